Source: an optimization exercise on an open RTL-to-GDS flow (aim: small area). Production flows keep margins and buffers that such runs may drop. At most, simulation tests tie the RTL to the original design; equivalence was not proved. The runs stand in the order in which they began. Some may have run side by side, so a run need not build on the results above it, and the first need not be the original design. Some runs may be left out. An edit can pass the tests and still lose a function that they never use. The RTL of run 1 was laid out without a check of its function. No activity file was given, so power comes from the tool's default toggle rates.

<file path="flow/design.v">
module clock_divider #(parameter div_val=1)(
    input clk,
    input rst,
    output reg clk_div,
    output rise
    );
    integer counter_val;
    assign rise = (counter_val==div_val) && !clk_div;
    always @(posedge clk) 
    begin
    if (rst)
    counter_val<=0;
    else if (counter_val==div_val)
    counter_val<=0;
    else 
    counter_val<=counter_val+1;
    end
    always @(posedge clk) begin
    if (rst)
    clk_div<=1'b0;
    else if(counter_val==div_val) 
    clk_div<=~clk_div;
    else
    clk_div<=clk_div;
    end
endmodule
`timescale 1ns / 1ps
module Horizontal_counter(
    input clk_25MHz,
    input rst,
    output reg enable_V_Counter,
    output reg [15:0] H_count_value
);
    always @(posedge clk_25MHz) begin
        if(rst) begin
            H_count_value<=0;
            enable_V_Counter<=0;
        end
        else if(H_count_value<799) begin
            H_count_value<=H_count_value+1;
            enable_V_Counter<=0;
        end
        else begin
            H_count_value<=0;
            enable_V_Counter<=1;
        end
       end
endmodule
module Vertical_counter(
input clk_25MHz,
input rst,
input enable_V_Counter,
output reg [15:0] V_count_value
);
always @(posedge clk_25MHz) begin
if (rst)
    V_count_value<=0;
else if (enable_V_Counter==1'b1) begin
    if(V_count_value<524 && enable_V_Counter==1'b1) begin
        V_count_value<=V_count_value+1;
    end
    else
        V_count_value<=0;
    end
end
endmodule
`timescale 1ns / 1ps
module dino(
    input clk,
    input rst,
    input clk_animate,  
    input jump,
    input duck,
    input [2:0] gameState,
    input [15:0] Hcount,
    input [15:0] Vcount,
    output reg [3:0] r_red,
    output reg [3:0] r_blue,
    output reg [3:0] r_green
    );
    wire clk_jump;
    integer ox;
    always @(posedge clk) begin
        if(rst) begin
            ox=0;
            r_red <= 4'h0;
            r_green <= 4'h0;
            r_blue <=4'h0;
        end
        else
        if(gameState==3'b001) begin
        case (jump)
        1'b0: ox=120;
        1'b1: ox=0;
        endcase
        case(duck)
        1'b1: 
        if(Hcount>=195 && Hcount<200 && Vcount>=275-ox && Vcount<385-ox) begin
            if(Vcount>=275-ox && Vcount<300-ox) begin
                r_red <= 4'hF;
                r_green <= 4'hF;
                r_blue <=4'hF;
            end
            else if(Vcount>=300-ox && Vcount<350-ox) begin
                r_red <= 4'h0;
                r_green <= 4'h0;
                r_blue <=4'h0;
            end
            else if(Vcount>=350-ox && Vcount <385-ox) begin
                r_red <= 4'hF;
                r_green <= 4'hF;
                r_blue <=4'hF;
            end
        end
        else if(Hcount>=200 && Hcount<205 && Vcount>=275-ox && Vcount<385-ox) begin
            if(Vcount>=275-ox && Vcount<315-ox) begin
                r_red <= 4'hF;
                r_green <= 4'hF;
                r_blue <=4'hF;
            end
            else if(Vcount>=315-ox && Vcount<350-ox) begin
                r_red <= 4'h0;
                r_green <= 4'h0;
                r_blue <=4'h0;
            end
            else if(Vcount>=350-ox && Vcount <385-ox) begin
                r_red <= 4'hF;
                r_green <= 4'hF;
                r_blue <=4'hF;
            end
        end
        else if(Hcount>=205 && Hcount<215 && Vcount>=275-ox && Vcount<385-ox) begin
            if(Vcount>=275-ox && Vcount<315-ox) begin
                r_red <= 4'hF;
                r_green <= 4'hF;
                r_blue <=4'hF;
            end
            else if(Vcount>=315-ox && Vcount<360-ox) begin
                r_red <= 4'h0;
                r_green <= 4'h0;
                r_blue <=4'h0;
            end
            else if(Vcount>=360-ox && Vcount <385-ox) begin
                r_red <= 4'hF;
                r_green <= 4'hF;
                r_blue <=4'hF;
            end
        end
        else if(Hcount>=215 && Hcount<225 && Vcount>=275-ox && Vcount<385-ox) begin
            if(Vcount>=275-ox && Vcount<325-ox) begin
                r_red <= 4'hF;
                r_green <= 4'hF;
                r_blue <=4'hF;
            end
            else if(Vcount>=325-ox && Vcount<360-ox) begin
                r_red <= 4'h0;
                r_green <= 4'h0;
                r_blue <=4'h0;
            end
            else if(Vcount>=360-ox && Vcount <385-ox) begin
                r_red <= 4'hF;
                r_green <= 4'hF;
                r_blue <=4'hF;
            end
        end
        else if(Hcount>=225 && Hcount<235 && Vcount>=275-ox && Vcount<365-ox) begin
            if(Vcount>=275-ox && Vcount<330-ox) begin
                r_red <= 4'hF;
                r_green <= 4'hF;
                r_blue <=4'hF;
            end
            else if(Vcount>=330-ox && Vcount<365-ox) begin
                r_red <= 4'h0;
                r_green <= 4'h0;
                r_blue <=4'h0;
            end
        end
        else if(Hcount>=235 && Hcount<240 && Vcount>=275-ox && Vcount<365-ox) begin
            if(Vcount>=275-ox && Vcount<325-ox) begin
                r_red <= 4'hF;
                r_green <= 4'hF;
                r_blue <=4'hF;
            end
            else if(Vcount>=325-ox && Vcount<365-ox) begin
                r_red <= 4'h0;
                r_green <= 4'h0;
                r_blue <=4'h0;
            end
        end
        else if (Hcount>=225 && Hcount<235 && Vcount>=365-ox && Vcount<385-ox) begin
            if(clk_animate) begin
                if(Vcount>=365-ox && Vcount <375-ox) begin
                    r_red <= 4'h0;
                    r_green <= 4'h0;
                    r_blue <=4'h0;
                end 
                else if(Vcount >=376-ox && Vcount < 385-ox) begin
                    r_red <= 4'hF;
                    r_green <= 4'hF;
                    r_blue <=4'hF;
                end
            end
            else begin
                if(Vcount>=365-ox && Vcount <375-ox) begin
                    r_red <= 4'h0;
                    r_green <= 4'h0;
                    r_blue <=4'h0;
                end 
                else if(Vcount >=375-ox && Vcount < 385-ox) begin
                    r_red <= 4'h0;
                    r_green <= 4'h0;
                    r_blue <=4'h0;
                end
            end
        end
        else if (Hcount>=235 && Hcount<240 && Vcount>=365-ox && Vcount<385-ox) begin
            if(clk_animate) begin
                if(Vcount >=365-ox && Vcount <375-ox) begin
                    r_red <= 4'h0;
                    r_green <= 4'h0;
                    r_blue <=4'h0;
                end
                else if (Vcount >=375-ox && Vcount<385-ox) begin
                    r_red <= 4'hF;
                    r_green <= 4'hF;
                    r_blue <=4'hF;
                end
            end
            else begin
                if(Vcount >=365-ox && Vcount <375-ox) begin
                    r_red <= 4'hF;
                    r_green <= 4'hF;
                    r_blue <=4'hF;
                end
                else if (Vcount >=375-ox && Vcount<385-ox) begin
                    r_red <= 4'h0;
                    r_green <= 4'h0;
                    r_blue <=4'h0;
                end
            end
        end
        else if(Hcount>=240 && Hcount<250 && Vcount>=275-ox && Vcount<385-ox) begin
            if(Vcount>=275-ox && Vcount<325-ox) begin
                r_red <= 4'hF;
                r_green <= 4'hF;
                r_blue <=4'hF;
            end
            else if(Vcount>=325-ox && Vcount<365-ox) begin
                r_red <= 4'h0;
                r_green <= 4'h0;
                r_blue <=4'h0;
            end
            else if(Vcount>=365-ox && Vcount <385-ox) begin
                r_red <= 4'hF;
                r_green <= 4'hF;
                r_blue <=4'hF;
            end
        end
        else if(Hcount>=250 && Hcount<255 && Vcount>=275-ox && Vcount<365-ox) begin
            if(Vcount>=275-ox && Vcount<305-ox) begin
                r_red <= 4'hF;
                r_green <= 4'hF;
                r_blue <=4'hF;
            end
            else if(Vcount>=305-ox && Vcount<365-ox) begin
                r_red <= 4'h0;
                r_green <= 4'h0;
                r_blue <=4'h0;
            end
        end
        else if(Hcount>=255 && Hcount<265 && Vcount>=275-ox && Vcount<365-ox) begin
            if(Vcount>=275-ox && Vcount<305-ox) begin
                r_red <= 4'hF;
                r_green <= 4'hF;
                r_blue <=4'hF;
            end
            else if(Vcount>=305-ox && Vcount<360-ox) begin
                r_red <= 4'h0;
                r_green <= 4'h0;
                r_blue <=4'h0;
            end
        end
        else if (Hcount>=250 && Hcount<255 && Vcount>=365-ox && Vcount<385-ox) begin
            if (clk_animate) begin
                if(Vcount>=365-ox && Vcount<375-ox) begin
                    r_red <= 4'h0;
                    r_green <= 4'h0;
                    r_blue <=4'h0;
                end
                else if (Vcount>= 375-ox && Vcount<385-ox) begin
                    r_red <= 4'h0;
                    r_green <= 4'h0;
                    r_blue <=4'h0;
                end  
            end
            else begin
                if(Vcount>=365-ox && Vcount<375-ox) begin
                    r_red <= 4'h0;
                    r_green <= 4'h0;
                    r_blue <=4'h0;
                end
                else if (Vcount>= 375-ox && Vcount<385-ox) begin
                    r_red <= 4'hF;
                    r_green <= 4'hF;
                    r_blue <=4'hF;
                end  
            end
        end
        else if(Hcount>=255 && Hcount<265 && Vcount>=365-ox && Vcount<385-ox) begin
            if(clk_animate) begin
                if(Vcount>=365-ox && Vcount<=375-ox) begin
                    r_red <= 4'hF;
                    r_green <= 4'hF;
                    r_blue <=4'hF;
                end
                else if(Vcount>=375-ox && Vcount<385-ox) begin
                    r_red <= 4'h0;
                    r_green <= 4'h0;
                    r_blue <=4'h0;
                end
            end
            else begin
                if(Vcount>=365-ox && Vcount<=375-ox) begin
                    r_red <= 4'h0;
                    r_green <= 4'h0;
                    r_blue <=4'h0;
                end
                else if(Vcount>=375-ox && Vcount<385-ox) begin
                    r_red <= 4'hF;
                    r_green <= 4'hF;
                    r_blue <=4'hF;
                end
            end
        end
        else if(Hcount>=265 && Hcount<270 && Vcount>=270-ox && Vcount<385-ox) begin
            if(Vcount>=275-ox && Vcount<360-ox) begin
                r_red <= 4'h0;
                r_green <= 4'h0;
                r_blue <=4'h0;
            end
            else if(Vcount>=360-ox && Vcount<385-ox) begin
                r_red <= 4'hF;
                r_green <= 4'hF;
                r_blue <=4'hF;
            end
        end
        else if(Hcount>=270 && Hcount<275 && Vcount>=275-ox && Vcount<385-ox) begin
            if(Vcount>=275-ox && Vcount<285-ox) begin
                r_red <= 4'h0;
                r_green <= 4'h0;
                r_blue <=4'h0;
            end
            else if(Vcount>=285-ox && Vcount<290-ox) begin
                r_red <= 4'hF;
                r_green <= 4'hF;
                r_blue <=4'hF;
            end
            else if(Vcount>=290-ox && Vcount <360-ox) begin
                r_red <= 4'h0;
                r_green <= 4'h0;
                r_blue <=4'h0;
            end
             else if(Vcount>=360-ox && Vcount<385-ox) begin
                r_red <= 4'hF;
                r_green <= 4'hF;
                r_blue <=4'hF;
            end
        end
        else if(Hcount>=275 && Hcount<285 && Vcount>=275-ox && Vcount<385-ox) begin
            if(Vcount>=275-ox && Vcount<335-ox) begin
                r_red <= 4'h0;
                r_green <= 4'h0;
                r_blue <=4'h0;
            end
            else if(Vcount>=335-ox && Vcount <385-ox) begin
                r_red <= 4'hF;
                r_green <= 4'hF;
                r_blue <=4'hF;
            end
        end
        else if(Hcount>=285 && Hcount<290 && Vcount>=275-ox && Vcount<385-ox) begin
            if(Vcount>=275-ox && Vcount<300-ox) begin
                r_red <= 4'h0;
                r_green <= 4'h0;
                r_blue <=4'h0;
            end
            else if(Vcount>=300-ox && Vcount<305-ox) begin
                r_red <= 4'hF;
                r_green <= 4'hF;
                r_blue <=4'hF;
            end
            else if(Vcount>=305-ox && Vcount <310-ox) begin
                r_red <= 4'h0;
                r_green <= 4'h0;
                r_blue <=4'h0;
            end
            else if(Vcount>=310-ox && Vcount<320-ox) begin
                r_red <= 4'hF;
                r_green <= 4'hF;
                r_blue <=4'hF;
            end
            else if(Vcount>=320-ox && Vcount <325-ox) begin
                r_red <= 4'h0;
                r_green <= 4'h0;
                r_blue <=4'h0;
            end
            else if(Vcount>=325-ox && Vcount<385-ox) begin
                r_red <= 4'hF;
                r_green <= 4'hF;
                r_blue <=4'hF;
            end
        end
        else if(Hcount>=290 && Hcount<300 && Vcount>=275-ox && Vcount<385-ox) begin
            if(Vcount>=275-ox && Vcount<300-ox) begin
                r_red <= 4'h0;
                r_green <= 4'h0;
                r_blue <=4'h0;
            end
            else if(Vcount>=300-ox && Vcount<305-ox) begin
                r_red <= 4'hF;
                r_green <= 4'hF;
                r_blue <=4'hF;
            end
            else if(Vcount>=305-ox && Vcount <310-ox) begin
                r_red <= 4'h0;
                r_green <= 4'h0;
                r_blue <=4'h0;
            end
            else if(Vcount>=310-ox && Vcount<320-ox) begin
                r_red <= 4'hF;
                r_green <= 4'hF;
                r_blue <=4'hF;
            end
            else if(Vcount>=320-ox && Vcount <335-ox) begin
                r_red <= 4'h0;
                r_green <= 4'h0;
                r_blue <=4'h0;
            end
            else if(Vcount>=335-ox && Vcount<385-ox) begin
                r_red <= 4'hF;
                r_green <= 4'hF;
                r_blue <=4'hF;
            end
        end
        else if(Hcount>=300 && Hcount<305 && Vcount>=275-ox && Vcount<385-ox) begin
            if(Vcount>=275-ox && Vcount<300-ox) begin
                r_red <= 4'h0;
                r_green <= 4'h0;
                r_blue <=4'h0;
            end
            else if(Vcount>=300-ox && Vcount<385-ox) begin
                r_red <= 4'hF;
                r_green <= 4'hF;
                r_blue <=4'hF;
            end
        end
        else begin
            r_red <= 4'hF;
            r_green <= 4'hF;
            r_blue <=4'hF;
        end
        1'b0:
        if (Hcount>=285 && Hcount<305 && Vcount>=330 && Vcount<340) begin
            r_red <= 4'h0;
            r_green <= 4'h0;
            r_blue <=4'h0;
        end
        else if(Hcount>=285 && Hcount<330 && Vcount>=310 && Vcount<330) begin
            if(Hcount>=290 && Hcount<295 && Vcount >= 315 && Vcount<320) begin
                r_red <= 4'hF;
                r_green <= 4'hF;
                r_blue <=4'hF;
            end
            else begin
                r_red <= 4'h0;
                r_green <= 4'h0;
                r_blue <=4'h0;
            end
        end
        else if (Hcount>=305 && Hcount<325 && Vcount>=335 && Vcount<340) begin
            r_red <= 4'h0;
            r_green <= 4'h0;
            r_blue <=4'h0;
        end
        else if (Hcount>=280 && Hcount<285 && Vcount>=320 && Vcount<340) begin
            r_red <= 4'h0;
            r_green <= 4'h0;
            r_blue <=4'h0;
        end
        else if (Hcount>=270 && Hcount<280 && Vcount>=325 && Vcount<335) begin
            r_red <= 4'h0;
            r_green <= 4'h0;
            r_blue <=4'h0;
        end
        else if (Hcount>=260 && Hcount<270 && Vcount>=325 && Vcount<350) begin
            r_red <= 4'h0;
            r_green <= 4'h0;
            r_blue <=4'h0;
        end
         else if (Hcount>=245 && Hcount<260 && Vcount>=320 && Vcount<350) begin
            r_red <= 4'h0;
            r_green <= 4'h0;
            r_blue <=4'h0;
        end
         else if (Hcount>=220 && Hcount<245 && Vcount>=320 && Vcount<360) begin
            r_red <= 4'h0;
            r_green <= 4'h0;
            r_blue <=4'h0;
        end
          else if (Hcount>=265 && Hcount<270 && Vcount>=355 && Vcount<360) begin
            r_red <= 4'h0;
            r_green <= 4'h0;
            r_blue <=4'h0;
        end
         else if (Hcount>=255 && Hcount<265 && Vcount>=350 && Vcount<360) begin
            r_red <= 4'h0;
            r_green <= 4'h0;
            r_blue <=4'h0;
        end
        else if (Hcount>=210 && Hcount<225 && Vcount>=325 && Vcount<360) begin
            r_red <= 4'h0;
            r_green <= 4'h0;
            r_blue <=4'h0;
        end
        else if (Hcount>=200 && Hcount<210 && Vcount>=315 && Vcount<360) begin
            r_red <= 4'h0;
            r_green <= 4'h0;
            r_blue <=4'h0;
        end
         else if (Hcount>=200 && Hcount<235 && Vcount>=360 && Vcount<365) begin
            r_red <= 4'h0;
            r_green <= 4'h0;
            r_blue <=4'h0;
        end
         else if (Hcount>=200 && Hcount<205 && Vcount>=365 && Vcount<370) begin
            r_red <= 4'h0;
            r_green <= 4'h0;
            r_blue <=4'h0;
        end
         else if (Hcount>=200 && Hcount<210 && Vcount>=370 && Vcount<375) begin
            r_red <= 4'h0;
            r_green <= 4'h0;
            r_blue <=4'h0;
        end
         else if (Hcount>=220 && Hcount<235 && Vcount>=365 && Vcount<370) begin
            r_red <= 4'h0;
            r_green <= 4'h0;
            r_blue <=4'h0;
        end
         else if (Hcount>=220 && Hcount<225 && Vcount>=370 && Vcount<385) begin
            r_red <= 4'h0;
            r_green <= 4'h0;
            r_blue <=4'h0;
        end
         else if (Hcount>=225 && Hcount<235 && Vcount>=380 && Vcount<385) begin
            r_red <= 4'h0;
            r_green <= 4'h0;
            r_blue <=4'h0;
        end
         else if (Hcount>=195 && Hcount<200 && Vcount>=310 && Vcount<360) begin
            r_red <= 4'h0;
            r_green <= 4'h0;
            r_blue <=4'h0;
        end
        else begin
            r_red <= 4'hF;
            r_green <= 4'hF;
            r_blue <=4'hF;
        end
    endcase
    end
    else if(gameState==3'b100) begin
            if(Hcount>=195 && Hcount<200 && Vcount>=275-ox && Vcount<385-ox) begin
            if(Vcount>=275-ox && Vcount<300-ox) begin
                r_red <= 4'hF;
                r_green <= 4'hF;
                r_blue <=4'hF;
            end
            else if(Vcount>=300-ox && Vcount<350-ox) begin
                r_red <= 4'h0;
                r_green <= 4'h0;
                r_blue <=4'h0;
            end
            else if(Vcount>=350-ox && Vcount <385-ox) begin
                r_red <= 4'hF;
                r_green <= 4'hF;
                r_blue <=4'hF;
            end
        end
        else if(Hcount>=200 && Hcount<205 && Vcount>=275-ox && Vcount<385-ox) begin
            if(Vcount>=275-ox && Vcount<315-ox) begin
                r_red <= 4'hF;
                r_green <= 4'hF;
                r_blue <=4'hF;
            end
            else if(Vcount>=315-ox && Vcount<350-ox) begin
                r_red <= 4'h0;
                r_green <= 4'h0;
                r_blue <=4'h0;
            end
            else if(Vcount>=350-ox && Vcount <385-ox) begin
                r_red <= 4'hF;
                r_green <= 4'hF;
                r_blue <=4'hF;
            end
        end
        else if(Hcount>=205 && Hcount<215 && Vcount>=275-ox && Vcount<385-ox) begin
            if(Vcount>=275-ox && Vcount<315-ox) begin
                r_red <= 4'hF;
                r_green <= 4'hF;
                r_blue <=4'hF;
            end
            else if(Vcount>=315-ox && Vcount<360-ox) begin
                r_red <= 4'h0;
                r_green <= 4'h0;
                r_blue <=4'h0;
            end
            else if(Vcount>=360-ox && Vcount <385-ox) begin
                r_red <= 4'hF;
                r_green <= 4'hF;
                r_blue <=4'hF;
            end
        end
        else if(Hcount>=215 && Hcount<225 && Vcount>=275-ox && Vcount<385-ox) begin
            if(Vcount>=275-ox && Vcount<325-ox) begin
                r_red <= 4'hF;
                r_green <= 4'hF;
                r_blue <=4'hF;
            end
            else if(Vcount>=325-ox && Vcount<360-ox) begin
                r_red <= 4'h0;
                r_green <= 4'h0;
                r_blue <=4'h0;
            end
            else if(Vcount>=360-ox && Vcount <385-ox) begin
                r_red <= 4'hF;
                r_green <= 4'hF;
                r_blue <=4'hF;
            end
        end
        else if(Hcount>=225 && Hcount<235 && Vcount>=275-ox && Vcount<385-ox) begin
            if(Vcount>=275-ox && Vcount<330-ox) begin
                r_red <= 4'hF;
                r_green <= 4'hF;
                r_blue <=4'hF;
            end
            else if(Vcount>=330-ox && Vcount<385-ox) begin
                r_red <= 4'h0;
                r_green <= 4'h0;
                r_blue <=4'h0;
            end
        end
        else if(Hcount>=235 && Hcount<240 && Vcount>=275-ox && Vcount<385-ox) begin
            if(Vcount>=275-ox && Vcount<325-ox) begin
                r_red <= 4'hF;
                r_green <= 4'hF;
                r_blue <=4'hF;
            end
            else if(Vcount>=325-ox && Vcount<365-ox) begin
                r_red <= 4'h0;
                r_green <= 4'h0;
                r_blue <=4'h0;
            end
            else if(Vcount>=365-ox && Vcount <375-ox) begin
                r_red <= 4'hF;
                r_green <= 4'hF;
                r_blue <=4'hF;
            end
             else if(Vcount>=375-ox && Vcount<385-ox) begin
                r_red <= 4'h0;
                r_green <= 4'h0;
                r_blue <=4'h0;
            end
        end
        else if(Hcount>=240 && Hcount<250 && Vcount>=275-ox && Vcount<385-ox) begin
            if(Vcount>=275-ox && Vcount<325-ox) begin
                r_red <= 4'hF;
                r_green <= 4'hF;
                r_blue <=4'hF;
            end
            else if(Vcount>=325-ox && Vcount<365-ox) begin
                r_red <= 4'h0;
                r_green <= 4'h0;
                r_blue <=4'h0;
            end
            else if(Vcount>=365-ox && Vcount <385-ox) begin
                r_red <= 4'hF;
                r_green <= 4'hF;
                r_blue <=4'hF;
            end
        end
        else if(Hcount>=250 && Hcount<255 && Vcount>=275-ox && Vcount<385-ox) begin
            if(Vcount>=275-ox && Vcount<305-ox) begin
                r_red <= 4'hF;
                r_green <= 4'hF;
                r_blue <=4'hF;
            end
            else if(Vcount>=305-ox && Vcount<385-ox) begin
                r_red <= 4'h0;
                r_green <= 4'h0;
                r_blue <=4'h0;
            end
        end
        else if(Hcount>=255 && Hcount<265 && Vcount>=275-ox && Vcount<385-ox) begin
            if(Vcount>=275-ox && Vcount<305-ox) begin
                r_red <= 4'hF;
                r_green <= 4'hF;
                r_blue <=4'hF;
            end
            else if(Vcount>=305-ox && Vcount<360-ox) begin
                r_red <= 4'h0;
                r_green <= 4'h0;
                r_blue <=4'h0;
            end
            else if(Vcount>=360-ox && Vcount <375-ox) begin
                r_red <= 4'hF;
                r_green <= 4'hF;
                r_blue <=4'hF;
            end
             else if(Vcount>=375-ox && Vcount<385-ox) begin
                r_red <= 4'h0;
                r_green <= 4'h0;
                r_blue <=4'h0;
            end
        end
        else if(Hcount>=265 && Hcount<270 && Vcount>=270-ox && Vcount<385-ox) begin
            if(Vcount>=275-ox && Vcount<360-ox) begin
                r_red <= 4'h0;
                r_green <= 4'h0;
                r_blue <=4'h0;
            end
            else if(Vcount>=360-ox && Vcount<385-ox) begin
                r_red <= 4'hF;
                r_green <= 4'hF;
                r_blue <=4'hF;
            end
        end
        else if(Hcount>=270 && Hcount<275 && Vcount>=275-ox && Vcount<385-ox) begin
            if(Vcount>=275-ox && Vcount<285-ox) begin
                r_red <= 4'h0;
                r_green <= 4'h0;
                r_blue <=4'h0;
            end
            else if(Vcount>=285-ox && Vcount<290-ox) begin
                r_red <= 4'hF;
                r_green <= 4'hF;
                r_blue <=4'hF;
            end
            else if(Vcount>=290-ox && Vcount <360-ox) begin
                r_red <= 4'h0;
                r_green <= 4'h0;
                r_blue <=4'h0;
            end
             else if(Vcount>=360-ox && Vcount<385-ox) begin
                r_red <= 4'hF;
                r_green <= 4'hF;
                r_blue <=4'hF;
            end
        end
        else if(Hcount>=275 && Hcount<285 && Vcount>=275-ox && Vcount<385-ox) begin
            if(Vcount>=275-ox && Vcount<335-ox) begin
                r_red <= 4'h0;
                r_green <= 4'h0;
                r_blue <=4'h0;
            end
            else if(Vcount>=335-ox && Vcount <385-ox) begin
                r_red <= 4'hF;
                r_green <= 4'hF;
                r_blue <=4'hF;
            end
        end
        else if(Hcount>=285 && Hcount<290 && Vcount>=275-ox && Vcount<385-ox) begin
            if(Vcount>=275-ox && Vcount<300-ox) begin
                r_red <= 4'h0;
                r_green <= 4'h0;
                r_blue <=4'h0;
            end
            else if(Vcount>=300-ox && Vcount<305-ox) begin
                r_red <= 4'hF;
                r_green <= 4'hF;
                r_blue <=4'hF;
            end
            else if(Vcount>=305-ox && Vcount <310-ox) begin
                r_red <= 4'h0;
                r_green <= 4'h0;
                r_blue <=4'h0;
            end
            else if(Vcount>=310-ox && Vcount<320-ox) begin
                r_red <= 4'hF;
                r_green <= 4'hF;
                r_blue <=4'hF;
            end
            else if(Vcount>=320-ox && Vcount <325-ox) begin
                r_red <= 4'h0;
                r_green <= 4'h0;
                r_blue <=4'h0;
            end
            else if(Vcount>=325-ox && Vcount<385-ox) begin
                r_red <= 4'hF;
                r_green <= 4'hF;
                r_blue <=4'hF;
            end
        end
        else if(Hcount>=290 && Hcount<300 && Vcount>=275-ox && Vcount<385-ox) begin
            if(Vcount>=275-ox && Vcount<300-ox) begin
                r_red <= 4'h0;
                r_green <= 4'h0;
                r_blue <=4'h0;
            end
            else if(Vcount>=300-ox && Vcount<305-ox) begin
                r_red <= 4'hF;
                r_green <= 4'hF;
                r_blue <=4'hF;
            end
            else if(Vcount>=305-ox && Vcount <310-ox) begin
                r_red <= 4'h0;
                r_green <= 4'h0;
                r_blue <=4'h0;
            end
            else if(Vcount>=310-ox && Vcount<320-ox) begin
                r_red <= 4'hF;
                r_green <= 4'hF;
                r_blue <=4'hF;
            end
            else if(Vcount>=320-ox && Vcount <335-ox) begin
                r_red <= 4'h0;
                r_green <= 4'h0;
                r_blue <=4'h0;
            end
            else if(Vcount>=335-ox && Vcount<385-ox) begin
                r_red <= 4'hF;
                r_green <= 4'hF;
                r_blue <=4'hF;
            end
        end
        else if(Hcount>=300 && Hcount<305 && Vcount>=275-ox && Vcount<385-ox) begin
            if(Vcount>=275-ox && Vcount<300-ox) begin
                r_red <= 4'h0;
                r_green <= 4'h0;
                r_blue <=4'h0;
            end
            else if(Vcount>=300-ox && Vcount<385-ox) begin
                r_red <= 4'hF;
                r_green <= 4'hF;
                r_blue <=4'hF;
            end
        end
        else begin
            r_red <= 4'hF;
            r_green <= 4'hF;
            r_blue <=4'hF;
        end
    end
    else begin
        r_red <= 4'hF;
        r_green <= 4'hF;
        r_blue <=4'hF;
    end
    end
endmodule
`timescale 1ns / 1ps
module obstacle(
    input clk,
    input rst,
    input jump,
    input reset,
    input [2:0] gameState,
    input [15:0] Hcount,
    input [15:0] Vcount,
    output reg collision,
    output reg [3:0] r_red,
    output reg [3:0] r_blue,
    output reg [3:0] r_green
    );
    wire clk_obstacle;
    wire obstacle_tick;
    integer ox;
    clock_divider #(.div_val(1999)) obs(clk, rst, clk_obstacle, obstacle_tick);  
    always @(posedge clk) begin
    if(rst) begin
        collision<=1'b0;
        ox<=0;
    end
    else if(obstacle_tick) begin
    if(reset==1'b1) begin   
        collision<=1'b0;  
        ox<=0;   
    end
    else begin
    if(gameState == 3'b001) begin  
        if(ox<470) begin
            ox<=ox+10;
            collision<=1'b0;
        end
        else if(ox>=470 && ox<473) begin
            ox<=ox+3;
            collision<=1'b0;
        end
        else if(jump==1'b0 && ox>=473 && ox<670) begin
            ox<=ox+10;
            collision<=1'b0;  
        end
        else if(jump==1'b1 && ox>=473 && ox<660) begin
            collision<=1'b1;     
        end
        else begin
            ox<=0;    
        end
    end
    end
    end
    end
    always @(posedge clk) begin
    if(rst) begin
        r_red <= 4'h0;
        r_green <= 4'h0;
        r_blue <=4'h0;
    end
    else if(gameState==3'b001) begin   
        if(Hcount>=783-ox && Hcount<788-ox && Vcount>=300 && Vcount<350) begin
            r_red <= 4'h0;
            r_green <= 4'h0;
            r_blue <=4'h0;
        end
        else if (Hcount>=788-ox && Hcount<798-ox && Vcount>=295 && Vcount<350) begin
            r_red <= 4'h0;
            r_green <= 4'h0;
            r_blue <=4'h0;
        end
         else if (Hcount>=798-ox && Hcount<803-ox && Vcount>=300 && Vcount<350) begin
            r_red <= 4'h0;
            r_green <= 4'h0;
            r_blue <=4'h0;
        end
          else if (Hcount>=803-ox && Hcount<813-ox && Vcount>=335 && Vcount<350) begin
            r_red <= 4'h0;
            r_green <= 4'h0;
            r_blue <=4'h0;
        end
        else if (Hcount>=813-ox && Hcount<818-ox && Vcount>=285 && Vcount<385) begin
            r_red <= 4'h0;
            r_green <= 4'h0;
            r_blue <=4'h0;
        end
        else if (Hcount>=818-ox && Hcount<823-ox && Vcount>=280 && Vcount<385) begin
            r_red <= 4'h0;
            r_green <= 4'h0;
            r_blue <=4'h0;
        end
        else if (Hcount>=823-ox && Hcount<838-ox && Vcount>=280 && Vcount<385) begin
            r_red <= 4'h0;
            r_green <= 4'h0;
            r_blue <=4'h0;
        end
        else if (Hcount>=823-ox && Hcount<833-ox && Vcount>=275 && Vcount<385) begin
            r_red <= 4'h0;
            r_green <= 4'h0;
            r_blue <=4'h0;
        end
        else if (Hcount>=838-ox && Hcount<858-ox && Vcount>=335 && Vcount<350) begin
            r_red <= 4'h0;
            r_green <= 4'h0;
            r_blue <=4'h0;
        end
         else if (Hcount>=858-ox && Hcount<863-ox && Vcount>=300 && Vcount<350) begin
            r_red <= 4'h0;
            r_green <= 4'h0;
            r_blue <=4'h0;
        end
         else if (Hcount>=863-ox && Hcount<873-ox && Vcount>=295 && Vcount<350) begin
            r_red <= 4'h0;
            r_green <= 4'h0;
            r_blue <=4'h0;
        end
         else if (Hcount>=873-ox && Hcount<878-ox && Vcount>=300 && Vcount<350) begin
            r_red <= 4'h0;
            r_green <= 4'h0;
            r_blue <=4'h0;
        end
         else if (Hcount>=145 && Hcount<783 && Vcount>=385 && Vcount<390) begin
            r_red <= 4'h0;
            r_green <= 4'h0;
            r_blue <=4'h0;
        end
        else begin
            r_red <= 4'hF;
            r_green <= 4'hF;
            r_blue <=4'hF;
        end
    end
    end
endmodule
`timescale 1ns / 1ps
module gameFSM(
    input clk,  
    input start,   
    input collided,
    input reset,
    input rst,
    output reg [2:0]state,  
    output reg run,
    output reg dead
    );
    always @(posedge clk) begin
        if(rst) begin
            state<=3'b000;
            run<=1'b0;
            dead<=1'b0;
        end
        else if(start==1'b0) begin
            state<=000;
        end
        else if(collided) begin
            state <= 3'b100;  
            run<=1'b0;
            dead<=1'b1;
        end
        else begin 
            state<= 3'b001;
            run<= 1'b1;
            dead<=1'b0;
        end
    end
endmodule
`timescale 1ns / 1ps
module gameoverscreen(
    input clk,
    input [15:0] Hcount,
    input [15:0] Vcount,
    output reg [3:0] r_red,
    output reg [3:0] r_blue,
    output reg [3:0] r_green
    );
    always @(posedge clk) begin
        if(Hcount>=220 && Hcount<320 && Vcount>=110 && Vcount<135) begin
            r_red<=4'hF;
            r_blue<=4'hF;
            r_green<=4'hF;
        end
        else if(Hcount>=220 && Hcount<245 && Vcount>=135 && Vcount<235) begin
            r_red<=4'hF;
            r_blue<=4'hF;
            r_green<=4'hF;
        end
        else if(Hcount>=245 && Hcount<320 && Vcount>=210 && Vcount<235) begin
            r_red<=4'hF;
            r_blue<=4'hF;
            r_green<=4'hF;
        end
        else if(Hcount>=295 && Hcount<320 && Vcount>=160 && Vcount<210) begin
            r_red<=4'hF;
            r_blue<=4'hF;
            r_green<=4'hF;
        end
        else if(Hcount>=270 && Hcount<295 && Vcount>=160 && Vcount<185) begin
            r_red<=4'hF;
            r_blue<=4'hF;
            r_green<=4'hF;
        end
        else if(Hcount>=345 && Hcount<370 && Vcount>=110 && Vcount<235) begin
            r_red<=4'hF;
            r_blue<=4'hF;
            r_green<=4'hF;
        end
        else if(Hcount>=370 && Hcount<420 && Vcount>=110 && Vcount<135) begin
            r_red<=4'hF;
            r_blue<=4'hF;
            r_green<=4'hF;
        end
        else if(Hcount>=370 && Hcount<420 && Vcount>=160 && Vcount<185) begin
            r_red<=4'hF;
            r_blue<=4'hF;
            r_green<=4'hF;
        end
        else if(Hcount>=420 && Hcount<445 && Vcount>=110 && Vcount<235) begin
            r_red<=4'hF;
            r_blue<=4'hF;
            r_green<=4'hF;
        end
        else if(Hcount>=470 && Hcount<495 && Vcount>=110 && Vcount<235) begin
            r_red<=4'hF;
            r_blue<=4'hF;
            r_green<=4'hF;
        end
        else if(Hcount>=495 && Hcount<570 && Vcount>=110 && Vcount<135) begin
            r_red<=4'hF;
            r_blue<=4'hF;
            r_green<=4'hF;
        end
        else if(Hcount>=520 && Hcount<545 && Vcount>=135 && Vcount<185) begin
            r_red<=4'hF;
            r_blue<=4'hF;
            r_green<=4'hF;
        end
        else if(Hcount>=570 && Hcount<595 && Vcount>=110 && Vcount<235) begin
            r_red<=4'hF;
            r_blue<=4'hF;
            r_green<=4'hF;
        end
        else if(Hcount>=620 && Hcount<645 && Vcount>=110 && Vcount<235) begin
            r_red<=4'hF;
            r_blue<=4'hF;
            r_green<=4'hF;
        end
        else if(Hcount>=645 && Hcount<720 && Vcount>=110 && Vcount<135) begin
            r_red<=4'hF;
            r_blue<=4'hF;
            r_green<=4'hF;
        end
        else if(Hcount>=645 && Hcount<720 && Vcount>=160 && Vcount<185) begin
            r_red<=4'hF;
            r_blue<=4'hF;
            r_green<=4'hF;
        end
        else if(Hcount>=645 && Hcount<720 && Vcount>=210 && Vcount<235) begin
            r_red<=4'hF;
            r_blue<=4'hF;
            r_green<=4'hF;
        end
        else if(Hcount>=245 && Hcount<270 && Vcount>=260 && Vcount<385) begin
            r_red<=4'hF;
            r_blue<=4'hF;
            r_green<=4'hF;
        end
        else if(Hcount>=270 && Hcount<320 && Vcount>=260 && Vcount<285) begin
            r_red<=4'hF;
            r_blue<=4'hF;
            r_green<=4'hF;
        end
        else if(Hcount>=270 && Hcount<320 && Vcount>=360 && Vcount<385) begin
            r_red<=4'hF;
            r_blue<=4'hF;
            r_green<=4'hF;
        end
        else if(Hcount>=320 && Hcount<345 && Vcount>=260 && Vcount<385) begin
            r_red<=4'hF;
            r_blue<=4'hF;
            r_green<=4'hF;
        end 
        else if(Hcount>=370 && Hcount<395 && Vcount>=260 && Vcount<335) begin
            r_red<=4'hF;
            r_blue<=4'hF;
            r_green<=4'hF;
        end
        else if(Hcount>=370 && Hcount<405 && Vcount>=335 && Vcount<345) begin
            r_red<=4'hF;
            r_blue<=4'hF;
            r_green<=4'hF;
        end
        else if(Hcount>=380 && Hcount<415 && Vcount>=345 && Vcount<355) begin
            r_red<=4'hF;
            r_blue<=4'hF;
            r_green<=4'hF;
        end
        else if(Hcount>=390 && Hcount<450 && Vcount>=355 && Vcount<365) begin
            r_red<=4'hF;
            r_blue<=4'hF;
            r_green<=4'hF;
        end
        else if(Hcount>=395 && Hcount<440 && Vcount>=365 && Vcount<375) begin
            r_red<=4'hF;
            r_blue<=4'hF;
            r_green<=4'hF;
        end
        else if(Hcount>=405 && Hcount<430 && Vcount>=375 && Vcount<385) begin
            r_red<=4'hF;
            r_blue<=4'hF;
            r_green<=4'hF;
        end
        else if(Hcount>=425 && Hcount<460 && Vcount>=345 && Vcount<355) begin
            r_red<=4'hF;
            r_blue<=4'hF;
            r_green<=4'hF;
        end
        else if(Hcount>=435 && Hcount<470 && Vcount>=335 && Vcount<345) begin
            r_red<=4'hF;
            r_blue<=4'hF;
            r_green<=4'hF;
        end
        else if(Hcount>=445 && Hcount<470 && Vcount>=260 && Vcount<335) begin
            r_red<=4'hF;
            r_blue<=4'hF;
            r_green<=4'hF;
        end
        else if(Hcount>=495 && Hcount<520 && Vcount>=260 && Vcount<385) begin
            r_red<=4'hF;
            r_blue<=4'hF;
            r_green<=4'hF;
        end
        else if(Hcount>=520 && Hcount<595 && Vcount>=260 && Vcount<285) begin
            r_red<=4'hF;
            r_blue<=4'hF;
            r_green<=4'hF;
        end
        else if(Hcount>=520 && Hcount<595 && Vcount>=310 && Vcount<335) begin
            r_red<=4'hF;
            r_blue<=4'hF;
            r_green<=4'hF;
        end
        else if(Hcount>=520 && Hcount<595 && Vcount>=360 && Vcount<385) begin
            r_red<=4'hF;
            r_blue<=4'hF;
            r_green<=4'hF;
        end
        else if(Hcount>=620 && Hcount<645 && Vcount>=260 && Vcount<385) begin
            r_red<=4'hF;
            r_blue<=4'hF;
            r_green<=4'hF;
        end
        else if(Hcount>=645 && Hcount<720 && Vcount>=260 && Vcount<285) begin
            r_red<=4'hF;
            r_blue<=4'hF;
            r_green<=4'hF;
        end
        else if(Hcount>=695 && Hcount<720 && Vcount>=285 && Vcount<335) begin
            r_red<=4'hF;
            r_blue<=4'hF;
            r_green<=4'hF;
        end
        else if(Hcount>=645 && Hcount<695 && Vcount>=310 && Vcount<335) begin
            r_red<=4'hF;
            r_blue<=4'hF;
            r_green<=4'hF;
        end
        else if(Hcount>=655 && Hcount<680 && Vcount>=335 && Vcount<345) begin
            r_red<=4'hF;
            r_blue<=4'hF;
            r_green<=4'hF;
        end
        else if(Hcount>=665 && Hcount<690 && Vcount>=345 && Vcount<355) begin
            r_red<=4'hF;
            r_blue<=4'hF;
            r_green<=4'hF;
        end
        else if(Hcount>=675 && Hcount<700 && Vcount>=355 && Vcount<365) begin
            r_red<=4'hF;
            r_blue<=4'hF;
            r_green<=4'hF;
        end
        else if(Hcount>=685 && Hcount<710 && Vcount>=365 && Vcount<375) begin
            r_red<=4'hF;
            r_blue<=4'hF;
            r_green<=4'hF;
        end
        else if(Hcount>=695 && Hcount<720 && Vcount>=375 && Vcount<385) begin
            r_red<=4'hF;
            r_blue<=4'hF;
            r_green<=4'hF;
        end
        else begin
            r_red<=4'h0;
            r_blue<=4'h0;
            r_green<=4'h0;
        end
    end
endmodule
`timescale 1ns / 1ps
module mainmenu(
    input clk,
    input [15:0] Hcount,
    input [15:0] Vcount,
    output reg [3:0] r_red,
    output reg [3:0] r_blue,
    output reg [3:0] r_green
    );
    always @(posedge clk) begin
        if(Hcount>=310 && Hcount<620 && Vcount>=220 && Vcount<300) begin
            if(Hcount>=320 && Hcount<370 && Vcount>=235 && Vcount<245) begin
                r_red<=4'h0;
                r_blue<=4'h0;
                r_green<=4'h0;
            end
            else if(Hcount>=320 && Hcount<330 && Vcount>=245 && Vcount<265) begin
                r_red<=4'h0;
                r_blue<=4'h0;
                r_green<=4'h0;
            end
            else if(Hcount>=330 && Hcount<370 && Vcount>=255 && Vcount<265) begin
                r_red<=4'h0;
                r_blue<=4'h0;
                r_green<=4'h0;
            end
            else if(Hcount>=360 && Hcount<370 && Vcount>=265 && Vcount<285) begin
                r_red<=4'h0;
                r_blue<=4'h0;
                r_green<=4'h0;
            end
            else if(Hcount>=320 && Hcount<370 && Vcount>=275 && Vcount<285) begin
                r_red<=4'h0;
                r_blue<=4'h0;
                r_green<=4'h0;
            end
            else if(Hcount>=380 && Hcount<430 && Vcount>=235 && Vcount<245) begin
                r_red<=4'h0;
                r_blue<=4'h0;
                r_green<=4'h0;
            end
            else if(Hcount>=400 && Hcount<410 && Vcount>=245 && Vcount<285) begin
                r_red<=4'h0;
                r_blue<=4'h0;
                r_green<=4'h0;
            end
            else if(Hcount>=440 && Hcount<450 && Vcount>=235 && Vcount<285) begin
                r_red<=4'h0;
                r_blue<=4'h0;
                r_green<=4'h0;
            end
            else if(Hcount>=450 && Hcount<485 && Vcount>=235 && Vcount<245) begin
                r_red<=4'h0;
                r_blue<=4'h0;
                r_green<=4'h0;
            end
            else if(Hcount>=475 && Hcount<485 && Vcount>=245 && Vcount<285) begin
                r_red<=4'h0;
                r_blue<=4'h0;
                r_green<=4'h0;
            end
            else if(Hcount>=450 && Hcount<475 && Vcount>=255 && Vcount<265) begin
                r_red<=4'h0;
                r_blue<=4'h0;
                r_green<=4'h0;
            end
            else if(Hcount>=495 && Hcount<505 && Vcount>=235 && Vcount<285) begin
                r_red<=4'h0;
                r_blue<=4'h0;
                r_green<=4'h0;
            end
            else if(Hcount>=505 && Hcount<515 && Vcount>=245 && Vcount<255) begin
                r_red<=4'h0;
                r_blue<=4'h0;
                r_green<=4'h0;
            end
            else if(Hcount>=510 && Hcount<520 && Vcount>=240 && Vcount<250) begin
                r_red<=4'h0;
                r_blue<=4'h0;
                r_green<=4'h0;
            end
            else if(Hcount>=515 && Hcount<540 && Vcount>=235 && Vcount<245) begin
                r_red<=4'h0;
                r_blue<=4'h0;
                r_green<=4'h0;
            end
            else if(Hcount>=550 && Hcount<600 && Vcount>=235 && Vcount<245) begin
                r_red<=4'h0;
                r_blue<=4'h0;
                r_green<=4'h0;
            end
            else if(Hcount>=570 && Hcount<580 && Vcount>=245 && Vcount<285) begin
                r_red<=4'h0;
                r_blue<=4'h0;
                r_green<=4'h0;
            end
            else begin
                r_red<=4'hF;
                r_blue<=4'hF;
                r_green<=4'hF;
            end
        end
        else begin
            r_red<=4'h0;
            r_blue<=4'h0;
            r_green<=4'h0;
        end
    end
endmodule
`timescale 1ns / 1ps
module top(
    input clk,
    input rst,
    input jumpButton,
    input duckButton,
    input start,
    output collided,
    output Hsynq,
    output Vsynq,
    output run,
    output dead,
    input resetButton,
    output [3:0] Red,
    output [3:0] Green,
    output [3:0] Blue
    );
    wire clk_animate;  
    wire enable_V_Counter;
    wire [15:0] Hcount;
    wire [15:0] Vcount;
    wire [3:0] r_red;
    wire [3:0] r_green;
    wire [3:0] r_blue;
    wire [3:0] o_red;
    wire [3:0] o_green;
    wire [3:0] o_blue;
    wire [3:0] g_red;
    wire [3:0] g_green;
    wire [3:0] g_blue;
    wire [3:0] m_red;
    wire [3:0] m_green;
    wire [3:0] m_blue;
    wire [3:0] c_red;
    wire [3:0] c_green;
    wire [3:0] c_blue;
    wire [2:0] gameState;
    wire collision;
    reg reset;
    integer ox;
    wire clk_score;
    wire animate_tick;
    clock_divider #(.div_val(31249)) animate(clk, rst, clk_animate, animate_tick);
    Horizontal_counter VGAHoriz(clk, rst, enable_V_Counter, Hcount);
    Vertical_counter VGAVerti(clk, rst, enable_V_Counter, Vcount);
    assign Hsynq = (Hcount<96)? 1'b1:1'b0;
    assign Vsynq = (Vcount<2)? 1'b1:1'b0;
    dino Trexstate(clk, rst, clk_animate, jumpButton, duckButton, gameState, Hcount, Vcount, r_red, r_blue, r_green);
    obstacle cactusState(clk, rst, jumpButton, resetButton, gameState, Hcount, Vcount, collided, o_red, o_blue, o_green);
    gameFSM gamestate(clk, start, collided, resetButton, rst, gameState, run, dead);
    gameoverscreen deadstatescreen(clk, Hcount, Vcount, g_red, g_blue, g_green);
    mainmenu mainscreen(clk, Hcount, Vcount, m_red, m_blue, m_green);
    assign Red = (Hcount < 784 && Hcount > 143 && Vcount <515 && Vcount > 34 && gameState==3'b000)?m_red
    :(Hcount < 784 && Hcount > 143 && Vcount <515 && Vcount > 34 && gameState==3'b100)? g_red
    :(Hcount>=330 && Hcount<784 && Vcount>=275 && Vcount<385 && jumpButton==1'b1 && duckButton==1'b0 && gameState==3'b001)?o_red
    :(Hcount>=305 && Hcount<784 && Vcount>=275 && Vcount<385 && jumpButton==1'b1 && duckButton==1'b1 && gameState==3'b001)?o_red
    :(Hcount>=143 && Hcount<784 && Vcount>=275 && Vcount<385 && jumpButton==1'b0 && gameState==3'b001)?o_red
    :(Hcount >= 195 && Hcount < 330 && Vcount >=275 && Vcount < 385 && gameState==3'b001)? r_red
    : ((Hcount>=145 && Hcount<784 && Vcount>=385 && Vcount<390 && gameState==3'b001)? o_red
    :(Hcount >= 195 && Hcount < 305 && Vcount >=155 && Vcount < 265 && gameState ==3'b001)?r_red
    :(Hcount < 784 && Hcount > 143 && Vcount <515 && Vcount > 34)? 4'hF:4'h0);
    assign Green = (Hcount < 784 && Hcount > 143 && Vcount <515 && Vcount > 34 && gameState==3'b000)?m_green
    :(Hcount < 784 && Hcount > 143 && Vcount <515 && Vcount > 34 && gameState==3'b100)? g_green
    :(Hcount>=330 && Hcount<784 && Vcount>=275 && Vcount<385 && jumpButton==1'b1 && duckButton==1'b0 && gameState==3'b001)?o_green
    :(Hcount>=305 && Hcount<784 && Vcount>=275 && Vcount<385 && jumpButton==1'b1 && duckButton==1'b1 && gameState==3'b001)?o_green
    :(Hcount>=143 && Hcount<784 && Vcount>=275 && Vcount<385 && jumpButton==1'b0 && gameState==3'b001)?o_green
    :(Hcount >= 195 && Hcount < 330 && Vcount >=275 && Vcount < 385 && gameState==3'b001)? r_green
    : ((Hcount>=145 && Hcount<784 && Vcount>=385 && Vcount<390 && gameState==3'b001)? o_green
    :(Hcount >= 195 && Hcount < 305 && Vcount >=155 && Vcount < 265 && gameState ==3'b001)?r_green
    :(Hcount < 784 && Hcount > 143 && Vcount <515 && Vcount > 34)? 4'hF:4'h0);
    assign Blue = (Hcount < 784 && Hcount > 143 && Vcount <515 && Vcount > 34 && gameState==3'b000)?m_blue
    :(Hcount < 784 && Hcount > 143 && Vcount <515 && Vcount > 34 && gameState==3'b100)?g_blue  
    :(Hcount>=330 && Hcount<784 && Vcount>=275 && Vcount<385 && jumpButton==1'b1 && duckButton==1'b0 && gameState==3'b001)?o_blue  
    :(Hcount>=305 && Hcount<784 && Vcount>=275 && Vcount<385 && jumpButton==1'b1 && duckButton==1'b1 && gameState==3'b001)?o_blue  
    :(Hcount>=143 && Hcount<784 && Vcount>=275 && Vcount<385 && jumpButton==1'b0 && gameState==3'b001)?o_blue  
    :(Hcount >= 195 && Hcount < 330 && Vcount >=275 && Vcount < 385 && gameState==3'b001)? r_blue  
    : ((Hcount>=145 && Hcount<784 && Vcount>=385 && Vcount<390 && gameState==3'b001)?o_blue  
    :(Hcount >= 195 && Hcount < 305 && Vcount >=155 && Vcount < 265 && gameState==3'b001)?r_blue  
    :(Hcount < 784 && Hcount > 143 && Vcount <515 && Vcount > 34)? 4'hF:4'h0);  
endmodule
</file>
<file path="flow/run.sh">
#!/bin/bash
# synth_recipe.tcl (not shown) runs the flow's synth.tcl, then flattens the netlist and writes it again
# the make line also repeats each setting of config.mk as NAME=value (left out here)
make -C /OpenROAD-flow-scripts/flow DESIGN_CONFIG=/design/flow/config.mk WORK_HOME=/design/flow/orfs CLKGATE_MAP_FILE= SYNTH_SCRIPT=/design/flow/synth_recipe.tcl finish
</file>
<file path="flow/config.mk">
export PLATFORM = sky130hd
export DESIGN_NAME = top
export DESIGN_NICKNAME = top
export VERILOG_FILES = /design/flow/design.v
export SDC_FILE = /design/flow/constraint.sdc
export NUM_CORES = 4
export LEC_CHECK = 0
export CAP_MARGIN = 20
export CORE_MARGIN = 2
export CORE_UTILIZATION = 40
export SLEW_MARGIN = 20
</file>
<file path="flow/constraint.sdc">
create_clock -name core_clock -period 10.0 [get_ports {clk}]
set_input_delay 2.0000 -clock core_clock [delete_from_list [all_inputs] [get_ports {clk}]]
set_output_delay 2.0000 -clock core_clock [all_outputs]
set_load 0.01 [all_outputs]
</file>
==> results of run 1 <==
[critical path, stage by stage]
cell	delay [ns]
clkdlybuf4s50_1	0.86
inv_1	0.41
a211o_1	0.38
o2bb2ai_1	0.81
a21o_1	0.15
a21oi_1	0.07
nor2_1	0.12
clkdlybuf4s50_1	0.54
[area by class of cell]
| class | instances | area, µm² |
|---|---|---|
| fill | 6274 | 34400 |
| inverter | 72 | 270 |
| clock buffer | 18 | 429 |
| clock inverter | 14 | 204 |
| sequential | 152 | 3050 |
| timing repair buffer | 103 | 823 |
| multi-input combinational | 3037 | 20100 |
| tap | 782 | 978 |
[layer usage]
layer  vias to the layer above  global-route usage, %
met5                         -                      0
met3                       363                   8.43
met2                      1883                   49.2
met4                         4                   15.2
met1                     13400                   49.2
li1                      12800                      -
[final timing paths]
kind,startpoint,end,slack [ns],cells after the start
setup / recovery,jumpButton,Green[2],2.64,8
hold / removal,VGAVerti.V_count_value[15],VGAVerti.V_count_value[15],0.44,2
setup reg to reg,cactusState.ox[5],cactusState.r_red[2],3.83,18
hold reg to reg,VGAVerti.V_count_value[15],VGAVerti.V_count_value[15],0.44,2
[kinds of logic (layout without fill, tap and decap cells)]
family,after synthesis,count (layout),share of synthesized area (%)
AOI/OAI and AO/OA,1066,1066,28.5
xor gates and xnor gates,245,245,8.81
adders and majority gates,240,240,12.3
buffers and inverters,325,207,5.33
DFF,152,152,12.5
muxes,23,23,0.991
other,1,6,0.0154
and+or+nand+nor,1457,1457,31.5
[cell usage after synthesis (24+ instances only)]
cell       number
a2111oi_0      24
or2_2          24
a211oi_1       33
a21o_1         67
a31oi_1        50
xnor2_1       163
nor2b_1        41
o31ai_1        24
nor4_1         59
clkbuf_1      198
buf_2          25
o211ai_1       52
or3_1          48
nand3_1       120
nand2_1       315
dfxtp_1       152
inv_1          68
a21oi_1       280
xor2_1         82
and2_1         43
nor2_1        357
o21ai_0       252
or4_1          32
nand2b_1       47
and3_1         45
nand4_1        83
ha_1          240
nor3_1        113
[through the flow]
stage,cell area [µm²],hold slack [ns]
2_1_floorplan,24400,0.418
3_3_place_gp,25200,0.434
3_5_place_dp,25200,0.437
4_1_cts,25800,0.447
5_1_grt,25800,0.480
6_report,25800,0.444
[power breakdown]
part | leakage (nW) | switching, mW | internal (mW)
sequential | 1.24 | 0.0114 | 0.613
clock | 0.302 | 0.339 | 0.383
combinational | 8.59 | 0.0993 | 0.0512
total | 10.1 | 0.449 | 1.05
[registers in the layout, indices dropped and copies added, names as in the netlist, 4 cells and up]
signal and count:
VGAHoriz.H_count_value 16, animate.counter_val 32, Trexstate.r_green 4, Trexstate.r_blue 4, cactusState.obs.counter_val 32, VGAVerti.V_count_value 16, Trexstate.r_red 4, cactusState.ox 32
==> reports/results.txt, run 1 <==
CTS root buf = clkbuf_16
Final Hold Fails = 0
Post-synth top area share = 12.5%
Met2 routed WL = 45100 µm
Util after Layout = 42.9%
Share of post-route cells with drive strength above 1 = 6.57%
TritonRoute pass-1 iters = 8
Post-synth EDFFs = 0
Share of synthesized flip-flops with an asynchronous set or reset = 0%
WS Path Type = input pin to output port
Fin. max-slew vios = 0
VDD IR max = 0.138 mV
Power Dens Cells = 58.0 nW/µm²
Initial Util = 40.4%
Longest Clk Path Bufs = 2
Leakage = 10.1 nW
Gr ovfl total = 0
Post-Route WL = 113000 µm
CP Capture Type = output port
Synth unique cells = 108
Sequential fraction of the synthesis area = 12.5%
Critical Path Source Type = input pin
Primary FF master, synth = dfxtp_1
Synth top area cells = dfxtp_1 (12%), ha_1 (12%), xnor2_1 (5.9%)
Pre-CTS worst setup slack = 2.68 ns
TNS Setup = 0 ns
Setup bufs post-CTS = 0
Final ANT Viol Nets = 0
Status = complete, no violations
CTS tree = yes
Relative slew slack = 22.9%
Met1 wire length = 48700 µm
Core ar. = 60200 µm²
Slew @ Worst Pin = 1.15 ns
Post-placement cell count = 4146
Crit-path max FO = 12
Finish-stage setup viols = 0
Ys Warns = 9
Overall power = 1.50 mW
Post-CTS sizing = 0
Fmax = 0.136 GHz
Via density = 6.82
DR vias = 28500
Die width = 251 µm
Post-CTS Hold Buffers = 0
Antenna Cells = 0
Synthesized flop and latch total = 152
WL per Instance = 26.9 µm
Post-DP HPWL = 83000 µm
Clk pin slew, worst setup/hold paths = 0.06 ns
Chip height = 251 µm
First-pass GRT wire length = 167000 µm
Most common cell after layout, fill and taps aside = nor2_1
Worst setup margin = 2.64 ns
Area growth syn-to-layout = 6.03%
Clk latency of the worst-skew pair = 0.50 ns
Period utilization = 73.6%
Syn_area_per_cell = 6.94 µm²
WP data required = 8.00 ns
Synth area leader = dfxtp_1
Netlist Area Pre-Place = 24400 µm²
Clock Sinks = 152
Clk_skew = 0.0220 ns
I/O Buffers = 22
Met3 Wirelength = 13400 µm
HP Class = register to register
DRT iter0 DRCs = 4045
Total die area = 62900 µm²
Commonest cells after routing, fill and taps aside = nor2_1 (357), nand2_1 (315), a21oi_1 (280)
Final Non-Filler Cells = 4178
Number of global-route vias before repair = 25600
Initial antenna violation count = 3
Cell count after synthesis = 3509
RSZ-0062 raised after global routing = no
IO Pins = 23
Largest net degree at the start of global routing = 59
FP Rows = 90
CTS Buf Count = 17
Total routing usage reported by global routing = 34.7%
Nets = 3629
Final min period = 7.36 ns
WP data arrival = 5.36 ns
GP Congestion = 1.03
H-tree depth = 4
DRC = 0
Max Cap Viol = 0
Max layer used = met5
==> run 2: changes to the inputs <==
==> flow/design.v (replaced) <==
module top(
    input clk,
    input rst,
    input jumpButton,
    input duckButton,
    input start,
    output collided,
    output Hsynq,
    output Vsynq,
    output run,
    output dead,
    input resetButton,
    output [3:0] Red,
    output [3:0] Green,
    output [3:0] Blue
    );
    reg [7:0] hq;    
    reg [2:0] hr;    
    reg [6:0] vq;    
    reg [2:0] vr;    
    reg en;          
    wire hr4 = hr[2];                        
    wire hend = hr4 & hq[7] & (&hq[4:0]);    
    always @(posedge clk) begin
        if (rst) begin
            hq <= 0; hr <= 0; en <= 0;
        end else begin
            en <= hend;
            if (hr4) begin
                hr <= 0;
                hq <= hend ? 8'd0 : hq + 8'd1;
            end else
                hr <= hr + 3'd1;
        end
    end
    always @(posedge clk) begin
        if (rst) begin
            vq <= 0; vr <= 0;
        end else if (en) begin
            if (vr[2]) begin
                vr <= 0;
                vq <= (vq[6] & vq[5] & vq[3]) ? 7'd0 : vq + 7'd1;    
            end else
                vr <= vr + 3'd1;
        end
    end
    assign Hsynq = (hq < 19) | ((hq == 19) & (hr == 0));    
    assign Vsynq = (vq == 0) & ~vr[2] & ~vr[1];            
    reg [11:0] ac;
    reg anim;
    wire t10 = hq[0] & hr4;                  
    wire awrap = t10 & (ac == 12'd3124);
    always @(posedge clk) begin
        if (rst) begin
            ac <= 0; anim <= 0;
        end else begin
            if (t10) ac <= awrap ? 12'd0 : ac + 12'd1;
            if (awrap) anim <= ~anim;
        end
    end
    reg menu, run_r, dead_r, col;
    always @(posedge clk) begin
        if (rst) begin
            menu <= 1; run_r <= 0; dead_r <= 0;
        end else begin
            menu <= ~start;
            if (start) begin
                run_r <= ~col;
                dead_r <= col;
            end
        end
    end
    wire gs1 = ~menu & run_r;
    assign run = run_r;
    assign dead = dead_r;
    assign collided = col;
    reg seg;
    reg [6:0] c;
    wire otick = hr4 & (hq == 8'd79) & (vr == 3'd2);
    always @(posedge clk) begin
        if (rst) begin
            seg <= 1; c <= 7'd78; col <= 0;
        end else if (otick) begin
            if (resetButton) begin
                seg <= 1; c <= 7'd78; col <= 0;
            end else if (gs1) begin
                if (seg) begin
                    col <= 0;
                    if (c == 7'd31) seg <= 0;
                    else c <= c - 7'd1;
                end else if (~jumpButton && c >= 7'd12) begin
                    c <= c - 7'd1; col <= 0;
                end else if (jumpButton && c >= 7'd13) begin
                    col <= 1;
                end else begin
                    seg <= 1; c <= 7'd78;
                end
            end
        end
    end
    wire [7:0] e = hq - {c, 1'b0} - {7'd0, seg & (hr < 3)};
  wire cact_px = (e>=0 && e<4 && vq>=60 && vq<70)
      | (e>=1 && e<3 && vq>=59 && vq<70)
      | (e>=0 && e<19 && vq>=67 && vq<70)
      | (e>=6 && e<11 && vq>=57 && vq<77)
      | (e>=7 && e<11 && vq>=56 && vq<77)
      | (e>=8 && e<10 && vq>=55 && vq<77)
      | (e>=15 && e<19 && vq>=60 && vq<70)
      | (e>=16 && e<18 && vq>=59 && vq<70);
    wire hlt783 = (hq < 156) | ((hq == 156) & (hr < 3));
    wire ground = (vq == 77) & (hq >= 29) & hlt783;
    reg o;
    always @(posedge clk) begin
        if (rst) o <= 0;
        else if (gs1) o <= ~((e < 19) & cact_px | ground);
    end
    reg jreg;    
    always @(posedge clk) if (gs1) jreg <= ~jumpButton;
    wire jeff = gs1 ? (duckButton & ~jumpButton) : jreg;
    wire [6:0] db0 = vq + (jeff ? 7'd98 : 7'd74);    
    wire [4:0] db = ((db0 == 7'd21) & (vr == 0)) ? 5'd23 : db0[4:0];
    wire dbok = db0 < 7'd23;
  wire body_blk = (hq>=39 && hq<40 && db>=6 && db<16)
      | (hq>=39 && hq<43 && db>=9 && db<16)
      | (hq>=41 && hq<43 && db>=9 && db<18)
      | (hq>=41 && hq<45 && db>=11 && db<18)
      | (hq>=41 && hq<55 && db>=12 && db<18)
      | (hq>=47 && hq<55 && db>=11 && db<18)
      | (hq>=50 && hq<55 && db>=7 && db<18)
      | (hq>=53 && hq<54 && db>=1 && db<18)
      | (hq>=53 && hq<61 && db>=1 && db<3)
      | (hq>=53 && hq<55 && db>=4 && db<18)
      | (hq>=55 && hq<57 && db>=1 && db<13)
      | (hq>=55 && hq<61 && db>=1 && db<6)
      | (hq>=50 && hq<60 && db>=7 && db<8)
      | (hq>=50 && hq<60 && db>=10 && db<11)
      | (hq>=58 && hq<60 && db>=10 && db<13);
  wire body_hld = (hq>=53 && hq<54 && db>=0 && db<1);
  wire st0_blk = (hq>=45 && hq<47 && db>=18 && db<24)
      | (hq>=45 && hq<51 && db>=18 && db<19)
      | (hq>=45 && hq<48 && db>=21 && db<24)
      | (hq>=50 && hq<51 && db>=18 && db<21)
      | (hq>=50 && hq<53 && db>=19 && db<21)
      | (hq>=51 && hq<53 && db>=23 && db<24);
  wire st0_hld = (hq>=51 && hq<53 && db>=18 && db<19);
  wire st1_blk = (hq>=45 && hq<48 && db>=18 && db<21)
      | (hq>=45 && hq<51 && db>=18 && db<19)
      | (hq>=50 && hq<51 && db>=18 && db<24)
      | (hq>=50 && hq<53 && db>=21 && db<23);
  wire st1_hld = (hq>=45 && hq<47 && db>=23 && db<24)
      | (hq>=51 && hq<53 && db>=18 && db<19);
  wire dd_blk = (hq>=45 && hq<47 && db>=18 && db<24)
      | (hq>=45 && hq<51 && db>=18 && db<19)
      | (hq>=45 && hq<48 && db>=21 && db<24)
      | (hq>=50 && hq<51 && db>=18 && db<24)
      | (hq>=50 && hq<53 && db>=21 && db<24);
  wire dd_hld = 1'b0;
  wire cr_blk = (hq>=39 && hq<40 && db>=8 && db<18)
      | (hq>=40 && hq<41 && db>=9 && db<21)
      | (hq>=40 && hq<42 && db>=9 && db<19)
      | (hq>=40 && hq<42 && db>=20 && db<21)
      | (hq>=40 && hq<47 && db>=11 && db<19)
      | (hq>=44 && hq<45 && db>=10 && db<24)
      | (hq>=44 && hq<47 && db>=10 && db<20)
      | (hq>=44 && hq<47 && db>=22 && db<23)
      | (hq>=44 && hq<49 && db>=10 && db<18)
      | (hq>=44 && hq<52 && db>=10 && db<16)
      | (hq>=51 && hq<52 && db>=10 && db<18)
      | (hq>=51 && hq<53 && db>=11 && db<18)
      | (hq>=39 && hq<54 && db>=11 && db<16)
      | (hq>=51 && hq<54 && db>=17 && db<18)
      | (hq>=39 && hq<61 && db>=11 && db<13)
      | (hq>=56 && hq<61 && db>=10 && db<14)
      | (hq>=57 && hq<58 && db>=8 && db<14)
      | (hq>=57 && hq<66 && db>=8 && db<9)
      | (hq>=59 && hq<61 && db>=8 && db<14)
      | (hq>=59 && hq<66 && db>=8 && db<12)
      | (hq>=56 && hq<65 && db>=13 && db<14);
    wire stand = gs1 & duckButton;
    wire crouch = gs1 & ~duckButton;
    wire legs = db >= 18;
    wire st_blk = legs ? (gs1 ? (anim ? st1_blk : st0_blk) : dd_blk) : body_blk;
    wire st_hld = legs ? (gs1 ? (anim ? st1_hld : st0_hld) : dd_hld) : body_hld;
    wire d_blk = dbok & (crouch ? cr_blk : st_blk);
    wire d_hld = dbok & ~crouch & st_hld;
    reg r;
    always @(posedge clk) begin
        if (menu) r <= 1;
        else if (~d_hld) r <= ~d_blk;
    end
  wire menu_px = (hq>=62 && hq<64 && vq>=44 && vq<60)
      | (hq>=62 && hq<124 && vq>=44 && vq<47)
      | (hq>=62 && hq<72 && vq>=53 && vq<55)
      | (hq>=62 && hq<124 && vq>=57 && vq<60)
      | (hq>=66 && hq<80 && vq>=49 && vq<51)
      | (hq>=74 && hq<76 && vq>=44 && vq<60)
      | (hq>=74 && hq<80 && vq>=49 && vq<60)
      | (hq>=82 && hq<88 && vq>=49 && vq<60)
      | (hq>=86 && hq<88 && vq>=44 && vq<60)
      | (hq>=90 && hq<95 && vq>=49 && vq<51)
      | (hq>=90 && hq<95 && vq>=53 && vq<60)
      | (hq>=97 && hq<99 && vq>=44 && vq<60)
      | (hq>=101 && hq<102 && vq>=44 && vq<49)
      | (hq>=101 && hq<114 && vq>=51 && vq<60)
      | (hq>=101 && hq<103 && vq>=44 && vq<48)
      | (hq>=103 && hq<114 && vq>=50 && vq<60)
      | (hq>=104 && hq<114 && vq>=49 && vq<60)
      | (hq>=108 && hq<110 && vq>=44 && vq<60)
      | (hq>=116 && hq<124 && vq>=49 && vq<60)
      | (hq>=120 && hq<124 && vq>=44 && vq<60);
  wire gover_px = (hq>=44 && hq<49 && vq>=22 && vq<47)
      | (hq>=44 && hq<64 && vq>=22 && vq<27)
      | (hq>=44 && hq<64 && vq>=42 && vq<47)
      | (hq>=49 && hq<54 && vq>=52 && vq<77)
      | (hq>=54 && hq<64 && vq>=32 && vq<37)
      | (hq>=49 && hq<69 && vq>=52 && vq<57)
      | (hq>=49 && hq<69 && vq>=72 && vq<77)
      | (hq>=59 && hq<64 && vq>=32 && vq<47)
      | (hq>=64 && hq<69 && vq>=52 && vq<77)
      | (hq>=69 && hq<74 && vq>=22 && vq<47)
      | (hq>=69 && hq<89 && vq>=22 && vq<27)
      | (hq>=69 && hq<89 && vq>=32 && vq<37)
      | (hq>=74 && hq<79 && vq>=52 && vq<69)
      | (hq>=76 && hq<79 && vq>=52 && vq<71)
      | (hq>=78 && hq<79 && vq>=52 && vq<73)
      | (hq>=79 && hq<81 && vq>=67 && vq<75)
      | (hq>=81 && hq<83 && vq>=69 && vq<77)
      | (hq>=81 && hq<86 && vq>=71 && vq<77)
      | (hq>=84 && hq<89 && vq>=22 && vq<47)
      | (hq>=85 && hq<86 && vq>=69 && vq<77)
      | (hq>=85 && hq<88 && vq>=69 && vq<75)
      | (hq>=87 && hq<88 && vq>=67 && vq<75)
      | (hq>=87 && hq<90 && vq>=67 && vq<73)
      | (hq>=89 && hq<90 && vq>=52 && vq<73)
      | (hq>=89 && hq<92 && vq>=52 && vq<71)
      | (hq>=89 && hq<94 && vq>=52 && vq<69)
      | (hq>=94 && hq<99 && vq>=22 && vq<47)
      | (hq>=94 && hq<119 && vq>=22 && vq<27)
      | (hq>=99 && hq<104 && vq>=52 && vq<77)
      | (hq>=104 && hq<109 && vq>=22 && vq<37)
      | (hq>=99 && hq<119 && vq>=52 && vq<57)
      | (hq>=99 && hq<119 && vq>=62 && vq<67)
      | (hq>=99 && hq<119 && vq>=72 && vq<77)
      | (hq>=114 && hq<119 && vq>=22 && vq<47)
      | (hq>=124 && hq<129 && vq>=22 && vq<47)
      | (hq>=124 && hq<129 && vq>=52 && vq<77)
      | (hq>=124 && hq<144 && vq>=22 && vq<27)
      | (hq>=124 && hq<144 && vq>=32 && vq<37)
      | (hq>=124 && hq<144 && vq>=42 && vq<47)
      | (hq>=124 && hq<144 && vq>=52 && vq<57)
      | (hq>=124 && hq<144 && vq>=62 && vq<67)
      | (hq>=131 && hq<136 && vq>=62 && vq<69)
      | (hq>=133 && hq<136 && vq>=62 && vq<71)
      | (hq>=135 && hq<136 && vq>=62 && vq<73)
      | (hq>=135 && hq<138 && vq>=69 && vq<73)
      | (hq>=137 && hq<138 && vq>=69 && vq<75)
      | (hq>=137 && hq<140 && vq>=71 && vq<75)
      | (hq>=139 && hq<144 && vq>=52 && vq<67)
      | (hq>=139 && hq<140 && vq>=71 && vq<77)
      | (hq>=139 && hq<142 && vq>=73 && vq<77)
      | (hq>=139 && hq<144 && vq>=75 && vq<77);
    reg p;
    always @(posedge clk) p <= start ? gover_px : menu_px;
    wire hge143 = (hq >= 29) | ((hq == 28) & (hr >= 3));
    wire hge144 = (hq >= 29) | ((hq == 28) & hr4);
    wire hlt784 = (hq < 156) | ((hq == 156) & ~hr4);
    wire inF = hge144 & hlt784 & (vq >= 7) & (vq < 103);
    wire R1 = (vq >= 55) & (vq < 77);
    wire R2 = (vq == 77);
    wire R3 = (vq >= 31) & (vq < 53);
    wire [7:0] lim = duckButton ? 8'd61 : 8'd66;
    reg w1;
    always @* begin
        if (R1) begin
            if (~jumpButton) w1 = hge143 & hlt784 & o;
            else if ((hq >= lim) & hlt784) w1 = o;
            else if ((hq >= 39) & (hq < lim)) w1 = r;
            else w1 = inF;
        end else if (R2) begin
            if ((hq >= 29) & hlt784) w1 = o;
            else w1 = inF;
        end else if (R3 & (hq >= 39) & (hq < 61)) w1 = r;
        else w1 = inF;
    end
    wire w = gs1 ? w1 : (inF & p);
    assign Red = {4{w}};
    assign Green = {4{w}};
    assign Blue = {4{w}};
endmodule
==> reports/results.txt, run 2 <==
Status = complete, no violations
Final ANT Viol Nets = 0
GP Congestion = 1.02
Area growth syn-to-layout = 5.90%
Total die area = 16800 µm²
Placed cell area = 6520 µm²
Netlist Area Pre-Place = 6290 µm²
Most frequent cells after synthesis = nor2_1 (118), nand2_1 (95), a21oi_1 (75)
Pre-CTS worst setup slack = 2.86 ns
WP data required = 8.00 ns
Worst setup margin = 2.88 ns
Critical Path Source Type = input pin
Post-DP HPWL = 17500 µm
WL per Instance = 21.0 µm
CTS tree = yes
DRC = 0
Primary FF master, synth = dfxtp_1
Core ar. = 15300 µm²
Slew @ Worst Pin = 1.09 ns
Fin. max-slew vios = 0
DR vias = 6907
I/O Buffers = 22
IO Pins = 23
Die width = 129 µm
FP Rows = 45
Fmax = 0.140 GHz
Clk latency of the worst-skew pair = 0.31 ns
CP Capture Type = output port
Util after Layout = 43.5%
Largest net degree at the start of global routing = 39
Syn_area_per_cell = 6.87 µm²
Clk_skew = 0.0105 ns
Clk pin slew, worst setup/hold paths = 0.08 ns
Period utilization = 71.2%
Most common cell after layout, fill and taps aside = nor2_1
Total routing usage reported by global routing = 28.0%
TNS Setup = 0 ns
Sequential fraction of the synthesis area = 16.4%
Synthesized flop and latch total = 51
HP Class = register to register
Final min period = 7.12 ns
Clock Sinks = 51
Ys Warns = 1
Antenna Cells = 0
DRT iter0 DRCs = 1076
Overall power = 461 µW
CTS root buf = clkbuf_16
Final Hold Fails = 0
Max Cap Viol = 0
Post-CTS sizing = 0
Post-CTS Hold Buffers = 0
Synth area leader = dfxtp_1
Final Non-Filler Cells = 1104
Longest Clk Path Bufs = 2
Cell with the most instances after synthesis = nor2_1
WHS = 0.486 ns
Initial antenna violation count = 0
Number of global-route vias before repair = 6359
VDD IR max = 0.0711 mV
Post-synth top area share = 15.9%
Setup bufs post-CTS = 0
Cell area after layout = 6670 µm²
First-pass GRT wire length = 36000 µm
Fill cells = 1690
Synth unique cells = 88
WS Path Type = input pin to output port
Relative slew slack = 26.5%
Post-synth EDFFs = 1
Synth top area cells = dfxtp_1 (16%), ha_1 (8.9%), nor2_1 (7.0%)
Biggest register = ac
Post-placement cell count = 1096
Flip-flop count of the largest register after layout = 12
Initial Util = 41.1%
Via density = 6.26
RSZ-0062 raised after global routing = no
Biggest regs = ac (12), hq (8)
Nets = 944
Share of synthesized flip-flops with an asynchronous set or reset = 0%
Commonest cells after routing, fill and taps aside = nor2_1 (118), nand2_1 (95), a21oi_1 (75)
Power Dens Cells = 69.1 nW/µm²
Crit-path max FO = 12
TritonRoute pass-1 iters = 6
WP data arrival = 5.12 ns
Gr ovfl total = 0
H-tree depth = 2
Cell count after synthesis = 916
Post-Route WL = 23200 µm
Finish-stage setup viols = 0
Leakage = 2.42 nW
Chip height = 129 µm
Share of post-route cells with drive strength above 1 = 5.71%
CTS Buf Count = 5
==> run 2: worst paths after layout <==
kind / from / end / slack [ns] / cells after the start
max: duckButton / Green[2] / 2.88 / 11
min: hr[0] / hr[0] / 0.49 / 1
max reg2reg: menu / r / 6.02 / 13
min reg2reg: hr[0] / hr[0] / 0.49 / 1
==> run 2: where the power goes <==
part	internal (mW)	switching [mW]	leakage, nW
clock	0.0947	0.0939	0.0746
sequential	0.207	0.00339	0.414
combinational	0.0218	0.0405	1.93
total	0.323	0.138	2.42
==> run 2: final cells by class <==
class	instances	area, µm²	share of cell area (%)
sequential	51	1030	15.5
multi-input combinational	758	4750	71.3
timing repair buffer	34	310	4.66
clock buffer	5	125	1.88
inverter	42	158	2.37
tap	211	264	3.96
clock inverter	3	22.5	0.338
==> run 2: cell families after synthesis <==
logic type      count (synthesis)  share of synthesized area [%]
compound gates                275                           28.4
xor+xnor                       39                           6.08
fa+ha+maj                      46                           9.26
buf+inv                       107                           8.07
flops                          51                           16.4
mux                             4                          0.636
simple gates                  394                           31.2
==> run 2: layer usage <==
| metal | routed length (µm) | GRT usage [%] |
|---|---|---|
| met5 | 0 | 0 |
| met4 | 954 | 13.4 |
| met3 | 1940 | 3.55 |
| met2 | 10100 | 43.0 |
| met1 | 10200 | 38.8 |
==> run 2: critical path, cell delays in order <==
cell and delay (ns):
clkdlybuf4s50_1 0.61, inv_1 0.15, ha_1 0.33, or2_2 0.27, a211oi_1 0.24, a21oi_1 0.09, a41oi_1 0.23, o21ai_0 0.11
o21ai_1 0.14, a22o_1 0.35, clkdlybuf4s50_1 0.61
==> run 3: changes to the inputs <==
==> flow/design.v (replaced) <==
module top(clk, rst, jumpButton, duckButton, start, collided, Hsynq, Vsynq, run, dead, resetButton, Red, Green, Blue);
  input clk;
  wire clk;
  input rst;
  wire rst;
  input jumpButton;
  wire jumpButton;
  input duckButton;
  wire duckButton;
  input start;
  wire start;
  output collided;
  reg collided;
  output Hsynq;
  wire Hsynq;
  output Vsynq;
  wire Vsynq;
  output run;
  reg run;
  output dead;
  reg dead;
  input resetButton;
  wire resetButton;
  output [3:0] Red;
  wire [3:0] Red;
  output [3:0] Green;
  wire [3:0] Green;
  output [3:0] Blue;
  wire [3:0] Blue;
  reg [14:0] ac;
  reg anim;
  reg [6:0] c;
  wire d_hld;
  wire [6:0] db0;
  reg en;
  wire gs1;
  wire hend;
  reg [7:0] hq;
  wire [2:0] hr;
  reg hr4;
  reg jreg;
  reg menu;
  wire n0;
  wire n1;
  wire n10;
  wire n100;
  wire n101;
  wire n102;
  wire n103;
  wire n104;
  wire n105;
  wire n106;
  wire n107;
  wire n108;
  wire n109;
  wire n11;
  wire n110;
  wire n111;
  wire n112;
  wire n113;
  wire n114;
  wire n115;
  wire n116;
  wire n117;
  wire n118;
  wire n119;
  wire n12;
  wire n120;
  wire n121;
  wire n122;
  wire n123;
  wire n124;
  wire n125;
  wire n126;
  wire n127;
  wire n128;
  wire n129;
  wire n13;
  wire n130;
  wire n131;
  wire n132;
  wire n133;
  wire n134;
  wire n135;
  wire n136;
  wire n137;
  wire n138;
  wire n139;
  wire n14;
  wire n140;
  wire n141;
  wire n142;
  wire n143;
  wire n144;
  wire n145;
  wire n146;
  wire n147;
  wire n148;
  wire n149;
  wire n15;
  wire n150;
  wire n151;
  wire n152;
  wire n153;
  wire n154;
  wire n155;
  wire n156;
  wire n157;
  wire n158;
  wire n159;
  wire n16;
  wire n160;
  wire n161;
  wire n162;
  wire n163;
  wire n164;
  wire n165;
  wire n166;
  wire n167;
  wire n168;
  wire n169;
  wire n17;
  wire n170;
  wire n171;
  wire n172;
  wire n173;
  wire n174;
  wire n175;
  wire n176;
  wire n177;
  wire n178;
  wire n179;
  wire n18;
  wire n180;
  wire n181;
  wire n182;
  wire n183;
  wire n184;
  wire n185;
  wire n186;
  wire n187;
  wire n188;
  wire n189;
  wire n19;
  wire n190;
  wire n191;
  wire n192;
  wire n193;
  wire n194;
  wire n195;
  wire n196;
  wire n197;
  wire n198;
  wire n199;
  wire n2;
  wire n20;
  wire n200;
  wire n201;
  wire n202;
  wire n203;
  wire n204;
  wire n205;
  wire n206;
  wire n207;
  wire n208;
  wire n209;
  wire n21;
  wire n210;
  wire n211;
  wire n212;
  wire n213;
  wire n214;
  wire n215;
  wire n216;
  wire n217;
  wire n218;
  wire n219;
  wire n22;
  wire n220;
  wire n221;
  wire n222;
  wire n223;
  wire n224;
  wire n225;
  wire n226;
  wire n227;
  wire n228;
  wire n229;
  wire n23;
  wire n230;
  wire n231;
  wire n232;
  wire n233;
  wire n234;
  wire n235;
  wire n236;
  wire n237;
  wire n238;
  wire n239;
  wire n24;
  wire n240;
  wire n241;
  wire n242;
  wire n243;
  wire n244;
  wire n245;
  wire n246;
  wire n247;
  wire n248;
  wire n249;
  wire n25;
  wire n250;
  wire n251;
  wire n252;
  wire n253;
  wire n254;
  wire n255;
  wire n256;
  wire n257;
  wire n258;
  wire n259;
  wire n26;
  wire n260;
  wire n261;
  wire n262;
  wire n263;
  wire n264;
  wire n265;
  wire n266;
  wire n267;
  wire n268;
  wire n269;
  wire n27;
  wire n270;
  wire n271;
  wire n272;
  wire n273;
  wire n274;
  wire n275;
  wire n276;
  wire n277;
  wire n278;
  wire n279;
  wire n28;
  wire n280;
  wire n281;
  wire n282;
  wire n283;
  wire n284;
  wire n285;
  wire n286;
  wire n287;
  wire n288;
  wire n289;
  wire n29;
  wire n290;
  wire n291;
  wire n292;
  wire n293;
  wire n294;
  wire n295;
  wire n296;
  wire n297;
  wire n298;
  wire n299;
  wire n3;
  wire n30;
  wire n300;
  wire n301;
  wire n302;
  wire n303;
  wire n304;
  wire n305;
  wire n306;
  wire n307;
  wire n308;
  wire n309;
  wire n31;
  wire n310;
  wire n311;
  wire n312;
  wire n313;
  wire n314;
  wire n315;
  wire n316;
  wire n317;
  wire n318;
  wire n319;
  wire n32;
  wire n320;
  wire n321;
  wire n322;
  wire n323;
  wire n324;
  wire n325;
  wire n326;
  wire n327;
  wire n328;
  wire n329;
  wire n33;
  wire n330;
  wire n331;
  wire n332;
  wire n333;
  wire n334;
  wire n335;
  wire n336;
  wire n337;
  wire n338;
  wire n339;
  wire n34;
  wire n340;
  wire n341;
  wire n342;
  wire n343;
  wire n344;
  wire n345;
  wire n346;
  wire n347;
  wire n348;
  wire n349;
  wire n35;
  wire n350;
  wire n351;
  wire n352;
  wire n353;
  wire n354;
  wire n355;
  wire n356;
  wire n357;
  wire n358;
  wire n359;
  wire n36;
  wire n360;
  wire n361;
  wire n362;
  wire n363;
  wire n364;
  wire n365;
  wire n366;
  wire n367;
  wire n368;
  wire n369;
  wire n37;
  wire n370;
  wire n371;
  wire n372;
  wire n373;
  wire n374;
  wire n375;
  wire n376;
  wire n377;
  wire n378;
  wire n379;
  wire n38;
  wire n380;
  wire n381;
  wire n382;
  wire n383;
  wire n384;
  wire n385;
  wire n386;
  wire n387;
  wire n388;
  wire n389;
  wire n39;
  wire n390;
  wire n391;
  wire n392;
  wire n393;
  wire n394;
  wire n395;
  wire n396;
  wire n397;
  wire n398;
  wire n399;
  wire n4;
  wire n40;
  wire n400;
  wire n401;
  wire n402;
  wire n403;
  wire n404;
  wire n405;
  wire n406;
  wire n407;
  wire n408;
  wire n409;
  wire n41;
  wire n410;
  wire n411;
  wire n412;
  wire n413;
  wire n414;
  wire n415;
  wire n416;
  wire n417;
  wire n418;
  wire n419;
  wire n42;
  wire n420;
  wire n421;
  wire n422;
  wire n423;
  wire n424;
  wire n425;
  wire n426;
  wire n427;
  wire n428;
  wire n429;
  wire n43;
  wire n430;
  wire n431;
  wire n432;
  wire n433;
  wire n434;
  wire n435;
  wire n436;
  wire n437;
  wire n438;
  wire n439;
  wire n44;
  wire n440;
  wire n441;
  wire n442;
  wire n443;
  wire n444;
  wire n445;
  wire n446;
  wire n447;
  wire n448;
  wire n449;
  wire n45;
  wire n450;
  wire n451;
  wire n452;
  wire n453;
  wire n454;
  wire n455;
  wire n456;
  wire n457;
  wire n458;
  wire n459;
  wire n46;
  wire n460;
  wire n461;
  wire n462;
  wire n463;
  wire n464;
  wire n465;
  wire n466;
  wire n467;
  wire n468;
  wire n469;
  wire n47;
  wire n470;
  wire n471;
  wire n472;
  wire n473;
  wire n474;
  wire n475;
  wire n476;
  wire n477;
  wire n478;
  wire n479;
  wire n48;
  wire n480;
  wire n481;
  wire n482;
  wire n483;
  wire n484;
  wire n485;
  wire n486;
  wire n487;
  wire n488;
  wire n489;
  wire n49;
  wire n490;
  wire n491;
  wire n492;
  wire n493;
  wire n494;
  wire n495;
  wire n496;
  wire n497;
  wire n498;
  wire n499;
  wire n5;
  wire n50;
  wire n500;
  wire n501;
  wire n502;
  wire n503;
  wire n504;
  wire n505;
  wire n506;
  wire n507;
  wire n508;
  wire n509;
  wire n51;
  wire n510;
  wire n511;
  wire n512;
  wire n513;
  wire n514;
  wire n515;
  wire [2:0] n516;
  wire n517;
  wire n518;
  wire n519;
  wire n52;
  wire n520;
  wire n521;
  wire n522;
  wire n523;
  wire n524;
  wire n525;
  wire n526;
  wire n527;
  wire n528;
  wire n529;
  wire n53;
  wire n530;
  wire n531;
  wire n532;
  wire n533;
  wire n534;
  wire n535;
  wire n536;
  wire n537;
  wire n538;
  wire n539;
  wire n54;
  wire n540;
  wire n541;
  wire n542;
  wire n543;
  wire n544;
  wire n545;
  wire n546;
  wire n547;
  wire n548;
  wire n549;
  wire n55;
  wire n550;
  wire n551;
  wire n552;
  wire n553;
  wire n554;
  wire n555;
  wire n556;
  wire n557;
  wire n558;
  wire n559;
  wire n56;
  wire n560;
  wire n561;
  wire n562;
  wire n563;
  wire n564;
  wire n565;
  wire n566;
  wire n567;
  wire n568;
  wire n569;
  wire n57;
  wire n570;
  wire n571;
  wire n572;
  wire n573;
  wire n574;
  wire n575;
  wire n576;
  wire n577;
  wire n578;
  wire n579;
  wire n58;
  wire n580;
  wire n581;
  wire n582;
  wire n583;
  wire n584;
  wire n585;
  wire n586;
  wire n587;
  wire n588;
  wire n589;
  wire n59;
  wire n590;
  wire n591;
  wire n592;
  wire n593;
  wire n594;
  wire n595;
  wire n596;
  wire n597;
  wire n598;
  wire n599;
  wire n6;
  wire n60;
  wire n600;
  wire n601;
  wire n602;
  wire n603;
  wire n604;
  wire n605;
  wire n606;
  wire n607;
  wire n608;
  wire n609;
  wire n61;
  wire n610;
  wire n611;
  wire n612;
  wire n613;
  wire n614;
  wire n615;
  wire n616;
  wire n617;
  wire n618;
  wire n619;
  wire n62;
  wire n620;
  wire n621;
  wire n622;
  wire [2:0] n623;
  wire n624;
  wire n625;
  wire n626;
  wire n627;
  wire n628;
  wire n629;
  wire n63;
  wire n630;
  wire n631;
  wire n632;
  wire n633;
  wire n634;
  wire n635;
  wire n636;
  wire n637;
  wire n638;
  wire n639;
  wire n64;
  wire n640;
  wire n641;
  wire n642;
  wire n643;
  wire n644;
  wire n645;
  wire n646;
  wire n65;
  wire n66;
  wire n67;
  wire n68;
  wire n69;
  wire n7;
  wire n70;
  wire n71;
  wire n72;
  wire n73;
  wire n74;
  wire n75;
  wire n76;
  wire n77;
  wire n78;
  wire n79;
  wire n8;
  wire n80;
  wire n81;
  wire n82;
  wire n83;
  wire n84;
  wire n85;
  wire n86;
  wire n87;
  wire n88;
  wire n89;
  wire n9;
  wire n90;
  wire n91;
  wire n92;
  wire n93;
  wire n94;
  wire n95;
  wire n96;
  wire n97;
  wire n98;
  wire n99;
  reg o;
  reg p;
  reg r;
  reg seg;
  wire [6:0] vq;
  reg [2:0] vr;
  wire w;
  assign n171 = n443 | duckButton;
  assign n170 = n277 & ~(n268);
  assign n169 = ~n430;
  assign n168 = n494 | vr[0];
  assign n167 = n168 | n169;
  assign n166 = n170 & ~(n167);
  assign n165 = anim & ~(n166);
  assign n164 = n165 ^ hq[3];
  assign n163 = n164 | n443;
  assign n162 = n383 & ~(n163);
  assign n161 = n410 | n580;
  assign n160 = n161 | n162;
  assign n159 = n410 & ~(n163);
  assign n158 = n357 ^ hq[3];
  assign n157 = ~(n158 & n385);
  assign n156 = n157 | n159;
  assign n155 = n160 & ~(n156);
  assign n154 = ~(n357 & n539);
  assign n153 = n166 & ~(n154);
  assign n152 = duckButton & ~(jumpButton);
  assign n151 = n443 ? jreg : n152;
  assign n150 = n151 ^ vq[3];
  assign n149 = vq[4] ^ vq[3];
  assign n148 = ~(n149 & n150);
  assign n147 = n565 | ~(n387);
  assign n146 = n450 & ~(n147);
  assign n145 = n146 | n148;
  assign n144 = n145 | n153;
  assign n143 = n144 | n155;
  assign n142 = n340 | n292;
  assign n141 = ~n151;
  assign n140 = vq[1] & ~(n431);
  assign n139 = vq[4] & ~(n140);
  assign n138 = n257 & ~(vq[4]);
  assign n137 = n151 & ~(n138);
  assign n136 = n139 ? n141 : n137;
  assign n135 = n136 | n569;
  assign n134 = n395 & ~(vq[1]);
  assign n133 = n387 | n279;
  assign n132 = n150 ? n134 : n133;
  assign n131 = n132 | ~(n135);
  assign n130 = ~(n131 & n142);
  assign n129 = n561 & ~(n410);
  assign n128 = ~(n129 & n150);
  assign n127 = n150 | n185;
  assign n126 = ~(n127 & n296);
  assign n125 = n128 & ~(n126);
  assign n124 = db0[0] & ~(n357);
  assign n123 = n420 & ~(n124);
  assign n122 = n169 & ~(n123);
  assign n121 = n122 | n158;
  assign n120 = n136 & ~(n121);
  assign n119 = n120 | n125;
  assign n118 = n130 & ~(n119);
  assign n117 = n118 | n329;
  assign n116 = ~(n388 | n258);
  assign n115 = n151 & n431;
  assign n114 = n432 & ~(n406);
  assign n113 = n115 ? vq[4] : n114;
  assign n112 = ~(n113 | n116);
  assign n111 = n580 & ~(n460);
  assign n110 = n111 | ~(n382);
  assign n109 = ~(n110 & n112);
  assign n108 = n136 | n298;
  assign n107 = n109 & ~(n108);
  assign n106 = ~(n430 | n462);
  assign n105 = vq[2] & ~(n106);
  assign n104 = n150 ? n105 : n187;
  assign n103 = ~(n302 | n571);
  assign n102 = n565 | ~(n103);
  assign n101 = n104 & ~(n102);
  assign n100 = n101 | n107;
  assign n99 = n117 & ~(n100);
  assign n98 = n143 & ~(n99);
  assign n97 = n98 | ~(n171);
  assign n96 = vq[3] & ~(vq[4]);
  assign n95 = vq[1] & ~(n455);
  assign n94 = n324 & ~(n95);
  assign n93 = n96 & ~(n94);
  assign n92 = db0[0] | ~(vq[1]);
  assign n91 = vq[2] & ~(n92);
  assign n90 = n91 & ~(n357);
  assign n89 = n90 | n387;
  assign n88 = n170 & ~(n89);
  assign n87 = n297 & ~(n88);
  assign n86 = n87 | vq[4];
  assign n85 = hq[1] & ~(db0[0]);
  assign n84 = n142 & ~(n85);
  assign n83 = n293 & ~(n391);
  assign n82 = hq[3] & ~(n329);
  assign n81 = ~(n82 | n83);
  assign n80 = n81 | n84;
  assign n79 = n112 & ~(n80);
  assign n78 = n86 & ~(n79);
  assign n77 = n78 | n93;
  assign n76 = n96 | ~(n451);
  assign n75 = hq[0] & ~(vq[1]);
  assign n74 = n421 & ~(n75);
  assign n73 = n74 ^ n113;
  assign n72 = n293 & ~(n73);
  assign n71 = n76 & ~(n72);
  assign n70 = n103 & ~(n71);
  assign n69 = n77 & ~(n70);
  assign n68 = n69 | n136;
  assign n67 = n323 & ~(n382);
  assign n66 = n67 | n257;
  assign n65 = ~(n386 | n448);
  assign n64 = n65 & ~(n112);
  assign n63 = n66 & ~(n64);
  assign n62 = ~(n63 | n302);
  assign n61 = ~(n92 & n406);
  assign n60 = n140 & ~(n561);
  assign n59 = n61 & ~(n60);
  assign n58 = n318 & ~(n59);
  assign n57 = n58 & ~(n81);
  assign n56 = n57 | n171;
  assign n55 = n56 | n62;
  assign n54 = n68 & ~(n55);
  assign n53 = n396 | ~(n186);
  assign n52 = n407 & ~(n393);
  assign n51 = n140 & ~(n255);
  assign n50 = n51 | n52;
  assign n49 = n141 ? n53 : n50;
  assign n48 = n49 & ~(n54);
  assign n554 = ~(n48 & n97);
  assign n47 = n90 & ~(n268);
  assign n46 = ~(n47 & n136);
  assign n45 = ~(n357 & n422);
  assign n44 = n170 & ~(n45);
  assign n43 = anim & ~(n167);
  assign n42 = ~(n43 & n111);
  assign n41 = ~(n42 | n298);
  assign n40 = n41 | n44;
  assign n39 = n443 | vq[2];
  assign n38 = n39 | n148;
  assign n37 = n40 & ~(n38);
  assign n36 = n46 & ~(n37);
  assign d_hld = n48 & ~(n36);
  assign n551 = n475 | rst;
  assign n550 = n495 & vr[0];
  assign n545 = ~jumpButton;
  assign n35 = n357 & ~(n459);
  assign n34 = n384 & ~(n35);
  assign n33 = n304 | ~(duckButton);
  assign n32 = n33 | n34;
  assign n31 = n331 & ~(n83);
  assign n30 = n31 | n545;
  assign n29 = n32 & ~(n30);
  assign n28 = n29 | ~(n396);
  assign n27 = n368 | n305;
  assign n26 = ~(n27 | hq[7]);
  assign n25 = n192 | ~(n134);
  assign n24 = ~(n25 | n26);
  assign n23 = n28 & ~(n24);
  assign n22 = n23 | o;
  assign n21 = n302 | n414;
  assign n20 = n50 & ~(n21);
  assign n19 = n20 | n396;
  assign n18 = n306 ^ n384;
  assign n17 = n18 | r;
  assign n16 = n19 & ~(n17);
  assign n15 = n22 & ~(n16);
  assign n14 = n15 | n443;
  assign n13 = n397 & n402;
  assign n12 = n443 & ~(p);
  assign n11 = n432 & ~(n418);
  assign n10 = n425 & ~(n11);
  assign n9 = n10 | n12;
  assign n8 = n9 | n13;
  assign n7 = ~(n458 & hr4);
  assign n6 = n7 & ~(n27);
  assign n5 = n6 ^ hq[7];
  assign n4 = n5 | n8;
  assign n3 = n14 & ~(n4);
  assign n2 = n454 & n458;
  assign n1 = n26 & ~(n2);
  assign n0 = hq[7] & ~(n6);
  assign n646 = n443 | ~(o);
  assign n645 = n646 | n0;
  assign n644 = ~(n645 | n1);
  assign n643 = n644 & ~(n28);
  assign w = n643 | n3;
  assign n642 = n413 & ~(c[5]);
  assign n641 = c[6] & ~(n642);
  assign n640 = ~(n413 & n489);
  assign n639 = ~(n640 & n484);
  assign n548 = n639 | n641;
  assign n638 = seg | jumpButton;
  assign n637 = n483 & ~(n545);
  assign n636 = n490 & ~(n637);
  assign n635 = n636 | n487;
  assign n634 = n490 & c[4];
  assign n633 = n479 | ~(n489);
  assign n632 = n634 & ~(n633);
  assign n631 = seg & ~(n632);
  assign n630 = n492 & ~(n631);
  assign n543 = ~(n630 & n635);
  assign n629 = n638 & ~(n543);
  assign n547 = n566 & ~(n629);
  assign n546 = n485 & ~(resetButton);
  assign n628 = n173 | hq[6];
  assign n627 = n173 & hq[6];
  assign n626 = n627 | hend;
  assign n581 = n628 & ~(n626);
  assign n625 = n2 & hq[7];
  assign n624 = ~(n625 | n0);
  assign n622 = ~(n624 & n24);
  assign n621 = n410 & ~(n257);
  assign n620 = hq[2] & ~(c[1]);
  assign n619 = c[1] & ~(hq[2]);
  assign n618 = ~(n619 | n620);
  assign n617 = hq[1] | ~(c[0]);
  assign n616 = hq[1] & ~(c[0]);
  assign n615 = n617 & ~(n616);
  assign n614 = n454 | hr4;
  assign n613 = n614 | ~(seg);
  assign n612 = n561 & ~(n613);
  assign n611 = n612 & n615;
  assign n610 = n617 & ~(n611);
  assign n609 = n610 ^ n618;
  assign n608 = n612 | n615;
  assign n607 = n608 & ~(n609);
  assign n606 = n251 | ~(vq[1]);
  assign n605 = n606 | n607;
  assign n604 = n613 & ~(n561);
  assign n603 = n615 ? n612 : n604;
  assign n602 = n603 | ~(n609);
  assign n601 = n608 | ~(n251);
  assign n600 = n601 & ~(n602);
  assign n599 = n603 & ~(n609);
  assign n598 = hq[3] & ~(c[2]);
  assign n597 = c[2] & ~(hq[3]);
  assign n596 = ~(n597 | n598);
  assign n595 = n616 ? n620 : n619;
  assign n594 = n595 ^ n596;
  assign n593 = n594 | n599;
  assign n592 = n593 | n600;
  assign n591 = n605 & ~(n592);
  assign n590 = ~(n591 | n621);
  assign n589 = n590 & ~(n406);
  assign n588 = n396 & ~(n589);
  assign n587 = ~n615;
  assign n586 = c[3] & ~(hq[4]);
  assign n585 = hq[4] & ~(c[3]);
  assign n584 = ~(n585 | n586);
  assign n583 = ~(n610 & n618);
  assign n575 = n598 | n620;
  assign n574 = n575 | ~(n583);
  assign n573 = n574 & ~(n597);
  assign n572 = ~(n573 ^ n584);
  assign n556 = n572 & ~(n604);
  assign n553 = n556 ? n587 : n608;
  assign n552 = n553 | ~(n431);
  assign n549 = n405 | ~(n249);
  assign n536 = n552 & ~(n549);
  assign n535 = n536 | n588;
  assign n532 = n590 | ~(n572);
  assign n531 = n594 & n602;
  assign n530 = n532 & ~(n531);
  assign n529 = n603 & ~(n572);
  assign n528 = n597 & ~(n585);
  assign n527 = ~(n528 | n586);
  assign n526 = c[4] | ~(hq[5]);
  assign n525 = n526 & ~(n527);
  assign n524 = c[5] & ~(hq[6]);
  assign n523 = n524 | n525;
  assign n522 = hq[6] & ~(c[5]);
  assign n521 = c[6] ^ hq[7];
  assign n520 = ~(n521 | n522);
  assign n519 = hq[5] | ~(c[4]);
  assign n518 = n519 & n526;
  assign n517 = n518 | ~(n527);
  assign n515 = ~(n517 & n520);
  assign n514 = n515 | n523;
  assign n513 = n524 | ~(n521);
  assign n512 = n513 & ~(n527);
  assign n511 = n519 | n520;
  assign n510 = n512 & ~(n511);
  assign n509 = n514 & ~(n510);
  assign n508 = n509 | n529;
  assign n507 = n508 | n530;
  assign n506 = n535 & ~(n507);
  assign n544 = n622 & ~(n506);
  assign n505 = n492 & ~(n635);
  assign n542 = n566 & ~(n505);
  assign n541 = ~collided;
  assign n538 = en & vr[2];
  assign n537 = ~(ac[14] ^ ac[13]);
  assign n504 = ~(n387 & n493);
  assign Vsynq = n13 & ~(n504);
  assign n503 = ~(n453 | hr4);
  assign n502 = n503 | n461;
  assign n501 = n502 & ~(n323);
  assign n500 = hq[4] & ~(n501);
  assign Hsynq = n26 & ~(n500);
  assign n499 = n427 & ~(n416);
  assign n498 = n403 & ~(n499);
  assign n534 = n411 & ~(n498);
  assign n497 = hq[7] & ~(n626);
  assign n496 = n173 & ~(n437);
  assign n533 = n496 | n497;
  always @(posedge clk)
    if (gs1) jreg <= n545;
  always @(posedge clk)
    if (rst) vr[1] <= 1'h0;
    else if (en) vr[1] <= n579;
  always @(posedge clk)
    if (rst) vr[0] <= 1'h0;
    else if (en) vr[0] <= n567;
  always @(posedge clk)
    if (n551) ac[10] <= 1'h0;
    else ac[10] <= ac[9];
  reg n1305;
  always @(posedge clk)
    if (rst) n1305 <= 1'h0;
    else if (n538) n1305 <= n562;
  assign vq[3] = n1305;
  always @(posedge clk)
    if (menu) r <= 1'h1;
    else if (!d_hld) r <= n554;
  always @(posedge clk)
    if (rst) hq[4] <= 1'h0;
    else if (hr4) hq[4] <= n571;
  always @(posedge clk)
    if (n551) ac[3] <= 1'h0;
    else ac[3] <= ac[2];
  reg n1309;
  always @(posedge clk)
    if (n555) n1309 <= 1'h0;
    else n1309 <= n516[0];
  assign hr[0] = n1309;
  always @(posedge clk)
    if (rst) run <= 1'h0;
    else if (start) run <= n541;
  always @(posedge clk)
    if (rst) c[2] <= 1'h1;
    else if (n547) c[2] <= n568;
  always @(posedge clk)
    if (rst) hq[5] <= 1'h0;
    else if (hr4) hq[5] <= n582;
  always @(posedge clk)
    if (n551) ac[14] <= 1'h0;
    else ac[14] <= ac[13];
  always @(posedge clk)
    if (rst) seg <= 1'h1;
    else if (n566) seg <= n543;
  reg n1315;
  always @(posedge clk)
    if (rst) n1315 <= 1'h0;
    else if (n538) n1315 <= n534;
  assign vq[6] = n1315;
  always @(posedge clk)
    if (rst) dead <= 1'h0;
    else if (start) dead <= collided;
  always @(posedge clk)
    if (rst) c[0] <= 1'h0;
    else if (n547) c[0] <= n570;
  reg n1318;
  always @(posedge clk)
    if (rst) n1318 <= 1'h0;
    else if (n538) n1318 <= n557;
  assign vq[2] = n1318;
  always @(posedge clk)
    p <= n354;
  reg n1320;
  always @(posedge clk)
    if (n555) n1320 <= 1'h0;
    else n1320 <= n516[1];
  assign hr[1] = n1320;
  always @(posedge clk)
    if (rst) c[5] <= 1'h0;
    else if (n547) c[5] <= n559;
  always @(posedge clk)
    if (n551) ac[9] <= 1'h0;
    else ac[9] <= ac[8];
  reg n1323;
  always @(posedge clk)
    if (rst) n1323 <= 1'h0;
    else if (n538) n1323 <= n563;
  assign vq[1] = n1323;
  always @(posedge clk)
    if (rst) hq[0] <= 1'h0;
    else if (hr4) hq[0] <= n561;
  reg n1325;
  always @(posedge clk)
    if (rst) n1325 <= 1'h0;
    else if (n538) n1325 <= n564;
  assign vq[4] = n1325;
  always @(posedge clk)
    if (n551) ac[5] <= 1'h0;
    else ac[5] <= ac[4];
  always @(posedge clk)
    if (n551) ac[4] <= 1'h0;
    else ac[4] <= ac[3];
  always @(posedge clk)
    if (n551) ac[0] <= 1'h0;
    else ac[0] <= n537;
  always @(posedge clk)
    if (rst) hq[7] <= 1'h0;
    else if (hr4) hq[7] <= n533;
  always @(posedge clk)
    if (rst) hq[3] <= 1'h0;
    else if (hr4) hq[3] <= n569;
  always @(posedge clk)
    if (n551) ac[7] <= 1'h0;
    else ac[7] <= ac[6];
  always @(posedge clk)
    if (rst) hq[1] <= 1'h0;
    else if (hr4) hq[1] <= n580;
  always @(posedge clk)
    if (rst) en <= 1'h0;
    else en <= hend;
  always @(posedge clk)
    if (rst) vr[2] <= 1'h0;
    else if (en) vr[2] <= n550;
  always @(posedge clk)
    if (rst) anim <= 1'h0;
    else if (n475) anim <= n539;
  always @(posedge clk)
    if (n551) ac[2] <= 1'h0;
    else ac[2] <= ac[1];
  always @(posedge clk)
    if (n551) ac[13] <= 1'h0;
    else ac[13] <= ac[12];
  always @(posedge clk)
    if (rst) collided <= 1'h0;
    else if (n542) collided <= n546;
  always @(posedge clk)
    if (n551) ac[11] <= 1'h0;
    else ac[11] <= ac[10];
  always @(posedge clk)
    if (rst) hq[2] <= 1'h0;
    else if (hr4) hq[2] <= n565;
  always @(posedge clk)
    if (rst) c[4] <= 1'h0;
    else if (n547) c[4] <= n578;
  always @(posedge clk)
    if (rst) o <= 1'h0;
    else if (gs1) o <= n544;
  always @(posedge clk)
    if (n551) ac[6] <= 1'h0;
    else ac[6] <= ac[5];
  always @(posedge clk)
    if (rst) menu <= 1'h1;
    else menu <= n540;
  always @(posedge clk)
    if (rst) c[6] <= 1'h1;
    else if (n547) c[6] <= n548;
  reg n1346;
  always @(posedge clk)
    if (rst) n1346 <= 1'h0;
    else if (n538) n1346 <= n560;
  assign vq[5] = n1346;
  always @(posedge clk)
    if (n551) ac[8] <= 1'h0;
    else ac[8] <= ac[7];
  always @(posedge clk)
    if (rst) c[3] <= 1'h1;
    else if (n547) c[3] <= n576;
  always @(posedge clk)
    if (n551) ac[12] <= 1'h0;
    else ac[12] <= ac[11];
  always @(posedge clk)
    if (n555) hr4 <= 1'h0;
    else hr4 <= n623[2];
  always @(posedge clk)
    if (rst) c[1] <= 1'h1;
    else if (n547) c[1] <= n577;
  always @(posedge clk)
    if (rst) hq[6] <= 1'h0;
    else if (hr4) hq[6] <= n581;
  reg n1353;
  always @(posedge clk)
    if (rst) n1353 <= 1'h0;
    else if (n538) n1353 <= n558;
  assign db0[0] = n1353;
  always @(posedge clk)
    if (n551) ac[1] <= 1'h0;
    else ac[1] <= ac[0];
  assign n495 = vr[1] & ~(vr[2]);
  assign n494 = vr[1] | vr[2];
  assign n493 = ~n494;
  assign n579 = vr[0] ? n493 : n495;
  assign n492 = ~resetButton;
  assign n491 = jumpButton & ~(seg);
  assign n490 = c[2] & c[3];
  assign n489 = ~(c[6] | c[5]);
  assign n488 = ~(seg | c[4]);
  assign n487 = ~(n488 & n489);
  assign n486 = ~(n487 | n490);
  assign n485 = n486 | n491;
  assign n484 = n492 & ~(n485);
  assign n483 = ~(c[0] | c[1]);
  assign n482 = n483 & ~(c[2]);
  assign n481 = n482 & ~(c[3]);
  assign n480 = ~(n481 ^ c[4]);
  assign n578 = n484 & ~(n480);
  assign n479 = ~(c[0] & c[1]);
  assign n478 = n479 & ~(n483);
  assign n577 = ~(n478 & n484);
  assign n477 = ~(n482 ^ c[3]);
  assign n576 = ~(n477 & n484);
  assign n516[0] = ~hr[0];
  assign n476 = ac[2] & ~(ac[3]);
  assign n474 = ~(ac[5] & ac[4]);
  assign n473 = n476 & ~(n474);
  assign n472 = ac[14] | ~(ac[13]);
  assign n471 = ac[0] | ~(ac[1]);
  assign n470 = n471 | n472;
  assign n469 = n473 & ~(n470);
  assign n468 = ac[11] & ~(ac[10]);
  assign n467 = ~(n468 & ac[12]);
  assign n466 = ac[6] | ~(ac[7]);
  assign n465 = ac[8] | ~(ac[9]);
  assign n464 = n465 | n466;
  assign n463 = n464 | n467;
  assign n475 = n469 & ~(n463);
  assign n462 = hq[1] & hq[0];
  assign n461 = ~n462;
  assign n460 = ~hq[2];
  assign n459 = hq[3] & hq[4];
  assign n458 = n459 & ~(n460);
  assign n457 = n458 & ~(n461);
  assign n456 = ~(hq[7] & hr4);
  assign hend = n457 & ~(n456);
  assign n455 = ~(hq[1] | hq[0]);
  assign n580 = ~(n455 | n462);
  assign n454 = hr[1] & hr[0];
  assign n623[2] = n454 ^ hr4;
  assign n453 = hr[1] | hr[0];
  assign n516[1] = n453 & ~(n454);
  assign n452 = ~hq[3];
  assign n451 = n462 & ~(n460);
  assign n450 = n451 ^ n452;
  assign n449 = hq[4] & ~(n450);
  assign n448 = n451 | hq[4];
  assign n447 = ~(hq[3] | hq[4]);
  assign n446 = n447 | n459;
  assign n445 = n448 & ~(n446);
  assign n571 = n445 | n449;
  assign n570 = n484 & ~(c[0]);
  assign n569 = ~n450;
  assign n444 = ~(n483 ^ c[2]);
  assign n568 = ~(n444 & n484);
  assign n567 = ~(vr[0] | vr[2]);
  assign n443 = menu | ~(run);
  assign gs1 = ~n443;
  assign n442 = n567 & vr[1];
  assign n441 = hq[3] & ~(hq[4]);
  assign n440 = ~(n441 & hr4);
  assign n439 = n442 & ~(n440);
  assign n438 = n443 & ~(resetButton);
  assign n437 = hq[7] | ~(hq[6]);
  assign n436 = n437 | hq[5];
  assign n435 = n436 | ~(n451);
  assign n434 = n435 | n438;
  assign n566 = n439 & ~(n434);
  assign n433 = n460 & ~(n462);
  assign n565 = ~(n433 | n451);
  assign n432 = ~vq[4];
  assign n431 = ~(vq[2] & vq[3]);
  assign n430 = db0[0] & vq[1];
  assign n429 = n431 | ~(n430);
  assign n428 = ~(n429 & n432);
  assign n427 = vq[4] & ~(n429);
  assign n426 = ~vq[3];
  assign n425 = vq[6] & vq[5];
  assign n424 = n425 & ~(n426);
  assign n423 = n424 | n427;
  assign n564 = n428 & ~(n423);
  assign n422 = ~(db0[0] | vq[1]);
  assign n421 = ~(n422 | n430);
  assign n563 = n421 & ~(n424);
  assign n420 = ~vq[2];
  assign n419 = n430 & ~(n420);
  assign n418 = n419 | vq[3];
  assign n417 = n424 | ~(n429);
  assign n562 = n418 & ~(n417);
  assign n561 = ~hq[0];
  assign n416 = ~vq[5];
  assign n415 = ~n427;
  assign n414 = n416 ? n415 : n423;
  assign n560 = ~n414;
  assign n413 = n481 & ~(c[4]);
  assign n412 = ~(n413 ^ c[5]);
  assign n559 = n484 & ~(n412);
  assign n558 = ~(n424 | db0[0]);
  assign n411 = ~n424;
  assign n410 = n430 | vq[2];
  assign n409 = n419 | ~(n410);
  assign n557 = n411 & ~(n409);
  assign n540 = ~start;
  assign n408 = vq[6] | ~(vq[5]);
  assign n407 = ~n408;
  assign n406 = ~(vq[2] | vq[3]);
  assign n405 = n408 | n432;
  assign n404 = n405 | n406;
  assign n403 = ~vq[6];
  assign n402 = ~(vq[5] | vq[4]);
  assign n401 = n402 & ~(n403);
  assign n400 = ~(n422 | n431);
  assign n399 = n401 & ~(n400);
  assign n398 = n404 & ~(n399);
  assign n397 = n403 & ~(n418);
  assign n396 = ~(n397 | n398);
  assign n395 = vq[2] & ~(n422);
  assign n394 = n426 & ~(n395);
  assign n393 = vq[4] & ~(n394);
  assign n392 = ~n447;
  assign n391 = n436 | n392;
  assign n390 = n391 | ~(n393);
  assign n389 = n390 | n396;
  assign n388 = ~(vq[1] | vq[2]);
  assign n387 = n388 & ~(db0[0]);
  assign n386 = vq[3] & ~(n387);
  assign n385 = hq[1] | hq[2];
  assign n384 = ~hq[5];
  assign n383 = ~n422;
  assign n382 = n383 & ~(n410);
  assign n381 = n382 & ~(hq[4]);
  assign n380 = n384 & ~(n381);
  assign n379 = n392 & ~(n380);
  assign n378 = n379 | n385;
  assign n377 = hq[2] | ~(hq[4]);
  assign n376 = hq[1] & ~(n377);
  assign n375 = n392 & ~(n376);
  assign n374 = hq[5] & ~(n375);
  assign n373 = n446 & ~(n382);
  assign n372 = n373 | n457;
  assign n371 = n372 | n374;
  assign n370 = n378 & ~(n371);
  assign n369 = n370 | n386;
  assign n368 = hq[5] | hq[6];
  assign n367 = hq[4] | ~(hq[7]);
  assign n366 = n367 | n368;
  assign n365 = n437 | n384;
  assign n364 = n458 & ~(n365);
  assign n363 = n364 | ~(n366);
  assign n362 = n406 & n422;
  assign n361 = n437 | ~(n429);
  assign n360 = n361 | n362;
  assign n359 = n360 | n363;
  assign n358 = n369 & ~(n359);
  assign n357 = n455 | n460;
  assign n356 = ~n357;
  assign n355 = vq[1] | ~(hq[1]);
  assign n353 = n421 & ~(n462);
  assign n352 = n355 & ~(n353);
  assign n351 = n406 & ~(n352);
  assign n350 = n356 & ~(n351);
  assign n349 = n350 | hq[3];
  assign n348 = hq[4] | ~(hq[2]);
  assign n347 = n348 | hq[1];
  assign n346 = vq[4] | ~(hq[0]);
  assign n345 = ~(n346 & n447);
  assign n344 = ~(n345 & n377);
  assign n343 = n347 & ~(n344);
  assign n342 = n343 | n365;
  assign n341 = n349 & ~(n342);
  assign n340 = hq[1] & ~(hq[2]);
  assign n339 = ~(n340 & n441);
  assign n338 = ~(n385 & hq[4]);
  assign n337 = n338 | n451;
  assign n336 = n393 & ~(n337);
  assign n335 = n336 | ~(n339);
  assign n334 = n335 & ~(n436);
  assign n333 = hq[1] & hq[2];
  assign n332 = n333 & ~(n452);
  assign n331 = hq[6] | hq[7];
  assign n330 = ~(hq[5] & hq[4]);
  assign n329 = n330 | n331;
  assign n328 = n332 & ~(n329);
  assign n327 = ~hq[4];
  assign n326 = n436 | n327;
  assign n325 = n333 & ~(n326);
  assign n324 = n327 & ~(n462);
  assign n323 = hq[3] | hq[2];
  assign n322 = n365 | n323;
  assign n321 = n324 & ~(n322);
  assign n320 = n321 | n325;
  assign n319 = n452 & ~(n455);
  assign n318 = ~n319;
  assign n317 = n320 & ~(n318);
  assign n316 = n317 | n328;
  assign n315 = n316 | n334;
  assign n314 = n315 | n341;
  assign n313 = n314 | n358;
  assign n312 = n431 ^ vq[4];
  assign n311 = n313 & ~(n312);
  assign n310 = n389 & ~(n311);
  assign n309 = n407 & ~(n310);
  assign n308 = n309 | start;
  assign n307 = n460 & ~(n455);
  assign n306 = n447 & ~(n451);
  assign n305 = n459 & ~(n357);
  assign n304 = hq[5] & ~(n305);
  assign n303 = n331 | ~(n304);
  assign n302 = n303 | n306;
  assign n301 = n561 & ~(n385);
  assign n300 = n441 & ~(n301);
  assign n299 = n323 & ~(n300);
  assign n298 = n299 | n302;
  assign n297 = n298 | n307;
  assign n296 = n452 ? n356 : n301;
  assign n295 = n446 & ~(n296);
  assign n294 = ~(n295 | n436);
  assign n293 = ~n385;
  assign n292 = n452 ? hq[2] : n293;
  assign n291 = n292 & n294;
  assign n290 = n291 | n320;
  assign n289 = n297 & ~(n290);
  assign n288 = n445 & ~(n436);
  assign n287 = n366 | n452;
  assign n286 = n307 & ~(n287);
  assign n285 = n286 | n288;
  assign n284 = vq[6] & hq[3];
  assign n283 = n284 & ~(n394);
  assign n282 = n283 | n436;
  assign n281 = ~(n282 | n285);
  assign n280 = ~(n281 & n289);
  assign n279 = hq[1] & ~(n410);
  assign n278 = ~(n279 & vq[6]);
  assign n277 = ~n433;
  assign n276 = n277 & ~(n287);
  assign n275 = ~(n276 & n386);
  assign n274 = n278 & ~(n275);
  assign n273 = n333 | hq[3];
  assign n272 = n273 | n301;
  assign n271 = n323 & ~(n366);
  assign n270 = n271 | ~(n272);
  assign n269 = n363 & ~(n270);
  assign n268 = n329 | n272;
  assign n267 = n447 & ~(n433);
  assign n266 = n267 & ~(n365);
  assign n265 = n266 | ~(n268);
  assign n264 = n265 | n269;
  assign n263 = n264 | n274;
  assign n262 = n280 & ~(n263);
  assign n261 = n262 | n398;
  assign n260 = n408 | vq[4];
  assign n259 = n260 | ~(n394);
  assign n258 = vq[1] & vq[2];
  assign n257 = n258 | vq[3];
  assign n256 = vq[6] | ~(vq[4]);
  assign n255 = n256 | vq[5];
  assign n254 = n257 & ~(n255);
  assign n253 = n254 | ~(n259);
  assign n252 = n404 & ~(n253);
  assign n251 = n252 | n386;
  assign n250 = n363 & ~(n251);
  assign n249 = n410 & ~(n426);
  assign n248 = vq[5] & ~(n294);
  assign n247 = n248 | n249;
  assign n246 = ~(n441 & hq[5]);
  assign n245 = n357 & ~(n246);
  assign n244 = n247 & ~(n245);
  assign n243 = n253 & ~(n244);
  assign n242 = n243 | n250;
  assign n241 = n365 | n449;
  assign n240 = n363 | ~(n329);
  assign n239 = n240 | n294;
  assign n238 = n241 & ~(n239);
  assign n237 = n242 & ~(n238);
  assign n236 = n261 & ~(n237);
  assign n235 = n429 & ~(n260);
  assign n234 = n235 | n253;
  assign n233 = ~(n338 | n241);
  assign n232 = ~n459;
  assign n231 = n433 | n232;
  assign n230 = vq[3] & ~(n388);
  assign n229 = n231 & ~(n230);
  assign n228 = n229 | n416;
  assign n227 = n240 & ~(n228);
  assign n226 = n227 | n269;
  assign n225 = n226 | n233;
  assign n224 = n289 & ~(n225);
  assign n223 = n234 & ~(n224);
  assign n222 = n385 & ~(n319);
  assign n221 = n580 & ~(n421);
  assign n220 = n271 & ~(n221);
  assign n219 = n326 & ~(n220);
  assign n218 = n219 | n222;
  assign n217 = n294 & n332;
  assign n216 = n218 & ~(n217);
  assign n215 = n462 & ~(hq[2]);
  assign n214 = n215 | n394;
  assign n213 = n214 | n386;
  assign n212 = n213 | n216;
  assign n211 = n318 | n449;
  assign n210 = n348 & n377;
  assign n209 = n210 & ~(n319);
  assign n208 = n436 | ~(n410);
  assign n207 = n208 | n418;
  assign n206 = n207 | n209;
  assign n205 = n211 & ~(n206);
  assign n204 = n272 | n395;
  assign n203 = ~(n204 & n249);
  assign n202 = ~(n203 & n418);
  assign n201 = n285 & ~(n202);
  assign n200 = n201 | n205;
  assign n199 = n212 & ~(n200);
  assign n198 = n401 & ~(n199);
  assign n197 = ~(n241 | n446);
  assign n196 = n197 & ~(n253);
  assign n195 = n273 & ~(n329);
  assign n194 = n195 | n196;
  assign n193 = ~n395;
  assign n192 = ~(n401 & vq[3]);
  assign n191 = n193 & ~(n192);
  assign n190 = n251 & ~(n191);
  assign n189 = n194 & ~(n190);
  assign n188 = n197 | n363;
  assign n187 = ~n258;
  assign n186 = n405 | n187;
  assign n185 = ~n410;
  assign n184 = n267 | n185;
  assign n183 = ~(n394 & n401);
  assign n182 = n184 & ~(n183);
  assign n181 = n186 & ~(n182);
  assign n180 = n188 & ~(n181);
  assign n179 = n180 | n540;
  assign n178 = n179 | n189;
  assign n177 = n178 | n198;
  assign n176 = n177 | n223;
  assign n175 = n236 & ~(n176);
  assign n354 = n308 & ~(n175);
  assign n555 = rst | hr4;
  assign n539 = ~anim;
  assign n174 = n457 | hq[5];
  assign n173 = n457 & ~(n384);
  assign n172 = n173 | hend;
  assign n582 = n174 & ~(n172);
  assign n623[1:0] = n516[1:0];
  assign vq[0] = db0[0];
  assign hr[2] = hr4;
  assign Blue = { w, w, w, w };
  assign Green = { w, w, w, w };
  assign Red = { w, w, w, w };
endmodule
--- a/flow/config.mk
+++ b/flow/config.mk
@@ -6,4 +6,5 @@
 export NUM_CORES = 4
 export LEC_CHECK = 0
+export ABC_AREA = 1
 export CAP_MARGIN = 20
 export CORE_MARGIN = 2
==> reports/results.txt, run 3 <==
Nets = 772
DRT iter0 DRCs = 497
Antenna Cells = 0
RSZ-0062 raised after global routing = no
Post-synthesis xor/xnor area fraction = 0.585%
Post-Route WL = 16900 µm
Total routing usage reported by global routing = 30.0%
Flip-flop count of the largest register after layout = 15
Slowest stage delay, CP = 0.68 ns
WS Path Type = input pin to output port
Post-synth top area share = 23.6%
Primary FF master, synth = dfxtp_1
Total die area = 12100 µm²
Seq. cell area = 1090 µm²
Commonest cells after routing, fill and taps aside = nand2_1 (168), inv_1 (109), nor2_1 (79)
Leakage = 2.24 nW
DRC = 0
VDD IR max = 0.117 mV
Clk pin slew, worst setup/hold paths = 0.11 ns
Ys Warns = 1
Slew @ Worst Pin = 0.857 ns
CTS Buf Count = 5
Final Hold Fails = 0
Fmax = 0.163 GHz
FP Rows = 38
WL per Instance = 19.5 µm
Slowest-stage cell, CP = clkdlybuf4s50_1
Cell with the most instances after synthesis = nand2_1
Worst flop-to-flop path startpoint = hq[3]
Area growth syn-to-layout = 7.66%
WP data required = 8.00 ns
Placed cell area = 4740 µm²
Status = complete, no violations
First-pass GRT wire length = 26700 µm
Cell area after layout = 4830 µm²
Post-CTS Hold Buffers = 0
R2r endpoint = r
WHS Endpoint = ac[2]
Synth unique cells = 47
Number of global-route vias before repair = 4740
Cell count after synthesis = 718
Compound-Gate Fraction of Synth Area = 17.6%
Largest family of logic cells by synthesized area = simple AND/OR/NAND/NOR gates
Setup bufs post-CTS = 0
Finish-stage setup viols = 0
Critical Path Source Type = input pin
Biggest regs = ac (15), hq (8), c (7)
Period utilization = 61.4%
Largest net degree at the start of global routing = 20
Clk latency of the worst-skew pair = 0.34 ns
Crit-path max FO = 12
H-tree depth = 2
GP Congestion = 1.01
Netlist Area Pre-Place = 4490 µm²
Via density = 5.69
Post-synth EDFFs = 1
IO Pins = 23
Delay-heaviest family, CP = buffers and inverters
R2r setup slk = 6.81 ns
Cell chain of the critical path = clkdlybuf4s50_1, nand3_1, nand3_1, a21oi_1, o21ai_0, nand2_1, nand2_1, o21ai_1, clkdlybuf4s50_1
Relative slew slack = 42.4%
Worst Hold Path Cells = 2
Biggest register = ac
Initial antenna violation count = 0
I/O Buffers = 22
Reg2Reg Depth = 14
HP Class = register to register
Synth Area in Simple Gates = 33.1%
Longest Clk Path Bufs = 2
DR vias = 4931
TNS Setup = 0 ns
CP Capture Type = output port
Most frequent cells after synthesis = nand2_1 (168), inv_1 (109), nor2_1 (79)
Chip height = 110 µm
Final ANT Viol Nets = 0
Clk_skew = 0.0163 ns
Die width = 110 µm
Share of post-route cells with drive strength above 1 = 4.68%
TritonRoute pass-1 iters = 5
Most common cell after layout, fill and taps aside = nand2_1
Max Cap Viol = 0
Post-CTS sizing = 0
Synth top area cells = dfxtp_1 (24%), nand2_1 (14%), ha_1 (11%)
Share of synthesized flip-flops with an asynchronous set or reset = 0%
Clock Sinks = 54
Core ar. = 10900 µm²
CTS root buf = clkbuf_8
Initial Util = 41.2%
Post-DP HPWL = 13300 µm
Fill cells = 1195
Sequential fraction of the synthesis area = 24.3%
Synthesized flop and latch total = 54
Fin. max-slew vios = 0
CTS tree = yes
Adder-Cell Fraction of Synth Area = 11.1%
Worst hold start = ac[1]
Post-synthesis mux area share = 0%
Final min period = 6.14 ns
Syn_area_per_cell = 6.25 µm²
Buffers plus inverters on the worst setup path = 2
Power Dens Cells = 84.1 nW/µm²
Multi-input logic area = 2800 µm²
Synth area leader = dfxtp_1
WP data arrival = 4.14 ns
Gr ovfl total = 0
## run 3: stage by stage
stage	cells	util (%)	power [mW]	setup WS, ns	hold WS (ns)
after global placement	859	43.5	0.267	3.62	0.416
after CTS	867	44.4	0.409	3.50	0.438
final	867	44.4	0.406	3.86	0.435
after floorplan	718	-	0.252	4.84	0.408
after detailed placement	859	43.5	0.268	3.50	0.420
after global routing	867	44.4	0.423	3.71	0.454
## run 3: cells by family after synthesis
logic type,count (synthesis)
DFF,54
and+or+nand+nor,343
xor gates and xnor gates,3
adders and majority gates,40
AOI/OAI and AO/OA,139
buffers and inverters,139
## run 3: power by group
| part | total, mW | internal (mW) | switching (mW) |
|---|---|---|---|
| Sequential | 0.223 | 0.220 | 0.00350 |
| Clock | 0.143 | 0.0527 | 0.0900 |
| Combinational | 0.0405 | 0.0122 | 0.0283 |
## run 3: area by class of cell
class	count	share of cell area [%]
Clock buffer	5	1.42
Tap cell	140	3.62
Timing Repair Buffer	22	4.55
Multi-Input combinational cell	525	58.0
Clock inverter	3	0.595
Inverter	118	9.24
Sequential cell	54	22.6
## run 3: worst min-delay path, stage by stage (launching register included)
cell     delay, ns
dfxtp_1       0.33
inv_1         0.04
nor2_1        0.03
## run 3: how the worst max path moves through the flow
stage | start | endpoint | slack (ns) | cells past startpoint
CTS | duckButton | Green[3] | 3.50 | 6
floorplan | duckButton | Blue[0] | 4.84 | 5
global placement | duckButton | Green[1] | 3.62 | 6
global route | duckButton | Green[3] | 3.71 | 6
detailed placement | duckButton | Green[3] | 3.50 | 6
finish | duckButton | Green[3] | 3.86 | 9
## run 3: per-layer routing
layer  GRT usage (%)  vias up  routed length (µm)
li1                -     2358                   -
met1            39.7     2294                7530
met2            46.0      225                7290
met3            5.33       54                1160
met4            15.8        0                 887
met5               0        -                   0
==> run 4: changes to the inputs <==
==> flow/flow/run.sh (new file) <==
#!/bin/bash
# Standard ORFS layout, with two changes:
#  - port buffers are sky130_fd_sc_hd__buf_1 (every input and output still gets one);
#  - clock tree synthesis adds no dummy loads.
set -euo pipefail
export BUFFER_PORTS_ARGS="-buffer_cell sky130_fd_sc_hd__buf_1"
export CTS_ARGS="-sink_clustering_enable -repair_clock_nets -dont_use_dummy_load"
bash standard.sh > standard_flow.log 2>&1
==> flow/standard.sh (new file) <==
#!/bin/bash
# synth_recipe.tcl (not shown) runs the flow's synth.tcl, then flattens the netlist and writes it again
# the make line also repeats each setting of config.mk as NAME=value (left out here)
make -C /OpenROAD-flow-scripts/flow DESIGN_CONFIG=/design/flow/config.mk WORK_HOME=/design/flow/orfs CLKGATE_MAP_FILE= SYNTH_SCRIPT=/design/flow/synth_recipe.tcl "${@:-finish}"
removed: flow/run.sh
==> reports/results.txt, run 4 <==
Antenna Cells = 0
Chip height = 110 µm
Primary FF master, synth = dfxtp_1
I/O Buffers = 22
Synthesized flop and latch total = 54
IO Pins = 23
Slowest-stage cell, CP = o21ai_0
WP data required = 8.00 ns
Most frequent cells after synthesis = nand2_1 (168), inv_1 (109), nor2_1 (79)
Clk pwr share = 31.7%
Ys Warns = 1
Setup bufs post-CTS = 0
Share of post-route cells with drive strength above 1 = 4.41%
HP Class = register to register
Commonest cells after routing, fill and taps aside = nand2_1 (168), inv_1 (109), nor2_1 (79)
Largest net degree at the start of global routing = 18
DRC = 0
WS Path Type = register to output port
Most common cell after layout, fill and taps aside = nand2_1
Cell with the most instances after synthesis = nand2_1
Final min period = 5.34 ns
Crit-path max FO = 12
Internal power = 276 µW
Number of global-route vias before repair = 4585
CTS root buf = clkbuf_8
Nets = 773
Seq. cell area = 1090 µm²
Slew @ Worst Pin = 0.810 ns
Switching share of total power = 28.3%
Core ar. = 10900 µm²
CP Capture Type = output port
CTS Buf Count = 5
Period utilization = 53.4%
Gate power share = 10.4%
Overall power = 385 µW
Leakage = 2.18 nW
Flip-flop count of the largest register after layout = 15
Post-CTS sizing = 0
Area growth syn-to-layout = 4.12%
GP Congestion = 1.02
H-tree depth = 2
Synth area leader = dfxtp_1
DRT iter0 DRCs = 459
Sequential share of power = 57.9%
Cell chain of the critical path = ha_1, ha_1, nor2_1, inv_1, o21ai_0, inv_1, a21oi_1, o21ai_0, nand2_1, nand2_1, o21ai_1, buf_1
P_sw = 109 µW
WHS = 0.421 ns
Initial Util = 41.2%
Relative slew slack = 45.7%
CTS tree = yes
Synth top area cells = dfxtp_1 (24%), nand2_1 (14%), ha_1 (11%)
Fill cells = 1213
Via density = 5.69
Gr ovfl total = 0
Total die area = 12100 µm²
Clk_skew = 0.0272 ns
Util after Layout = 42.9%
Post-Route WL = 16600 µm
Slowest stage delay, CP = 0.52 ns
Die width = 110 µm
VDD IR max = 0.0918 mV
Fin. max-slew vios = 0
Share of synthesized flip-flops with an asynchronous set or reset = 0%
Status = complete, no violations
Netlist Area Pre-Place = 4490 µm²
Final ANT Viol Nets = 0
Finish-stage setup viols = 0
Post-DP HPWL = 13200 µm
Synth unique cells = 47
RSZ-0062 raised after global routing = no
DR vias = 4922
Post-synth EDFFs = 1
Fmax = 0.187 GHz
WL per Instance = 19.2 µm
Clk latency of the worst-skew pair = 0.34 ns
First-pass GRT wire length = 25900 µm
Post-synth top area share = 23.6%
Sequential fraction of the synthesis area = 24.3%
Cell count after synthesis = 718
Biggest regs = ac (15), hq (8), c (7)
Initial antenna violation count = 0
WP data arrival = 3.34 ns
Syn_area_per_cell = 6.25 µm²
Final Hold Fails = 0
Multi-input logic area = 2800 µm²
Clock Sinks = 54
TritonRoute pass-1 iters = 5
Critical Path Source Type = register
Power Dens Cells = 82.3 nW/µm²
Biggest register = ac
Post-CTS Hold Buffers = 0
TNS Setup = 0 ns
FP Rows = 38
Longest Clk Path Bufs = 2
Total routing usage reported by global routing = 29.0%
Clk pin slew, worst setup/hold paths = 0.11 ns
Max Cap Viol = 0
run 4: path summary, 6_finish.rpt:
kind	start	endpoint	slack [ns]	cells past startpoint
hold / removal	ac[5]	ac[6]	0.42	2
setup reg to reg	hq[3]	r	6.94	14
setup / recovery	n1323	Blue[2]	4.66	12
hold reg to reg	ac[5]	ac[6]	0.42	2
run 4: cells by family (layout without fill, tap and decap cells):
family,Yosys count,count (layout),share of synthesized area (%)
adder cells (fa/ha/maj),40,40,11.1
AND/OR/NAND/NOR,343,343,33.1
XOR/XNOR,3,3,0.585
AO/OA/AOI/OAI,139,139,17.6
buffers and inverters,139,146,13.3
flip-flops,54,54,24.3
run 4: layout make-up:
type	instances	area share (%)
Timing Repair Buffer	23	1.93
Multi-Input combinational cell	525	60.0
Clock buffer	5	1.47
Inverter	118	9.55
Sequential cell	54	23.3
Tap cell	140	3.75
run 4: power by group through the flow:
stage / registers [mW] / clock network, mW / logic, mW
final: 0.223 / 0.122 / 0.0400
after global placement: 0.228 / 0 / 0.0391
after CTS: 0.223 / 0.127 / 0.0392
after detailed placement: 0.228 / 0 / 0.0390
after floorplan: 0.227 / 0 / 0.0253
after global routing: 0.223 / 0.132 / 0.0451
run 4: critical path: cells and delay by family (launching register included):
| family | cells | cell delay (ns) |
|---|---|---|
| adder cells (fa/ha/maj) | 2 | 0.45 |
| buffers and inverters | 3 | 0.64 |
| AO/OA/AOI/OAI | 4 | 1.22 |
| flip-flops | 1 | 0.39 |
| AND/OR/NAND/NOR | 3 | 0.29 |
run 4: metal layers:
| layer | GRT usage, % | vias up | routed length [µm] |
|---|---|---|---|
| met4 | 11.8 | 0 | 738 |
| met1 | 39.7 | 2290 | 7430 |
| met2 | 44.9 | 221 | 7180 |
| met3 | 5.16 | 56 | 1230 |
| li1 | - | 2355 | - |
| met5 | 0 | - | 0 |
run 4: through the flow:
step                      area, µm²  cells  worst slack (ns)
after floorplan                4490    718              4.84
after global placement         4610    860              4.44
after detailed placement       4610    860              4.38
after CTS                      4680    865              4.38
after global routing           4680    865              4.45
final                          4680    865              4.66
==> run 5: changes to the inputs <==
==> flow/design.v (replaced) <==
module top(clk, rst, jumpButton, duckButton, start, collided, Hsynq, Vsynq, run, dead, resetButton, Red, Green, Blue);
  input clk;
  wire clk;
  input rst;
  wire rst;
  input jumpButton;
  wire jumpButton;
  input duckButton;
  wire duckButton;
  input start;
  wire start;
  output collided;
  reg collided;
  output Hsynq;
  wire Hsynq;
  output Vsynq;
  wire Vsynq;
  output run;
  reg run;
  output dead;
  reg dead;
  input resetButton;
  wire resetButton;
  output [3:0] Red;
  wire [3:0] Red;
  output [3:0] Green;
  wire [3:0] Green;
  output [3:0] Blue;
  wire [3:0] Blue;
  reg [14:0] ac;
  reg anim;
  reg [6:0] c;
  wire d_hld;
  wire [6:0] db0;
  reg en;
  wire gs1;
  wire hend;
  reg [7:0] hq;
  wire [2:0] hr;
  reg hr4;
  reg jreg;
  reg menu;
  wire n0;
  wire n1;
  wire n10;
  wire n100;
  wire n101;
  wire n102;
  wire n103;
  wire n104;
  wire n105;
  wire n106;
  wire n107;
  wire n108;
  wire n109;
  wire n11;
  wire n110;
  wire n111;
  wire n112;
  wire n113;
  wire n114;
  wire n115;
  wire n116;
  wire n117;
  wire n118;
  wire n119;
  wire n12;
  wire n120;
  wire n121;
  wire n122;
  wire n123;
  wire n124;
  wire n125;
  wire n126;
  wire n127;
  wire n128;
  wire n129;
  wire n13;
  wire n130;
  wire n131;
  wire n132;
  wire n133;
  wire n134;
  wire n135;
  wire n136;
  wire n137;
  wire n138;
  wire n139;
  wire n14;
  wire n140;
  wire n141;
  wire n142;
  wire n143;
  wire n144;
  wire n145;
  wire n146;
  wire n147;
  wire n148;
  wire n149;
  wire n15;
  wire n150;
  wire n151;
  wire n152;
  wire n153;
  wire n154;
  wire n155;
  wire n156;
  wire n157;
  wire n158;
  wire n159;
  wire n16;
  wire n160;
  wire n161;
  wire n162;
  wire n163;
  wire n164;
  wire n165;
  wire n166;
  wire n167;
  wire n168;
  wire n169;
  wire n17;
  wire n170;
  wire n171;
  wire n172;
  wire n173;
  wire n174;
  wire n175;
  wire n176;
  wire n177;
  wire n178;
  wire n179;
  wire n18;
  wire n180;
  wire n181;
  wire n182;
  wire n183;
  wire n184;
  wire n185;
  wire n186;
  wire n187;
  wire n188;
  wire n189;
  wire n19;
  wire n190;
  wire n191;
  wire n192;
  wire n193;
  wire n194;
  wire n195;
  wire n196;
  wire n197;
  wire n198;
  wire n199;
  wire n2;
  wire n20;
  wire n200;
  wire n201;
  wire n202;
  wire n203;
  wire n204;
  wire n205;
  wire n206;
  wire n207;
  wire n208;
  wire n209;
  wire n21;
  wire n210;
  wire n211;
  wire n212;
  wire n213;
  wire n214;
  wire n215;
  wire n216;
  wire n217;
  wire n218;
  wire n219;
  wire n22;
  wire n220;
  wire n221;
  wire n222;
  wire n223;
  wire n224;
  wire n225;
  wire n226;
  wire n227;
  wire n228;
  wire n229;
  wire n23;
  wire n230;
  wire n231;
  wire n232;
  wire n233;
  wire n234;
  wire n235;
  wire n236;
  wire n237;
  wire n238;
  wire n239;
  wire n24;
  wire n240;
  wire n241;
  wire n242;
  wire n243;
  wire n244;
  wire n245;
  wire n246;
  wire n247;
  wire n248;
  wire n249;
  wire n25;
  wire n250;
  wire n251;
  wire n252;
  wire n253;
  wire n254;
  wire n255;
  wire n256;
  wire n257;
  wire n258;
  wire n259;
  wire n26;
  wire n260;
  wire n261;
  wire n262;
  wire n263;
  wire n264;
  wire n265;
  wire n266;
  wire n267;
  wire n268;
  wire n269;
  wire n27;
  wire n270;
  wire n271;
  wire n272;
  wire n273;
  wire n274;
  wire n275;
  wire n276;
  wire n277;
  wire n278;
  wire n279;
  wire n28;
  wire n280;
  wire n281;
  wire n282;
  wire n283;
  wire n284;
  wire n285;
  wire n286;
  wire n287;
  wire n288;
  wire n289;
  wire n29;
  wire n290;
  wire n291;
  wire n292;
  wire n293;
  wire n294;
  wire n295;
  wire n296;
  wire n297;
  wire n298;
  wire n299;
  wire n3;
  wire n30;
  wire n300;
  wire n301;
  wire n302;
  wire n303;
  wire n304;
  wire n305;
  wire n306;
  wire n307;
  wire n308;
  wire n309;
  wire n31;
  wire n310;
  wire n311;
  wire n312;
  wire n313;
  wire n314;
  wire n315;
  wire n316;
  wire n317;
  wire n318;
  wire n319;
  wire n32;
  wire n320;
  wire n321;
  wire n322;
  wire n323;
  wire n324;
  wire n325;
  wire n326;
  wire n327;
  wire n328;
  wire n329;
  wire n33;
  wire n330;
  wire n331;
  wire n332;
  wire n333;
  wire n334;
  wire n335;
  wire n336;
  wire n337;
  wire n338;
  wire n339;
  wire n34;
  wire n340;
  wire n341;
  wire n342;
  wire n343;
  wire n344;
  wire n345;
  wire n346;
  wire n347;
  wire n348;
  wire n349;
  wire n35;
  wire n350;
  wire n351;
  wire n352;
  wire n353;
  wire n354;
  wire n355;
  wire n356;
  wire n357;
  wire n358;
  wire n359;
  wire n36;
  wire n360;
  wire n361;
  wire n362;
  wire n363;
  wire n364;
  wire n365;
  wire n366;
  wire n367;
  wire n368;
  wire n369;
  wire n37;
  wire n370;
  wire n371;
  wire n372;
  wire n373;
  wire n374;
  wire n375;
  wire n376;
  wire n377;
  wire n378;
  wire n379;
  wire n38;
  wire n380;
  wire n381;
  wire n382;
  wire n383;
  wire n384;
  wire n385;
  wire n386;
  wire n387;
  wire n388;
  wire n389;
  wire n39;
  wire n390;
  wire n391;
  wire n392;
  wire n393;
  wire n394;
  wire n395;
  wire n396;
  wire n397;
  wire n398;
  wire n399;
  wire n4;
  wire n40;
  wire n400;
  wire n401;
  wire n402;
  wire n403;
  wire n404;
  wire n405;
  wire n406;
  wire n407;
  wire n408;
  wire n409;
  wire n41;
  wire n410;
  wire n411;
  wire n412;
  wire n413;
  wire n414;
  wire n415;
  wire n416;
  wire n417;
  wire n418;
  wire n419;
  wire n42;
  wire n420;
  wire n421;
  wire n422;
  wire n423;
  wire n424;
  wire n425;
  wire n426;
  wire n427;
  wire n428;
  wire n429;
  wire n43;
  wire n430;
  wire n431;
  wire n432;
  wire n433;
  wire n434;
  wire n435;
  wire n436;
  wire n437;
  wire n438;
  wire n439;
  wire n44;
  wire n440;
  wire n441;
  wire n442;
  wire n443;
  wire n444;
  wire n445;
  wire n446;
  wire n447;
  wire n448;
  wire n449;
  wire n45;
  wire n450;
  wire n451;
  wire n452;
  wire n453;
  wire n454;
  wire n455;
  wire n456;
  wire n457;
  wire n458;
  wire n459;
  wire n46;
  wire n460;
  wire n461;
  wire n462;
  wire n463;
  wire n464;
  wire n465;
  wire n466;
  wire n467;
  wire n468;
  wire n469;
  wire n47;
  wire n470;
  wire n471;
  wire n472;
  wire n473;
  wire n474;
  wire n475;
  wire n476;
  wire n477;
  wire n478;
  wire n479;
  wire n48;
  wire n480;
  wire n481;
  wire n482;
  wire n483;
  wire n484;
  wire n485;
  wire n486;
  wire n487;
  wire n488;
  wire n489;
  wire n49;
  wire n490;
  wire n491;
  wire n492;
  wire n493;
  wire n494;
  wire n495;
  wire n496;
  wire n497;
  wire n498;
  wire n499;
  wire n5;
  wire n50;
  wire n500;
  wire n501;
  wire n502;
  wire n503;
  wire n504;
  wire n505;
  wire n506;
  wire n507;
  wire n508;
  wire n509;
  wire n51;
  wire n510;
  wire n511;
  wire n512;
  wire n513;
  wire n514;
  wire n515;
  wire n516;
  wire n517;
  wire n518;
  wire n519;
  wire n52;
  wire n520;
  wire n521;
  wire n522;
  wire n523;
  wire n524;
  wire n525;
  wire n526;
  wire n527;
  wire n528;
  wire [2:0] n529;
  wire n53;
  wire n530;
  wire n531;
  wire n532;
  wire n533;
  wire n534;
  wire n535;
  wire n536;
  wire n537;
  wire n538;
  wire n539;
  wire n54;
  wire n540;
  wire n541;
  wire n542;
  wire n543;
  wire n544;
  wire n545;
  wire n546;
  wire n547;
  wire n548;
  wire n549;
  wire n55;
  wire n550;
  wire n551;
  wire n552;
  wire n553;
  wire n554;
  wire n555;
  wire n556;
  wire n557;
  wire n558;
  wire n559;
  wire n56;
  wire n560;
  wire n561;
  wire n562;
  wire n563;
  wire n564;
  wire n565;
  wire n566;
  wire n567;
  wire n568;
  wire n569;
  wire n57;
  wire n570;
  wire n571;
  wire n572;
  wire n573;
  wire n574;
  wire n575;
  wire n576;
  wire n577;
  wire n578;
  wire n579;
  wire n58;
  wire n580;
  wire n581;
  wire n582;
  wire n583;
  wire n584;
  wire n585;
  wire n586;
  wire n587;
  wire n588;
  wire n589;
  wire n59;
  wire n590;
  wire n591;
  wire n592;
  wire n593;
  wire n594;
  wire n595;
  wire n596;
  wire n597;
  wire n598;
  wire n599;
  wire n6;
  wire n60;
  wire n600;
  wire n601;
  wire n602;
  wire n603;
  wire n604;
  wire n605;
  wire n606;
  wire n607;
  wire n608;
  wire n609;
  wire n61;
  wire n610;
  wire n611;
  wire n612;
  wire n613;
  wire n614;
  wire n615;
  wire n616;
  wire n617;
  wire n618;
  wire n619;
  wire n62;
  wire n620;
  wire n621;
  wire n622;
  wire n623;
  wire n624;
  wire n625;
  wire n626;
  wire n627;
  wire n628;
  wire n629;
  wire n63;
  wire n630;
  wire n631;
  wire n632;
  wire n633;
  wire n634;
  wire n635;
  wire [2:0] n636;
  wire n637;
  wire n638;
  wire n639;
  wire n64;
  wire n640;
  wire n641;
  wire n642;
  wire n643;
  wire n644;
  wire n645;
  wire n646;
  wire n647;
  wire n648;
  wire n649;
  wire n65;
  wire n650;
  wire n651;
  wire n652;
  wire n653;
  wire n654;
  wire n655;
  wire n656;
  wire n657;
  wire n658;
  wire n659;
  wire n66;
  wire n67;
  wire n68;
  wire n69;
  wire n7;
  wire n70;
  wire n71;
  wire n72;
  wire n73;
  wire n74;
  wire n75;
  wire n76;
  wire n77;
  wire n78;
  wire n79;
  wire n8;
  wire n80;
  wire n81;
  wire n82;
  wire n83;
  wire n84;
  wire n85;
  wire n86;
  wire n87;
  wire n88;
  wire n89;
  wire n9;
  wire n90;
  wire n91;
  wire n92;
  wire n93;
  wire n94;
  wire n95;
  wire n96;
  wire n97;
  wire n98;
  wire n99;
  reg o;
  reg p;
  reg r;
  reg seg;
  wire [6:0] vq;
  reg [2:0] vr;
  wire w;
  assign n197 = ~duckButton;
  assign n196 = n197 & ~(n460);
  assign n195 = ~n196;
  assign n194 = hq[3] ? hq[2] : n413;
  assign n193 = ~n383;
  assign n192 = n460 & jreg;
  assign n558 = ~jumpButton;
  assign n191 = n460 | n197;
  assign n190 = n558 & ~(n191);
  assign n189 = ~(n190 | n192);
  assign n188 = n437 ^ vq[3];
  assign n187 = n188 ^ n189;
  assign n186 = n412 & ~(n475);
  assign n185 = ~(n186 | n312);
  assign n184 = n187 ? n185 : n193;
  assign n183 = n184 | n194;
  assign n182 = n187 & ~(n437);
  assign n181 = n182 & ~(n424);
  assign n180 = vq[1] & ~(db0[0]);
  assign n179 = n180 & ~(n425);
  assign n178 = n179 & ~(n187);
  assign n177 = ~(n178 | n181);
  assign n176 = n188 & ~(n189);
  assign n175 = n382 & ~(n176);
  assign n174 = n175 ^ vq[4];
  assign n173 = n187 | n384;
  assign n172 = n173 | n263;
  assign n171 = n387 & n470;
  assign n170 = vq[1] | ~(db0[0]);
  assign n169 = n574 & ~(n170);
  assign n168 = n399 & ~(n169);
  assign n167 = n168 | n171;
  assign n166 = n172 & ~(n167);
  assign n165 = n166 | n174;
  assign n164 = n177 & ~(n165);
  assign n163 = n183 & ~(n164);
  assign n162 = ~(n163 | n337);
  assign n161 = n421 & n593;
  assign n160 = n161 & ~(n359);
  assign n159 = n160 | n420;
  assign n158 = n159 | ~(n182);
  assign n157 = n158 & ~(n174);
  assign n156 = n326 & ~(n157);
  assign n155 = n179 | ~(n447);
  assign n154 = n155 | n329;
  assign n153 = n187 & ~(n154);
  assign n152 = n422 & ~(n470);
  assign n151 = n415 & ~(n474);
  assign n150 = n151 | n360;
  assign n149 = n150 | n152;
  assign n148 = n149 | n414;
  assign n147 = n173 & ~(n148);
  assign n146 = n147 | n153;
  assign n145 = n146 | n156;
  assign n144 = n145 | n162;
  assign n143 = n400 | ~(n412);
  assign n142 = ~n447;
  assign n141 = n508 | vr[0];
  assign n140 = ~n446;
  assign n139 = n140 | n141;
  assign n138 = n142 & ~(n139);
  assign n137 = anim & ~(n138);
  assign n136 = gs1 & ~(n137);
  assign n135 = n136 | n143;
  assign n134 = anim & ~(n460);
  assign n133 = n466 & ~(n134);
  assign n132 = n135 & ~(n133);
  assign n131 = n424 & n466;
  assign n130 = n132 & ~(n131);
  assign n129 = n132 | ~(n424);
  assign n128 = n409 | ~(n129);
  assign n127 = n128 & ~(n593);
  assign n126 = n127 | n130;
  assign n125 = ~n420;
  assign n124 = ~(n125 | n578);
  assign n123 = n124 & ~(n582);
  assign n122 = gs1 & ~(n430);
  assign n121 = n122 | n138;
  assign n120 = n143 | anim;
  assign n119 = n121 & ~(n120);
  assign n118 = n119 | n123;
  assign n117 = ~(n174 & n230);
  assign n116 = n117 | n118;
  assign n115 = n126 & ~(n116);
  assign n114 = n144 & ~(n115);
  assign n113 = n195 & ~(n114);
  assign n112 = n193 & ~(n187);
  assign n111 = n174 & ~(n112);
  assign n110 = ~(n344 | n351);
  assign n109 = ~n253;
  assign n108 = n434 ? n354 : n109;
  assign n107 = n189 ? n110 : n108;
  assign n106 = ~(n107 | n111);
  assign n105 = ~(n400 & n438);
  assign n104 = n174 & ~(n105);
  assign n103 = ~(n281 & n142);
  assign n102 = n103 | n104;
  assign n101 = n125 & ~(n102);
  assign n100 = n101 | n324;
  assign n99 = ~(n100 & n338);
  assign n98 = db0[0] | hq[2];
  assign n97 = n98 & ~(n470);
  assign n96 = n421 & ~(n97);
  assign n95 = n470 | ~(vq[1]);
  assign n94 = n471 | n448;
  assign n93 = n95 & ~(n94);
  assign n92 = n93 | n96;
  assign n91 = n180 & n413;
  assign n90 = vq[3] & ~(n91);
  assign n89 = n92 ? n442 : n90;
  assign n88 = n188 | n374;
  assign n87 = ~(n88 & n89);
  assign n86 = vq[4] & ~(n89);
  assign n85 = n86 | n329;
  assign n84 = n87 & ~(n85);
  assign n83 = vq[2] & hq[3];
  assign n82 = n437 | hq[2];
  assign n81 = n82 & ~(n83);
  assign n80 = hq[0] & vq[1];
  assign n79 = n80 | ~(n83);
  assign n78 = ~(n79 & n359);
  assign n77 = n78 | n81;
  assign n76 = db0[0] | ~(hq[1]);
  assign n75 = n76 & ~(n194);
  assign n74 = ~(n413 & n459);
  assign n73 = n415 & ~(n74);
  assign n72 = hq[6] & ~(n73);
  assign n71 = n72 | n75;
  assign n70 = ~(n80 & n467);
  assign n69 = n180 | vq[2];
  assign n68 = n70 & ~(n69);
  assign n67 = n230 & ~(n68);
  assign n66 = n67 | n71;
  assign n65 = n358 & ~(n66);
  assign n64 = n77 & ~(n65);
  assign n63 = n187 & ~(n64);
  assign n62 = n368 | n415;
  assign n61 = n442 ? vq[4] : n230;
  assign n60 = n61 | n149;
  assign n59 = n62 & ~(n60);
  assign n58 = n59 | n195;
  assign n57 = n58 | n63;
  assign n56 = n57 | n84;
  assign n55 = n56 | ~(n99);
  assign n54 = ~(n55 & n106);
  assign n567 = n54 | n113;
  assign n53 = n139 & n102;
  assign n52 = ~(n593 & anim);
  assign n51 = n324 & ~(n52);
  assign n50 = n125 & ~(n51);
  assign n49 = n50 | n191;
  assign n48 = n49 | n117;
  assign n47 = n48 | n53;
  assign n46 = ~(n400 & vq[4]);
  assign n45 = n195 & ~(n46);
  assign n44 = n45 & n281;
  assign n43 = n44 & ~(n177);
  assign n42 = n47 & ~(n43);
  assign d_hld = n106 & ~(n42);
  assign n564 = n488 | rst;
  assign n41 = vr[2] | ~(vr[1]);
  assign n563 = vr[0] & ~(n41);
  assign n40 = hq[5] & ~(n152);
  assign n39 = n422 & ~(hq[5]);
  assign n38 = n39 | n197;
  assign n37 = n38 | n40;
  assign n36 = hq[7] | ~(jumpButton);
  assign n35 = n36 | n72;
  assign n34 = n37 & ~(n35);
  assign n33 = n34 | n340;
  assign n32 = n318 & ~(n317);
  assign n31 = n32 & ~(n152);
  assign n30 = ~(n383 & vq[3]);
  assign n29 = n30 | n234;
  assign n28 = ~(n29 | n31);
  assign n27 = n33 & ~(n28);
  assign n26 = n27 | o;
  assign n25 = ~(n381 & vq[4]);
  assign n24 = n297 & ~(n351);
  assign n23 = n25 & ~(n24);
  assign n22 = n573 & ~(n23);
  assign n21 = n358 & ~(n22);
  assign n20 = n21 | ~(n149);
  assign n19 = n340 & ~(n22);
  assign n18 = r | ~(n33);
  assign n17 = n18 | n19;
  assign n16 = n20 & ~(n17);
  assign n15 = n26 & ~(n16);
  assign n14 = n15 | n460;
  assign n13 = ~(n469 & n422);
  assign n12 = n13 | n33;
  assign n11 = n470 & ~(hr4);
  assign n10 = n422 & ~(n11);
  assign n9 = ~(n10 | n317);
  assign n8 = n9 & ~(hq[7]);
  assign n7 = n436 | ~(n338);
  assign n6 = n7 ? n441 : n253;
  assign n5 = ~(n6 | n8);
  assign n4 = n12 & ~(n5);
  assign n3 = hq[7] & ~(n9);
  assign n2 = p & ~(n8);
  assign n1 = n460 & ~(n2);
  assign n0 = n1 | n3;
  assign n659 = n0 | n4;
  assign w = n14 & ~(n659);
  assign n658 = n427 & ~(c[5]);
  assign n657 = ~(n658 ^ c[6]);
  assign n561 = ~(n657 & n498);
  assign n656 = seg | jumpButton;
  assign n655 = n506 | ~(n497);
  assign n654 = n503 & ~(n655);
  assign n653 = ~(n654 | n500);
  assign n652 = c[4] & ~(n504);
  assign n651 = n493 | ~(n502);
  assign n650 = n652 & ~(n651);
  assign n649 = seg & ~(n650);
  assign n648 = n507 & ~(n649);
  assign n556 = ~(n648 & n653);
  assign n647 = n656 & ~(n556);
  assign n560 = n579 & ~(n647);
  assign n559 = n499 & ~(resetButton);
  assign n646 = n199 | hq[6];
  assign n645 = n199 & hq[6];
  assign n644 = n645 | hend;
  assign n594 = n646 & ~(n644);
  assign n643 = n469 | hr4;
  assign n642 = n643 | ~(seg);
  assign n641 = n642 & ~(n574);
  assign n640 = hq[4] | ~(c[3]);
  assign n639 = c[3] | ~(hq[4]);
  assign n638 = ~(n639 & n640);
  assign n637 = c[2] | ~(hq[3]);
  assign n635 = hq[3] | ~(c[2]);
  assign n634 = c[1] & ~(hq[2]);
  assign n633 = c[1] | ~(hq[2]);
  assign n632 = c[0] & ~(hq[1]);
  assign n631 = hq[1] ^ c[0];
  assign n630 = n574 & ~(n642);
  assign n629 = n630 & ~(n631);
  assign n628 = n629 | n632;
  assign n627 = n628 & n633;
  assign n626 = n627 | n634;
  assign n625 = n635 & ~(n626);
  assign n624 = n637 & ~(n625);
  assign n623 = n624 ^ n638;
  assign n622 = n623 | n641;
  assign n621 = n631 & ~(n630);
  assign n620 = ~(n621 & n622);
  assign n619 = ~(n622 | n631);
  assign n618 = n619 | n140;
  assign n617 = n618 | ~(n620);
  assign n616 = n617 & ~(n349);
  assign n615 = n382 | ~(n344);
  assign n614 = n351 & ~(n442);
  assign n613 = n615 & ~(n614);
  assign n612 = n631 ? n641 : n630;
  assign n611 = n635 & n637;
  assign n610 = ~n634;
  assign n609 = n628 ? n610 : n633;
  assign n608 = n609 ^ n611;
  assign n607 = ~n608;
  assign n606 = n628 | n633;
  assign n605 = ~n628;
  assign n604 = n634 ? n605 : n627;
  assign n603 = n606 & ~(n604);
  assign n602 = n612 ? n607 : n603;
  assign n601 = ~(n602 | n268);
  assign n600 = n601 | n613;
  assign n599 = n600 | n616;
  assign n598 = n621 | n629;
  assign n597 = n420 & ~(vq[6]);
  assign n596 = n597 & ~(n612);
  assign n588 = n596 | ~(n598);
  assign n587 = n603 ? n612 : n588;
  assign n586 = n608 & ~(n340);
  assign n585 = n586 & ~(n587);
  assign n569 = n599 & ~(n585);
  assign n566 = n603 & ~(n612);
  assign n565 = n566 & ~(n608);
  assign n562 = n623 & ~(n565);
  assign n549 = vq[6] | vq[3];
  assign n548 = n598 & ~(n549);
  assign n545 = hq[6] & ~(c[5]);
  assign n544 = c[6] ^ hq[7];
  assign n543 = ~(n544 | n545);
  assign n542 = c[5] & ~(hq[6]);
  assign n541 = c[4] | ~(hq[5]);
  assign n540 = n639 & ~(n635);
  assign n539 = n640 & ~(n540);
  assign n538 = n539 | ~(n541);
  assign n537 = n538 & ~(n542);
  assign n536 = n543 & ~(n537);
  assign n535 = c[4] & ~(hq[5]);
  assign n534 = n541 & ~(n535);
  assign n533 = n539 & ~(n534);
  assign n532 = n544 & ~(n542);
  assign n531 = n532 | ~(n535);
  assign n530 = n531 & ~(n543);
  assign n528 = n530 | n533;
  assign n527 = n528 | n536;
  assign n526 = n527 | n548;
  assign n525 = n526 | n562;
  assign n524 = n525 | n569;
  assign n523 = n13 | n318;
  assign n522 = n523 & n28;
  assign n521 = n522 & ~(n3);
  assign n557 = n524 & ~(n521);
  assign n520 = n507 & ~(n653);
  assign n555 = n579 & ~(n520);
  assign n554 = ~collided;
  assign n551 = en & vr[2];
  assign n550 = ~(ac[14] ^ ac[13]);
  assign n519 = n253 & ~(n7);
  assign n518 = n508 | ~(n420);
  assign Vsynq = n519 & ~(n518);
  assign n517 = n468 | hr4;
  assign n516 = ~(n517 & n471);
  assign n515 = hq[3] | hq[2];
  assign n514 = n516 & ~(n515);
  assign n513 = hq[4] & ~(n514);
  assign Hsynq = n32 & ~(n513);
  assign n512 = vq[5] & ~(n432);
  assign n511 = n297 & ~(n512);
  assign n547 = n439 & ~(n511);
  assign n510 = hq[7] & ~(n644);
  assign n509 = n473 & ~(n335);
  assign n546 = n509 | n510;
  always @(posedge clk)
    if (gs1) jreg <= n558;
  always @(posedge clk)
    if (rst) vr[1] <= 1'h0;
    else if (en) vr[1] <= n592;
  always @(posedge clk)
    if (rst) vr[0] <= 1'h0;
    else if (en) vr[0] <= n580;
  always @(posedge clk)
    if (n564) ac[10] <= 1'h0;
    else ac[10] <= ac[9];
  reg n1331;
  always @(posedge clk)
    if (rst) n1331 <= 1'h0;
    else if (n551) n1331 <= n575;
  assign vq[3] = n1331;
  always @(posedge clk)
    if (menu) r <= 1'h1;
    else if (!d_hld) r <= n567;
  always @(posedge clk)
    if (rst) hq[4] <= 1'h0;
    else if (hr4) hq[4] <= n584;
  always @(posedge clk)
    if (n564) ac[3] <= 1'h0;
    else ac[3] <= ac[2];
  reg n1335;
  always @(posedge clk)
    if (n568) n1335 <= 1'h0;
    else n1335 <= n529[0];
  assign hr[0] = n1335;
  always @(posedge clk)
    if (rst) run <= 1'h0;
    else if (start) run <= n554;
  always @(posedge clk)
    if (rst) c[2] <= 1'h1;
    else if (n560) c[2] <= n581;
  always @(posedge clk)
    if (rst) hq[5] <= 1'h0;
    else if (hr4) hq[5] <= n595;
  always @(posedge clk)
    if (n564) ac[14] <= 1'h0;
    else ac[14] <= ac[13];
  always @(posedge clk)
    if (rst) seg <= 1'h1;
    else if (n579) seg <= n556;
  reg n1341;
  always @(posedge clk)
    if (rst) n1341 <= 1'h0;
    else if (n551) n1341 <= n547;
  assign vq[6] = n1341;
  always @(posedge clk)
    if (rst) dead <= 1'h0;
    else if (start) dead <= collided;
  always @(posedge clk)
    if (rst) c[0] <= 1'h0;
    else if (n560) c[0] <= n583;
  reg n1344;
  always @(posedge clk)
    if (rst) n1344 <= 1'h0;
    else if (n551) n1344 <= n570;
  assign vq[2] = n1344;
  always @(posedge clk)
    p <= n367;
  reg n1346;
  always @(posedge clk)
    if (n568) n1346 <= 1'h0;
    else n1346 <= n529[1];
  assign hr[1] = n1346;
  always @(posedge clk)
    if (rst) c[5] <= 1'h0;
    else if (n560) c[5] <= n572;
  always @(posedge clk)
    if (n564) ac[9] <= 1'h0;
    else ac[9] <= ac[8];
  reg n1349;
  always @(posedge clk)
    if (rst) n1349 <= 1'h0;
    else if (n551) n1349 <= n576;
  assign vq[1] = n1349;
  always @(posedge clk)
    if (rst) hq[0] <= 1'h0;
    else if (hr4) hq[0] <= n574;
  reg n1351;
  always @(posedge clk)
    if (rst) n1351 <= 1'h0;
    else if (n551) n1351 <= n577;
  assign vq[4] = n1351;
  always @(posedge clk)
    if (n564) ac[5] <= 1'h0;
    else ac[5] <= ac[4];
  always @(posedge clk)
    if (n564) ac[4] <= 1'h0;
    else ac[4] <= ac[3];
  always @(posedge clk)
    if (n564) ac[0] <= 1'h0;
    else ac[0] <= n550;
  always @(posedge clk)
    if (rst) hq[7] <= 1'h0;
    else if (hr4) hq[7] <= n546;
  always @(posedge clk)
    if (rst) hq[3] <= 1'h0;
    else if (hr4) hq[3] <= n582;
  always @(posedge clk)
    if (n564) ac[7] <= 1'h0;
    else ac[7] <= ac[6];
  always @(posedge clk)
    if (rst) hq[1] <= 1'h0;
    else if (hr4) hq[1] <= n593;
  always @(posedge clk)
    if (rst) en <= 1'h0;
    else en <= hend;
  always @(posedge clk)
    if (rst) vr[2] <= 1'h0;
    else if (en) vr[2] <= n563;
  always @(posedge clk)
    if (rst) anim <= 1'h0;
    else if (n488) anim <= n552;
  always @(posedge clk)
    if (n564) ac[2] <= 1'h0;
    else ac[2] <= ac[1];
  always @(posedge clk)
    if (n564) ac[13] <= 1'h0;
    else ac[13] <= ac[12];
  always @(posedge clk)
    if (rst) collided <= 1'h0;
    else if (n555) collided <= n559;
  always @(posedge clk)
    if (n564) ac[11] <= 1'h0;
    else ac[11] <= ac[10];
  always @(posedge clk)
    if (rst) hq[2] <= 1'h0;
    else if (hr4) hq[2] <= n578;
  always @(posedge clk)
    if (rst) c[4] <= 1'h0;
    else if (n560) c[4] <= n591;
  always @(posedge clk)
    if (rst) o <= 1'h0;
    else if (gs1) o <= n557;
  always @(posedge clk)
    if (n564) ac[6] <= 1'h0;
    else ac[6] <= ac[5];
  always @(posedge clk)
    if (rst) menu <= 1'h1;
    else menu <= n553;
  always @(posedge clk)
    if (rst) c[6] <= 1'h1;
    else if (n560) c[6] <= n561;
  reg n1372;
  always @(posedge clk)
    if (rst) n1372 <= 1'h0;
    else if (n551) n1372 <= n573;
  assign vq[5] = n1372;
  always @(posedge clk)
    if (n564) ac[8] <= 1'h0;
    else ac[8] <= ac[7];
  always @(posedge clk)
    if (rst) c[3] <= 1'h1;
    else if (n560) c[3] <= n589;
  always @(posedge clk)
    if (n564) ac[12] <= 1'h0;
    else ac[12] <= ac[11];
  always @(posedge clk)
    if (n568) hr4 <= 1'h0;
    else hr4 <= n636[2];
  always @(posedge clk)
    if (rst) c[1] <= 1'h1;
    else if (n560) c[1] <= n590;
  always @(posedge clk)
    if (rst) hq[6] <= 1'h0;
    else if (hr4) hq[6] <= n594;
  reg n1379;
  always @(posedge clk)
    if (rst) n1379 <= 1'h0;
    else if (n551) n1379 <= n571;
  assign db0[0] = n1379;
  always @(posedge clk)
    if (n564) ac[1] <= 1'h0;
    else ac[1] <= ac[0];
  assign n508 = vr[1] | vr[2];
  assign n580 = ~(vr[0] | vr[2]);
  assign n592 = n508 ? n580 : vr[0];
  assign n507 = ~resetButton;
  assign n506 = seg | ~(jumpButton);
  assign n505 = ~c[4];
  assign n504 = c[6] | c[5];
  assign n503 = n505 & ~(n504);
  assign n502 = c[2] & c[3];
  assign n501 = n502 | seg;
  assign n500 = n503 & ~(n501);
  assign n499 = n500 | ~(n506);
  assign n498 = n507 & ~(n499);
  assign n497 = ~(c[0] | c[1]);
  assign n496 = n497 & ~(c[2]);
  assign n495 = n496 & ~(c[3]);
  assign n494 = n495 ^ n505;
  assign n591 = n498 & ~(n494);
  assign n493 = ~(c[0] & c[1]);
  assign n492 = n493 & ~(n497);
  assign n590 = ~(n492 & n498);
  assign n491 = ~(n496 ^ c[3]);
  assign n589 = ~(n491 & n498);
  assign n529[0] = ~hr[0];
  assign n490 = ac[2] & ~(ac[3]);
  assign n489 = ~(ac[5] & ac[4]);
  assign n487 = n490 & ~(n489);
  assign n486 = ac[14] | ~(ac[13]);
  assign n485 = ac[0] | ~(ac[1]);
  assign n484 = n485 | n486;
  assign n483 = n487 & ~(n484);
  assign n482 = ac[11] & ~(ac[10]);
  assign n481 = ~(n482 & ac[12]);
  assign n480 = ac[6] | ~(ac[7]);
  assign n479 = ac[8] | ~(ac[9]);
  assign n478 = n479 | n480;
  assign n477 = n478 | n481;
  assign n488 = n483 & ~(n477);
  assign n476 = hq[3] & hq[4];
  assign n574 = ~hq[0];
  assign n475 = hq[1] & hq[2];
  assign n474 = n475 & ~(n574);
  assign n473 = n474 & n476;
  assign n472 = hq[7] & hr4;
  assign hend = n472 & n473;
  assign n471 = hq[1] & hq[0];
  assign n470 = ~(hq[1] | hq[0]);
  assign n593 = ~(n470 | n471);
  assign n469 = hr[1] & hr[0];
  assign n636[2] = n469 ^ hr4;
  assign n468 = hr[1] | hr[0];
  assign n529[1] = n468 & ~(n469);
  assign n467 = ~hq[4];
  assign n466 = hq[3] & hq[2];
  assign n465 = n466 & n471;
  assign n464 = n467 & ~(n465);
  assign n584 = ~(n464 | n473);
  assign n583 = n498 & ~(c[0]);
  assign n463 = ~hq[3];
  assign n462 = n463 & ~(n474);
  assign n582 = ~(n462 | n465);
  assign n461 = ~(n497 ^ c[2]);
  assign n581 = ~(n461 & n498);
  assign n460 = menu | ~(run);
  assign gs1 = ~n460;
  assign n459 = ~hq[5];
  assign n458 = hq[7] | ~(hq[6]);
  assign n457 = n459 & ~(n458);
  assign n456 = hq[3] & ~(hq[4]);
  assign n455 = ~(n456 & n475);
  assign n454 = n457 & ~(n455);
  assign n453 = n460 & ~(resetButton);
  assign n452 = ~(hr4 & vr[1]);
  assign n451 = hq[0] & ~(n452);
  assign n450 = ~(n451 & n580);
  assign n449 = n450 | n453;
  assign n579 = n454 & ~(n449);
  assign n448 = ~hq[2];
  assign n447 = n448 & ~(n471);
  assign n578 = ~(n447 | n474);
  assign n446 = db0[0] & vq[1];
  assign n445 = vq[2] & vq[3];
  assign n444 = n445 & n446;
  assign n443 = n444 | vq[4];
  assign n442 = ~vq[3];
  assign n441 = vq[6] & vq[5];
  assign n440 = n441 & ~(n442);
  assign n439 = ~n440;
  assign n438 = ~db0[0];
  assign n437 = vq[1] & vq[2];
  assign n436 = n437 & ~(n438);
  assign n435 = vq[4] & vq[3];
  assign n434 = ~n435;
  assign n433 = n436 & ~(n434);
  assign n432 = n439 & ~(n433);
  assign n577 = n432 & n443;
  assign n431 = ~(db0[0] | vq[1]);
  assign n430 = n431 | n446;
  assign n576 = ~(n430 | n440);
  assign n429 = n442 & ~(n436);
  assign n428 = ~(n440 | n444);
  assign n575 = n428 & ~(n429);
  assign n573 = vq[5] ? n432 : n433;
  assign n427 = n495 & ~(c[4]);
  assign n426 = ~(n427 ^ c[5]);
  assign n572 = n498 & ~(n426);
  assign n571 = n438 & ~(n440);
  assign n425 = ~vq[2];
  assign n424 = n425 & ~(n446);
  assign n423 = ~(n424 | n436);
  assign n570 = n423 & ~(n440);
  assign n553 = ~start;
  assign n422 = n476 & ~(n448);
  assign n421 = ~(vq[1] | vq[2]);
  assign n420 = n421 & ~(db0[0]);
  assign n419 = n420 ^ vq[3];
  assign n418 = ~n419;
  assign n417 = n575 & ~(n418);
  assign n416 = hq[2] & hq[4];
  assign n415 = ~(hq[3] | hq[4]);
  assign n414 = ~n415;
  assign n413 = ~(hq[1] | hq[2]);
  assign n412 = n463 & ~(n413);
  assign n411 = n414 & ~(n412);
  assign n410 = n411 | n416;
  assign n409 = n466 & ~(hq[1]);
  assign n408 = n409 | n476;
  assign n407 = n419 & ~(n408);
  assign n406 = n407 | ~(n410);
  assign n405 = n417 | ~(n406);
  assign n404 = n405 & ~(n422);
  assign n403 = n424 & ~(vq[3]);
  assign n402 = ~(n471 & vq[1]);
  assign n401 = ~(n402 & n403);
  assign n400 = hq[2] & ~(n470);
  assign n399 = n400 & ~(hq[3]);
  assign n398 = ~(n399 & vq[4]);
  assign n397 = n401 & ~(n398);
  assign n396 = n420 & ~(hq[1]);
  assign n395 = vq[3] | ~(hq[2]);
  assign n394 = n395 | n396;
  assign n393 = ~(n415 & n593);
  assign n392 = n394 & ~(n393);
  assign n391 = n392 | n459;
  assign n390 = n391 | n397;
  assign n389 = n390 | n404;
  assign n388 = n415 | n476;
  assign n387 = hq[3] & ~(hq[2]);
  assign n386 = n419 & ~(n387);
  assign n385 = n386 | n388;
  assign n384 = vq[2] & ~(vq[1]);
  assign n383 = n384 & ~(n438);
  assign n382 = n437 | vq[3];
  assign n381 = ~(n382 | n383);
  assign n380 = hq[3] & ~(n381);
  assign n379 = ~vq[4];
  assign n378 = n474 | n379;
  assign n377 = n380 & ~(n378);
  assign n376 = n385 & ~(n377);
  assign n375 = n376 | n413;
  assign n374 = ~n413;
  assign n373 = n374 & ~(n465);
  assign n372 = n456 | vq[2];
  assign n371 = n372 | n373;
  assign n370 = vq[2] & ~(n415);
  assign n369 = n370 | n430;
  assign n368 = n371 & ~(n369);
  assign n366 = n368 | hq[5];
  assign n365 = n366 | n417;
  assign n364 = n375 & ~(n365);
  assign n363 = n364 | n458;
  assign n362 = n389 & ~(n363);
  assign n361 = hq[6] | hq[7];
  assign n360 = n361 | n459;
  assign n359 = hq[4] & ~(n360);
  assign n358 = n463 ? n457 : n359;
  assign n357 = ~(n475 & hq[4]);
  assign n356 = n358 & ~(n357);
  assign n355 = n356 | n362;
  assign n354 = vq[6] | ~(vq[5]);
  assign n353 = n379 & ~(n354);
  assign n352 = ~n353;
  assign n351 = vq[4] & ~(n354);
  assign n350 = ~n351;
  assign n349 = n445 ? n352 : n350;
  assign n348 = n355 & ~(n349);
  assign n347 = n348 | start;
  assign n346 = n351 & ~(n425);
  assign n345 = vq[5] | vq[4];
  assign n344 = vq[6] & ~(n345);
  assign n343 = n431 | ~(n445);
  assign n342 = ~(n343 & n344);
  assign n341 = n351 & ~(n429);
  assign n340 = n342 & ~(n341);
  assign n339 = n340 & ~(n346);
  assign n338 = ~(vq[4] | vq[3]);
  assign n337 = ~n359;
  assign n336 = hq[5] & ~(n458);
  assign n335 = ~n336;
  assign n334 = hq[4] & ~(n462);
  assign n333 = n334 | n335;
  assign n332 = n414 & ~(n333);
  assign n331 = n337 & ~(n332);
  assign n330 = n413 & ~(hq[0]);
  assign n329 = n360 | ~(n456);
  assign n328 = ~(n329 | n330);
  assign n327 = n359 & n462;
  assign n326 = n327 | n328;
  assign n325 = ~(n330 | n466);
  assign n324 = n326 & ~(n325);
  assign n323 = n435 & ~(n420);
  assign n322 = n323 | n324;
  assign n321 = n322 | n331;
  assign n320 = hq[3] & ~(n447);
  assign n319 = n320 | ~(n419);
  assign n318 = ~hq[7];
  assign n317 = hq[5] | hq[6];
  assign n316 = n317 | n318;
  assign n315 = n467 & ~(n316);
  assign n314 = ~n315;
  assign n313 = ~(n431 | hq[1]);
  assign n312 = n424 & ~(n313);
  assign n311 = n312 & ~(vq[4]);
  assign n310 = n311 | n314;
  assign n309 = n319 & ~(n310);
  assign n308 = n321 & ~(n309);
  assign n307 = n308 | n338;
  assign n306 = n400 | n456;
  assign n305 = hq[1] & hq[3];
  assign n304 = n306 & ~(n305);
  assign n303 = n470 & ~(n463);
  assign n302 = n303 | n416;
  assign n301 = n302 | n304;
  assign n300 = n409 | ~(n457);
  assign n299 = n301 & ~(n300);
  assign n298 = ~(n299 | n324);
  assign n297 = ~vq[6];
  assign n296 = n380 & ~(n297);
  assign n295 = n388 | ~(n457);
  assign n294 = ~(n295 | n464);
  assign n293 = n470 | ~(n387);
  assign n292 = n315 & ~(n293);
  assign n291 = ~(n292 | n294);
  assign n290 = ~(n291 & n457);
  assign n289 = n290 | n296;
  assign n288 = n298 & ~(n289);
  assign n287 = n336 & n422;
  assign n286 = n330 & ~(n414);
  assign n285 = n286 & ~(n316);
  assign n284 = n285 | n287;
  assign n283 = n475 | hq[3];
  assign n282 = n283 | n330;
  assign n281 = n359 & ~(n282);
  assign n280 = n414 | n447;
  assign n279 = n336 & ~(n280);
  assign n278 = n279 | n281;
  assign n277 = n278 | n284;
  assign n276 = n277 | n288;
  assign n275 = n307 & ~(n276);
  assign n274 = n275 | n339;
  assign n273 = hq[4] ? n360 : n316;
  assign n272 = ~(n273 & n295);
  assign n271 = n281 | ~(n381);
  assign n270 = n424 | n442;
  assign n269 = n403 | vq[5];
  assign n268 = n270 & ~(n269);
  assign n267 = n271 & ~(n268);
  assign n266 = n272 & ~(n267);
  assign n265 = ~(n444 & n379);
  assign n264 = n379 & ~(n381);
  assign n263 = n400 | n463;
  assign n262 = n263 | n264;
  assign n261 = n415 ? n447 : n412;
  assign n260 = n261 | n268;
  assign n259 = n262 & ~(n260);
  assign n258 = n259 | n333;
  assign n257 = n284 | ~(n298);
  assign n256 = n258 & ~(n257);
  assign n255 = n265 & ~(n256);
  assign n254 = n255 | n266;
  assign n253 = ~(vq[6] | vq[5]);
  assign n252 = ~(n253 & vq[4]);
  assign n251 = n382 & ~(n252);
  assign n250 = n352 & ~(n251);
  assign n249 = n254 & ~(n250);
  assign n248 = n400 & n429;
  assign n247 = ~(n447 & hq[4]);
  assign n246 = ~(n247 & n462);
  assign n245 = n246 | n248;
  assign n244 = ~n457;
  assign n243 = hq[4] ? n244 : n316;
  assign n242 = hq[3] & ~(n413);
  assign n241 = n242 | n243;
  assign n240 = n241 | ~(n245);
  assign n239 = n240 & ~(n454);
  assign n238 = n418 & ~(n239);
  assign n237 = ~(n423 | n445);
  assign n236 = n237 & ~(n291);
  assign n235 = n236 | n238;
  assign n234 = ~n344;
  assign n233 = n234 | n381;
  assign n232 = n235 & ~(n233);
  assign n231 = n381 & ~(n234);
  assign n230 = ~n437;
  assign n229 = n351 & ~(n230);
  assign n228 = ~(n229 | n231);
  assign n227 = n424 | n297;
  assign n226 = n280 & ~(n227);
  assign n225 = ~(n226 | n228);
  assign n224 = n314 & ~(n332);
  assign n223 = n225 & ~(n224);
  assign n222 = vq[3] & ~(n421);
  assign n221 = n320 & n359;
  assign n220 = n221 | n222;
  assign n219 = n444 | ~(n353);
  assign n218 = n219 | n273;
  assign n217 = n220 & ~(n218);
  assign n216 = n217 | n553;
  assign n215 = ~(n466 | n474);
  assign n214 = n215 | n388;
  assign n213 = n330 | n387;
  assign n212 = n429 & ~(n213);
  assign n211 = hq[4] & ~(n212);
  assign n210 = n214 & ~(n211);
  assign n209 = n282 & ~(n429);
  assign n208 = n342 | n244;
  assign n207 = n208 | n209;
  assign n206 = ~(n207 | n210);
  assign n205 = n206 & ~(n225);
  assign n204 = n205 | n216;
  assign n203 = n204 | n223;
  assign n202 = n203 | n232;
  assign n201 = n202 | n249;
  assign n200 = n274 & ~(n201);
  assign n367 = n347 & ~(n200);
  assign n568 = rst | hr4;
  assign n552 = ~anim;
  assign n199 = n473 & ~(n459);
  assign n198 = n473 ? n472 : n459;
  assign n595 = ~(n198 | n199);
  assign n636[1:0] = n529[1:0];
  assign vq[0] = db0[0];
  assign hr[2] = hr4;
  assign Blue = { w, w, w, w };
  assign Green = { w, w, w, w };
  assign Red = { w, w, w, w };
endmodule
==> reports/results.txt, run 5 <==
GP Congestion = 1.02
Initial Util = 41.1%
WP data arrival = 3.43 ns
Gate power share = 11.3%
Post-synth EDFFs = 1
Util after Layout = 42.6%
FP Rows = 38
Synth top area cells = dfxtp_1 (24%), nand2_1 (15%), ha_1 (7.9%)
I/O Buffers = 22
First-pass GRT wire length = 25400 µm
Fmax = 0.184 GHz
TritonRoute pass-1 iters = 5
Cell count after synthesis = 699
Post-Route WL = 16400 µm
Gr ovfl total = 0
Via density = 5.58
WS Path Type = input pin to output port
Final ANT Viol Nets = 0
P_sw = 103 µW
WL per Instance = 19.5 µm
TNS Setup = 0 ns
Clock Sinks = 54
Max Cap Viol = 0
DRC = 0
Post-CTS sizing = 0
Core ar. = 10800 µm²
CP Capture Type = output port
Post-synth top area share = 23.8%
Sequential share of power = 58.4%
Clk_skew = 0.0300 ns
Finish-stage setup viols = 0
Period utilization = 54.3%
Initial antenna violation count = 0
Synthesized flop and latch total = 54
Total routing usage reported by global routing = 28.8%
DR vias = 4692
CTS tree = yes
Critical Path Source Type = input pin
Final min period = 5.43 ns
Clk pwr share = 30.3%
Share of synthesized flip-flops with an asynchronous set or reset = 0%
Die width = 110 µm
Clk pin slew, worst setup/hold paths = 0.10 ns
Chip height = 110 µm
Pre-CTS worst setup slack = 4.56 ns
H-tree depth = 2
Primary FF master, synth = dfxtp_1
Setup bufs post-CTS = 0
Post-placement cell count = 836
Switching share of total power = 27.1%
VDD IR max = 0.105 mV
Ys Warns = 1
Final Hold Fails = 0
Antenna Cells = 0
Power Dens Cells = 82.4 nW/µm²
Post-CTS Hold Buffers = 0
Cell with the most instances after synthesis = nand2_1
HP Class = register to register
Syn_area_per_cell = 6.38 µm²
Post-DP HPWL = 13400 µm
Biggest regs = ac (15), hq (8), c (7)
Netlist Area Pre-Place = 4460 µm²
WP data required = 8.00 ns
Nets = 740
Fin. max-slew vios = 0
Crit-path max FO = 12
Internal power = 278 µW
CTS Buf Count = 5
Most common cell after layout, fill and taps aside = nand2_1
Share of post-route cells with drive strength above 1 = 7.42%
Longest Clk Path Bufs = 2
Cell area after layout = 4620 µm²
Number of global-route vias before repair = 4481
Final Non-Filler Cells = 841
Slew @ Worst Pin = 0.796 ns
Area growth syn-to-layout = 3.68%
CTS root buf = clkbuf_8
RSZ-0062 raised after global routing = no
Most frequent cells after synthesis = nand2_1 (174), inv_1 (86), nor2_1 (73)
Total die area = 12000 µm²
Leakage = 2.06 nW
Commonest cells after routing, fill and taps aside = nand2_1 (174), inv_1 (86), nor2_1 (73)
Worst setup margin = 4.57 ns
Placed cell area = 4550 µm²
Biggest register = ac
Status = complete, no violations
Largest net degree at the start of global routing = 22
Synth area leader = dfxtp_1
Synth unique cells = 50
Relative slew slack = 46.9%
Clk latency of the worst-skew pair = 0.33 ns
Sequential fraction of the synthesis area = 24.5%
IO Pins = 23
Flip-flop count of the largest register after layout = 15
DRT iter0 DRCs = 331
run 5: area by class of cell:
cell class / count / area [µm²]
timing repair buffer: 22 / 82.6
tap: 140 / 175
fill: 1206 / 6220
multi-input combinational: 514 / 2800
clock buffer: 5 / 68.8
sequential: 54 / 1090
inverter: 106 / 405
run 5: cells by family (layout without fill, tap and decap cells):
logic type / after synthesis / after routing / share of synthesized area [%]
and+or+nand+nor: 341 / 341 / 34.2
AOI/OAI and AO/OA: 137 / 137 / 18.4
buffers and inverters: 131 / 133 / 12.7
DFF: 54 / 54 / 24.5
adders and majority gates: 31 / 31 / 9.20
xor gates and xnor gates: 5 / 5 / 0.982
run 5: power groups by stage:
stage	registers (mW)	clock network [mW]	logic, mW
2_1_floorplan	0.227	0	0.0291
3_3_place_gp	0.228	0	0.0426
3_5_place_dp	0.228	0	0.0427
4_1_cts	0.223	0.119	0.0428
5_1_grt	0.223	0.125	0.0487
6_report	0.223	0.115	0.0429
run 5: per-stage QoR:
stage	hold WS, ns	power (mW)
after floorplan	0.408	0.256
after global placement	0.418	0.270
after detailed placement	0.424	0.270
after CTS	0.440	0.384
after global routing	0.454	0.397
final	0.435	0.381
run 5: metal layers:
| layer | vias to the layer above | routed length [µm] | track usage [%] |
|---|---|---|---|
| met5 | - | 0 | 0 |
| met4 | 0 | 682 | 11.1 |
| met3 | 44 | 1130 | 3.97 |
| met2 | 195 | 7880 | 49.5 |
| met1 | 2166 | 6710 | 36.5 |
| li1 | 2287 | - | - |
run 5: path summary, 6_finish.rpt:
kind / start / cells past startpoint / endpoint / slack [ns]
max: duckButton / 8 / Red[1] / 4.57
min: ac[1] / 2 / ac[2] / 0.44
max reg2reg: run / 19 / r / 6.96
min reg2reg: ac[1] / 2 / ac[2] / 0.44
run 5: critical path, stage by stage:
cell and delay, ns:
buf_1 0.13, o211ai_1 0.11, nand4_1 0.14, nand2_1 0.10
o22ai_1 0.13, nand3_1 0.08, a21oi_1 0.52, buf_1 0.22
==> run 6: changes to the inputs <==
==> flow/flow/run.sh (replaced) <==
#!/bin/bash
# Standard ORFS layout (standard.sh), with three changes:
#  - synthesis does not extract half/full adder cells (ADDER_MAP_FILE empty):
#    the logic is mapped by ABC like any other logic; registers are unchanged;
#  - port buffers are sky130_fd_sc_hd__buf_1 (every input and output still gets one);
#  - clock tree synthesis adds no dummy loads.
set -euo pipefail
export ADDER_MAP_FILE=
export BUFFER_PORTS_ARGS="-buffer_cell sky130_fd_sc_hd__buf_1"
export CTS_ARGS="-sink_clustering_enable -repair_clock_nets -dont_use_dummy_load"
bash standard.sh > standard_flow.log 2>&1
==> reports/results.txt, run 6 <==
Total die area = 11100 µm²
Clk pwr share = 31.8%
Overall power = 360 µW
Commonest cells after routing, fill and taps aside = nand2_1 (148), inv_1 (100), nor2_1 (95)
Gr ovfl total = 0
Post-Route WL = 15800 µm
Util after Layout = 43.1%
Clk latency of the worst-skew pair = 0.32 ns
Worst setup margin = 4.61 ns
Largest family of logic cells by synthesized area = simple AND/OR/NAND/NOR gates
HP Class = register to register
Clk pin slew, worst setup/hold paths = 0.10 ns
I/O Buffers = 22
WL per Instance = 19.3 µm
Fmax = 0.186 GHz
Post-synthesis xor/xnor area fraction = 0.824%
Initial antenna violation count = 0
Adder-Cell Fraction of Synth Area = 0%
CTS Buf Count = 5
Post-synth EDFFs = 1
Fin. max-slew vios = 0
Synth area leader = dfxtp_1
CTS root buf = clkbuf_8
Core ar. = 9860 µm²
Clk_skew = 0.0204 ns
Cell count after synthesis = 683
Internal power = 271 µW
Slew @ Worst Pin = 0.614 ns
DRC = 0
FP Rows = 36
Setup bufs post-CTS = 0
Total routing usage reported by global routing = 28.6%
Share of synthesized flip-flops with an asynchronous set or reset = 0%
Biggest register = ac
Synth unique cells = 53
P_sw = 89.2 µW
WP data arrival = 3.39 ns
Final min period = 5.39 ns
Post-CTS sizing = 0
Finish-stage setup viols = 0
WS Path Type = input pin to output port
Worst hold start = ac[9]
Leakage = 1.91 nW
Number of global-route vias before repair = 4578
Share of post-route cells with drive strength above 1 = 5.41%
Critical Path Source Type = input pin
TNS Setup = 0 ns
Nets = 692
GP Congestion = 1.07
Period utilization = 53.9%
DRT iter0 DRCs = 336
Compound-Gate Fraction of Synth Area = 22.4%
Status = complete, no violations
Clock Sinks = 54
Post-DP HPWL = 12600 µm
RSZ-0062 raised after global routing = no
Flip-flop count of the largest register after layout = 15
Final Hold Fails = 0
Largest net degree at the start of global routing = 20
DR vias = 4764
First-pass GRT wire length = 24500 µm
H-tree depth = 2
Relative slew slack = 58.7%
IO Pins = 23
Sequential share of power = 61.2%
CTS tree = yes
Placed cell area = 4190 µm²
Biggest regs = ac (15), hq (8), c (7)
Pre-CTS worst setup slack = 4.61 ns
WHS = 0.435 ns
VDD IR max = 0.0860 mV
CP Capture Type = output port
Area growth syn-to-layout = 3.75%
Setup crit start = duckButton
Longest Clk Path Bufs = 2
WP data required = 8.00 ns
Post-synth top area share = 25.9%
Power Dens Cells = 84.6 nW/µm²
Syn_area_per_cell = 6.01 µm²
Final ANT Viol Nets = 0
Primary FF master, synth = dfxtp_1
Most common cell after layout, fill and taps aside = nand2_1
Synthesized flop and latch total = 54
TritonRoute pass-1 iters = 5
Crit-path max FO = 12
Via density = 5.83
Max Cap Viol = 0
Post-placement cell count = 812
Worst flop-to-flop path startpoint = n1344
Sequential fraction of the synthesis area = 26.6%
Post-CTS Hold Buffers = 0
Cell with the most instances after synthesis = nand2_1
Gate power share = 7.0%
Ys Warns = 1
Post-synthesis mux area share = 0%
Cell area after layout = 4260 µm²
Initial Util = 41.6%
Switching share of total power = 24.8%
Final Non-Filler Cells = 817
Synth Area in Simple Gates = 36.3%
Synth top area cells = dfxtp_1 (26%), nand2_1 (14%), inv_1 (9.2%)
Antenna Cells = 0
Die width = 105 µm
Most frequent cells after synthesis = nand2_1 (148), inv_1 (100), nor2_1 (95)
Netlist Area Pre-Place = 4100 µm²
Chip height = 105 µm
==> run 6: cell types whose count changed after synthesis, sizes merged, moves of 4 or more <==
cell	before	now
a211oi	6	2
a21oi	44	53
nand3	49	40
ha	28	0
nor2	82	102
o22ai	9	14
o211ai	16	4
nor3	7	22
nand2	185	155
==> run 6: cells by family after synthesis <==
logic type	Yosys count
compound gates	153
simple gates	340
flops	54
buf+inv	133
xor+xnor	3
==> run 6: critical path, stage by stage <==
cell and delay (ns):
buf_1 0.12, inv_1 0.07, a21oi_1 0.10, o21ai_0 0.09, nand4_1 0.10, nand2_1 0.09, o32ai_1 0.25, o211a_1 0.37
buf_1 0.20
==> run 6: cell type report <==
| cell class | instances | area, µm² |
|---|---|---|
| Sequential cell | 54 | 1090 |
| Tap cell | 133 | 166 |
| Timing Repair Buffer | 22 | 82.6 |
| Fill cell | 1092 | 5610 |
| Clock buffer | 5 | 68.8 |
| Inverter | 107 | 407 |
| Multi-Input combinational cell | 496 | 2440 |
==> run 6: power groups by stage <==
stage	clock network, mW	logic, mW	registers [mW]
global placement	0	0.0239	0.225
floorplan	0	0.0165	0.225
global route	0.125	0.0280	0.221
finish	0.114	0.0251	0.220
detailed placement	0	0.0243	0.225
CTS	0.118	0.0245	0.220
==> run 6: final timing paths <==
check / end / slack (ns) / depth (start not counted)
worst max register to register: r / 7.20 / 15
worst max-delay path: Red[0] / 4.61 / 9
worst min register to register: ac[10] / 0.43 / 2
worst min-delay path: ac[10] / 0.43 / 2
==> run 6: layer usage <==
layer | GRT usage (%) | vias to the layer above | part of all wire (%)
met5 | 0 | - | 0
met4 | 16.5 | 0 | 6.1
met3 | 5.32 | 62 | 7.8
met2 | 47.1 | 222 | 46
met1 | 34.7 | 2219 | 40
li1 | - | 2261 | -
==> run 7: changes to the inputs <==
--- a/flow/flow/run.sh
+++ b/flow/flow/run.sh
@@ -8,4 +8,4 @@
 export ADDER_MAP_FILE=
 export BUFFER_PORTS_ARGS="-buffer_cell sky130_fd_sc_hd__buf_1"
-export CTS_ARGS="-sink_clustering_enable -repair_clock_nets -dont_use_dummy_load"
+export CTS_ARGS="-sink_clustering_enable -repair_clock_nets -dont_use_dummy_load -sink_clustering_size 30 -sink_clustering_max_diameter 300 -buf_list sky130_fd_sc_hd__clkbuf_16"
 bash standard.sh > standard_flow.log 2>&1
==> reports/results.txt, run 7 <==
Status = complete, no violations
Relative slew slack = 59.8%
Most common cell after layout, fill and taps aside = nand2_1
First-pass GRT wire length = 24600 µm
Placed cell area = 4190 µm²
Met1 wire length = 6380 µm
Most frequent cells after synthesis = nand2_1 (148), inv_1 (100), nor2_1 (95)
CTS Buf Count = 5
Biggest regs = ac (15), hq (8), c (7)
Clk latency of the worst-skew pair = 0.30 ns
WS Path Type = input pin to output port
Synth top area cells = dfxtp_1 (26%), nand2_1 (14%), inv_1 (9.2%)
R2r setup slk = 7.23 ns
Total routing usage reported by global routing = 28.7%
Switching share of total power = 23.5%
Primary FF master, synth = dfxtp_1
Fmax = 0.184 GHz
TritonRoute pass-1 iters = 5
Cell area after layout = 4310 µm²
TNS Setup = 0 ns
Post-Route WL = 15800 µm
H-tree depth = 2
Gr ovfl total = 0
Number of global-route vias before repair = 4553
Met2 routed WL = 7320 µm
DRT iter0 DRCs = 330
Clk pwr share = 40.2%
Flip-flop count of the largest register after layout = 15
Commonest cells after routing, fill and taps aside = nand2_1 (148), inv_1 (100), nor2_1 (95)
I/O Buffers = 22
DRC = 0
P_sw = 96.5 µW
Leakage = 1.94 nW
Clk_skew = 0.0133 ns
Setup crit start = duckButton
Power Dens Cells = 95.2 nW/µm²
Syn_area_per_cell = 6.01 µm²
Largest net degree at the start of global routing = 20
Final ANT Viol Nets = 0
FP Rows = 36
WP data arrival = 3.44 ns
Antenna Cells = 0
HP Class = register to register
Post-DP HPWL = 12600 µm
Crit-path max FO = 12
RSZ-0062 raised after global routing = no
Synth area leader = dfxtp_1
Area growth syn-to-layout = 5.13%
Biggest register = ac
IO Pins = 23
Post-synth EDFFs = 1
Post-CTS Hold Buffers = 0
Share of synthesized flip-flops with an asynchronous set or reset = 0%
Chip height = 105 µm
Finish-stage setup viols = 0
VDD IR max = 0.0986 mV
Post-synth top area share = 25.9%
Ys Warns = 1
Max Cap Viol = 0
Cell count after synthesis = 683
Clock Sinks = 54
Critical Path Source Type = input pin
Cell with the most instances after synthesis = nand2_1
Post-CTS sizing = 0
Period utilization = 54.4%
Worst flop-to-flop path startpoint = n1344
Fin. max-slew vios = 0
Synthesized flop and latch total = 54
Gate power share = 6.2%
Final Non-Filler Cells = 817
CTS root buf = clkbuf_16
Netlist Area Pre-Place = 4100 µm²
Post-placement cell count = 812
Setup bufs post-CTS = 0
Max layer used = met4
Initial Util = 41.6%
Via density = 5.85
Total die area = 11100 µm²
Worst setup margin = 4.56 ns
Initial antenna violation count = 0
Met3 Wirelength = 1200 µm
Final Hold Fails = 0
Nets = 692
Fill cells = 1081
Worst hold start = ac[9]
Pre-CTS worst setup slack = 4.61 ns
DR vias = 4776
CTS tree = yes
Longest Clk Path Bufs = 2
WP data required = 8.00 ns
Synth unique cells = 53
Clk pin slew, worst setup/hold paths = 0.08 ns
Core ar. = 9860 µm²
GP Congestion = 1.07
Sequential share of power = 53.7%
Internal power = 314 µW
CP Capture Type = output port
Slew @ Worst Pin = 0.597 ns
Sequential fraction of the synthesis area = 26.6%
WL per Instance = 19.4 µm
Final min period = 5.44 ns
Die width = 105 µm
Share of post-route cells with drive strength above 1 = 5.41%
run 7: cell types whose count changed in the layout (fill, tap and decap cells not counted):
cell,delta
clkbuf_8,-5
clkbuf_16,+5
run 7: power by group through the flow:
stage	Clock [mW]	Sequential [mW]	Combinational (mW)
floorplan	0	0.225	0.0165
global placement	0	0.225	0.0239
detailed placement	0	0.225	0.0243
CTS	0.168	0.220	0.0247
global route	0.175	0.221	0.0281
finish	0.165	0.220	0.0253
run 7: kinds of logic after synthesis:
group,Yosys count,synth area share [%]
compound gates,153,22.4
xor+xnor,3,0.824
buf+inv,133,13.9
flops,54,26.6
simple gates,340,36.3
run 7: cell type report:
class	count	area, µm²	share of cell area, %
clock buffers	5	125	2.90
inverters	107	407	9.43
multi-input cells	496	2440	56.6
flip-flops and latches	54	1090	25.3
well taps	133	166	3.86
repair buffers	22	82.6	1.92
run 7: critical path, stage by stage:
cell and delay [ns]:
buf_1 0.12, inv_1 0.07, a21oi_1 0.10, o21ai_0 0.09, nand4_1 0.10, nand2_1 0.09, o32ai_1 0.28, o211a_1 0.39
buf_1 0.20
run 7: worst paths after layout:
check	cells past startpoint	endpoint
worst max-delay path	9	Red[0]
worst min-delay path	2	ac[10]
worst max register to register	15	r
worst min register to register	2	ac[10]
run 7: per-stage QoR:
step           hold slack, ns  total power [mW]  utilization (%)
2_1_floorplan           0.403             0.242                -
3_3_place_gp            0.411             0.249             42.4
3_5_place_dp            0.421             0.250             42.4
4_1_cts                 0.435             0.413             43.7
5_1_grt                 0.453             0.423             43.7
6_report                0.432             0.411             43.7
run 7: layer usage:
layer	vias up	GRT usage (%)
li1	2258	-
met1	2209	35.1
met2	248	47.2
met3	61	5.19
met4	0	16.4
met5	-	0
==> run 8: changes to the inputs <==
==> flow/flow/run.sh (replaced) <==
#!/bin/bash
# Standard ORFS layout (standard.sh), with these changes:
#  - synthesis maps the logic with ABC's area-oriented mapper (amap) instead of
#    ORFS's abc_area.script; the ORFS scripts are copied unchanged otherwise;
#  - synthesis does not extract half/full adder cells (ADDER_MAP_FILE empty);
#    registers are exactly those of the standard synthesis;
#  - port buffers are sky130_fd_sc_hd__buf_1 (every input and output still gets one);
#  - clock tree synthesis adds no dummy loads.
set -euo pipefail
here=$(pwd)
rm -rf "$here/scripts_mod"
cp -r "$FLOW_HOME/scripts" "$here/scripts_mod"
cp "$here/flow/abc_area.script" "$here/scripts_mod/abc_area.script"
export SCRIPTS_DIR="$here/scripts_mod"
export ADDER_MAP_FILE=
export BUFFER_PORTS_ARGS="-buffer_cell sky130_fd_sc_hd__buf_1"
export CTS_ARGS="-sink_clustering_enable -repair_clock_nets -dont_use_dummy_load"
bash standard.sh > standard_flow.log 2>&1
==> flow/flow/abc_area.script (new file) <==
strash
dch
amap
topo
==> reports/results.txt, run 8 <==
Status = complete, no violations
Netlist Area Pre-Place = 3760 µm²
Period utilization = 60.9%
Nets = 609
CTS tree = yes
Slowest stage delay, CP = 0.70 ns
Area growth syn-to-layout = 6.25%
CTS Buf Count = 5
Post-CTS Hold Buffers = 0
HP Class = register to register
Switching share of total power = 24.8%
Clock Sinks = 54
Number of global-route vias before repair = 4201
IO Pins = 23
Most frequent cells after synthesis = nor2_1 (151), clkinv_1 (82), dfxtp_1 (53)
Clk pwr share = 32.4%
Initial Util = 40.9%
Slew @ Worst Pin = 0.736 ns
WL per Instance = 21.0 µm
Gr ovfl total = 0
Chip height = 101 µm
Post-synth EDFFs = 1
Post-Route WL = 14900 µm
FP Rows = 35
Fill cells = 1033
Util after Layout = 43.5%
Share of post-route cells with drive strength above 1 = 1.66%
VDD IR max = 0.0824 mV
Primary FF master, synth = dfxtp_1
Post-placement cell count = 707
Synth unique cells = 44
Leakage = 1.28 nW
Power Dens Cells = 90.0 nW/µm²
Total routing usage reported by global routing = 30.0%
TritonRoute pass-1 iters = 5
Worst hold start = ac[12]
Synth top area cells = dfxtp_1 (28%), nor2_1 (15%), clkinv_1 (8.2%)
Worst Hold Path Cells = 2
Core ar. = 9200 µm²
Initial antenna violation count = 0
DR vias = 4455
Longest Clk Path Bufs = 2
Final ANT Viol Nets = 0
Clk latency of the worst-skew pair = 0.31 ns
WP data required = 8.00 ns
RSZ-0062 raised after global routing = no
Setup crit start = hq[1]
Cell chain of the critical path = clkinv_1, nor2_1, clkinv_1, nor2_1, clkinv_1, a211oi_1, nor2_1, nor4_1, nor3_1, a31oi_1, nor3_2, buf_1
Synthesized flop and latch total = 54
Post-synth top area share = 28.2%
H-tree depth = 2
Clk pin slew, worst setup/hold paths = 0.11 ns
Sequential share of power = 61.3%
Flip-flop count of the largest register after layout = 15
Crit-path max FO = 12
Cell with the most instances after synthesis = nor2_1
Largest net degree at the start of global routing = 20
Cell count after synthesis = 582
Fin. max-slew vios = 0
Reg2Reg Depth = 16
Biggest regs = ac (15), hq (8), c (7)
R2r setup slk = 5.60 ns
WP data arrival = 4.09 ns
GP Congestion = 1.03
TNS Setup = 0 ns
Via density = 6.26
First-pass GRT wire length = 23200 µm
Slowest-stage cell, CP = a211oi_1
Syn_area_per_cell = 6.47 µm²
Internal power = 271 µW
Total die area = 10200 µm²
Antenna Cells = 0
Worst flop-to-flop path startpoint = hq[3]
P_sw = 89.3 µW
Max Cap Viol = 0
CTS root buf = clkbuf_8
Ys Warns = 1
Fmax = 0.164 GHz
Gate power share = 6.3%
Relative slew slack = 50.6%
Biggest register = ac
Share of synthesized flip-flops with an asynchronous set or reset = 0%
WS Path Type = register to output port
DRT iter0 DRCs = 461
DRC = 0
CP Capture Type = output port
Sequential fraction of the synthesis area = 29.0%
Setup bufs post-CTS = 0
Final Hold Fails = 0
Finish-stage setup viols = 0
Clk_skew = 0.0165 ns
Most common cell after layout, fill and taps aside = nor2_1
Final Non-Filler Cells = 712
Commonest cells after routing, fill and taps aside = nor2_1 (151), clkinv_1 (82), dfxtp_1 (53)
Post-CTS sizing = 0
Final min period = 6.09 ns
Critical Path Source Type = register
Post-DP HPWL = 11900 µm
Die width = 101 µm
Synth area leader = dfxtp_1
I/O Buffers = 22
run 8: changes by cell type after synthesis, moves of 16 or more:
| cell | delta |
|---|---|
| a21oi_1 | -27 |
| clkinv_1 | +82 |
| inv_1 | -100 |
| nand2_1 | -114 |
| nand3_1 | -30 |
| nor2_1 | +56 |
| nor3_1 | +16 |
run 8: per-layer routing:
| metal | up-vias | share of wire (%) | GRT usage [%] |
|---|---|---|---|
| met3 | 56 | 6.3 | 3.88 |
| met2 | 216 | 47 | 49.5 |
| met5 | - | 0 | 0 |
| met1 | 2075 | 42 | 38.4 |
| met4 | 0 | 5.0 | 14.8 |
| li1 | 2108 | - | - |
run 8: worst paths after layout:
kind              endpoint
setup / recovery    Red[2]
hold / removal      ac[13]
setup reg to reg         r
hold reg to reg     ac[13]
run 8: final cells by class:
class	count	area, µm²	share of cell area (%)
inverters	82	308	7.70
well taps	111	139	3.47
flip-flops and latches	54	1090	27.3
repair buffers	26	113	2.82
clock buffers	5	68.8	1.72
multi-input cells	434	2280	57.0
run 8: power groups by stage:
stage	Combinational, mW	Sequential, mW	Clock, mW
3_5_place_dp	0.0221	0.226	0
3_3_place_gp	0.0219	0.225	0
5_1_grt	0.0254	0.221	0.125
4_1_cts	0.0222	0.221	0.119
2_1_floorplan	0.0139	0.225	0
6_report	0.0227	0.221	0.117
run 8: worst max-delay path: cells and delay by family, from the launching register on:
kind | cells | cell delay (ns)
simple gates | 6 | 1.22
buf+inv | 4 | 1.04
compound gates | 2 | 0.88
flops | 1 | 0.64
run 8: cells by family (layout without fill, tap and decap cells):
| family | count (synthesis) | count (layout) | share of synthesized area, % |
|---|---|---|---|
| compound gates | 170 | 170 | 30.2 |
| flops | 54 | 54 | 29.0 |
| buf+inv | 94 | 113 | 10.6 |
| simple gates | 264 | 264 | 30.3 |
run 8: metrics by stage:
| step | instance area, µm² | power [mW] | hold slack, ns | worst slack [ns] |
|---|---|---|---|---|
| floorplan | 3760 | 0.239 | 0.398 | 4.24 |
| global placement | 3930 | 0.247 | 0.411 | 3.90 |
| detailed placement | 3930 | 0.248 | 0.416 | 3.80 |
| CTS | 3990 | 0.362 | 0.432 | 3.80 |
| global route | 4000 | 0.372 | 0.451 | 3.74 |
| finish | 4000 | 0.360 | 0.426 | 3.91 |
==> run 9: changes to the inputs <==
==> flow/design.v (replaced) <==
module top(clk, rst, jumpButton, duckButton, start, collided, Hsynq, Vsynq, run, dead, resetButton, Red, Green, Blue);
  input clk;
  wire clk;
  input rst;
  wire rst;
  input jumpButton;
  wire jumpButton;
  input duckButton;
  wire duckButton;
  input start;
  wire start;
  output collided;
  reg collided;
  output Hsynq;
  wire Hsynq;
  output Vsynq;
  wire Vsynq;
  output run;
  reg run;
  output dead;
  reg dead;
  input resetButton;
  wire resetButton;
  output [3:0] Red;
  wire [3:0] Red;
  output [3:0] Green;
  wire [3:0] Green;
  output [3:0] Blue;
  wire [3:0] Blue;
  wire q686;
  reg q687;
  wire q688;
  reg q689;
  wire q690;
  reg q691;
  wire q692;
  wire q693;
  reg q694;
  wire q695;
  reg q696;
  wire q697;
  reg q698;
  wire q699;
  reg q700;
  wire q701;
  reg q702;
  wire q703;
  reg q704;
  wire q705;
  reg q706;
  wire q707;
  reg q708;
  wire q709;
  reg q710;
  wire q711;
  reg q712;
  wire q713;
  reg q714;
  wire q715;
  wire q716;
  reg q717;
  wire q718;
  reg q719;
  wire q720;
  reg q721;
  wire q722;
  reg q723;
  wire q724;
  reg q725;
  wire q726;
  reg q727;
  wire q728;
  reg q729;
  wire q730;
  reg q731;
  wire q732;
  reg q733;
  wire q734;
  reg q735;
  wire q736;
  reg q737;
  wire q738;
  reg q739;
  wire q740;
  reg q741;
  wire q742;
  reg q743;
  wire q744;
  reg q745;
  wire q746;
  reg q747;
  wire q748;
  reg q749;
  wire q750;
  reg q751;
  wire q752;
  reg q753;
  wire q754;
  reg q755;
  wire q756;
  reg q757;
  wire q758;
  reg q759;
  wire q760;
  reg q761;
  wire q762;
  reg q763;
  wire q764;
  reg q765;
  wire q766;
  reg q767;
  wire q768;
  reg q769;
  wire q770;
  reg q771;
  wire q772;
  reg q773;
  wire q774;
  wire q775;
  reg q776;
  wire q777;
  reg q778;
  wire q779;
  reg q780;
  wire q781;
  reg q782;
  wire q783;
  reg q784;
  wire q785;
  reg q786;
  wire q787;
  reg q788;
  wire q789;
  reg q790;
  wire w;
  wire z0;
  wire z1;
  wire z10;
  wire z100;
  wire z101;
  wire z102;
  wire z103;
  wire z104;
  wire z105;
  wire z106;
  wire z107;
  wire z108;
  wire z109;
  wire z11;
  wire z110;
  wire z111;
  wire z112;
  wire z113;
  wire z114;
  wire z115;
  wire z116;
  wire z117;
  wire z118;
  wire z119;
  wire z12;
  wire z120;
  wire z121;
  wire z122;
  wire z123;
  wire z124;
  wire z125;
  wire z126;
  wire z127;
  wire z128;
  wire z129;
  wire z13;
  wire z130;
  wire z131;
  wire z132;
  wire z133;
  wire z134;
  wire z135;
  wire z136;
  wire z137;
  wire z138;
  wire z139;
  wire z14;
  wire z140;
  wire z141;
  wire z142;
  wire z143;
  wire z144;
  wire z145;
  wire z146;
  wire z147;
  wire z148;
  wire z149;
  wire z15;
  wire z150;
  wire z151;
  wire z152;
  wire z153;
  wire z154;
  wire z155;
  wire z156;
  wire z157;
  wire z158;
  wire z159;
  wire z16;
  wire z160;
  wire z161;
  wire z162;
  wire z163;
  wire z164;
  wire z165;
  wire z166;
  wire z167;
  wire z168;
  wire z169;
  wire z17;
  wire z170;
  wire z171;
  wire z172;
  wire z173;
  wire z174;
  wire z175;
  wire z176;
  wire z177;
  wire z178;
  wire z179;
  wire z18;
  wire z180;
  wire z181;
  wire z182;
  wire z183;
  wire z184;
  wire z185;
  wire z186;
  wire z187;
  wire z188;
  wire z189;
  wire z19;
  wire z190;
  wire z191;
  wire z192;
  wire z193;
  wire z194;
  wire z195;
  wire z196;
  wire z197;
  wire z198;
  wire z199;
  wire z2;
  wire z20;
  wire z200;
  wire z201;
  wire z202;
  wire z203;
  wire z204;
  wire z205;
  wire z206;
  wire z207;
  wire z208;
  wire z209;
  wire z21;
  wire z210;
  wire z211;
  wire z212;
  wire z213;
  wire z214;
  wire z215;
  wire z216;
  wire z217;
  wire z218;
  wire z219;
  wire z22;
  wire z220;
  wire z221;
  wire z222;
  wire z223;
  wire z224;
  wire z225;
  wire z226;
  wire z227;
  wire z228;
  wire z229;
  wire z23;
  wire z230;
  wire z231;
  wire z232;
  wire z233;
  wire z234;
  wire z235;
  wire z236;
  wire z237;
  wire z238;
  wire z239;
  wire z24;
  wire z240;
  wire z241;
  wire z242;
  wire z243;
  wire z244;
  wire z245;
  wire z246;
  wire z247;
  wire z248;
  wire z249;
  wire z25;
  wire z250;
  wire z251;
  wire z252;
  wire z253;
  wire z254;
  wire z255;
  wire z256;
  wire z257;
  wire z258;
  wire z259;
  wire z26;
  wire z260;
  wire z261;
  wire z262;
  wire z263;
  wire z264;
  wire z265;
  wire z266;
  wire z267;
  wire z268;
  wire z269;
  wire z27;
  wire z270;
  wire z271;
  wire z272;
  wire z273;
  wire z274;
  wire z275;
  wire z276;
  wire z277;
  wire z278;
  wire z279;
  wire z28;
  wire z280;
  wire z281;
  wire z282;
  wire z283;
  wire z284;
  wire z285;
  wire z286;
  wire z287;
  wire z288;
  wire z289;
  wire z29;
  wire z290;
  wire z291;
  wire z292;
  wire z293;
  wire z294;
  wire z295;
  wire z296;
  wire z297;
  wire z298;
  wire z299;
  wire z3;
  wire z30;
  wire z300;
  wire z301;
  wire z302;
  wire z303;
  wire z304;
  wire z305;
  wire z306;
  wire z307;
  wire z308;
  wire z309;
  wire z31;
  wire z310;
  wire z311;
  wire z312;
  wire z313;
  wire z314;
  wire z315;
  wire z316;
  wire z317;
  wire z318;
  wire z319;
  wire z32;
  wire z320;
  wire z321;
  wire z322;
  wire z323;
  wire z324;
  wire z325;
  wire z326;
  wire z327;
  wire z328;
  wire z329;
  wire z33;
  wire z330;
  wire z331;
  wire z332;
  wire z333;
  wire z334;
  wire z335;
  wire z336;
  wire z337;
  wire z338;
  wire z339;
  wire z34;
  wire z340;
  wire z341;
  wire z342;
  wire z343;
  wire z344;
  wire z345;
  wire z346;
  wire z347;
  wire z348;
  wire z349;
  wire z35;
  wire z350;
  wire z351;
  wire z352;
  wire z353;
  wire z354;
  wire z355;
  wire z356;
  wire z357;
  wire z358;
  wire z359;
  wire z36;
  wire z360;
  wire z361;
  wire z362;
  wire z363;
  wire z364;
  wire z365;
  wire z366;
  wire z367;
  wire z368;
  wire z369;
  wire z37;
  wire z370;
  wire z371;
  wire z372;
  wire z373;
  wire z374;
  wire z375;
  wire z376;
  wire z377;
  wire z378;
  wire z379;
  wire z38;
  wire z380;
  wire z381;
  wire z382;
  wire z383;
  wire z384;
  wire z385;
  wire z386;
  wire z387;
  wire z388;
  wire z389;
  wire z39;
  wire z390;
  wire z391;
  wire z392;
  wire z393;
  wire z394;
  wire z395;
  wire z396;
  wire z397;
  wire z398;
  wire z399;
  wire z4;
  wire z40;
  wire z400;
  wire z401;
  wire z402;
  wire z403;
  wire z404;
  wire z405;
  wire z406;
  wire z407;
  wire z408;
  wire z409;
  wire z41;
  wire z410;
  wire z411;
  wire z412;
  wire z413;
  wire z414;
  wire z415;
  wire z416;
  wire z417;
  wire z418;
  wire z419;
  wire z42;
  wire z420;
  wire z421;
  wire z422;
  wire z423;
  wire z424;
  wire z425;
  wire z426;
  wire z427;
  wire z428;
  wire z429;
  wire z43;
  wire z430;
  wire z431;
  wire z432;
  wire z433;
  wire z434;
  wire z435;
  wire z436;
  wire z437;
  wire z438;
  wire z439;
  wire z44;
  wire z440;
  wire z441;
  wire z442;
  wire z443;
  wire z444;
  wire z445;
  wire z446;
  wire z447;
  wire z448;
  wire z449;
  wire z45;
  wire z450;
  wire z451;
  wire z452;
  wire z453;
  wire z454;
  wire z455;
  wire z456;
  wire z457;
  wire z458;
  wire z459;
  wire z46;
  wire z460;
  wire z461;
  wire z462;
  wire z463;
  wire z464;
  wire z465;
  wire z466;
  wire z467;
  wire z468;
  wire z469;
  wire z47;
  wire z470;
  wire z471;
  wire z472;
  wire z473;
  wire z474;
  wire z475;
  wire z476;
  wire z477;
  wire z478;
  wire z479;
  wire z48;
  wire z480;
  wire z481;
  wire z482;
  wire z483;
  wire z484;
  wire z485;
  wire z486;
  wire z487;
  wire z488;
  wire z489;
  wire z49;
  wire z490;
  wire z491;
  wire z492;
  wire z493;
  wire z494;
  wire z495;
  wire z496;
  wire z497;
  wire z498;
  wire z499;
  wire z5;
  wire z50;
  wire z500;
  wire z501;
  wire z502;
  wire z503;
  wire z504;
  wire z505;
  wire z506;
  wire z507;
  wire z508;
  wire z509;
  wire z51;
  wire z510;
  wire z511;
  wire z512;
  wire z513;
  wire z514;
  wire z515;
  wire z516;
  wire z517;
  wire z518;
  wire z519;
  wire z52;
  wire z520;
  wire z521;
  wire z522;
  wire z523;
  wire z524;
  wire z525;
  wire z526;
  wire z527;
  wire z528;
  wire z529;
  wire z53;
  wire z530;
  wire z531;
  wire z532;
  wire z533;
  wire z534;
  wire z535;
  wire z536;
  wire z537;
  wire z538;
  wire z539;
  wire z54;
  wire z540;
  wire z541;
  wire z542;
  wire z543;
  wire z544;
  wire z545;
  wire z546;
  wire z547;
  wire z548;
  wire z549;
  wire z55;
  wire z550;
  wire z551;
  wire z552;
  wire z553;
  wire z554;
  wire z555;
  wire z556;
  wire z557;
  wire z558;
  wire z559;
  wire z56;
  wire z560;
  wire z561;
  wire z562;
  wire z563;
  wire z564;
  wire z565;
  wire z566;
  wire z567;
  wire z568;
  wire z569;
  wire z57;
  wire z570;
  wire z571;
  wire z572;
  wire z573;
  wire z574;
  wire z575;
  wire z576;
  wire z577;
  wire z578;
  wire z579;
  wire z58;
  wire z580;
  wire z581;
  wire z582;
  wire z583;
  wire z584;
  wire z585;
  wire z586;
  wire z587;
  wire z588;
  wire z589;
  wire z59;
  wire z590;
  wire z591;
  wire z592;
  wire z593;
  wire z594;
  wire z595;
  wire z596;
  wire z597;
  wire z598;
  wire z599;
  wire z6;
  wire z60;
  wire z600;
  wire z601;
  wire z602;
  wire z603;
  wire z604;
  wire z605;
  wire z606;
  wire z607;
  wire z608;
  wire z609;
  wire z61;
  wire z610;
  wire z611;
  wire z612;
  wire z613;
  wire z614;
  wire z615;
  wire z616;
  wire z617;
  wire z618;
  wire z619;
  wire z62;
  wire z620;
  wire z621;
  wire z622;
  wire z623;
  wire z624;
  wire z625;
  wire z626;
  wire z627;
  wire z628;
  wire z629;
  wire z63;
  wire z630;
  wire z631;
  wire z632;
  wire z633;
  wire z634;
  wire z635;
  wire z636;
  wire z637;
  wire z638;
  wire z639;
  wire z64;
  wire z640;
  wire z641;
  wire z642;
  wire z643;
  wire z644;
  wire z645;
  wire z646;
  wire z647;
  wire z648;
  wire z649;
  wire z65;
  wire z650;
  wire z651;
  wire z652;
  wire z653;
  wire z654;
  wire z655;
  wire z656;
  wire z657;
  wire z658;
  wire z659;
  wire z66;
  wire z660;
  wire z67;
  wire z68;
  wire z69;
  wire z7;
  wire z70;
  wire z71;
  wire z72;
  wire z73;
  wire z74;
  wire z75;
  wire z76;
  wire z77;
  wire z78;
  wire z79;
  wire z8;
  wire z80;
  wire z81;
  wire z82;
  wire z83;
  wire z84;
  wire z85;
  wire z86;
  wire z87;
  wire z88;
  wire z89;
  wire z9;
  wire z90;
  wire z91;
  wire z92;
  wire z93;
  wire z94;
  wire z95;
  wire z96;
  wire z97;
  wire z98;
  wire z99;
  assign z216 = z217 | z239;
  assign z215 = z225 | z231;
  assign z214 = z216 & ~(z215);
  assign z213 = z226 & ~(z214);
  assign z212 = z213 ^ z218;
  assign z211 = z234 & ~(z212);
  assign z210 = z211 | z235;
  assign z209 = z233 & ~(z212);
  assign z208 = z239 & ~(z236);
  assign z207 = z208 | q733;
  assign z206 = z207 | z209;
  assign z205 = z210 & ~(z206);
  assign z204 = z410 | ~(z441);
  assign z203 = z204 | z205;
  assign z202 = z222 | z510;
  assign z201 = z202 | ~(z203);
  assign z200 = z201 & ~(z221);
  assign z199 = ~(z410 | z511);
  assign z198 = z537 & ~(q735);
  assign z197 = ~(z198 | z239);
  assign z196 = z197 | ~(z232);
  assign z195 = z223 | ~(z227);
  assign z194 = ~(z229 | z237);
  assign z193 = z194 & ~(z224);
  assign z192 = z195 & ~(z193);
  assign z191 = z196 & ~(z192);
  assign z190 = z191 | z199;
  assign z189 = z190 | z200;
  assign z188 = z232 & ~(z228);
  assign z187 = z188 & ~(z222);
  assign z186 = z212 & ~(z187);
  assign z185 = ~(q735 | q784);
  assign z184 = z208 | ~(z235);
  assign z183 = z185 & ~(z184);
  assign z182 = q761 | ~(q729);
  assign z181 = q710 | ~(q704);
  assign z180 = ~(q712 ^ q771);
  assign z179 = z181 & ~(z180);
  assign z178 = z179 | z182;
  assign z177 = q761 & ~(q729);
  assign z176 = ~(z220 | z226);
  assign z175 = z219 & ~(z176);
  assign z174 = z175 | z177;
  assign z173 = q710 & ~(q704);
  assign z172 = z173 | ~(z181);
  assign z171 = z174 & ~(z172);
  assign z170 = z178 & ~(z171);
  assign z169 = z182 & ~(z177);
  assign z168 = z175 & ~(z169);
  assign z167 = ~z255;
  assign z166 = z180 & ~(z173);
  assign z165 = z166 | z167;
  assign z164 = z165 | z168;
  assign z163 = z164 | z312;
  assign z162 = z163 | z170;
  assign z161 = z162 | z183;
  assign z160 = z161 | z186;
  assign z159 = z189 & ~(z160);
  assign q695 = z242 & ~(z159);
  assign q697 = z268 & q759;
  assign z158 = ~resetButton;
  assign z157 = jumpButton & q788;
  assign z156 = ~(q749 | q753);
  assign z155 = q712 & ~(q710);
  assign z154 = q788 & ~(q729);
  assign z153 = ~(z154 & z155);
  assign z152 = ~(z153 | z156);
  assign z151 = ~(z152 | z157);
  assign z150 = ~(z151 & z158);
  assign z149 = z158 & ~(z255);
  assign z148 = z449 | ~(z286);
  assign z147 = ~q778;
  assign z146 = q721 | q725;
  assign z145 = z146 | z147;
  assign z144 = z145 | z148;
  assign z143 = z144 | z298;
  assign z142 = ~(z143 | z149);
  assign z141 = q788 & ~(jumpButton);
  assign z140 = q719 | ~(q700);
  assign z139 = jumpButton & ~(z140);
  assign z138 = z156 & ~(z139);
  assign z137 = ~(z138 | z153);
  assign z136 = ~(z155 & z158);
  assign z135 = ~(z136 | z137);
  assign z134 = z135 & ~(z141);
  assign z133 = z134 | ~(z142);
  assign z132 = z150 & ~(z133);
  assign z131 = z283 & ~(z132);
  assign z130 = z155 & ~(z141);
  assign z129 = q719 | ~(z255);
  assign z128 = z129 | z130;
  assign z127 = z128 | z143;
  assign z126 = z127 ^ q700;
  assign q699 = z131 & ~(z126);
  assign q701 = z268 & q691;
  assign z125 = ~(z148 | z534);
  assign z124 = z283 & ~(z125);
  assign z123 = z124 & q704;
  assign z122 = ~(z125 & z283);
  assign z121 = z333 & ~(z122);
  assign z120 = z121 & ~(z442);
  assign q703 = z120 | z123;
  assign q707 = z268 & q743;
  assign z119 = ~q749;
  assign z118 = z127 | ~(q700);
  assign z117 = z118 | ~(q753);
  assign z116 = z117 | z119;
  assign z115 = ~(z116 | q729);
  assign z114 = ~(z115 ^ q710);
  assign q709 = z131 & ~(z114);
  assign z113 = z115 & ~(q710);
  assign z112 = ~(z113 | q712);
  assign q711 = z131 & ~(z112);
  assign z111 = ~z262;
  assign z110 = z455 & ~(z111);
  assign z109 = z110 | q714;
  assign z108 = z257 | ~(z259);
  assign q713 = z109 & ~(z108);
  assign z107 = dead & ~(z265);
  assign z106 = q705 & collided;
  assign q715 = z106 | z107;
  assign z105 = ~(rst | q741);
  assign z104 = z524 | ~(z247);
  assign q716 = z105 & ~(z104);
  assign z103 = z133 ^ q719;
  assign q718 = z131 & ~(z103);
  assign z102 = z283 & ~(z262);
  assign z101 = ~(q721 ^ q723);
  assign q720 = z102 & ~(z101);
  assign q722 = q771 & ~(z122);
  assign z100 = q723 | ~(q725);
  assign z99 = q721 & q723;
  assign z98 = z99 & ~(z147);
  assign z97 = z100 & ~(z98);
  assign q724 = z283 & ~(z97);
  assign z96 = z269 | q727;
  assign z95 = ~q727;
  assign z94 = z269 & ~(z95);
  assign z93 = z94 | rst;
  assign q726 = z96 & ~(z93);
  assign z92 = z116 ^ q729;
  assign q728 = z131 & ~(z92);
  assign q730 = z268 & q708;
  assign z91 = z258 | q733;
  assign z90 = z542 & ~(z111);
  assign z89 = z90 | rst;
  assign q732 = z91 & ~(z89);
  assign z88 = ~(z257 & q694);
  assign z87 = z88 & ~(q735);
  assign q734 = z259 & ~(z87);
  assign q736 = z268 & q731;
  assign q738 = z268 & q702;
  assign q740 = z105 & ~(z247);
  assign q742 = q757 & ~(rst);
  assign q744 = z105 & ~(q745);
  assign q746 = z268 & q767;
  assign z86 = ~(z117 & z119);
  assign z85 = ~(z116 & z131);
  assign q748 = z86 & ~(z85);
  assign z84 = ~jumpButton;
  assign q750 = z255 ? z84 : q751;
  assign z83 = z118 ^ q753;
  assign q752 = z131 & ~(z83);
  assign q754 = z268 & q739;
  assign q756 = z268 & q763;
  assign q758 = z268 & q689;
  assign q760 = q761 ? z124 : z121;
  assign q762 = z268 & q698;
  assign z82 = z262 & ~(z515);
  assign z81 = z82 | q765;
  assign z80 = z258 | rst;
  assign q764 = z81 & ~(z80);
  assign q766 = z268 & q755;
  assign z79 = z521 | q769;
  assign z78 = ~(z148 & z283);
  assign q768 = z79 & ~(z78);
  assign z77 = z124 & ~(z333);
  assign z76 = z397 & ~(z122);
  assign q770 = z76 | z77;
  assign z75 = z262 ^ z515;
  assign q772 = z259 & ~(z75);
  assign z74 = z142 & ~(z137);
  assign z73 = z74 | collided;
  assign z72 = z158 & ~(z151);
  assign z71 = z142 & ~(z72);
  assign z70 = z71 | rst;
  assign q774 = z73 & ~(z70);
  assign z69 = ~(z148 & z387);
  assign z68 = q776 & ~(z148);
  assign z67 = z68 | rst;
  assign q775 = z69 & ~(z67);
  assign z66 = z99 | q778;
  assign z65 = z98 | rst;
  assign q777 = z66 & ~(z65);
  assign z64 = z493 & ~(z68);
  assign q779 = z124 & ~(z64);
  assign z63 = q782 | q741;
  assign z62 = z286 | rst;
  assign q781 = z63 & ~(z62);
  assign z61 = z90 | q784;
  assign z60 = z110 | ~(z259);
  assign q783 = z61 & ~(z60);
  assign z59 = q687 & ~(z255);
  assign z58 = z59 & ~(z526);
  assign z57 = z391 & ~(q704);
  assign z56 = ~(z529 & duckButton);
  assign z55 = z56 | z57;
  assign z54 = q771 | ~(jumpButton);
  assign z53 = z496 | z500;
  assign z52 = ~(z53 | z424);
  assign z51 = q704 & ~(z52);
  assign z50 = z51 | z54;
  assign z49 = z55 & ~(z50);
  assign z48 = z49 | z312;
  assign z47 = z48 & z249;
  assign z46 = z47 | q696;
  assign z45 = q784 | ~(q714);
  assign z44 = z45 | z510;
  assign z43 = z439 & ~(z542);
  assign z42 = z43 | z429;
  assign z41 = z42 | z529;
  assign z40 = z44 & ~(z41);
  assign z39 = z312 & ~(z40);
  assign z38 = ~q786;
  assign z37 = z57 | z38;
  assign z36 = z37 | z39;
  assign z35 = z48 & ~(z36);
  assign z34 = z35 | z167;
  assign z33 = z46 & ~(z34);
  assign z32 = z33 | z58;
  assign z31 = q771 & ~(z527);
  assign z30 = z48 | ~(z246);
  assign z29 = z540 ? z546 : z263;
  assign z28 = ~(z29 | z526);
  assign z27 = z30 & ~(z28);
  assign z26 = z27 | z31;
  assign w = z32 & ~(z26);
  assign z25 = ~(z380 & z469);
  assign z24 = ~(z255 & q727);
  assign z23 = z517 & ~(z525);
  assign z22 = ~(z23 & z24);
  assign z21 = z531 | ~(z483);
  assign z20 = ~(z24 | z410);
  assign z19 = z20 | z21;
  assign z18 = z22 & ~(z19);
  assign z17 = z18 | z512;
  assign z16 = ~(z17 & z534);
  assign z15 = q778 | ~(q773);
  assign z14 = z15 | z146;
  assign z13 = z405 & ~(z14);
  assign z12 = z13 | z517;
  assign z11 = ~(z255 & z95);
  assign z10 = z11 | z12;
  assign z9 = z462 | z495;
  assign z8 = z10 & ~(z9);
  assign z7 = z8 | z537;
  assign z6 = z12 & ~(z167);
  assign z5 = z6 | z410;
  assign z4 = ~z405;
  assign z3 = z12 & ~(z11);
  assign z2 = z3 | z4;
  assign z1 = z5 & ~(z2);
  assign z0 = z1 | q776;
  assign z660 = z7 & ~(z0);
  assign z659 = z16 & ~(z660);
  assign z658 = z25 & ~(z659);
  assign z657 = z255 & ~(duckButton);
  assign z656 = z496 & ~(z493);
  assign z655 = q790 & q765;
  assign z654 = q790 & ~(q773);
  assign z653 = z654 | q782;
  assign z652 = ~(z653 | z655);
  assign z651 = z652 & ~(z513);
  assign z650 = z656 & ~(z651);
  assign z649 = z534 & ~(z650);
  assign z648 = q790 & ~(z494);
  assign z647 = q782 & ~(q790);
  assign z646 = z460 ? q733 : z647;
  assign z645 = z646 | z648;
  assign z644 = ~z645;
  assign z643 = q750 & ~(z657);
  assign z642 = ~(z512 & q784);
  assign z641 = z642 & z511;
  assign z640 = ~(z641 ^ z643);
  assign z639 = z417 & ~(z640);
  assign z638 = z639 | z644;
  assign z637 = q773 & ~(q733);
  assign z636 = z460 & ~(z647);
  assign z635 = z637 & ~(z636);
  assign z634 = z417 & ~(z635);
  assign z633 = z514 | z522;
  assign z632 = z356 | q765;
  assign z631 = q773 | ~(q733);
  assign z630 = z632 & ~(z631);
  assign z629 = z633 & ~(z630);
  assign z628 = z640 ? z634 : z629;
  assign z627 = ~(z628 & z638);
  assign z626 = z627 | z649;
  assign z625 = ~(z12 | z412);
  assign z624 = ~(z537 & run);
  assign z623 = z483 & ~(z469);
  assign z547 = z624 & ~(z623);
  assign z548 = z547 | z38;
  assign z549 = z548 | z625;
  assign z550 = z626 & ~(z549);
  assign z551 = z550 | z657;
  assign z552 = z551 | z658;
  assign z553 = z640 | z513;
  assign z554 = z553 | ~(z552);
  assign z555 = z641 & ~(z643);
  assign z556 = z642 & ~(z555);
  assign z557 = z556 ^ z438;
  assign z558 = ~(z557 & z554);
  assign z559 = ~(z407 | z512);
  assign z560 = q782 & ~(q780);
  assign z561 = z637 & ~(z560);
  assign z562 = z559 & ~(z561);
  assign z563 = z506 & ~(z654);
  assign z564 = z563 | ~(z446);
  assign z565 = z564 & ~(z52);
  assign z566 = ~(z565 | z562);
  assign z567 = ~(z566 & z640);
  assign z568 = z451 | z438;
  assign z569 = z635 | q790;
  assign z570 = z501 | q769;
  assign z571 = z569 & ~(z570);
  assign z572 = z470 | q765;
  assign z573 = ~(z572 & z462);
  assign z574 = z514 & ~(z405);
  assign z575 = z573 & ~(z574);
  assign z576 = q784 & ~(z575);
  assign z577 = z576 | q780;
  assign z578 = z577 | z571;
  assign z579 = z568 & ~(z578);
  assign z580 = z629 | z644;
  assign z581 = q782 & ~(q769);
  assign z582 = z305 & ~(z581);
  assign z583 = ~(z541 & z387);
  assign z584 = z583 | z582;
  assign z585 = z580 & ~(z584);
  assign z586 = z534 & ~(z517);
  assign z587 = z544 & ~(z586);
  assign z588 = z587 | ~(z522);
  assign z589 = z588 & ~(z511);
  assign z590 = z383 | z642;
  assign z591 = ~(z590 & z657);
  assign z592 = z591 | z589;
  assign z593 = z592 | z585;
  assign z594 = z593 | z579;
  assign z595 = z391 | z529;
  assign z596 = z594 & ~(z595);
  assign z597 = z567 & ~(z596);
  assign z598 = z514 & ~(z500);
  assign z599 = z640 & z418;
  assign z600 = z599 | z598;
  assign z601 = z493 & ~(z469);
  assign z602 = z601 | ~(z637);
  assign z603 = z602 & ~(z559);
  assign z604 = z603 | z471;
  assign z605 = z4 ? z629 : z387;
  assign z606 = z604 & ~(z605);
  assign z607 = z600 & ~(z606);
  assign z608 = ~(z462 & q786);
  assign z609 = z412 & ~(z608);
  assign z610 = z557 | z657;
  assign z611 = z610 | z609;
  assign z612 = z611 | z607;
  assign z613 = z626 & ~(z612);
  assign z614 = z441 ? z545 : z323;
  assign z615 = z325 & ~(z322);
  assign z616 = z643 ? z614 : z615;
  assign z617 = z616 | ~(q706);
  assign z618 = z617 | z613;
  assign z619 = z618 | z597;
  assign q785 = z558 & ~(z619);
  assign z620 = z142 | q788;
  assign z621 = z142 & ~(z135);
  assign z622 = z621 | rst;
  assign q787 = z620 & ~(z622);
  always @(posedge clk)
    q687 <= q686;
  always @(posedge clk)
    q765 <= q764;
  always @(posedge clk)
    q745 <= q744;
  always @(posedge clk)
    q725 <= q724;
  always @(posedge clk)
    q704 <= q703;
  always @(posedge clk)
    q771 <= q770;
  always @(posedge clk)
    q712 <= q711;
  always @(posedge clk)
    q721 <= q720;
  always @(posedge clk)
    q778 <= q777;
  always @(posedge clk)
    q708 <= q707;
  always @(posedge clk)
    q689 <= q688;
  always @(posedge clk)
    q751 <= q750;
  always @(posedge clk)
    q717 <= q716;
  always @(posedge clk)
    q691 <= q690;
  always @(posedge clk)
    q733 <= q732;
  always @(posedge clk)
    q767 <= q766;
  always @(posedge clk)
    q753 <= q752;
  always @(posedge clk)
    q761 <= q760;
  always @(posedge clk)
    q757 <= q756;
  always @(posedge clk)
    q735 <= q734;
  always @(posedge clk)
    q727 <= q726;
  always @(posedge clk)
    q773 <= q772;
  always @(posedge clk)
    q780 <= q779;
  always @(posedge clk)
    q700 <= q699;
  always @(posedge clk)
    q698 <= q697;
  always @(posedge clk)
    q737 <= q736;
  always @(posedge clk)
    q759 <= q758;
  always @(posedge clk)
    q714 <= q713;
  always @(posedge clk)
    q694 <= q693;
  always @(posedge clk)
    q743 <= q742;
  always @(posedge clk)
    q702 <= q701;
  always @(posedge clk)
    q782 <= q781;
  always @(posedge clk)
    q747 <= q746;
  always @(posedge clk)
    q710 <= q709;
  always @(posedge clk)
    q755 <= q754;
  always @(posedge clk)
    run <= q692;
  always @(posedge clk)
    q749 <= q748;
  always @(posedge clk)
    dead <= q715;
  always @(posedge clk)
    collided <= q774;
  always @(posedge clk)
    q719 <= q718;
  always @(posedge clk)
    q776 <= q775;
  always @(posedge clk)
    q706 <= q705;
  always @(posedge clk)
    q784 <= q783;
  always @(posedge clk)
    q729 <= q728;
  always @(posedge clk)
    q763 <= q762;
  always @(posedge clk)
    q739 <= q738;
  always @(posedge clk)
    q696 <= q695;
  always @(posedge clk)
    q731 <= q730;
  always @(posedge clk)
    q786 <= q785;
  always @(posedge clk)
    q741 <= q740;
  always @(posedge clk)
    q723 <= q722;
  always @(posedge clk)
    q769 <= q768;
  always @(posedge clk)
    q790 <= q789;
  always @(posedge clk)
    q788 <= q787;
  assign z546 = ~(q694 | q735);
  assign z545 = ~z546;
  assign z544 = ~q733;
  assign z543 = q765 & q773;
  assign z542 = z543 & ~(z544);
  assign z541 = ~(q784 | q714);
  assign z540 = z541 & ~(z542);
  assign z539 = z540 & ~(z545);
  assign z538 = q765 | q773;
  assign z537 = z544 & ~(z538);
  assign z536 = ~(q725 | q778);
  assign z535 = ~(z536 & z537);
  assign Vsynq = z539 & ~(z535);
  assign z534 = ~(q776 & q780);
  assign z533 = q769 & ~(z534);
  assign z532 = z533 & q741;
  assign z531 = ~(q782 | q790);
  assign z530 = z533 & ~(z531);
  assign z529 = z530 | q704;
  assign z528 = z529 | q761;
  assign z527 = ~(z528 | z532);
  assign z526 = z527 & ~(q771);
  assign z525 = ~(q782 & q790);
  assign z524 = ~(q717 | q745);
  assign z523 = z524 | z525;
  assign z522 = q769 | q776;
  assign z521 = q741 & ~(z525);
  assign z520 = z521 | z522;
  assign z519 = z523 & ~(z520);
  assign z518 = q780 & ~(z519);
  assign Hsynq = z526 & ~(z518);
  assign z517 = z538 & ~(z543);
  assign z516 = q784 & ~(z537);
  assign z515 = ~q773;
  assign z514 = q733 & ~(q765);
  assign z513 = z514 & ~(z515);
  assign z512 = q733 & q765;
  assign z511 = z512 | q784;
  assign z510 = ~(z511 | z513);
  assign z509 = z510 | z516;
  assign z508 = q780 & ~(z509);
  assign z507 = z508 | z517;
  assign z506 = ~q769;
  assign z505 = z525 | z506;
  assign z504 = q780 & ~(z505);
  assign z503 = z507 & ~(z504);
  assign z502 = ~q784;
  assign z501 = z537 ^ z502;
  assign z500 = q776 | q780;
  assign z499 = ~(z500 & z534);
  assign z498 = z501 & ~(z499);
  assign z497 = z498 | z503;
  assign z496 = q790 | q769;
  assign z495 = ~z496;
  assign z494 = ~(q776 & q733);
  assign z493 = ~q780;
  assign z492 = ~(q776 | q733);
  assign z491 = z493 & ~(z492);
  assign z490 = ~(z491 & z494);
  assign z489 = z517 & ~(z490);
  assign z488 = z495 & ~(z489);
  assign z487 = z497 & ~(z488);
  assign z486 = ~(q790 & q780);
  assign z485 = z506 & ~(z486);
  assign z484 = z485 | ~(z500);
  assign z483 = q769 & q776;
  assign z482 = q790 & ~(z483);
  assign z481 = z482 & ~(z484);
  assign z480 = z516 & ~(z542);
  assign z479 = z480 | q761;
  assign z478 = z479 | z481;
  assign z477 = z478 | z487;
  assign z476 = ~(q761 & q704);
  assign z475 = ~q782;
  assign z474 = z538 | z475;
  assign z473 = z543 | z506;
  assign z472 = z474 & ~(z473);
  assign z471 = ~z500;
  assign z470 = q782 & q790;
  assign z469 = z470 | z531;
  assign z468 = z471 & ~(z469);
  assign z467 = z534 & ~(z468);
  assign z466 = z467 | z472;
  assign z465 = z501 & ~(z484);
  assign z464 = z466 & ~(z465);
  assign z463 = z483 & ~(q790);
  assign z462 = q769 & ~(z531);
  assign z461 = z462 | z516;
  assign z460 = ~q765;
  assign z459 = z525 | z460;
  assign z458 = q733 | q784;
  assign z457 = z459 & ~(z458);
  assign z456 = q733 & q784;
  assign z455 = z456 & z543;
  assign z454 = z455 | z457;
  assign z453 = z461 & ~(z454);
  assign z452 = z453 | z463;
  assign z451 = z464 & ~(z452);
  assign z450 = z451 & ~(z476);
  assign z449 = ~(q790 & q769);
  assign z448 = ~(q761 & q780);
  assign z447 = z448 | q704;
  assign z446 = q776 & ~(z447);
  assign z445 = z446 & ~(z449);
  assign z444 = z483 & ~(z448);
  assign z443 = q704 & ~(z444);
  assign z442 = ~(z443 | z445);
  assign z441 = q784 & q714;
  assign z440 = z441 & ~(z544);
  assign z439 = ~q694;
  assign z438 = ~q714;
  assign z437 = z438 & ~(z456);
  assign z436 = z437 | z439;
  assign z435 = z436 | z440;
  assign z434 = z435 | z442;
  assign z433 = z434 | z450;
  assign z432 = z477 & ~(z433);
  assign z431 = z432 | start;
  assign z430 = ~(q694 | q714);
  assign z429 = z430 | q735;
  assign z428 = z438 & ~(z455);
  assign z427 = z428 | z439;
  assign z426 = q714 & ~(z511);
  assign z425 = z427 & ~(z426);
  assign z424 = q761 | ~(q704);
  assign z423 = z424 | z499;
  assign z422 = q780 | ~(q771);
  assign z421 = ~(z422 & z447);
  assign z420 = z423 & ~(z421);
  assign z419 = ~z510;
  assign z418 = z534 & ~(z504);
  assign z417 = ~z483;
  assign z416 = z531 & ~(z522);
  assign z415 = z417 & ~(z416);
  assign z414 = ~(z415 & z418);
  assign z413 = z414 | ~(z449);
  assign z412 = ~(z413 | z447);
  assign z411 = z412 | z419;
  assign z410 = z544 & ~(z543);
  assign z409 = q784 & ~(z410);
  assign z408 = z439 & ~(z409);
  assign z407 = ~(q733 | q765);
  assign z406 = q784 & ~(z407);
  assign z405 = z470 | q769;
  assign z404 = z405 & ~(z534);
  assign z403 = z404 | z406;
  assign z402 = q704 | ~(q694);
  assign z401 = z403 & ~(z402);
  assign z400 = z401 | z408;
  assign z399 = z411 & ~(z400);
  assign z398 = z399 | z420;
  assign z397 = ~z476;
  assign z396 = ~(z418 & z397);
  assign z395 = z500 & ~(z396);
  assign z394 = z447 | ~(z522);
  assign z393 = z394 & ~(z395);
  assign z392 = z505 & ~(z500);
  assign z391 = z392 | ~(q761);
  assign z390 = z391 | z415;
  assign z389 = z393 & ~(z390);
  assign z388 = z416 & ~(z422);
  assign z387 = ~q776;
  assign z386 = z387 & ~(z531);
  assign z385 = z486 & ~(z386);
  assign z384 = z385 | z506;
  assign z383 = ~(z499 & q782);
  assign z382 = z496 | z387;
  assign z381 = z383 & ~(z382);
  assign z380 = z381 | ~(z384);
  assign z379 = q776 | ~(q780);
  assign z378 = z379 | z506;
  assign z377 = z378 & ~(z380);
  assign z376 = ~(z377 | z424);
  assign z375 = z376 | z388;
  assign z374 = z405 & ~(z500);
  assign z373 = q780 ? z495 : z462;
  assign z372 = ~(z373 | z374);
  assign z371 = z372 | z408;
  assign z370 = q776 & ~(q714);
  assign z369 = z370 & ~(z510);
  assign z368 = z369 | z396;
  assign z367 = z371 & ~(z368);
  assign z366 = z367 | z375;
  assign z365 = z366 | z389;
  assign z364 = z398 & ~(z365);
  assign z363 = z425 & ~(z364);
  assign z362 = start & ~(z363);
  assign z361 = z362 | z429;
  assign z360 = z542 | q784;
  assign z359 = z414 | z360;
  assign z358 = z505 & ~(z387);
  assign z357 = z358 | z423;
  assign z356 = z506 & ~(z531);
  assign z355 = z422 | z387;
  assign z354 = z356 & ~(z355);
  assign z353 = z354 | ~(z357);
  assign z352 = z409 | ~(z353);
  assign z351 = z517 | z493;
  assign z350 = ~(z351 | z413);
  assign z349 = z350 | z502;
  assign z348 = z424 | z542;
  assign z347 = z348 | z533;
  assign z346 = z349 & ~(z347);
  assign z345 = z352 & ~(z346);
  assign z344 = z359 & ~(z345);
  assign z343 = ~z410;
  assign z342 = z343 & ~(z374);
  assign z341 = z510 & ~(z342);
  assign z340 = z341 | q714;
  assign z339 = z423 | z449;
  assign z338 = z500 & ~(z405);
  assign z337 = z525 & ~(z517);
  assign z336 = q769 & ~(z337);
  assign z335 = z336 | z338;
  assign z334 = z496 & ~(z386);
  assign z333 = ~q771;
  assign z332 = z493 ? z333 : z424;
  assign z331 = z332 | z334;
  assign z330 = z335 & ~(z331);
  assign z329 = z330 | ~(z339);
  assign z328 = z329 & ~(z509);
  assign z327 = z328 | z340;
  assign z326 = z327 | z344;
  assign z325 = ~(z430 & q735);
  assign z324 = ~z512;
  assign z323 = q735 | ~(q694);
  assign z322 = q714 & ~(z323);
  assign z321 = z322 & ~(z324);
  assign z320 = z325 & ~(z321);
  assign z319 = z395 | ~(z422);
  assign z318 = z340 & ~(z319);
  assign z317 = z318 | z320;
  assign z316 = z326 & ~(z317);
  assign z315 = z456 & z538;
  assign z314 = z315 | z325;
  assign z313 = z322 & z360;
  assign z312 = z314 & ~(z313);
  assign z311 = z322 & ~(z544);
  assign z310 = z311 | ~(z312);
  assign z309 = z441 & ~(z537);
  assign z308 = z309 | z393;
  assign z307 = z405 & ~(z387);
  assign z306 = z307 | z501;
  assign z305 = z537 | q790;
  assign z304 = ~(z410 & z438);
  assign z303 = z305 & ~(z304);
  assign z302 = z303 | z422;
  assign z301 = z306 & ~(z302);
  assign z300 = z308 & ~(z301);
  assign z299 = z300 | z541;
  assign z298 = z380 | z424;
  assign z297 = ~(z353 | z369);
  assign z296 = z297 & ~(z298);
  assign z295 = ~(z374 | z533);
  assign z294 = z397 & ~(z295);
  assign z293 = z294 | z388;
  assign z292 = z293 | z412;
  assign z291 = z292 | z296;
  assign z290 = z299 & ~(z291);
  assign z289 = z310 & ~(z290);
  assign z288 = z289 | z316;
  assign z287 = z361 & ~(z288);
  assign q686 = z431 & ~(z287);
  assign z286 = q782 & q741;
  assign z285 = z286 | q790;
  assign z284 = z521 | rst;
  assign q789 = z285 & ~(z284);
  assign z283 = ~rst;
  assign z282 = q731 & ~(q737);
  assign z281 = q757 | ~(q759);
  assign z280 = z282 & ~(z281);
  assign z279 = q755 | ~(q747);
  assign z278 = ~(q767 & q763);
  assign z277 = z278 | z279;
  assign z276 = z280 & ~(z277);
  assign z275 = q702 & q743;
  assign z274 = ~(z275 & q708);
  assign z273 = q691 | q698;
  assign z272 = q689 | ~(q739);
  assign z271 = z272 | z273;
  assign z270 = z271 | z274;
  assign z269 = z276 & ~(z270);
  assign z268 = z283 & ~(z269);
  assign q688 = z268 & q747;
  assign z267 = q731 ^ q737;
  assign q690 = z268 & ~(z267);
  assign q705 = start & ~(rst);
  assign z266 = q705 & ~(collided);
  assign z265 = rst | start;
  assign z264 = run & ~(z265);
  assign q692 = z264 | z266;
  assign z263 = q694 & q735;
  assign z262 = q723 & q725;
  assign z261 = ~(z262 & q784);
  assign z260 = z263 & ~(z261);
  assign z259 = z283 & ~(z260);
  assign z258 = z262 & z543;
  assign z257 = z258 & z440;
  assign z256 = z257 ^ z439;
  assign q693 = z259 & ~(z256);
  assign z255 = q706 & run;
  assign z254 = ~(z255 | q696);
  assign z253 = z283 & ~(z254);
  assign z252 = z333 & ~(z528);
  assign z251 = ~(z513 & q784);
  assign z250 = z251 | z325;
  assign z249 = z250 | z252;
  assign z248 = z255 & ~(z249);
  assign z247 = ~(q717 & q745);
  assign z246 = z533 & ~(z247);
  assign z245 = z527 & ~(z246);
  assign z244 = q771 & ~(z245);
  assign z243 = z248 & ~(z244);
  assign z242 = z253 & ~(z243);
  assign z241 = q788 | q741;
  assign z240 = z247 & ~(z241);
  assign z239 = z240 & ~(q782);
  assign z238 = q719 & ~(q790);
  assign z237 = q790 & ~(q719);
  assign z236 = ~(z237 | z238);
  assign z235 = z239 | ~(z236);
  assign z234 = z240 | z475;
  assign z233 = z234 & ~(z236);
  assign z232 = z233 | ~(z235);
  assign z231 = q700 & q769;
  assign z230 = ~(q700 | q769);
  assign z229 = z230 | z231;
  assign z228 = z229 ^ z238;
  assign z227 = z229 & z237;
  assign z226 = q753 | q776;
  assign z225 = q753 & q776;
  assign z224 = z226 & ~(z225);
  assign z223 = ~(z224 ^ z230);
  assign z222 = z223 & ~(z227);
  assign z221 = z232 ? z228 : z222;
  assign z220 = q749 & q780;
  assign z219 = q749 | q780;
  assign z218 = z219 & ~(z220);
  assign z217 = z229 | z238;
  assign Blue = { w, w, w, w };
  assign Green = { w, w, w, w };
  assign Red = { w, w, w, w };
endmodule
==> reports/results.txt, run 9 <==
Status = complete, no violations
Total die area = 9840 µm²
Final Hold Fails = 0
Share of synthesized flip-flops with an asynchronous set or reset = 0%
Synth area leader = dfxtp_1
WP data arrival = 4.61 ns
Initial Util = 41.3%
Leakage = 1.16 nW
Largest family of logic cells by synthesized area = compound AO/OA/AOI/OAI gates
Cell with the most instances after synthesis = nor2_1
Chip height = 99.2 µm
CTS Buf Count = 5
Power Dens Cells = 95.0 nW/µm²
Cell area after layout = 3830 µm²
Worst setup margin = 3.39 ns
Met2 routed WL = 6340 µm
Gate power share = 7.3%
Primary FF master, synth = dfxtp_1
Clk latency of the worst-skew pair = 0.32 ns
Gr ovfl total = 0
Compound-Gate Fraction of Synth Area = 30.5%
Syn_area_per_cell = 6.51 µm²
Setup bufs post-CTS = 0
Synth unique cells = 42
H-tree depth = 2
Fill cells = 977
Post-synth top area share = 29.8%
CTS tree = yes
Netlist Area Pre-Place = 3620 µm²
Post-DP HPWL = 11400 µm
Seq. cell area = 1080 µm²
Most frequent cells after synthesis = nor2_1 (141), clkinv_1 (80), dfxtp_1 (54)
Initial antenna violation count = 0
Post-CTS Hold Buffers = 0
Pre-CTS worst setup slack = 3.80 ns
Switching share of total power = 25.4%
HP Class = register to register
R2r setup slk = 4.61 ns
Post-synth EDFFs = 0
Post-CTS sizing = 0
Clock Sinks = 54
TNS Setup = 0 ns
Synth Area in Simple Gates = 28.9%
Slew @ Worst Pin = 0.918 ns
Multi-input logic area = 2150 µm²
GP Congestion = 1.06
Sequential fraction of the synthesis area = 29.8%
I/O Buffers = 22
Core ar. = 8760 µm²
Via density = 6.42
Internal power = 272 µW
Largest net degree at the start of global routing = 20
Sequential share of power = 60.6%
Antenna Cells = 0
Synthesized flop and latch total = 54
RSZ-0062 raised after global routing = no
Placed cell area = 3760 µm²
IO Pins = 23
R2r endpoint = q749
Final min period = 6.61 ns
Reg2Reg Depth = 16
Relative slew slack = 38.0%
Final ANT Viol Nets = 0
Number of global-route vias before repair = 4026
Post-synthesis mux area share = 0%
Commonest cells after routing, fill and taps aside = nor2_1 (141), clkinv_1 (80), dfxtp_1 (54)
First-pass GRT wire length = 22900 µm
Cell count after synthesis = 557
Nets = 582
Ys Warns = 1
VDD IR max = 0.0635 mV
DRT iter0 DRCs = 404
Share of post-route cells with drive strength above 1 = 1.22%
Post-Route WL = 14700 µm
WS Path Type = register to output port
Adder-Cell Fraction of Synth Area = 0%
Die width = 99.2 µm
End of the critical path = Blue[2]
Clk_skew = 0.0233 ns
Fmax = 0.151 GHz
Area growth syn-to-layout = 5.77%
Most common cell after layout, fill and taps aside = nor2_1
Met1 wire length = 6080 µm
CTS root buf = clkbuf_8
Post-synthesis xor/xnor area fraction = 0%
DR vias = 4376
WL per Instance = 21.5 µm
DRC = 0
Worst flop-to-flop path startpoint = q780
Overall power = 364 µW
FP Rows = 34
Crit-path max FO = 14
Finish-stage setup viols = 0
P_sw = 92.4 µW
Fin. max-slew vios = 0
Clk pwr share = 32.1%
Synth top area cells = dfxtp_1 (30%), nor2_1 (15%), clkinv_1 (8.3%)
Met3 Wirelength = 1440 µm
Setup crit start = q776
Longest Clk Path Bufs = 2
Critical Path Source Type = register
Clk pin slew, worst setup/hold paths = 0.11 ns
Max layer used = met4
WP data required = 8.00 ns
CP Capture Type = output port
TritonRoute pass-1 iters = 16
Total routing usage reported by global routing = 30.2%
Period utilization = 66.1%
Max Cap Viol = 0
[run 9: cell types whose count changed after synthesis, sizes merged, moves of 5 or more]
cell    before  now
nor2       151  141
nand2       34   46
o22ai       17    9
o221ai       2    7
nor3        37   30
a211oi       9   16
a22oi       12    3
[run 9: cells by family after synthesis]
| logic type | Yosys count |
|---|---|
| buffers and inverters | 92 |
| AOI/OAI and AO/OA | 163 |
| and+or+nand+nor | 248 |
| DFF | 54 |
[run 9: cell type report]
type / count / area share [%]
Clock buffer: 5 / 1.80
Inverter: 80 / 7.84
Multi-Input combinational cell: 411 / 56.2
Sequential cell: 54 / 28.2
Tap cell: 108 / 3.53
Timing Repair Buffer: 24 / 2.48
[run 9: how the worst min path moves through the flow]
stage | from | endpoint | cells past startpoint
3_5_place_dp | q702 | q739 | 2
4_1_cts | q702 | q739 | 2
3_3_place_gp | q702 | q739 | 2
5_1_grt | q708 | q731 | 2
6_report | q757 | q743 | 2
2_1_floorplan | q757 | q743 | 2
[run 9: power groups by stage]
| stage | combinational, mW | sequential [mW] | clock, mW |
|---|---|---|---|
| after detailed placement | 0.0259 | 0.226 | 0 |
| final | 0.0267 | 0.221 | 0.117 |
| after floorplan | 0.0169 | 0.225 | 0 |
| after global routing | 0.0291 | 0.221 | 0.130 |
| after global placement | 0.0263 | 0.226 | 0 |
| after CTS | 0.0261 | 0.221 | 0.120 |
[run 9: worst max-delay path: stages, from the launching register on]
cell      delay (ns)
dfxtp_1         0.68
clkinv_1        0.45
nor2_1          0.49
clkinv_1        0.17
nor2_1          0.24
clkinv_1        0.18
o21ai_0         0.46
nor3_1          0.14
o21ai_0         0.21
o311a_1         0.25
a21oi_1         0.04
a211oi_1        0.57
clkbuf_2        0.27
buf_1           0.17
[run 9: metrics by stage]
| step | hold WS (ns) | std cells | util, % |
|---|---|---|---|
| after global placement | 0.412 | 676 | 42.9 |
| after detailed placement | 0.415 | 676 | 42.9 |
| after floorplan | 0.397 | 557 | - |
| after CTS | 0.431 | 681 | 43.7 |
| final | 0.425 | 682 | 43.7 |
| after global routing | 0.452 | 682 | 43.7 |
[run 9: per-layer routing]
metal | global-route usage (%) | vias up
li1 | - | 2019
met1 | 40.0 | 2001
met2 | 46.7 | 286
met3 | 6.47 | 70
met4 | 14.6 | 0
met5 | 0 | -
==> run 10: changes to the inputs <==
--- a/flow/flow/run.sh
+++ b/flow/flow/run.sh
@@ -15,4 +15,4 @@
 export ADDER_MAP_FILE=
 export BUFFER_PORTS_ARGS="-buffer_cell sky130_fd_sc_hd__buf_1"
-export CTS_ARGS="-sink_clustering_enable -repair_clock_nets -dont_use_dummy_load"
+export CTS_ARGS="-sink_clustering_enable -repair_clock_nets -dont_use_dummy_load -sink_clustering_size 28 -sink_clustering_max_diameter 400 -buf_list sky130_fd_sc_hd__clkbuf_8"
 bash standard.sh > standard_flow.log 2>&1
--- a/flow/config.mk
+++ b/flow/config.mk
@@ -9,4 +9,4 @@
 export CAP_MARGIN = 20
 export CORE_MARGIN = 2
-export CORE_UTILIZATION = 40
+export CORE_UTILIZATION = 70
 export SLEW_MARGIN = 20
==> reports/results.txt, run 10 <==
Status = complete, no violations
Finish-stage setup viols = 0
Netlist Area Pre-Place = 3620 µm²
Worst setup margin = 3.60 ns
Synth unique cells = 42
Period utilization = 64.0%
Number of global-route vias before repair = 4143
HP Class = register to register
Share of post-route cells with drive strength above 1 = 1.05%
VDD IR max = 0.101 mV
Relative slew slack = 36.8%
CTS Buf Count = 5
First-pass GRT wire length = 19500 µm
Clk latency of the worst-skew pair = 0.31 ns
Pre-CTS worst setup slack = 3.82 ns
Syn_area_per_cell = 6.51 µm²
Fin. max-slew vios = 0
Synth area leader = dfxtp_1
Clk_skew = 0.0249 ns
Clk pin slew, worst setup/hold paths = 0.10 ns
Largest net degree at the start of global routing = 19
DRT iter0 DRCs = 955
Commonest cells after routing, fill and taps aside = nor2_1 (141), clkinv_1 (80), dfxtp_1 (54)
TritonRoute pass-1 iters = 21
Post-DP HPWL = 8890 µm
Setup bufs post-CTS = 0
RSZ-0062 raised after global routing = no
Slowest-stage cell, CP = dfxtp_1
Cell chain of the critical path = clkinv_1, nor2_1, clkinv_1, nor2_1, clkinv_1, o21ai_0, nor3_1, o21ai_0, o311a_1, a21oi_1, a211oi_2, buf_1
Slowest stage delay, CP = 0.65 ns
Grt peak-use layer = met2
Final Hold Fails = 0
Nets = 580
Final min period = 6.40 ns
Longest Clk Path Bufs = 2
Total routing usage reported by global routing = 41.5%
I/O Buffers = 22
Most frequent cells after synthesis = nor2_1 (141), clkinv_1 (80), dfxtp_1 (54)
DRC = 0
FP Rows = 26
CTS root buf = clkbuf_8
Post-synth EDFFs = 0
CP Capture Type = output port
Primary FF master, synth = dfxtp_1
Post-CTS Hold Buffers = 0
WP data required = 8.00 ns
TNS Setup = 0 ns
Share of synthesized flip-flops with an asynchronous set or reset = 0%
Crit-path max FO = 14
Met3 GRT Util = 16.1%
CTS tree = yes
Area growth syn-to-layout = 4.25%
Most common cell after layout, fill and taps aside = nor2_1
Clock Sinks = 54
Critical Path Source Type = register
Core ar. = 5040 µm²
GR met1 Demand/Resource = 51.3%
Fmax = 0.156 GHz
Cell with the most instances after synthesis = nor2_1
WP data arrival = 4.40 ns
Ys Warns = 1
Synth top area cells = dfxtp_1 (30%), nor2_1 (15%), clkinv_1 (8.3%)
Worst Hold Path Cells = 2
Initial Util = 71.9%
WL per Instance = 18.8 µm
Die width = 75.9 µm
Via density = 6.98
Chip height = 75.9 µm
GRT met2 Usage = 62.1%
IO Pins = 23
Antenna Cells = 0
Post-CTS sizing = 0
Sequential fraction of the synthesis area = 29.8%
Power Dens Cells = 94.4 nW/µm²
Placed cell area = 3700 µm²
Overall power = 357 µW
Gr ovfl total = 0
Synthesized flop and latch total = 54
Total die area = 5770 µm²
DR vias = 4482
GP Congestion = 1.26
Top cell by count, worst path = clkinv_1
Slew @ Worst Pin = 0.938 ns
Leakage = 1.15 nW
Util after Layout = 74.9%
Final ANT Viol Nets = 0
WS Path Type = register to output port
Cell count after synthesis = 557
Cell area after layout = 3780 µm²
Post-synth top area share = 29.8%
H-tree depth = 2
Max Cap Viol = 0
Post-Route WL = 12100 µm
Initial antenna violation count = 0
Reg2Reg Depth = 16
==> run 10: cell type report <==
cell class,count,area [µm²]
Clock buffer,5,68.8
Fill cell,442,1260
Inverter,80,300
Multi-Input combinational cell,411,2160
Sequential cell,54,1080
Tap cell,70,87.6
Timing Repair Buffer,22,82.6
==> run 10: worst max-delay path, delay by kind of cell (launching register included) <==
kind | cells | cell delay [ns]
AO/OA/AOI/OAI | 5 | 1.58
buffers and inverters | 4 | 1.02
flip-flops | 1 | 0.65
AND/OR/NAND/NOR | 3 | 0.84
==> run 10: logic make-up after synthesis <==
group                  synth area share, %
buffers and inverters                 10.8
AND/OR/NAND/NOR                       28.9
AO/OA/AOI/OAI                         30.5
flip-flops                            29.8
==> run 10: per-stage QoR <==
step	hold slack, ns	instances
after detailed placement	0.414	637
after CTS	0.409	642
after global placement	0.412	637
final	0.412	642
after global routing	0.426	642
after floorplan	0.397	557
==> run 10: final timing paths <==
check        from  endpoint  slack [ns]
max reg2reg  q780      q700        4.54
max          q776  Green[0]        3.60
min reg2reg  q757      q743        0.41
min          q757      q743        0.41
==> run 10: power by group <==
part           switching [mW]  total [mW]  internal [mW]
Clock                  0.0647       0.110         0.0454
Combinational          0.0184      0.0260        0.00759
Sequential            0.00211       0.220          0.218
==> run 10: metal layers <==
metal | routed length, µm | up-vias | part of all wire (%)
li1 | - | 2019 | -
met1 | 4440 | 1926 | 37
met2 | 4860 | 406 | 40
met3 | 1840 | 131 | 15
met4 | 955 | 0 | 7.9
met5 | 0 | - | 0
==> run 11: changes to the inputs <==
==> flow/design.v (replaced) <==
module top(clk, rst, jumpButton, duckButton, start, collided, Hsynq, Vsynq, run, dead, resetButton, Red, Green, Blue);
  input clk;
  wire clk;
  input rst;
  wire rst;
  input jumpButton;
  wire jumpButton;
  input duckButton;
  wire duckButton;
  input start;
  wire start;
  output collided;
  reg collided;
  output Hsynq;
  wire Hsynq;
  output Vsynq;
  wire Vsynq;
  output run;
  reg run;
  output dead;
  reg dead;
  input resetButton;
  wire resetButton;
  output [3:0] Red;
  wire [3:0] Red;
  output [3:0] Green;
  wire [3:0] Green;
  output [3:0] Blue;
  wire [3:0] Blue;
  wire k0;
  wire k1;
  wire k10;
  wire k100;
  wire k101;
  wire k102;
  wire k103;
  wire k104;
  wire k105;
  wire k106;
  wire k107;
  wire k108;
  wire k109;
  wire k11;
  wire k110;
  wire k111;
  wire k112;
  wire k113;
  wire k114;
  wire k115;
  wire k116;
  wire k117;
  wire k118;
  wire k119;
  wire k12;
  wire k120;
  wire k121;
  wire k122;
  wire k123;
  wire k124;
  wire k125;
  wire k126;
  wire k127;
  wire k128;
  wire k129;
  wire k13;
  wire k130;
  wire k131;
  wire k132;
  wire k133;
  wire k134;
  wire k135;
  wire k136;
  wire k137;
  wire k138;
  wire k139;
  wire k14;
  wire k140;
  wire k141;
  wire k142;
  wire k143;
  wire k144;
  wire k145;
  wire k146;
  wire k147;
  wire k148;
  wire k149;
  wire k15;
  wire k150;
  wire k151;
  wire k152;
  wire k153;
  wire k154;
  wire k155;
  wire k156;
  wire k157;
  wire k158;
  wire k159;
  wire k16;
  wire k160;
  wire k161;
  wire k162;
  wire k163;
  wire k164;
  wire k165;
  wire k166;
  wire k167;
  wire k168;
  wire k169;
  wire k17;
  wire k170;
  wire k171;
  wire k172;
  wire k173;
  wire k174;
  wire k175;
  wire k176;
  wire k177;
  wire k178;
  wire k179;
  wire k18;
  wire k180;
  wire k181;
  wire k182;
  wire k183;
  wire k184;
  wire k185;
  wire k186;
  wire k187;
  wire k188;
  wire k189;
  wire k19;
  wire k190;
  wire k191;
  wire k192;
  wire k193;
  wire k194;
  wire k195;
  wire k196;
  wire k197;
  wire k198;
  wire k199;
  wire k2;
  wire k20;
  wire k200;
  wire k201;
  wire k202;
  wire k203;
  wire k204;
  wire k205;
  wire k206;
  wire k207;
  wire k208;
  wire k209;
  wire k21;
  wire k210;
  wire k211;
  wire k212;
  wire k213;
  wire k214;
  wire k215;
  wire k216;
  wire k217;
  wire k218;
  wire k219;
  wire k22;
  wire k220;
  wire k221;
  wire k222;
  wire k223;
  wire k224;
  wire k225;
  wire k226;
  wire k227;
  wire k228;
  wire k229;
  wire k23;
  wire k230;
  wire k231;
  wire k232;
  wire k233;
  wire k234;
  wire k235;
  wire k236;
  wire k237;
  wire k238;
  wire k239;
  wire k24;
  wire k240;
  wire k241;
  wire k242;
  wire k243;
  wire k244;
  wire k245;
  wire k246;
  wire k247;
  wire k248;
  wire k249;
  wire k25;
  wire k250;
  wire k251;
  wire k252;
  wire k253;
  wire k254;
  wire k255;
  wire k256;
  wire k257;
  wire k258;
  wire k259;
  wire k26;
  wire k260;
  wire k261;
  wire k262;
  wire k263;
  wire k264;
  wire k265;
  wire k266;
  wire k267;
  wire k268;
  wire k269;
  wire k27;
  wire k270;
  wire k271;
  wire k272;
  wire k273;
  wire k274;
  wire k275;
  wire k276;
  wire k277;
  wire k278;
  wire k279;
  wire k28;
  wire k280;
  wire k281;
  wire k282;
  wire k283;
  wire k284;
  wire k285;
  wire k286;
  wire k287;
  wire k288;
  wire k289;
  wire k29;
  wire k290;
  wire k291;
  wire k292;
  wire k293;
  wire k294;
  wire k295;
  wire k296;
  wire k297;
  wire k298;
  wire k299;
  wire k3;
  wire k30;
  wire k300;
  wire k301;
  wire k302;
  wire k303;
  wire k304;
  wire k305;
  wire k306;
  wire k307;
  wire k308;
  wire k309;
  wire k31;
  wire k310;
  wire k311;
  wire k312;
  wire k313;
  wire k314;
  wire k315;
  wire k316;
  wire k317;
  wire k318;
  wire k319;
  wire k32;
  wire k320;
  wire k321;
  wire k322;
  wire k323;
  wire k324;
  wire k325;
  wire k326;
  wire k327;
  wire k328;
  wire k329;
  wire k33;
  wire k330;
  wire k331;
  wire k332;
  wire k333;
  wire k334;
  wire k335;
  wire k336;
  wire k337;
  wire k338;
  wire k339;
  wire k34;
  wire k340;
  wire k341;
  wire k342;
  wire k343;
  wire k344;
  wire k345;
  wire k346;
  wire k347;
  wire k348;
  wire k349;
  wire k35;
  wire k350;
  wire k351;
  wire k352;
  wire k353;
  wire k354;
  wire k355;
  wire k356;
  wire k357;
  wire k358;
  wire k359;
  wire k36;
  wire k360;
  wire k361;
  wire k362;
  wire k363;
  wire k364;
  wire k365;
  wire k366;
  wire k367;
  wire k368;
  wire k369;
  wire k37;
  wire k370;
  wire k371;
  wire k372;
  wire k373;
  wire k374;
  wire k375;
  wire k376;
  wire k377;
  wire k378;
  wire k379;
  wire k38;
  wire k380;
  wire k381;
  wire k382;
  wire k383;
  wire k384;
  wire k385;
  wire k386;
  wire k387;
  wire k388;
  wire k389;
  wire k39;
  wire k390;
  wire k391;
  wire k392;
  wire k393;
  wire k394;
  wire k395;
  wire k396;
  wire k397;
  wire k398;
  wire k399;
  wire k4;
  wire k40;
  wire k400;
  wire k401;
  wire k402;
  wire k403;
  wire k404;
  wire k405;
  wire k406;
  wire k407;
  wire k408;
  wire k409;
  wire k41;
  wire k410;
  wire k411;
  wire k412;
  wire k413;
  wire k414;
  wire k415;
  wire k416;
  wire k417;
  wire k418;
  wire k419;
  wire k42;
  wire k420;
  wire k421;
  wire k422;
  wire k423;
  wire k424;
  wire k425;
  wire k426;
  wire k427;
  wire k428;
  wire k429;
  wire k43;
  wire k430;
  wire k431;
  wire k432;
  wire k433;
  wire k434;
  wire k435;
  wire k436;
  wire k437;
  wire k438;
  wire k439;
  wire k44;
  wire k440;
  wire k441;
  wire k442;
  wire k443;
  wire k444;
  wire k445;
  wire k446;
  wire k447;
  wire k448;
  wire k449;
  wire k45;
  wire k450;
  wire k451;
  wire k452;
  wire k453;
  wire k454;
  wire k455;
  wire k456;
  wire k457;
  wire k458;
  wire k459;
  wire k46;
  wire k460;
  wire k461;
  wire k462;
  wire k463;
  wire k464;
  wire k465;
  wire k466;
  wire k467;
  wire k468;
  wire k469;
  wire k47;
  wire k470;
  wire k471;
  wire k472;
  wire k473;
  wire k474;
  wire k475;
  wire k476;
  wire k477;
  wire k478;
  wire k479;
  wire k48;
  wire k480;
  wire k481;
  wire k482;
  wire k483;
  wire k484;
  wire k485;
  wire k486;
  wire k487;
  wire k488;
  wire k489;
  wire k49;
  wire k490;
  wire k491;
  wire k492;
  wire k493;
  wire k494;
  wire k495;
  wire k496;
  wire k497;
  wire k498;
  wire k499;
  wire k5;
  wire k50;
  wire k500;
  wire k501;
  wire k502;
  wire k503;
  wire k504;
  wire k505;
  wire k506;
  wire k507;
  wire k508;
  wire k509;
  wire k51;
  wire k510;
  wire k511;
  wire k512;
  wire k513;
  wire k514;
  wire k515;
  wire k516;
  wire k517;
  wire k518;
  wire k519;
  wire k52;
  wire k520;
  wire k521;
  wire k522;
  wire k523;
  wire k524;
  wire k525;
  wire k526;
  wire k527;
  wire k528;
  wire k529;
  wire k53;
  wire k530;
  wire k531;
  wire k532;
  wire k533;
  wire k534;
  wire k535;
  wire k536;
  wire k537;
  wire k538;
  wire k539;
  wire k54;
  wire k540;
  wire k541;
  wire k542;
  wire k543;
  wire k544;
  wire k545;
  wire k546;
  wire k547;
  wire k548;
  wire k549;
  wire k55;
  wire k550;
  wire k551;
  wire k552;
  wire k553;
  wire k554;
  wire k555;
  wire k556;
  wire k557;
  wire k558;
  wire k559;
  wire k56;
  wire k560;
  wire k561;
  wire k562;
  wire k563;
  wire k564;
  wire k565;
  wire k566;
  wire k567;
  wire k568;
  wire k569;
  wire k57;
  wire k570;
  wire k571;
  wire k572;
  wire k573;
  wire k574;
  wire k575;
  wire k576;
  wire k577;
  wire k578;
  wire k579;
  wire k58;
  wire k580;
  wire k581;
  wire k582;
  wire k583;
  wire k584;
  wire k585;
  wire k586;
  wire k587;
  wire k588;
  wire k589;
  wire k59;
  wire k590;
  wire k591;
  wire k592;
  wire k593;
  wire k594;
  wire k595;
  wire k596;
  wire k597;
  wire k598;
  wire k599;
  wire k6;
  wire k60;
  wire k600;
  wire k601;
  wire k602;
  wire k603;
  wire k604;
  wire k605;
  wire k606;
  wire k607;
  wire k608;
  wire k609;
  wire k61;
  wire k610;
  wire k611;
  wire k612;
  wire k613;
  wire k614;
  wire k615;
  wire k616;
  wire k617;
  wire k618;
  wire k619;
  wire k62;
  wire k620;
  wire k621;
  wire k622;
  wire k623;
  wire k624;
  wire k625;
  wire k626;
  wire k627;
  wire k628;
  wire k629;
  wire k63;
  wire k630;
  wire k631;
  wire k632;
  wire k633;
  wire k634;
  wire k635;
  wire k636;
  wire k637;
  wire k638;
  wire k639;
  wire k64;
  wire k640;
  wire k641;
  wire k642;
  wire k643;
  wire k644;
  wire k645;
  wire k646;
  wire k647;
  wire k648;
  wire k649;
  wire k65;
  wire k650;
  wire k651;
  wire k652;
  wire k653;
  wire k654;
  wire k655;
  wire k656;
  wire k66;
  wire k67;
  wire k68;
  wire k69;
  wire k7;
  wire k70;
  wire k71;
  wire k72;
  wire k73;
  wire k74;
  wire k75;
  wire k76;
  wire k77;
  wire k78;
  wire k79;
  wire k8;
  wire k80;
  wire k81;
  wire k82;
  wire k83;
  wire k84;
  wire k85;
  wire k86;
  wire k87;
  wire k88;
  wire k89;
  wire k9;
  wire k90;
  wire k91;
  wire k92;
  wire k93;
  wire k94;
  wire k95;
  wire k96;
  wire k97;
  wire k98;
  wire k99;
  wire r643;
  reg r644;
  wire r645;
  reg r646;
  wire r647;
  reg r648;
  wire r649;
  reg r650;
  wire r651;
  reg r652;
  wire r653;
  reg r654;
  wire r655;
  reg r656;
  wire r657;
  reg r658;
  wire r659;
  reg r660;
  wire r661;
  reg r662;
  wire r663;
  reg r664;
  wire r665;
  reg r666;
  wire r667;
  reg r668;
  wire r669;
  reg r670;
  wire r671;
  reg r672;
  wire r673;
  reg r674;
  wire r675;
  reg r676;
  wire r677;
  reg r678;
  wire r679;
  reg r680;
  wire r681;
  wire r682;
  reg r683;
  wire r684;
  wire r685;
  reg r686;
  wire r687;
  reg r688;
  wire r689;
  reg r690;
  wire r691;
  wire r692;
  reg r693;
  wire r694;
  reg r695;
  wire r696;
  reg r697;
  wire r698;
  reg r699;
  wire r700;
  reg r701;
  wire r702;
  reg r703;
  wire r704;
  reg r705;
  wire r706;
  reg r707;
  wire r708;
  reg r709;
  wire r710;
  reg r711;
  wire r712;
  reg r713;
  wire r714;
  reg r715;
  wire r716;
  reg r717;
  wire r718;
  reg r719;
  wire r720;
  reg r721;
  wire r722;
  reg r723;
  wire r724;
  reg r725;
  wire r726;
  reg r727;
  wire r728;
  reg r729;
  wire r730;
  reg r731;
  wire r732;
  reg r733;
  wire r734;
  reg r735;
  wire r736;
  reg r737;
  wire r738;
  reg r739;
  wire r740;
  reg r741;
  wire r742;
  reg r743;
  wire r744;
  reg r745;
  wire r746;
  reg r747;
  wire w;
  assign k211 = k212 | k343;
  assign k210 = k211 | k213;
  assign k209 = k210 | k219;
  assign k208 = k343 & ~(k257);
  assign k207 = ~(k531 & run);
  assign k206 = k514 & ~(k341);
  assign k205 = k207 & ~(k206);
  assign k204 = k205 | k442;
  assign k203 = k204 | k208;
  assign k202 = k203 | ~(k209);
  assign k201 = ~(k202 & k220);
  assign k200 = k201 | k222;
  assign k199 = r670 ? r666 : k540;
  assign k198 = k225 | ~(k199);
  assign k197 = k198 & ~(k352);
  assign k196 = k197 | k209;
  assign k195 = k343 & ~(k341);
  assign k194 = k351 & ~(k195);
  assign k193 = k347 & ~(k194);
  assign k192 = k307 & ~(k193);
  assign k191 = k261 | k334;
  assign k190 = k191 | k192;
  assign k189 = r741 & ~(k246);
  assign k188 = k189 & k193;
  assign k187 = r713 & ~(k231);
  assign k186 = k187 | k352;
  assign k185 = k186 | k188;
  assign k184 = k190 & ~(k185);
  assign k183 = k508 & ~(k336);
  assign k182 = k423 & ~(k503);
  assign k181 = k434 | r741;
  assign k180 = ~(k181 | k182);
  assign k179 = ~(k302 & r660);
  assign k178 = k180 & ~(k179);
  assign k177 = k178 | k183;
  assign k176 = k177 | k220;
  assign k175 = k176 | k184;
  assign k174 = k196 & ~(k175);
  assign k173 = k200 & ~(k174);
  assign k172 = k357 & ~(k173);
  assign k171 = k354 | k518;
  assign k170 = k171 & ~(k448);
  assign k169 = k354 | k449;
  assign k168 = ~(k169 & r717);
  assign k167 = k168 | k170;
  assign k166 = k167 | k172;
  assign r659 = k262 & ~(k166);
  assign k165 = r701 | r743;
  assign k164 = k433 | rst;
  assign r742 = k165 & ~(k164);
  assign k163 = k374 | ~(r644);
  assign k162 = k163 | ~(r680);
  assign k161 = ~(k162 | r705);
  assign k160 = k161 & ~(r747);
  assign k159 = ~(k160 | r745);
  assign r744 = k376 & ~(k159);
  assign r687 = ~k355;
  assign k158 = ~(k161 ^ r747);
  assign r746 = k376 & ~(k158);
  assign k157 = k396 | r662;
  assign k156 = k383 | k397;
  assign r661 = k157 & ~(k156);
  assign r663 = k405 & r683;
  assign k155 = k372 & ~(k460);
  assign k154 = k155 | r666;
  assign k153 = k372 & ~(k540);
  assign k152 = k153 | rst;
  assign r665 = k154 & ~(k152);
  assign r667 = k405 & r664;
  assign k151 = k153 | r670;
  assign k150 = k372 & k539;
  assign k149 = k150 | rst;
  assign r669 = k151 & ~(k149);
  assign k148 = k430 & ~(k363);
  assign k147 = k148 & ~(k496);
  assign k146 = r733 & ~(k511);
  assign k145 = k146 | k510;
  assign k144 = k362 & ~(r709);
  assign k143 = k144 & k145;
  assign r671 = k143 | k147;
  assign k142 = k406 | r674;
  assign k141 = k406 & ~(k256);
  assign k140 = k141 | rst;
  assign r673 = k142 & ~(k140);
  assign r675 = k405 & r729;
  assign r677 = k405 & r739;
  assign k139 = r680 | ~(k163);
  assign k138 = ~(k162 & k376);
  assign r679 = k139 & ~(k138);
  assign r716 = start & ~(rst);
  assign k137 = start | rst;
  assign k136 = dead & ~(k137);
  assign k135 = r716 & collided;
  assign r681 = k135 | k136;
  assign r682 = k405 & r676;
  assign k134 = r716 & ~(collided);
  assign k133 = run & ~(k137);
  assign r684 = k133 | k134;
  assign k132 = r723 & r703;
  assign k131 = ~(k372 & r697);
  assign k130 = k132 & ~(k131);
  assign k129 = k430 & ~(k130);
  assign k128 = k372 ^ k460;
  assign r685 = k129 & ~(k128);
  assign k127 = r678 ^ r739;
  assign r689 = k405 & ~(k127);
  assign k126 = k396 & ~(k385);
  assign k125 = k126 | collided;
  assign k124 = k396 & ~(k378);
  assign k123 = k124 | k397;
  assign r691 = k125 & ~(k123);
  assign r692 = r656 & ~(rst);
  assign k122 = k485 | k483;
  assign k121 = ~(k122 & k466);
  assign k120 = k121 | k438;
  assign k119 = k471 & ~(k529);
  assign k118 = k119 | rst;
  assign k117 = k120 & ~(k118);
  assign k116 = k486 | r701;
  assign k115 = ~(k116 | r662);
  assign k114 = k115 ^ r743;
  assign k113 = k115 & ~(r743);
  assign k112 = r725 | ~(r733);
  assign k111 = r725 & ~(r733);
  assign k110 = k112 & ~(k111);
  assign k109 = k110 ^ k113;
  assign k108 = k109 | ~(k114);
  assign k107 = ~(r652 ^ r721);
  assign k106 = k107 ^ k111;
  assign k105 = ~k106;
  assign k104 = r652 | r721;
  assign k103 = r644 & r741;
  assign k102 = ~(r644 | r741);
  assign k101 = k102 | k103;
  assign k100 = ~(k101 ^ k104);
  assign k99 = k107 & ~(k112);
  assign k98 = k99 | ~(k100);
  assign k97 = k104 & ~(k101);
  assign k96 = k112 & ~(k107);
  assign k95 = k97 & ~(k96);
  assign k94 = ~(k95 | k103);
  assign k93 = ~(r680 | r713);
  assign k92 = r680 & r713;
  assign k91 = ~(k92 | k93);
  assign k90 = k91 ^ k94;
  assign k89 = k90 | k114;
  assign k88 = r670 | ~(r735);
  assign k87 = k88 | k540;
  assign k86 = k89 & ~(k87);
  assign k85 = k98 & ~(k86);
  assign k84 = k108 ? k105 : k85;
  assign k83 = ~r735;
  assign k82 = k521 & ~(k83);
  assign k81 = k82 | k525;
  assign k80 = k85 & ~(k81);
  assign k79 = k84 & ~(k80);
  assign k78 = k99 & ~(k100);
  assign k77 = k96 & k101;
  assign k76 = k77 | k78;
  assign k75 = r697 | ~(k531);
  assign k74 = k75 & ~(k113);
  assign k73 = k108 & ~(k74);
  assign k72 = k76 & ~(k73);
  assign k71 = k456 & ~(k249);
  assign k70 = k71 | k72;
  assign k69 = k70 | k79;
  assign k68 = k108 & ~(k106);
  assign k67 = k100 | ~(k68);
  assign k66 = k67 & ~(k90);
  assign k65 = k102 & ~(k92);
  assign k64 = ~(k65 | k93);
  assign k63 = r715 & ~(r705);
  assign k62 = r705 & ~(r715);
  assign k61 = ~(k62 | k63);
  assign k60 = k64 & ~(k61);
  assign k59 = k60 | k516;
  assign k58 = k538 & ~(k109);
  assign k57 = ~(k63 | k64);
  assign k56 = r747 & ~(r672);
  assign k55 = r745 ^ r709;
  assign k54 = r672 & ~(r747);
  assign k53 = k55 & ~(k54);
  assign k52 = k56 | ~(k53);
  assign k51 = k52 | k57;
  assign k50 = k55 ? k54 : k56;
  assign k49 = k50 & k62;
  assign k48 = k51 & ~(k49);
  assign k47 = k48 | k58;
  assign k46 = k47 | k59;
  assign k45 = k46 | k66;
  assign k44 = k69 & ~(k45);
  assign r694 = k117 & ~(k44);
  assign k43 = k82 & k153;
  assign k42 = ~(k43 & r723);
  assign k41 = k42 & ~(r697);
  assign r696 = k129 & ~(k41);
  assign r698 = k405 & r646;
  assign r700 = k369 & k486;
  assign k40 = k150 | r703;
  assign k39 = k155 & k453;
  assign k38 = k39 | ~(k129);
  assign r702 = k40 & ~(k38);
  assign k37 = k162 ^ r705;
  assign r704 = k376 & ~(k37);
  assign r706 = k405 & r693;
  assign k36 = k148 & ~(k483);
  assign k35 = ~(r715 & r672);
  assign k34 = k362 & ~(k35);
  assign r708 = k34 | k36;
  assign k33 = k425 | k486;
  assign r710 = k369 & ~(k33);
  assign k32 = k427 & ~(r713);
  assign r712 = k148 & ~(k32);
  assign r714 = r715 ? k148 : k144;
  assign k31 = k367 | r719;
  assign k30 = k366 | rst;
  assign r718 = k31 & ~(k30);
  assign k29 = ~(k428 & k502);
  assign k28 = k432 | rst;
  assign r720 = k29 & ~(k28);
  assign k27 = ~r723;
  assign k26 = k43 ^ k27;
  assign r722 = k129 & ~(k26);
  assign k25 = k382 ^ r725;
  assign r724 = k376 & ~(k25);
  assign r726 = k405 & r668;
  assign r728 = k405 & r699;
  assign k24 = k500 & ~(k496);
  assign k23 = k24 & ~(k286);
  assign k22 = k23 | k145;
  assign k21 = r713 & ~(k521);
  assign k20 = k21 & ~(k456);
  assign k19 = k20 | ~(k319);
  assign k18 = k19 & ~(k494);
  assign k17 = k304 & ~(k18);
  assign k16 = k17 | k509;
  assign k15 = k311 | r715;
  assign k14 = k16 & ~(k15);
  assign k13 = k83 & ~(k521);
  assign k12 = k82 | k27;
  assign k11 = k12 | k13;
  assign k10 = k11 | k14;
  assign k9 = k22 & ~(k10);
  assign k8 = k9 | start;
  assign k7 = k458 & ~(k325);
  assign k6 = k319 | k341;
  assign k5 = ~(k6 & k231);
  assign k4 = k343 & ~(k434);
  assign k541 = k321 & ~(k509);
  assign k542 = k541 | k404;
  assign k543 = k542 | k4;
  assign k544 = r721 & ~(k307);
  assign k545 = r709 & ~(r713);
  assign k546 = ~(k545 & r741);
  assign k547 = k509 & ~(k546);
  assign k548 = k547 | k544;
  assign k549 = k543 & ~(k548);
  assign k550 = k5 & ~(k549);
  assign k551 = ~(k550 | k7);
  assign k552 = ~k326;
  assign k553 = k508 & ~(k246);
  assign k554 = k533 ? k540 : k532;
  assign k555 = k554 | k553;
  assign k556 = ~(k555 & k552);
  assign k557 = k556 | k551;
  assign k558 = k546 | k339;
  assign k559 = k306 | k404;
  assign k560 = k494 | r713;
  assign k561 = k560 & ~(k559);
  assign k562 = k558 & ~(k561);
  assign k563 = k249 & ~(k562);
  assign k564 = k180 & ~(k555);
  assign k565 = r703 & ~(k564);
  assign k566 = k500 & ~(k565);
  assign k567 = k510 & ~(k539);
  assign k568 = k562 & ~(k567);
  assign k569 = k566 & ~(k568);
  assign k570 = k569 | k563;
  assign k571 = ~(k515 & k458);
  assign k572 = k501 & ~(k571);
  assign k573 = k494 | k539;
  assign k574 = k573 | k182;
  assign k575 = k572 & ~(k574);
  assign k576 = k570 & ~(k575);
  assign k577 = k557 & ~(k576);
  assign k578 = ~(k577 | k523);
  assign k579 = k457 & ~(k526);
  assign k580 = k577 & ~(k579);
  assign k581 = ~k545;
  assign k582 = ~(k35 | k187);
  assign k583 = k525 & ~(k320);
  assign k584 = k583 | r735;
  assign k585 = k584 & ~(k582);
  assign k586 = k307 & ~(k585);
  assign k587 = k581 & ~(k586);
  assign k588 = k587 | k580;
  assign k589 = k588 | k578;
  assign k590 = k545 | k512;
  assign k591 = ~(k590 & k182);
  assign k592 = r715 & ~(k515);
  assign k593 = k496 ? r713 : k500;
  assign k594 = k592 & ~(k593);
  assign k595 = k594 | ~(k591);
  assign k596 = ~(k595 & k306);
  assign k597 = k249 & ~(k310);
  assign k598 = k326 & ~(k597);
  assign k599 = k598 | r735;
  assign k600 = k326 & ~(k189);
  assign k601 = k600 | k581;
  assign k602 = k599 & ~(k601);
  assign k603 = k180 & k512;
  assign k604 = k603 | k602;
  assign k605 = k596 & ~(k604);
  assign k606 = k562 & ~(k404);
  assign k607 = k232 & ~(k342);
  assign k608 = k607 | ~(k316);
  assign k609 = r733 | r713;
  assign k610 = k609 & ~(k339);
  assign k611 = k290 | k423;
  assign k612 = k611 | k610;
  assign k613 = k612 | ~(k608);
  assign k614 = k7 | k232;
  assign k615 = k614 | r735;
  assign k616 = ~(k615 & k613);
  assign k617 = k606 & ~(k616);
  assign k618 = k512 & ~(k423);
  assign k619 = k618 | k582;
  assign k620 = ~(k326 & r735);
  assign k621 = k478 | k508;
  assign k622 = k621 | ~(k620);
  assign k623 = k622 & ~(k553);
  assign k624 = k619 & ~(k623);
  assign k625 = k624 | k617;
  assign k626 = k625 | ~(k605);
  assign k627 = k626 & ~(k518);
  assign k628 = k27 & ~(k456);
  assign k629 = k83 & ~(k298);
  assign k630 = k629 | k628;
  assign k631 = r703 & ~(k249);
  assign k632 = k321 & ~(k246);
  assign k633 = r723 & ~(k632);
  assign k634 = k633 | k631;
  assign k635 = k348 | r672;
  assign k636 = k132 & ~(k635);
  assign k637 = k634 & ~(k636);
  assign k638 = k7 & ~(k603);
  assign k639 = k637 & ~(k638);
  assign k640 = k559 & ~(k590);
  assign k641 = k640 | k639;
  assign k642 = k614 | k27;
  assign k643 = r713 ? k509 : k302;
  assign k644 = k643 | k553;
  assign k645 = k642 & ~(k644);
  assign k646 = k637 & ~(k645);
  assign k647 = k582 & ~(k646);
  assign k648 = k510 & ~(k613);
  assign k649 = k648 | k595;
  assign k650 = k649 | k647;
  assign k651 = k641 & ~(k650);
  assign k652 = k630 & ~(k651);
  assign k653 = start & ~(k652);
  assign k654 = k451 & ~(k653);
  assign k655 = k654 | k627;
  assign k656 = k589 & ~(k655);
  assign r730 = k8 & ~(k656);
  assign k0 = k433 | r733;
  assign k1 = ~(k428 & k430);
  assign r732 = k0 & ~(k1);
  assign k2 = k39 | r735;
  assign k3 = k43 | ~(k129);
  assign r734 = k2 & ~(k3);
  always @(posedge clk)
    r701 <= r700;
  always @(posedge clk)
    r715 <= r714;
  always @(posedge clk)
    r650 <= r649;
  always @(posedge clk)
    r690 <= r689;
  always @(posedge clk)
    r709 <= r708;
  always @(posedge clk)
    r680 <= r679;
  always @(posedge clk)
    dead <= r681;
  always @(posedge clk)
    r654 <= r653;
  always @(posedge clk)
    r733 <= r732;
  always @(posedge clk)
    r683 <= r682;
  always @(posedge clk)
    r727 <= r726;
  always @(posedge clk)
    r648 <= r647;
  always @(posedge clk)
    r735 <= r734;
  always @(posedge clk)
    r719 <= r718;
  always @(posedge clk)
    r668 <= r667;
  always @(posedge clk)
    r652 <= r651;
  always @(posedge clk)
    r674 <= r673;
  always @(posedge clk)
    r678 <= r677;
  always @(posedge clk)
    r672 <= r671;
  always @(posedge clk)
    r670 <= r669;
  always @(posedge clk)
    collided <= r691;
  always @(posedge clk)
    r644 <= r643;
  always @(posedge clk)
    run <= r684;
  always @(posedge clk)
    r697 <= r696;
  always @(posedge clk)
    r656 <= r655;
  always @(posedge clk)
    r688 <= r687;
  always @(posedge clk)
    r646 <= r645;
  always @(posedge clk)
    r737 <= r736;
  always @(posedge clk)
    r739 <= r738;
  always @(posedge clk)
    r721 <= r720;
  always @(posedge clk)
    r725 <= r724;
  always @(posedge clk)
    r658 <= r657;
  always @(posedge clk)
    r703 <= r702;
  always @(posedge clk)
    r707 <= r706;
  always @(posedge clk)
    r664 <= r663;
  always @(posedge clk)
    r662 <= r661;
  always @(posedge clk)
    r723 <= r722;
  always @(posedge clk)
    r711 <= r710;
  always @(posedge clk)
    r660 <= r659;
  always @(posedge clk)
    r741 <= r740;
  always @(posedge clk)
    r686 <= r685;
  always @(posedge clk)
    r717 <= r716;
  always @(posedge clk)
    r729 <= r728;
  always @(posedge clk)
    r713 <= r712;
  always @(posedge clk)
    r695 <= r694;
  always @(posedge clk)
    r743 <= r742;
  always @(posedge clk)
    r666 <= r665;
  always @(posedge clk)
    r693 <= r692;
  always @(posedge clk)
    r699 <= r698;
  always @(posedge clk)
    r745 <= r744;
  always @(posedge clk)
    r676 <= r675;
  always @(posedge clk)
    r747 <= r746;
  always @(posedge clk)
    r731 <= r730;
  always @(posedge clk)
    r705 <= r704;
  assign k540 = ~(r666 & r686);
  assign k539 = r670 & ~(k540);
  assign k538 = ~(r697 | r703);
  assign k537 = k538 & ~(k539);
  assign k536 = r723 | r735;
  assign k535 = k537 & ~(k536);
  assign k534 = r654 | r719;
  assign k533 = ~r670;
  assign k532 = r666 | r686;
  assign k531 = k533 & ~(k532);
  assign k530 = k534 | ~(k531);
  assign Vsynq = k535 & ~(k530);
  assign k529 = run & r717;
  assign k528 = ~k529;
  assign k527 = ~(r723 & r735);
  assign k526 = k527 | r697;
  assign k525 = ~(r670 | r703);
  assign k524 = k525 | k526;
  assign k523 = r697 & ~(k536);
  assign k522 = ~(r666 | r686);
  assign k521 = r670 & r703;
  assign k520 = k521 & ~(k522);
  assign k519 = k523 & ~(k520);
  assign k518 = k524 & ~(k519);
  assign k517 = k518 | k537;
  assign k516 = k517 | k528;
  assign k515 = ~(r721 & r741);
  assign k514 = ~k515;
  assign k513 = r672 | ~(r713);
  assign k512 = r715 & ~(k513);
  assign k511 = ~(k512 & k514);
  assign k510 = r672 & ~(r715);
  assign k509 = ~(r721 | r733);
  assign k508 = ~(r713 | r741);
  assign k507 = ~(k508 & k509);
  assign k506 = k510 & ~(k507);
  assign k505 = k511 & ~(k506);
  assign k504 = ~(k505 | duckButton);
  assign k503 = r733 | r743;
  assign k502 = ~r721;
  assign k501 = ~(r713 & r741);
  assign k500 = k501 | k502;
  assign k499 = k503 & ~(k500);
  assign k498 = k499 | r672;
  assign k497 = k504 | ~(k498);
  assign k496 = ~r672;
  assign k495 = ~(r733 & r743);
  assign k494 = r721 & ~(k495);
  assign k493 = k508 & ~(k494);
  assign k492 = r715 & ~(k493);
  assign k491 = k496 & ~(k492);
  assign k490 = k491 | k497;
  assign k489 = r709 | ~(jumpButton);
  assign k488 = k490 & ~(k489);
  assign k487 = k488 | k516;
  assign k486 = r650 & r711;
  assign k485 = k500 | ~(k486);
  assign k484 = ~(k485 | k487);
  assign k483 = ~r709;
  assign k482 = k498 | r715;
  assign k481 = r701 & ~(k500);
  assign k480 = ~(k481 | k482);
  assign k479 = ~(k480 & k483);
  assign k478 = ~(r735 | r703);
  assign k477 = k539 | ~(k478);
  assign k476 = ~(r723 & r697);
  assign k475 = k477 & ~(k476);
  assign k474 = k475 | k535;
  assign k473 = k479 & ~(k474);
  assign k472 = k473 | k484;
  assign k471 = ~r695;
  assign k470 = k483 & ~(k482);
  assign k469 = k529 & ~(r666);
  assign k468 = k469 & k523;
  assign k467 = ~(k468 & k518);
  assign k466 = ~(k467 | k470);
  assign k465 = k487 & ~(k466);
  assign k464 = k471 & ~(k465);
  assign k463 = ~(k529 & jumpButton);
  assign k462 = k463 | k517;
  assign k461 = k497 & ~(k462);
  assign k460 = ~r686;
  assign k459 = k518 | k460;
  assign k458 = ~r703;
  assign k457 = r670 & r666;
  assign k456 = k458 & ~(k457);
  assign k455 = ~(k456 | k527);
  assign k454 = ~r666;
  assign k453 = k521 & ~(k454);
  assign k452 = k453 | r723;
  assign k451 = k536 & ~(r697);
  assign k450 = ~(k451 & k452);
  assign k449 = k450 | k455;
  assign k448 = k459 & ~(k449);
  assign k447 = r723 | r686;
  assign k446 = ~(k447 & k529);
  assign k445 = k446 | k498;
  assign k444 = k448 & ~(k445);
  assign k443 = k444 | k461;
  assign k442 = ~r660;
  assign k441 = k491 | k442;
  assign k440 = k443 & ~(k441);
  assign k439 = ~(k529 | r731);
  assign k438 = r709 & ~(k480);
  assign k437 = k438 | k439;
  assign k436 = k437 | k440;
  assign k435 = k436 | k464;
  assign w = k472 & ~(k435);
  assign k434 = r721 & r733;
  assign k433 = r701 & r743;
  assign k432 = k433 & k434;
  assign k431 = k432 | r741;
  assign k430 = ~rst;
  assign k429 = r733 & r743;
  assign k428 = ~(k429 & r701);
  assign k427 = k428 | k515;
  assign k426 = ~(k427 & k430);
  assign r740 = k431 & ~(k426);
  assign k425 = ~(r650 | r711);
  assign k424 = k425 | k495;
  assign k423 = ~(r721 | r741);
  assign k422 = ~(k428 & k423);
  assign k421 = k424 & ~(k422);
  assign k420 = r713 & ~(k421);
  assign Hsynq = k470 & ~(k420);
  assign k419 = r739 & ~(r678);
  assign k418 = r729 | ~(r737);
  assign k417 = k419 & ~(k418);
  assign k416 = ~(r693 & r707);
  assign k415 = r727 | ~(r699);
  assign k414 = k415 | k416;
  assign k413 = k417 & ~(k414);
  assign k412 = r668 & ~(r690);
  assign k411 = ~(k412 & r683);
  assign k410 = r664 | r656;
  assign k409 = ~(r676 & r646);
  assign k408 = k409 | k410;
  assign k407 = k408 | k411;
  assign k406 = k413 & ~(k407);
  assign k405 = k430 & ~(k406);
  assign r738 = k405 & r707;
  assign k404 = ~k510;
  assign k403 = r654 | ~(r719);
  assign k402 = r648 | r713;
  assign k401 = k402 | k403;
  assign k400 = k401 | k404;
  assign k399 = k400 | k427;
  assign k398 = resetButton & ~(k399);
  assign k397 = k398 | rst;
  assign k396 = k529 & ~(k399);
  assign k395 = r745 & ~(r747);
  assign k394 = r662 & ~(jumpButton);
  assign k393 = k395 & ~(k394);
  assign k392 = k393 | ~(k396);
  assign k391 = r705 | ~(r662);
  assign k390 = k395 & ~(k391);
  assign k389 = ~(r680 | r644);
  assign k388 = r725 | ~(jumpButton);
  assign k387 = r652 & ~(k388);
  assign k386 = k389 & ~(k387);
  assign k385 = k390 & ~(k386);
  assign k384 = k395 & ~(k385);
  assign k383 = k396 & ~(k384);
  assign k382 = k392 & ~(k383);
  assign k381 = k390 & ~(k389);
  assign k380 = r662 & jumpButton;
  assign k379 = ~(k380 | k381);
  assign k378 = ~k379;
  assign k377 = k378 & ~(k382);
  assign k376 = ~(k377 | k397);
  assign k375 = k392 | r725;
  assign k374 = k375 | ~(r652);
  assign k373 = k374 ^ r644;
  assign r643 = k376 & ~(k373);
  assign r645 = k405 & r690;
  assign k372 = r658 & r654;
  assign k371 = k430 & ~(k372);
  assign k370 = ~(r658 ^ r648);
  assign r647 = k371 & ~(k370);
  assign r736 = r727 & ~(rst);
  assign k369 = ~(rst | r701);
  assign r649 = k369 & ~(r650);
  assign k368 = k375 ^ r652;
  assign r651 = k376 & ~(k368);
  assign k367 = r658 & r648;
  assign k366 = k367 & r719;
  assign k365 = r658 | ~(r654);
  assign k364 = k365 & ~(k366);
  assign r653 = k430 & ~(k364);
  assign r655 = k405 & r737;
  assign k363 = k432 & ~(k501);
  assign k362 = k363 & ~(rst);
  assign r657 = k362 & ~(k483);
  assign k361 = ~(r733 & r741);
  assign k360 = k460 & ~(k361);
  assign k359 = ~(k360 & k512);
  assign k358 = ~(k359 & k505);
  assign k357 = duckButton | ~(run);
  assign k356 = ~r688;
  assign k355 = k529 ? jumpButton : k356;
  assign k354 = k357 & ~(k355);
  assign k353 = ~(k453 | k456);
  assign k352 = k353 ^ k354;
  assign k351 = r686 & ~(r670);
  assign k350 = r713 | ~(r743);
  assign k349 = ~(k350 & k351);
  assign k348 = ~(r670 | r666);
  assign k347 = k348 | k457;
  assign k346 = k349 & ~(k347);
  assign k345 = k346 | k352;
  assign k344 = k358 & ~(k345);
  assign k343 = ~r713;
  assign k342 = ~(r733 | r743);
  assign k341 = k342 | ~(k495);
  assign k340 = r670 & ~(r686);
  assign k339 = k342 | r721;
  assign k338 = k339 & ~(r666);
  assign k337 = k338 | ~(k340);
  assign k336 = r666 | ~(r670);
  assign k335 = k336 & k423;
  assign k334 = k337 & ~(k335);
  assign k333 = k334 & ~(r733);
  assign k332 = k333 | k341;
  assign k331 = r741 | r735;
  assign k330 = k331 | k531;
  assign k329 = k332 & ~(k330);
  assign k328 = k329 | k343;
  assign k327 = ~k539;
  assign k326 = r703 & ~(k531);
  assign k325 = r670 & ~(k522);
  assign k324 = ~(k325 & k508);
  assign k323 = k324 & ~(k326);
  assign k322 = k327 & ~(k323);
  assign k321 = r713 & r741;
  assign k320 = r666 & r686;
  assign k319 = k522 | k320;
  assign k318 = k319 & ~(k321);
  assign k317 = k525 & ~(k318);
  assign k316 = r721 & ~(r713);
  assign k315 = r733 & ~(k316);
  assign k314 = k315 | k317;
  assign k313 = k321 | k423;
  assign k312 = k314 & ~(k313);
  assign k311 = k312 | k322;
  assign k310 = ~r733;
  assign k309 = k423 & ~(k310);
  assign k308 = k525 & ~(k532);
  assign k307 = r713 | r741;
  assign k306 = ~(k501 & k307);
  assign k305 = k306 | k308;
  assign k304 = k305 | k326;
  assign k303 = k304 | k309;
  assign k302 = r721 & ~(k342);
  assign k301 = k326 | k302;
  assign k300 = r666 & ~(k495);
  assign k299 = k525 & ~(k300);
  assign k298 = k521 & ~(k540);
  assign k297 = k298 | k299;
  assign k296 = k301 & ~(k297);
  assign k295 = r743 & ~(k532);
  assign k294 = k320 | k502;
  assign k293 = k294 | k295;
  assign k292 = k341 | k307;
  assign k291 = k293 & ~(k292);
  assign k290 = k310 & ~(k515);
  assign k289 = k290 | k321;
  assign k288 = k289 | k291;
  assign k287 = k288 | k296;
  assign k286 = k303 & ~(k287);
  assign k285 = k343 & ~(k286);
  assign k284 = k311 & ~(k285);
  assign k283 = k503 & ~(k509);
  assign k282 = k283 & ~(k454);
  assign k281 = k340 | k351;
  assign k280 = r721 ? k429 : k281;
  assign k279 = k280 | k282;
  assign k278 = k348 & ~(k503);
  assign k277 = k278 | k458;
  assign k276 = k279 & ~(k277);
  assign k275 = r735 & ~(k286);
  assign k274 = k275 | k276;
  assign k273 = k274 | k284;
  assign k272 = k328 & ~(k273);
  assign k271 = ~(k306 & r743);
  assign k270 = k453 & ~(k271);
  assign k269 = k456 & k423;
  assign k268 = k269 | k357;
  assign k267 = k268 | k317;
  assign k266 = k267 | k270;
  assign k265 = k266 | k272;
  assign k264 = k498 | ~(k492);
  assign k263 = k265 & ~(k264);
  assign k262 = k263 | k344;
  assign k261 = k429 | r721;
  assign k260 = r648 | ~(r686);
  assign k259 = k260 | k534;
  assign k258 = k261 & ~(k259);
  assign k257 = k258 | ~(k319);
  assign k256 = ~r674;
  assign k255 = ~(k529 & k256);
  assign k254 = k255 | k257;
  assign k253 = k502 ? k310 : k503;
  assign k252 = k253 | r741;
  assign k251 = k254 & ~(k252);
  assign k250 = k251 | k531;
  assign k249 = k533 & ~(k320);
  assign k248 = k257 & ~(k528);
  assign k247 = k248 | k249;
  assign k246 = k502 & ~(k429);
  assign k245 = k257 & ~(k255);
  assign k244 = k245 | k246;
  assign k243 = k247 & ~(k244);
  assign k242 = k250 & ~(k243);
  assign k241 = ~(k529 & r674);
  assign k240 = k319 | k495;
  assign k239 = k240 | ~(k241);
  assign k238 = k503 & ~(k515);
  assign k237 = ~(k241 | k249);
  assign k236 = k237 | ~(k238);
  assign k235 = k239 & ~(k236);
  assign k234 = k235 | k457;
  assign k233 = k234 | k242;
  assign k232 = ~r741;
  assign k231 = k232 & ~(k494);
  assign k230 = ~k231;
  assign k229 = r733 | ~(r743);
  assign k228 = k532 & ~(k229);
  assign k227 = r670 & ~(k361);
  assign k226 = k227 | k514;
  assign k225 = k226 | k228;
  assign k224 = k225 & ~(r713);
  assign k223 = k230 & ~(k224);
  assign k222 = k233 & ~(k223);
  assign k221 = k352 & ~(r735);
  assign k220 = k456 ? r735 : k221;
  assign k219 = k352 & ~(k334);
  assign k218 = r686 & ~(k294);
  assign k217 = k218 | k283;
  assign k216 = r743 | ~(r686);
  assign k215 = k348 & ~(k216);
  assign k214 = k217 & ~(k215);
  assign k213 = k232 & ~(k214);
  assign k212 = ~(k336 | k515);
  assign Blue = { w, w, w, w };
  assign Green = { w, w, w, w };
  assign Red = { w, w, w, w };
endmodule
--- a/flow/flow/run.sh
+++ b/flow/flow/run.sh
@@ -15,4 +15,4 @@
 export ADDER_MAP_FILE=
 export BUFFER_PORTS_ARGS="-buffer_cell sky130_fd_sc_hd__buf_1"
-export CTS_ARGS="-sink_clustering_enable -repair_clock_nets -dont_use_dummy_load -sink_clustering_size 28 -sink_clustering_max_diameter 400 -buf_list sky130_fd_sc_hd__clkbuf_8"
+export CTS_ARGS="-sink_clustering_enable -repair_clock_nets -dont_use_dummy_load"
 bash standard.sh > standard_flow.log 2>&1
--- a/flow/config.mk
+++ b/flow/config.mk
@@ -9,4 +9,4 @@
 export CAP_MARGIN = 20
 export CORE_MARGIN = 2
-export CORE_UTILIZATION = 70
+export CORE_UTILIZATION = 40
 export SLEW_MARGIN = 20
==> reports/results.txt, run 11 <==
Post-placement cell count = 667
Adder-Cell Fraction of Synth Area = 0%
Total die area = 9670 µm²
Post-synth EDFFs = 0
Util after Layout = 43.6%
Finish-stage setup viols = 0
Post-DP HPWL = 11300 µm
Netlist Area Pre-Place = 3560 µm²
Gate power share = 6.9%
Clock Sinks = 54
Synth Area in Simple Gates = 28.8%
Compound-Gate Fraction of Synth Area = 30.0%
VDD IR max = 0.0603 mV
Area growth syn-to-layout = 6.36%
Sequential share of power = 60.0%
Chip height = 98.3 µm
Number of global-route vias before repair = 3941
I/O Buffers = 22
Critical Path Source Type = register
RSZ-0062 raised after global routing = no
Sequential fraction of the synthesis area = 30.4%
Clk latency of the worst-skew pair = 0.31 ns
Cell count after synthesis = 546
DRC = 0
TNS Setup = 0 ns
Clk_skew = 0.0120 ns
Synth top area cells = dfxtp_1 (30%), nor2_1 (15%), clkinv_1 (8.3%)
WP data arrival = 4.61 ns
Crit-path max FO = 14
Cell with the most instances after synthesis = nor2_1
Clk pwr share = 33.1%
Largest family of logic cells by synthesized area = compound AO/OA/AOI/OAI gates
DR vias = 4308
Post-CTS Hold Buffers = 0
Overall power = 367 µW
Fmax = 0.151 GHz
Synthesized flop and latch total = 54
Pre-CTS worst setup slack = 3.98 ns
Post-synth top area share = 30.4%
Final Hold Fails = 0
Post-synthesis xor/xnor area fraction = 0%
Status = complete, no violations
Synth area leader = dfxtp_1
Initial Util = 41.0%
CTS Buf Count = 5
TritonRoute pass-1 iters = 8
Nets = 572
Setup bufs post-CTS = 0
Relative slew slack = 49.0%
Internal power = 271 µW
Ys Warns = 1
First-pass GRT wire length = 22100 µm
WL per Instance = 21.5 µm
HP Class = register to register
P_sw = 96.5 µW
Initial antenna violation count = 0
Most common cell after layout, fill and taps aside = nor2_1
WS Path Type = register to output port
Largest net degree at the start of global routing = 20
Post-Route WL = 14500 µm
Cell area after layout = 3780 µm²
H-tree depth = 2
Longest Clk Path Bufs = 2
GP Congestion = 1.07
Via density = 6.41
Max Cap Viol = 0
Final ANT Viol Nets = 0
Die width = 98.3 µm
Total routing usage reported by global routing = 29.6%
IO Pins = 23
DRT iter0 DRCs = 643
CP Capture Type = output port
Core ar. = 8680 µm²
Post-CTS sizing = 0
Fin. max-slew vios = 0
Most frequent cells after synthesis = nor2_1 (139), clkinv_1 (79), dfxtp_1 (54)
Worst setup margin = 3.39 ns
Commonest cells after routing, fill and taps aside = nor2_1 (139), clkinv_1 (79), dfxtp_1 (54)
Power Dens Cells = 97.0 nW/µm²
Gr ovfl total = 0
FP Rows = 34
Syn_area_per_cell = 6.52 µm²
Period utilization = 66.1%
Switching share of total power = 26.3%
Leakage = 1.19 nW
CTS root buf = clkbuf_8
Post-synthesis mux area share = 0%
WP data required = 8.00 ns
Placed cell area = 3710 µm²
Synth unique cells = 40
Share of synthesized flip-flops with an asynchronous set or reset = 0%
Clk pin slew, worst setup/hold paths = 0.11 ns
CTS tree = yes
Final min period = 6.61 ns
Primary FF master, synth = dfxtp_1
Share of post-route cells with drive strength above 1 = 1.60%
Final Non-Filler Cells = 672
Slew @ Worst Pin = 0.762 ns
Antenna Cells = 0
WHS = 0.431 ns
-- run 11: changes by cell type after synthesis, sizes merged, moves of 5 or more --
cell    previous run  this run
nor3              30        24
o221ai             7         2
o21ai             36        46
a31oi             19        14
nand2             46        35
nand3              5        11
-- run 11: worst max-delay path, stage by stage (launching register included) --
cell	delay, ns
dfxtp_1	0.64
clkinv_1	0.38
nor2_1	0.40
clkinv_1	0.25
nor2_1	0.41
clkinv_1	0.24
o21ai_0	0.44
o21ai_0	0.20
or2_0	0.25
a31o_1	0.24
nor3_1	0.16
a21oi_1	0.07
nor4_1	0.23
buf_4	0.22
buf_1	0.16
-- run 11: layer usage --
layer | share of wire, % | up-vias | track usage (%)
li1 | - | 1981 | -
met1 | 41 | 1970 | 39.6
met5 | 0 | - | 0
met2 | 42 | 280 | 45.2
met4 | 7.9 | 0 | 17.3
met3 | 8.9 | 77 | 4.65
-- run 11: cell families after synthesis --
| group | after synthesis |
|---|---|
| simple gates | 240 |
| flops | 54 |
| compound gates | 161 |
| buf+inv | 91 |
-- run 11: power groups by stage --
| stage | Clock, mW | Combinational [mW] | Sequential, mW |
|---|---|---|---|
| 2_1_floorplan | 0 | 0.0147 | 0.225 |
| 3_3_place_gp | 0 | 0.0251 | 0.225 |
| 3_5_place_dp | 0 | 0.0245 | 0.225 |
| 4_1_cts | 0.123 | 0.0246 | 0.220 |
| 5_1_grt | 0.130 | 0.0275 | 0.221 |
| 6_report | 0.122 | 0.0254 | 0.220 |
-- run 11: worst paths after layout --
path	start	to	slack (ns)	cells after the start
min reg2reg	r668	r727	0.43	2
max	r741	Red[2]	3.39	14
max reg2reg	r670	r660	5.72	12
min	r668	r727	0.43	2
-- run 11: area by class of cell --
cell class	instances	area, µm²
sequential	54	1080
fill	1004	4890
tap	108	135
timing repair buffer	25	105
inverter	79	297
multi-input combinational	401	2100
clock buffer	5	68.8

==> port drivers added, routing unchanged <==
No port has a modelled driver above. Below, the same layouts with a new extraction and two added sets of constraints. Step 1 (the two cells are an assumption about what drives the block):
set clk [get_ports {clk}]
set_driving_cell -lib_cell sky130_fd_sc_hd__clkbuf_16 $clk
set_driving_cell -lib_cell sky130_fd_sc_hd__buf_2 [delete_from_list [all_inputs] $clk]
Step 2 moves the port delays by t, midway between the first and last clock arrival at a register: inputs arrive t later, outputs are due t later. That takes back most of the time a late clock gives input paths. a / b / c = ideal ports / drivers / drivers and shift; a / b = the first two.
run	shift t [ns]	slack for setup (ns)	worst setup path at the end
run 1	0.557	2.643 / 2.621 / 2.621	input to output
run 2	0.350	2.877 / 2.848 / 2.848	input to output
run 3	0.368	3.863 / 3.842 / 3.842	input to output
run 4	0.367	4.665 / 4.626 / 4.671	input to output
run 5	0.351	4.569 / 4.526 / 4.526	input to output
run 6	0.341	4.614 / 4.579 / 4.579	input to output
run 7	0.332	4.560 / 4.527 / 4.527	input to output
run 8	0.335	3.913 / 3.883 / 4.115	input to output
run 9	0.340	3.392 / 3.358 / 3.698	register to output
run 10	0.326	3.596 / 3.566 / 3.892	register to output
run 11	0.340	3.392 / 3.361 / 3.701	register to output
After both steps setup and hold are still met in every run listed. For run 5, which loses most, drivers alone change the setup slack by -0.043 ns; drivers and shift together by -0.043 ns.
